This design comes from an exercise in tuning for small area on the open sky130 flow, not from production work. At most, simulation tests tie the RTL to the original design; equivalence was not proved. Order is by start time. A run may have started before the one above it ended, and the first run may already hold edits. Some runs may be left out. An edit can pass the tests and still lose a function that they never use. No functional check of the RTL was part of run 1. Power and IR drop assume default switching activity.

==> flow/design.v <==
module core
(
    input               clock,
    input               reset_n,
    input               ce,
    output      [15:0]  address,
    input       [ 7:0]  in,
    output reg  [ 7:0]  out,
    output reg          rd,
    output reg          we
);
localparam [4:0]
    LDC  = 5'd0,  ZP   = 5'd1,  AB1  = 5'd2,  ABZ  = 5'd3,
    IX1  = 5'd4,  IX2  = 5'd5,  IX3  = 5'd6,  RUN  = 5'd7,
    BRA  = 5'd8,  JP1  = 5'd9,  JP2  = 5'd10, TRM  = 5'd11,
    POP  = 5'd12, JND0 = 5'd13, JND1 = 5'd14, JND2 = 5'd15,
    JND3 = 5'd16, JSR0 = 5'd17, JSR1 = 5'd18, JSR2 = 5'd19,
    JSR3 = 5'd20, RTS0 = 5'd21, RTS1 = 5'd22, BRK0 = 5'd23,
    BRK1 = 5'd24, BRK2 = 5'd25, BRK3 = 5'd26, BRK4 = 5'd27,
    BRK5 = 5'd28, RTI0 = 5'd29, RTI1 = 5'd30, RTI2 = 5'd31;
localparam [3:0]
    ORA = 0,    AND = 1,    EOR = 2,    ADC = 3,
    STA = 4,    LDA = 5,    CMP = 6,    SBC = 7,
    ASL = 8,    ROL = 9,    LSR = 10,   ROR = 11,
    BIT = 13,   DEC = 14,   INC = 15;
reg [7:0]  a, x, y, s;
reg        fn, fv, f5, fd, fi, fz, fc;
wire [7:0] p = {fn, fv, f5, 1'b0, fd, fi, fz, fc};
reg        cp, vec;
reg [4:0]  t;
reg [15:0] ab, pc;
reg [7:0]  op, w;
assign address = cp ? ab : pc;
reg [3:0] alu;
always @* begin
    alu = 4'bxxxx;
    casex (op)
    8'bxxx_xxx_01: alu = {1'b0, op[7:5]};
    8'b100_xx1_x0: alu = STA;
    8'b101_xx1_x0,
    8'b101_000_x0,
    8'b101_010_00,
    8'b10x_010_10,
    8'b100_110_00: alu = LDA;
    8'b11x_000_00,
    8'b11x_xx1_00: alu = CMP;
    8'b001_0x1_00: alu = BIT;
    8'b110_xx1_10,
    8'b100_010_00,
    8'b110_010_10: alu = DEC;
    8'b111_xx1_10,
    8'b11x_010_00: alu = INC;
    8'b0xx_010_10,
    8'b0xx_xx1_10: alu = {1'b1, op[7:5]};
    endcase
end
reg [1:0] dst;
always @* begin
    casex (op)
    8'h86, 8'hA6, 8'hB6, 8'h96, 8'h8E, 8'hAE,
    8'hBE, 8'hA2, 8'hCA, 8'hE8, 8'h9A,
    8'hE0, 8'b111_xx1_00: dst = 2'd1;
    8'hA0, 8'h84, 8'hA4, 8'h88, 8'hC8,
    8'h8C, 8'hAC, 8'h94, 8'hB4, 8'hBC,
    8'hC0, 8'b110_xx1_00: dst = 2'd2;
    default:              dst = 2'd0;
    endcase
end
reg [1:0] src;
always @* begin
    case (op)
    8'hE8, 8'hCA, 8'h8A: src = 2'd1;
    8'h88, 8'hC8, 8'h98: src = 2'd2;
    8'hA8, 8'hAA,
    8'h0A, 8'h2A, 8'h4A, 8'h6A: src = 2'd3;
    default:             src = 2'd0;
    endcase
end
reg run_st, run_a, run_y, run_x, run_rmw, run_f;
always @* begin
    {run_st, run_a, run_y, run_x, run_rmw, run_f} = 6'b0;
    casex (op)
    8'b100_xxx_01,
    8'b100_xx1_x0: run_st = 1'b1;
    8'bxxx_xxx_01,
    8'b0xx_010_10,
    8'b100_010_10,
    8'b100_110_00: run_a = 1'b1;
    8'b101_xx1_00,
    8'b101_000_00,
    8'b1x0_010_00,
    8'b101_010_00: run_y = 1'b1;
    8'b101_xx1_10,
    8'b101_000_10,
    8'b111_010_00,
    8'b110_010_10,
    8'b101_010_10: run_x = 1'b1;
    8'b0xx_xx1_10,
    8'b11x_xx1_10: run_rmw = 1'b1;
    8'b110_xxx_01,
    8'b11x_000_00,
    8'b11x_xx1_00,
    8'b001_0x1_00: run_f = 1'b1;
    endcase
end
reg imm;
always @* begin
    casex (op)
    8'bxxx_010_x1, 8'b1xx_000_x0: imm = 1'b1;
    default: imm = 1'b0;
    endcase
end
wire idx_y = (op[4:2] == 3'b110) | (op[4] & op[2] & op[7] & ~op[6] & op[1]);
wire idx_x = (op[4:2] == 3'b000) | (op[4] & op[2] & ~(op[7] & ~op[6] & op[1]));
reg [4:0] tn;
always @* begin
    casex (in)
    8'b000_000_00: tn = BRK0;
    8'b010_000_00: tn = RTI0;
    8'b010_011_00: tn = JP1;
    8'b011_011_00: tn = JND0;
    8'b001_000_00: tn = JSR0;
    8'b011_000_00: tn = RTS0;
    8'bxxx_000_x1: tn = IX1;
    8'bxxx_010_x1,
    8'b1xx_000_x0: tn = RUN;
    8'bxxx_100_x1: tn = IX1;
    8'bxxx_110_x1: tn = AB1;
    8'bxxx_001_xx: tn = ZP;
    8'bxxx_011_xx: tn = AB1;
    8'bxxx_101_xx: tn = ZP;
    8'bxxx_111_xx: tn = AB1;
    8'bxxx_100_00: tn = BRA;
    default:       tn = RUN;
    endcase
    casex (in)
    8'b0xx_110_00,
    8'b101_110_00,
    8'b11x_110_00,
    8'b111_010_10,
    8'b10x_110_10: tn = LDC;
    8'b0x0_010_00: tn = TRM;
    8'b0x1_010_00: tn = POP;
    endcase
end
wire l_push = (in[7] == 1'b0) && (in[5:0] == 6'b001000);    
wire l_pull = (in[7] == 1'b0) && (in[5:0] == 6'b101000);    
wire l_rtx  = (in[7:6] == 2'b01) && (in[4:0] == 5'b00000);  
wire l_txs  = (in == 8'h9A);
wire l_tsx  = (in == 8'hBA);
wire l_brk  = (in == 8'h00);
wire [7:0] op1 = dst == 2'd1 ? x : dst == 2'd2 ? y : a;
wire [7:0] op2 = src == 2'd1 ? x : src == 2'd2 ? y : src == 2'd3 ? a : in;
reg  [7:0] ad_a, ad_b;
reg        ad_c;
always @* begin
    ad_a = in; ad_b = 8'h00; ad_c = 1'b0;
    case (t)
    LDC: begin
        ad_a = l_txs ? x : s;
        ad_b = l_push ? 8'hFF : 8'h00;
        ad_c = ~(l_push | l_txs | l_tsx);
    end
    ZP, AB1, IX1: begin
        ad_a = in;
        ad_b = idx_x ? x : idx_y ? y : 8'h00;
    end
    ABZ: begin ad_a = in; ad_c = ab[8]; end
    IX2, JND2, RTS0, RTI0, RTI1, BRK4: begin ad_a = ab[7:0]; ad_c = 1'b1; end
    JSR2, JSR3, BRK1, BRK2, BRK3: begin ad_a = ab[7:0]; ad_b = 8'hFF; end
    RTS1, RTI2: begin ad_a = ab[7:0]; end
    default: begin  
        case (alu)
        ADC: begin ad_a = op1; ad_b = op2;  ad_c = fc; end
        SBC: begin ad_a = op1; ad_b = ~op2; ad_c = fc; end
        CMP: begin ad_a = op1; ad_b = ~op2; ad_c = 1'b1; end
        INC: begin ad_a = op2; ad_c = 1'b1; end
        DEC: begin ad_a = op2; ad_b = 8'hFF; end
        ASL: begin ad_a = op2; ad_b = op2; end
        ROL: begin ad_a = op2; ad_b = op2; ad_c = fc; end
        STA: begin ad_a = op1; end
        default: begin ad_a = op2; end
        endcase
    end
    endcase
end
wire [8:0] ad_cy;
assign ad_cy[0] = ad_c;
genvar gi;
generate for (gi = 0; gi < 8; gi = gi + 1) begin : g_add
    assign ad_cy[gi+1] = (ad_a[gi] & ad_b[gi]) | (ad_cy[gi] & (ad_a[gi] ^ ad_b[gi]));
end endgenerate
wire [8:0] sum = {ad_cy[8], ad_a ^ ad_b ^ ad_cy[7:0]};
reg [7:0] R;
always @* begin
    R = sum[7:0];
    if (t == RUN)
        case (alu)
        ORA: R = op1 | op2;
        AND, BIT: R = op1 & op2;
        EOR: R = op1 ^ op2;
        LSR: R = {1'b0, op2[7:1]};
        ROR: R = {fc, op2[7:1]};
        default: R = sum[7:0];
        endcase
end
wire zero = ~|R;
wire ovf  = ~(ad_a[7] ^ ad_b[7]) & (ad_a[7] ^ sum[7] ^ (alu == SBC));
wire [3:0] bra = {fz, fc, fv, fn};
wire taken = bra[op[7:6]] == op[5];
wire br    = (t == BRA) && taken;
wire [7:0]  pc_ah = (t == RTS1) ? in : pc[15:8];
wire [15:0] pc_b  = br ? {{8{in[7]}}, in} : {15'b0, (t == LDC) && l_brk};
wire [15:0] pc_a = {pc_ah, pc[7:0]};
wire [16:0] pc_cy;
assign pc_cy[0] = 1'b1;
generate for (gi = 0; gi < 16; gi = gi + 1) begin : g_pc
    assign pc_cy[gi+1] = (pc_a[gi] & pc_b[gi]) | (pc_cy[gi] & (pc_a[gi] ^ pc_b[gi]));
end endgenerate
wire [15:0] pc_inc = pc_a ^ pc_b ^ pc_cy[15:0];
always @(posedge clock)
if (reset_n == 1'b0) begin
    {fn, fv, f5, fd, fi, fz, fc} <= 7'b0110001;
    cp  <= 1'b0;
    pc  <= 16'h0000;
    a   <= 8'h80;
    x   <= 8'hFE;
    y   <= 8'hDA;
    s   <= 8'h00;
    t   <= BRK3;
    vec <= 1'b0;
    rd  <= 1'b0;
    we  <= 1'b0;
end
else if (ce) begin
    rd <= 1'b0;
    we <= 1'b0;
    case (t)
    LDC: begin
        pc <= pc_inc;
        op <= in;
        t  <= tn;
        if (l_brk) vec <= 1'b1;
        casex (in)
        8'b00x_110_00: fc <= in[5];
        8'b01x_110_00: fi <= in[5];
        8'b101_110_00: fv <= 1'b0;
        8'b11x_110_00: fd <= in[5];
        endcase
        if (l_txs) s <= sum[7:0];
        if (l_tsx) begin x <= R; fn <= R[7]; fz <= zero; end
        if (l_push) begin
            we  <= 1'b1;
            cp  <= 1'b1;
            out <= in[6] ? a : (p | 8'h30);
            ab  <= {8'h01, s};
            s   <= sum[7:0];
        end
        if (l_pull) begin
            cp <= 1'b1;
            ab <= {8'h01, sum[7:0]};
            s  <= sum[7:0];
        end
        if (l_rtx) begin
            cp <= 1'b1;
            ab <= {8'h01, sum[7:0]};
        end
    end
    ZP:  begin t <= RUN; ab <= {8'h00, sum[7:0]}; cp <= 1'b1; rd <= 1'b1; pc <= pc_inc; end
    AB1: begin t <= ABZ; ab <= {7'h00, sum};                              pc <= pc_inc; end
    ABZ: begin t <= RUN; ab[15:8] <= sum[7:0];    cp <= 1'b1; rd <= 1'b1; pc <= pc_inc; end
    IX1: begin t <= IX2; ab <= {8'h00, sum[7:0]}; cp <= 1'b1;             pc <= pc_inc; end
    IX2: begin t <= IX3; w <= in; ab[7:0] <= sum[7:0]; end
    IX3: begin t <= RUN; rd <= 1'b1; ab <= {in, w}; end
    BRA: begin t <= LDC; pc <= pc_inc; end
    JP1: begin t <= JP2; pc <= pc_inc; w <= in; end
    JP2: begin t <= LDC; pc <= {in, w}; end
    JND0: begin t <= JND1; ab[7:0]  <= in; pc <= pc_inc; end
    JND1: begin t <= JND2; ab[15:8] <= in; pc <= pc_inc; cp <= 1'b1; end
    JND2: begin t <= JND3; pc[7:0]  <= in; ab[7:0] <= sum[7:0]; end
    JND3: begin t <= LDC;  pc[15:8] <= in; cp <= 1'b0; end
    POP: begin
        t  <= LDC;
        cp <= 1'b0;
        if (op[6]) a <= in;
        else {fn, fv, f5, fd, fi, fz, fc} <= {in[7:5], in[3:0]};
    end
    JSR0: begin t <= JSR1; w <= in; pc <= pc_inc; end
    JSR1: begin t <= JSR2; we <= 1'b1; out <= pc[15:8]; ab <= {8'h01, s}; pc[15:8] <= in; cp <= 1'b1; end
    JSR2: begin t <= JSR3; we <= 1'b1; out <= pc[7:0];  ab[7:0] <= sum[7:0]; pc[7:0] <= w; end
    JSR3: begin t <= LDC;  cp <= 1'b0; s <= sum[7:0]; end
    RTS0: begin t <= RTS1; pc[7:0] <= in; ab[7:0] <= sum[7:0]; end
    RTS1: begin t <= LDC;  pc <= pc_inc; s <= sum[7:0]; end
    BRK0: begin t <= BRK1; we <= 1'b1; ab <= {8'h01, s}; out <= pc[15:8]; cp <= 1'b1; end
    BRK1: begin t <= BRK2; we <= 1'b1; ab[7:0] <= sum[7:0]; out <= pc[7:0]; end
    BRK2: begin t <= BRK3; we <= 1'b1; ab[7:0] <= sum[7:0]; out <= p | 8'h10; fi <= 1'b1; end
    BRK3: begin
        t  <= BRK4;
        ab <= {13'h1FFF, vec, vec, 1'b0};
        cp <= 1'b1;
        if (vec) s <= sum[7:0];
    end
    BRK4: begin t <= BRK5; pc[7:0] <= in; ab[7:0] <= sum[7:0]; end
    BRK5: begin t <= LDC;  pc[15:8] <= in; cp <= 1'b0; end
    RTI0: begin t <= RTI1; {fn, fv, f5, fd, fi, fz, fc} <= {in[7:5], in[3:0]}; ab[7:0] <= sum[7:0]; end
    RTI1: begin t <= RTI2; pc[7:0]  <= in; ab[7:0] <= sum[7:0]; end
    RTI2: begin t <= LDC;  pc[15:8] <= in; s <= sum[7:0]; cp <= 1'b0; end
    RUN: begin
        cp <= 1'b0;
        t  <= LDC;
        if (imm) pc <= pc_inc;
        if (run_st) begin
            t <= TRM; out <= R; we <= 1'b1; cp <= 1'b1;
        end else if (run_a | run_y | run_x | run_rmw | run_f) begin
            if (run_a) a <= R;
            if (run_y) y <= R;
            if (run_x) x <= R;
            if (run_rmw) begin t <= TRM; out <= R; we <= 1'b1; cp <= 1'b1; end
            fn <= (alu == BIT) ? in[7] : R[7];
            fz <= zero;
            case (alu)
            ADC, SBC: begin fv <= ovf; fc <= sum[8]; end
            CMP, ASL, ROL: fc <= sum[8];
            LSR, ROR: fc <= op2[0];
            BIT: fv <= in[6];
            default: ;
            endcase
        end
    end
    TRM: begin t <= LDC; cp <= 1'b0; end
    endcase
end
endmodule
==> flow/constraint.sdc <==
create_clock -name core_clock -period 10.0 [get_ports {clock}]
set_input_delay 2.0000 -clock core_clock [delete_from_list [all_inputs] [get_ports {clock}]]
set_output_delay 2.0000 -clock core_clock [all_outputs]
set_load 0.01 [all_outputs]
==> flow/run.sh <==
#!/bin/bash
# synth_recipe.tcl (not shown) runs the flow's synth.tcl, then flattens the netlist and writes it again
# the make line also repeats each setting of config.mk as NAME=value (left out here)
make -C /OpenROAD-flow-scripts/flow DESIGN_CONFIG=/design/flow/config.mk WORK_HOME=/design/flow/orfs CLKGATE_MAP_FILE= SYNTH_SCRIPT=/design/flow/synth_recipe.tcl finish
==> flow/config.mk <==
export PLATFORM = sky130hd
export DESIGN_NAME = core
export DESIGN_NICKNAME = core
export VERILOG_FILES = /design/flow/design.v
export SDC_FILE = /design/flow/constraint.sdc
export NUM_CORES = 4
export LEC_CHECK = 0
export ABC_AREA = 1
export CAP_MARGIN = 20
export CORE_MARGIN = 2
export CORE_UTILIZATION = 60
export SLEW_MARGIN = 20
==> reports/metrics.yaml, run 1 <==
synthesis:
  netlist_instances: 1393
  syn_area_sq_um: 9092
  netlist-cell-type-count: 58
  synth.avg_cell_area_sq_um: 6.527
  synth_edf_count: 40
  yosys_warnings: 1
  async_reset_ff_share_pct: 0
  synth-seq-cells: 104
  synth.net_count: 1444
  ys.flop_type: "sky130_fd_sc_hd__dfxtp_1"
  synth.yosys.seq_area_share_pct: 27.30
grt:
  grt-ovfl-total: 0
  grt.total_usage_pct: 41.58
  maximum_number_of_pins_on_one_net_before_global_route_repair: 38
  antenna_violations_before_repair: 0
  via_count_of_the_first_global_routing_pass: 9473
  wire_length_of_the_first_global_routing_pass_mm: 52.36
die:
  rows: 44
  initial_utilization_pct: 62.09
  horizontal_extent_of_the_die_um: 127.1
  coreArea_sq_um: 14640
  num_io_pins: 37
  die-area_sq_um: 16150
  die-height_um: 127.1
sta:
  timing_worst_slew_pin_value_ns: 1.067
  setup_total_negative_slack_ns: 0
  final_number_of_hold_violating_endpoints: 0
  rsz_0062_raised_after_global_routing: "false"
  timing.fmax_ghz: 0.1041
  period_minus_slack_ns: 9.603
  setup_viol: 0
  relSlewSlack_pct: 28.75
  smallest_setup_slack_after_layout_ns: 0.3969
  drv_slew: 0
  final_min_period_over_clock_period_pct: 96.03
  timing.clock.skew_ns: 0.01066
placement:
  post-dp-hpwl_mm: 25.85
  finalWeightedCongestion: 1.005
  pre_cts_ws_ns: -0.05397
  port_buffers: 36
  postPlaceCellArea_sq_um: 9610
setup_path:
  critical_path.slowest_cell: "sky130_fd_sc_hd__fa_1"
  critical_path.top_delay_family: "adder cells"
  crit_path_frequent_cell: "sky130_fd_sc_hd__fa_1"
  slowest_delay_ns: 0.55
  wp_data_arrival_ns: 9.82
  start_kind: "primary input"
  timing.critical_path.required_ns: 10.22
  cp.buffers_inverters: 8
  worst-setup-path-type: "primary input to flop"
  endpoint_kind: "flop"
  crit_path_max_fanout: 3
pwr:
  vdd_ir_drop_max_v: 0.0001022
  power.density_nw_per_um2: 184.4
  leakage_nw: 4.427
  p_total_w: 0.001826
clock_network:
  cts_tree: "built"
  clockRootBuffer: "sky130_fd_sc_hd__clkbuf_16"
  ctsLongestPathBuffers: 2
  clock_buffers_created_by_tritoncts: 9
  cts_resized: 0
  clk_pin_slew_ns: 0.08
  cts_hold_buf: 0
  worst_skew_pair.late_latency_ns: 0.36
  ctsHtreeMaxLevel: 3
  clkSinkCount: 104
  post_cts.repair.setup_buffers: 0
cells_and_area:
  multi_input_comb_area_sq_um: 5624
  design_area_sq_um: 9907
  fillers: 1303
  drive_gt1_share_pct: 6.921
  seq_area_sq_um: 2482
  n_antenna_cell: 0
  design.final.nets: 1462
  syn2layout_area_growth_pct: 8.958
worst_hold_path:
  timing.hold.worst.class: "flop to flop"
routing:
  detail_route.wl_per_cell_um: 21.01
  route.detailed.vias_per_inst: 6.510
  detail_route.drc_violations: 0
  drt-pass1-iter-count: 7
  wl_mm: 33.62
  dr.first_iter.drc_count: 1644
  num_vias: 10420
  drtAntennaViolNets: 0
flow_run:
  maxCapViolations: 0
status:
  run_status: "no timing/DRC/antenna violations"
[cell usage in the layout (no fill, tap or decap), types with 3 or more instances in the layout]
master and n:
sky130_fd_sc_hd__nand4_2 3, sky130_fd_sc_hd__nor2_2 5, sky130_fd_sc_hd__fa_1 22, sky130_fd_sc_hd__nor2_1 147, sky130_fd_sc_hd__buf_4 18, sky130_fd_sc_hd__o211ai_1 25
sky130_fd_sc_hd__a211oi_1 24, sky130_fd_sc_hd__nand3_1 76, sky130_fd_sc_hd__nand4_1 12, sky130_fd_sc_hd__clkdlybuf4s50_1 36, sky130_fd_sc_hd__nand2_2 15, sky130_fd_sc_hd__nand2_1 316
sky130_fd_sc_hd__nor4_1 9, sky130_fd_sc_hd__ha_1 18, sky130_fd_sc_hd__o21ai_0 125, sky130_fd_sc_hd__edfxtp_1 40, sky130_fd_sc_hd__o21ai_1 3, sky130_fd_sc_hd__nor2_4 5
sky130_fd_sc_hd__inv_2 19, sky130_fd_sc_hd__a221oi_1 14, sky130_fd_sc_hd__o22ai_1 16, sky130_fd_sc_hd__a31oi_1 12, sky130_fd_sc_hd__a22oi_1 8, sky130_fd_sc_hd__nand3b_1 5
sky130_fd_sc_hd__o221ai_1 16, sky130_fd_sc_hd__clkinv_1 3, sky130_fd_sc_hd__dfxtp_1 64, sky130_fd_sc_hd__clkbuf_16 9, sky130_fd_sc_hd__a21oi_1 100, sky130_fd_sc_hd__nor3_1 22
sky130_fd_sc_hd__inv_1 187, sky130_fd_sc_hd__or2_2 4
[synthesized netlist by cell type (all sizes together), types with 14 or more instances]
| master | instances | area (sq um) |
|---|---|---|
| nor3 | 25 | 146.4 |
| a211oi | 24 | 180.2 |
| a21oi | 102 | 525.5 |
| edfxtp | 40 | 1201 |
| o211ai | 26 | 200.2 |
| inv | 206 | 773.2 |
| nand4 | 15 | 112.6 |
| nand3 | 79 | 417.9 |
| clkbuf | 35 | 131.4 |
| o22ai | 16 | 100.1 |
| dfxtp | 64 | 1281 |
| nor2 | 157 | 639.4 |
| nand2 | 332 | 1291 |
| o21ai | 128 | 640.6 |
| o221ai | 16 | 140.1 |
| fa | 22 | 440.4 |
| a221oi | 14 | 122.6 |
| ha | 18 | 225.2 |
[worst paths after layout]
check,end,from,slack (ns),depth (start not counted)
worst min-delay path,pc[15],pc[15],0.47,2
worst min register to register,pc[15],pc[15],0.47,2
worst max register to register,pc[14],op[6],1.43,30
worst max-delay path,pc[14],in[3],0.40,31
[layer usage]
layer,part of all wire (%),global-route usage [%]
met1,38,54.99
met2,44,65.97
met3,12,7.747
met5,0,0
met4,5.8,20.23
[power by group]
| group | total [W] | leakage, nW | switching, W | internal, W |
|---|---|---|---|---|
| Clock | 0.000361 | 0.137 | 0.000187 | 0.000174 |
| Combinational | 0.000934 | 3.40 | 0.000636 | 0.000298 |
| Sequential | 0.000532 | 0.886 | 0.0000395 | 0.000492 |
| Total | 0.00183 | 4.43 | 0.000862 | 0.000964 |
[final cells by class]
cell class	instances	share of cell area, %
multi-input combinational	1033	56.77
sequential	104	25.06
inverter	209	7.919
timing repair buffer	54	5.001
tap	184	2.324
clock buffer	9	2.273
clock inverter	7	0.6567
[through the flow]
step / utilization [%] / hold WS, ns / instances
2_1_floorplan: - / 0.4425 / 1393
3_3_place_gp: 65.63 / 0.4543 / 1584
3_5_place_dp: 65.63 / 0.4567 / 1584
4_1_cts: 67.61 / 0.4686 / 1600
5_1_grt: 67.65 / 0.4912 / 1600
6_report: 67.65 / 0.4671 / 1600
[cell families (layout without fill, tap and decap cells)]
| kind of cell | after synthesis | after routing | share of synthesized area (%) |
|---|---|---|---|
| buffers and inverters | 256 | 279 | 10.91 |
| flip-flops | 104 | 104 | 27.30 |
| AO/OA/AOI/OAI | 359 | 359 | 23.75 |
| adder cells (fa/ha/maj) | 40 | 40 | 7.321 |
| AND/OR/NAND/NOR | 631 | 631 | 30.43 |
| XOR/XNOR | 3 | 3 | 0.2890 |
[flip-flops by register name, indices dropped and copies added (netlist names), 5 cells and up]
name	cells
ab	16
pc	16
a	8
op	8
out	8
s	8
w	8
x	8
y	8
t	5
[worst min-delay path, cell delays in order (launching register included)]
cell,delay [ns]
sky130_fd_sc_hd__dfxtp_1,0.32
sky130_fd_sc_hd__nand2_1,0.06
sky130_fd_sc_hd__a21oi_1,0.05
==> run 2, diff against run 1 <==
==> flow/design.v (replaced) <==
module core
(
    input               clock,
    input               reset_n,
    input               ce,
    output      [15:0]  address,
    input       [ 7:0]  in,
    output reg  [ 7:0]  out,
    output              rd,
    output              we
);
localparam [4:0]
    LDC  = 5'd0,  ZP   = 5'd1,  AB1  = 5'd2,  ABZ  = 5'd3,
    IX1  = 5'd4,  IX2  = 5'd5,  IX3  = 5'd6,  RUN  = 5'd7,
    BRA  = 5'd8,  JP1  = 5'd9,  JP2  = 5'd10, TRM  = 5'd11,
    POP  = 5'd12, JND0 = 5'd13, JND1 = 5'd14, RUNM = 5'd15,
    PCL  = 5'd16, JSR0 = 5'd17, JSR1 = 5'd18, JSR2 = 5'd19,
    JSR3 = 5'd20, PCH  = 5'd21, RTS1 = 5'd22, BRK0 = 5'd23,
    BRK1 = 5'd24, BRK2 = 5'd25, BRK3 = 5'd26, RST3 = 5'd27,
    RTI0 = 5'd29;
localparam [3:0]
    ORA = 0,    AND = 1,    EOR = 2,    ADC = 3,
    STA = 4,    LDA = 5,    CMP = 6,    SBC = 7,
    ASL = 8,    ROL = 9,    LSR = 10,   ROR = 11,
    BIT = 13,   DEC = 14,   INC = 15;
reg [7:0]  a, x, y, s;
reg        fn, fv, f5, fd, fi, fz, fc;
wire [7:0] p = {fn, fv, f5, 1'b0, fd, fi, fz, fc};
reg        cp;
reg [4:0]  t;
reg [15:0] ab, pc;
reg [7:0]  op, w;
assign address = cp ? ab : pc;
wire [19:0] ctl;
assign ctl[0] = (~op[7] & op[2] & op[1] & ~op[0]) | (op[6] & op[2] & op[1] & ~op[0]);
assign ctl[1] = (op[7] & ~op[6] & ~op[5] & ~op[1] & op[0]) | (~op[7] & op[2] & op[1] & ~op[0]) | (op[6] & op[2] & op[1] & ~op[0]) | (op[7] & ~op[6] & ~op[5] & op[2] & ~op[0]);
assign ctl[2] = (op[6] & op[5] & ~op[1] & op[0]);
assign ctl[3] = (op[7] & op[6] & op[5] & ~op[1] & op[0]) | (~op[7] & ~op[6] & op[5] & ~op[4] & op[2] & ~op[1] & ~op[0]);
assign ctl[4] = (op[7] & op[6] & ~op[4] & ~op[3] & ~op[1]) | (~op[7] & op[6] & op[2] & op[1] & ~op[0]) | (op[7] & op[6] & ~op[1] & op[0]) | (op[6] & op[5] & ~op[1] & op[0]) | (~op[7] & op[6] & ~op[4] & op[3] & op[1] & ~op[0]) | (op[7] & op[6] & op[2] & ~op[1]);
assign ctl[5] = (~op[7] & op[2] & op[1] & ~op[0]) | (~op[7] & ~op[4] & op[3] & op[1] & ~op[0]);
assign ctl[6] = (~op[7] & ~op[1] & ~op[0]);
assign ctl[7] = (~op[7] & ~op[1] & op[0]) | (~op[7] & op[2] & op[1] & ~op[0]) | (op[7] & ~op[6] & ~op[5] & op[3] & ~op[2] & ~op[1] & ~op[0]) | (op[7] & ~op[6] & op[5] & ~op[4] & ~op[0]) | (op[5] & ~op[1] & op[0]) | (op[7] & op[6] & ~op[4] & ~op[1]) | (op[6] & ~op[1] & op[0]) | (~op[7] & ~op[4] & op[3] & op[1] & ~op[0]) | (op[7] & op[6] & op[2] & ~op[0]) | (op[7] & op[5] & op[2] & ~op[0]) | (~op[6] & op[5] & ~op[4] & op[2] & ~op[0]) | (~op[5] & ~op[4] & op[3] & ~op[2] & op[1] & ~op[0]);
assign ctl[8] = (op[7] & ~op[6] & op[5] & ~op[4] & ~op[1] & ~op[0]) | (op[7] & ~op[6] & op[5] & op[2] & ~op[1] & ~op[0]) | (op[7] & ~op[5] & ~op[4] & op[3] & ~op[2] & ~op[1] & ~op[0]);
assign ctl[9] = (op[7] & ~op[6] & op[5] & ~op[4] & op[1] & ~op[0]) | (op[7] & op[6] & op[5] & ~op[4] & op[3] & ~op[2] & ~op[1] & ~op[0]) | (op[7] & op[6] & ~op[5] & ~op[4] & op[3] & ~op[2] & op[1] & ~op[0]) | (op[7] & ~op[6] & op[5] & op[2] & op[1] & ~op[0]);
assign ctl[10] = (~op[7] & ~op[1] & op[0]) | (~op[6] & ~op[5] & ~op[4] & op[3] & ~op[2] & op[1] & ~op[0]) | (op[7] & ~op[6] & ~op[5] & op[4] & op[3] & ~op[2] & ~op[1] & ~op[0]) | (op[5] & ~op[1] & op[0]) | (op[6] & ~op[1] & op[0]) | (~op[7] & ~op[4] & op[3] & ~op[2] & op[1] & ~op[0]);
assign ctl[11] = (~op[7] & op[6] & ~op[5]) | (~op[7] & ~op[6] & op[5] & ~op[1]) | (~op[7] & op[6] & op[1]);
assign ctl[12] = (~op[7] & ~op[5] & ~op[1]);
assign ctl[13] = (~op[7] & op[1]);
assign ctl[14] = (op[6] & ~op[5] & ~op[1]) | (op[7] & op[6] & op[5] & ~op[0]);
assign ctl[15] = (op[6] & op[5] & op[0]) | (~op[7] & op[5]);
assign ctl[16] = (~op[6] & ~op[5] & ~op[4] & ~op[1]) | (~op[7]) | (op[6] & ~op[5] & op[1]);
assign ctl[17] = (op[7] & op[6] & op[0]) | (~op[5] & op[2] & ~op[0]) | (op[6] & op[2] & ~op[1] & ~op[0]) | (op[6] & ~op[3] & ~op[1] & ~op[0]) | (op[6] & ~op[2] & op[1]) | (op[7] & ~op[6] & ~op[5] & ~op[4] & ~op[1]);
assign ctl[18] = (op[7] & ~op[5] & op[1]) | (op[7] & ~op[6] & op[0]) | (op[2] & op[1]) | (op[7] & op[5] & op[2] & ~op[0]) | (op[5] & ~op[3] & ~op[2] & ~op[0]) | (op[7] & op[6] & op[5] & ~op[0]);
assign ctl[19] = (op[7] & ~op[6] & op[0]) | (op[7] & ~op[6] & op[2]) | (op[2] & op[1]) | (~op[5] & ~op[1] & ~op[0]) | (op[7] & ~op[6] & ~op[3]);
wire [1:0] r_asel = ctl[19:18];
wire [1:0] r_bsel = ctl[17:16];
wire [1:0] r_csel = ctl[15:14];
wire [2:0] r_rsel = ctl[13:11];
wire       r_wa   = ctl[10];
wire       r_wx   = ctl[9];
wire       r_wy   = ctl[8];
wire       r_fnz  = ctl[7];
wire       r_nbit = ctl[6];
wire [1:0] r_cm   = ctl[5:4];
wire [1:0] r_vm   = ctl[3:2];
wire       r_st   = ctl[1];
wire       r_rmw  = ctl[0];
wire [2:0] osel;
assign osel[0] = (op[7] & ~op[6] & ~op[3] & op[1]) | (op[7] & ~op[6] & ~op[4] & op[1]) | (~op[7] & ~op[6] & ~op[1]);
assign osel[1] = (~op[3] & ~op[1] & ~op[0]) | (~op[6] & ~op[4] & ~op[1] & ~op[0]);
assign osel[2] = (op[6] & op[2]) | (~op[7] & op[2]);
reg imm;
always @* begin
    casex (op)
    8'bxxx_010_x1, 8'b1xx_000_x0: imm = 1'b1;
    default: imm = 1'b0;
    endcase
end
wire idx_y = (op[4:2] == 3'b110) | (op[4] & op[2] & op[7] & ~op[6] & op[1]);
wire idx_x = (op[4:2] == 3'b000) | (op[4] & op[2] & ~(op[7] & ~op[6] & op[1]));
reg [4:0] tn;
always @* begin
    casex (in)
    8'b000_000_00: tn = BRK0;
    8'b010_000_00: tn = RTI0;
    8'b010_011_00: tn = JP1;
    8'b011_011_00: tn = JND0;
    8'b001_000_00: tn = JSR0;
    8'b011_000_00: tn = PCL;
    8'bxxx_000_x1: tn = IX1;
    8'bxxx_010_x1,
    8'b1xx_000_x0: tn = RUN;
    8'bxxx_100_x1: tn = IX1;
    8'bxxx_110_x1: tn = AB1;
    8'bxxx_001_xx: tn = ZP;
    8'bxxx_011_xx: tn = AB1;
    8'bxxx_101_xx: tn = ZP;
    8'bxxx_111_xx: tn = AB1;
    8'bxxx_100_00: tn = BRA;
    default:       tn = RUN;
    endcase
    casex (in)
    8'b0xx_110_00,
    8'b101_110_00,
    8'b11x_110_00,
    8'b111_010_10,
    8'b10x_110_10: tn = LDC;
    8'b0x0_010_00: tn = TRM;
    8'b0x1_010_00: tn = POP;
    endcase
end
wire l_push = (in[7] == 1'b0) && (in[5:0] == 6'b001000);    
wire l_pull = (in[7] == 1'b0) && (in[5:0] == 6'b101000);    
wire l_rtx  = (in[7:6] == 2'b01) && (in[4:0] == 5'b00000);  
wire l_txs  = (in == 8'h9A);
wire l_tsx  = (in == 8'hBA);
wire l_brk  = (in == 8'h00);
wire st_run  = (t == RUN) | (t == RUNM);
wire st_ain  = (t == ZP) | (t == AB1) | (t == IX1) | (t == ABZ) | (t == JND0);
wire st_inc  = (t == IX2) | (t == PCL) | (t == RTI0);
wire st_dec  = (t == JSR2) | (t == JSR3) | (t == BRK1) | (t == BRK2) | (t == BRK3);
wire st_idx  = (t == ZP) | (t == AB1) | (t == IX1);
wire st_ldc  = (t == LDC);
wire sa_a  = st_run & (r_asel == 2'd0);
wire sa_x  = (st_run & (r_asel == 2'd1)) | (st_ldc & l_txs);
wire sa_y  = st_run & (r_asel == 2'd2);
wire sa_in = (st_run & (r_asel == 2'd3)) | st_ain;
wire sa_s  = st_ldc & ~l_txs;
wire sa_ab = st_inc | st_dec;
wire [7:0] ad_a = ({8{sa_a}} & a) | ({8{sa_x}} & x) | ({8{sa_y}} & y) |
                  ({8{sa_in}} & in) | ({8{sa_s}} & s) | ({8{sa_ab}} & ab[7:0]);
wire sb_in  = st_run & (r_bsel == 2'd1);
wire sb_nin = st_run & (r_bsel == 2'd2);
wire sb_ff  = (st_run & (r_bsel == 2'd3)) | st_dec | (st_ldc & l_push);
wire sb_x   = st_idx & idx_x;
wire sb_y   = st_idx & idx_y;
wire [7:0] ad_b = ({8{sb_in}} & in) | ({8{sb_nin}} & ~in) | {8{sb_ff}} |
                  ({8{sb_x}} & x) | ({8{sb_y}} & y);
wire ad_c = (st_run & ((r_csel == 2'd1) | ((r_csel == 2'd2) & fc))) |
            (st_ldc & ~(l_push | l_txs | l_tsx)) |
            ((t == ABZ) & ab[8]) | st_inc;
wire [8:0] ad_cy;
assign ad_cy[0] = ad_c;
genvar gi;
generate for (gi = 0; gi < 8; gi = gi + 1) begin : g_add
    assign ad_cy[gi+1] = (ad_a[gi] & ad_b[gi]) | (ad_cy[gi] & (ad_a[gi] ^ ad_b[gi]));
end endgenerate
wire [8:0] sum = {ad_cy[8], ad_a ^ ad_b ^ ad_cy[7:0]};
reg [7:0] R;
always @* begin
    case (st_run ? r_rsel : 3'd0)
    3'd1:    R = ad_a & ad_b;
    3'd2:    R = ad_a | ad_b;
    3'd3:    R = ad_a ^ ad_b;
    3'd4:    R = {ad_a[6:0], ad_c};
    3'd5:    R = {ad_c, ad_a[7:1]};
    default: R = sum[7:0];
    endcase
end
wire zero = ~|R;
wire ovf  = ~(ad_a[7] ^ ad_b[7]) & (ad_a[7] ^ sum[7] ^ r_vm[1]);
wire [3:0] bra = {fz, fc, fv, fn};
wire taken = bra[op[7:6]] == op[5];
wire br    = (t == BRA) && taken;
wire [7:0]  pc_ah = (t == RTS1) ? in : pc[15:8];
wire [15:0] pc_b  = br ? {{8{in[7]}}, in} : {15'b0, (t == LDC) && l_brk};
wire [15:0] pc_a = {pc_ah, pc[7:0]};
wire [16:0] pc_cy;
assign pc_cy[0] = 1'b1;
generate for (gi = 0; gi < 16; gi = gi + 1) begin : g_pc
    assign pc_cy[gi+1] = (pc_a[gi] & pc_b[gi]) | (pc_cy[gi] & (pc_a[gi] ^ pc_b[gi]));
end endgenerate
wire [15:0] pc_inc = pc_a ^ pc_b ^ pc_cy[15:0];
assign we = (t == TRM) | (t == JSR2) | (t == JSR3) | (t == BRK1) | (t == BRK2) | (t == BRK3);
assign rd = (t == RUNM);
always @* begin
    case (t)
    JSR2, BRK1: out = pc[15:8];
    JSR3, BRK2: out = pc[7:0];
    BRK3:       out = p | 8'h10;
    default:
        case (osel)
        3'd0:    out = a;
        3'd1:    out = x;
        3'd2:    out = y;
        3'd3:    out = p | 8'h30;
        default: out = w;
        endcase
    endcase
end
always @(posedge clock)
if (reset_n == 1'b0) begin
    {fn, fv, f5, fd, fi, fz, fc} <= 7'b0110001;
    cp  <= 1'b0;
    pc  <= 16'h0000;
    a   <= 8'h80;
    x   <= 8'hFE;
    y   <= 8'hDA;
    s   <= 8'h00;
    t   <= RST3;
    op[6:5] <= 2'b00;
end
else if (ce) begin
    case (t)
    LDC: begin
        pc <= pc_inc;
        op <= in;
        t  <= tn;
        casex (in)
        8'b00x_110_00: fc <= in[5];
        8'b01x_110_00: fi <= in[5];
        8'b101_110_00: fv <= 1'b0;
        8'b11x_110_00: fd <= in[5];
        endcase
        if (l_txs) s <= sum[7:0];
        if (l_tsx) begin x <= R; fn <= R[7]; fz <= zero; end
        if (l_push) begin
            cp  <= 1'b1;
            ab  <= {8'h01, s};
            s   <= sum[7:0];
        end
        if (l_pull) begin
            cp <= 1'b1;
            ab <= {8'h01, sum[7:0]};
            s  <= sum[7:0];
        end
        if (l_rtx) begin
            cp <= 1'b1;
            ab <= {8'h01, sum[7:0]};
        end
    end
    ZP:  begin t <= RUNM; ab <= {8'h00, sum[7:0]}; cp <= 1'b1; pc <= pc_inc; end
    AB1: begin t <= ABZ;  ab <= {7'h00, sum};                  pc <= pc_inc; end
    ABZ: begin t <= RUNM; ab[15:8] <= sum[7:0];    cp <= 1'b1; pc <= pc_inc; end
    IX1: begin t <= IX2;  ab <= {8'h00, sum[7:0]}; cp <= 1'b1; pc <= pc_inc; end
    IX2: begin t <= IX3;  w <= in; ab[7:0] <= sum[7:0]; end
    IX3: begin t <= RUNM; ab <= {in, w}; end
    BRA: begin t <= LDC; pc <= pc_inc; end
    JP1: begin t <= JP2; pc <= pc_inc; w <= in; end
    JP2: begin t <= LDC; pc <= {in, w}; end
    JND0: begin t <= JND1; ab[7:0]  <= sum[7:0]; pc <= pc_inc; end
    JND1: begin t <= PCL;  ab[15:8] <= in; pc <= pc_inc; cp <= 1'b1; end
    PCL: begin
        t <= (op[5] & ~op[3]) ? RTS1 : PCH;
        pc[7:0] <= in;
        ab[7:0] <= sum[7:0];
        if (op[6] & ~op[3]) s <= sum[7:0];
    end
    PCH: begin t <= LDC; pc[15:8] <= in; cp <= 1'b0; end
    POP: begin
        t  <= LDC;
        cp <= 1'b0;
        if (op[6]) a <= in;
        else {fn, fv, f5, fd, fi, fz, fc} <= {in[7:5], in[3:0]};
    end
    JSR0: begin t <= JSR1; w <= in; pc <= pc_inc; end
    JSR1: begin t <= JSR2; ab <= {8'h01, s}; op <= in; cp <= 1'b1; end
    JSR2: begin t <= JSR3; ab[7:0] <= sum[7:0]; end
    JSR3: begin t <= LDC;  cp <= 1'b0; s <= sum[7:0]; pc <= {op, w}; end
    RTS1: begin t <= LDC;  pc <= pc_inc; end
    BRK0: begin t <= BRK1; ab <= {8'h01, s}; cp <= 1'b1; end
    BRK1: begin t <= BRK2; ab[7:0] <= sum[7:0]; end
    BRK2: begin t <= BRK3; ab[7:0] <= sum[7:0]; end
    BRK3: begin t <= PCL;  ab <= 16'hFFFE; cp <= 1'b1; s <= sum[7:0]; fi <= 1'b1; end
    RST3: begin t <= PCL;  ab <= 16'hFFF8; cp <= 1'b1; end
    RTI0: begin t <= PCL; {fn, fv, f5, fd, fi, fz, fc} <= {in[7:5], in[3:0]}; ab[7:0] <= sum[7:0]; end
    RUN, RUNM: begin
        cp <= 1'b0;
        t  <= LDC;
        if (imm) pc <= pc_inc;
        if (r_st) begin t <= TRM; cp <= 1'b1; end
        if (r_rmw) w <= R;
        if (r_wa) a <= R;
        if (r_wx) x <= R;
        if (r_wy) y <= R;
        if (r_fnz) begin
            fn <= r_nbit ? in[7] : R[7];
            fz <= zero;
        end
        case (r_cm)
        2'd1: fc <= sum[8];
        2'd2: fc <= ad_a[7];
        2'd3: fc <= ad_a[0];
        default: ;
        endcase
        case (r_vm)
        2'd1, 2'd3: fv <= ovf;
        2'd2: fv <= in[6];
        default: ;
        endcase
    end
    TRM: begin t <= LDC; cp <= 1'b0; end
    default: ;
    endcase
end
endmodule
==> run 2 against run 1 <==
Effect of this change:
- still clean on timing, DRC and antenna
- sequential power grew 9.6%
- area after synthesis shrank 6.0%
- sequential share of layout area shrank 1.7 points
- non-clock buffer count shrank 4
- cell count shrank 5.6%
- worst setup slack gained 0.59 ns
- global-route usage grew 1.3 points
- clock power shrank 2%
- power grew 39%
- first-iteration DRC count grew 0.49%
- flip-flop and latch count shrank 11
- largest power group unchanged
==> reports/metrics.yaml, run 2 <==
sta:
  final_number_of_hold_violating_endpoints: 0  # unchanged
  timing.clock.skew_ns: 0.01014  # -0.0005181 ns
  setup_total_negative_slack_ns: 0  # unchanged
  drv_slew: 0  # unchanged
  timing_worst_slew_pin_value_ns: 1.109  # +0.04221 ns
  timing.fmax_ghz: 0.1109  # +6.5%
  relSlewSlack_pct: 25.96  # -2.8 points
  rsz_0062_raised_after_global_routing: "false"
  final_min_period_over_clock_period_pct: 90.16  # -5.9 points
  period_minus_slack_ns: 9.016  # -0.5867 ns
  setup_viol: 0  # unchanged
cells_and_area:
  n_antenna_cell: 0  # unchanged
  final_util_pct: 66.77  # -0.89 points
  biggestRegsByFlops: "ab: 16 flops, pc: 16 flops"
  syn2layout_area_growth_pct: 8.400
  layout_commonest_cell: "sky130_fd_sc_hd__nand2_1"
  design.final.nets: 1378  # -5.7%
  mostFrequentLayoutCells: "sky130_fd_sc_hd__nand2_1, sky130_fd_sc_hd__inv_1, sky130_fd_sc_hd__o21ai_0"
  fillers: 1325  # +1.7%
  design_area_sq_um: 9268  # -6.5%
  drive_gt1_share_pct: 6.386  # -0.53 points
die:
  coreArea_sq_um: 13880  # -5.2%
  initial_utilization_pct: 61.59  # -0.50 points
  num_io_pins: 37  # unchanged
  horizontal_extent_of_the_die_um: 123.4  # -2.9%
  die-area_sq_um: 15220  # -5.8%
  die-height_um: 123.4  # -2.9%
  rows: 43  # -2.3%
setup_path:
  r2r_setup_slk_ns: 2.34  # +0.91 ns
  wp_data_arrival_ns: 9.26  # -0.56 ns
  crit_path_max_fanout: 4  # +1
  start_kind: "primary input"
  endpoint_kind: "flop"
  worst-setup-path-type: "primary input to flop"
  rr_worst_depth: 30  # unchanged
  critical_path.slowest_cell: "sky130_fd_sc_hd__fa_1"
  slowest_delay_ns: 0.54  # about the same
  timing.rr.start: "op[7]"
  rr_endpoint: "pc[14]"
  crit_path_frequent_cell: "sky130_fd_sc_hd__fa_1"
  timing.critical_path.required_ns: 10.25  # +0.03 ns
grt:
  antenna_violations_before_repair: 0  # unchanged
  grt-ovfl-total: 0  # unchanged
  via_count_of_the_first_global_routing_pass: 8550  # -9.7%
  maximum_number_of_pins_on_one_net_before_global_route_repair: 36  # -5.3%
  grt.total_usage_pct: 42.84  # +1.3 points
  wire_length_of_the_first_global_routing_pass_mm: 48.42  # -7.5%
pwr:
  vdd_ir_drop_max_v: 0.0003129  # +210%
  leakage_nw: 4.113  # -7.1%
  power.density_nw_per_um2: 274.2  # +49%
  p_total_w: 0.002541  # +39%
clock_network:
  ctsHtreeMaxLevel: 3  # unchanged
  clock_buffers_created_by_tritoncts: 9  # unchanged
  cts_hold_buf: 0  # unchanged
  worst_skew_pair.late_latency_ns: 0.37  # about the same
  clockRootBuffer: "sky130_fd_sc_hd__clkbuf_16"
  post_cts.repair.setup_buffers: 0  # unchanged
  clk_pin_slew_ns: 0.07  # about the same
  cts_tree: "built"
  ctsLongestPathBuffers: 2  # unchanged
  clkSinkCount: 93  # -11%
  cts_resized: 0  # unchanged
routing:
  num_vias: 9689  # -7.0%
  drt-pass1-iter-count: 7  # unchanged
  wl_mm: 31.96  # -4.9%
  detail_route.wl_per_cell_um: 21.15  # +0.66%
  drtAntennaViolNets: 0  # unchanged
  route.detailed.vias_per_inst: 6.412  # -1.5%
  dr.first_iter.drc_count: 1652  # +0.49%
  detail_route.drc_violations: 0  # unchanged
synthesis:
  synthTopCellsByCount: "sky130_fd_sc_hd__nand2_1, sky130_fd_sc_hd__inv_1, sky130_fd_sc_hd__o21ai_0, sky130_fd_sc_hd__nor2_1, sky130_fd_sc_hd__nand3_1"
  synth.yosys.seq_area_share_pct: 25.29  # -2.0 points
  netlist_instances: 1315  # -5.6%
  yosysTopAreaCell: "sky130_fd_sc_hd__dfxtp_1"
  syn_area_sq_um: 8549  # -6.0%
  netlist-cell-type-count: 57  # -1.7%
  async_reset_ff_share_pct: 0  # unchanged
  yosys_warnings: 1  # unchanged
  synth-seq-cells: 93  # -11%
  synth_edf_count: 30  # -25%
  ys.flop_type: "sky130_fd_sc_hd__dfxtp_1"
  synth.net_count: 1367  # -5.3%
  yosysMostFrequentCell: "sky130_fd_sc_hd__nand2_1"
  area_share_of_the_largest_cell_type_after_synthesis_pct: 14.75  # +0.66 points
  synthTopCellsByArea: "sky130_fd_sc_hd__dfxtp_1, sky130_fd_sc_hd__nand2_1, sky130_fd_sc_hd__edfxtp_1"
  synth.avg_cell_area_sq_um: 6.501  # -0.39%
worst_hold_path:
  whs_endpoint: "s[6]"
  timing.hold.worst.class: "flop to flop"
  hold-path-cell-count: 2  # unchanged
  hold_start: "s[6]"
flow_run:
  maxCapViolations: 0  # unchanged
placement:
  finalWeightedCongestion: 1.078  # +7.3%
  post-dp-hpwl_mm: 24.30  # -6.0%
  port_buffers: 36  # unchanged
  postPlaceCellArea_sq_um: 8975  # -6.6%
status:
  run_status: "no timing/DRC/antenna violations"
==> run 2: power breakdown <==
group          switching (W)  internal [W]  leakage (nW)
sequential         0.0000941      0.000489         0.786
combinational        0.00106      0.000544          3.18
clock               0.000168      0.000187         0.147
==> run 2: cells by family (layout without fill, tap and decap cells) <==
| group | after synthesis | in the layout | share of synthesized area [%] |
|---|---|---|---|
| muxes | 6 | 6 | 0.7902 |
| adders and majority gates | 41 | 41 | 7.932 |
| and+or+nand+nor | 579 | 579 | 29.47 |
| DFF | 93 | 93 | 25.29 |
| AOI/OAI and AO/OA | 341 | 341 | 24.26 |
| buffers and inverters | 253 | 269 | 12.04 |
| xor gates and xnor gates | 2 | 2 | 0.2049 |
==> run 2: critical path: cells and delay by family <==
family	cells	cell delay, ns
AO/OA/AOI/OAI	4	0.45
adder cells (fa/ha/maj)	15	4.79
buffers and inverters	7	0.98
AND/OR/NAND/NOR	5	1.07
==> run 2: worst max path at each step <==
stage,start,to,slack [ns],depth (start not counted)
floorplan,in[3],pc[14],1.81,31
global placement,in[1],pc[14],0.92,31
detailed placement,in[1],pc[14],0.75,31
CTS,in[1],pc[14],1.07,31
global route,in[1],pc[14],0.52,31
finish,in[1],pc[14],0.98,31
==> run 2: through the flow <==
stage | hold WS [ns] | instances | setup WS [ns]
detailed placement | 0.4742 | 1495 | 0.7516
global placement | 0.4624 | 1495 | 0.9190
finish | 0.4824 | 1511 | 0.9836
floorplan | 0.4371 | 1315 | 1.814
global route | 0.5200 | 1511 | 0.5227
CTS | 0.4843 | 1511 | 1.072
==> run 2: per-layer routing <==
layer	GRT usage, %	part of all wire [%]	vias to the layer above
met2	62.40	41	816
met1	58.31	39	4291
met4	18.96	4.9	0
met5	0	0	-
met3	13.15	15	121
li1	-	-	4461
==> run 2: cell type report <==
type	instances	area, sq um	share of cell area (%)
clock buffers	11	254.0	2.741
clock inverters	5	38.79	0.4185
inverters	203	764.5	8.249
multi-input cells	969	5358	57.81
flip-flops and latches	93	2162	23.33
well taps	180	225.2	2.430
repair buffers	50	465.4	5.022
==> run 3, diff against run 2 <==
==> flow/design.v (replaced) <==
module core(clock, reset_n, ce, address, in, out, rd, we);
  input clock;
  wire clock;
  input reset_n;
  wire reset_n;
  input ce;
  wire ce;
  output [15:0] address;
  wire [15:0] address;
  input [7:0] in;
  wire [7:0] in;
  output [7:0] out;
  reg [7:0] out;
  output rd;
  wire rd;
  output we;
  wire we;
  wire [7:0] R;
  wire _0_;
  wire _1000_;
  wire _1001_;
  wire _1002_;
  wire _1003_;
  wire _1004_;
  wire _1005_;
  wire _1006_;
  wire _1007_;
  wire _1008_;
  wire _1009_;
  wire _100_;
  wire _1010_;
  wire _1011_;
  wire _1012_;
  wire _1013_;
  wire _1014_;
  wire _1015_;
  wire _1016_;
  wire _1017_;
  wire _1018_;
  wire _1019_;
  wire _101_;
  wire _1020_;
  wire _1021_;
  wire _1022_;
  wire _1023_;
  wire _1024_;
  wire _1025_;
  wire _1026_;
  wire _1027_;
  wire _1028_;
  wire _1029_;
  wire _102_;
  wire _1030_;
  wire _1031_;
  wire _1032_;
  wire _1033_;
  wire _1034_;
  wire _103_;
  wire _104_;
  wire _105_;
  wire _106_;
  wire _107_;
  wire _108_;
  wire _109_;
  wire _10_;
  wire _110_;
  wire _111_;
  wire _112_;
  wire _113_;
  wire _114_;
  wire _115_;
  wire _116_;
  wire _117_;
  wire _118_;
  wire _119_;
  wire _11_;
  wire _120_;
  wire _121_;
  wire _122_;
  wire _123_;
  wire _124_;
  wire _125_;
  wire _126_;
  wire _127_;
  wire _128_;
  wire _129_;
  wire _12_;
  wire _130_;
  wire _131_;
  wire _132_;
  wire _133_;
  wire _134_;
  wire _135_;
  wire _136_;
  wire _137_;
  wire _138_;
  wire _139_;
  wire _13_;
  wire _140_;
  wire _141_;
  wire _142_;
  wire _143_;
  wire _144_;
  wire _145_;
  wire _146_;
  wire _147_;
  wire _148_;
  wire _149_;
  wire _14_;
  wire _150_;
  wire _151_;
  wire _152_;
  wire _153_;
  wire _154_;
  wire _155_;
  wire _156_;
  wire _157_;
  wire _158_;
  wire _159_;
  wire _15_;
  wire _160_;
  wire _161_;
  wire _162_;
  wire _163_;
  wire _164_;
  wire _165_;
  wire _166_;
  wire _167_;
  wire _168_;
  wire _169_;
  wire _16_;
  wire _170_;
  wire _171_;
  wire [7:0] _172_;
  wire _173_;
  wire _174_;
  wire _175_;
  wire _176_;
  wire _177_;
  wire _178_;
  wire _179_;
  wire _17_;
  wire _180_;
  wire _181_;
  wire _182_;
  wire _183_;
  wire _184_;
  wire _185_;
  wire _186_;
  wire _187_;
  wire _188_;
  wire _189_;
  wire _18_;
  wire _190_;
  wire _191_;
  wire _192_;
  wire _193_;
  wire _194_;
  wire _195_;
  wire _196_;
  wire _197_;
  wire _198_;
  wire [0:0] _199_;
  wire _19_;
  wire _1_;
  wire _200_;
  wire _201_;
  wire _202_;
  wire _203_;
  wire [7:0] _204_;
  wire _205_;
  wire _206_;
  wire _207_;
  wire _208_;
  wire _209_;
  wire _20_;
  wire _210_;
  wire _211_;
  wire _212_;
  wire _213_;
  wire _214_;
  wire _215_;
  wire _216_;
  wire _217_;
  wire _218_;
  wire _219_;
  wire _21_;
  wire _220_;
  wire [0:0] _221_;
  wire _222_;
  wire _223_;
  wire _224_;
  wire _225_;
  wire _226_;
  wire _227_;
  wire _228_;
  wire _229_;
  wire _22_;
  wire _230_;
  wire _231_;
  wire _232_;
  wire _233_;
  wire _234_;
  wire _235_;
  wire _236_;
  wire _237_;
  wire _238_;
  wire _239_;
  wire _23_;
  wire _240_;
  wire _241_;
  wire _242_;
  wire _243_;
  wire _244_;
  wire _245_;
  wire _246_;
  wire _247_;
  wire _248_;
  wire _249_;
  wire _24_;
  wire _250_;
  wire _251_;
  wire _252_;
  wire _253_;
  wire _254_;
  wire _255_;
  wire _256_;
  wire _257_;
  wire _258_;
  wire _259_;
  wire _25_;
  wire _260_;
  wire _261_;
  wire [7:0] _262_;
  wire _263_;
  wire _264_;
  wire _265_;
  wire _266_;
  wire _267_;
  wire _268_;
  wire _269_;
  wire _26_;
  wire _270_;
  wire _271_;
  wire _272_;
  wire _273_;
  wire _274_;
  wire _275_;
  wire _276_;
  wire _277_;
  wire _278_;
  wire [0:0] _279_;
  wire _27_;
  wire _280_;
  wire _281_;
  wire _282_;
  wire _283_;
  wire _284_;
  wire _285_;
  wire _286_;
  wire _287_;
  wire _288_;
  wire _289_;
  wire _28_;
  wire _290_;
  wire _291_;
  wire _292_;
  wire _293_;
  wire _294_;
  wire _295_;
  wire _296_;
  wire _297_;
  wire _298_;
  wire _299_;
  wire _29_;
  wire _2_;
  wire _300_;
  wire _301_;
  wire _302_;
  wire _303_;
  wire _304_;
  wire _305_;
  wire _306_;
  wire _307_;
  wire _308_;
  wire _309_;
  wire _30_;
  wire _310_;
  wire _311_;
  wire _312_;
  wire _313_;
  wire _314_;
  wire _315_;
  wire _316_;
  wire _317_;
  wire _318_;
  wire _319_;
  wire _31_;
  wire _320_;
  wire _321_;
  wire _322_;
  wire _323_;
  wire _324_;
  wire _325_;
  wire _326_;
  wire _327_;
  wire _328_;
  wire _329_;
  wire _32_;
  wire _330_;
  wire _331_;
  wire _332_;
  wire _333_;
  wire _334_;
  wire _335_;
  wire _336_;
  wire _337_;
  wire _338_;
  wire _339_;
  wire _33_;
  wire [0:0] _340_;
  wire _341_;
  wire _342_;
  wire _343_;
  wire _344_;
  wire _345_;
  wire _346_;
  wire _347_;
  wire _348_;
  wire _349_;
  wire _34_;
  wire _350_;
  wire _351_;
  wire _352_;
  wire _353_;
  wire _354_;
  wire _355_;
  wire _356_;
  wire _357_;
  wire _358_;
  wire _359_;
  wire _35_;
  wire _360_;
  wire _361_;
  wire _362_;
  wire _363_;
  wire _364_;
  wire _365_;
  wire _366_;
  wire _367_;
  wire _368_;
  wire _369_;
  wire _36_;
  wire _370_;
  wire _371_;
  wire _372_;
  wire _373_;
  wire _374_;
  wire _375_;
  wire _376_;
  wire _377_;
  wire _378_;
  wire _379_;
  wire _37_;
  wire _380_;
  wire _381_;
  wire _382_;
  wire _383_;
  wire _384_;
  wire _385_;
  wire _386_;
  wire _387_;
  wire _388_;
  wire _389_;
  wire _38_;
  wire _390_;
  wire _391_;
  wire _392_;
  wire [0:0] _393_;
  wire _394_;
  wire _395_;
  wire _396_;
  wire _397_;
  wire _398_;
  wire _399_;
  wire _39_;
  wire _3_;
  wire _400_;
  wire _401_;
  wire _402_;
  wire _403_;
  wire _404_;
  wire _405_;
  wire _406_;
  wire _407_;
  wire _408_;
  wire _409_;
  wire _40_;
  wire _410_;
  wire _411_;
  wire _412_;
  wire _413_;
  wire _414_;
  wire _415_;
  wire _416_;
  wire _417_;
  wire _418_;
  wire _419_;
  wire _41_;
  wire _420_;
  wire _421_;
  wire _422_;
  wire _423_;
  wire _424_;
  wire _425_;
  wire _426_;
  wire _427_;
  wire _428_;
  wire _429_;
  wire _42_;
  wire _430_;
  wire _431_;
  wire _432_;
  wire _433_;
  wire _434_;
  wire _435_;
  wire _436_;
  wire _437_;
  wire _438_;
  wire _439_;
  wire _43_;
  wire _440_;
  wire _441_;
  wire _442_;
  wire _443_;
  wire _444_;
  wire _445_;
  wire _446_;
  wire _447_;
  wire _448_;
  wire _449_;
  wire _44_;
  wire _450_;
  wire _451_;
  wire _452_;
  wire _453_;
  wire _454_;
  wire _455_;
  wire _456_;
  wire _457_;
  wire _458_;
  wire _459_;
  wire _45_;
  wire _460_;
  wire _461_;
  wire _462_;
  wire _463_;
  wire _464_;
  wire _465_;
  wire _466_;
  wire _467_;
  wire _468_;
  wire _469_;
  wire _46_;
  wire [4:0] _470_;
  wire _471_;
  wire _472_;
  wire _473_;
  wire _474_;
  wire _475_;
  wire _476_;
  wire _477_;
  wire _478_;
  wire _479_;
  wire _47_;
  wire _480_;
  wire _481_;
  wire _482_;
  wire _483_;
  wire _484_;
  wire _485_;
  wire _486_;
  wire _487_;
  wire _488_;
  wire _489_;
  wire _48_;
  wire _490_;
  wire _491_;
  wire _492_;
  wire _493_;
  wire [7:0] _494_;
  wire _495_;
  wire _496_;
  wire _497_;
  wire _498_;
  wire _499_;
  wire _49_;
  wire _4_;
  wire _500_;
  wire _501_;
  wire _502_;
  wire _503_;
  wire _504_;
  wire _505_;
  wire _506_;
  wire _507_;
  wire _508_;
  wire _509_;
  wire _50_;
  wire _510_;
  wire _511_;
  wire _512_;
  wire _513_;
  wire _514_;
  wire _515_;
  wire _516_;
  wire _517_;
  wire _518_;
  wire _519_;
  wire _51_;
  wire _520_;
  wire _521_;
  wire _522_;
  wire _523_;
  wire _524_;
  wire _525_;
  wire _526_;
  wire _527_;
  wire _528_;
  wire _529_;
  wire _52_;
  wire _530_;
  wire _531_;
  wire _532_;
  wire _533_;
  wire _534_;
  wire _535_;
  wire _536_;
  wire _537_;
  wire _538_;
  wire _539_;
  wire _53_;
  wire _540_;
  wire _541_;
  wire _542_;
  wire _543_;
  wire _544_;
  wire _545_;
  wire _546_;
  wire _547_;
  wire _548_;
  wire _549_;
  wire _54_;
  wire _550_;
  wire _551_;
  wire _552_;
  wire _553_;
  wire _554_;
  wire _555_;
  wire _556_;
  wire _557_;
  wire _558_;
  wire _559_;
  wire _55_;
  wire _560_;
  wire _561_;
  wire _562_;
  wire _563_;
  wire _564_;
  wire _565_;
  wire _566_;
  wire _567_;
  wire _568_;
  wire _569_;
  wire _56_;
  wire _570_;
  wire _571_;
  wire _572_;
  wire _573_;
  wire _574_;
  wire _575_;
  wire _576_;
  wire _577_;
  wire _578_;
  wire _579_;
  wire _57_;
  wire _580_;
  wire _581_;
  wire _582_;
  wire _583_;
  wire _584_;
  wire _585_;
  wire _586_;
  wire _587_;
  wire _588_;
  wire _589_;
  wire _58_;
  wire _590_;
  wire _591_;
  wire _592_;
  wire _593_;
  wire _594_;
  wire _595_;
  wire _596_;
  wire _597_;
  wire _598_;
  wire _599_;
  wire _59_;
  wire _5_;
  wire _600_;
  wire _601_;
  wire _602_;
  wire _603_;
  wire _604_;
  wire _605_;
  wire _606_;
  wire _607_;
  wire _608_;
  wire _609_;
  wire _60_;
  wire _610_;
  wire _611_;
  wire _612_;
  wire _613_;
  wire _614_;
  wire _615_;
  wire _616_;
  wire _617_;
  wire _618_;
  wire _619_;
  wire _61_;
  wire _620_;
  wire _621_;
  wire _622_;
  wire _623_;
  wire _624_;
  wire _625_;
  wire _626_;
  wire _627_;
  wire _628_;
  wire _629_;
  wire _62_;
  wire _630_;
  wire _631_;
  wire _632_;
  wire _633_;
  wire _634_;
  wire _635_;
  wire _636_;
  wire _637_;
  wire _638_;
  wire _639_;
  wire _63_;
  wire _640_;
  wire _641_;
  wire _642_;
  wire _643_;
  wire _644_;
  wire _645_;
  wire _646_;
  wire _647_;
  wire _648_;
  wire _649_;
  wire _64_;
  wire _650_;
  wire _651_;
  wire _652_;
  wire _653_;
  wire _654_;
  wire _655_;
  wire _656_;
  wire _657_;
  wire _658_;
  wire _659_;
  wire _65_;
  wire _660_;
  wire _661_;
  wire _662_;
  wire _663_;
  wire _664_;
  wire _665_;
  wire _666_;
  wire _667_;
  wire _668_;
  wire _669_;
  wire _66_;
  wire _670_;
  wire _671_;
  wire _672_;
  wire _673_;
  wire _674_;
  wire _675_;
  wire _676_;
  wire _677_;
  wire _678_;
  wire _679_;
  wire _67_;
  wire _680_;
  wire _681_;
  wire _682_;
  wire _683_;
  wire _684_;
  wire _685_;
  wire _686_;
  wire _687_;
  wire _688_;
  wire _689_;
  wire _68_;
  wire _690_;
  wire _691_;
  wire _692_;
  wire _693_;
  wire _694_;
  wire _695_;
  wire _696_;
  wire _697_;
  wire _698_;
  wire _699_;
  wire _69_;
  wire _6_;
  wire _700_;
  wire _701_;
  wire _702_;
  wire _703_;
  wire _704_;
  wire _705_;
  wire _706_;
  wire _707_;
  wire _708_;
  wire _709_;
  wire _70_;
  wire _710_;
  wire _711_;
  wire _712_;
  wire _713_;
  wire _714_;
  wire _715_;
  wire _716_;
  wire _717_;
  wire _718_;
  wire _719_;
  wire _71_;
  wire _720_;
  wire _721_;
  wire _722_;
  wire _723_;
  wire _724_;
  wire _725_;
  wire _726_;
  wire _727_;
  wire _728_;
  wire _729_;
  wire _72_;
  wire _730_;
  wire _731_;
  wire _732_;
  wire _733_;
  wire _734_;
  wire _735_;
  wire _736_;
  wire _737_;
  wire _738_;
  wire _739_;
  wire _73_;
  wire _740_;
  wire _741_;
  wire _742_;
  wire _743_;
  wire _744_;
  wire _745_;
  wire _746_;
  wire _747_;
  wire _748_;
  wire _749_;
  wire _74_;
  wire _750_;
  wire _751_;
  wire _752_;
  wire _753_;
  wire _754_;
  wire _755_;
  wire _756_;
  wire _757_;
  wire _758_;
  wire _759_;
  wire _75_;
  wire _760_;
  wire _761_;
  wire _762_;
  wire _763_;
  wire _764_;
  wire _765_;
  wire _766_;
  wire _767_;
  wire _768_;
  wire _769_;
  wire _76_;
  wire _770_;
  wire _771_;
  wire _772_;
  wire _773_;
  wire _774_;
  wire _775_;
  wire _776_;
  wire _777_;
  wire _778_;
  wire _779_;
  wire _77_;
  wire _780_;
  wire _781_;
  wire _782_;
  wire _783_;
  wire _784_;
  wire _785_;
  wire _786_;
  wire _787_;
  wire _788_;
  wire _789_;
  wire _78_;
  wire _790_;
  wire _791_;
  wire _792_;
  wire _793_;
  wire _794_;
  wire _795_;
  wire _796_;
  wire _797_;
  wire _798_;
  wire _799_;
  wire _79_;
  wire _7_;
  wire _800_;
  wire _801_;
  wire _802_;
  wire _803_;
  wire _804_;
  wire _805_;
  wire _806_;
  wire _807_;
  wire _808_;
  wire _809_;
  wire _80_;
  wire _810_;
  wire _811_;
  wire _812_;
  wire _813_;
  wire _814_;
  wire _815_;
  wire _816_;
  wire _817_;
  wire _818_;
  wire _819_;
  wire _81_;
  wire _820_;
  wire _821_;
  wire _822_;
  wire _823_;
  wire _824_;
  wire _825_;
  wire _826_;
  wire _827_;
  wire _828_;
  wire _829_;
  wire _82_;
  wire _830_;
  wire _831_;
  wire _832_;
  wire _833_;
  wire _834_;
  wire _835_;
  wire _836_;
  wire _837_;
  wire _838_;
  wire _839_;
  wire _83_;
  wire _840_;
  wire _841_;
  wire _842_;
  wire _843_;
  wire _844_;
  wire _845_;
  wire _846_;
  wire _847_;
  wire _848_;
  wire _849_;
  wire _84_;
  wire _850_;
  wire _851_;
  wire _852_;
  wire _853_;
  wire _854_;
  wire _855_;
  wire _856_;
  wire _857_;
  wire _858_;
  wire _859_;
  wire _85_;
  wire _860_;
  wire _861_;
  wire _862_;
  wire _863_;
  wire _864_;
  wire _865_;
  wire _866_;
  wire _867_;
  wire _868_;
  wire _869_;
  wire _86_;
  wire _870_;
  wire _871_;
  wire _872_;
  wire _873_;
  wire _874_;
  wire _875_;
  wire _876_;
  wire _877_;
  wire _878_;
  wire _879_;
  wire _87_;
  wire _880_;
  wire _881_;
  wire _882_;
  wire _883_;
  wire _884_;
  wire _885_;
  wire _886_;
  wire _887_;
  wire _888_;
  wire _889_;
  wire _88_;
  wire _890_;
  wire _891_;
  wire _892_;
  wire _893_;
  wire _894_;
  wire _895_;
  wire _896_;
  wire _897_;
  wire _898_;
  wire _899_;
  wire _89_;
  wire _8_;
  wire _900_;
  wire _901_;
  wire _902_;
  wire _903_;
  wire _904_;
  wire _905_;
  wire _906_;
  wire _907_;
  wire _908_;
  wire _909_;
  wire _90_;
  wire _910_;
  wire _911_;
  wire _912_;
  wire _913_;
  wire _914_;
  wire _915_;
  wire _916_;
  wire _917_;
  wire _918_;
  wire _919_;
  wire _91_;
  wire _920_;
  wire _921_;
  wire _922_;
  wire _923_;
  wire _924_;
  wire _925_;
  wire _926_;
  wire _927_;
  wire _928_;
  wire _929_;
  wire _92_;
  wire _930_;
  wire _931_;
  wire _932_;
  wire _933_;
  wire _934_;
  wire _935_;
  wire _936_;
  wire _937_;
  wire _938_;
  wire _939_;
  wire _93_;
  wire _940_;
  wire _941_;
  wire _942_;
  wire _943_;
  wire _944_;
  wire _945_;
  wire _946_;
  wire _947_;
  wire _948_;
  wire _949_;
  wire _94_;
  wire _950_;
  wire _951_;
  wire _952_;
  wire _953_;
  wire _954_;
  wire _955_;
  wire _956_;
  wire _957_;
  wire _958_;
  wire _959_;
  wire _95_;
  wire _960_;
  wire _961_;
  wire _962_;
  wire _963_;
  wire _964_;
  wire _965_;
  wire _966_;
  wire _967_;
  wire _968_;
  wire _969_;
  wire _96_;
  wire _970_;
  wire _971_;
  wire _972_;
  wire _973_;
  wire _974_;
  wire _975_;
  wire _976_;
  wire _977_;
  wire _978_;
  wire _979_;
  wire _97_;
  wire _980_;
  wire _981_;
  wire _982_;
  wire _983_;
  wire _984_;
  wire _985_;
  wire _986_;
  wire _987_;
  wire _988_;
  wire _989_;
  wire _98_;
  wire _990_;
  wire _991_;
  wire _992_;
  wire _993_;
  wire _994_;
  wire _995_;
  wire _996_;
  wire _997_;
  wire _998_;
  wire _999_;
  wire _99_;
  wire _9_;
  reg [7:0] a;
  reg [15:0] ab;
  reg cp;
  reg f5;
  reg fc;
  reg fd;
  reg fi;
  reg fn;
  reg fv;
  reg fz;
  reg [7:0] op;
  reg [15:0] pc;
  reg [7:0] s;
  wire [8:0] sum;
  reg [4:0] t;
  reg [7:0] x;
  reg [7:0] y;
  assign _818_ = ~(t[1] & t[0]);
  assign _817_ = t[2] & ~(t[4]);
  assign _816_ = _818_ | ~(_817_);
  assign _815_ = ~op[7];
  assign _814_ = _815_ & ~(_816_);
  assign _813_ = op[1] | ~(op[5]);
  assign _812_ = op[6] & ~(_813_);
  assign _811_ = _814_ & ~(_812_);
  assign _810_ = ~in[3];
  assign _809_ = ~op[0];
  assign _808_ = op[6] & ~(op[2]);
  assign _807_ = op[2] | op[3];
  assign _806_ = op[6] & ~(op[5]);
  assign _805_ = _807_ & ~(_806_);
  assign _804_ = _805_ | _808_;
  assign _803_ = op[4] & ~(op[2]);
  assign _802_ = ~(op[5] | op[1]);
  assign _801_ = op[4] & op[3];
  assign _800_ = _802_ & ~(_801_);
  assign _799_ = _800_ | _803_;
  assign _798_ = _804_ & ~(_799_);
  assign _797_ = _809_ & ~(_798_);
  assign _796_ = op[2] | ~(op[3]);
  assign _795_ = ~op[5];
  assign _794_ = op[6] | ~(op[7]);
  assign _793_ = _794_ | _795_;
  assign _792_ = _809_ & ~(_793_);
  assign _791_ = op[7] & ~(_792_);
  assign _790_ = _791_ | _796_;
  assign _789_ = op[1] | ~(op[0]);
  assign _788_ = op[6] & ~(_789_);
  assign _787_ = _801_ | ~(op[1]);
  assign _786_ = op[5] & op[7];
  assign _785_ = op[1] & op[6];
  assign _784_ = _785_ | _786_;
  assign _783_ = _787_ & ~(_784_);
  assign _782_ = _783_ | _788_;
  assign _781_ = _790_ & ~(_782_);
  assign _780_ = _781_ | _816_;
  assign _779_ = _780_ | ~(_797_);
  assign _778_ = ~(op[1] & op[2]);
  assign _777_ = _815_ & ~(_778_);
  assign _776_ = _777_ | _797_;
  assign _775_ = _778_ & _794_;
  assign _774_ = op[5] & ~(_775_);
  assign _773_ = ~(_774_ | _776_);
  assign _772_ = _776_ | _780_;
  assign _771_ = _816_ | ~(_772_);
  assign _770_ = _771_ | _773_;
  assign _769_ = t[1] | ~(t[0]);
  assign _768_ = ~(t[3] & t[4]);
  assign _767_ = _768_ | _769_;
  assign _766_ = t[3] & ~(t[1]);
  assign _765_ = t[0] | t[4];
  assign _764_ = _766_ & ~(_765_);
  assign _763_ = _767_ & ~(_764_);
  assign _762_ = _763_ | ~(t[2]);
  assign _761_ = t[1] & ~(t[0]);
  assign _760_ = _761_ & _817_;
  assign _759_ = t[3] ? t[4] : _760_;
  assign _758_ = _759_ | ~(_762_);
  assign _757_ = t[3] | t[2];
  assign _756_ = _769_ | t[3];
  assign _755_ = t[1] & ~(t[2]);
  assign _754_ = _756_ & ~(_755_);
  assign _753_ = _754_ | ~(_757_);
  assign _752_ = t[4] & ~(t[2]);
  assign _751_ = _752_ & _761_;
  assign _750_ = ~t[4];
  assign _749_ = _761_ | _750_;
  assign _748_ = t[2] & ~(_749_);
  assign _747_ = ~(_748_ | _751_);
  assign _746_ = ~(_747_ & _753_);
  assign _745_ = ~(_746_ | _758_);
  assign _744_ = _769_ & ~(_749_);
  assign _743_ = _744_ | ~(_745_);
  assign _742_ = ~t[3];
  assign _741_ = t[1] | t[0];
  assign _740_ = t[2] | t[4];
  assign _739_ = _740_ | _741_;
  assign _738_ = _742_ & ~(_739_);
  assign _737_ = t[3] & ~(t[2]);
  assign _736_ = _818_ & ~(_737_);
  assign _735_ = _750_ & ~(_736_);
  assign _734_ = t[4] & ~(_756_);
  assign _733_ = ~t[0];
  assign _732_ = ~(t[2] & t[4]);
  assign _731_ = _733_ & ~(_732_);
  assign _730_ = t[3] & t[2];
  assign _729_ = _730_ & _769_;
  assign _728_ = _729_ | _731_;
  assign _727_ = _728_ | _734_;
  assign _726_ = _727_ | _735_;
  assign _725_ = ~(_726_ | _738_);
  assign _724_ = ~(_725_ | _755_);
  assign _723_ = ~(_724_ | _743_);
  assign _722_ = _770_ & ~(_723_);
  assign _721_ = _722_ | ~(_779_);
  assign _720_ = _721_ | _810_;
  assign _719_ = _732_ | _742_;
  assign _718_ = _817_ & ~(_769_);
  assign _717_ = _718_ | ~(_719_);
  assign _716_ = t[3] & ~(_769_);
  assign _715_ = _752_ & ~(t[1]);
  assign _714_ = _715_ | _716_;
  assign _713_ = _714_ | _717_;
  assign _712_ = _730_ | _733_;
  assign _711_ = _712_ | ~(_754_);
  assign _710_ = t[3] | ~(t[1]);
  assign _709_ = _710_ & ~(_766_);
  assign _708_ = _752_ & ~(_709_);
  assign _707_ = _711_ & ~(_708_);
  assign _706_ = _707_ | _747_;
  assign _705_ = _706_ & _725_;
  assign _704_ = _755_ | t[3];
  assign _703_ = _705_ & ~(_704_);
  assign _702_ = _703_ | ~(_762_);
  assign _701_ = ~(_702_ & _713_);
  assign _700_ = _733_ & ~(_752_);
  assign _699_ = ~(t[3] | t[1]);
  assign _698_ = _699_ | _730_;
  assign _697_ = _700_ & ~(_698_);
  assign _696_ = _697_ | _713_;
  assign _695_ = _696_ | ~(_731_);
  assign _694_ = _818_ ^ t[4];
  assign _693_ = _737_ & ~(_694_);
  assign _692_ = _757_ | _818_;
  assign _691_ = t[4] & ~(_692_);
  assign _690_ = _691_ | _693_;
  assign _689_ = _695_ & ~(_690_);
  assign _688_ = t[4] & ~(_689_);
  assign _687_ = _701_ & ~(_688_);
  assign _686_ = ab[3] & ~(_687_);
  assign _685_ = ~in[5];
  assign _684_ = in[3] & ~(in[2]);
  assign _683_ = ~in[1];
  assign _682_ = in[0] | ~(in[7]);
  assign _681_ = _682_ | _683_;
  assign _680_ = _684_ & ~(_681_);
  assign _679_ = in[6] | ~(in[4]);
  assign _678_ = _679_ | ~(_680_);
  assign _677_ = _685_ & ~(_678_);
  assign _676_ = ~(_677_ & _738_);
  assign _675_ = _773_ & ~(_771_);
  assign _674_ = _676_ & ~(_675_);
  assign _673_ = x[3] & ~(_674_);
  assign _672_ = a[3] & ~(_772_);
  assign _671_ = y[3] & ~(_779_);
  assign _670_ = _677_ | ~(_738_);
  assign _669_ = s[3] & ~(_670_);
  assign _668_ = _669_ | _671_;
  assign _667_ = _668_ | _672_;
  assign _666_ = _667_ | _673_;
  assign _665_ = _666_ | _686_;
  assign _664_ = _720_ & ~(_665_);
  assign _663_ = _718_ | ~(_692_);
  assign _662_ = _663_ | ~(_723_);
  assign _661_ = op[1] & ~(op[6]);
  assign _660_ = _661_ & ~(_815_);
  assign _659_ = op[4] & ~(_660_);
  assign _658_ = _807_ & ~(_659_);
  assign _657_ = ~(_658_ | _803_);
  assign _656_ = ~(_807_ & op[4]);
  assign _655_ = _656_ | _657_;
  assign _654_ = _655_ | _662_;
  assign _653_ = _654_ | ~(y[3]);
  assign _652_ = in[1] | in[0];
  assign _651_ = _652_ | in[7];
  assign _650_ = _651_ | ~(_684_);
  assign _649_ = _650_ | in[4];
  assign _648_ = _649_ | in[5];
  assign _647_ = _738_ & ~(_648_);
  assign _646_ = ~(op[1] | op[6]);
  assign _645_ = op[2] | op[4];
  assign _644_ = _645_ | op[0];
  assign _643_ = _646_ & ~(_644_);
  assign _642_ = _643_ | _785_;
  assign _641_ = _816_ | op[5];
  assign _640_ = _642_ & ~(_641_);
  assign _639_ = _640_ | _647_;
  assign _638_ = _639_ | _688_;
  assign _637_ = op[7] & op[0];
  assign _636_ = op[1] | op[0];
  assign _635_ = _796_ & ~(_636_);
  assign _634_ = _635_ | _637_;
  assign _633_ = ~op[6];
  assign _632_ = _816_ | _633_;
  assign _631_ = _634_ & ~(_632_);
  assign _630_ = ~(_631_ | _638_);
  assign _629_ = _810_ & ~(_630_);
  assign _628_ = _653_ & ~(_629_);
  assign _627_ = _662_ | ~(_657_);
  assign _626_ = x[3] & ~(_627_);
  assign _625_ = ~(_638_ | _814_);
  assign _624_ = in[3] & ~(_625_);
  assign _623_ = _624_ | _626_;
  assign _622_ = _628_ & ~(_623_);
  assign _621_ = _622_ ^ _664_;
  assign _620_ = ~in[2];
  assign _619_ = _721_ | _620_;
  assign _618_ = ab[2] & ~(_687_);
  assign _617_ = a[2] & ~(_772_);
  assign _616_ = s[2] & ~(_670_);
  assign _615_ = y[2] & ~(_779_);
  assign _614_ = _615_ | _616_;
  assign _613_ = _614_ | _617_;
  assign _612_ = _613_ | _618_;
  assign _611_ = x[2] & ~(_674_);
  assign _610_ = _611_ | _612_;
  assign _609_ = _619_ & ~(_610_);
  assign _608_ = _627_ | ~(x[2]);
  assign _607_ = _620_ & ~(_630_);
  assign _606_ = _608_ & ~(_607_);
  assign _605_ = y[2] & ~(_654_);
  assign _604_ = in[2] & ~(_625_);
  assign _603_ = _604_ | _605_;
  assign _602_ = _606_ & ~(_603_);
  assign _601_ = _602_ | _609_;
  assign _600_ = _627_ | ~(x[1]);
  assign _599_ = _683_ & ~(_630_);
  assign _598_ = _600_ & ~(_599_);
  assign _597_ = y[1] & ~(_654_);
  assign _596_ = in[1] & ~(_625_);
  assign _595_ = _596_ | _597_;
  assign _594_ = _598_ & ~(_595_);
  assign _593_ = x[1] & ~(_674_);
  assign _592_ = ab[1] & ~(_687_);
  assign _591_ = a[1] & ~(_772_);
  assign _590_ = y[1] & ~(_779_);
  assign _589_ = s[1] & ~(_670_);
  assign _588_ = _589_ | _590_;
  assign _587_ = _588_ | _591_;
  assign _586_ = _587_ | _592_;
  assign _585_ = _586_ | _593_;
  assign _584_ = in[1] & ~(_721_);
  assign _583_ = ~(_584_ | _585_);
  assign _582_ = ~(_583_ & _594_);
  assign _581_ = ~in[0];
  assign _580_ = _721_ | _581_;
  assign _579_ = ab[0] & ~(_687_);
  assign _578_ = x[0] & ~(_674_);
  assign _577_ = a[0] & ~(_772_);
  assign _576_ = y[0] & ~(_779_);
  assign _575_ = s[0] & ~(_670_);
  assign _574_ = _575_ | _576_;
  assign _573_ = _574_ | _577_;
  assign _572_ = _573_ | _578_;
  assign _571_ = _572_ | _579_;
  assign _570_ = _580_ & ~(_571_);
  assign _569_ = _581_ ? _630_ : _625_;
  assign _568_ = y[0] & ~(_654_);
  assign _567_ = x[0] & ~(_627_);
  assign _566_ = _567_ | _568_;
  assign _565_ = _569_ & ~(_566_);
  assign _564_ = _565_ | _570_;
  assign _563_ = _750_ & ~(_818_);
  assign _562_ = _757_ | ~(ab[8]);
  assign _561_ = op[7] & ~(op[0]);
  assign _560_ = _561_ | fc;
  assign _559_ = op[5] & t[2];
  assign _558_ = ~(_559_ & _794_);
  assign _557_ = _560_ & ~(_558_);
  assign _556_ = _562_ & ~(_557_);
  assign _555_ = _563_ & ~(_556_);
  assign _554_ = _741_ | _757_;
  assign _553_ = _554_ | ~(_678_);
  assign _552_ = _648_ & ~(_553_);
  assign _551_ = _552_ | _555_;
  assign _550_ = _551_ | ~(_701_);
  assign _549_ = _802_ & ~(_632_);
  assign _548_ = _549_ | _550_;
  assign _547_ = _565_ ^ _570_;
  assign _546_ = _547_ & _548_;
  assign _545_ = _564_ & ~(_546_);
  assign _544_ = _583_ ^ _594_;
  assign _543_ = _544_ & _545_;
  assign _542_ = _582_ & ~(_543_);
  assign _541_ = _602_ ^ _609_;
  assign _540_ = _541_ & _542_;
  assign _539_ = _601_ & ~(_540_);
  assign sum[3] = ~(_539_ ^ _621_);
  assign _538_ = sum[3] & ~(_811_);
  assign _537_ = ~_802_;
  assign _536_ = _814_ & ~(_537_);
  assign _535_ = _536_ & _621_;
  assign _534_ = ~_646_;
  assign _533_ = _622_ | _664_;
  assign _532_ = _533_ | _534_;
  assign _531_ = ~in[4];
  assign _530_ = _721_ | _531_;
  assign _529_ = ab[4] & ~(_687_);
  assign _528_ = x[4] & ~(_674_);
  assign _527_ = a[4] & ~(_772_);
  assign _526_ = y[4] & ~(_779_);
  assign _525_ = s[4] & ~(_670_);
  assign _524_ = _525_ | _526_;
  assign _523_ = _524_ | _527_;
  assign _522_ = _523_ | _528_;
  assign _521_ = _522_ | _529_;
  assign _520_ = _530_ & ~(_521_);
  assign _519_ = _785_ & ~(_520_);
  assign _518_ = _661_ & ~(_609_);
  assign _517_ = _518_ | _519_;
  assign _516_ = _532_ & ~(_517_);
  assign _515_ = _811_ & ~(_516_);
  assign _514_ = _515_ | _535_;
  assign R[3] = _514_ | _538_;
  assign _513_ = R[3] & ~(_816_);
  assign _512_ = _817_ & ~(_712_);
  assign _511_ = _512_ | ~(_816_);
  assign _510_ = _707_ & ~(_511_);
  assign _509_ = _510_ | ~(_767_);
  assign _508_ = _509_ | _769_;
  assign _507_ = in[3] & ~(_508_);
  assign _506_ = ~(_510_ & in[6]);
  assign _505_ = a[3] & ~(_506_);
  assign _504_ = pc[11] & ~(_706_);
  assign _503_ = _504_ | _505_;
  assign _502_ = _503_ | _507_;
  assign _501_ = _509_ | _689_;
  assign _500_ = pc[3] & ~(_501_);
  assign _499_ = _510_ ? in[6] : _767_;
  assign _498_ = fd & ~(_499_);
  assign _497_ = _498_ | _500_;
  assign _496_ = _497_ | _502_;
  assign _262_[3] = _496_ | _513_;
  assign _495_ = _794_ ? op[1] : _795_;
  assign _493_ = op[0] | ~(op[2]);
  assign _492_ = _493_ & _789_;
  assign _491_ = _492_ | _816_;
  assign _490_ = _495_ & ~(_491_);
  assign _489_ = _749_ & ~(_757_);
  assign _488_ = _729_ & ~(_750_);
  assign _487_ = _488_ | _489_;
  assign _486_ = _487_ | _490_;
  assign _485_ = op[5] & ~(op[3]);
  assign _484_ = _485_ & ~(_757_);
  assign _483_ = _484_ | t[0];
  assign _482_ = _483_ | _751_;
  assign _481_ = _705_ & ~(_482_);
  assign _480_ = _481_ | _486_;
  assign _479_ = in[5] & ~(_651_);
  assign _478_ = _620_ & ~(_479_);
  assign _477_ = _810_ & ~(_478_);
  assign _476_ = in[0] & ~(in[3]);
  assign _475_ = _651_ | in[4];
  assign _474_ = ~in[6];
  assign _473_ = _474_ & ~(_684_);
  assign _472_ = ~(_473_ | _475_);
  assign _471_ = _472_ | _476_;
  assign _469_ = ~(_471_ | _477_);
  assign _468_ = _472_ & ~(_685_);
  assign _467_ = in[2] | ~(in[4]);
  assign _466_ = ~(_467_ | _652_);
  assign _465_ = in[6] | ~(in[3]);
  assign _464_ = _685_ & ~(_465_);
  assign _463_ = _466_ & ~(_464_);
  assign _462_ = _650_ & ~(_463_);
  assign _461_ = in[5] & in[6];
  assign _460_ = in[4] ? _474_ : _461_;
  assign _459_ = _460_ & _680_;
  assign _458_ = _459_ | ~(_462_);
  assign _457_ = _620_ & ~(_458_);
  assign _456_ = ~(_457_ | _468_);
  assign _455_ = ~(in[3] & in[4]);
  assign _454_ = in[0] & ~(_455_);
  assign _453_ = ~(_454_ | _456_);
  assign _452_ = ~(_453_ & _469_);
  assign _451_ = _461_ | in[0];
  assign _450_ = _462_ & ~(_451_);
  assign _449_ = _450_ | in[2];
  assign _448_ = _449_ & ~(_469_);
  assign _447_ = _732_ & _739_;
  assign _446_ = _447_ | ~(_648_);
  assign _445_ = _446_ | _448_;
  assign _444_ = _452_ & ~(_445_);
  assign _470_[0] = _480_ & ~(_444_);
  assign _443_ = _721_ | _685_;
  assign _442_ = ab[5] & ~(_687_);
  assign _441_ = x[5] & ~(_674_);
  assign _440_ = y[5] & ~(_779_);
  assign _439_ = a[5] & ~(_772_);
  assign _438_ = s[5] & ~(_670_);
  assign _437_ = _438_ | _439_;
  assign _436_ = _437_ | _440_;
  assign _435_ = _436_ | _441_;
  assign _434_ = _435_ | _442_;
  assign _433_ = _443_ & ~(_434_);
  assign _432_ = _654_ | ~(y[5]);
  assign _431_ = _685_ & ~(_630_);
  assign _430_ = _432_ & ~(_431_);
  assign _429_ = x[5] & ~(_627_);
  assign _428_ = in[5] & ~(_625_);
  assign _427_ = _428_ | _429_;
  assign _426_ = _430_ & ~(_427_);
  assign _425_ = _426_ ^ _433_;
  assign _424_ = x[4] & ~(_627_);
  assign _423_ = _531_ ? _630_ : _625_;
  assign _422_ = _423_ & ~(_424_);
  assign _421_ = y[4] & ~(_654_);
  assign _420_ = _422_ & ~(_421_);
  assign _419_ = ~(_420_ & _520_);
  assign _418_ = _621_ & ~(_539_);
  assign _417_ = _533_ & ~(_418_);
  assign _416_ = ~(_420_ ^ _520_);
  assign _415_ = _417_ & ~(_416_);
  assign _414_ = _419_ & ~(_415_);
  assign sum[5] = _414_ ^ _425_;
  assign _413_ = sum[5] & ~(_811_);
  assign _412_ = _425_ & _536_;
  assign _411_ = _426_ | _433_;
  assign _410_ = _411_ | _534_;
  assign _409_ = in[6] & ~(_721_);
  assign _408_ = ab[6] & ~(_687_);
  assign _407_ = x[6] & ~(_674_);
  assign _406_ = a[6] & ~(_772_);
  assign _405_ = y[6] & ~(_779_);
  assign _404_ = s[6] & ~(_670_);
  assign _403_ = _404_ | _405_;
  assign _402_ = _403_ | _406_;
  assign _401_ = _402_ | _407_;
  assign _400_ = _401_ | _408_;
  assign _399_ = ~(_400_ | _409_);
  assign _398_ = _785_ & ~(_399_);
  assign _397_ = _661_ & ~(_520_);
  assign _396_ = _397_ | _398_;
  assign _395_ = _410_ & ~(_396_);
  assign _394_ = _811_ & ~(_395_);
  assign _392_ = _394_ | _412_;
  assign R[5] = _392_ | _413_;
  assign _928_ = _816_ ? in[5] : R[5];
  assign sum[4] = _416_ ^ _417_;
  assign _391_ = sum[4] & ~(_811_);
  assign _390_ = _422_ | _534_;
  assign _389_ = _390_ | _520_;
  assign _388_ = _661_ & ~(_664_);
  assign _387_ = _785_ & ~(_433_);
  assign _386_ = _387_ | _388_;
  assign _385_ = _389_ & ~(_386_);
  assign _384_ = _811_ & ~(_385_);
  assign _383_ = _536_ & ~(_416_);
  assign _382_ = _383_ | _384_;
  assign R[4] = _382_ | _391_;
  assign _926_ = _816_ ? in[4] : R[4];
  assign _381_ = _762_ | in[2];
  assign _380_ = ~(_762_ & _685_);
  assign _379_ = _767_ & ~(_380_);
  assign _340_ = _381_ & ~(_379_);
  assign _923_ = _816_ ? in[3] : R[3];
  assign _378_ = op[7] | op[0];
  assign _377_ = op[1] & ~(_378_);
  assign _376_ = _803_ | ~(_807_);
  assign _375_ = _377_ & ~(_376_);
  assign _374_ = ~in[7];
  assign _373_ = _721_ | _374_;
  assign _372_ = s[7] & ~(_670_);
  assign _371_ = a[7] & ~(_772_);
  assign _370_ = _371_ | _372_;
  assign _369_ = _373_ & ~(_370_);
  assign _368_ = x[7] & ~(_674_);
  assign _367_ = ab[7] & ~(_687_);
  assign _366_ = y[7] & ~(_779_);
  assign _365_ = _366_ | _367_;
  assign _364_ = _365_ | _368_;
  assign _363_ = _364_ | ~(_369_);
  assign _362_ = _374_ ? _630_ : _625_;
  assign _361_ = _363_ | ~(_362_);
  assign _360_ = _363_ & ~(_362_);
  assign _359_ = _360_ | ~(_361_);
  assign _358_ = _654_ | ~(y[7]);
  assign _357_ = x[7] & ~(_627_);
  assign _356_ = _358_ & ~(_357_);
  assign _355_ = _356_ ^ _359_;
  assign _354_ = ~_355_;
  assign _353_ = _654_ | ~(y[6]);
  assign _352_ = _474_ & ~(_630_);
  assign _351_ = _353_ & ~(_352_);
  assign _350_ = x[6] & ~(_627_);
  assign _349_ = in[6] & ~(_625_);
  assign _348_ = _349_ | _350_;
  assign _347_ = _351_ & ~(_348_);
  assign _346_ = _347_ | _399_;
  assign _345_ = ~(_414_ & _425_);
  assign _344_ = ~(_345_ & _411_);
  assign _343_ = _347_ ^ _399_;
  assign _342_ = ~_343_;
  assign _341_ = _344_ & ~(_342_);
  assign _339_ = _341_ | ~(_346_);
  assign _338_ = _354_ ? _363_ : _339_;
  assign _337_ = _338_ | _375_;
  assign _336_ = _570_ | _633_;
  assign _335_ = _633_ & ~(_369_);
  assign _334_ = _335_ | ~(_375_);
  assign _333_ = _336_ & ~(_334_);
  assign _332_ = _333_ | _816_;
  assign _331_ = _337_ & ~(_332_);
  assign _330_ = _816_ & ~(_685_);
  assign _329_ = _762_ ? _330_ : in[0];
  assign _279_ = _329_ | _331_;
  assign _328_ = op[6] ? fv : fn;
  assign _327_ = _328_ | op[5];
  assign _326_ = _328_ & ~(_795_);
  assign _325_ = _326_ | op[7];
  assign _324_ = _327_ & ~(_325_);
  assign _323_ = op[6] ? fz : fc;
  assign _322_ = op[5] | ~(op[7]);
  assign _321_ = _323_ & ~(_322_);
  assign _320_ = _786_ & ~(_323_);
  assign _319_ = _741_ | _742_;
  assign _318_ = _319_ | _320_;
  assign _317_ = _318_ | _321_;
  assign _316_ = _317_ | _324_;
  assign _315_ = in[5] & ~(_316_);
  assign _314_ = ~(_315_ & pc[5]);
  assign _313_ = in[4] & ~(_316_);
  assign _312_ = ~(_313_ & pc[4]);
  assign _311_ = in[3] & ~(_316_);
  assign _310_ = ~(_311_ & pc[3]);
  assign _309_ = in[2] & ~(_316_);
  assign _308_ = ~(_309_ & pc[2]);
  assign _307_ = in[1] & ~(_316_);
  assign _306_ = ~(_307_ & pc[1]);
  assign _305_ = ~pc[0];
  assign _304_ = in[0] & ~(_316_);
  assign _303_ = _475_ | in[2];
  assign _302_ = _303_ | _554_;
  assign _301_ = _469_ & ~(_302_);
  assign _300_ = ~(_301_ | _304_);
  assign _299_ = ~(_300_ & _305_);
  assign _298_ = _307_ ^ pc[1];
  assign _297_ = _298_ & _299_;
  assign _296_ = _297_ | ~(_306_);
  assign _295_ = _309_ ^ pc[2];
  assign _294_ = _295_ & _296_;
  assign _293_ = _294_ | ~(_308_);
  assign _292_ = _311_ ^ pc[3];
  assign _291_ = _292_ & _293_;
  assign _290_ = _291_ | ~(_310_);
  assign _289_ = _313_ ^ pc[4];
  assign _288_ = _289_ & _290_;
  assign _287_ = _288_ | ~(_312_);
  assign _286_ = _315_ ^ pc[5];
  assign _285_ = _286_ & _287_;
  assign _284_ = _285_ | ~(_314_);
  assign _283_ = in[6] & ~(_316_);
  assign _282_ = _283_ ^ pc[6];
  assign _281_ = _282_ ^ _284_;
  assign _280_ = ~(_281_ | _743_);
  assign _278_ = _818_ | op[6];
  assign _277_ = _474_ & ~(_741_);
  assign _276_ = _278_ & ~(_277_);
  assign _275_ = _276_ | _750_;
  assign _274_ = _745_ ? _275_ : out[6];
  assign _172_[6] = _274_ & ~(_280_);
  assign _273_ = _298_ | _299_;
  assign _272_ = _297_ | _743_;
  assign _271_ = _273_ & ~(_272_);
  assign _270_ = out[1] & ~(_745_);
  assign _269_ = _691_ & op[1];
  assign _268_ = _554_ | _750_;
  assign _267_ = in[1] & ~(_268_);
  assign _266_ = _267_ | _269_;
  assign _265_ = _266_ | _270_;
  assign _172_[1] = _265_ | _271_;
  assign _264_ = _602_ | ~(_612_);
  assign _263_ = ~(_264_ | _534_);
  assign _261_ = _785_ & ~(_664_);
  assign _260_ = _261_ | _263_;
  assign _259_ = _612_ | ~(_602_);
  assign _258_ = _537_ | ~(_264_);
  assign _257_ = _259_ & ~(_258_);
  assign _256_ = _661_ & ~(_583_);
  assign _255_ = _256_ | _257_;
  assign _254_ = _255_ | _260_;
  assign sum[2] = _541_ ^ _542_;
  assign R[2] = _811_ ? _254_ : sum[2];
  assign _918_ = _816_ ? in[2] : R[2];
  assign _253_ = _585_ | ~(_594_);
  assign _252_ = _594_ | _633_;
  assign _251_ = _585_ & ~(_252_);
  assign _250_ = _251_ | _537_;
  assign _249_ = _253_ & ~(_250_);
  assign _248_ = _785_ & ~(_609_);
  assign _247_ = _248_ | ~(_811_);
  assign _246_ = _661_ & ~(_570_);
  assign _245_ = _813_ | _683_;
  assign _244_ = ~(_245_ | _583_);
  assign _243_ = _244_ | _246_;
  assign _242_ = _243_ | _247_;
  assign _241_ = _242_ | _249_;
  assign sum[1] = ~(_544_ ^ _545_);
  assign _240_ = ~(sum[1] | _811_);
  assign R[1] = _241_ & ~(_240_);
  assign _916_ = _816_ ? in[1] : R[1];
  assign sum[0] = _547_ ^ _548_;
  assign _239_ = sum[0] & ~(_811_);
  assign _238_ = _536_ & _547_;
  assign _237_ = _564_ | _534_;
  assign _236_ = _550_ & _661_;
  assign _235_ = _785_ & ~(_583_);
  assign _234_ = _235_ | _236_;
  assign _233_ = _237_ & ~(_234_);
  assign _232_ = _811_ & ~(_233_);
  assign _231_ = _232_ | _238_;
  assign R[0] = _231_ | _239_;
  assign _914_ = _816_ ? in[0] : R[0];
  assign _230_ = ~(_740_ | _818_);
  assign _229_ = ~_230_;
  assign _228_ = sum[3] & ~(_229_);
  assign _227_ = _755_ & ~(_768_);
  assign _226_ = _760_ & ~(_810_);
  assign _225_ = _226_ | _227_;
  assign _494_[3] = _225_ | _228_;
  assign _224_ = sum[2] & ~(_229_);
  assign _223_ = _760_ & ~(_620_);
  assign _222_ = _223_ | _227_;
  assign _494_[2] = _222_ | _224_;
  assign _220_ = _292_ | _293_;
  assign _219_ = _291_ | _743_;
  assign _218_ = _220_ & ~(_219_);
  assign _217_ = out[3] & ~(_745_);
  assign _216_ = in[3] & ~(_268_);
  assign _215_ = _691_ & op[3];
  assign _214_ = _215_ | _216_;
  assign _213_ = _214_ | _217_;
  assign _172_[3] = _213_ | _218_;
  assign _212_ = _346_ & ~(_341_);
  assign _211_ = _212_ ^ _355_;
  assign _210_ = _230_ & ~(_211_);
  assign _209_ = _760_ & ~(_374_);
  assign _208_ = _209_ | _227_;
  assign _494_[7] = _208_ | _210_;
  assign sum[7] = ~_211_;
  assign _207_ = R[0] & ~(_816_);
  assign _206_ = in[0] & ~(_508_);
  assign _205_ = pc[8] & ~(_706_);
  assign _203_ = a[0] & ~(_506_);
  assign _202_ = _203_ | _205_;
  assign _201_ = _202_ | _206_;
  assign _200_ = fc & ~(_499_);
  assign _198_ = pc[0] & ~(_501_);
  assign _197_ = _198_ | _200_;
  assign _196_ = _197_ | _201_;
  assign _262_[0] = _196_ | _207_;
  assign _195_ = _506_ | a[5];
  assign _194_ = ~(_928_ & _750_);
  assign _193_ = f5 | t[1];
  assign _192_ = t[1] & ~(pc[13]);
  assign _191_ = _192_ | _750_;
  assign _190_ = _193_ & ~(_191_);
  assign _189_ = _190_ | _510_;
  assign _188_ = _501_ ? _189_ : pc[5];
  assign _187_ = _194_ & ~(_188_);
  assign _262_[5] = _195_ & ~(_187_);
  assign _186_ = _300_ ^ _305_;
  assign _185_ = ~(_186_ | _743_);
  assign _184_ = out[0] & ~(_745_);
  assign _183_ = _691_ & ~(_809_);
  assign _182_ = in[0] & ~(_268_);
  assign _181_ = _182_ | _183_;
  assign _180_ = _181_ | _184_;
  assign _172_[0] = _180_ | _185_;
  assign _179_ = _342_ ^ _344_;
  assign sum[6] = ~_179_;
  assign _178_ = _295_ | _296_;
  assign _177_ = _294_ | _743_;
  assign _176_ = _178_ & ~(_177_);
  assign _175_ = out[2] & ~(_745_);
  assign _174_ = _691_ & op[2];
  assign _173_ = in[2] & ~(_268_);
  assign _171_ = _173_ | _174_;
  assign _170_ = _171_ | _175_;
  assign _172_[2] = _170_ | _176_;
  assign _169_ = ~(_303_ | _473_);
  assign _819_ = _169_ & _648_;
  assign _821_ = ~(_819_ | _725_);
  assign _822_ = _706_ & ~(_821_);
  assign _825_ = _822_ & ~(_211_);
  assign _830_ = s[7] & ~(_822_);
  assign _831_ = ~(_760_ & _742_);
  assign _841_ = out[7] & ~(_831_);
  assign _850_ = _841_ | _227_;
  assign _851_ = _850_ | _830_;
  assign _204_[7] = _851_ | _825_;
  assign _852_ = ~(_211_ | _811_);
  assign _853_ = _536_ & ~(_359_);
  assign _854_ = _360_ | op[1];
  assign _855_ = _399_ & _661_;
  assign _856_ = op[6] & ~(_550_);
  assign _857_ = _856_ | ~(_811_);
  assign _858_ = _857_ | _855_;
  assign _859_ = _854_ & ~(_858_);
  assign _860_ = _859_ | _853_;
  assign R[7] = _860_ | _852_;
  assign _861_ = R[7] & ~(_816_);
  assign _862_ = pc[7] & ~(_501_);
  assign _863_ = a[7] & ~(_506_);
  assign _864_ = pc[15] & ~(_706_);
  assign _865_ = _864_ | _863_;
  assign _866_ = _865_ | _862_;
  assign _867_ = fn & ~(_499_);
  assign _868_ = in[7] & ~(_508_);
  assign _869_ = _868_ | _867_;
  assign _870_ = _869_ | _866_;
  assign _262_[7] = _870_ | _861_;
  assign _871_ = ~(_711_ | _732_);
  assign _872_ = _871_ | _227_;
  assign _873_ = _489_ | _760_;
  assign _874_ = _873_ | _872_;
  assign _875_ = _874_ | ~(_662_);
  assign _883_ = ~(_691_ | _696_);
  assign _884_ = _831_ & ~(_486_);
  assign _885_ = ~(_884_ & _883_);
  assign _393_ = _885_ | _875_;
  assign _886_ = ~(_179_ | _811_);
  assign _887_ = _343_ & _536_;
  assign _888_ = _346_ | _534_;
  assign _889_ = _363_ & _785_;
  assign _890_ = _661_ & ~(_433_);
  assign _891_ = _890_ | _889_;
  assign _892_ = _888_ & ~(_891_);
  assign _893_ = _811_ & ~(_892_);
  assign _894_ = _893_ | _887_;
  assign R[6] = _894_ | _886_;
  assign _895_ = R[6] & ~(_816_);
  assign _896_ = in[6] & ~(_508_);
  assign _897_ = pc[14] & ~(_706_);
  assign _898_ = a[6] & ~(_506_);
  assign _899_ = _898_ | _897_;
  assign _900_ = _899_ | _896_;
  assign _901_ = pc[6] & ~(_501_);
  assign _902_ = fv & ~(_499_);
  assign _903_ = _902_ | _901_;
  assign _904_ = _903_ | _900_;
  assign _262_[6] = _904_ | _895_;
  assign _905_ = sum[1] & ~(_229_);
  assign _906_ = _760_ & ~(_683_);
  assign _907_ = _906_ | _227_;
  assign _494_[1] = _907_ | _905_;
  assign _908_ = R[1] & ~(_816_);
  assign _909_ = fz & ~(_499_);
  assign _910_ = a[1] & ~(_506_);
  assign _911_ = pc[9] & ~(_706_);
  assign _912_ = _911_ | _910_;
  assign _913_ = _912_ | _909_;
  assign _915_ = pc[1] & ~(_501_);
  assign _917_ = in[1] & ~(_508_);
  assign _919_ = _917_ | _915_;
  assign _920_ = _919_ | _913_;
  assign _262_[1] = _920_ | _908_;
  assign _921_ = _554_ & ~(_488_);
  assign _922_ = _921_ | in[3];
  assign _924_ = ~(_922_ | _303_);
  assign _925_ = _760_ & ~(_742_);
  assign _927_ = _752_ | ~(_767_);
  assign _929_ = _927_ | _925_;
  assign _930_ = _929_ | _872_;
  assign _470_[4] = _930_ | _924_;
  assign _931_ = _921_ | _477_;
  assign _932_ = _453_ & ~(_931_);
  assign _933_ = _663_ | _703_;
  assign _470_[2] = _933_ | _932_;
  assign _934_ = _469_ & ~(_458_);
  assign _935_ = _934_ | _446_;
  assign _936_ = t[1] | ~(_732_);
  assign _937_ = _483_ & ~(_936_);
  assign _938_ = _884_ & ~(_937_);
  assign _470_[1] = _935_ & ~(_938_);
  assign _939_ = _286_ | _287_;
  assign _940_ = _285_ | _743_;
  assign _941_ = _939_ & ~(_940_);
  assign _942_ = out[5] & ~(_745_);
  assign _943_ = _691_ & ~(_795_);
  assign _944_ = in[5] & ~(_268_);
  assign _945_ = _944_ | _943_;
  assign _946_ = _945_ | _942_;
  assign _172_[5] = _946_ | _941_;
  assign _947_ = _289_ | _290_;
  assign _948_ = _288_ | _743_;
  assign _949_ = _947_ & ~(_948_);
  assign _950_ = out[4] & ~(_745_);
  assign _951_ = ~op[4];
  assign _952_ = _691_ & ~(_951_);
  assign _953_ = in[4] & ~(_268_);
  assign _954_ = _953_ | _952_;
  assign _955_ = _954_ | _950_;
  assign _172_[4] = _955_ | _949_;
  assign _956_ = _283_ & pc[6];
  assign _957_ = _282_ & _284_;
  assign _958_ = ~(_957_ | _956_);
  assign _959_ = in[7] & ~(_316_);
  assign _960_ = _959_ & ~(pc[7]);
  assign _961_ = pc[7] & ~(_959_);
  assign _962_ = ~(_961_ | _960_);
  assign _963_ = _962_ | _958_;
  assign _964_ = _962_ & _958_;
  assign _965_ = _964_ | _743_;
  assign _966_ = _963_ & ~(_965_);
  assign _967_ = out[7] & ~(_745_);
  assign _968_ = in[7] & ~(_268_);
  assign _969_ = _691_ & ~(_815_);
  assign _970_ = _969_ | _968_;
  assign _971_ = _970_ | _967_;
  assign _172_[7] = _971_ | _966_;
  assign _972_ = op[6] | op[4];
  assign _973_ = _972_ | _795_;
  assign _974_ = _973_ | _493_;
  assign _975_ = _974_ | ~(_775_);
  assign _976_ = _975_ & ~(_816_);
  assign _977_ = ~_360_;
  assign _978_ = _786_ & _788_;
  assign _979_ = _978_ ^ _339_;
  assign _980_ = _979_ ? _361_ : _977_;
  assign _981_ = _976_ & ~(_980_);
  assign _982_ = _814_ & ~(_636_);
  assign _983_ = _982_ | ~(_762_);
  assign _984_ = _976_ | _474_;
  assign _985_ = _983_ & ~(_984_);
  assign _199_ = _985_ | _981_;
  assign _221_ = _983_ ? in[7] : R[7];
  assign _986_ = ~(_961_ | _958_);
  assign _987_ = _958_ & ~(_960_);
  assign _988_ = _987_ | _743_;
  assign _989_ = _988_ | _986_;
  assign _990_ = ~pc[8];
  assign _991_ = _761_ & ~(_704_);
  assign _992_ = ~(_991_ | _743_);
  assign _993_ = _992_ ? _990_ : _581_;
  assign _994_ = _993_ ^ _959_;
  assign _995_ = _994_ | _989_;
  assign _996_ = ~pc[9];
  assign _997_ = _992_ ? _996_ : _683_;
  assign _998_ = ~(_997_ ^ pc[7]);
  assign _999_ = ~(_998_ | _995_);
  assign _1000_ = ~(pc[10] & pc[11]);
  assign _1001_ = _1000_ | _991_;
  assign _1002_ = _1001_ | _959_;
  assign _1003_ = pc[10] | pc[11];
  assign _1004_ = _959_ & ~(_1003_);
  assign _1005_ = ~(in[3] & in[2]);
  assign _1006_ = _991_ & ~(_1005_);
  assign _1007_ = _1006_ | _1004_;
  assign _1008_ = _1002_ & ~(_1007_);
  assign _1009_ = _999_ & ~(_1008_);
  assign _1010_ = pc[12] & pc[13];
  assign _1011_ = ~(pc[12] | pc[13]);
  assign _1012_ = _959_ ? _1011_ : _1010_;
  assign _1013_ = ~(_1012_ & _992_);
  assign _1014_ = _992_ | _531_;
  assign _1015_ = in[5] & ~(_1014_);
  assign _1016_ = _1013_ & ~(_1015_);
  assign _1017_ = _1009_ & ~(_1016_);
  assign _1018_ = ~pc[14];
  assign _1019_ = _992_ ? _1018_ : _474_;
  assign _882_ = ~(_1019_ ^ _1017_);
  assign _1020_ = _992_ ? pc[13] : in[5];
  assign _1021_ = ~pc[12];
  assign _1022_ = _992_ ? _1021_ : _531_;
  assign _1023_ = _1022_ ^ _959_;
  assign _1024_ = _1009_ & ~(_1023_);
  assign _881_ = _1024_ ^ _1020_;
  assign _880_ = ~(_1022_ ^ _1009_);
  assign _1025_ = _992_ ? pc[11] : in[3];
  assign _1026_ = ~pc[10];
  assign _1027_ = _992_ ? _1026_ : _620_;
  assign _1028_ = _1027_ ^ _959_;
  assign _1029_ = _999_ & ~(_1028_);
  assign _879_ = _1029_ ^ _1025_;
  assign _878_ = ~(_1027_ ^ _999_);
  assign _877_ = _997_ ^ _995_;
  assign _876_ = _993_ ^ _989_;
  assign _1030_ = _760_ & ~(in[0]);
  assign _1031_ = _662_ & ~(_1030_);
  assign _1032_ = _710_ | _740_;
  assign _1033_ = _338_ & ~(_1032_);
  assign _1034_ = _1033_ | _1031_;
  assign _0_ = _1031_ & ~(_1032_);
  assign _1_ = _0_ & ~(sum[0]);
  assign _494_[0] = _1034_ & ~(_1_);
  assign address[14] = cp ? ab[14] : pc[14];
  assign address[13] = cp ? ab[13] : pc[13];
  assign address[12] = cp ? ab[12] : pc[12];
  assign address[11] = cp ? ab[11] : pc[11];
  assign address[10] = cp ? ab[10] : pc[10];
  assign address[9] = cp ? ab[9] : pc[9];
  assign address[8] = cp ? ab[8] : pc[8];
  assign address[7] = cp ? ab[7] : pc[7];
  assign address[6] = cp ? ab[6] : pc[6];
  assign address[5] = cp ? ab[5] : pc[5];
  assign address[4] = cp ? ab[4] : pc[4];
  assign address[3] = cp ? ab[3] : pc[3];
  assign address[2] = cp ? ab[2] : pc[2];
  assign address[1] = cp ? ab[1] : pc[1];
  assign address[0] = cp ? ab[0] : pc[0];
  assign _2_ = R[4] & ~(_816_);
  assign _3_ = pc[12] & ~(_706_);
  assign _4_ = in[4] & ~(_508_);
  assign _5_ = _4_ | _3_;
  assign _6_ = pc[4] & ~(_501_);
  assign _7_ = ~(_506_ | a[4]);
  assign _8_ = _509_ & ~(_7_);
  assign _9_ = _8_ | _6_;
  assign _10_ = _9_ | _5_;
  assign _262_[4] = _10_ | _2_;
  assign _11_ = s[0] & ~(_822_);
  assign _12_ = out[0] & ~(_831_);
  assign _13_ = _12_ | sum[0];
  assign _14_ = _227_ | ~(_822_);
  assign _15_ = _13_ & ~(_14_);
  assign _204_[0] = _15_ | _11_;
  assign _16_ = _822_ | s[1];
  assign _17_ = _751_ | ~(_822_);
  assign _18_ = out[1] & ~(_831_);
  assign _19_ = _18_ | _17_;
  assign _20_ = ~(_19_ | sum[1]);
  assign _204_[1] = _16_ & ~(_20_);
  assign _21_ = _822_ & ~(_179_);
  assign _22_ = s[6] & ~(_822_);
  assign _23_ = out[6] & ~(_831_);
  assign _24_ = _23_ | _227_;
  assign _25_ = _24_ | _22_;
  assign _204_[6] = _25_ | _21_;
  assign _26_ = _822_ & sum[5];
  assign _27_ = s[5] & ~(_822_);
  assign _28_ = out[5] & ~(_831_);
  assign _29_ = _28_ | _227_;
  assign _30_ = _29_ | _27_;
  assign _204_[5] = _30_ | _26_;
  assign _31_ = _822_ & sum[4];
  assign _32_ = s[4] & ~(_822_);
  assign _33_ = out[4] & ~(_831_);
  assign _34_ = _33_ | _227_;
  assign _35_ = _34_ | _32_;
  assign _204_[4] = _35_ | _31_;
  assign _36_ = _822_ | s[2];
  assign _37_ = ~(_17_ | sum[2]);
  assign _38_ = _36_ & ~(_37_);
  assign _39_ = out[2] & ~(_831_);
  assign _204_[2] = _39_ | _38_;
  assign _40_ = _822_ & sum[3];
  assign _41_ = s[3] & ~(_822_);
  assign _42_ = out[3] & ~(_831_);
  assign _43_ = _42_ | _227_;
  assign _44_ = _43_ | _41_;
  assign _204_[3] = _44_ | _40_;
  assign _45_ = t[3] & ~(_818_);
  assign rd = _45_ & _817_;
  assign _46_ = _670_ | ~(_649_);
  assign _47_ = op[6] & ~(op[3]);
  assign _48_ = _752_ & ~(_47_);
  assign _49_ = _48_ | ~(_699_);
  assign _50_ = _49_ & ~(_227_);
  assign _51_ = t[0] | ~(ce);
  assign _52_ = _51_ | _817_;
  assign _53_ = _52_ | _50_;
  assign _849_ = _46_ & ~(_53_);
  assign _848_ = _816_ ? in[7] : R[7];
  assign _54_ = ~reset_n;
  assign _55_ = ~ce;
  assign _56_ = _757_ | _55_;
  assign _843_ = _724_ & ~(_56_);
  assign _847_ = _843_ & ~(_54_);
  assign _57_ = ce & ~(_762_);
  assign _58_ = op[6] & ~(t[0]);
  assign _842_ = _57_ & ~(_58_);
  assign _59_ = ~(_650_ | _679_);
  assign _60_ = _738_ & ~(_59_);
  assign _61_ = _650_ | _531_;
  assign _62_ = _60_ & ~(_61_);
  assign _63_ = _767_ & ~(_62_);
  assign _64_ = ce & ~(_63_);
  assign _846_ = _64_ | _842_;
  assign _65_ = _843_ & ~(t[4]);
  assign _66_ = _466_ & ~(_374_);
  assign _67_ = in[3] & in[6];
  assign _68_ = ~(_67_ & _66_);
  assign _69_ = _65_ & ~(_68_);
  assign _845_ = _69_ | _842_;
  assign _70_ = ce & ~(_816_);
  assign _71_ = _70_ | _842_;
  assign _72_ = _71_ | _65_;
  assign _73_ = _951_ & ~(_636_);
  assign _74_ = _73_ | ~(_493_);
  assign _75_ = ~(op[6] & op[7]);
  assign _76_ = _74_ & ~(_75_);
  assign _77_ = _796_ & ~(op[1]);
  assign _78_ = ~(_77_ & _76_);
  assign _79_ = ~(_788_ | _816_);
  assign _80_ = _375_ | ~(_79_);
  assign _81_ = _78_ & ~(_80_);
  assign _82_ = _60_ | _536_;
  assign _83_ = _82_ | _81_;
  assign _844_ = _72_ & ~(_83_);
  assign we = ~_689_;
  assign _840_ = _762_ ? in[5] : in[3];
  assign _84_ = _678_ | _685_;
  assign _85_ = _65_ & ~(_84_);
  assign _86_ = _85_ | _71_;
  assign _87_ = _796_ | ~(_561_);
  assign _88_ = _795_ & ~(_87_);
  assign _89_ = ~(_88_ | _792_);
  assign _90_ = ~(_89_ | _803_);
  assign _91_ = _76_ | _375_;
  assign _92_ = ~(_495_ | _789_);
  assign _93_ = _88_ & ~(_534_);
  assign _94_ = _93_ | _92_;
  assign _95_ = _94_ | _91_;
  assign _96_ = ~(_95_ | _90_);
  assign _97_ = _96_ & _976_;
  assign _839_ = _86_ & ~(_97_);
  assign _98_ = _70_ & ~(_96_);
  assign _99_ = op[5] & ~(_646_);
  assign _100_ = _99_ | _785_;
  assign _101_ = _87_ ? _660_ : _100_;
  assign _102_ = _101_ & _98_;
  assign _838_ = _102_ | _85_;
  assign _103_ = op[1] | ~(_70_);
  assign _837_ = _90_ & ~(_103_);
  assign _104_ = _641_ & ~(_79_);
  assign _105_ = _975_ & ~(_104_);
  assign _106_ = _465_ | _685_;
  assign _107_ = _66_ & ~(_106_);
  assign _108_ = _738_ & ~(_107_);
  assign _109_ = _108_ | _105_;
  assign _836_ = _72_ & ~(_109_);
  assign _110_ = in[1] & ~(_762_);
  assign _111_ = R[0] | ~(_762_);
  assign _112_ = _111_ | R[1];
  assign _113_ = _112_ | R[2];
  assign _114_ = _113_ | R[3];
  assign _115_ = _114_ | R[4];
  assign _116_ = _115_ | R[5];
  assign _117_ = _116_ | R[6];
  assign _118_ = ~(_117_ | R[7]);
  assign _835_ = _118_ | _110_;
  assign _119_ = _58_ & _57_;
  assign _120_ = _101_ | _74_;
  assign _121_ = _98_ & ~(_120_);
  assign _834_ = _121_ | _119_;
  assign _122_ = _393_ & ~(_510_);
  assign _123_ = _122_ | _647_;
  assign _124_ = ~(ce & reset_n);
  assign _833_ = _123_ & ~(_124_);
  assign _125_ = _738_ & ~(_169_);
  assign _126_ = _125_ | _55_;
  assign _832_ = _883_ & ~(_126_);
  assign _127_ = R[2] & ~(_816_);
  assign _128_ = fi & ~(_499_);
  assign _129_ = pc[10] & ~(_706_);
  assign _130_ = a[2] & ~(_506_);
  assign _131_ = _130_ | _129_;
  assign _132_ = _131_ | _128_;
  assign _133_ = in[2] & ~(_508_);
  assign _134_ = pc[2] & ~(_501_);
  assign _135_ = _134_ | _133_;
  assign _136_ = _135_ | _132_;
  assign _262_[2] = _136_ | _127_;
  assign _137_ = _472_ & ~(_931_);
  assign _138_ = _466_ & ~(_922_);
  assign _139_ = _733_ & ~(_757_);
  assign _140_ = _719_ & ~(_139_);
  assign _141_ = _140_ | _138_;
  assign _142_ = _141_ | _137_;
  assign _143_ = _765_ & _766_;
  assign _144_ = _143_ | _871_;
  assign _145_ = _884_ & ~(_144_);
  assign _470_[3] = _142_ & ~(_145_);
  assign _146_ = _126_ | _54_;
  assign _829_ = _875_ & ~(_146_);
  assign _147_ = _45_ | _512_;
  assign _148_ = _561_ | op[3];
  assign _149_ = op[3] & ~(op[0]);
  assign _150_ = ~(t[1] & t[2]);
  assign _151_ = _150_ | _645_;
  assign _152_ = _151_ | _149_;
  assign _153_ = _148_ & ~(_152_);
  assign _154_ = _147_ & ~(_153_);
  assign _155_ = _758_ | _55_;
  assign _156_ = _155_ | _154_;
  assign _828_ = ~(_156_ | _744_);
  assign _827_ = _747_ & ~(_156_);
  assign _826_ = ce & ~(_488_);
  assign _157_ = ~(_179_ | _229_);
  assign _158_ = _760_ & ~(_474_);
  assign _159_ = _158_ | _227_;
  assign _494_[6] = _159_ | _157_;
  assign _160_ = _1019_ ^ _958_;
  assign _161_ = _1017_ & ~(_160_);
  assign _162_ = _992_ ? pc[15] : in[7];
  assign _824_ = _162_ ^ _161_;
  assign _823_ = ~(_146_ | _726_);
  assign _163_ = sum[5] & ~(_229_);
  assign _164_ = _760_ & ~(_685_);
  assign _165_ = _164_ | _227_;
  assign _494_[5] = _165_ | _163_;
  assign _166_ = sum[4] & ~(_229_);
  assign _167_ = _760_ & ~(_531_);
  assign _168_ = _167_ | _227_;
  assign _494_[4] = _168_ | _166_;
  assign _820_ = _816_ ? in[6] : R[6];
  assign address[15] = cp ? ab[15] : pc[15];
  always @(posedge clock)
    if (!reset_n) a[2] <= 1'h0;
    else if (_834_) a[2] <= _918_;
  always @(posedge clock)
    if (!reset_n) a[1] <= 1'h0;
    else if (_834_) a[1] <= _916_;
  always @(posedge clock)
    if (!reset_n) a[0] <= 1'h0;
    else if (_834_) a[0] <= _914_;
  always @(posedge clock)
    if (_829_) ab[10] <= _494_[2];
  always @(posedge clock)
    if (!reset_n) s[6] <= 1'h0;
    else if (_849_) s[6] <= sum[6];
  always @(posedge clock)
    if (!reset_n) op[6] <= 1'h0;
    else if (_843_) op[6] <= in[6];
  always @(posedge clock)
    if (!reset_n) s[5] <= 1'h0;
    else if (_849_) s[5] <= sum[5];
  always @(posedge clock)
    if (!reset_n) s[4] <= 1'h0;
    else if (_849_) s[4] <= sum[4];
  always @(posedge clock)
    if (!reset_n) s[3] <= 1'h0;
    else if (_849_) s[3] <= sum[3];
  always @(posedge clock)
    if (!reset_n) s[2] <= 1'h0;
    else if (_849_) s[2] <= sum[2];
  always @(posedge clock)
    if (_833_) out[6] <= _262_[6];
  always @(posedge clock)
    if (_833_) out[5] <= _262_[5];
  always @(posedge clock)
    if (_833_) out[4] <= _262_[4];
  always @(posedge clock)
    if (_833_) out[3] <= _262_[3];
  always @(posedge clock)
    if (_833_) out[2] <= _262_[2];
  always @(posedge clock)
    if (_833_) out[1] <= _262_[1];
  always @(posedge clock)
    if (_833_) out[0] <= _262_[0];
  always @(posedge clock)
    if (!reset_n) s[1] <= 1'h0;
    else if (_849_) s[1] <= sum[1];
  always @(posedge clock)
    if (!reset_n) s[0] <= 1'h0;
    else if (_849_) s[0] <= sum[0];
  always @(posedge clock)
    if (_829_) ab[15] <= _494_[7];
  always @(posedge clock)
    if (_829_) ab[9] <= _494_[1];
  always @(posedge clock)
    if (!reset_n) t[3] <= 1'h1;
    else if (_826_) t[3] <= _470_[3];
  always @(posedge clock)
    if (!reset_n) t[2] <= 1'h0;
    else if (_826_) t[2] <= _470_[2];
  always @(posedge clock)
    if (!reset_n) t[1] <= 1'h1;
    else if (_826_) t[1] <= _470_[1];
  always @(posedge clock)
    if (!reset_n) t[0] <= 1'h1;
    else if (_826_) t[0] <= _470_[0];
  always @(posedge clock)
    if (_829_) ab[8] <= _494_[0];
  always @(posedge clock)
    if (_823_) ab[6] <= _204_[6];
  always @(posedge clock)
    if (_823_) ab[5] <= _204_[5];
  always @(posedge clock)
    if (_823_) ab[4] <= _204_[4];
  always @(posedge clock)
    if (!reset_n) pc[14] <= 1'h0;
    else if (_828_) pc[14] <= _882_;
  always @(posedge clock)
    if (!reset_n) pc[13] <= 1'h0;
    else if (_828_) pc[13] <= _881_;
  always @(posedge clock)
    if (!reset_n) a[7] <= 1'h1;
    else if (_834_) a[7] <= _848_;
  always @(posedge clock)
    if (!reset_n) pc[12] <= 1'h0;
    else if (_828_) pc[12] <= _880_;
  always @(posedge clock)
    if (!reset_n) y[7] <= 1'h1;
    else if (_837_) y[7] <= R[7];
  always @(posedge clock)
    if (!reset_n) x[7] <= 1'h1;
    else if (_838_) x[7] <= R[7];
  always @(posedge clock)
    if (!reset_n) pc[11] <= 1'h0;
    else if (_828_) pc[11] <= _879_;
  always @(posedge clock)
    if (!reset_n) pc[10] <= 1'h0;
    else if (_828_) pc[10] <= _878_;
  always @(posedge clock)
    if (!reset_n) pc[9] <= 1'h0;
    else if (_828_) pc[9] <= _877_;
  always @(posedge clock)
    if (!reset_n) pc[8] <= 1'h0;
    else if (_828_) pc[8] <= _876_;
  always @(posedge clock)
    if (_823_) ab[3] <= _204_[3];
  always @(posedge clock)
    if (_823_) ab[2] <= _204_[2];
  always @(posedge clock)
    if (_847_) op[4] <= in[4];
  always @(posedge clock)
    if (_847_) op[3] <= in[3];
  always @(posedge clock)
    if (!reset_n) pc[6] <= 1'h0;
    else if (_827_) pc[6] <= _172_[6];
  always @(posedge clock)
    if (!reset_n) pc[5] <= 1'h0;
    else if (_827_) pc[5] <= _172_[5];
  always @(posedge clock)
    if (!reset_n) pc[4] <= 1'h0;
    else if (_827_) pc[4] <= _172_[4];
  always @(posedge clock)
    if (!reset_n) pc[3] <= 1'h0;
    else if (_827_) pc[3] <= _172_[3];
  always @(posedge clock)
    if (!reset_n) pc[15] <= 1'h0;
    else if (_828_) pc[15] <= _824_;
  always @(posedge clock)
    if (!reset_n) pc[2] <= 1'h0;
    else if (_827_) pc[2] <= _172_[2];
  always @(posedge clock)
    if (!reset_n) pc[1] <= 1'h0;
    else if (_827_) pc[1] <= _172_[1];
  always @(posedge clock)
    if (!reset_n) pc[0] <= 1'h0;
    else if (_827_) pc[0] <= _172_[0];
  always @(posedge clock)
    if (_847_) op[2] <= in[2];
  always @(posedge clock)
    if (_847_) op[1] <= in[1];
  always @(posedge clock)
    if (!reset_n) pc[7] <= 1'h0;
    else if (_827_) pc[7] <= _172_[7];
  always @(posedge clock)
    if (_833_) out[7] <= _262_[7];
  always @(posedge clock)
    if (_847_) op[0] <= in[0];
  always @(posedge clock)
    if (_823_) ab[1] <= _204_[1];
  always @(posedge clock)
    if (!reset_n) op[5] <= 1'h0;
    else if (_843_) op[5] <= in[5];
  always @(posedge clock)
    if (!reset_n) x[6] <= 1'h1;
    else if (_838_) x[6] <= R[6];
  always @(posedge clock)
    if (!reset_n) x[5] <= 1'h1;
    else if (_838_) x[5] <= R[5];
  always @(posedge clock)
    if (!reset_n) x[4] <= 1'h1;
    else if (_838_) x[4] <= R[4];
  always @(posedge clock)
    if (!reset_n) x[3] <= 1'h1;
    else if (_838_) x[3] <= R[3];
  always @(posedge clock)
    if (!reset_n) x[2] <= 1'h1;
    else if (_838_) x[2] <= R[2];
  always @(posedge clock)
    if (!reset_n) x[1] <= 1'h1;
    else if (_838_) x[1] <= R[1];
  always @(posedge clock)
    if (!reset_n) x[0] <= 1'h0;
    else if (_838_) x[0] <= R[0];
  always @(posedge clock)
    if (_823_) ab[0] <= _204_[0];
  always @(posedge clock)
    if (_829_) ab[14] <= _494_[6];
  always @(posedge clock)
    if (_829_) ab[13] <= _494_[5];
  always @(posedge clock)
    if (_829_) ab[12] <= _494_[4];
  always @(posedge clock)
    if (!reset_n) y[6] <= 1'h1;
    else if (_837_) y[6] <= R[6];
  always @(posedge clock)
    if (!reset_n) y[5] <= 1'h0;
    else if (_837_) y[5] <= R[5];
  always @(posedge clock)
    if (!reset_n) y[4] <= 1'h1;
    else if (_837_) y[4] <= R[4];
  always @(posedge clock)
    if (_847_) op[7] <= in[7];
  always @(posedge clock)
    if (!reset_n) y[3] <= 1'h1;
    else if (_837_) y[3] <= R[3];
  always @(posedge clock)
    if (!reset_n) y[2] <= 1'h0;
    else if (_837_) y[2] <= R[2];
  always @(posedge clock)
    if (!reset_n) y[1] <= 1'h1;
    else if (_837_) y[1] <= R[1];
  always @(posedge clock)
    if (!reset_n) y[0] <= 1'h0;
    else if (_837_) y[0] <= R[0];
  always @(posedge clock)
    if (_829_) ab[11] <= _494_[3];
  always @(posedge clock)
    if (!reset_n) s[7] <= 1'h0;
    else if (_849_) s[7] <= sum[7];
  always @(posedge clock)
    if (!reset_n) a[6] <= 1'h0;
    else if (_834_) a[6] <= _820_;
  always @(posedge clock)
    if (!reset_n) a[5] <= 1'h0;
    else if (_834_) a[5] <= _928_;
  always @(posedge clock)
    if (!reset_n) a[4] <= 1'h0;
    else if (_834_) a[4] <= _926_;
  always @(posedge clock)
    if (!reset_n) fn <= 1'h0;
    else if (_839_) fn <= _221_;
  always @(posedge clock)
    if (!reset_n) fv <= 1'h1;
    else if (_836_) fv <= _199_;
  always @(posedge clock)
    if (!reset_n) f5 <= 1'h1;
    else if (_842_) f5 <= in[5];
  always @(posedge clock)
    if (!reset_n) fd <= 1'h0;
    else if (_845_) fd <= _840_;
  always @(posedge clock)
    if (!reset_n) fi <= 1'h0;
    else if (_846_) fi <= _340_;
  always @(posedge clock)
    if (!reset_n) fz <= 1'h0;
    else if (_839_) fz <= _835_;
  always @(posedge clock)
    if (!reset_n) fc <= 1'h1;
    else if (_844_) fc <= _279_;
  always @(posedge clock)
    if (!reset_n) cp <= 1'h0;
    else if (_832_) cp <= _393_;
  always @(posedge clock)
    if (!reset_n) t[4] <= 1'h1;
    else if (_826_) t[4] <= _470_[4];
  always @(posedge clock)
    if (_823_) ab[7] <= _204_[7];
  always @(posedge clock)
    if (!reset_n) a[3] <= 1'h0;
    else if (_834_) a[3] <= _923_;
endmodule
==> run 3 against run 2 <==
Effect of this change:
- clock skew grew 0.0018 ns
- maximum frequency rose by 17%
- flip-flop and latch count did not move
- combinational power decreased by 56%
- cell area is 8.0% lower
- synthesized cell count down 7.0%
- register-to-register slack better by 0.65 ns
- global-route usage grew 4.4 points
==> reports/metrics.yaml, run 3 <==
sta:
  timing_worst_slew_pin_value_ns: 1.144  # +0.03498 ns
  rsz_0062_raised_after_global_routing: "false"
  setup_total_negative_slack_ns: 0  # unchanged
  final_number_of_hold_violating_endpoints: 0  # unchanged
  drv_slew: 0  # unchanged
  setup_viol: 0  # unchanged
  period_minus_slack_ns: 7.717  # -1.299 ns
  timing.fmax_ghz: 0.1296  # +17%
  final_min_period_over_clock_period_pct: 77.17  # -13 points
  timing.clock.skew_ns: 0.01197  # +0.001834 ns
  relSlewSlack_pct: 23.42  # -2.5 points
synthesis:
  yosysTopAreaCell: "sky130_fd_sc_hd__dfxtp_1"
  area_share_of_the_largest_cell_type_after_synthesis_pct: 16.24  # +1.5 points
  synth.avg_cell_area_sq_um: 6.349  # -2.3%
  async_reset_ff_share_pct: 0  # unchanged
  synth.yosys.seq_area_share_pct: 27.84  # +2.6 points
  ys.flop_type: "sky130_fd_sc_hd__dfxtp_1"
  synth-seq-cells: 93  # unchanged
  synth.net_count: 1261  # -7.8%
  yosys_warnings: 1  # unchanged
  synthTopCellsByArea: "sky130_fd_sc_hd__dfxtp_1, sky130_fd_sc_hd__nand2_1, sky130_fd_sc_hd__edfxtp_1"
  netlist_instances: 1223  # -7.0%
  synth_edf_count: 30  # unchanged
  netlist-cell-type-count: 58  # +1.8%
  yosysMostFrequentCell: "sky130_fd_sc_hd__nand2_1"
  synthTopCellsByCount: "sky130_fd_sc_hd__nand2_1, sky130_fd_sc_hd__inv_1, sky130_fd_sc_hd__o21ai_0, sky130_fd_sc_hd__nor2_1, sky130_fd_sc_hd__a21oi_1"
  syn_area_sq_um: 7765  # -9.2%
clock_network:
  clkSinkCount: 93  # unchanged
  clockRootBuffer: "sky130_fd_sc_hd__clkbuf_16"
  ctsHtreeMaxLevel: 3  # unchanged
  clock_buffers_created_by_tritoncts: 9  # unchanged
  cts_resized: 0  # unchanged
  cts_tree: "built"
  cts_hold_buf: 0  # unchanged
  ctsLongestPathBuffers: 2  # unchanged
  clk_pin_slew_ns: 0.08  # about the same
  worst_skew_pair.late_latency_ns: 0.38  # about the same
  post_cts.repair.setup_buffers: 0  # unchanged
grt:
  grt-ovfl-total: 0  # unchanged
  via_count_of_the_first_global_routing_pass: 8597  # +0.55%
  wire_length_of_the_first_global_routing_pass_mm: 50.18  # +3.6%
  antenna_violations_before_repair: 0  # unchanged
  grt.total_usage_pct: 47.25  # +4.4 points
  maximum_number_of_pins_on_one_net_before_global_route_repair: 39  # +8.3%
setup_path:
  critical_path.slowest_cell: "sky130_fd_sc_hd__clkdlybuf4s50_1"
  rr_endpoint: "out[6]"
  critical_path.endpoint: "out[6]"
  worst_setup_path_startpoint: "in[2]"
  crit_path_max_fanout: 10  # +6
  rr_worst_depth: 28  # -6.7%
  timing.rr.start: "t[1]"
  slowest_delay_ns: 0.83  # +0.29 ns
  timing.critical_path.required_ns: 10.11  # -0.14 ns
  endpoint_kind: "flop"
  worst-setup-path-type: "primary input to flop"
  wp_data_arrival_ns: 7.83  # -1.43 ns
  start_kind: "primary input"
  r2r_setup_slk_ns: 2.99  # +0.65 ns
  crit_path_frequent_cell: "sky130_fd_sc_hd__fa_1"
worst_hold_path:
  timing.hold.worst.class: "flop to flop"
placement:
  finalWeightedCongestion: 1.134  # +5.3%
  port_buffers: 36  # unchanged
  post-dp-hpwl_mm: 25.31  # +4.1%
  postPlaceCellArea_sq_um: 8212  # -8.5%
die:
  initial_utilization_pct: 61.53  # about the same
  die-area_sq_um: 13870  # -8.9%
  coreArea_sq_um: 12620  # -9.1%
  rows: 41  # -4.7%
  num_io_pins: 37  # unchanged
  die-height_um: 117.8  # -4.5%
  horizontal_extent_of_the_die_um: 117.8  # -4.5%
flow_run:
  maxCapViolations: 0  # unchanged
pwr:
  power.share.clock_pct: 23.7  # +9.7 points
  seqPwrFrac_pct: 30.6  # +7.6 points
  internal_power_w: 0.0008285  # -32%
  vdd_ir_drop_max_v: 0.0002337  # -25%
  leakage_nw: 3.836  # -6.7%
  netSwitchingFraction_pct: 46.48  # -5.5 points
  switching_power_w: 0.0007196  # -46%
  power.density_nw_per_um2: 181.5  # -34%
  comb_power_share_pct: 45.7  # -17 points
cells_and_area:
  design_area_sq_um: 8528  # -8.0%
  n_antenna_cell: 0  # unchanged
  mostFrequentLayoutCells: "sky130_fd_sc_hd__nand2_1, sky130_fd_sc_hd__inv_1, sky130_fd_sc_hd__o21ai_0"
  drive_gt1_share_pct: 5.318  # -1.1 points
  design.final.nets: 1274  # -7.5%
  syn2layout_area_growth_pct: 9.829
  fillers: 1189  # -10%
  layout_commonest_cell: "sky130_fd_sc_hd__nand2_1"
  biggestRegsByFlops: "ab: 16 flops, pc: 16 flops"
routing:
  drt-pass1-iter-count: 9  # +2
  wl_mm: 33.17  # +3.8%
  dr.first_iter.drc_count: 1670  # +1.1%
  detail_route.wl_per_cell_um: 23.48  # +11%
  detail_route.drc_violations: 0  # unchanged
  num_vias: 9430  # -2.7%
  drtAntennaViolNets: 0  # unchanged
  route.detailed.vias_per_inst: 6.674  # +4.1%
status:
  run_status: "no timing/DRC/antenna violations"
## run 3: cell count changes in the layout (fill, tap and decap cells not counted), sizes merged, moves of 6 or more
cell	before	now
a21oi	79	88
o21ai	144	120
mux2	6	0
fa	22	8
a211oi	17	8
nor3	37	17
buf	14	7
nand2	310	317
inv	202	177
o221ai	11	5
nor2	126	110
o211ai	10	20
clkinv	6	12
## run 3: worst min-delay path by stage
stage | start | endpoint | slack (ns) | cells after the start
after global routing | f5 | f5 | 0.52 | 2
after global placement | f5 | f5 | 0.45 | 2
after detailed placement | f5 | f5 | 0.46 | 2
after floorplan | f5 | f5 | 0.44 | 2
final | f5 | f5 | 0.52 | 2
after CTS | f5 | f5 | 0.51 | 2
## run 3: power by group through the flow
stage | clock (W) | combinational (W) | sequential [W]
CTS | 0.000362 | 0.000672 | 0.000470
global placement | 0 | 0.000660 | 0.000479
detailed placement | 0 | 0.000664 | 0.000479
global route | 0.000377 | 0.000753 | 0.000475
floorplan | 0 | 0.000448 | 0.000453
finish | 0.000367 | 0.000707 | 0.000474
## run 3: final cells by class
cell class	count	area, sq um	share of cell area [%]
Clock buffer	9	225.2	2.641
Clock inverter	7	91.34	1.071
Inverter	182	685.7	8.040
Multi-Input combinational cell	907	4736	55.53
Sequential cell	93	2162	25.35
Tap cell	172	215.2	2.523
Timing Repair Buffer	43	412.9	4.842
## run 3: metal layers
metal	vias to the layer above	wire [um]	track usage (%)
li1	4143	-	-
met4	0	2408	26.51
met2	915	13420	68.75
met1	4170	11830	60.71
met5	-	0	0
met3	202	5522	16.86
## run 3: worst max-delay path, delay by kind of cell
kind	cells	cell delay (ns)
buf+inv	8	1.80
fa+ha+maj	7	2.41
compound gates	4	0.46
simple gates	8	1.16
## run 3: cell families after synthesis
kind of cell / after synthesis / share of synthesized area [%]
simple gates: 561 / 31.28
compound gates: 307 / 23.22
buf+inv: 223 / 11.17
flops: 93 / 27.84
fa+ha+maj: 27 / 5.124
xor+xnor: 11 / 1.241
mux: 1 / 0.1289
## run 3: through the flow
stage	setup slack (ns)	power (W)	hold WS [ns]	instances	utilization (%)
after global routing	2.053	0.001605	0.5235	1413	67.58
after global placement	2.317	0.001138	0.4505	1397	65.07
final	2.283	0.001548	0.5156	1413	67.58
after CTS	2.497	0.001504	0.5051	1413	67.58
after floorplan	3.433	0.0009012	0.4407	1223	-
after detailed placement	2.171	0.001143	0.4584	1397	65.07
==> run 4: too many edits to list; what changed since run 3 <==
flow/design.v: 2421 -> 2429 lines; modules unchanged: 0
  core: edited, 2421 -> 2429 lines, shown in part
==> module core, changes in run 4, first 112 of 2711 lines <==
@@ -55,6 +55,10 @@
   wire _1032_;
   wire _1033_;
   wire _1034_;
+  wire _1035_;
+  wire _1036_;
+  wire _1037_;
+  wire _1038_;
   wire _103_;
   wire _104_;
   wire _105_;
@@ -131,7 +135,7 @@
   wire _16_;
   wire _170_;
   wire _171_;
-  wire [7:0] _172_;
+  wire _172_;
   wire _173_;
   wire _174_;
   wire _175_;
@@ -160,37 +164,37 @@
   wire _196_;
   wire _197_;
   wire _198_;
-  wire [0:0] _199_;
+  wire [7:0] _199_;
   wire _19_;
   wire _1_;
   wire _200_;
   wire _201_;
   wire _202_;
   wire _203_;
-  wire [7:0] _204_;
+  wire _204_;
   wire _205_;
   wire _206_;
   wire _207_;
   wire _208_;
-  wire _209_;
+  wire [7:0] _209_;
   wire _20_;
   wire _210_;
   wire _211_;
   wire _212_;
   wire _213_;
   wire _214_;
-  wire _215_;
+  wire [0:0] _215_;
   wire _216_;
   wire _217_;
   wire _218_;
   wire _219_;
   wire _21_;
   wire _220_;
-  wire [0:0] _221_;
+  wire _221_;
   wire _222_;
   wire _223_;
   wire _224_;
-  wire _225_;
+  wire [0:0] _225_;
   wire _226_;
   wire _227_;
   wire _228_;
@@ -224,14 +228,14 @@
   wire _253_;
   wire _254_;
   wire _255_;
-  wire _256_;
+  wire [7:0] _256_;
   wire _257_;
   wire _258_;
   wire _259_;
   wire _25_;
   wire _260_;
   wire _261_;
-  wire [7:0] _262_;
+  wire _262_;
   wire _263_;
   wire _264_;
   wire _265_;
@@ -249,7 +253,7 @@
   wire _276_;
   wire _277_;
   wire _278_;
-  wire [0:0] _279_;
+  wire _279_;
   wire _27_;
   wire _280_;
   wire _281_;
@@ -318,7 +322,7 @@
   wire _338_;
   wire _339_;
   wire _33_;
-  wire [0:0] _340_;
+  wire _340_;
   wire _341_;
   wire _342_;
   wire _343_;
@@ -332,7 +336,7 @@
   wire _350_;
   wire _351_;
   wire _352_;
-  wire _353_;
+  wire [0:0] _353_;
   wire _354_;
   wire _355_;
   wire _356_;
@@ -376,7 +380,7 @@
   wire _390_;
   wire _391_;
   wire _392_;
removed: flow/run.sh
==> flow/flow/run.sh (new file) <==
#!/bin/bash
# The standard layout (standard.sh) with two changes:
#  - after the standard synthesis, the combinational logic between the registers
#    is re-mapped for area with ABC's &nf mapper (flow/remap.tcl); the registers
#    keep their cells and names;
#  - the port buffers inserted at global placement are the smallest buffer cell.
set -euo pipefail
export RES_DIR=$PWD/orfs/results/${FLOW_PLATFORM}/core/base
export BUFFER_PORTS_ARGS="-buffer_cell sky130_fd_sc_hd__buf_1"
YOSYS=$FLOW_HOME/../tools/install/yosys/bin/yosys
bash standard.sh synth > standard_synth.log 2>&1
cp "$RES_DIR/1_2_yosys.v" "$RES_DIR/1_2_yosys_std.v"
"$YOSYS" -c flow/remap.tcl > remap.log 2>&1
rm -f "$RES_DIR/1_synth.odb" "$RES_DIR/1_synth.sdc"
bash standard.sh > standard.log 2>&1
==> flow/flow/dont_use.txt (new file) <==
-dont_use sky130_fd_sc_hd__probe_p_8 -dont_use sky130_fd_sc_hd__probec_p_8 -dont_use sky130_fd_sc_hd__lpflow_bleeder_1 -dont_use sky130_fd_sc_hd__lpflow_clkbufkapwr_1 -dont_use sky130_fd_sc_hd__lpflow_clkbufkapwr_16 -dont_use sky130_fd_sc_hd__lpflow_clkbufkapwr_2 -dont_use sky130_fd_sc_hd__lpflow_clkbufkapwr_4 -dont_use sky130_fd_sc_hd__lpflow_clkbufkapwr_8 -dont_use sky130_fd_sc_hd__lpflow_clkinvkapwr_1 -dont_use sky130_fd_sc_hd__lpflow_clkinvkapwr_16 -dont_use sky130_fd_sc_hd__lpflow_clkinvkapwr_2 -dont_use sky130_fd_sc_hd__lpflow_clkinvkapwr_4 -dont_use sky130_fd_sc_hd__lpflow_clkinvkapwr_8 -dont_use sky130_fd_sc_hd__lpflow_decapkapwr_12 -dont_use sky130_fd_sc_hd__lpflow_decapkapwr_3 -dont_use sky130_fd_sc_hd__lpflow_decapkapwr_4 -dont_use sky130_fd_sc_hd__lpflow_decapkapwr_6 -dont_use sky130_fd_sc_hd__lpflow_decapkapwr_8 -dont_use sky130_fd_sc_hd__lpflow_inputiso0n_1 -dont_use sky130_fd_sc_hd__lpflow_inputiso0p_1 -dont_use sky130_fd_sc_hd__lpflow_inputiso1n_1 -dont_use sky130_fd_sc_hd__lpflow_inputiso1p_1 -dont_use sky130_fd_sc_hd__lpflow_inputisolatch_1 -dont_use sky130_fd_sc_hd__lpflow_isobufsrc_1 -dont_use sky130_fd_sc_hd__lpflow_isobufsrc_16 -dont_use sky130_fd_sc_hd__lpflow_isobufsrc_2 -dont_use sky130_fd_sc_hd__lpflow_isobufsrc_4 -dont_use sky130_fd_sc_hd__lpflow_isobufsrc_8 -dont_use sky130_fd_sc_hd__lpflow_isobufsrckapwr_16 -dont_use sky130_fd_sc_hd__lpflow_lsbuf_lh_hl_isowell_tap_1 -dont_use sky130_fd_sc_hd__lpflow_lsbuf_lh_hl_isowell_tap_2 -dont_use sky130_fd_sc_hd__lpflow_lsbuf_lh_hl_isowell_tap_4 -dont_use sky130_fd_sc_hd__lpflow_lsbuf_lh_isowell_4 -dont_use sky130_fd_sc_hd__lpflow_lsbuf_lh_isowell_tap_1 -dont_use sky130_fd_sc_hd__lpflow_lsbuf_lh_isowell_tap_2 -dont_use sky130_fd_sc_hd__lpflow_lsbuf_lh_isowell_tap_4 
==> flow/flow/remap.tcl (new file) <==
# Re-maps the combinational logic of the standard synthesis netlist for area.
# The registers (and tie cells) are kept as they are, instance for instance:
# they are black boxes here, so only the logic between them is re-mapped.
yosys -import
set lib $::env(FLOW_HOME)/platforms/sky130hd/lib/sky130_fd_sc_hd__tt_025C_1v80.lib
set res $::env(RES_DIR)
set fp [open flow/dont_use.txt r]; set du [string trim [read $fp]]; close $fp
read_liberty -ignore_miss_func $lib
blackbox sky130_fd_sc_hd__dfxtp_1 sky130_fd_sc_hd__edfxtp_1 sky130_fd_sc_hd__conb_1
read_verilog $res/1_2_yosys_std.v
hierarchy -check -top core
flatten
yosys rename -hide w:*.*
opt_clean
tee -o remap_before.txt stat -liberty $lib
abc -liberty $lib {*}$du -script "+strash;&get -n;&dch;&nf -R 1000;&put;topo"
read_liberty -lib -ignore_redef $lib
splitnets
opt_clean -purge
hilomap -singleton -hicell sky130_fd_sc_hd__conb_1 HI -locell sky130_fd_sc_hd__conb_1 LO
insbuf -buf sky130_fd_sc_hd__buf_4 A X
check -assert
tee -o remap_after.txt stat -liberty $lib
write_verilog -noattr -nohex -nodec $res/1_2_yosys.v
==> flow/standard.sh (new file) <==
#!/bin/bash
# synth_recipe.tcl (not shown) runs the flow's synth.tcl, then flattens the netlist and writes it again
# the make line also repeats each setting of config.mk as NAME=value (left out here)
make -C /OpenROAD-flow-scripts/flow DESIGN_CONFIG=/design/flow/config.mk WORK_HOME=/design/flow/orfs CLKGATE_MAP_FILE= SYNTH_SCRIPT=/design/flow/synth_recipe.tcl "${@:-finish}"
--- a/flow/config.mk
+++ b/flow/config.mk
@@ -8,5 +8,6 @@
 export ABC_AREA = 1
 export CAP_MARGIN = 20
 export CORE_MARGIN = 2
-export CORE_UTILIZATION = 60
+export CORE_UTILIZATION = 45
+export CTS_BUF_LIST = sky130_fd_sc_hd__clkbuf_8
 export SLEW_MARGIN = 20
==> run 4 against run 3 <==
Effect of this change:
- synthesized cell count fell by 27%
- worst setup slack got worse by 1.4 ns
- clock-buffer cell count did not move
- first-iteration DRC count fell by 15%
- flip-flop and latch count did not move
- combinational power rose by 8.9%
- critical endpoint is now pc[15]
- still clean
- hold slack got worse by 0.035 ns
- non-clock buffer count rose by 16
- largest power group unchanged
==> reports/metrics.yaml, run 4 <==
status:
  run_status: "no timing/DRC/antenna violations"
routing:
  drt-pass1-iter-count: 9  # unchanged
  route.met2.wl_mm: 12.70  # -5.3%
  detail_route.wl_per_cell_um: 25.49  # +8.6%
  wl_met3_mm: 3.455  # -37%
  wl_mm: 29.24  # -12%
  num_vias: 7994  # -15%
  met1_length_mm: 11.94  # +0.93%
  drtAntennaViolNets: 0  # unchanged
  highest-signal-layer: "met4"
  dr.first_iter.drc_count: 1421  # -15%
  detail_route.drc_violations: 0  # unchanged
  route.detailed.vias_per_inst: 6.969  # +4.4%
setup_path:
  endpoint_kind: "flop"
  worst-setup-path-type: "primary input to flop"
  slowest_delay_ns: 0.58  # -0.25 ns
  timing.critical_path.required_ns: 10.28  # +0.17 ns
  crit_path_frequent_cell: "sky130_fd_sc_hd__a21oi_1"
  wp_data_arrival_ns: 9.39  # +1.56 ns
  start_kind: "primary input"
  critical_path.slowest_cell: "sky130_fd_sc_hd__a2111oi_0"
  crit_path_max_fanout: 5  # -5
sta:
  timing.clock.skew_ns: 0.01621  # +0.004237 ns
  relSlewSlack_pct: 30.44  # +7.0 points
  final_number_of_hold_violating_endpoints: 0  # unchanged
  final_min_period_over_clock_period_pct: 91.10  # +14 points
  timing_worst_slew_pin_value_ns: 1.041  # -0.1032 ns
  drv_slew: 0  # unchanged
  rsz_0062_raised_after_global_routing: "false"
  setup_total_negative_slack_ns: 0  # unchanged
  setup_viol: 0  # unchanged
  timing.fmax_ghz: 0.1098  # -15%
  period_minus_slack_ns: 9.110  # +1.393 ns
placement:
  port_buffers: 36  # unchanged
  postPlaceCellArea_sq_um: 7282  # -11%
  post-dp-hpwl_mm: 21.96  # -13%
  finalWeightedCongestion: 0.9871  # -13%
  dpl.cell_count: 1131  # -19%
clock_network:
  clockRootBuffer: "sky130_fd_sc_hd__clkbuf_8"
  ctsHtreeMaxLevel: 3  # unchanged
  clkSinkCount: 93  # unchanged
  clk_pin_slew_ns: 0.10  # +0.02 ns
  clock_buffers_created_by_tritoncts: 9  # unchanged
  cts_tree: "built"
  cts_hold_buf: 0  # unchanged
  cts_resized: 0  # unchanged
  post_cts.repair.setup_buffers: 0  # unchanged
  ctsLongestPathBuffers: 2  # unchanged
  worst_skew_pair.late_latency_ns: 0.40  # +0.02 ns
synthesis:
  yosys_warnings: 1  # unchanged
  synth.net_count: 899  # -29%
  synth.avg_cell_area_sq_um: 7.585  # +19%
  netlist_instances: 888  # -27%
  syn_area_sq_um: 6735  # -13%
cells_and_area:
  final_instance_count_without_filler_cells: 1147  # -19%
  design.final.nets: 969  # -24%
  layout_commonest_cell: "sky130_fd_sc_hd__nand2_1"
  biggestRegsByFlops: "ab: 16 flops, pc: 16 flops"
  n_antenna_cell: 0  # unchanged
  multi_input_comb_area_sq_um: 4497  # -5.0%
  drive_gt1_share_pct: 4.465  # -0.85 points
  final_util_pct: 51.48  # -16 points
  design_area_sq_um: 7510  # -12%
  syn2layout_area_growth_pct: 11.50
  seq_area_sq_um: 2162  # unchanged
  fillers: 1471  # +24%
  mostFrequentLayoutCells: "sky130_fd_sc_hd__nand2_1, sky130_fd_sc_hd__a21oi_1, sky130_fd_sc_hd__nor2_1"
grt:
  grt.total_usage_pct: 36.24  # -11 points
  antenna_violations_before_repair: 0  # unchanged
  via_count_of_the_first_global_routing_pass: 7313  # -15%
  maximum_number_of_pins_on_one_net_before_global_route_repair: 54  # +38%
  grt-ovfl-total: 0  # unchanged
  wire_length_of_the_first_global_routing_pass_mm: 44.53  # -11%
flow_run:
  maxCapViolations: 0  # unchanged
pwr:
  leakage_nw: 2.619  # -32%
  p_total_w: 0.001569  # +1.3%
  vdd_ir_drop_max_v: 0.0001342  # -43%
  power.density_nw_per_um2: 208.9  # +15%
die:
  initial_utilization_pct: 46.17  # -15 points
  coreArea_sq_um: 14590  # +16%
  die-area_sq_um: 15960  # +15%
  num_io_pins: 37  # unchanged
  rows: 44  # +7.3%
  horizontal_extent_of_the_die_um: 126.3  # +7.3%
  die-height_um: 126.3  # +7.3%
worst_hold_path:
  timing.hold.worst.class: "flop to flop"
[run 4: metrics by stage]
stage                     setup slack [ns]  hold WS, ns
after detailed placement            0.7764       0.4672
after floorplan                      2.036       0.4175
after global placement               1.041       0.4648
final                               0.8896       0.4808
after CTS                            1.176       0.4817
after global routing                0.2117       0.5026
[run 4: worst paths after layout]
kind | depth (start not counted) | startpoint | slack (ns) | to
max reg2reg | 29 | t[4] | 2.51 | fz
min | 2 | fi | 0.48 | fi
min reg2reg | 2 | fi | 0.48 | fi
max | 35 | in[7] | 0.89 | pc[15]
[run 4: worst max-delay path: cells and delay by family]
| kind | cells | cell delay, ns |
|---|---|---|
| adder cells (fa/ha/maj) | 1 | 0.38 |
| AO/OA/AOI/OAI | 14 | 3.26 |
| AND/OR/NAND/NOR | 15 | 2.69 |
| buffers and inverters | 1 | 0.27 |
| XOR/XNOR | 4 | 0.74 |
[run 4: layout make-up]
cell class | instances | share of cell area (%)
Clock buffer | 9 | 1.649
Clock inverter | 7 | 1.300
Inverter | 24 | 1.200
Multi-Input combinational cell | 771 | 59.88
Sequential cell | 93 | 28.79
Tap cell | 184 | 3.066
Timing Repair Buffer | 59 | 4.115
[run 4: power breakdown]
group | internal, W | switching, W
sequential | 0.000441 | 0.0000604
clock | 0.000142 | 0.000156
combinational | 0.000240 | 0.000530
[run 4: layer usage]
layer,GRT usage (%),vias up
met3,6.411,80
met5,0,-
met4,15.00,0
met2,54.95,605
li1,-,3563
met1,51.03,3746
==> run 5, diff against run 4 <==
==> flow/run.sh (new file) <==
#!/bin/bash
# synth_recipe.tcl (not shown) runs the flow's synth.tcl, then flattens the netlist and writes it again
# the make line also repeats each setting of config.mk as NAME=value (left out here)
make -C /OpenROAD-flow-scripts/flow DESIGN_CONFIG=/design/flow/config.mk WORK_HOME=/design/flow/orfs CLKGATE_MAP_FILE= SYNTH_SCRIPT=/design/flow/synth_recipe.tcl finish
removed: flow/flow/run.sh
removed: flow/flow/dont_use.txt
removed: flow/flow/remap.tcl
removed: flow/standard.sh
==> run 5 against run 4 <==
Effect of this change:
- critical path depth rose by 8
- synthesized cell count grew 38%
- flip-flop and latch count is the same
- die area is 18% higher
- cell count increased by 29%
- power grew 18%
- global-route usage is 0.42 points higher
- via count grew 12%
- routed wire length increased by 15%
- non-clock buffer count fell by 9
- clock skew is 0.0026 ns lower
- clock power decreased by 2%
==> reports/metrics.yaml, run 5 <==
status:
  run_status: "no timing/DRC/antenna violations"
placement:
  port_buffers: 36  # unchanged
  post-dp-hpwl_mm: 26.20  # +19%
  finalWeightedCongestion: 1.103  # +12%
  postPlaceCellArea_sq_um: 8493  # +17%
pwr:
  leakage_nw: 4.001  # +53%
  netSwitchingFraction_pct: 50.71  # +3.2 points
  vdd_ir_drop_max_v: 0.0002085  # +55%
  power.density_nw_per_um2: 212.9  # +1.9%
  p_total_w: 0.001854  # +18%
  comb_power_share_pct: 57.2  # +8.1 points
  internal_power_w: 0.0009140  # +11%
  seqPwrFrac_pct: 27.0  # -5.0 points
  switching_power_w: 0.0009404  # +26%
  power.share.clock_pct: 15.8  # -3.2 points
die:
  horizontal_extent_of_the_die_um: 137.1  # +8.5%
  coreArea_sq_um: 17300  # +19%
  initial_utilization_pct: 46.08  # -0.087 points
  die-area_sq_um: 18790  # +18%
  num_io_pins: 37  # unchanged
  rows: 48  # +9.1%
  die-height_um: 137.1  # +8.5%
routing:
  detail_route.drc_violations: 0  # unchanged
  route.met2.wl_mm: 14.78  # +16%
  wl_mm: 33.76  # +15%
  detail_route.wl_per_cell_um: 22.86  # -10%
  drt-pass1-iter-count: 6  # -3
  wl_met3_mm: 3.706  # +7.3%
  route.detailed.vias_per_inst: 6.068  # -13%
  met1_length_mm: 13.77  # +15%
  drtAntennaViolNets: 0  # unchanged
  highest-signal-layer: "met4"
  dr.first_iter.drc_count: 1218  # -14%
  num_vias: 8962  # +12%
sta:
  timing_worst_slew_pin_value_ns: 1.030  # -0.01157 ns
  setup_viol: 0  # unchanged
  final_min_period_over_clock_period_pct: 85.56  # -5.5 points
  setup_total_negative_slack_ns: 0  # unchanged
  timing.clock.skew_ns: 0.01365  # -0.002565 ns
  rsz_0062_raised_after_global_routing: "false"
  relSlewSlack_pct: 31.10  # +0.66 points
  drv_slew: 0  # unchanged
  period_minus_slack_ns: 8.556  # -0.5540 ns
  timing.fmax_ghz: 0.1169  # +6.5%
  final_number_of_hold_violating_endpoints: 0  # unchanged
worst_hold_path:
  timing.hold.worst.class: "flop to flop"
grt:
  via_count_of_the_first_global_routing_pass: 8288  # +13%
  wire_length_of_the_first_global_routing_pass_mm: 50.64  # +14%
  grt-ovfl-total: 0  # unchanged
  grt.total_usage_pct: 36.66  # +0.42 points
  maximum_number_of_pins_on_one_net_before_global_route_repair: 35  # -35%
  antenna_violations_before_repair: 0  # unchanged
cells_and_area:
  design_area_sq_um: 8710  # +16%
  biggestRegsByFlops: "ab: 16 flops, pc: 16 flops"
  mostFrequentLayoutCells: "sky130_fd_sc_hd__nand2_1, sky130_fd_sc_hd__inv_1, sky130_fd_sc_hd__o21ai_0"
  n_antenna_cell: 0  # unchanged
  syn2layout_area_growth_pct: 9.278
  drive_gt1_share_pct: 8.227  # +3.8 points
  design.final.nets: 1290  # +33%
  layout_commonest_cell: "sky130_fd_sc_hd__nand2_1"
setup_path:
  wp_data_arrival_ns: 8.85  # -0.54 ns
  crit_path_max_fanout: 14  # +9
  critical_path.slowest_cell: "sky130_fd_sc_hd__clkdlybuf4s50_1"
  worst-setup-path-type: "primary input to flop"
  endpoint_kind: "flop"
  slowest_delay_ns: 0.86  # +0.28 ns
  start_kind: "primary input"
  r2r_setup_slk_ns: 2.79  # +0.28 ns
  timing.critical_path.required_ns: 10.29  # about the same
clock_network:
  clock_buffers_created_by_tritoncts: 9  # unchanged
  cts_resized: 0  # unchanged
  cts_hold_buf: 0  # unchanged
  worst_skew_pair.late_latency_ns: 0.39  # about the same
  post_cts.repair.setup_buffers: 0  # unchanged
  clk_pin_slew_ns: 0.10  # about the same
  clockRootBuffer: "sky130_fd_sc_hd__clkbuf_8"
  ctsHtreeMaxLevel: 3  # unchanged
  cts_tree: "built"
  clkSinkCount: 93  # unchanged
  ctsLongestPathBuffers: 2  # unchanged
synthesis:
  ys.flop_type: "sky130_fd_sc_hd__dfxtp_1"
  synth.yosys.seq_area_share_pct: 27.13
  synthTopCellsByCount: "sky130_fd_sc_hd__nand2_1, sky130_fd_sc_hd__inv_1, sky130_fd_sc_hd__o21ai_0, sky130_fd_sc_hd__nor2_1, sky130_fd_sc_hd__a21oi_1"
  syn_area_sq_um: 7970  # +18%
  synth-seq-cells: 93
  yosys_warnings: 1  # unchanged
  netlist_instances: 1224  # +38%
  synth.avg_cell_area_sq_um: 6.512  # -14%
  netlist-cell-type-count: 59
  yosysTopAreaCell: "sky130_fd_sc_hd__dfxtp_1"
  yosysMostFrequentCell: "sky130_fd_sc_hd__nand2_1"
  synth_edf_count: 30
  synthTopCellsByArea: "sky130_fd_sc_hd__dfxtp_1, sky130_fd_sc_hd__nand2_1, sky130_fd_sc_hd__edfxtp_1"
  synth.net_count: 1267  # +41%
  area_share_of_the_largest_cell_type_after_synthesis_pct: 15.82
  async_reset_ff_share_pct: 0
flow_run:
  maxCapViolations: 0  # unchanged
[run 5: cell types whose count changed in the layout (fill, tap and decap cells not counted), sizes merged, moves of 25 or more]
cell	before	now
nand2	115	306
inv	3	192
buf	58	14
nand3	33	76
o21ai	94	132
clkdlybuf4s50	0	36
a21oi	111	85
ha	0	25
[run 5: per-layer routing]
metal | track usage [%] | vias up
met3 | 6.852 | 100
met5 | 0 | -
met4 | 15.46 | 0
li1 | - | 4157
met2 | 56.52 | 602
met1 | 50.09 | 4103
[run 5: worst paths after layout]
path,to,startpoint,cells after the start
min reg2reg,fn,fn,2
max reg2reg,fz,t[4],35
max,pc[14],in[6],43
min,fn,fn,2
[run 5: power by group through the flow]
stage / Clock [W] / Sequential (W) / Combinational (W)
after floorplan: 0 / 0.000477 / 0.000678
after global placement: 0 / 0.000508 / 0.00103
after detailed placement: 0 / 0.000506 / 0.00102
after CTS: 0.000293 / 0.000498 / 0.00103
after global routing: 0.000306 / 0.000506 / 0.00114
final: 0.000293 / 0.000500 / 0.00106
[run 5: cells by family (layout without fill, tap and decap cells)]
group / Yosys count / after routing / synth area share [%]
simple gates: 555 / 555 / 31.52
flops: 93 / 93 / 27.13
xor+xnor: 7 / 7 / 0.8635
compound gates: 309 / 309 / 22.89
buf+inv: 227 / 255 / 11.77
mux: 1 / 1 / 0.1413
fa+ha+maj: 32 / 32 / 5.683
[run 5: cell type report]
type	count	area, sq um
inverter	189	714.4
clock inverter	7	91.34
fill	1867	8587
clock buffer	9	123.9
tap	225	281.5
sequential	93	2163
multi-input combinational	904	4870
timing repair buffer	50	465.4
[run 5: critical path: cells and delay by family]
family	cells	cell delay, ns
buffers and inverters	6	1.56
adders and majority gates	6	1.33
xor gates and xnor gates	1	0.18
AOI/OAI and AO/OA	9	1.47
and+or+nand+nor	21	2.34
[run 5: through the flow]
step	utilization, %	setup slack [ns]	hold slack (ns)	std cells
floorplan	-	2.831	0.4387	1224
finish	50.35	1.444	0.4763	1477
global placement	49.10	1.374	0.4568	1461
CTS	50.35	1.633	0.4762	1477
global route	50.35	0.9358	0.5138	1477
detailed placement	49.10	1.255	0.4613	1461
==> run 6, diff against run 5 <==
==> flow/flow/run.sh (new file) <==
#!/bin/bash
# The standard layout (standard.sh) with these changes:
#  - after the standard synthesis, the combinational logic between the registers
#    is re-mapped for area with ABC's &nf mapper (flow/remap.tcl); the registers
#    keep their cells and names;
#  - the port buffers inserted at global placement are the smallest buffer cell;
#  - clock tree synthesis inserts no dummy loads.
set -euo pipefail
export RES_DIR=$PWD/orfs/results/${FLOW_PLATFORM}/core/base
export BUFFER_PORTS_ARGS="-buffer_cell sky130_fd_sc_hd__buf_1"
export CTS_ARGS="-sink_clustering_enable -repair_clock_nets -buf_list sky130_fd_sc_hd__clkbuf_8 -dont_use_dummy_load"
YOSYS=$FLOW_HOME/../tools/install/yosys/bin/yosys
bash standard.sh synth > standard_synth.log 2>&1
cp "$RES_DIR/1_2_yosys.v" "$RES_DIR/1_2_yosys_std.v"
"$YOSYS" -c flow/remap.tcl > remap.log 2>&1
rm -f "$RES_DIR/1_synth.odb" "$RES_DIR/1_synth.sdc"
bash standard.sh > standard.log 2>&1
==> flow/flow/dont_use.txt (new file) <==
-dont_use sky130_fd_sc_hd__probe_p_8 -dont_use sky130_fd_sc_hd__probec_p_8 -dont_use sky130_fd_sc_hd__lpflow_bleeder_1 -dont_use sky130_fd_sc_hd__lpflow_clkbufkapwr_1 -dont_use sky130_fd_sc_hd__lpflow_clkbufkapwr_16 -dont_use sky130_fd_sc_hd__lpflow_clkbufkapwr_2 -dont_use sky130_fd_sc_hd__lpflow_clkbufkapwr_4 -dont_use sky130_fd_sc_hd__lpflow_clkbufkapwr_8 -dont_use sky130_fd_sc_hd__lpflow_clkinvkapwr_1 -dont_use sky130_fd_sc_hd__lpflow_clkinvkapwr_16 -dont_use sky130_fd_sc_hd__lpflow_clkinvkapwr_2 -dont_use sky130_fd_sc_hd__lpflow_clkinvkapwr_4 -dont_use sky130_fd_sc_hd__lpflow_clkinvkapwr_8 -dont_use sky130_fd_sc_hd__lpflow_decapkapwr_12 -dont_use sky130_fd_sc_hd__lpflow_decapkapwr_3 -dont_use sky130_fd_sc_hd__lpflow_decapkapwr_4 -dont_use sky130_fd_sc_hd__lpflow_decapkapwr_6 -dont_use sky130_fd_sc_hd__lpflow_decapkapwr_8 -dont_use sky130_fd_sc_hd__lpflow_inputiso0n_1 -dont_use sky130_fd_sc_hd__lpflow_inputiso0p_1 -dont_use sky130_fd_sc_hd__lpflow_inputiso1n_1 -dont_use sky130_fd_sc_hd__lpflow_inputiso1p_1 -dont_use sky130_fd_sc_hd__lpflow_inputisolatch_1 -dont_use sky130_fd_sc_hd__lpflow_isobufsrc_1 -dont_use sky130_fd_sc_hd__lpflow_isobufsrc_16 -dont_use sky130_fd_sc_hd__lpflow_isobufsrc_2 -dont_use sky130_fd_sc_hd__lpflow_isobufsrc_4 -dont_use sky130_fd_sc_hd__lpflow_isobufsrc_8 -dont_use sky130_fd_sc_hd__lpflow_isobufsrckapwr_16 -dont_use sky130_fd_sc_hd__lpflow_lsbuf_lh_hl_isowell_tap_1 -dont_use sky130_fd_sc_hd__lpflow_lsbuf_lh_hl_isowell_tap_2 -dont_use sky130_fd_sc_hd__lpflow_lsbuf_lh_hl_isowell_tap_4 -dont_use sky130_fd_sc_hd__lpflow_lsbuf_lh_isowell_4 -dont_use sky130_fd_sc_hd__lpflow_lsbuf_lh_isowell_tap_1 -dont_use sky130_fd_sc_hd__lpflow_lsbuf_lh_isowell_tap_2 -dont_use sky130_fd_sc_hd__lpflow_lsbuf_lh_isowell_tap_4 
==> flow/flow/remap.tcl (new file) <==
# Re-maps the combinational logic of the standard synthesis netlist for area.
# The registers (and tie cells) are kept as they are, instance for instance:
# they are black boxes here, so only the logic between them is re-mapped.
yosys -import
set lib $::env(FLOW_HOME)/platforms/sky130hd/lib/sky130_fd_sc_hd__tt_025C_1v80.lib
set res $::env(RES_DIR)
set fp [open flow/dont_use.txt r]; set du [string trim [read $fp]]; close $fp
read_liberty -ignore_miss_func $lib
blackbox sky130_fd_sc_hd__dfxtp_1 sky130_fd_sc_hd__edfxtp_1 sky130_fd_sc_hd__conb_1
read_verilog $res/1_2_yosys_std.v
hierarchy -check -top core
flatten
yosys rename -hide w:*.*
opt_clean
tee -o remap_before.txt stat -liberty $lib
abc -liberty $lib {*}$du -script "+strash;&get -n;&dch;&nf -R 1000 -F 10 -A 10 -a -p;&put;topo"
read_liberty -lib -ignore_redef $lib
splitnets
opt_clean -purge
hilomap -singleton -hicell sky130_fd_sc_hd__conb_1 HI -locell sky130_fd_sc_hd__conb_1 LO
insbuf -buf sky130_fd_sc_hd__buf_4 A X
check -assert
tee -o remap_after.txt stat -liberty $lib
write_verilog -noattr -nohex -nodec $res/1_2_yosys.v
==> flow/standard.sh (new file) <==
#!/bin/bash
# synth_recipe.tcl (not shown) runs the flow's synth.tcl, then flattens the netlist and writes it again
# the make line also repeats each setting of config.mk as NAME=value (left out here)
make -C /OpenROAD-flow-scripts/flow DESIGN_CONFIG=/design/flow/config.mk WORK_HOME=/design/flow/orfs CLKGATE_MAP_FILE= SYNTH_SCRIPT=/design/flow/synth_recipe.tcl "${@:-finish}"
removed: flow/run.sh
==> run 6 against run 5 <==
Effect of this change:
- still clean
- hold slack better by 0.036 ns
- routed wire length is 14% lower
- clock-buffer cell count is the same
- cell area is 15% lower
- clock power down 26%
- via count decreased by 11%
- power is 19% lower
- critical path type unchanged
- largest cell class unchanged
==> reports/metrics.yaml, run 6 <==
status:
  run_status: "no timing/DRC/antenna violations"
worst_hold_path:
  whs_endpoint: "x[4]"
  timing.hold.worst.class: "flop to flop"
  hold_start: "x[4]"
  hold-path-cell-count: 2  # unchanged
routing:
  route.detailed.vias_per_inst: 7.033  # +16%
  dr.first_iter.drc_count: 1312  # +7.7%
  wl_mm: 29.16  # -14%
  drt-pass1-iter-count: 8  # +2
  num_vias: 7996  # -11%
  detail_route.drc_violations: 0  # unchanged
  drtAntennaViolNets: 0  # unchanged
  detail_route.wl_per_cell_um: 25.65  # +12%
cells_and_area:
  mostFrequentLayoutCells: "sky130_fd_sc_hd__a21oi_1, sky130_fd_sc_hd__o21ai_0, sky130_fd_sc_hd__nand2_1"
  drive_gt1_share_pct: 4.302  # -3.9 points
  fillers: 1458  # -22%
  biggestRegsByFlops: "ab: 16 flops, pc: 16 flops"
  layout_commonest_cell: "sky130_fd_sc_hd__a21oi_1"
  final_instance_count_without_filler_cells: 1137  # -23%
  design_area_sq_um: 7397  # -15%
  syn2layout_area_growth_pct: 10.65
  design.final.nets: 966  # -25%
  n_antenna_cell: 0  # unchanged
grt:
  gr-usage-met2_pct: 54.65  # -1.9 points
  globalRoute.busiestLayer: "met2"
  antenna_violations_before_repair: 0  # unchanged
  maximum_number_of_pins_on_one_net_before_global_route_repair: 50  # +43%
  grt.total_usage_pct: 36.01  # -0.65 points
  grt-ovfl-total: 0  # unchanged
  wire_length_of_the_first_global_routing_pass_mm: 44.02  # -13%
  gr-usage-met1_pct: 50.44  # +0.35 points
  globalRouteMet3Util_pct: 7.137  # +0.28 points
  via_count_of_the_first_global_routing_pass: 7240  # -13%
clock_network:
  post_cts.repair.setup_buffers: 0  # unchanged
  cts_hold_buf: 0  # unchanged
  clk_pin_slew_ns: 0.09  # about the same
  ctsHtreeMaxLevel: 3  # unchanged
  worst_skew_pair.late_latency_ns: 0.39  # about the same
  clock_buffers_created_by_tritoncts: 9  # unchanged
  cts_tree: "built"
  clkSinkCount: 93  # unchanged
  clockRootBuffer: "sky130_fd_sc_hd__clkbuf_8"
  ctsLongestPathBuffers: 2  # unchanged
sta:
  timing.fmax_ghz: 0.1079  # -7.7%
  timing.clock.skew_ns: 0.03033  # +0.01669 ns
  rsz_0062_raised_after_global_routing: "false"
  period_minus_slack_ns: 9.269  # +0.7131 ns
  relSlewSlack_pct: 21.36  # -9.7 points
  final_min_period_over_clock_period_pct: 92.69  # +7.1 points
  final_number_of_hold_violating_endpoints: 0  # unchanged
  drv_slew: 0  # unchanged
  setup_viol: 0  # unchanged
  setup_total_negative_slack_ns: 0  # unchanged
  timing_worst_slew_pin_value_ns: 1.177  # +0.1473 ns
pwr:
  netSwitchingFraction_pct: 48.92  # -1.8 points
  leakage_nw: 2.491  # -38%
  power.share.clock_pct: 14.5  # -1.3 points
  seqPwrFrac_pct: 33.9  # +6.9 points
  power.density_nw_per_um2: 201.9  # -5.2%
  internal_power_w: 0.0007627  # -17%
  comb_power_share_pct: 51.7  # -5.5 points
  switching_power_w: 0.0007304  # -22%
  vdd_ir_drop_max_v: 0.0001455  # -30%
setup_path:
  worst-setup-path-type: "primary input to flop"
  critical_path.slowest_cell: "sky130_fd_sc_hd__a31oi_1"
  crit_path_frequent_cell: "sky130_fd_sc_hd__nor2_1"
  rr_worst_depth: 28  # -20%
  wp_data_arrival_ns: 9.57  # +0.72 ns
  timing.critical_path.required_ns: 10.30  # about the same
  endpoint_kind: "flop"
  crit_path_max_fanout: 7  # -7
  r2r_setup_slk_ns: 1.91  # -0.88 ns
  timing.rr.start: "op[5]"
  rr_endpoint: "fz"
  slowest_delay_ns: 0.59  # -0.27 ns
  start_kind: "primary input"
die:
  die-height_um: 125.9  # -8.2%
  horizontal_extent_of_the_die_um: 125.9  # -8.2%
  rows: 44  # -8.3%
  coreArea_sq_um: 14530  # -16%
  initial_utilization_pct: 46.00  # -0.082 points
  die-area_sq_um: 15850  # -16%
  num_io_pins: 37  # unchanged
placement:
  post-dp-hpwl_mm: 21.37  # -18%
  postPlaceCellArea_sq_um: 7269  # -14%
  finalWeightedCongestion: 1.003  # -9.0%
  dpl.cell_count: 1128  # -23%
  port_buffers: 36  # unchanged
synthesis:
  syn_area_sq_um: 6685  # -16%
  yosys_warnings: 1  # unchanged
  synth.avg_cell_area_sq_um: 7.605  # +17%
  synth.net_count: 890  # -30%
  netlist_instances: 879  # -28%
flow_run:
  maxCapViolations: 0  # unchanged
==> run 6: worst max-delay path by stage <==
| stage | endpoint | from | depth (start not counted) |
|---|---|---|---|
| 2_1_floorplan | pc[15] | in[7] | 34 |
| 5_1_grt | fz | in[4] | 33 |
| 3_3_place_gp | fz | in[4] | 33 |
| 3_5_place_dp | fz | in[4] | 33 |
| 6_report | fz | in[4] | 33 |
| 4_1_cts | fz | in[4] | 33 |
==> run 6: what timing repair did <==
action | CTS | global route
setup endpoints to repair | 0 | 1
gates resized for setup | 0 | 1
endpoints found under the hold margin | 0 | 0
==> run 6: through the flow <==
stage	hold slack (ns)	total power, W	worst slack [ns]	util [%]
2_1_floorplan	0.4393	0.0009618	2.293	-
3_3_place_gp	0.4828	0.001238	0.5147	50.02
3_5_place_dp	0.4952	0.001244	0.2898	50.02
4_1_cts	0.5184	0.001456	0.6723	50.87
5_1_grt	0.5371	0.001564	0.08492	50.90
6_report	0.5125	0.001493	0.7305	50.90
==> run 6: power by group through the flow <==
stage | Sequential [W] | Combinational, W | Clock [W]
after floorplan | 0.000488 | 0.000474 | 0
after global placement | 0.000510 | 0.000728 | 0
after detailed placement | 0.000510 | 0.000734 | 0
after CTS | 0.000502 | 0.000737 | 0.000217
after global routing | 0.000509 | 0.000824 | 0.000231
final | 0.000506 | 0.000771 | 0.000216
==> run 6: critical path: cells and delay by family <==
family	cells	cell delay (ns)
compound gates	12	3.22
simple gates	12	2.18
buf+inv	6	0.95
fa+ha+maj	2	0.88
xor+xnor	1	0.34
==> run 6: layer usage <==
layer	routed length, um	up-vias
li1	-	3545
met1	11780	3733
met2	12540	632
met3	3680	86
met4	1162	0
met5	0	-
==> run 6: final cells by class <==
type / count / area, sq um / area share [%]
timing repair buffer: 65 / 354.1 / 4.787
sequential: 93 / 2162 / 29.23
clock buffer: 9 / 123.9 / 1.675
multi-input combinational: 762 / 4437 / 59.98
inverter: 24 / 90.09 / 1.218
tap: 184 / 230.2 / 3.112
==> run 7, diff against run 6 <==
--- a/flow/config.mk
+++ b/flow/config.mk
@@ -10,4 +10,5 @@
 export CORE_MARGIN = 2
 export CORE_UTILIZATION = 45
 export CTS_BUF_LIST = sky130_fd_sc_hd__clkbuf_8
+export GPL_TIMING_DRIVEN = 0
 export SLEW_MARGIN = 20
==> run 7 against run 6 <==
Effect of this change:
- core utilization decreased by 0.90 points
- sequential share of layout area increased by 0.55 points
- cell count decreased by 2.2%
- critical endpoint unchanged
- highest routed layer unchanged
==> reports/metrics.yaml, run 7 <==
placement:
  finalWeightedCongestion: 0.9728  # -3.0%
  postPlaceCellArea_sq_um: 7117  # -2.1%
  port_buffers: 36  # unchanged
  post-dp-hpwl_mm: 20.89  # -2.2%
grt:
  grt-ovfl-total: 0  # unchanged
  via_count_of_the_first_global_routing_pass: 7289  # +0.68%
  maximum_number_of_pins_on_one_net_before_global_route_repair: 36  # -28%
  grt.total_usage_pct: 35.63  # -0.38 points
  antenna_violations_before_repair: 0  # unchanged
  wire_length_of_the_first_global_routing_pass_mm: 43.83  # -0.44%
clock_network:
  ctsHtreeMaxLevel: 3  # unchanged
  clockRootBuffer: "sky130_fd_sc_hd__clkbuf_8"
  worst_skew_pair.late_latency_ns: 0.40  # about the same
  clock_buffers_created_by_tritoncts: 9  # unchanged
  clk_pin_slew_ns: 0.09  # about the same
  clkSinkCount: 93  # unchanged
  cts_tree: "built"
  ctsLongestPathBuffers: 2  # unchanged
routing:
  met1_length_mm: 11.72  # -0.44%
  drtAntennaViolNets: 0  # unchanged
  detail_route.drc_violations: 0  # unchanged
  detail_route.wl_per_cell_um: 25.89  # +0.96%
  dr.first_iter.drc_count: 1398  # +6.6%
  num_vias: 7913  # -1.0%
  wl_mm: 28.79  # -1.3%
  route.detailed.vias_per_inst: 7.116  # +1.2%
  highest-signal-layer: "met4"
  route.met2.wl_mm: 12.80  # +2.1%
  wl_met3_mm: 3.215  # -13%
  drt-pass1-iter-count: 6  # -2
setup_path:
  wp_data_arrival_ns: 9.66  # +0.09 ns
  crit_path_frequent_cell: "sky130_fd_sc_hd__nor2_1"
  rr_worst_depth: 28  # unchanged
  slowest_delay_ns: 0.53  # -0.06 ns
  start_kind: "primary input"
  critical_path.slowest_cell: "sky130_fd_sc_hd__or3_1"
  timing.critical_path.required_ns: 10.31  # about the same
  critical_path.endpoint: "fz"
  endpoint_kind: "flop"
  r2r_setup_slk_ns: 1.61  # -0.30 ns
  rr_endpoint: "fz"
  worst-setup-path-type: "primary input to flop"
  worst_setup_path_startpoint: "in[1]"
  timing.rr.start: "op[6]"
  crit_path_max_fanout: 14  # +7
synthesis:
  netlist_instances: 879  # unchanged
  synth.avg_cell_area_sq_um: 7.605  # unchanged
  yosys_warnings: 1  # unchanged
  syn_area_sq_um: 6685  # unchanged
  synth.net_count: 890  # unchanged
sta:
  timing.hold.ws_ns: 0.5115  # -0.0009650 ns
  final_min_period_over_clock_period_pct: 93.57  # +0.87 points
  setup_viol: 0  # unchanged
  relSlewSlack_pct: 22.39  # +1.0 points
  timing.clock.skew_ns: 0.02991  # -0.0004282 ns
  rsz_0062_raised_after_global_routing: "false"
  timing_worst_slew_pin_value_ns: 1.164  # -0.01284 ns
  period_minus_slack_ns: 9.357  # +0.08736 ns
  final_number_of_hold_violating_endpoints: 0  # unchanged
  timing.fmax_ghz: 0.1069  # -0.93%
  drv_slew: 0  # unchanged
  setup_total_negative_slack_ns: 0  # unchanged
pwr:
  seqPwrFrac_pct: 35.0  # +1.1 points
  p_total_w: 0.001471  # -1.5%
  internal_power_w: 0.0007496  # -1.7%
  power.density_nw_per_um2: 202.5  # +0.32%
  switching_power_w: 0.0007217  # -1.2%
  leakage_nw: 2.392  # -4.0%
  comb_power_share_pct: 50.4  # -1.3 points
  power.share.clock_pct: 14.6  # about the same
  vdd_ir_drop_max_v: 0.0001667  # +15%
  netSwitchingFraction_pct: 49.05  # +0.13 points
cells_and_area:
  syn2layout_area_growth_pct: 8.684
  mostFrequentLayoutCells: "sky130_fd_sc_hd__a21oi_1, sky130_fd_sc_hd__nand2_1, sky130_fd_sc_hd__o21ai_0"
  drive_gt1_share_pct: 3.125  # -1.2 points
  biggestRegsByFlops: "ab: 16 flops, pc: 16 flops"
  n_antenna_cell: 0  # unchanged
  final_util_pct: 49.99  # -0.90 points
  design_area_sq_um: 7266  # -1.8%
  layout_commonest_cell: "sky130_fd_sc_hd__a21oi_1"
  design.final.nets: 941  # -2.6%
  fillers: 1509  # +3.5%
die:
  horizontal_extent_of_the_die_um: 125.9  # unchanged
  num_io_pins: 37  # unchanged
  die-area_sq_um: 15850  # unchanged
  coreArea_sq_um: 14530  # unchanged
  rows: 44  # unchanged
  die-height_um: 125.9  # unchanged
  initial_utilization_pct: 46.00  # unchanged
worst_hold_path:
  hold-path-cell-count: 2  # unchanged
  timing.hold.worst.class: "flop to flop"
flow_run:
  maxCapViolations: 0  # unchanged
status:
  run_status: "no timing/DRC/antenna violations"
==> run 7: layout make-up <==
type	instances	area, sq um	share of cell area, %
inverter	24	90.09	1.240
timing repair buffer	40	185.2	2.549
multi-input combinational	762	4473	61.56
sequential	93	2163	29.77
clock buffer	9	123.9	1.705
tap	184	230.2	3.169
==> run 7: worst min-delay path by stage <==
stage               from  slack (ns)    to
floorplan             f5        0.44    f5
global placement    x[7]        0.48  x[7]
detailed placement  x[7]        0.49  x[7]
CTS                 x[7]        0.51  x[7]
global route        a[7]        0.56  a[7]
finish              x[7]        0.51  x[7]
==> run 7: repair_timing <==
action,CTS,global route
hold buffers,0,0
resized for setup,0,9
setup buffers,0,0
endpoints found under the setup margin,0,6
==> run 7: per-layer routing <==
| metal | vias up | track usage (%) |
|---|---|---|
| met4 | 0 | 14.87 |
| met2 | 569 | 54.27 |
| met5 | - | 0 |
| met1 | 3753 | 49.68 |
| li1 | 3498 | - |
| met3 | 93 | 6.797 |
==> run 7: stage by stage <==
stage,setup WS [ns],std cells
detailed placement,-0.1740,1103
CTS,0.1950,1112
finish,0.6432,1112
global placement,0.01619,1099
floorplan,2.293,879
global route,0.04113,1112
==> run 7: power groups by stage <==
stage | clock network [W] | registers (W) | logic [W]
finish | 0.000215 | 0.000516 | 0.000741
detailed placement | 0 | 0.000519 | 0.000703
global placement | 0 | 0.000517 | 0.000685
global route | 0.000228 | 0.000519 | 0.000787
floorplan | 0 | 0.000488 | 0.000474
CTS | 0.000215 | 0.000510 | 0.000707
==> run 7: critical path, delay by kind of cell <==
family	cells	cell delay [ns]
buffers and inverters	6	1.07
AOI/OAI and AO/OA	12	3.09
adders and majority gates	2	0.86
and+or+nand+nor	11	2.25
xor gates and xnor gates	1	0.39
==> run 8, diff against run 7 <==
==> flow/design.v (replaced) <==
module core(clock, reset_n, ce, address, in, out, rd, we);
  input clock;
  wire clock;
  input reset_n;
  wire reset_n;
  input ce;
  wire ce;
  output [15:0] address;
  wire [15:0] address;
  input [7:0] in;
  wire [7:0] in;
  output [7:0] out;
  reg [7:0] out;
  output rd;
  wire rd;
  output we;
  wire we;
  wire [7:0] R;
  wire _0_;
  wire _1000_;
  wire _1001_;
  wire _1002_;
  wire _1003_;
  wire _1004_;
  wire _1005_;
  wire _1006_;
  wire _1007_;
  wire _1008_;
  wire _1009_;
  wire _100_;
  wire _1010_;
  wire _1011_;
  wire _1012_;
  wire _1013_;
  wire _1014_;
  wire _1015_;
  wire _101_;
  wire _102_;
  wire _103_;
  wire _104_;
  wire _105_;
  wire _106_;
  wire _107_;
  wire _108_;
  wire _109_;
  wire _10_;
  wire _110_;
  wire _111_;
  wire _112_;
  wire _113_;
  wire _114_;
  wire _115_;
  wire _116_;
  wire _117_;
  wire _118_;
  wire _119_;
  wire _11_;
  wire _120_;
  wire _121_;
  wire _122_;
  wire _123_;
  wire _124_;
  wire _125_;
  wire _126_;
  wire _127_;
  wire _128_;
  wire _129_;
  wire _12_;
  wire _130_;
  wire _131_;
  wire _132_;
  wire _133_;
  wire _134_;
  wire _135_;
  wire _136_;
  wire _137_;
  wire _138_;
  wire _139_;
  wire _13_;
  wire _140_;
  wire _141_;
  wire _142_;
  wire _143_;
  wire _144_;
  wire _145_;
  wire _146_;
  wire _147_;
  wire _148_;
  wire _149_;
  wire _14_;
  wire _150_;
  wire _151_;
  wire _152_;
  wire _153_;
  wire _154_;
  wire _155_;
  wire _156_;
  wire _157_;
  wire _158_;
  wire _159_;
  wire _15_;
  wire _160_;
  wire _161_;
  wire _162_;
  wire _163_;
  wire _164_;
  wire _165_;
  wire _166_;
  wire _167_;
  wire _168_;
  wire _169_;
  wire _16_;
  wire _170_;
  wire _171_;
  wire _172_;
  wire _173_;
  wire _174_;
  wire _175_;
  wire _176_;
  wire _177_;
  wire _178_;
  wire _179_;
  wire _17_;
  wire _180_;
  wire _181_;
  wire _182_;
  wire _183_;
  wire _184_;
  wire _185_;
  wire _186_;
  wire _187_;
  wire _188_;
  wire _189_;
  wire _18_;
  wire _190_;
  wire _191_;
  wire _192_;
  wire _193_;
  wire _194_;
  wire _195_;
  wire _196_;
  wire _197_;
  wire _198_;
  wire _199_;
  wire _19_;
  wire _1_;
  wire _200_;
  wire _201_;
  wire _202_;
  wire _203_;
  wire _204_;
  wire _205_;
  wire [0:0] _206_;
  wire _207_;
  wire _208_;
  wire _209_;
  wire _20_;
  wire _210_;
  wire _211_;
  wire _212_;
  wire _213_;
  wire _214_;
  wire _215_;
  wire _216_;
  wire _217_;
  wire [7:0] _218_;
  wire _219_;
  wire _21_;
  wire _220_;
  wire _221_;
  wire _222_;
  wire _223_;
  wire _224_;
  wire _225_;
  wire _226_;
  wire _227_;
  wire _228_;
  wire _229_;
  wire _22_;
  wire _230_;
  wire _231_;
  wire _232_;
  wire _233_;
  wire _234_;
  wire _235_;
  wire _236_;
  wire _237_;
  wire _238_;
  wire _239_;
  wire _23_;
  wire [7:0] _240_;
  wire _241_;
  wire _242_;
  wire _243_;
  wire [0:0] _244_;
  wire _245_;
  wire _246_;
  wire _247_;
  wire _248_;
  wire _249_;
  wire _24_;
  wire _250_;
  wire _251_;
  wire _252_;
  wire _253_;
  wire _254_;
  wire _255_;
  wire _256_;
  wire _257_;
  wire _258_;
  wire _259_;
  wire _25_;
  wire _260_;
  wire _261_;
  wire _262_;
  wire _263_;
  wire _264_;
  wire [0:0] _265_;
  wire _266_;
  wire _267_;
  wire _268_;
  wire _269_;
  wire _26_;
  wire _270_;
  wire _271_;
  wire _272_;
  wire _273_;
  wire _274_;
  wire _275_;
  wire _276_;
  wire _277_;
  wire _278_;
  wire _279_;
  wire _27_;
  wire _280_;
  wire _281_;
  wire _282_;
  wire _283_;
  wire _284_;
  wire _285_;
  wire _286_;
  wire _287_;
  wire _288_;
  wire _289_;
  wire _28_;
  wire _290_;
  wire _291_;
  wire _292_;
  wire _293_;
  wire _294_;
  wire _295_;
  wire _296_;
  wire _297_;
  wire _298_;
  wire _299_;
  wire _29_;
  wire _2_;
  wire _300_;
  wire _301_;
  wire _302_;
  wire _303_;
  wire _304_;
  wire _305_;
  wire _306_;
  wire _307_;
  wire _308_;
  wire _309_;
  wire _30_;
  wire [0:0] _310_;
  wire _311_;
  wire _312_;
  wire _313_;
  wire _314_;
  wire _315_;
  wire _316_;
  wire _317_;
  wire _318_;
  wire _319_;
  wire _31_;
  wire _320_;
  wire _321_;
  wire _322_;
  wire _323_;
  wire _324_;
  wire _325_;
  wire _326_;
  wire _327_;
  wire [7:0] _328_;
  wire _329_;
  wire _32_;
  wire _330_;
  wire _331_;
  wire _332_;
  wire _333_;
  wire _334_;
  wire _335_;
  wire _336_;
  wire _337_;
  wire _338_;
  wire _339_;
  wire _33_;
  wire _340_;
  wire _341_;
  wire _342_;
  wire _343_;
  wire _344_;
  wire _345_;
  wire _346_;
  wire _347_;
  wire _348_;
  wire _349_;
  wire _34_;
  wire _350_;
  wire _351_;
  wire _352_;
  wire _353_;
  wire _354_;
  wire _355_;
  wire _356_;
  wire _357_;
  wire _358_;
  wire _359_;
  wire _35_;
  wire _360_;
  wire _361_;
  wire _362_;
  wire _363_;
  wire _364_;
  wire _365_;
  wire _366_;
  wire _367_;
  wire _368_;
  wire _369_;
  wire _36_;
  wire _370_;
  wire _371_;
  wire _372_;
  wire _373_;
  wire _374_;
  wire _375_;
  wire _376_;
  wire _377_;
  wire _378_;
  wire _379_;
  wire _37_;
  wire _380_;
  wire _381_;
  wire _382_;
  wire _383_;
  wire _384_;
  wire [0:0] _385_;
  wire _386_;
  wire _387_;
  wire _388_;
  wire _389_;
  wire _38_;
  wire [4:0] _390_;
  wire _391_;
  wire _392_;
  wire _393_;
  wire _394_;
  wire _395_;
  wire _396_;
  wire _397_;
  wire _398_;
  wire _399_;
  wire _39_;
  wire _3_;
  wire _400_;
  wire _401_;
  wire _402_;
  wire _403_;
  wire _404_;
  wire _405_;
  wire _406_;
  wire _407_;
  wire _408_;
  wire _409_;
  wire _40_;
  wire _410_;
  wire _411_;
  wire _412_;
  wire _413_;
  wire _414_;
  wire _415_;
  wire _416_;
  wire _417_;
  wire _418_;
  wire _419_;
  wire _41_;
  wire _420_;
  wire _421_;
  wire _422_;
  wire _423_;
  wire _424_;
  wire _425_;
  wire _426_;
  wire _427_;
  wire _428_;
  wire _429_;
  wire _42_;
  wire _430_;
  wire _431_;
  wire _432_;
  wire _433_;
  wire _434_;
  wire _435_;
  wire _436_;
  wire _437_;
  wire _438_;
  wire _439_;
  wire _43_;
  wire _440_;
  wire _441_;
  wire _442_;
  wire _443_;
  wire _444_;
  wire _445_;
  wire _446_;
  wire _447_;
  wire _448_;
  wire _449_;
  wire _44_;
  wire _450_;
  wire _451_;
  wire _452_;
  wire _453_;
  wire _454_;
  wire _455_;
  wire _456_;
  wire _457_;
  wire _458_;
  wire _459_;
  wire _45_;
  wire _460_;
  wire _461_;
  wire _462_;
  wire _463_;
  wire _464_;
  wire _465_;
  wire _466_;
  wire _467_;
  wire _468_;
  wire _469_;
  wire _46_;
  wire _470_;
  wire _471_;
  wire _472_;
  wire _473_;
  wire _474_;
  wire _475_;
  wire _476_;
  wire _477_;
  wire _478_;
  wire _479_;
  wire _47_;
  wire _480_;
  wire _481_;
  wire _482_;
  wire _483_;
  wire _484_;
  wire _485_;
  wire _486_;
  wire _487_;
  wire _488_;
  wire _489_;
  wire _48_;
  wire _490_;
  wire _491_;
  wire _492_;
  wire _493_;
  wire _494_;
  wire _495_;
  wire _496_;
  wire _497_;
  wire _498_;
  wire _499_;
  wire _49_;
  wire _4_;
  wire _500_;
  wire _501_;
  wire _502_;
  wire _503_;
  wire _504_;
  wire _505_;
  wire _506_;
  wire _507_;
  wire _508_;
  wire _509_;
  wire _50_;
  wire _510_;
  wire _511_;
  wire _512_;
  wire _513_;
  wire _514_;
  wire _515_;
  wire _516_;
  wire _517_;
  wire _518_;
  wire _519_;
  wire _51_;
  wire _520_;
  wire _521_;
  wire _522_;
  wire _523_;
  wire _524_;
  wire _525_;
  wire _526_;
  wire _527_;
  wire _528_;
  wire _529_;
  wire _52_;
  wire _530_;
  wire _531_;
  wire _532_;
  wire _533_;
  wire _534_;
  wire _535_;
  wire _536_;
  wire _537_;
  wire _538_;
  wire _539_;
  wire _53_;
  wire _540_;
  wire _541_;
  wire _542_;
  wire _543_;
  wire _544_;
  wire _545_;
  wire _546_;
  wire _547_;
  wire _548_;
  wire _549_;
  wire _54_;
  wire _550_;
  wire _551_;
  wire _552_;
  wire _553_;
  wire _554_;
  wire _555_;
  wire _556_;
  wire _557_;
  wire _558_;
  wire _559_;
  wire _55_;
  wire _560_;
  wire _561_;
  wire _562_;
  wire _563_;
  wire _564_;
  wire _565_;
  wire _566_;
  wire _567_;
  wire _568_;
  wire _569_;
  wire _56_;
  wire _570_;
  wire _571_;
  wire _572_;
  wire _573_;
  wire _574_;
  wire _575_;
  wire _576_;
  wire _577_;
  wire _578_;
  wire _579_;
  wire _57_;
  wire _580_;
  wire _581_;
  wire _582_;
  wire _583_;
  wire _584_;
  wire _585_;
  wire _586_;
  wire _587_;
  wire _588_;
  wire _589_;
  wire _58_;
  wire _590_;
  wire _591_;
  wire _592_;
  wire _593_;
  wire _594_;
  wire _595_;
  wire _596_;
  wire _597_;
  wire _598_;
  wire _599_;
  wire _59_;
  wire _5_;
  wire _600_;
  wire _601_;
  wire _602_;
  wire _603_;
  wire _604_;
  wire _605_;
  wire _606_;
  wire _607_;
  wire _608_;
  wire _609_;
  wire _60_;
  wire _610_;
  wire _611_;
  wire _612_;
  wire _613_;
  wire _614_;
  wire _615_;
  wire _616_;
  wire _617_;
  wire _618_;
  wire _619_;
  wire _61_;
  wire _620_;
  wire _621_;
  wire _622_;
  wire _623_;
  wire _624_;
  wire _625_;
  wire _626_;
  wire _627_;
  wire _628_;
  wire _629_;
  wire _62_;
  wire _630_;
  wire _631_;
  wire _632_;
  wire _633_;
  wire _634_;
  wire _635_;
  wire _636_;
  wire _637_;
  wire _638_;
  wire _639_;
  wire _63_;
  wire _640_;
  wire _641_;
  wire _642_;
  wire _643_;
  wire _644_;
  wire _645_;
  wire _646_;
  wire _647_;
  wire _648_;
  wire _649_;
  wire _64_;
  wire _650_;
  wire _651_;
  wire _652_;
  wire _653_;
  wire _654_;
  wire _655_;
  wire _656_;
  wire _657_;
  wire _658_;
  wire _659_;
  wire _65_;
  wire _660_;
  wire _661_;
  wire _662_;
  wire _663_;
  wire _664_;
  wire _665_;
  wire _666_;
  wire _667_;
  wire _668_;
  wire _669_;
  wire _66_;
  wire _670_;
  wire _671_;
  wire _672_;
  wire _673_;
  wire _674_;
  wire _675_;
  wire _676_;
  wire _677_;
  wire _678_;
  wire _679_;
  wire _67_;
  wire _680_;
  wire _681_;
  wire _682_;
  wire _683_;
  wire _684_;
  wire _685_;
  wire _686_;
  wire _687_;
  wire _688_;
  wire _689_;
  wire _68_;
  wire _690_;
  wire _691_;
  wire _692_;
  wire _693_;
  wire _694_;
  wire _695_;
  wire _696_;
  wire _697_;
  wire _698_;
  wire _699_;
  wire _69_;
  wire _6_;
  wire _700_;
  wire _701_;
  wire _702_;
  wire _703_;
  wire _704_;
  wire _705_;
  wire _706_;
  wire _707_;
  wire _708_;
  wire _709_;
  wire _70_;
  wire _710_;
  wire _711_;
  wire _712_;
  wire _713_;
  wire _714_;
  wire _715_;
  wire _716_;
  wire _717_;
  wire _718_;
  wire _719_;
  wire _71_;
  wire _720_;
  wire _721_;
  wire _722_;
  wire _723_;
  wire _724_;
  wire _725_;
  wire _726_;
  wire _727_;
  wire _728_;
  wire _729_;
  wire _72_;
  wire _730_;
  wire _731_;
  wire _732_;
  wire _733_;
  wire _734_;
  wire _735_;
  wire _736_;
  wire _737_;
  wire _738_;
  wire _739_;
  wire _73_;
  wire _740_;
  wire _741_;
  wire _742_;
  wire _743_;
  wire _744_;
  wire _745_;
  wire _746_;
  wire _747_;
  wire _748_;
  wire _749_;
  wire _74_;
  wire _750_;
  wire _751_;
  wire _752_;
  wire _753_;
  wire _754_;
  wire _755_;
  wire _756_;
  wire _757_;
  wire _758_;
  wire _759_;
  wire _75_;
  wire _760_;
  wire _761_;
  wire _762_;
  wire _763_;
  wire _764_;
  wire _765_;
  wire _766_;
  wire _767_;
  wire _768_;
  wire _769_;
  wire _76_;
  wire _770_;
  wire _771_;
  wire _772_;
  wire _773_;
  wire _774_;
  wire _775_;
  wire _776_;
  wire _777_;
  wire _778_;
  wire _779_;
  wire _77_;
  wire _780_;
  wire _781_;
  wire _782_;
  wire _783_;
  wire _784_;
  wire _785_;
  wire _786_;
  wire _787_;
  wire _788_;
  wire _789_;
  wire _78_;
  wire _790_;
  wire _791_;
  wire _792_;
  wire _793_;
  wire _794_;
  wire _795_;
  wire _796_;
  wire _797_;
  wire _798_;
  wire _799_;
  wire _79_;
  wire _7_;
  wire _800_;
  wire _801_;
  wire _802_;
  wire _803_;
  wire _804_;
  wire _805_;
  wire _806_;
  wire _807_;
  wire _808_;
  wire _809_;
  wire _80_;
  wire _810_;
  wire _811_;
  wire _812_;
  wire _813_;
  wire _814_;
  wire _815_;
  wire _816_;
  wire _817_;
  wire _818_;
  wire _819_;
  wire _81_;
  wire _820_;
  wire _821_;
  wire _822_;
  wire _823_;
  wire _824_;
  wire _825_;
  wire _826_;
  wire _827_;
  wire _828_;
  wire _829_;
  wire _82_;
  wire _830_;
  wire _831_;
  wire _832_;
  wire _833_;
  wire _834_;
  wire _835_;
  wire _836_;
  wire _837_;
  wire _838_;
  wire _839_;
  wire _83_;
  wire _840_;
  wire _841_;
  wire _842_;
  wire _843_;
  wire _844_;
  wire _845_;
  wire _846_;
  wire _847_;
  wire _848_;
  wire _849_;
  wire _84_;
  wire _850_;
  wire _851_;
  wire _852_;
  wire _853_;
  wire _854_;
  wire _855_;
  wire _856_;
  wire _857_;
  wire _858_;
  wire [7:0] _859_;
  wire _85_;
  wire _860_;
  wire _861_;
  wire _862_;
  wire _863_;
  wire _864_;
  wire _865_;
  wire _866_;
  wire _867_;
  wire _868_;
  wire _869_;
  wire _86_;
  wire _870_;
  wire _871_;
  wire _872_;
  wire _873_;
  wire _874_;
  wire _875_;
  wire _876_;
  wire _877_;
  wire _878_;
  wire _879_;
  wire _87_;
  wire _880_;
  wire _881_;
  wire _882_;
  wire _883_;
  wire _884_;
  wire _885_;
  wire _886_;
  wire _887_;
  wire _888_;
  wire _889_;
  wire _88_;
  wire _890_;
  wire _891_;
  wire _892_;
  wire _893_;
  wire _894_;
  wire _895_;
  wire _896_;
  wire _897_;
  wire _898_;
  wire _899_;
  wire _89_;
  wire _8_;
  wire _900_;
  wire _901_;
  wire _902_;
  wire _903_;
  wire _904_;
  wire _905_;
  wire _906_;
  wire _907_;
  wire _908_;
  wire _909_;
  wire _90_;
  wire _910_;
  wire _911_;
  wire _912_;
  wire _913_;
  wire _914_;
  wire _915_;
  wire _916_;
  wire _917_;
  wire _918_;
  wire _919_;
  wire _91_;
  wire _920_;
  wire _921_;
  wire _922_;
  wire _923_;
  wire _924_;
  wire _925_;
  wire _926_;
  wire _927_;
  wire _928_;
  wire _929_;
  wire _92_;
  wire _930_;
  wire _931_;
  wire _932_;
  wire _933_;
  wire _934_;
  wire _935_;
  wire _936_;
  wire _937_;
  wire _938_;
  wire _939_;
  wire _93_;
  wire _940_;
  wire _941_;
  wire _942_;
  wire _943_;
  wire _944_;
  wire _945_;
  wire _946_;
  wire _947_;
  wire _948_;
  wire _949_;
  wire _94_;
  wire _950_;
  wire _951_;
  wire _952_;
  wire _953_;
  wire _954_;
  wire _955_;
  wire _956_;
  wire _957_;
  wire _958_;
  wire _959_;
  wire _95_;
  wire _960_;
  wire _961_;
  wire _962_;
  wire _963_;
  wire _964_;
  wire _965_;
  wire _966_;
  wire _967_;
  wire _968_;
  wire _969_;
  wire _96_;
  wire _970_;
  wire _971_;
  wire _972_;
  wire _973_;
  wire _974_;
  wire _975_;
  wire _976_;
  wire _977_;
  wire _978_;
  wire _979_;
  wire _97_;
  wire _980_;
  wire _981_;
  wire _982_;
  wire _983_;
  wire _984_;
  wire _985_;
  wire _986_;
  wire _987_;
  wire _988_;
  wire _989_;
  wire _98_;
  wire _990_;
  wire _991_;
  wire _992_;
  wire _993_;
  wire _994_;
  wire _995_;
  wire _996_;
  wire _997_;
  wire _998_;
  wire _999_;
  wire _99_;
  wire _9_;
  reg [7:0] a;
  reg [15:0] ab;
  reg cp;
  reg f5;
  reg fc;
  reg fd;
  reg fi;
  reg fn;
  reg fv;
  reg fz;
  wire [7:0] op;
  reg [15:0] pc;
  reg rv_sbc;
  reg [7:0] s;
  wire [8:0] sum;
  reg [4:0] t;
  reg [7:0] x;
  reg [7:0] y;
  assign _806_ = t[0] & t[1];
  assign _805_ = ~_806_;
  assign _804_ = ~t[4];
  assign _803_ = ~(t[3] | t[2]);
  assign _802_ = ~(_803_ & _804_);
  assign _801_ = ~(_802_ | _805_);
  assign _800_ = t[2] | ~(t[3]);
  assign _799_ = t[1] & ~(_800_);
  assign _798_ = _799_ & ~(_804_);
  assign _797_ = _798_ & ~(t[0]);
  assign _796_ = t[0] | t[4];
  assign _795_ = t[3] & t[4];
  assign _794_ = ~(_795_ | _799_);
  assign _793_ = _796_ & ~(_794_);
  assign _792_ = t[0] | t[1];
  assign _791_ = _792_ & ~(_806_);
  assign _790_ = t[4] & ~(_791_);
  assign _789_ = t[0] & ~(t[1]);
  assign _788_ = t[3] | ~(t[2]);
  assign _787_ = _789_ & ~(_788_);
  assign _786_ = _787_ & ~(t[4]);
  assign _785_ = _786_ | _790_;
  assign _784_ = _785_ | _793_;
  assign _783_ = t[0] | ~(t[1]);
  assign _782_ = ~t[3];
  assign _781_ = t[4] & ~(t[2]);
  assign _780_ = ~(_781_ & _782_);
  assign _779_ = ~(_780_ | _783_);
  assign _778_ = _779_ | ~(_802_);
  assign _777_ = t[2] & ~(t[0]);
  assign _776_ = ~(_777_ & t[1]);
  assign _775_ = _776_ | t[4];
  assign _774_ = t[3] | t[0];
  assign _773_ = _804_ & ~(_774_);
  assign _772_ = _773_ | ~(_775_);
  assign _771_ = ~t[1];
  assign _770_ = t[0] & ~(t[3]);
  assign _769_ = ~(t[2] & t[4]);
  assign _768_ = _770_ & ~(_769_);
  assign _767_ = _768_ & ~(_771_);
  assign _766_ = _767_ | _798_;
  assign _765_ = _766_ | _772_;
  assign _764_ = _765_ | _778_;
  assign _763_ = ~(t[3] & t[2]);
  assign _762_ = ~(_763_ | _796_);
  assign _761_ = _806_ & ~(t[4]);
  assign _760_ = _761_ | _768_;
  assign _759_ = ~(_760_ | _762_);
  assign _758_ = _779_ | _798_;
  assign _757_ = t[0] & ~(_802_);
  assign _756_ = _782_ & ~(_792_);
  assign _755_ = _756_ & ~(_781_);
  assign _754_ = _755_ | _757_;
  assign _753_ = _754_ | _758_;
  assign _752_ = _759_ & ~(_753_);
  assign _751_ = _752_ | _764_;
  assign _750_ = ~(_780_ | _805_);
  assign _749_ = t[1] | ~(t[3]);
  assign _748_ = _781_ & ~(_749_);
  assign _747_ = t[2] & ~(t[4]);
  assign _746_ = _747_ & _806_;
  assign _745_ = _746_ | _748_;
  assign _744_ = ~(_745_ | _750_);
  assign _743_ = _744_ & _751_;
  assign _742_ = _784_ & ~(_743_);
  assign we = _742_ | _797_;
  assign _741_ = op[6] & op[1];
  assign _740_ = ~(op[0] | op[4]);
  assign _739_ = op[6] | op[1];
  assign _738_ = _739_ | op[2];
  assign _737_ = _740_ & ~(_738_);
  assign _736_ = ~(_737_ | _741_);
  assign _735_ = _746_ & ~(op[5]);
  assign _734_ = _735_ & ~(_736_);
  assign _733_ = ~(_734_ | we);
  assign _732_ = _746_ & ~(rv_sbc);
  assign _731_ = _733_ & ~(_732_);
  assign _730_ = in[6] & ~(_731_);
  assign _729_ = ~in[6];
  assign _728_ = ~(op[6] & op[0]);
  assign _727_ = rv_sbc & ~(_728_);
  assign _726_ = op[3] & ~(op[2]);
  assign _725_ = op[0] | op[1];
  assign _724_ = op[6] & ~(_725_);
  assign _723_ = _724_ & ~(_726_);
  assign _722_ = _723_ | _727_;
  assign _721_ = _722_ & _746_;
  assign _720_ = _733_ & ~(_721_);
  assign _719_ = _729_ & ~(_720_);
  assign _718_ = t[2] | t[1];
  assign _717_ = _718_ | ~(_773_);
  assign _716_ = ~_717_;
  assign _715_ = in[2] | in[0];
  assign _714_ = ~(in[3] & in[4]);
  assign _713_ = _714_ | in[6];
  assign _712_ = ~(in[1] & in[7]);
  assign _711_ = _712_ | _713_;
  assign _710_ = ~(_711_ | _715_);
  assign _709_ = _710_ & ~(in[5]);
  assign _708_ = ~(_709_ & _716_);
  assign _707_ = _802_ | ~(_792_);
  assign _706_ = _770_ | t[1];
  assign _705_ = _747_ & ~(_706_);
  assign _704_ = _707_ & ~(_705_);
  assign _703_ = _806_ | t[3];
  assign _702_ = ~(_703_ | _704_);
  assign _701_ = op[4] & ~(op[2]);
  assign _700_ = rv_sbc & ~(op[6]);
  assign _699_ = ~(op[1] & op[4]);
  assign _698_ = _700_ & ~(_699_);
  assign _697_ = ~(_698_ | _701_);
  assign _696_ = ~(op[3] | op[2]);
  assign _695_ = _696_ | op[4];
  assign _694_ = ~(_695_ & _697_);
  assign _693_ = _702_ & ~(_694_);
  assign _692_ = _708_ & ~(_693_);
  assign _691_ = x[6] & ~(_692_);
  assign _690_ = ~(_696_ | _697_);
  assign _689_ = ~(_690_ & _702_);
  assign _688_ = y[6] & ~(_689_);
  assign _687_ = _688_ | _691_;
  assign _686_ = _687_ | _719_;
  assign _685_ = ~(_686_ | _730_);
  assign _684_ = _771_ & ~(_777_);
  assign _683_ = ~(_684_ & _800_);
  assign _682_ = _784_ & ~(_683_);
  assign _681_ = ~(_682_ | we);
  assign _680_ = _681_ | ~(ab[6]);
  assign _679_ = ~op[0];
  assign _678_ = ~(_746_ & _679_);
  assign _677_ = ~op[5];
  assign _676_ = ~op[6];
  assign _675_ = op[3] & op[4];
  assign _674_ = _676_ & ~(_675_);
  assign _673_ = op[2] & ~(_674_);
  assign _672_ = _677_ & ~(_673_);
  assign _671_ = _672_ | op[6];
  assign _670_ = op[1] | op[5];
  assign _669_ = _670_ | ~(_671_);
  assign _668_ = _669_ & ~(_701_);
  assign _667_ = _668_ | _678_;
  assign _666_ = y[6] & ~(_667_);
  assign _665_ = ~(_767_ | _779_);
  assign _664_ = _716_ & ~(_709_);
  assign _663_ = _665_ & ~(_664_);
  assign _662_ = s[6] & ~(_663_);
  assign _661_ = rv_sbc & ~(op[0]);
  assign _660_ = ~_661_;
  assign _659_ = _671_ & ~(_660_);
  assign _658_ = op[1] & op[2];
  assign _657_ = _658_ | _700_;
  assign _656_ = _726_ & ~(op[0]);
  assign _655_ = _657_ & ~(_656_);
  assign _654_ = op[6] | ~(op[5]);
  assign _653_ = ~(op[0] | rv_sbc);
  assign _652_ = _654_ & ~(_653_);
  assign _651_ = _655_ & ~(_652_);
  assign _650_ = _651_ | ~(_746_);
  assign _649_ = _650_ | _659_;
  assign _648_ = a[6] & ~(_649_);
  assign _647_ = op[1] | ~(op[6]);
  assign _646_ = op[5] & ~(_647_);
  assign _645_ = ~_646_;
  assign _644_ = _645_ | _678_;
  assign _643_ = ~op[1];
  assign _642_ = ~(_746_ & rv_sbc);
  assign _641_ = _642_ | _643_;
  assign _640_ = _672_ & ~(_641_);
  assign _639_ = _644_ & ~(_640_);
  assign _638_ = x[6] & ~(_639_);
  assign _637_ = _700_ & ~(op[5]);
  assign _636_ = _637_ | ~(_746_);
  assign _635_ = _655_ & ~(_636_);
  assign _634_ = _704_ & ~(_635_);
  assign _633_ = in[6] & ~(_634_);
  assign _632_ = _633_ | _638_;
  assign _631_ = _632_ | _648_;
  assign _630_ = _631_ | _662_;
  assign _629_ = _630_ | _666_;
  assign _628_ = _680_ & ~(_629_);
  assign _627_ = _628_ | _685_;
  assign _626_ = ~in[5];
  assign _625_ = _626_ & ~(_720_);
  assign _624_ = in[5] & ~(_731_);
  assign _623_ = y[5] & ~(_689_);
  assign _622_ = x[5] & ~(_692_);
  assign _621_ = _622_ | _623_;
  assign _620_ = _621_ | _624_;
  assign _619_ = ~(_620_ | _625_);
  assign _618_ = _681_ | ~(ab[5]);
  assign _617_ = y[5] & ~(_667_);
  assign _616_ = s[5] & ~(_663_);
  assign _615_ = a[5] & ~(_649_);
  assign _614_ = in[5] & ~(_634_);
  assign _613_ = x[5] & ~(_639_);
  assign _612_ = _613_ | _614_;
  assign _611_ = _612_ | _615_;
  assign _610_ = _611_ | _616_;
  assign _609_ = _610_ | _617_;
  assign _608_ = _618_ & ~(_609_);
  assign _607_ = _608_ | _619_;
  assign _606_ = in[4] & ~(_731_);
  assign _605_ = ~in[4];
  assign _604_ = _605_ & ~(_720_);
  assign _603_ = x[4] & ~(_692_);
  assign _602_ = y[4] & ~(_689_);
  assign _601_ = _602_ | _603_;
  assign _600_ = _601_ | _604_;
  assign _599_ = ~(_600_ | _606_);
  assign _598_ = _681_ | ~(ab[4]);
  assign _597_ = y[4] & ~(_667_);
  assign _596_ = s[4] & ~(_663_);
  assign _595_ = a[4] & ~(_649_);
  assign _594_ = in[4] & ~(_634_);
  assign _593_ = x[4] & ~(_639_);
  assign _592_ = _593_ | _594_;
  assign _591_ = _592_ | _595_;
  assign _590_ = _591_ | _596_;
  assign _589_ = _590_ | _597_;
  assign _588_ = _598_ & ~(_589_);
  assign _587_ = _588_ | _599_;
  assign _586_ = in[3] & ~(_731_);
  assign _585_ = ~in[3];
  assign _584_ = _585_ & ~(_720_);
  assign _583_ = x[3] & ~(_692_);
  assign _582_ = y[3] & ~(_689_);
  assign _581_ = _582_ | _583_;
  assign _580_ = _581_ | _584_;
  assign _579_ = ~(_580_ | _586_);
  assign _578_ = _681_ | ~(ab[3]);
  assign _577_ = y[3] & ~(_667_);
  assign _576_ = s[3] & ~(_663_);
  assign _575_ = a[3] & ~(_649_);
  assign _574_ = in[3] & ~(_634_);
  assign _573_ = x[3] & ~(_639_);
  assign _572_ = _573_ | _574_;
  assign _571_ = _572_ | _575_;
  assign _570_ = _571_ | _576_;
  assign _569_ = _570_ | _577_;
  assign _568_ = _578_ & ~(_569_);
  assign _567_ = _568_ | _579_;
  assign _566_ = ~(_568_ ^ _579_);
  assign _565_ = in[2] & ~(_731_);
  assign _564_ = ~in[2];
  assign _563_ = _564_ & ~(_720_);
  assign _562_ = x[2] & ~(_692_);
  assign _561_ = y[2] & ~(_689_);
  assign _560_ = _561_ | _562_;
  assign _559_ = _560_ | _563_;
  assign _558_ = _559_ | _565_;
  assign _557_ = _681_ | ~(ab[2]);
  assign _556_ = y[2] & ~(_667_);
  assign _555_ = a[2] & ~(_649_);
  assign _554_ = x[2] & ~(_639_);
  assign _553_ = _554_ | _555_;
  assign _552_ = ~(_553_ | _556_);
  assign _551_ = s[2] & ~(_663_);
  assign _550_ = in[2] & ~(_634_);
  assign _549_ = ~(_550_ | _551_);
  assign _548_ = ~(_549_ & _552_);
  assign _547_ = _557_ & ~(_548_);
  assign _546_ = _547_ | ~(_558_);
  assign _545_ = _558_ | ~(_547_);
  assign _544_ = _720_ | in[1];
  assign _543_ = in[1] & ~(_731_);
  assign _542_ = y[1] & ~(_689_);
  assign _541_ = x[1] & ~(_692_);
  assign _540_ = _541_ | _542_;
  assign _539_ = _540_ | _543_;
  assign _538_ = _544_ & ~(_539_);
  assign _537_ = _681_ | ~(ab[1]);
  assign _536_ = y[1] & ~(_667_);
  assign _535_ = s[1] & ~(_663_);
  assign _534_ = a[1] & ~(_649_);
  assign _533_ = x[1] & ~(_639_);
  assign _532_ = in[1] & ~(_634_);
  assign _531_ = _532_ | _533_;
  assign _530_ = _531_ | _534_;
  assign _529_ = _530_ | _535_;
  assign _528_ = _529_ | _536_;
  assign _527_ = _537_ & ~(_528_);
  assign _526_ = _527_ | _538_;
  assign _525_ = ~in[0];
  assign _524_ = _731_ | _525_;
  assign _523_ = _525_ & ~(_720_);
  assign _522_ = x[0] & ~(_692_);
  assign _521_ = y[0] & ~(_689_);
  assign _520_ = _521_ | _522_;
  assign _519_ = _520_ | _523_;
  assign _518_ = _524_ & ~(_519_);
  assign _517_ = _681_ | ~(ab[0]);
  assign _516_ = y[0] & ~(_667_);
  assign _515_ = s[0] & ~(_663_);
  assign _514_ = a[0] & ~(_649_);
  assign _513_ = in[0] & ~(_634_);
  assign _512_ = x[0] & ~(_639_);
  assign _511_ = _512_ | _513_;
  assign _510_ = _511_ | _514_;
  assign _509_ = _510_ | _515_;
  assign _508_ = _509_ | _516_;
  assign _507_ = _517_ & ~(_508_);
  assign _506_ = _507_ | _518_;
  assign _505_ = _507_ ^ _518_;
  assign _504_ = in[1] | in[7];
  assign _503_ = _504_ | _715_;
  assign _502_ = _503_ | in[4];
  assign _501_ = _502_ | in[5];
  assign _500_ = _501_ | _585_;
  assign _499_ = _803_ & ~(_792_);
  assign _498_ = _710_ | ~(_499_);
  assign _497_ = _500_ & ~(_498_);
  assign _496_ = _801_ & ab[8];
  assign _495_ = _661_ | fc;
  assign _494_ = op[5] & ~(_700_);
  assign _493_ = ~(_494_ & _746_);
  assign _492_ = _495_ & ~(_493_);
  assign _491_ = _492_ | _496_;
  assign _490_ = _491_ | _682_;
  assign _489_ = _490_ | _497_;
  assign _488_ = _735_ & ~(_647_);
  assign _487_ = ~(_488_ | _489_);
  assign _486_ = _505_ & ~(_487_);
  assign _485_ = _486_ | ~(_506_);
  assign _484_ = _527_ ^ _538_;
  assign _483_ = _484_ & _485_;
  assign _482_ = _526_ & ~(_483_);
  assign _481_ = _545_ & ~(_482_);
  assign _480_ = _546_ & ~(_481_);
  assign _479_ = ~(_480_ | _566_);
  assign _478_ = _479_ | ~(_567_);
  assign _477_ = _588_ ^ _599_;
  assign _476_ = _477_ & _478_;
  assign _475_ = _476_ | ~(_587_);
  assign _474_ = _608_ ^ _619_;
  assign _473_ = _474_ & _475_;
  assign _472_ = _473_ | ~(_607_);
  assign _471_ = _628_ ^ _685_;
  assign _470_ = _471_ & _472_;
  assign _469_ = _627_ & ~(_470_);
  assign _468_ = ~in[7];
  assign _467_ = _468_ & ~(_720_);
  assign _466_ = in[7] & ~(_731_);
  assign _465_ = y[7] & ~(_689_);
  assign _464_ = x[7] & ~(_692_);
  assign _463_ = _464_ | _465_;
  assign _462_ = _463_ | _466_;
  assign _461_ = ~(_462_ | _467_);
  assign _460_ = _681_ | ~(ab[7]);
  assign _459_ = y[7] & ~(_667_);
  assign _458_ = s[7] & ~(_663_);
  assign _457_ = a[7] & ~(_649_);
  assign _456_ = in[7] & ~(_634_);
  assign _455_ = x[7] & ~(_639_);
  assign _454_ = _455_ | _456_;
  assign _453_ = _454_ | _457_;
  assign _452_ = _453_ | _458_;
  assign _451_ = _452_ | _459_;
  assign _450_ = _460_ & ~(_451_);
  assign _449_ = ~(_450_ | _461_);
  assign _448_ = _450_ & _461_;
  assign _447_ = ~(_448_ | _449_);
  assign _446_ = _447_ & ~(_469_);
  assign _445_ = _469_ & ~(_447_);
  assign sum[7] = ~(_445_ | _446_);
  assign _444_ = sum[7] & _801_;
  assign _443_ = in[7] & ~(_775_);
  assign _442_ = _443_ | _798_;
  assign _328_[7] = _442_ | _444_;
  assign sum[6] = _471_ ^ _472_;
  assign sum[3] = _480_ ^ _566_;
  assign _441_ = ~(_645_ & _732_);
  assign sum[1] = _484_ ^ _485_;
  assign _440_ = sum[1] & _441_;
  assign _439_ = _670_ | ~(_732_);
  assign _438_ = _484_ & ~(_439_);
  assign _437_ = _526_ | _739_;
  assign _436_ = op[6] | ~(op[1]);
  assign _435_ = ~(_436_ | _507_);
  assign _434_ = _741_ & ~(_547_);
  assign _433_ = _434_ | _435_;
  assign _432_ = _437_ & ~(_433_);
  assign _431_ = ~(_432_ | _441_);
  assign _430_ = _431_ | _438_;
  assign R[1] = _430_ | _440_;
  assign _429_ = R[1] & _746_;
  assign _428_ = ~_786_;
  assign _427_ = ~(_665_ & _744_);
  assign _426_ = _428_ & ~(_427_);
  assign _425_ = _789_ & ~(_782_);
  assign _424_ = _426_ ? _729_ : _425_;
  assign _423_ = _424_ & fz;
  assign _422_ = ~(_426_ & in[6]);
  assign _421_ = a[1] & ~(_422_);
  assign _420_ = _744_ | ~(_790_);
  assign _419_ = pc[1] & ~(_420_);
  assign _418_ = ~in[1];
  assign _417_ = _786_ & ~(_418_);
  assign _416_ = pc[9] & ~(_665_);
  assign _415_ = _416_ | _417_;
  assign _414_ = _415_ | _419_;
  assign _413_ = _414_ | _421_;
  assign _412_ = _413_ | _423_;
  assign _240_[1] = _412_ | _429_;
  assign _411_ = ~pc[0];
  assign _410_ = in[6] & ~(_504_);
  assign _409_ = _525_ & ~(_410_);
  assign _408_ = in[3] & ~(in[4]);
  assign _407_ = _408_ | _409_;
  assign _406_ = in[1] | ~(in[4]);
  assign _405_ = _406_ | ~(_713_);
  assign _404_ = in[3] & ~(_504_);
  assign _403_ = _404_ | ~(_711_);
  assign _402_ = _403_ | ~(_405_);
  assign _401_ = _407_ & ~(_402_);
  assign _400_ = ~(_401_ | _502_);
  assign _399_ = _400_ | _717_;
  assign _398_ = ~(_399_ | _501_);
  assign _397_ = fz | ~(op[6]);
  assign _396_ = ~rv_sbc;
  assign _395_ = ~(op[6] | fc);
  assign _394_ = _395_ | _396_;
  assign _393_ = _394_ | ~(_397_);
  assign _392_ = fv | ~(op[6]);
  assign _391_ = ~(op[6] | fn);
  assign _389_ = _391_ | rv_sbc;
  assign _388_ = _392_ & ~(_389_);
  assign _387_ = _393_ & ~(_388_);
  assign _386_ = _387_ & ~(_677_);
  assign _384_ = _677_ & ~(_387_);
  assign _383_ = _800_ | t[0];
  assign _382_ = _383_ | _384_;
  assign _381_ = _382_ | _386_;
  assign _380_ = in[0] & ~(_381_);
  assign _379_ = _380_ | _398_;
  assign _378_ = _411_ & ~(_379_);
  assign _377_ = _379_ & ~(_411_);
  assign _376_ = ~(_783_ | _788_);
  assign _375_ = _376_ & ~(t[4]);
  assign _374_ = _777_ & ~(_749_);
  assign _373_ = _374_ | _375_;
  assign _372_ = t[0] & ~(t[2]);
  assign _371_ = _372_ | _804_;
  assign _370_ = _776_ & ~(_371_);
  assign _369_ = _370_ | _787_;
  assign _368_ = _369_ | _793_;
  assign _367_ = ~(_368_ | _373_);
  assign _366_ = _796_ | ~(_799_);
  assign _365_ = _366_ & ~(_750_);
  assign _364_ = ~(_365_ & _367_);
  assign _363_ = _364_ | _377_;
  assign _362_ = _363_ | _378_;
  assign _361_ = _525_ & ~(_367_);
  assign _360_ = _679_ & ~(_365_);
  assign _359_ = _360_ | _361_;
  assign _218_[0] = _362_ & ~(_359_);
  assign _358_ = _545_ & _546_;
  assign sum[2] = ~(_358_ ^ _482_);
  assign _357_ = _375_ & out[2];
  assign _356_ = _357_ | _797_;
  assign _859_[2] = _356_ | sum[2];
  assign _355_ = t[4] ? _799_ : _376_;
  assign _354_ = ~(_798_ | out[7]);
  assign _353_ = _355_ & ~(_354_);
  assign _859_[7] = _353_ | sum[7];
  assign _352_ = _447_ & ~(_670_);
  assign _351_ = _449_ | _739_;
  assign _350_ = op[6] & ~(_489_);
  assign _349_ = _628_ & ~(_436_);
  assign _348_ = _349_ | _350_;
  assign _347_ = _351_ & ~(_348_);
  assign _346_ = _347_ | _352_;
  assign R[7] = _441_ ? sum[7] : _346_;
  assign _345_ = R[7] & _746_;
  assign _344_ = _424_ & fn;
  assign _343_ = a[7] & ~(_422_);
  assign _342_ = pc[7] & ~(_420_);
  assign _341_ = pc[15] & ~(_665_);
  assign _340_ = _786_ & ~(_468_);
  assign _339_ = _340_ | _341_;
  assign _338_ = _339_ | _342_;
  assign _337_ = _338_ | _343_;
  assign _336_ = _337_ | _344_;
  assign _240_[7] = _336_ | _345_;
  assign _335_ = op[1] & ~(_700_);
  assign _334_ = ~(_335_ | _636_);
  assign _333_ = op[2] & ~(op[0]);
  assign _332_ = _746_ & ~(_333_);
  assign _331_ = op[0] & ~(op[1]);
  assign _330_ = _332_ & ~(_331_);
  assign _329_ = _330_ | _334_;
  assign _327_ = _746_ & ~(_329_);
  assign _310_ = _327_ | _751_;
  assign _326_ = _375_ & out[1];
  assign _325_ = _326_ | _797_;
  assign _859_[1] = _325_ | sum[1];
  assign _324_ = ~(_566_ | _670_);
  assign _323_ = ~(_567_ | _739_);
  assign _322_ = _741_ & ~(_588_);
  assign _321_ = ~(_436_ | _547_);
  assign _320_ = _321_ | _441_;
  assign _319_ = _320_ | _322_;
  assign _318_ = _319_ | _323_;
  assign _317_ = _318_ | _324_;
  assign _316_ = _441_ & ~(sum[3]);
  assign R[3] = _317_ & ~(_316_);
  assign _315_ = R[3] & _746_;
  assign _314_ = _424_ & fd;
  assign _313_ = a[3] & ~(_422_);
  assign _312_ = pc[3] & ~(_420_);
  assign _311_ = _786_ & ~(_585_);
  assign _309_ = pc[11] & ~(_665_);
  assign _308_ = _309_ | _311_;
  assign _307_ = _308_ | _312_;
  assign _306_ = _307_ | _313_;
  assign _305_ = _306_ | _314_;
  assign _240_[3] = _305_ | _315_;
  assign sum[5] = _474_ ^ _475_;
  assign _304_ = sum[5] | ~(_441_);
  assign _303_ = _670_ | ~(_474_);
  assign _302_ = ~(_607_ | _739_);
  assign _301_ = ~(_436_ | _588_);
  assign _300_ = _301_ | _441_;
  assign _299_ = _300_ | _302_;
  assign _298_ = _303_ & ~(_299_);
  assign _297_ = _304_ & ~(_298_);
  assign _296_ = ~(_732_ & _741_);
  assign _295_ = ~(_296_ | _628_);
  assign R[5] = _295_ | _297_;
  assign _294_ = R[5] & _746_;
  assign _293_ = _789_ ? f5 : pc[5];
  assign _292_ = _293_ & we;
  assign _291_ = _292_ | _426_;
  assign _290_ = ~(_422_ | a[5]);
  assign _289_ = _291_ & ~(_290_);
  assign _288_ = _786_ & ~(_626_);
  assign _287_ = pc[13] & ~(_665_);
  assign _286_ = _287_ | _288_;
  assign _285_ = _286_ | _289_;
  assign _240_[5] = _285_ | _294_;
  assign _284_ = ~(_798_ | out[6]);
  assign _283_ = _355_ & ~(_284_);
  assign _859_[6] = _283_ | sum[6];
  assign _282_ = sum[6] | ~(_441_);
  assign _281_ = _670_ | ~(_471_);
  assign _280_ = ~(_627_ | _739_);
  assign _279_ = ~(_436_ | _608_);
  assign _278_ = _741_ & ~(_450_);
  assign _277_ = _278_ | _441_;
  assign _276_ = _277_ | _279_;
  assign _275_ = _276_ | _280_;
  assign _274_ = _281_ & ~(_275_);
  assign R[6] = _282_ & ~(_274_);
  assign _273_ = R[6] & _746_;
  assign _272_ = _424_ & fv;
  assign _271_ = a[6] & ~(_427_);
  assign _270_ = _428_ & ~(_271_);
  assign _269_ = in[6] & ~(_270_);
  assign _268_ = pc[14] & ~(_665_);
  assign _267_ = pc[6] & ~(_420_);
  assign _266_ = _267_ | _268_;
  assign _264_ = _266_ | _269_;
  assign _263_ = _264_ | _272_;
  assign _240_[6] = _263_ | _273_;
  assign sum[0] = ~(_487_ ^ _505_);
  assign _262_ = ~_789_;
  assign _261_ = t[4] ? _262_ : _776_;
  assign _260_ = t[3] & ~(_261_);
  assign _259_ = _499_ | _795_;
  assign _258_ = _502_ | in[3];
  assign _257_ = _259_ & ~(_258_);
  assign _256_ = _767_ | _781_;
  assign _255_ = _256_ | _257_;
  assign _390_[4] = _255_ | _260_;
  assign _254_ = _769_ | _782_;
  assign _253_ = _262_ & ~(_254_);
  assign _252_ = _803_ & ~(_791_);
  assign _251_ = _252_ | _253_;
  assign _250_ = _406_ | _626_;
  assign _249_ = _250_ & ~(_402_);
  assign _248_ = ~(_249_ | _715_);
  assign _247_ = _408_ & ~(in[0]);
  assign _246_ = in[5] & in[6];
  assign _245_ = _712_ | ~(_246_);
  assign _243_ = _247_ & ~(_245_);
  assign _242_ = _243_ | _248_;
  assign _241_ = _247_ & _410_;
  assign _239_ = in[3] & in[2];
  assign _238_ = _239_ & ~(_241_);
  assign _237_ = _238_ | _242_;
  assign _236_ = in[5] & ~(_502_);
  assign _235_ = in[3] & in[5];
  assign _234_ = in[2] & ~(_235_);
  assign _233_ = in[0] & ~(_714_);
  assign _232_ = _233_ | _234_;
  assign _231_ = _232_ | _236_;
  assign _230_ = _231_ | _237_;
  assign _229_ = _236_ & _237_;
  assign _228_ = _229_ | _781_;
  assign _227_ = _230_ & ~(_228_);
  assign _226_ = _251_ & ~(_227_);
  assign _225_ = _789_ & ~(_804_);
  assign _224_ = _225_ | ~(_763_);
  assign _223_ = _224_ & ~(_425_);
  assign _222_ = _223_ | _761_;
  assign _221_ = _747_ & ~(_222_);
  assign _220_ = _221_ | _757_;
  assign _390_[2] = _220_ | _226_;
  assign _219_ = _715_ | ~(_714_);
  assign _217_ = _402_ & ~(_219_);
  assign _216_ = in[6] & ~(_501_);
  assign _215_ = _782_ ? t[0] : _769_;
  assign _214_ = _215_ | _241_;
  assign _213_ = _214_ | _216_;
  assign _212_ = _213_ | _217_;
  assign _211_ = t[3] & ~(_796_);
  assign _210_ = _789_ & ~(_769_);
  assign _209_ = _210_ | _211_;
  assign _208_ = _718_ & ~(_703_);
  assign _207_ = _799_ | ~(_780_);
  assign _807_ = _207_ | _208_;
  assign _808_ = _807_ | _209_;
  assign _809_ = _808_ | ~(_212_);
  assign _810_ = _809_ & ~(_375_);
  assign _390_[3] = ~(_810_ | _329_);
  assign _811_ = ~(_375_ & out[0]);
  assign _812_ = _811_ & ~(sum[0]);
  assign _859_[0] = ~(_812_ | _798_);
  assign _828_ = sum[0] & _441_;
  assign _836_ = _505_ & ~(_439_);
  assign _837_ = _506_ | _739_;
  assign _838_ = _489_ & ~(_436_);
  assign _839_ = _741_ & ~(_527_);
  assign _840_ = _839_ | _838_;
  assign _841_ = _837_ & ~(_840_);
  assign _842_ = ~(_841_ | _441_);
  assign _843_ = _842_ | _836_;
  assign R[0] = _843_ | _828_;
  assign _844_ = R[0] & _746_;
  assign _845_ = _424_ & fc;
  assign _846_ = a[0] & ~(_422_);
  assign _847_ = pc[0] & ~(_420_);
  assign _848_ = pc[8] & ~(_665_);
  assign _849_ = _786_ & ~(_525_);
  assign _850_ = _849_ | _848_;
  assign _851_ = _850_ | _847_;
  assign _852_ = _851_ | _846_;
  assign _853_ = _852_ | _845_;
  assign _240_[0] = _853_ | _844_;
  assign sum[4] = _477_ ^ _478_;
  assign _854_ = ~(_798_ | out[4]);
  assign _855_ = _355_ & ~(_854_);
  assign _859_[4] = _855_ | sum[4];
  assign _856_ = ~(_798_ | out[3]);
  assign _857_ = _355_ & ~(_856_);
  assign _859_[3] = _857_ | sum[3];
  assign _858_ = _358_ & ~(_670_);
  assign _860_ = _552_ | _739_;
  assign _861_ = _558_ & ~(_860_);
  assign _862_ = _741_ & ~(_568_);
  assign _863_ = ~(_436_ | _527_);
  assign _864_ = _863_ | _441_;
  assign _865_ = _864_ | _862_;
  assign _866_ = _865_ | _861_;
  assign _867_ = _866_ | _858_;
  assign _868_ = _441_ & ~(sum[2]);
  assign R[2] = _867_ & ~(_868_);
  assign _869_ = R[2] & _746_;
  assign _870_ = _424_ & fi;
  assign _871_ = a[2] & ~(_422_);
  assign _879_ = pc[2] & ~(_420_);
  assign _880_ = pc[10] & ~(_665_);
  assign _881_ = _786_ & ~(_564_);
  assign _882_ = _881_ | _880_;
  assign _883_ = _882_ | _879_;
  assign _884_ = _883_ | _871_;
  assign _885_ = _884_ | _870_;
  assign _240_[2] = _885_ | _869_;
  assign _886_ = ~(_373_ | _784_);
  assign _887_ = _209_ & ~(_886_);
  assign _888_ = ~(_887_ | _746_);
  assign _889_ = ~(op[1] | rv_sbc);
  assign _890_ = _740_ & ~(_654_);
  assign _891_ = _660_ & ~(_890_);
  assign _892_ = op[2] & ~(_891_);
  assign _893_ = _892_ & _889_;
  assign _894_ = _746_ & ~(_893_);
  assign _895_ = in[6] & ~(_894_);
  assign _896_ = _895_ & ~(_888_);
  assign _897_ = rv_sbc ? _449_ : _448_;
  assign _898_ = _897_ | _445_;
  assign _899_ = _897_ & _469_;
  assign _900_ = _899_ | ~(_894_);
  assign _901_ = _898_ & ~(_900_);
  assign _206_ = _901_ | _896_;
  assign _902_ = in[7] & ~(_381_);
  assign _903_ = ~_902_;
  assign _904_ = in[6] & ~(_381_);
  assign _905_ = _904_ | pc[6];
  assign _906_ = ~(_904_ & pc[6]);
  assign _907_ = ~(_906_ & _905_);
  assign _908_ = in[5] & ~(_381_);
  assign _909_ = _908_ | pc[5];
  assign _910_ = ~(_908_ & pc[5]);
  assign _911_ = ~(_910_ & _909_);
  assign _912_ = in[2] & ~(_381_);
  assign _913_ = _912_ | pc[2];
  assign _914_ = ~(_912_ & pc[2]);
  assign _915_ = ~(_914_ & _913_);
  assign _916_ = ~pc[1];
  assign _917_ = ~(_378_ & _916_);
  assign _918_ = _378_ | _916_;
  assign _919_ = in[1] & ~(_381_);
  assign _920_ = _918_ & ~(_919_);
  assign _921_ = _917_ & ~(_920_);
  assign _922_ = _921_ | _915_;
  assign _923_ = _921_ & _915_;
  assign _924_ = _923_ | _364_;
  assign _925_ = _922_ & ~(_924_);
  assign _926_ = _914_ & ~(_925_);
  assign _927_ = _913_ & ~(_926_);
  assign _928_ = _927_ | pc[3];
  assign _929_ = ~(_927_ & pc[3]);
  assign _930_ = in[3] & ~(_381_);
  assign _931_ = _929_ & ~(_930_);
  assign _932_ = _928_ & ~(_931_);
  assign _933_ = _932_ & pc[4];
  assign _934_ = _932_ | pc[4];
  assign _935_ = _381_ | _605_;
  assign _936_ = _934_ & ~(_935_);
  assign _937_ = _936_ | _933_;
  assign _938_ = _937_ | _911_;
  assign _939_ = _937_ & _911_;
  assign _940_ = _939_ | _364_;
  assign _941_ = _938_ & ~(_940_);
  assign _942_ = _677_ & ~(_365_);
  assign _943_ = _626_ & ~(_367_);
  assign _944_ = _943_ | _942_;
  assign _945_ = _944_ | _941_;
  assign _946_ = _910_ & ~(_945_);
  assign _947_ = _909_ & ~(_946_);
  assign _948_ = _947_ | _907_;
  assign _949_ = _947_ & _907_;
  assign _950_ = _949_ | _364_;
  assign _951_ = _948_ & ~(_950_);
  assign _952_ = _676_ & ~(_365_);
  assign _953_ = _729_ & ~(_367_);
  assign _954_ = _953_ | _952_;
  assign _955_ = _954_ | _951_;
  assign _956_ = _906_ & ~(_955_);
  assign _957_ = _905_ & ~(_956_);
  assign _958_ = ~(_957_ & _903_);
  assign _959_ = _957_ | _903_;
  assign _960_ = ~(_959_ & _958_);
  assign _961_ = _960_ ^ pc[7];
  assign _962_ = _961_ | _364_;
  assign _963_ = _468_ & ~(_367_);
  assign _964_ = _396_ & ~(_365_);
  assign _965_ = _964_ | _963_;
  assign _218_[7] = _962_ & ~(_965_);
  assign _966_ = _732_ & ~(_725_);
  assign _967_ = _966_ | _887_;
  assign _244_ = _967_ ? in[7] : R[7];
  assign _968_ = pc[7] ? _958_ : _959_;
  assign _969_ = ~(_968_ | _364_);
  assign _970_ = _769_ & ~(_364_);
  assign _971_ = _970_ ? pc[8] : in[0];
  assign _972_ = _971_ ^ _957_;
  assign _973_ = _969_ & ~(_972_);
  assign _974_ = ~(_376_ & in[1]);
  assign _975_ = _974_ | _564_;
  assign _976_ = ~(pc[9] & pc[7]);
  assign _977_ = pc[10] & ~(_976_);
  assign _978_ = _977_ & ~(_376_);
  assign _979_ = _975_ & ~(_978_);
  assign _980_ = _376_ ? in[3] : pc[11];
  assign _981_ = pc[9] | pc[7];
  assign _982_ = ~(_981_ | pc[10]);
  assign _983_ = ~_982_;
  assign _984_ = _980_ ? _979_ : _983_;
  assign _985_ = _973_ & ~(_984_);
  assign _986_ = _970_ ? pc[12] : in[4];
  assign _987_ = _986_ ^ _903_;
  assign _988_ = _985_ & ~(_987_);
  assign _989_ = pc[13] ^ pc[12];
  assign _990_ = _376_ ? _626_ : _989_;
  assign _991_ = _988_ & ~(_990_);
  assign _992_ = _970_ ? pc[14] : in[6];
  assign _878_ = _992_ ^ _991_;
  assign _993_ = _970_ ? pc[13] : in[5];
  assign _877_ = _993_ ^ _988_;
  assign _876_ = _986_ ^ _985_;
  assign _994_ = _979_ & ~(_982_);
  assign _995_ = _994_ | ~(_973_);
  assign _996_ = _980_ | ~(_995_);
  assign _997_ = _980_ & ~(_995_);
  assign _998_ = _997_ | _364_;
  assign _999_ = _996_ & ~(_998_);
  assign _1000_ = _364_ & ~(_585_);
  assign _875_ = _1000_ | _999_;
  assign _1001_ = _981_ & _976_;
  assign _1002_ = _376_ ? _418_ : _1001_;
  assign _1003_ = _973_ & ~(_1002_);
  assign _1004_ = _970_ ? pc[10] : in[2];
  assign _874_ = _1004_ ^ _1003_;
  assign _1005_ = _970_ ? pc[9] : in[1];
  assign _873_ = _1005_ ^ _973_;
  assign _872_ = _971_ ^ _969_;
  assign _1006_ = sum[4] | ~(_441_);
  assign _1007_ = _670_ | ~(_477_);
  assign _1008_ = ~(_587_ | _739_);
  assign _1009_ = _741_ & ~(_608_);
  assign _1010_ = ~(_436_ | _568_);
  assign _1011_ = _1010_ | _441_;
  assign _1012_ = _1011_ | _1009_;
  assign _1013_ = _1012_ | _1008_;
  assign _1014_ = _1007_ & ~(_1013_);
  assign R[4] = _1006_ & ~(_1014_);
  assign _218_[6] = ~_955_;
  assign _218_[5] = ~_945_;
  assign _1015_ = ~(_887_ & _564_);
  assign _0_ = ~(_789_ & _795_);
  assign _1_ = _626_ & ~(_887_);
  assign _2_ = _1_ & _0_;
  assign _385_ = _1015_ & ~(_2_);
  assign _3_ = sum[1] & _801_;
  assign _4_ = in[1] & ~(_775_);
  assign _5_ = _4_ | _798_;
  assign _328_[1] = _5_ | _3_;
  assign _6_ = _775_ | in[0];
  assign _7_ = _6_ & ~(_757_);
  assign _8_ = _7_ | sum[0];
  assign _9_ = ~(_446_ | _449_);
  assign _10_ = t[1] & ~(_9_);
  assign _11_ = _702_ & ~(_10_);
  assign _328_[0] = _8_ & ~(_11_);
  assign _12_ = sum[6] & _801_;
  assign _13_ = in[6] & ~(_775_);
  assign _14_ = _13_ | _798_;
  assign _328_[6] = _14_ | _12_;
  assign address[14] = cp ? ab[14] : pc[14];
  assign address[13] = cp ? ab[13] : pc[13];
  assign address[12] = cp ? ab[12] : pc[12];
  assign address[11] = cp ? ab[11] : pc[11];
  assign address[10] = cp ? ab[10] : pc[10];
  assign address[9] = cp ? ab[9] : pc[9];
  assign address[8] = cp ? ab[8] : pc[8];
  assign address[7] = cp ? ab[7] : pc[7];
  assign address[6] = cp ? ab[6] : pc[6];
  assign address[5] = cp ? ab[5] : pc[5];
  assign address[4] = cp ? ab[4] : pc[4];
  assign address[3] = cp ? ab[3] : pc[3];
  assign address[2] = cp ? ab[2] : pc[2];
  assign address[1] = cp ? ab[1] : pc[1];
  assign address[0] = cp ? ab[0] : pc[0];
  assign _15_ = sum[4] & _801_;
  assign _16_ = in[4] & ~(_775_);
  assign _17_ = _16_ | _798_;
  assign _328_[4] = _17_ | _15_;
  assign _18_ = sum[3] & _801_;
  assign _19_ = in[3] & ~(_775_);
  assign _20_ = _19_ | _798_;
  assign _328_[3] = _20_ | _18_;
  assign _21_ = _253_ | _778_;
  assign _22_ = _21_ | _327_;
  assign _23_ = op[3] | ~(op[5]);
  assign _24_ = _499_ & ~(_23_);
  assign _25_ = _262_ & ~(_376_);
  assign _26_ = _769_ & ~(_25_);
  assign _27_ = _26_ | _24_;
  assign _28_ = _27_ | _22_;
  assign _29_ = _504_ & ~(in[0]);
  assign _30_ = _585_ & ~(_29_);
  assign _31_ = _30_ | in[2];
  assign _32_ = _31_ | _242_;
  assign _33_ = _407_ & ~(_501_);
  assign _34_ = ~(_718_ | _796_);
  assign _35_ = _769_ & ~(_34_);
  assign _36_ = _35_ | _238_;
  assign _37_ = _36_ | _33_;
  assign _38_ = _32_ & ~(_37_);
  assign _390_[1] = _28_ & ~(_38_);
  assign _39_ = sum[2] & _801_;
  assign _40_ = in[2] & ~(_775_);
  assign _41_ = _40_ | _798_;
  assign _328_[2] = _41_ | _39_;
  assign _42_ = sum[5] & _801_;
  assign _43_ = in[5] & ~(_775_);
  assign _44_ = _43_ | _798_;
  assign _328_[5] = _44_ | _42_;
  assign _45_ = op[0] | ~(op[1]);
  assign _46_ = _45_ | _701_;
  assign _47_ = _46_ | _696_;
  assign _48_ = _732_ & ~(_47_);
  assign _49_ = _48_ | ~(_746_);
  assign _50_ = ~(_49_ | _9_);
  assign _51_ = ~(_450_ & _676_);
  assign _52_ = _507_ & ~(_676_);
  assign _53_ = _52_ | ~(_48_);
  assign _54_ = _51_ & ~(_53_);
  assign _55_ = _888_ & ~(_1_);
  assign _56_ = _887_ & ~(_525_);
  assign _57_ = _56_ | _55_;
  assign _58_ = _57_ | _54_;
  assign _265_ = _58_ | _50_;
  assign _59_ = t[0] | ~(_803_);
  assign _60_ = _23_ & ~(_59_);
  assign _61_ = _795_ & ~(_792_);
  assign _62_ = _61_ | _773_;
  assign _63_ = _62_ | _60_;
  assign _64_ = _63_ | _22_;
  assign _65_ = _564_ & ~(_407_);
  assign _66_ = _65_ | _237_;
  assign _67_ = _35_ | ~(_501_);
  assign _68_ = _66_ & ~(_67_);
  assign _390_[0] = _64_ & ~(_68_);
  assign _69_ = ~(_798_ | out[5]);
  assign _70_ = _355_ & ~(_69_);
  assign _859_[5] = _70_ | sum[5];
  assign _71_ = ~(_806_ & t[3]);
  assign rd = _747_ & ~(_71_);
  assign _72_ = ce & ~(_717_);
  assign _73_ = ~_72_;
  assign _74_ = _804_ & ~(_800_);
  assign _75_ = _74_ | _222_;
  assign _76_ = ~(_26_ & ce);
  assign _77_ = _75_ & ~(_76_);
  assign _78_ = _73_ & ~(_77_);
  assign _835_ = ~_78_;
  assign _79_ = op[6] & ~(op[3]);
  assign _80_ = ~(_79_ | _681_);
  assign _81_ = _499_ & ~(_80_);
  assign _82_ = _71_ | ~(_889_);
  assign _83_ = _82_ & ~(_777_);
  assign _84_ = ~(_83_ | _681_);
  assign _85_ = _84_ | _81_;
  assign _86_ = _664_ & ~(_229_);
  assign _87_ = _85_ & ~(_86_);
  assign _88_ = ~(_87_ | _797_);
  assign _834_ = ce & ~(_88_);
  assign _89_ = _500_ | _717_;
  assign _90_ = ~(_89_ & _426_);
  assign _91_ = ~(ce & reset_n);
  assign _92_ = _91_ | _329_;
  assign _833_ = _90_ & ~(_92_);
  assign _93_ = ~(_726_ & op[0]);
  assign _94_ = _661_ & _696_;
  assign _95_ = _94_ | ~(_93_);
  assign _96_ = _95_ & ~(op[4]);
  assign _97_ = _746_ & ~(_96_);
  assign _98_ = ce & ~(_97_);
  assign _832_ = _98_ & _886_;
  assign _99_ = ~(_399_ & ce);
  assign _100_ = reset_n & ~(_99_);
  assign _831_ = _100_ & _764_;
  assign _101_ = ~(_367_ | _499_);
  assign _830_ = _98_ & ~(_101_);
  assign _829_ = reset_n & ~(_78_);
  assign _102_ = R[4] & _746_;
  assign _103_ = _426_ & a[4];
  assign _104_ = pc[4] & ~(_420_);
  assign _105_ = _786_ & ~(_605_);
  assign _106_ = pc[12] & ~(_665_);
  assign _107_ = _106_ | _105_;
  assign _108_ = _107_ | _104_;
  assign _109_ = _108_ | _103_;
  assign _110_ = _109_ | _424_;
  assign _240_[4] = _110_ | _102_;
  assign _111_ = ~(_892_ | _331_);
  assign _112_ = _111_ | _637_;
  assign _113_ = _726_ & ~(op[5]);
  assign _114_ = op[1] ? op[4] : op[6];
  assign _115_ = _114_ | ~(_661_);
  assign _116_ = _113_ & ~(_115_);
  assign _117_ = _116_ | _49_;
  assign _118_ = _112_ & ~(_117_);
  assign _119_ = ~(_647_ & _654_);
  assign _120_ = ~(_740_ & rv_sbc);
  assign _121_ = _119_ & ~(_120_);
  assign _122_ = _118_ & ~(_121_);
  assign _123_ = ~ce;
  assign _124_ = op[6] & ~(t[0]);
  assign _125_ = _124_ | _123_;
  assign _822_ = _887_ & ~(_125_);
  assign _126_ = _746_ & ~(_123_);
  assign _127_ = _126_ | _822_;
  assign _128_ = ~(_710_ & in[5]);
  assign _129_ = _72_ & ~(_128_);
  assign _130_ = _129_ | _127_;
  assign _827_ = _130_ & ~(_122_);
  assign _826_ = _887_ ? in[3] : in[5];
  assign _131_ = _646_ & ~(_679_);
  assign _132_ = _894_ & ~(_131_);
  assign _133_ = _127_ & ~(_132_);
  assign _134_ = _715_ | ~(_72_);
  assign _135_ = _250_ | _402_;
  assign _136_ = ~(_135_ | _134_);
  assign _825_ = _136_ | _133_;
  assign _137_ = _646_ & ~(op[4]);
  assign _138_ = _654_ & ~(_113_);
  assign _139_ = ~(_46_ | _637_);
  assign _140_ = _139_ & ~(_138_);
  assign _141_ = _140_ | _137_;
  assign _142_ = ce & ~(_642_);
  assign _143_ = _722_ | ~(_142_);
  assign _144_ = _141_ & ~(_143_);
  assign _824_ = _144_ | _129_;
  assign _823_ = ce & ~(_253_);
  assign _145_ = rv_sbc & ~(_736_);
  assign _146_ = _332_ & ~(_145_);
  assign _147_ = op[6] & ~(_749_);
  assign _148_ = _147_ | _146_;
  assign _149_ = t[4] | ~(ce);
  assign _150_ = _149_ | _684_;
  assign _151_ = _150_ | _118_;
  assign _821_ = _148_ & ~(_151_);
  assign _152_ = _887_ & ~(_418_);
  assign _153_ = _887_ | R[0];
  assign _154_ = _153_ | R[1];
  assign _155_ = _154_ | R[2];
  assign _156_ = _155_ | R[3];
  assign _157_ = _156_ | R[4];
  assign _158_ = _157_ | R[5];
  assign _159_ = _158_ | R[6];
  assign _160_ = ~(_159_ | R[7]);
  assign _820_ = _160_ | _152_;
  assign _161_ = _701_ | _725_;
  assign _162_ = _161_ | _138_;
  assign _819_ = _142_ & ~(_162_);
  assign _818_ = ~(_99_ | _752_);
  assign _163_ = _777_ & ~(_804_);
  assign _164_ = _163_ | _75_;
  assign _817_ = _100_ & ~(_164_);
  assign _165_ = ~(_134_ | _714_);
  assign _166_ = _405_ | _468_;
  assign _167_ = _165_ & ~(_166_);
  assign _816_ = _167_ | _822_;
  assign _168_ = ce & ~(_0_);
  assign _169_ = _165_ & _410_;
  assign _170_ = _169_ | _168_;
  assign _815_ = _170_ | _822_;
  assign _171_ = _503_ | _713_;
  assign _172_ = _72_ & ~(_171_);
  assign _173_ = _172_ | _127_;
  assign _174_ = op[5] & ~(_728_);
  assign _175_ = _174_ | _722_;
  assign _176_ = ~(_175_ | _49_);
  assign _177_ = _176_ | _122_;
  assign _814_ = _173_ & ~(_177_);
  assign _178_ = ~(_902_ ^ pc[14]);
  assign _179_ = _991_ & ~(_178_);
  assign _180_ = _179_ ^ pc[15];
  assign _181_ = _988_ & _246_;
  assign _182_ = _181_ ^ in[7];
  assign _813_ = _970_ ? _180_ : _182_;
  assign _183_ = _934_ & ~(_933_);
  assign _184_ = _183_ ^ _935_;
  assign _185_ = ~(_184_ | _364_);
  assign _186_ = op[4] & ~(_365_);
  assign _187_ = in[4] & ~(_367_);
  assign _188_ = _187_ | _186_;
  assign _218_[4] = _188_ | _185_;
  assign _189_ = _929_ & _928_;
  assign _190_ = _930_ & ~(_189_);
  assign _191_ = _931_ & _928_;
  assign _192_ = _191_ | _364_;
  assign _193_ = _192_ | _190_;
  assign _194_ = ~(_365_ | op[3]);
  assign _195_ = _585_ & ~(_367_);
  assign _196_ = _195_ | _194_;
  assign _218_[3] = _193_ & ~(_196_);
  assign _197_ = _564_ & ~(_367_);
  assign _198_ = ~(_365_ | op[2]);
  assign _199_ = ~(_198_ | _197_);
  assign _218_[2] = _199_ & ~(_925_);
  assign _200_ = _918_ & _917_;
  assign _201_ = _200_ ^ _919_;
  assign _202_ = _201_ | _364_;
  assign _203_ = _418_ & ~(_367_);
  assign _204_ = _643_ & ~(_365_);
  assign _205_ = _204_ | _203_;
  assign _218_[1] = _202_ & ~(_205_);
  assign address[15] = cp ? ab[15] : pc[15];
  always @(posedge clock)
    if (!reset_n) pc[4] <= 1'h0;
    else if (_830_) pc[4] <= _218_[4];
  always @(posedge clock)
    if (!reset_n) pc[3] <= 1'h0;
    else if (_830_) pc[3] <= _218_[3];
  always @(posedge clock)
    if (!reset_n) a[7] <= 1'h1;
    else if (_821_) a[7] <= R[7];
  always @(posedge clock)
    if (!reset_n) pc[2] <= 1'h0;
    else if (_830_) pc[2] <= _218_[2];
  always @(posedge clock)
    if (!reset_n) pc[1] <= 1'h0;
    else if (_830_) pc[1] <= _218_[1];
  always @(posedge clock)
    if (!reset_n) pc[0] <= 1'h0;
    else if (_830_) pc[0] <= _218_[0];
  always @(posedge clock)
    if (_831_) ab[13] <= _328_[5];
  always @(posedge clock)
    if (_831_) ab[12] <= _328_[4];
  reg _2106_;
  always @(posedge clock)
    if (_829_) _2106_ <= in[4];
  assign op[4] = _2106_;
  always @(posedge clock)
    if (!reset_n) a[6] <= 1'h0;
    else if (_821_) a[6] <= R[6];
  always @(posedge clock)
    if (!reset_n) a[5] <= 1'h0;
    else if (_821_) a[5] <= R[5];
  always @(posedge clock)
    if (!reset_n) a[4] <= 1'h0;
    else if (_821_) a[4] <= R[4];
  always @(posedge clock)
    if (!reset_n) fz <= 1'h0;
    else if (_827_) fz <= _820_;
  always @(posedge clock)
    if (!reset_n) a[3] <= 1'h0;
    else if (_821_) a[3] <= R[3];
  always @(posedge clock)
    if (!reset_n) fc <= 1'h1;
    else if (_814_) fc <= _265_;
  always @(posedge clock)
    if (!reset_n) a[2] <= 1'h0;
    else if (_821_) a[2] <= R[2];
  always @(posedge clock)
    if (!reset_n) a[1] <= 1'h0;
    else if (_821_) a[1] <= R[1];
  always @(posedge clock)
    if (!reset_n) cp <= 1'h0;
    else if (_818_) cp <= _310_;
  always @(posedge clock)
    if (!reset_n) fi <= 1'h0;
    else if (_815_) fi <= _385_;
  always @(posedge clock)
    if (!reset_n) t[4] <= 1'h1;
    else if (_823_) t[4] <= _390_[4];
  always @(posedge clock)
    if (!reset_n) a[0] <= 1'h0;
    else if (_821_) a[0] <= R[0];
  reg _2119_;
  always @(posedge clock)
    if (_829_) _2119_ <= in[3];
  assign op[3] = _2119_;
  reg _2120_;
  always @(posedge clock)
    if (_829_) _2120_ <= in[2];
  assign op[2] = _2120_;
  reg _2121_;
  always @(posedge clock)
    if (_829_) _2121_ <= in[1];
  assign op[1] = _2121_;
  always @(posedge clock)
    if (!reset_n) fd <= 1'h0;
    else if (_816_) fd <= _826_;
  reg _2123_;
  always @(posedge clock)
    if (_829_) _2123_ <= in[0];
  assign op[0] = _2123_;
  reg _2124_;
  always @(posedge clock)
    if (!reset_n) _2124_ <= 1'h0;
    else if (_835_) _2124_ <= in[6];
  assign op[6] = _2124_;
  always @(posedge clock)
    if (_817_) ab[6] <= _859_[6];
  reg _2126_;
  always @(posedge clock)
    if (!reset_n) _2126_ <= 1'h0;
    else if (_835_) _2126_ <= in[5];
  assign op[5] = _2126_;
  always @(posedge clock)
    if (!reset_n) y[6] <= 1'h1;
    else if (_819_) y[6] <= R[6];
  always @(posedge clock)
    if (!reset_n) y[5] <= 1'h0;
    else if (_819_) y[5] <= R[5];
  always @(posedge clock)
    if (!reset_n) y[4] <= 1'h1;
    else if (_819_) y[4] <= R[4];
  always @(posedge clock)
    if (!reset_n) y[3] <= 1'h1;
    else if (_819_) y[3] <= R[3];
  always @(posedge clock)
    if (!reset_n) y[2] <= 1'h0;
    else if (_819_) y[2] <= R[2];
  always @(posedge clock)
    if (!reset_n) y[1] <= 1'h1;
    else if (_819_) y[1] <= R[1];
  always @(posedge clock)
    if (!reset_n) y[0] <= 1'h0;
    else if (_819_) y[0] <= R[0];
  always @(posedge clock)
    if (_831_) ab[15] <= _328_[7];
  always @(posedge clock)
    if (_833_) out[6] <= _240_[6];
  always @(posedge clock)
    if (!reset_n) x[6] <= 1'h1;
    else if (_824_) x[6] <= R[6];
  always @(posedge clock)
    if (!reset_n) s[7] <= 1'h0;
    else if (_834_) s[7] <= sum[7];
  always @(posedge clock)
    if (!reset_n) x[5] <= 1'h1;
    else if (_824_) x[5] <= R[5];
  always @(posedge clock)
    if (!reset_n) x[4] <= 1'h1;
    else if (_824_) x[4] <= R[4];
  always @(posedge clock)
    if (!reset_n) x[3] <= 1'h1;
    else if (_824_) x[3] <= R[3];
  always @(posedge clock)
    if (!reset_n) x[2] <= 1'h1;
    else if (_824_) x[2] <= R[2];
  always @(posedge clock)
    if (!reset_n) x[1] <= 1'h1;
    else if (_824_) x[1] <= R[1];
  always @(posedge clock)
    if (!reset_n) x[0] <= 1'h0;
    else if (_824_) x[0] <= R[0];
  always @(posedge clock)
    if (_833_) out[5] <= _240_[5];
  always @(posedge clock)
    if (_833_) out[4] <= _240_[4];
  always @(posedge clock)
    if (_833_) out[3] <= _240_[3];
  always @(posedge clock)
    if (_833_) out[2] <= _240_[2];
  always @(posedge clock)
    if (!reset_n) s[6] <= 1'h0;
    else if (_834_) s[6] <= sum[6];
  always @(posedge clock)
    if (!reset_n) s[5] <= 1'h0;
    else if (_834_) s[5] <= sum[5];
  always @(posedge clock)
    if (!reset_n) s[4] <= 1'h0;
    else if (_834_) s[4] <= sum[4];
  always @(posedge clock)
    if (!reset_n) s[3] <= 1'h0;
    else if (_834_) s[3] <= sum[3];
  always @(posedge clock)
    if (!reset_n) x[7] <= 1'h1;
    else if (_824_) x[7] <= R[7];
  always @(posedge clock)
    if (!reset_n) s[2] <= 1'h0;
    else if (_834_) s[2] <= sum[2];
  always @(posedge clock)
    if (!reset_n) pc[7] <= 1'h0;
    else if (_830_) pc[7] <= _218_[7];
  always @(posedge clock)
    if (!reset_n) s[1] <= 1'h0;
    else if (_834_) s[1] <= sum[1];
  always @(posedge clock)
    if (!reset_n) y[7] <= 1'h1;
    else if (_819_) y[7] <= R[7];
  always @(posedge clock)
    if (!reset_n) s[0] <= 1'h0;
    else if (_834_) s[0] <= sum[0];
  always @(posedge clock)
    if (_833_) out[1] <= _240_[1];
  always @(posedge clock)
    if (!reset_n) f5 <= 1'h1;
    else if (_822_) f5 <= in[5];
  always @(posedge clock)
    if (_833_) out[0] <= _240_[0];
  always @(posedge clock)
    if (!reset_n) fv <= 1'h1;
    else if (_825_) fv <= _206_;
  always @(posedge clock)
    if (_817_) ab[5] <= _859_[5];
  always @(posedge clock)
    if (_817_) ab[4] <= _859_[4];
  always @(posedge clock)
    if (_817_) ab[3] <= _859_[3];
  always @(posedge clock)
    if (_817_) ab[2] <= _859_[2];
  always @(posedge clock)
    if (_817_) ab[1] <= _859_[1];
  always @(posedge clock)
    if (_817_) ab[0] <= _859_[0];
  always @(posedge clock)
    if (_831_) ab[11] <= _328_[3];
  always @(posedge clock)
    if (_831_) ab[10] <= _328_[2];
  always @(posedge clock)
    if (_831_) ab[9] <= _328_[1];
  always @(posedge clock)
    if (_831_) ab[8] <= _328_[0];
  always @(posedge clock)
    if (!reset_n) t[2] <= 1'h0;
    else if (_823_) t[2] <= _390_[2];
  always @(posedge clock)
    if (!reset_n) pc[14] <= 1'h0;
    else if (_832_) pc[14] <= _878_;
  always @(posedge clock)
    if (!reset_n) pc[13] <= 1'h0;
    else if (_832_) pc[13] <= _877_;
  always @(posedge clock)
    if (!reset_n) pc[15] <= 1'h0;
    else if (_832_) pc[15] <= _813_;
  always @(posedge clock)
    if (_833_) out[7] <= _240_[7];
  always @(posedge clock)
    if (!reset_n) pc[12] <= 1'h0;
    else if (_832_) pc[12] <= _876_;
  always @(posedge clock)
    if (!reset_n) pc[11] <= 1'h0;
    else if (_832_) pc[11] <= _875_;
  always @(posedge clock)
    if (!reset_n) pc[10] <= 1'h0;
    else if (_832_) pc[10] <= _874_;
  always @(posedge clock)
    if (!reset_n) fn <= 1'h0;
    else if (_827_) fn <= _244_;
  always @(posedge clock)
    if (!reset_n) pc[9] <= 1'h0;
    else if (_832_) pc[9] <= _873_;
  always @(posedge clock)
    if (_829_) rv_sbc <= in[7];
  always @(posedge clock)
    if (!reset_n) pc[8] <= 1'h0;
    else if (_832_) pc[8] <= _872_;
  always @(posedge clock)
    if (!reset_n) t[1] <= 1'h1;
    else if (_823_) t[1] <= _390_[1];
  always @(posedge clock)
    if (!reset_n) t[0] <= 1'h1;
    else if (_823_) t[0] <= _390_[0];
  always @(posedge clock)
    if (_817_) ab[7] <= _859_[7];
  always @(posedge clock)
    if (!reset_n) t[3] <= 1'h1;
    else if (_823_) t[3] <= _390_[3];
  always @(posedge clock)
    if (_831_) ab[14] <= _328_[6];
  always @(posedge clock)
    if (!reset_n) pc[6] <= 1'h0;
    else if (_830_) pc[6] <= _218_[6];
  always @(posedge clock)
    if (!reset_n) pc[5] <= 1'h0;
    else if (_830_) pc[5] <= _218_[5];
  assign op[7] = rv_sbc;
endmodule
==> run 8 against run 7 <==
Effect of this change:
- area after synthesis fell by 0.54%
- power fell by 17%
- critical path type unchanged
- die area shrank 0.52%
- largest power group unchanged
- critical endpoint is now pc[15]
- largest cell class unchanged
- highest routed layer unchanged
- critical path depth is 2 lower
- worst setup slack better by 0.39 ns
- core utilization down 0.13 points
==> reports/metrics.yaml, run 8 <==
routing:
  drt-pass1-iter-count: 5  # -1
  detail_route.wl_per_cell_um: 25.01  # -3.4%
  drtAntennaViolNets: 0  # unchanged
  detail_route.drc_violations: 0  # unchanged
  dr.first_iter.drc_count: 1122  # -20%
  route.detailed.vias_per_inst: 6.871  # -3.4%
  num_vias: 7537  # -4.8%
  wl_mm: 27.43  # -4.7%
cells_and_area:
  layout_commonest_cell: "sky130_fd_sc_hd__nand2_1"
  drive_gt1_share_pct: 2.851  # -0.27 points
  design.final.nets: 925  # -1.7%
  biggestRegsByFlops: "ab: 16 flops, pc: 16 flops"
  mostFrequentLayoutCells: "sky130_fd_sc_hd__nand2_1, sky130_fd_sc_hd__a21oi_1, sky130_fd_sc_hd__o21ai_0"
  syn2layout_area_growth_pct: 8.581  # about the same
  fillers: 1447  # -4.1%
flow_run:
  maxCapViolations: 0  # unchanged
clock_network:
  post_cts.repair.setup_buffers: 0  # unchanged
  cts_hold_buf: 0  # unchanged
  clockRootBuffer: "sky130_fd_sc_hd__clkbuf_8"
  clkSinkCount: 93  # unchanged
  clock_buffers_created_by_tritoncts: 9  # unchanged
  cts_tree: "built"
  ctsHtreeMaxLevel: 3  # unchanged
  worst_skew_pair.late_latency_ns: 0.38  # -0.02 ns
  ctsLongestPathBuffers: 2  # unchanged
  cts_resized: 0  # unchanged
  clk_pin_slew_ns: 0.09  # about the same
synthesis:
  synth.net_count: 875  # -1.7%
  yosys_warnings: 1  # unchanged
  syn_area_sq_um: 6649  # -0.54%
  netlist_instances: 864  # -1.7%
  synth.avg_cell_area_sq_um: 7.695  # +1.2%
setup_path:
  crit_path_max_fanout: 17  # +3
  worst_setup_path_startpoint: "in[1]"
  slowest_delay_ns: 0.66  # +0.13 ns
  wp_data_arrival_ns: 9.28  # -0.38 ns
  timing.rr.start: "t[3]"
  critical_path.slowest_cell: "sky130_fd_sc_hd__nor2_1"
  timing.critical_path.required_ns: 10.31  # about the same
  worst-setup-path-type: "primary input to flop"
  endpoint_kind: "flop"
  start_kind: "primary input"
sta:
  period_minus_slack_ns: 8.970  # -0.3865 ns
  drv_slew: 0  # unchanged
  final_number_of_hold_violating_endpoints: 0  # unchanged
  setup_total_negative_slack_ns: 0  # unchanged
  rsz_0062_raised_after_global_routing: "false"
  timing.fmax_ghz: 0.1115  # +4.3%
  relSlewSlack_pct: 18.89  # -3.5 points
  timing_worst_slew_pin_value_ns: 1.217  # +0.05251 ns
  timing.clock.skew_ns: 0.01657  # -0.01333 ns
  final_min_period_over_clock_period_pct: 89.70  # -3.9 points
  setup_viol: 0  # unchanged
die:
  rows: 44  # unchanged
  die-area_sq_um: 15760  # -0.52%
  horizontal_extent_of_the_die_um: 125.6  # -0.26%
  die-height_um: 125.6  # -0.26%
  num_io_pins: 37  # unchanged
  initial_utilization_pct: 45.92  # -0.076 points
  coreArea_sq_um: 14480  # -0.38%
worst_hold_path:
  timing.hold.worst.class: "flop to flop"
  hold_start: "x[0]"
grt:
  antenna_violations_before_repair: 0  # unchanged
  grt-ovfl-total: 0  # unchanged
  via_count_of_the_first_global_routing_pass: 6943  # -4.7%
  grt.total_usage_pct: 34.05  # -1.6 points
  wire_length_of_the_first_global_routing_pass_mm: 41.59  # -5.1%
  maximum_number_of_pins_on_one_net_before_global_route_repair: 45  # +25%
placement:
  port_buffers: 36  # unchanged
  finalWeightedCongestion: 0.9873  # +1.5%
  post-dp-hpwl_mm: 19.79  # -5.2%
pwr:
  power.density_nw_per_um2: 168.5  # -17%
  switching_power_w: 0.0005479  # -24%
  power.share.clock_pct: 17.7  # +3.1 points
  internal_power_w: 0.0006683  # -11%
  seqPwrFrac_pct: 38.2  # +3.2 points
  vdd_ir_drop_max_v: 0.00007364  # -56%
  comb_power_share_pct: 44.1  # -6.3 points
  leakage_nw: 2.540  # +6.2%
  netSwitchingFraction_pct: 45.05  # -4.0 points
  p_total_w: 0.001216  # -17%
status:
  run_status: "no timing/DRC/antenna violations"
==> run 8: cell types whose count changed in the layout (fill, tap and decap cells not counted), sizes merged, moves of 7 or more <==
cell,before,now
nand2,109,125
o21ai,110,86
a22oi,17,10
nor3,11,22
a22o,0,8
nor2b,24,10
nand2b,12,19
o21a,2,10
a21oi,115,91
==> run 8: critical path, delay by kind of cell <==
family,cells,cell delay [ns]
and+or+nand+nor,15,3.65
AOI/OAI and AO/OA,9,2.06
adders and majority gates,2,0.58
buffers and inverters,1,0.48
muxes,1,0.28
xor gates and xnor gates,2,0.21
==> run 8: path summary, 6_finish.rpt <==
check | to | slack [ns] | cells after the start
max | pc[15] | 1.03 | 30
max reg2reg | fz | 1.99 | 20
min reg2reg | x[0] | 0.50 | 2
min | x[0] | 0.50 | 2
==> run 8: cell type report <==
cell class | instances | area (sq um) | share of cell area [%]
Clock buffer | 9 | 123.9 | 1.716
Antenna cell | 1 | 2.502 | 0.03466
Sequential cell | 93 | 2162 | 29.95
Inverter | 28 | 105.1 | 1.456
Timing Repair Buffer | 39 | 173.9 | 2.409
Multi-Input combinational cell | 743 | 4422 | 61.25
Tap cell | 184 | 230.2 | 3.189
==> run 8: power groups by stage <==
stage                     clock network (W)  logic (W)  registers, W
final                              0.000215   0.000537      0.000465
after detailed placement                  0   0.000517      0.000471
after CTS                          0.000219   0.000519      0.000462
after global placement                    0   0.000509      0.000471
after global routing               0.000229   0.000576      0.000467
after floorplan                           0   0.000346      0.000455
==> run 8: through the flow <==
| step | instances | hold WS, ns | utilization (%) | area, sq um | setup WS (ns) |
|---|---|---|---|---|---|
| floorplan | 864 | 0.4184 | - | 6649 | 2.602 |
| global placement | 1084 | 0.4714 | 48.44 | 7014 | 0.9489 |
| detailed placement | 1086 | 0.4782 | 48.89 | 7078 | 0.9125 |
| CTS | 1095 | 0.4905 | 49.74 | 7202 | 1.327 |
| global route | 1096 | 0.5041 | 49.84 | 7217 | 0.5735 |
| finish | 1097 | 0.5018 | 49.86 | 7219 | 1.030 |
==> run 8: routing by layer <==
| layer | up-vias | track usage [%] | part of all wire (%) |
|---|---|---|---|
| li1 | 3416 | - | - |
| met1 | 3655 | 47.03 | 42 |
| met2 | 424 | 54.21 | 46 |
| met3 | 42 | 6.632 | 9.5 |
| met4 | 0 | 9.935 | 2.4 |
| met5 | - | 0 | 0 |
==> run 9, diff against run 8 <==
--- a/flow/flow/run.sh
+++ b/flow/flow/run.sh
@@ -8,7 +8,7 @@
 set -euo pipefail
 export RES_DIR=$PWD/orfs/results/${FLOW_PLATFORM}/core/base
 export BUFFER_PORTS_ARGS="-buffer_cell sky130_fd_sc_hd__buf_1"
-export CTS_ARGS="-sink_clustering_enable -repair_clock_nets -buf_list sky130_fd_sc_hd__clkbuf_8 -dont_use_dummy_load"
+export CTS_ARGS="-sink_clustering_enable -repair_clock_nets -buf_list sky130_fd_sc_hd__clkbuf_4 -root_buf sky130_fd_sc_hd__clkbuf_8 -sink_clustering_size 8 -dont_use_dummy_load"
 YOSYS=$FLOW_HOME/../tools/install/yosys/bin/yosys
 bash standard.sh synth > standard_synth.log 2>&1
 cp "$RES_DIR/1_2_yosys.v" "$RES_DIR/1_2_yosys_std.v"
==> run 9 against run 8 <==
Effect of this change:
- highest routed layer unchanged
- die area stayed put
- clock power hardly changed
- via count stayed put
- sequential power hardly changed
==> reports/metrics.yaml, run 9 <==
status:
  run_status: "no timing/DRC/antenna violations"
clock_network:
  clockRootBuffer: "sky130_fd_sc_hd__clkbuf_8"
  worst_skew_pair.late_latency_ns: 0.38  # about the same
  post_cts.repair.setup_buffers: 0  # unchanged
  clkSinkCount: 93  # unchanged
  cts_tree: "built"
  ctsLongestPathBuffers: 2  # unchanged
  clk_pin_slew_ns: 0.09  # about the same
  cts_hold_buf: 0  # unchanged
  clock_buffers_created_by_tritoncts: 9  # unchanged
  cts_resized: 0  # unchanged
  ctsHtreeMaxLevel: 3  # unchanged
die:
  coreArea_sq_um: 14480  # unchanged
  rows: 44  # unchanged
  initial_utilization_pct: 45.92  # unchanged
  num_io_pins: 37  # unchanged
  horizontal_extent_of_the_die_um: 125.6  # unchanged
  die-area_sq_um: 15760  # unchanged
  die-height_um: 125.6  # unchanged
pwr:
  comb_power_share_pct: 44.1  # about the same
  switching_power_w: 0.0005479  # unchanged
  internal_power_w: 0.0006683  # unchanged
  vdd_ir_drop_max_v: 0.00007364  # unchanged
  power.share.clock_pct: 17.7  # about the same
  seqPwrFrac_pct: 38.2  # about the same
  leakage_nw: 2.540  # unchanged
  power.density_nw_per_um2: 168.5  # unchanged
  netSwitchingFraction_pct: 45.05  # unchanged
sta:
  setup_viol: 0  # unchanged
  drv_slew: 0  # unchanged
  rsz_0062_raised_after_global_routing: "false"
  final_number_of_hold_violating_endpoints: 0  # unchanged
  period_minus_slack_ns: 8.970  # unchanged
  setup_total_negative_slack_ns: 0  # unchanged
  timing.fmax_ghz: 0.1115  # unchanged
  timing.clock.skew_ns: 0.01657  # unchanged
  timing_worst_slew_pin_value_ns: 1.217  # unchanged
  relSlewSlack_pct: 18.89  # unchanged
  final_min_period_over_clock_period_pct: 89.70  # unchanged
cells_and_area:
  syn2layout_area_growth_pct: 8.581  # unchanged
  final_util_pct: 49.86  # unchanged
  seq_area_sq_um: 2162  # unchanged
  drive_gt1_share_pct: 2.851  # unchanged
  fillers: 1447  # unchanged
  design.final.nets: 925  # unchanged
  layout_commonest_cell: "sky130_fd_sc_hd__nand2_1"
  biggestRegsByFlops: "ab: 16 flops, pc: 16 flops"
  mostFrequentLayoutCells: "sky130_fd_sc_hd__nand2_1, sky130_fd_sc_hd__a21oi_1, sky130_fd_sc_hd__o21ai_0"
  multi_input_comb_area_sq_um: 4422  # unchanged
worst_hold_path:
  hold_start: "x[0]"
  timing.hold.worst.class: "flop to flop"
  whs_endpoint: "x[0]"
  hold-path-cell-count: 2  # unchanged
setup_path:
  endpoint_kind: "flop"
  crit_path_max_fanout: 17  # unchanged
  start_kind: "primary input"
  rr_worst_depth: 20  # unchanged
  timing.rr.start: "t[3]"
  critical_path.slowest_cell: "sky130_fd_sc_hd__nor2_1"
  worst-setup-path-type: "primary input to flop"
  slowest_delay_ns: 0.66  # about the same
  r2r_setup_slk_ns: 1.99  # about the same
  rr_endpoint: "fz"
  wp_data_arrival_ns: 9.28  # about the same
  timing.critical_path.required_ns: 10.31  # about the same
routing:
  dr.first_iter.drc_count: 1122  # unchanged
  drt-pass1-iter-count: 5  # unchanged
  wl_mm: 27.43  # unchanged
  detail_route.drc_violations: 0  # unchanged
  detail_route.wl_per_cell_um: 25.01  # unchanged
  drtAntennaViolNets: 0  # unchanged
  route.detailed.vias_per_inst: 6.871  # unchanged
  num_vias: 7537  # unchanged
grt:
  grt-ovfl-total: 0  # unchanged
  wire_length_of_the_first_global_routing_pass_mm: 41.59  # unchanged
  antenna_violations_before_repair: 0  # unchanged
  maximum_number_of_pins_on_one_net_before_global_route_repair: 45  # unchanged
  via_count_of_the_first_global_routing_pass: 6943  # unchanged
  grt.total_usage_pct: 34.05  # unchanged
placement:
  post-dp-hpwl_mm: 19.79  # unchanged
  finalWeightedCongestion: 0.9873  # unchanged
  port_buffers: 36  # unchanged
synthesis:
  netlist_instances: 864  # unchanged
  synth.net_count: 875  # unchanged
  syn_area_sq_um: 6649  # unchanged
  synth.avg_cell_area_sq_um: 7.695  # unchanged
  yosys_warnings: 1  # unchanged
flow_run:
  maxCapViolations: 0  # unchanged
==> run 9: power groups by stage <==
stage | logic, W | clock network [W] | registers [W]
2_1_floorplan | 0.000346 | 0 | 0.000455
3_3_place_gp | 0.000509 | 0 | 0.000471
3_5_place_dp | 0.000517 | 0 | 0.000471
4_1_cts | 0.000519 | 0.000219 | 0.000462
5_1_grt | 0.000576 | 0.000229 | 0.000467
6_report | 0.000537 | 0.000215 | 0.000465
==> run 9: metrics by stage <==
stage / power, W / instance area, sq um / setup WS [ns] / hold WS (ns) / cells
final: 0.001216 / 7219 / 1.030 / 0.5018 / 1097
after floorplan: 0.0008008 / 6649 / 2.602 / 0.4184 / 864
after global placement: 0.0009802 / 7014 / 0.9489 / 0.4714 / 1084
after CTS: 0.001200 / 7202 / 1.327 / 0.4905 / 1095
after global routing: 0.001273 / 7217 / 0.5735 / 0.5041 / 1096
after detailed placement: 0.0009884 / 7078 / 0.9125 / 0.4782 / 1086
==> run 9: how the worst max path moves through the flow <==
stage / start / cells after the start / to / slack [ns]
floorplan: in[7] / 29 / pc[15] / 2.60
global placement: in[3] / 33 / pc[15] / 0.95
detailed placement: in[1] / 30 / pc[15] / 0.91
CTS: in[1] / 30 / pc[15] / 1.33
global route: in[4] / 33 / pc[15] / 0.57
finish: in[1] / 30 / pc[15] / 1.03
==> run 9: area by class of cell <==
class                   count  share of cell area [%]
well taps                 184                   3.189
diodes                      1                 0.03466
inverters                  28                   1.456
flip-flops and latches     93                   29.95
repair buffers             39                   2.409
multi-input cells         743                   61.25
clock buffers               9                   1.716
==> run 9: worst max-delay path, delay by kind of cell <==
kind / cells / cell delay (ns)
adder cells (fa/ha/maj): 2 / 0.58
multiplexers: 1 / 0.28
AND/OR/NAND/NOR: 15 / 3.65
AO/OA/AOI/OAI: 9 / 2.06
XOR/XNOR: 2 / 0.21
buffers and inverters: 1 / 0.48
==> run 9: per-layer routing <==
layer / global-route usage (%) / part of all wire [%] / up-vias
met2: 54.21 / 46 / 424
li1: - / - / 3416
met5: 0 / 0 / -
met4: 9.935 / 2.4 / 0
met3: 6.632 / 9.5 / 42
met1: 47.03 / 42 / 3655
==> run 10, diff against run 9 <==
==> flow/flow/run.sh (replaced) <==
#!/bin/bash
# The standard layout (standard.sh) with these changes:
#  - after the standard synthesis, the combinational logic between the registers
#    is restructured (ABC &deepsyn) and re-mapped for area (ABC &nf), see flow/remap.tcl; the registers
#    keep their cells and names;
#  - the port buffers inserted at global placement are the smallest buffer cell;
#  - clock tree synthesis inserts no dummy loads.
set -euo pipefail
export RES_DIR=$PWD/orfs/results/${FLOW_PLATFORM}/core/base
export BUFFER_PORTS_ARGS="-buffer_cell sky130_fd_sc_hd__buf_1"
export CTS_ARGS="-sink_clustering_enable -repair_clock_nets -buf_list sky130_fd_sc_hd__clkbuf_8 -dont_use_dummy_load"
YOSYS=$FLOW_HOME/../tools/install/yosys/bin/yosys
bash standard.sh synth > standard_synth.log 2>&1
cp "$RES_DIR/1_2_yosys.v" "$RES_DIR/1_2_yosys_std.v"
"$YOSYS" -c flow/remap.tcl > remap.log 2>&1
rm -f "$RES_DIR/1_synth.odb" "$RES_DIR/1_synth.sdc"
bash standard.sh > standard.log 2>&1
--- a/flow/flow/remap.tcl
+++ b/flow/flow/remap.tcl
@@ -1,4 +1,5 @@
-# Re-maps the combinational logic of the standard synthesis netlist for area.
+# Re-maps the combinational logic of the standard synthesis netlist for area:
+# two rounds of ABC's &deepsyn (90 s each) followed by the &nf area mapper.
 # The registers (and tie cells) are kept as they are, instance for instance:
 # they are black boxes here, so only the logic between them is re-mapped.
 yosys -import
@@ -13,7 +14,9 @@
 yosys rename -hide w:*.*
 opt_clean
 tee -o remap_before.txt stat -liberty $lib
-abc -liberty $lib {*}$du -script "+strash;&get -n;&dch;&nf -R 1000 -F 10 -A 10 -a -p;&put;topo"
+set nf "&nf -R 1000 -F 10 -A 10 -a -p"
+set round "strash;&get -n;&deepsyn -T 90;&dch;$nf;&put"
+abc -liberty $lib {*}$du -script "+strash;dc2;&get -n;&deepsyn -T 90;&dch;$nf;&put;$round;topo"
 read_liberty -lib -ignore_redef $lib
 splitnets
 opt_clean -purge
==> run 10 against run 9 <==
Effect of this change:
- still clean
- first-iteration DRC count shrank 21%
- area after synthesis fell by 2.9%
- clock power about the same
- synthesized cell count shrank 3.0%
- core utilization is 0.55 points higher
- clock-buffer cell count stayed put
==> reports/metrics.yaml, run 10 <==
worst_hold_path:
  hold_start: "s[6]"
  hold-path-cell-count: 2  # unchanged
  timing.hold.worst.class: "flop to flop"
  whs_endpoint: "s[6]"
sta:
  period_minus_slack_ns: 9.230  # +0.2597 ns
  setup_total_negative_slack_ns: 0  # unchanged
  rsz_0062_raised_after_global_routing: "false"
  final_min_period_over_clock_period_pct: 92.30  # +2.6 points
  smallest_setup_slack_after_layout_ns: 0.7700  # -0.2597 ns
  setup_viol: 0  # unchanged
  relSlewSlack_pct: 22.74  # +3.8 points
  timing_worst_slew_pin_value_ns: 1.159  # -0.05774 ns
  timing.clock.skew_ns: 0.03786  # +0.02129 ns
  final_number_of_hold_violating_endpoints: 0  # unchanged
  drv_slew: 0  # unchanged
  timing.fmax_ghz: 0.1083  # -2.8%
setup_path:
  endpoint_kind: "flop"
  rr_worst_depth: 23  # +15%
  crit_path_max_fanout: 25  # +8
  start_kind: "flop"
  r2r_setup_slk_ns: 0.77  # -1.22 ns
  cell_chain_critical_path: "nor2b_1 -> nor2_1 -> nand2_1 -> nor2_1 -> nor4_1 -> clkinv_1 -> a31oi_1 -> and2_0 -> nand2b_1 -> or3_1 -> o32ai_2 -> a22o_1 -> o21ai_0 -> a31oi_1 -> a21boi_0 -> maj3_1 -> nor3_1 -> nor2_1 -> xnor2_1 -> o221ai_1 -> or4_1 -> or3_1 -> a31oi_1"
  timing.rr.start: "t[4]"
  critical_path.slowest_cell: "sky130_fd_sc_hd__dfxtp_1"
  timing.critical_path.required_ns: 10.30  # about the same
  wp_data_arrival_ns: 9.53  # +0.25 ns
  rr_endpoint: "fz"
  slowest_delay_ns: 0.93  # +0.27 ns
  worst-setup-path-type: "flop to flop"
flow_run:
  maxCapViolations: 0  # unchanged
routing:
  drt-pass1-iter-count: 6  # +1
  dr.first_iter.drc_count: 890  # -21%
  num_vias: 7300  # -3.1%
  wl_mm: 25.99  # -5.3%
  detail_route.drc_violations: 0  # unchanged
  drtAntennaViolNets: 0  # unchanged
  detail_route.wl_per_cell_um: 24.38  # -2.5%
  route.detailed.vias_per_inst: 6.848  # -0.33%
placement:
  post-dp-hpwl_mm: 18.74  # -5.3%
  finalWeightedCongestion: 0.9904  # +0.31%
  postPlaceCellArea_sq_um: 6893  # -2.6%
  port_buffers: 36  # unchanged
  pre_cts_ws_ns: 1.195  # +0.2829 ns
cells_and_area:
  design.final.nets: 899  # -2.8%
  layout_commonest_cell: "sky130_fd_sc_hd__nand2_1"
  n_antenna_cell: 0  # -1
  mostFrequentLayoutCells: "sky130_fd_sc_hd__nand2_1, sky130_fd_sc_hd__o21ai_0, sky130_fd_sc_hd__nor2_1"
  biggestRegsByFlops: "ab: 16 flops, pc: 16 flops"
  fillers: 1409  # -2.6%
  design_area_sq_um: 7024  # -2.7%
  syn2layout_area_growth_pct: 8.820
  drive_gt1_share_pct: 3.273  # +0.42 points
die:
  coreArea_sq_um: 13930  # -3.8%
  horizontal_extent_of_the_die_um: 123.8  # -1.4%
  initial_utilization_pct: 46.32  # +0.40 points
  num_io_pins: 37  # unchanged
  die-height_um: 123.8  # -1.4%
  die-area_sq_um: 15320  # -2.8%
  rows: 43  # -2.3%
synthesis:
  syn_area_sq_um: 6455  # -2.9%
  yosys_warnings: 1  # unchanged
  synth.avg_cell_area_sq_um: 7.703  # about the same
  netlist_instances: 838  # -3.0%
  synth.net_count: 849  # -3.0%
clock_network:
  clock_buffers_created_by_tritoncts: 9  # unchanged
  worst_skew_pair.late_latency_ns: 0.38  # about the same
  clkSinkCount: 93  # unchanged
  cts_tree: "built"
  ctsHtreeMaxLevel: 3  # unchanged
  cts_resized: 0  # unchanged
  cts_hold_buf: 0  # unchanged
  post_cts.repair.setup_buffers: 0  # unchanged
  clockRootBuffer: "sky130_fd_sc_hd__clkbuf_8"
  clk_pin_slew_ns: 0.08  # about the same
  ctsLongestPathBuffers: 2  # unchanged
pwr:
  leakage_nw: 2.394  # -5.7%
  vdd_ir_drop_max_v: 0.00009667  # +31%
  power.density_nw_per_um2: 164.6  # -2.3%
grt:
  wire_length_of_the_first_global_routing_pass_mm: 39.07  # -6.0%
  grt-ovfl-total: 0  # unchanged
  antenna_violations_before_repair: 0  # unchanged
  maximum_number_of_pins_on_one_net_before_global_route_repair: 26  # -42%
  via_count_of_the_first_global_routing_pass: 6612  # -4.8%
  grt.total_usage_pct: 34.43  # +0.39 points
status:
  run_status: "no timing/DRC/antenna violations"
-- run 10: how the worst max path moves through the flow --
stage	to	cells after the start	slack, ns	startpoint
2_1_floorplan	out[7]	24	3.32	t[4]
3_3_place_gp	fz	23	0.91	t[4]
3_5_place_dp	fz	23	1.20	t[4]
4_1_cts	fz	23	1.14	t[4]
5_1_grt	fn	25	0.28	t[4]
6_report	fz	23	0.77	t[4]
-- run 10: through the flow --
step                power (W)  hold WS [ns]  utilization, %  instances
global placement    0.0009174        0.4356           48.91       1054
detailed placement  0.0009288        0.4444           49.47       1057
floorplan           0.0007487        0.4240               -        838
global route         0.001203        0.4933           50.41       1066
finish               0.001156        0.4579           50.41       1066
CTS                  0.001137        0.4622           50.35       1066
-- run 10: routing by layer --
layer	part of all wire (%)	vias up	track usage (%)	wire [um]
li1	-	3296	-	-
met5	0	-	0	0
met2	44	449	51.61	11360
met3	11	67	9.386	2749
met1	42	3488	47.27	11040
met4	3.2	0	12.93	832
-- run 10: where the power goes --
| part | internal, W | switching, W |
|---|---|---|
| Sequential | 0.000423 | 0.0000381 |
| Combinational | 0.000140 | 0.000343 |
| Clock | 0.0000811 | 0.000131 |
| Total | 0.000644 | 0.000512 |
-- run 10: worst max-delay path, delay by kind of cell (launching register included) --
kind | cells | cell delay (ns)
fa+ha+maj | 1 | 0.43
compound gates | 8 | 3.06
buf+inv | 1 | 0.16
flops | 1 | 0.93
simple gates | 12 | 4.03
xor+xnor | 1 | 0.56
-- run 10: cell type report --
class	count	area [sq um]	area share [%]
multi-input combinational	721	4262	60.67
sequential	93	2162	30.78
tap	180	225.2	3.206
timing repair buffer	39	161.4	2.298
clock buffer	9	123.9	1.763
inverter	24	90.09	1.283
==> run 11, diff against run 10 <==
==> flow/flow/run.sh (replaced) <==
#!/bin/bash
# The standard layout (standard.sh) with these changes:
#  - after the standard synthesis, the combinational logic between the registers
#    is re-mapped for area with ABC's &nf mapper (flow/remap.tcl); the registers
#    keep their cells and names;
#  - the port buffers inserted at global placement are the smallest buffer cell;
#  - clock tree synthesis inserts no dummy loads.
set -euo pipefail
export RES_DIR=$PWD/orfs/results/${FLOW_PLATFORM}/core/base
export BUFFER_PORTS_ARGS="-buffer_cell sky130_fd_sc_hd__buf_1"
export CTS_ARGS="-sink_clustering_enable -repair_clock_nets -buf_list sky130_fd_sc_hd__clkbuf_16 -sink_clustering_size 32 -dont_use_dummy_load"
YOSYS=$FLOW_HOME/../tools/install/yosys/bin/yosys
bash standard.sh synth > standard_synth.log 2>&1
cp "$RES_DIR/1_2_yosys.v" "$RES_DIR/1_2_yosys_std.v"
"$YOSYS" -c flow/remap.tcl > remap.log 2>&1
rm -f "$RES_DIR/1_synth.odb" "$RES_DIR/1_synth.sdc"
bash standard.sh > standard.log 2>&1
--- a/flow/flow/remap.tcl
+++ b/flow/flow/remap.tcl
@@ -1,5 +1,4 @@
-# Re-maps the combinational logic of the standard synthesis netlist for area:
-# two rounds of ABC's &deepsyn (90 s each) followed by the &nf area mapper.
+# Re-maps the combinational logic of the standard synthesis netlist for area.
 # The registers (and tie cells) are kept as they are, instance for instance:
 # they are black boxes here, so only the logic between them is re-mapped.
 yosys -import
@@ -14,9 +13,7 @@
 yosys rename -hide w:*.*
 opt_clean
 tee -o remap_before.txt stat -liberty $lib
-set nf "&nf -R 1000 -F 10 -A 10 -a -p"
-set round "strash;&get -n;&deepsyn -T 90;&dch;$nf;&put"
-abc -liberty $lib {*}$du -script "+strash;dc2;&get -n;&deepsyn -T 90;&dch;$nf;&put;$round;topo"
+abc -liberty $lib {*}$du -script "+strash;&get -n;&dch;&nf -R 1000 -F 10 -A 10 -a -p;&put;topo"
 read_liberty -lib -ignore_redef $lib
 splitnets
 opt_clean -purge
==> run 11 against run 10 <==
Effect of this change:
- still clean on timing, DRC and antenna
- combinational power grew 11%
- synthesized cell count increased by 3.1%
- maximum frequency up 3.4%
- critical path type is now primary input to flop
==> reports/metrics.yaml, run 11 <==
grt:
  grt.total_usage_pct: 34.12  # -0.31 points
  grt-ovfl-total: 0  # unchanged
  wire_length_of_the_first_global_routing_pass_mm: 41.49  # +6.2%
  via_count_of_the_first_global_routing_pass: 6907  # +4.5%
  maximum_number_of_pins_on_one_net_before_global_route_repair: 45  # +73%
  antenna_violations_before_repair: 0  # unchanged
clock_network:
  post_cts.repair.setup_buffers: 0  # unchanged
  clkSinkCount: 93  # unchanged
  cts_resized: 0  # unchanged
  clock_buffers_created_by_tritoncts: 9  # unchanged
  cts_hold_buf: 0  # unchanged
  clk_pin_slew_ns: 0.07  # about the same
  cts_tree: "built"
  ctsHtreeMaxLevel: 3  # unchanged
  worst_skew_pair.late_latency_ns: 0.36  # -0.02 ns
  clockRootBuffer: "sky130_fd_sc_hd__clkbuf_16"
  ctsLongestPathBuffers: 2  # unchanged
setup_path:
  endpoint_kind: "flop"
  slowest_delay_ns: 0.65  # -0.28 ns
  wp_data_arrival_ns: 9.21  # -0.32 ns
  worst-setup-path-type: "primary input to flop"
  start_kind: "primary input"
  timing.critical_path.required_ns: 10.28  # -0.02 ns
  cp.buffers_inverters: 1  # unchanged
  crit_path_max_fanout: 15  # -40%
  critical_path.slowest_cell: "sky130_fd_sc_hd__nor4b_1"
  critical_path.top_delay_family: "simple AND/OR/NAND/NOR gates"
routing:
  route.detailed.vias_per_inst: 6.827  # -0.31%
  detail_route.drc_violations: 0  # unchanged
  wl_mm: 27.48  # +5.7%
  drtAntennaViolNets: 0  # unchanged
  dr.first_iter.drc_count: 1187  # +33%
  num_vias: 7496  # +2.7%
  drt-pass1-iter-count: 8  # +2
  detail_route.wl_per_cell_um: 25.02  # +2.7%
pwr:
  internal_power_w: 0.0007477  # +16%
  seqPwrFrac_pct: 35.6  # -4.3 points
  vdd_ir_drop_max_v: 0.0001045  # +8.0%
  netSwitchingFraction_pct: 42.84  # -1.5 points
  power.share.clock_pct: 23.3  # +4.9 points
  leakage_nw: 2.600  # +8.6%
  switching_power_w: 0.0005604  # +9.4%
  power.density_nw_per_um2: 178.1  # +8.2%
  comb_power_share_pct: 41.1  # -0.7 points
sta:
  setup_viol: 0  # unchanged
  timing.clock.skew_ns: 0.01025  # -0.02761 ns
  relSlewSlack_pct: 23.13  # +0.40 points
  timing.fmax_ghz: 0.1120  # +3.4%
  rsz_0062_raised_after_global_routing: "false"
  timing.hold.ws_ns: 0.4916  # +0.03369 ns
  drv_slew: 0  # unchanged
  period_minus_slack_ns: 8.926  # -0.3038 ns
  timing_worst_slew_pin_value_ns: 1.153  # -0.005936 ns
  setup_total_negative_slack_ns: 0  # unchanged
  final_number_of_hold_violating_endpoints: 0  # unchanged
  final_min_period_over_clock_period_pct: 89.26  # -3.0 points
die:
  horizontal_extent_of_the_die_um: 125.6  # +1.4%
  die-height_um: 125.6  # +1.4%
  num_io_pins: 37  # unchanged
  rows: 44  # +2.3%
  die-area_sq_um: 15760  # +2.9%
  coreArea_sq_um: 14480  # +3.9%
  initial_utilization_pct: 45.92  # -0.40 points
placement:
  port_buffers: 36  # unchanged
  finalWeightedCongestion: 0.9873  # -0.31%
  post-dp-hpwl_mm: 19.79  # +5.6%
synthesis:
  syn_area_sq_um: 6649  # +3.0%
  synth.net_count: 875  # +3.1%
  netlist_instances: 864  # +3.1%
  yosys_warnings: 1  # unchanged
  synth.avg_cell_area_sq_um: 7.695  # about the same
cells_and_area:
  design.final.nets: 927  # +3.1%
  mostFrequentLayoutCells: "sky130_fd_sc_hd__nand2_1, sky130_fd_sc_hd__a21oi_1, sky130_fd_sc_hd__o21ai_0"
  drive_gt1_share_pct: 3.063  # -0.21 points
  fillers: 1438  # +2.1%
  biggestRegsByFlops: "ab: 16 flops, pc: 16 flops"
  layout_commonest_cell: "sky130_fd_sc_hd__nand2_1"
  n_antenna_cell: 0  # unchanged
  syn2layout_area_growth_pct: 10.46
worst_hold_path:
  timing.hold.worst.class: "flop to flop"
flow_run:
  maxCapViolations: 0  # unchanged
status:
  run_status: "no timing/DRC/antenna violations"
run 11: power groups by stage:
stage | Clock (W) | Combinational, W | Sequential (W)
floorplan | 0 | 0.000346 | 0.000455
finish | 0.000305 | 0.000537 | 0.000465
global route | 0.000318 | 0.000577 | 0.000467
CTS | 0.000308 | 0.000519 | 0.000463
detailed placement | 0 | 0.000517 | 0.000471
global placement | 0 | 0.000509 | 0.000471
run 11: worst paths after layout:
kind	start	to	slack [ns]	cells after the start
max	in[7]	pc[15]	1.07	30
min	x[0]	x[0]	0.49	2
max reg2reg	t[3]	fz	2.09	20
min reg2reg	x[0]	x[0]	0.49	2
run 11: final cells by class:
class / count / area [sq um] / area share [%]
Tap cell: 184 / 230.2 / 3.135
Sequential cell: 93 / 2162 / 29.44
Timing Repair Buffer: 41 / 200.2 / 2.726
Inverter: 28 / 105.1 / 1.431
Multi-Input combinational cell: 743 / 4422 / 60.20
Clock buffer: 9 / 225.2 / 3.066
run 11: per-layer routing:
| metal | part of all wire [%] | track usage, % | vias to the layer above |
|---|---|---|---|
| li1 | - | - | 3418 |
| met5 | 0 | 0 | - |
| met1 | 41 | 47.08 | 3577 |
| met2 | 46 | 54.24 | 443 |
| met4 | 3.0 | 10.78 | 0 |
| met3 | 10 | 6.290 | 58 |
run 11: metrics by stage:
step	instances	utilization [%]	total power, W	worst slack [ns]	instance area [sq um]
final	1098	50.73	0.001308	1.074	7345
after CTS	1095	50.44	0.001290	1.288	7303
after detailed placement	1086	48.89	0.0009884	0.9125	7078
after floorplan	864	-	0.0008008	2.602	6649
after global placement	1084	48.44	0.0009802	0.9489	7014
after global routing	1098	50.73	0.001363	0.5772	7345
run 11: tightest hold or removal path, delay by kind of cell (launching register included):
| kind | cells | cell delay (ns) |
|---|---|---|
| flip-flops | 1 | 0.34 |
| buffers and inverters | 1 | 0.06 |
| AO/OA/AOI/OAI | 1 | 0.05 |
==> run 12, diff against run 11 <==
==> flow/design.v (replaced) <==
module core(clock, reset_n, ce, address, in, out, rd, we);
  input clock;
  wire clock;
  input reset_n;
  wire reset_n;
  input ce;
  wire ce;
  output [15:0] address;
  wire [15:0] address;
  input [7:0] in;
  wire [7:0] in;
  output [7:0] out;
  reg [7:0] out;
  output rd;
  wire rd;
  output we;
  wire we;
  wire [7:0] R;
  wire _0_;
  wire _1000_;
  wire _1001_;
  wire _1002_;
  wire _100_;
  wire _101_;
  wire _102_;
  wire _103_;
  wire _104_;
  wire _105_;
  wire _106_;
  wire _107_;
  wire _108_;
  wire _109_;
  wire _10_;
  wire _110_;
  wire _111_;
  wire _112_;
  wire _113_;
  wire _114_;
  wire _115_;
  wire _116_;
  wire _117_;
  wire _118_;
  wire _119_;
  wire _11_;
  wire _120_;
  wire _121_;
  wire _122_;
  wire _123_;
  wire _124_;
  wire _125_;
  wire _126_;
  wire _127_;
  wire _128_;
  wire _129_;
  wire _12_;
  wire _130_;
  wire _131_;
  wire _132_;
  wire _133_;
  wire _134_;
  wire _135_;
  wire _136_;
  wire _137_;
  wire _138_;
  wire _139_;
  wire _13_;
  wire _140_;
  wire _141_;
  wire _142_;
  wire _143_;
  wire _144_;
  wire _145_;
  wire _146_;
  wire _147_;
  wire _148_;
  wire _149_;
  wire _14_;
  wire _150_;
  wire _151_;
  wire _152_;
  wire _153_;
  wire _154_;
  wire _155_;
  wire _156_;
  wire _157_;
  wire _158_;
  wire _159_;
  wire _15_;
  wire _160_;
  wire _161_;
  wire _162_;
  wire _163_;
  wire _164_;
  wire _165_;
  wire _166_;
  wire _167_;
  wire _168_;
  wire _169_;
  wire _16_;
  wire _170_;
  wire _171_;
  wire _172_;
  wire _173_;
  wire _174_;
  wire _175_;
  wire _176_;
  wire _177_;
  wire _178_;
  wire _179_;
  wire _17_;
  wire _180_;
  wire _181_;
  wire _182_;
  wire _183_;
  wire _184_;
  wire _185_;
  wire _186_;
  wire _187_;
  wire _188_;
  wire _189_;
  wire _18_;
  wire _190_;
  wire _191_;
  wire _192_;
  wire _193_;
  wire _194_;
  wire _195_;
  wire _196_;
  wire _197_;
  wire _198_;
  wire _199_;
  wire _19_;
  wire _1_;
  wire _200_;
  wire _201_;
  wire _202_;
  wire _203_;
  wire _204_;
  wire _205_;
  wire _206_;
  wire _207_;
  wire _208_;
  wire _209_;
  wire _20_;
  wire _210_;
  wire _211_;
  wire _212_;
  wire _213_;
  wire _214_;
  wire _215_;
  wire _216_;
  wire _217_;
  wire _218_;
  wire _219_;
  wire _21_;
  wire _220_;
  wire _221_;
  wire _222_;
  wire [7:0] _223_;
  wire _224_;
  wire _225_;
  wire _226_;
  wire _227_;
  wire _228_;
  wire _229_;
  wire _22_;
  wire _230_;
  wire _231_;
  wire _232_;
  wire _233_;
  wire _234_;
  wire _235_;
  wire _236_;
  wire [7:0] _237_;
  wire _238_;
  wire _239_;
  wire _23_;
  wire _240_;
  wire _241_;
  wire _242_;
  wire _243_;
  wire [0:0] _244_;
  wire _245_;
  wire _246_;
  wire _247_;
  wire _248_;
  wire [0:0] _249_;
  wire _24_;
  wire _250_;
  wire _251_;
  wire _252_;
  wire _253_;
  wire _254_;
  wire _255_;
  wire _256_;
  wire _257_;
  wire _258_;
  wire _259_;
  wire _25_;
  wire _260_;
  wire _261_;
  wire _262_;
  wire _263_;
  wire _264_;
  wire _265_;
  wire _266_;
  wire _267_;
  wire _268_;
  wire _269_;
  wire _26_;
  wire _270_;
  wire _271_;
  wire _272_;
  wire _273_;
  wire _274_;
  wire _275_;
  wire _276_;
  wire _277_;
  wire _278_;
  wire _279_;
  wire _27_;
  wire _280_;
  wire _281_;
  wire _282_;
  wire _283_;
  wire [7:0] _284_;
  wire _285_;
  wire _286_;
  wire _287_;
  wire _288_;
  wire _289_;
  wire _28_;
  wire _290_;
  wire _291_;
  wire _292_;
  wire _293_;
  wire _294_;
  wire _295_;
  wire _296_;
  wire _297_;
  wire _298_;
  wire _299_;
  wire _29_;
  wire _2_;
  wire _300_;
  wire [0:0] _301_;
  wire _302_;
  wire _303_;
  wire _304_;
  wire _305_;
  wire _306_;
  wire _307_;
  wire _308_;
  wire _309_;
  wire _30_;
  wire _310_;
  wire _311_;
  wire _312_;
  wire _313_;
  wire _314_;
  wire _315_;
  wire _316_;
  wire _317_;
  wire _318_;
  wire _319_;
  wire _31_;
  wire _320_;
  wire _321_;
  wire _322_;
  wire _323_;
  wire _324_;
  wire _325_;
  wire _326_;
  wire _327_;
  wire _328_;
  wire _329_;
  wire _32_;
  wire _330_;
  wire _331_;
  wire _332_;
  wire _333_;
  wire _334_;
  wire _335_;
  wire _336_;
  wire _337_;
  wire _338_;
  wire _339_;
  wire _33_;
  wire _340_;
  wire _341_;
  wire _342_;
  wire _343_;
  wire _344_;
  wire _345_;
  wire _346_;
  wire _347_;
  wire _348_;
  wire _349_;
  wire _34_;
  wire _350_;
  wire _351_;
  wire _352_;
  wire _353_;
  wire _354_;
  wire _355_;
  wire _356_;
  wire _357_;
  wire _358_;
  wire _359_;
  wire _35_;
  wire _360_;
  wire _361_;
  wire _362_;
  wire _363_;
  wire _364_;
  wire _365_;
  wire _366_;
  wire _367_;
  wire _368_;
  wire _369_;
  wire _36_;
  wire _370_;
  wire _371_;
  wire _372_;
  wire _373_;
  wire _374_;
  wire _375_;
  wire _376_;
  wire _377_;
  wire _378_;
  wire _379_;
  wire _37_;
  wire _380_;
  wire _381_;
  wire _382_;
  wire _383_;
  wire [4:0] _384_;
  wire _385_;
  wire _386_;
  wire _387_;
  wire _388_;
  wire _389_;
  wire _38_;
  wire _390_;
  wire _391_;
  wire _392_;
  wire _393_;
  wire _394_;
  wire _395_;
  wire _396_;
  wire _397_;
  wire _398_;
  wire _399_;
  wire _39_;
  wire _3_;
  wire _400_;
  wire _401_;
  wire _402_;
  wire _403_;
  wire _404_;
  wire _405_;
  wire _406_;
  wire _407_;
  wire _408_;
  wire _409_;
  wire _40_;
  wire _410_;
  wire _411_;
  wire _412_;
  wire _413_;
  wire _414_;
  wire _415_;
  wire _416_;
  wire _417_;
  wire _418_;
  wire _419_;
  wire _41_;
  wire _420_;
  wire _421_;
  wire _422_;
  wire _423_;
  wire _424_;
  wire _425_;
  wire _426_;
  wire _427_;
  wire _428_;
  wire _429_;
  wire _42_;
  wire _430_;
  wire _431_;
  wire _432_;
  wire _433_;
  wire _434_;
  wire _435_;
  wire _436_;
  wire _437_;
  wire _438_;
  wire _439_;
  wire _43_;
  wire _440_;
  wire _441_;
  wire _442_;
  wire _443_;
  wire _444_;
  wire _445_;
  wire _446_;
  wire _447_;
  wire _448_;
  wire _449_;
  wire _44_;
  wire _450_;
  wire _451_;
  wire _452_;
  wire _453_;
  wire _454_;
  wire _455_;
  wire _456_;
  wire _457_;
  wire _458_;
  wire _459_;
  wire _45_;
  wire _460_;
  wire _461_;
  wire _462_;
  wire _463_;
  wire _464_;
  wire _465_;
  wire _466_;
  wire _467_;
  wire _468_;
  wire _469_;
  wire _46_;
  wire _470_;
  wire _471_;
  wire _472_;
  wire _473_;
  wire _474_;
  wire _475_;
  wire _476_;
  wire _477_;
  wire _478_;
  wire _479_;
  wire _47_;
  wire _480_;
  wire _481_;
  wire _482_;
  wire _483_;
  wire _484_;
  wire _485_;
  wire _486_;
  wire _487_;
  wire _488_;
  wire _489_;
  wire _48_;
  wire _490_;
  wire _491_;
  wire _492_;
  wire _493_;
  wire _494_;
  wire _495_;
  wire _496_;
  wire _497_;
  wire _498_;
  wire _499_;
  wire _49_;
  wire _4_;
  wire _500_;
  wire _501_;
  wire _502_;
  wire _503_;
  wire _504_;
  wire _505_;
  wire _506_;
  wire _507_;
  wire _508_;
  wire _509_;
  wire _50_;
  wire _510_;
  wire _511_;
  wire _512_;
  wire _513_;
  wire _514_;
  wire _515_;
  wire _516_;
  wire _517_;
  wire _518_;
  wire _519_;
  wire _51_;
  wire _520_;
  wire _521_;
  wire _522_;
  wire _523_;
  wire _524_;
  wire _525_;
  wire _526_;
  wire _527_;
  wire _528_;
  wire _529_;
  wire _52_;
  wire _530_;
  wire _531_;
  wire _532_;
  wire _533_;
  wire _534_;
  wire _535_;
  wire _536_;
  wire _537_;
  wire _538_;
  wire _539_;
  wire _53_;
  wire _540_;
  wire _541_;
  wire _542_;
  wire _543_;
  wire _544_;
  wire _545_;
  wire _546_;
  wire _547_;
  wire _548_;
  wire _549_;
  wire _54_;
  wire _550_;
  wire _551_;
  wire _552_;
  wire _553_;
  wire _554_;
  wire _555_;
  wire _556_;
  wire _557_;
  wire _558_;
  wire _559_;
  wire _55_;
  wire _560_;
  wire _561_;
  wire _562_;
  wire _563_;
  wire _564_;
  wire _565_;
  wire _566_;
  wire _567_;
  wire _568_;
  wire _569_;
  wire _56_;
  wire _570_;
  wire _571_;
  wire _572_;
  wire _573_;
  wire _574_;
  wire _575_;
  wire _576_;
  wire _577_;
  wire _578_;
  wire _579_;
  wire _57_;
  wire _580_;
  wire _581_;
  wire _582_;
  wire _583_;
  wire _584_;
  wire _585_;
  wire _586_;
  wire _587_;
  wire _588_;
  wire _589_;
  wire _58_;
  wire _590_;
  wire _591_;
  wire _592_;
  wire _593_;
  wire _594_;
  wire _595_;
  wire _596_;
  wire _597_;
  wire _598_;
  wire _599_;
  wire _59_;
  wire _5_;
  wire _600_;
  wire _601_;
  wire _602_;
  wire _603_;
  wire _604_;
  wire _605_;
  wire _606_;
  wire _607_;
  wire _608_;
  wire _609_;
  wire _60_;
  wire _610_;
  wire _611_;
  wire _612_;
  wire _613_;
  wire _614_;
  wire _615_;
  wire _616_;
  wire _617_;
  wire _618_;
  wire _619_;
  wire _61_;
  wire _620_;
  wire _621_;
  wire _622_;
  wire _623_;
  wire _624_;
  wire _625_;
  wire _626_;
  wire _627_;
  wire _628_;
  wire _629_;
  wire _62_;
  wire _630_;
  wire _631_;
  wire _632_;
  wire _633_;
  wire _634_;
  wire _635_;
  wire _636_;
  wire _637_;
  wire _638_;
  wire _639_;
  wire _63_;
  wire _640_;
  wire _641_;
  wire _642_;
  wire _643_;
  wire _644_;
  wire _645_;
  wire _646_;
  wire _647_;
  wire _648_;
  wire _649_;
  wire _64_;
  wire _650_;
  wire _651_;
  wire _652_;
  wire _653_;
  wire _654_;
  wire _655_;
  wire _656_;
  wire _657_;
  wire _658_;
  wire _659_;
  wire _65_;
  wire _660_;
  wire _661_;
  wire _662_;
  wire _663_;
  wire _664_;
  wire _665_;
  wire _666_;
  wire _667_;
  wire _668_;
  wire _669_;
  wire _66_;
  wire _670_;
  wire _671_;
  wire _672_;
  wire _673_;
  wire _674_;
  wire _675_;
  wire _676_;
  wire _677_;
  wire _678_;
  wire _679_;
  wire _67_;
  wire _680_;
  wire _681_;
  wire _682_;
  wire _683_;
  wire _684_;
  wire _685_;
  wire _686_;
  wire _687_;
  wire _688_;
  wire _689_;
  wire _68_;
  wire _690_;
  wire _691_;
  wire _692_;
  wire _693_;
  wire _694_;
  wire _695_;
  wire _696_;
  wire _697_;
  wire _698_;
  wire _699_;
  wire _69_;
  wire _6_;
  wire _700_;
  wire _701_;
  wire _702_;
  wire _703_;
  wire _704_;
  wire _705_;
  wire _706_;
  wire _707_;
  wire _708_;
  wire _709_;
  wire _70_;
  wire _710_;
  wire _711_;
  wire _712_;
  wire _713_;
  wire _714_;
  wire _715_;
  wire _716_;
  wire _717_;
  wire _718_;
  wire _719_;
  wire _71_;
  wire _720_;
  wire _721_;
  wire _722_;
  wire _723_;
  wire _724_;
  wire _725_;
  wire _726_;
  wire _727_;
  wire _728_;
  wire _729_;
  wire _72_;
  wire _730_;
  wire _731_;
  wire _732_;
  wire _733_;
  wire _734_;
  wire _735_;
  wire _736_;
  wire _737_;
  wire _738_;
  wire _739_;
  wire _73_;
  wire _740_;
  wire _741_;
  wire _742_;
  wire _743_;
  wire _744_;
  wire _745_;
  wire _746_;
  wire _747_;
  wire _748_;
  wire _749_;
  wire _74_;
  wire _750_;
  wire _751_;
  wire _752_;
  wire _753_;
  wire _754_;
  wire _755_;
  wire _756_;
  wire _757_;
  wire _758_;
  wire _759_;
  wire _75_;
  wire _760_;
  wire _761_;
  wire _762_;
  wire [7:0] _763_;
  wire _764_;
  wire _765_;
  wire _766_;
  wire _767_;
  wire _768_;
  wire _769_;
  wire _76_;
  wire _770_;
  wire _771_;
  wire _772_;
  wire _773_;
  wire _774_;
  wire _775_;
  wire _776_;
  wire _777_;
  wire _778_;
  wire _779_;
  wire _77_;
  wire _780_;
  wire _781_;
  wire _782_;
  wire _783_;
  wire _784_;
  wire _785_;
  wire _786_;
  wire _787_;
  wire _788_;
  wire _789_;
  wire _78_;
  wire _790_;
  wire _791_;
  wire _792_;
  wire _793_;
  wire _794_;
  wire _795_;
  wire _796_;
  wire _797_;
  wire _798_;
  wire _799_;
  wire _79_;
  wire _7_;
  wire _800_;
  wire _801_;
  wire _802_;
  wire _803_;
  wire _804_;
  wire _805_;
  wire _806_;
  wire _807_;
  wire _808_;
  wire _809_;
  wire _80_;
  wire _810_;
  wire _811_;
  wire _812_;
  wire _813_;
  wire _814_;
  wire _815_;
  wire _816_;
  wire _817_;
  wire _818_;
  wire _819_;
  wire _81_;
  wire _820_;
  wire _821_;
  wire _822_;
  wire _823_;
  wire _824_;
  wire _825_;
  wire _826_;
  wire _827_;
  wire _828_;
  wire _829_;
  wire _82_;
  wire _830_;
  wire _831_;
  wire _832_;
  wire _833_;
  wire _834_;
  wire _835_;
  wire _836_;
  wire _837_;
  wire _838_;
  wire _839_;
  wire _83_;
  wire _840_;
  wire _841_;
  wire _842_;
  wire _843_;
  wire _844_;
  wire _845_;
  wire _846_;
  wire _847_;
  wire _848_;
  wire _849_;
  wire _84_;
  wire _850_;
  wire _851_;
  wire _852_;
  wire _853_;
  wire _854_;
  wire _855_;
  wire _856_;
  wire _857_;
  wire _858_;
  wire _859_;
  wire _85_;
  wire _860_;
  wire _861_;
  wire _862_;
  wire _863_;
  wire _864_;
  wire _865_;
  wire _866_;
  wire _867_;
  wire _868_;
  wire _869_;
  wire _86_;
  wire _870_;
  wire _871_;
  wire _872_;
  wire _873_;
  wire _874_;
  wire _875_;
  wire _876_;
  wire _877_;
  wire _878_;
  wire _879_;
  wire _87_;
  wire _880_;
  wire _881_;
  wire _882_;
  wire _883_;
  wire _884_;
  wire _885_;
  wire _886_;
  wire _887_;
  wire _888_;
  wire _889_;
  wire _88_;
  wire _890_;
  wire _891_;
  wire [0:0] _892_;
  wire _893_;
  wire _894_;
  wire _895_;
  wire _896_;
  wire _897_;
  wire _898_;
  wire _899_;
  wire _89_;
  wire _8_;
  wire _900_;
  wire _901_;
  wire _902_;
  wire _903_;
  wire _904_;
  wire _905_;
  wire _906_;
  wire _907_;
  wire _908_;
  wire _909_;
  wire _90_;
  wire _910_;
  wire _911_;
  wire _912_;
  wire _913_;
  wire _914_;
  wire _915_;
  wire _916_;
  wire _917_;
  wire _918_;
  wire _919_;
  wire _91_;
  wire _920_;
  wire _921_;
  wire _922_;
  wire _923_;
  wire _924_;
  wire _925_;
  wire [0:0] _926_;
  wire _927_;
  wire _928_;
  wire _929_;
  wire _92_;
  wire _930_;
  wire _931_;
  wire _932_;
  wire _933_;
  wire _934_;
  wire _935_;
  wire _936_;
  wire _937_;
  wire _938_;
  wire _939_;
  wire _93_;
  wire _940_;
  wire _941_;
  wire _942_;
  wire _943_;
  wire _944_;
  wire _945_;
  wire _946_;
  wire _947_;
  wire _948_;
  wire _949_;
  wire _94_;
  wire _950_;
  wire _951_;
  wire _952_;
  wire _953_;
  wire _954_;
  wire _955_;
  wire _956_;
  wire _957_;
  wire _958_;
  wire _959_;
  wire _95_;
  wire _960_;
  wire _961_;
  wire _962_;
  wire _963_;
  wire _964_;
  wire _965_;
  wire _966_;
  wire _967_;
  wire _968_;
  wire _969_;
  wire _96_;
  wire _970_;
  wire _971_;
  wire _972_;
  wire _973_;
  wire _974_;
  wire _975_;
  wire _976_;
  wire _977_;
  wire _978_;
  wire _979_;
  wire _97_;
  wire _980_;
  wire _981_;
  wire _982_;
  wire _983_;
  wire _984_;
  wire _985_;
  wire _986_;
  wire _987_;
  wire _988_;
  wire _989_;
  wire _98_;
  wire _990_;
  wire _991_;
  wire _992_;
  wire _993_;
  wire _994_;
  wire _995_;
  wire _996_;
  wire _997_;
  wire _998_;
  wire _999_;
  wire _99_;
  wire _9_;
  reg [7:0] a;
  reg [15:0] ab;
  reg cp;
  reg f5;
  reg fc;
  reg fd;
  reg fi;
  reg fn;
  reg fv;
  reg fz;
  wire [7:0] op;
  reg [15:0] pc;
  reg rv_sbc;
  reg [7:0] s;
  wire [8:0] sum;
  reg [4:0] t;
  reg [7:0] x;
  reg [7:0] y;
  assign _792_ = ~(t[0] & t[1]);
  assign _791_ = t[4] | ~(t[2]);
  assign _790_ = _791_ | _792_;
  assign _789_ = t[3] & t[4];
  assign _788_ = _789_ & ~(t[2]);
  assign _787_ = _788_ & _792_;
  assign _786_ = ~t[2];
  assign _785_ = t[3] | ~(t[4]);
  assign _784_ = _785_ | _792_;
  assign _783_ = _786_ & ~(_784_);
  assign _782_ = ~(_783_ | _787_);
  assign _781_ = t[3] | ~(t[2]);
  assign _780_ = t[0] & ~(_781_);
  assign _779_ = t[0] | t[1];
  assign _778_ = _786_ & ~(_779_);
  assign _777_ = _778_ | _780_;
  assign _776_ = ~(t[3] | t[2]);
  assign _775_ = t[1] & ~(t[0]);
  assign _774_ = t[4] & ~(_775_);
  assign _773_ = _774_ | ~(_776_);
  assign _772_ = t[1] & t[4];
  assign _771_ = ~_772_;
  assign _770_ = _780_ & ~(_771_);
  assign _769_ = _773_ & ~(_770_);
  assign _768_ = ~t[0];
  assign _767_ = t[3] | t[4];
  assign _766_ = _768_ & ~(_767_);
  assign _765_ = t[3] & ~(t[2]);
  assign _764_ = _765_ & _772_;
  assign _762_ = _775_ & ~(_791_);
  assign _761_ = _762_ | _764_;
  assign _760_ = _761_ | _766_;
  assign _759_ = _760_ | ~(_769_);
  assign _758_ = t[4] & ~(_765_);
  assign _757_ = _758_ | _792_;
  assign _756_ = t[1] | ~(t[0]);
  assign _755_ = _756_ | _791_;
  assign _754_ = _755_ | t[3];
  assign _753_ = _775_ | _781_;
  assign _752_ = _754_ & ~(_753_);
  assign _751_ = _757_ & ~(_752_);
  assign _750_ = _751_ | ~(_791_);
  assign _749_ = _750_ | _759_;
  assign _748_ = ~(_749_ | _777_);
  assign _747_ = _782_ & ~(_748_);
  assign _746_ = ~(op[0] | op[1]);
  assign _745_ = op[2] | op[4];
  assign _744_ = _746_ & ~(_745_);
  assign _743_ = _744_ | op[6];
  assign _742_ = ~op[5];
  assign _741_ = op[6] & ~(op[1]);
  assign _740_ = _742_ & ~(_741_);
  assign _739_ = _790_ | ~(_740_);
  assign _738_ = _743_ & ~(_739_);
  assign _737_ = _747_ & ~(_738_);
  assign _736_ = ~rv_sbc;
  assign _735_ = _736_ & ~(_790_);
  assign _734_ = _737_ & ~(_735_);
  assign _733_ = in[2] & ~(_734_);
  assign _732_ = ~in[2];
  assign _731_ = op[0] | op[2];
  assign _730_ = op[3] & ~(_731_);
  assign _729_ = ~(_730_ | _790_);
  assign _728_ = op[0] & ~(rv_sbc);
  assign _727_ = ~op[6];
  assign _726_ = op[1] & ~(op[0]);
  assign _725_ = _726_ | _727_;
  assign _724_ = _725_ | _728_;
  assign _723_ = _729_ & ~(_724_);
  assign _722_ = _737_ & ~(_723_);
  assign _721_ = _732_ & ~(_722_);
  assign _720_ = in[4] & ~(in[6]);
  assign _719_ = ~in[3];
  assign _718_ = in[2] | in[0];
  assign _717_ = _718_ | _719_;
  assign _716_ = ~(in[1] & in[7]);
  assign _715_ = _716_ | _717_;
  assign _714_ = _715_ | ~(_720_);
  assign _713_ = in[5] & ~(_714_);
  assign _712_ = _767_ | ~(_778_);
  assign _711_ = _712_ | _713_;
  assign _710_ = ~(_711_ | _714_);
  assign _709_ = _792_ & ~(_767_);
  assign _708_ = t[2] & t[1];
  assign _707_ = _708_ | t[4];
  assign _706_ = _707_ | _765_;
  assign _705_ = _706_ | _777_;
  assign _704_ = _709_ & ~(_705_);
  assign _703_ = rv_sbc & ~(op[6]);
  assign _702_ = op[1] & op[2];
  assign _701_ = _702_ & _703_;
  assign _700_ = op[2] ^ op[4];
  assign _699_ = _700_ | _701_;
  assign _698_ = _699_ | ~(_704_);
  assign _697_ = _698_ & ~(_710_);
  assign _696_ = x[2] & ~(_697_);
  assign _695_ = ~(_701_ & op[4]);
  assign _694_ = op[3] & ~(op[2]);
  assign _693_ = ~_694_;
  assign _692_ = ~(_693_ & _695_);
  assign _691_ = ~(_692_ & _704_);
  assign _690_ = y[2] & ~(_691_);
  assign _689_ = _690_ | _696_;
  assign _688_ = _689_ | _721_;
  assign _687_ = ~(_688_ | _733_);
  assign _686_ = ~t[1];
  assign _685_ = _765_ & ~(_686_);
  assign _684_ = _767_ & ~(_789_);
  assign _683_ = _684_ & ~(t[0]);
  assign _682_ = _683_ & _685_;
  assign _681_ = ~(_682_ | _783_);
  assign _680_ = _775_ | ~(_756_);
  assign _679_ = t[4] & ~(_680_);
  assign _678_ = ~t[3];
  assign _677_ = _791_ | _678_;
  assign _676_ = ~(_677_ | _779_);
  assign _675_ = _676_ | _789_;
  assign _674_ = ~(_675_ | _679_);
  assign _673_ = t[0] | t[2];
  assign _672_ = _772_ & ~(_673_);
  assign _671_ = _672_ | _685_;
  assign _670_ = _781_ | ~(_680_);
  assign _669_ = _771_ & ~(_670_);
  assign _668_ = _669_ | _671_;
  assign _667_ = _668_ | ~(_674_);
  assign _666_ = ~(_667_ & _681_);
  assign _665_ = _792_ & ~(_679_);
  assign _664_ = _776_ & ~(_665_);
  assign _663_ = _755_ & ~(_664_);
  assign _662_ = ~(t[3] & t[2]);
  assign _661_ = t[0] & ~(_662_);
  assign _660_ = _661_ & ~(t[1]);
  assign _659_ = _663_ & ~(_660_);
  assign _658_ = ~(_659_ | _666_);
  assign _657_ = _747_ & ~(_658_);
  assign _656_ = _657_ | ~(ab[2]);
  assign _655_ = _710_ | _712_;
  assign _654_ = ~t[4];
  assign _653_ = _769_ | _654_;
  assign _652_ = _653_ & _655_;
  assign _651_ = s[2] & ~(_652_);
  assign _650_ = _702_ | ~(_735_);
  assign _649_ = ~_703_;
  assign _648_ = op[3] & op[4];
  assign _647_ = _727_ & ~(_648_);
  assign _646_ = op[2] & ~(_647_);
  assign _645_ = _646_ | op[5];
  assign _644_ = _645_ & ~(_649_);
  assign _643_ = _644_ | op[0];
  assign _642_ = op[6] | ~(op[5]);
  assign _641_ = ~(_642_ | _730_);
  assign _640_ = _641_ | _790_;
  assign _639_ = _643_ & ~(_640_);
  assign _638_ = _650_ & ~(_639_);
  assign _637_ = a[2] & ~(_638_);
  assign _636_ = op[1] & rv_sbc;
  assign _635_ = _645_ | ~(_636_);
  assign _634_ = _741_ & ~(_742_);
  assign _633_ = _634_ & ~(op[0]);
  assign _632_ = _635_ & ~(_633_);
  assign _631_ = _632_ | _790_;
  assign _630_ = x[2] & ~(_631_);
  assign _629_ = _703_ & ~(_742_);
  assign _628_ = ~(_629_ & _729_);
  assign _627_ = _703_ | _790_;
  assign _626_ = _702_ & ~(_627_);
  assign _625_ = _626_ | ~(_705_);
  assign _624_ = _628_ & ~(_625_);
  assign _623_ = in[2] & ~(_624_);
  assign _622_ = op[4] & ~(_731_);
  assign _621_ = ~(_648_ & _727_);
  assign _620_ = ~(_746_ & _742_);
  assign _619_ = _620_ | ~(_621_);
  assign _618_ = _619_ & ~(_622_);
  assign _617_ = _618_ | _790_;
  assign _616_ = y[2] & ~(_617_);
  assign _615_ = _616_ | _623_;
  assign _614_ = _615_ | _630_;
  assign _613_ = _614_ | _637_;
  assign _612_ = _613_ | _651_;
  assign _611_ = _656_ & ~(_612_);
  assign _610_ = _611_ ^ _687_;
  assign _609_ = ab[1] & ~(_657_);
  assign _608_ = s[1] & ~(_652_);
  assign _607_ = a[1] & ~(_638_);
  assign _606_ = x[1] & ~(_631_);
  assign _605_ = y[1] & ~(_617_);
  assign _604_ = in[1] & ~(_624_);
  assign _603_ = _604_ | _605_;
  assign _602_ = _603_ | _606_;
  assign _601_ = _602_ | _607_;
  assign _600_ = _601_ | _608_;
  assign _599_ = _600_ | _609_;
  assign _598_ = _697_ | ~(x[1]);
  assign _597_ = in[1] & ~(_734_);
  assign _596_ = ~in[1];
  assign _595_ = _596_ & ~(_722_);
  assign _594_ = y[1] & ~(_691_);
  assign _593_ = _594_ | _595_;
  assign _592_ = _593_ | _597_;
  assign _591_ = _598_ & ~(_592_);
  assign _590_ = _591_ | ~(_599_);
  assign _589_ = _657_ | ~(ab[0]);
  assign _588_ = s[0] & ~(_652_);
  assign _587_ = a[0] & ~(_638_);
  assign _586_ = x[0] & ~(_631_);
  assign _585_ = in[0] & ~(_624_);
  assign _584_ = y[0] & ~(_617_);
  assign _583_ = _584_ | _585_;
  assign _582_ = _583_ | _586_;
  assign _581_ = _582_ | _587_;
  assign _580_ = _581_ | _588_;
  assign _579_ = _589_ & ~(_580_);
  assign _578_ = in[0] ? _734_ : _722_;
  assign _577_ = ~(_578_ | _579_);
  assign _576_ = _578_ ^ _579_;
  assign _575_ = in[1] | in[7];
  assign _574_ = _575_ | in[4];
  assign _573_ = _574_ | _718_;
  assign _572_ = _573_ | in[5];
  assign _571_ = _572_ | _719_;
  assign _570_ = ~_712_;
  assign _569_ = ~(_570_ & _714_);
  assign _568_ = _571_ & ~(_569_);
  assign _567_ = t[2] | ~(t[0]);
  assign _566_ = ~(_567_ | _767_);
  assign _565_ = _566_ & ~(_686_);
  assign _564_ = _565_ & ab[8];
  assign _563_ = rv_sbc & ~(op[0]);
  assign _562_ = op[5] & ~(fc);
  assign _561_ = _562_ & ~(_563_);
  assign _560_ = ~(_561_ | _740_);
  assign _559_ = _560_ & ~(_627_);
  assign _558_ = _559_ | _564_;
  assign _557_ = _558_ | _568_;
  assign _556_ = ~(_557_ | _658_);
  assign _555_ = x[0] & ~(_697_);
  assign _554_ = y[0] & ~(_691_);
  assign _553_ = _554_ | _555_;
  assign _552_ = _556_ & ~(_553_);
  assign _551_ = _576_ & ~(_552_);
  assign _550_ = _551_ | _577_;
  assign _549_ = ~(_591_ ^ _599_);
  assign _548_ = _549_ & _550_;
  assign _547_ = _590_ & ~(_548_);
  assign sum[2] = ~(_547_ ^ _610_);
  assign _546_ = _735_ & ~(_634_);
  assign _545_ = sum[2] & ~(_546_);
  assign _544_ = ~(op[1] | rv_sbc);
  assign _543_ = ~(_708_ & _742_);
  assign _542_ = _543_ | ~(_544_);
  assign _541_ = _610_ & ~(_542_);
  assign _540_ = ~(_611_ | _687_);
  assign _539_ = op[6] | ~(t[2]);
  assign _538_ = _539_ | _768_;
  assign _537_ = _544_ & ~(_538_);
  assign _536_ = ~_537_;
  assign _535_ = _540_ & ~(_536_);
  assign _534_ = ~(_735_ & op[1]);
  assign _533_ = _727_ & ~(_534_);
  assign _532_ = _533_ & _599_;
  assign _531_ = op[6] & ~(_534_);
  assign _530_ = _657_ | ~(ab[3]);
  assign _529_ = s[3] & ~(_652_);
  assign _528_ = a[3] & ~(_638_);
  assign _527_ = x[3] & ~(_631_);
  assign _526_ = in[3] & ~(_624_);
  assign _525_ = y[3] & ~(_617_);
  assign _524_ = _525_ | _526_;
  assign _523_ = _524_ | _527_;
  assign _522_ = _523_ | _528_;
  assign _521_ = _522_ | _529_;
  assign _520_ = _530_ & ~(_521_);
  assign _519_ = _531_ & ~(_520_);
  assign _518_ = _519_ | _532_;
  assign _517_ = _518_ | _535_;
  assign _516_ = _517_ | _541_;
  assign R[2] = _516_ | _545_;
  assign _515_ = R[2] & ~(_790_);
  assign _514_ = _680_ | _782_;
  assign _513_ = ~(_754_ & _790_);
  assign _512_ = _513_ | ~(_514_);
  assign _511_ = _512_ | ~(_653_);
  assign _510_ = ~in[6];
  assign _509_ = _789_ & ~(_756_);
  assign _508_ = _509_ & ~(t[2]);
  assign _507_ = _508_ | _511_;
  assign _506_ = _507_ | _510_;
  assign _505_ = _511_ | ~(_506_);
  assign _504_ = fi & ~(_505_);
  assign _503_ = a[2] & ~(_506_);
  assign _502_ = pc[10] & ~(_653_);
  assign _501_ = pc[2] & ~(_514_);
  assign _500_ = in[2] & ~(_754_);
  assign _499_ = _500_ | _501_;
  assign _498_ = _499_ | _502_;
  assign _497_ = _498_ | _503_;
  assign _496_ = _497_ | _504_;
  assign _237_[2] = _496_ | _515_;
  assign _495_ = _697_ | ~(x[6]);
  assign _494_ = in[6] & ~(_734_);
  assign _493_ = _510_ & ~(_722_);
  assign _492_ = y[6] & ~(_691_);
  assign _491_ = _492_ | _493_;
  assign _490_ = _491_ | _494_;
  assign _489_ = _495_ & ~(_490_);
  assign _488_ = _657_ | ~(ab[6]);
  assign _487_ = s[6] & ~(_652_);
  assign _486_ = a[6] & ~(_638_);
  assign _485_ = x[6] & ~(_631_);
  assign _484_ = y[6] & ~(_617_);
  assign _483_ = in[6] & ~(_624_);
  assign _482_ = _483_ | _484_;
  assign _481_ = _482_ | _485_;
  assign _480_ = _481_ | _486_;
  assign _479_ = _480_ | _487_;
  assign _478_ = _488_ & ~(_479_);
  assign _477_ = _478_ | _489_;
  assign _476_ = x[5] & ~(_697_);
  assign _475_ = in[5] & ~(_734_);
  assign _474_ = ~in[5];
  assign _473_ = _474_ & ~(_722_);
  assign _472_ = y[5] & ~(_691_);
  assign _471_ = _472_ | _473_;
  assign _470_ = _471_ | _475_;
  assign _469_ = ~(_470_ | _476_);
  assign _468_ = _657_ | ~(ab[5]);
  assign _467_ = s[5] & ~(_652_);
  assign _466_ = a[5] & ~(_638_);
  assign _465_ = x[5] & ~(_631_);
  assign _464_ = in[5] & ~(_624_);
  assign _463_ = y[5] & ~(_617_);
  assign _462_ = _463_ | _464_;
  assign _461_ = _462_ | _465_;
  assign _460_ = _461_ | _466_;
  assign _459_ = _460_ | _467_;
  assign _458_ = _468_ & ~(_459_);
  assign _457_ = ~(_458_ | _469_);
  assign _456_ = ~(_458_ & _469_);
  assign _455_ = _697_ | ~(x[3]);
  assign _454_ = in[3] & ~(_734_);
  assign _453_ = _719_ & ~(_722_);
  assign _452_ = y[3] & ~(_691_);
  assign _451_ = _452_ | _453_;
  assign _450_ = _451_ | _454_;
  assign _449_ = _455_ & ~(_450_);
  assign _448_ = _449_ | _520_;
  assign _447_ = _610_ & ~(_547_);
  assign _446_ = _447_ | _540_;
  assign _445_ = _449_ ^ _520_;
  assign _444_ = _445_ & _446_;
  assign _443_ = _448_ & ~(_444_);
  assign _442_ = _657_ | ~(ab[4]);
  assign _441_ = s[4] & ~(_652_);
  assign _440_ = a[4] & ~(_638_);
  assign _439_ = x[4] & ~(_631_);
  assign _438_ = y[4] & ~(_617_);
  assign _437_ = in[4] & ~(_624_);
  assign _436_ = _437_ | _438_;
  assign _435_ = _436_ | _439_;
  assign _434_ = _435_ | _440_;
  assign _433_ = _434_ | _441_;
  assign _432_ = _442_ & ~(_433_);
  assign _431_ = _432_ | _443_;
  assign _430_ = x[4] & ~(_697_);
  assign _429_ = in[4] & ~(_734_);
  assign _428_ = ~in[4];
  assign _427_ = _428_ & ~(_722_);
  assign _426_ = y[4] & ~(_691_);
  assign _425_ = _426_ | _427_;
  assign _424_ = _425_ | _429_;
  assign _423_ = _424_ | _430_;
  assign _422_ = _432_ ^ _443_;
  assign _421_ = _422_ & _423_;
  assign _420_ = _431_ & ~(_421_);
  assign _419_ = _456_ & ~(_420_);
  assign _418_ = _419_ | _457_;
  assign _417_ = _478_ & _489_;
  assign _416_ = _418_ & ~(_417_);
  assign _415_ = _477_ & ~(_416_);
  assign _414_ = _652_ | ~(s[7]);
  assign _413_ = ab[7] & ~(_657_);
  assign _412_ = a[7] & ~(_638_);
  assign _411_ = x[7] & ~(_631_);
  assign _410_ = in[7] & ~(_624_);
  assign _409_ = y[7] & ~(_617_);
  assign _408_ = _409_ | _410_;
  assign _407_ = _408_ | _411_;
  assign _406_ = _407_ | _412_;
  assign _405_ = _406_ | _413_;
  assign _404_ = _414_ & ~(_405_);
  assign _403_ = ~in[7];
  assign _402_ = _734_ | _403_;
  assign _401_ = _403_ & ~(_722_);
  assign _400_ = x[7] & ~(_697_);
  assign _399_ = y[7] & ~(_691_);
  assign _398_ = _399_ | _400_;
  assign _397_ = _398_ | _401_;
  assign _396_ = _402_ & ~(_397_);
  assign _395_ = _396_ | _404_;
  assign _394_ = _396_ & _404_;
  assign _393_ = _395_ & ~(_394_);
  assign _392_ = _393_ ^ _415_;
  assign _391_ = _565_ & ~(_392_);
  assign _390_ = _762_ & ~(_403_);
  assign _389_ = _390_ | _764_;
  assign _284_[7] = _389_ | _391_;
  assign sum[7] = ~_392_;
  assign sum[4] = _422_ ^ _423_;
  assign sum[0] = ~(_552_ ^ _576_);
  assign _388_ = ~pc[0];
  assign _387_ = ~(in[3] | in[6]);
  assign _386_ = ~(_387_ | _573_);
  assign _385_ = ~(_386_ | _712_);
  assign _383_ = _385_ & ~(_572_);
  assign _382_ = fz | ~(op[6]);
  assign _381_ = ~(op[6] | fc);
  assign _380_ = _381_ | _736_;
  assign _379_ = _380_ | ~(_382_);
  assign _378_ = fv | ~(op[6]);
  assign _377_ = ~(op[6] | fn);
  assign _376_ = _377_ | rv_sbc;
  assign _375_ = _378_ & ~(_376_);
  assign _374_ = _379_ & ~(_375_);
  assign _373_ = _374_ & ~(_742_);
  assign _372_ = _742_ & ~(_374_);
  assign _371_ = _673_ | _678_;
  assign _370_ = _371_ | _372_;
  assign _369_ = _370_ | _373_;
  assign _368_ = in[0] & ~(_369_);
  assign _367_ = _368_ | _383_;
  assign _366_ = _367_ & ~(_388_);
  assign _365_ = _388_ & ~(_367_);
  assign _364_ = _365_ | _667_;
  assign _363_ = _364_ | _366_;
  assign _362_ = ~in[0];
  assign _361_ = _362_ & ~(_666_);
  assign _360_ = ~op[0];
  assign _359_ = _360_ & ~(_681_);
  assign _358_ = _359_ | _361_;
  assign _223_[0] = _363_ & ~(_358_);
  assign _357_ = _477_ & ~(_417_);
  assign _356_ = ~(_357_ ^ _418_);
  assign _355_ = ~(_356_ | _546_);
  assign _354_ = _478_ | _542_;
  assign _353_ = ~(_354_ | _490_);
  assign _352_ = _478_ ? _542_ : _536_;
  assign _351_ = _490_ & ~(_352_);
  assign _350_ = _533_ & ~(_458_);
  assign _349_ = _405_ & _531_;
  assign _348_ = _349_ | _350_;
  assign _347_ = _348_ | _351_;
  assign _346_ = _347_ | _353_;
  assign R[6] = _346_ | _355_;
  assign _345_ = R[6] & ~(_790_);
  assign _344_ = fv & ~(_505_);
  assign _343_ = a[6] & ~(_507_);
  assign _342_ = _754_ & ~(_343_);
  assign _341_ = in[6] & ~(_342_);
  assign _340_ = pc[6] & ~(_514_);
  assign _339_ = pc[14] & ~(_653_);
  assign _338_ = _339_ | _340_;
  assign _337_ = _338_ | _341_;
  assign _336_ = _337_ | _344_;
  assign _237_[6] = _336_ | _345_;
  assign _335_ = _456_ & ~(_457_);
  assign sum[5] = ~(_335_ ^ _420_);
  assign _334_ = ~(_762_ & _678_);
  assign _333_ = out[5] & ~(_334_);
  assign _332_ = _333_ | _764_;
  assign _763_[5] = _332_ | sum[5];
  assign _331_ = out[7] & ~(_334_);
  assign _330_ = _331_ | _764_;
  assign _763_[7] = _330_ | ~(_392_);
  assign _329_ = _392_ | _546_;
  assign _328_ = _393_ & ~(_542_);
  assign _327_ = ~(_395_ | _536_);
  assign _326_ = ~(fc & op[5]);
  assign _325_ = _531_ & ~(_326_);
  assign _324_ = _533_ & ~(_478_);
  assign _323_ = _324_ | _325_;
  assign _322_ = _323_ | _327_;
  assign _321_ = _322_ | _328_;
  assign R[7] = _321_ | ~(_329_);
  assign _320_ = R[7] & ~(_790_);
  assign _319_ = fn & ~(_505_);
  assign _318_ = a[7] & ~(_506_);
  assign _317_ = pc[15] & ~(_653_);
  assign _316_ = pc[7] & ~(_514_);
  assign _315_ = in[7] & ~(_754_);
  assign _314_ = _315_ | _316_;
  assign _313_ = _314_ | _317_;
  assign _312_ = _313_ | _318_;
  assign _311_ = _312_ | _319_;
  assign _237_[7] = _311_ | _320_;
  assign _310_ = sum[0] & ~(_764_);
  assign _309_ = out[0] & ~(_334_);
  assign _763_[0] = _309_ | _310_;
  assign _308_ = _731_ & ~(_629_);
  assign _307_ = op[1] ? op[0] : _649_;
  assign _306_ = _308_ & ~(_307_);
  assign _305_ = ~(_306_ | _790_);
  assign _304_ = _305_ | _676_;
  assign _301_ = _749_ & ~(_304_);
  assign _303_ = out[4] & ~(_334_);
  assign _302_ = _303_ | _764_;
  assign _763_[4] = _302_ | sum[4];
  assign _300_ = out[2] & ~(_334_);
  assign _299_ = _775_ & _788_;
  assign _298_ = _299_ | _300_;
  assign _763_[2] = _298_ | sum[2];
  assign sum[3] = _445_ ^ _446_;
  assign _297_ = sum[3] & ~(_546_);
  assign _296_ = _520_ | _542_;
  assign _295_ = ~(_296_ | _450_);
  assign _294_ = _520_ ? _542_ : _536_;
  assign _293_ = _450_ & ~(_294_);
  assign _292_ = _531_ & ~(_432_);
  assign _291_ = _533_ & ~(_611_);
  assign _290_ = _291_ | _292_;
  assign _289_ = _290_ | _293_;
  assign _288_ = _289_ | _295_;
  assign R[3] = _288_ | _297_;
  assign _287_ = R[3] & ~(_790_);
  assign _286_ = fd & ~(_505_);
  assign _285_ = a[3] & ~(_506_);
  assign _283_ = pc[11] & ~(_653_);
  assign _282_ = pc[3] & ~(_514_);
  assign _281_ = in[3] & ~(_754_);
  assign _280_ = _281_ | _282_;
  assign _279_ = _280_ | _283_;
  assign _278_ = _279_ | _285_;
  assign _277_ = _278_ | _286_;
  assign _237_[3] = _277_ | _287_;
  assign _276_ = _709_ | _788_;
  assign _275_ = _276_ | _660_;
  assign _274_ = _789_ & ~(_275_);
  assign _273_ = _274_ & ~(_661_);
  assign _272_ = _767_ & ~(_661_);
  assign _271_ = t[1] & ~(_272_);
  assign _270_ = ~(_271_ | _273_);
  assign _269_ = ~(_707_ & _781_);
  assign _268_ = _270_ & ~(_269_);
  assign _267_ = t[3] ? t[4] : _778_;
  assign _266_ = _573_ | in[3];
  assign _265_ = _267_ & ~(_266_);
  assign _264_ = _265_ | ~(_784_);
  assign _384_[4] = _264_ | _268_;
  assign _263_ = _270_ & _773_;
  assign _262_ = ~(_263_ | _305_);
  assign _261_ = op[5] & ~(op[3]);
  assign _260_ = _776_ & ~(_261_);
  assign _259_ = _260_ | ~(_684_);
  assign _258_ = _259_ & ~(_779_);
  assign _257_ = _258_ | _262_;
  assign _256_ = in[6] | ~(in[3]);
  assign _255_ = _256_ | in[5];
  assign _254_ = in[1] | ~(in[4]);
  assign _253_ = _254_ | _718_;
  assign _252_ = _255_ & ~(_253_);
  assign _251_ = in[4] | ~(in[6]);
  assign _250_ = in[5] & ~(_251_);
  assign _248_ = _250_ & ~(_715_);
  assign _247_ = _248_ | _252_;
  assign _246_ = ~(_575_ | _717_);
  assign _245_ = _246_ | ~(_714_);
  assign _243_ = _245_ | _247_;
  assign _242_ = _732_ & ~(_243_);
  assign _241_ = in[5] & ~(_574_);
  assign _240_ = ~(_241_ | _718_);
  assign _239_ = _719_ & ~(_240_);
  assign _238_ = _575_ | in[0];
  assign _236_ = ~(_238_ | _251_);
  assign _235_ = _236_ | _239_;
  assign _234_ = ~(_235_ | _242_);
  assign _233_ = _235_ | in[4];
  assign _232_ = _362_ & ~(_250_);
  assign _231_ = _232_ | in[2];
  assign _230_ = _233_ & ~(_231_);
  assign _229_ = ~(_230_ | _234_);
  assign _228_ = _712_ & ~(_274_);
  assign _227_ = _228_ | ~(_571_);
  assign _226_ = ~(_227_ | _229_);
  assign _384_[0] = _257_ & ~(_226_);
  assign _225_ = ~(_235_ | _243_);
  assign _224_ = _240_ ^ in[3];
  assign _222_ = _224_ & ~(_225_);
  assign _221_ = _222_ | _227_;
  assign _220_ = _686_ & ~(_767_);
  assign _219_ = _677_ & ~(_220_);
  assign _218_ = _768_ & ~(_219_);
  assign _217_ = _566_ | _672_;
  assign _216_ = _217_ | _218_;
  assign _215_ = _776_ & ~(_216_);
  assign _214_ = t[2] & t[4];
  assign _793_ = _214_ & ~(_768_);
  assign _794_ = _781_ & ~(_793_);
  assign _796_ = _686_ & ~(_794_);
  assign _797_ = _671_ | _683_;
  assign _798_ = _797_ | _796_;
  assign _799_ = _798_ | _305_;
  assign _811_ = _799_ | _215_;
  assign _384_[3] = _221_ & ~(_811_);
  assign _822_ = out[3] & ~(_334_);
  assign _823_ = _822_ | _764_;
  assign _763_[3] = _823_ | sum[3];
  assign sum[1] = _549_ ^ _550_;
  assign _824_ = sum[1] & ~(_546_);
  assign _825_ = _592_ | _599_;
  assign _826_ = _592_ & _599_;
  assign _827_ = _826_ | _542_;
  assign _828_ = _825_ & ~(_827_);
  assign _829_ = _826_ & ~(_536_);
  assign _830_ = _531_ & ~(_611_);
  assign _831_ = _533_ & ~(_579_);
  assign _832_ = _831_ | _830_;
  assign _833_ = _832_ | _829_;
  assign _834_ = _833_ | _828_;
  assign R[1] = _834_ | _824_;
  assign _835_ = R[1] & ~(_790_);
  assign _836_ = fz & ~(_505_);
  assign _837_ = a[1] & ~(_506_);
  assign _838_ = pc[9] & ~(_653_);
  assign _839_ = pc[1] & ~(_514_);
  assign _840_ = in[1] & ~(_754_);
  assign _841_ = _840_ | _839_;
  assign _842_ = _841_ | _838_;
  assign _843_ = _842_ | _837_;
  assign _844_ = _843_ | _836_;
  assign _237_[1] = _844_ | _835_;
  assign _845_ = _506_ | a[5];
  assign _846_ = sum[5] & ~(_546_);
  assign _847_ = _458_ | _542_;
  assign _848_ = ~(_847_ | _470_);
  assign _849_ = _458_ ? _542_ : _536_;
  assign _850_ = _470_ & ~(_849_);
  assign _851_ = _533_ & ~(_432_);
  assign _852_ = _531_ & ~(_478_);
  assign _853_ = _852_ | _851_;
  assign _854_ = _853_ | _850_;
  assign _855_ = _854_ | _848_;
  assign R[5] = _855_ | _846_;
  assign _856_ = _790_ | ~(R[5]);
  assign _857_ = pc[5] & ~(_514_);
  assign _865_ = _214_ & ~(_775_);
  assign _866_ = ~(_865_ | _672_);
  assign _867_ = pc[13] & ~(_866_);
  assign _868_ = f5 | ~(t[3]);
  assign _869_ = ~(t[3] | in[5]);
  assign _870_ = _869_ | _756_;
  assign _871_ = _868_ & ~(_870_);
  assign _872_ = _871_ | _867_;
  assign _873_ = _872_ | _857_;
  assign _874_ = _873_ | ~(_507_);
  assign _875_ = _856_ & ~(_874_);
  assign _237_[5] = _845_ & ~(_875_);
  assign sum[6] = ~_356_;
  assign _876_ = out[6] & ~(_334_);
  assign _877_ = _876_ | _764_;
  assign _763_[6] = _877_ | ~(_356_);
  assign _878_ = _415_ ^ _736_;
  assign _879_ = _394_ | ~(_878_);
  assign _880_ = _395_ & ~(_878_);
  assign _881_ = ~op[4];
  assign _882_ = ~(_746_ & _881_);
  assign _883_ = ~(_882_ | _642_);
  assign _884_ = _883_ & _308_;
  assign _885_ = ~(_884_ | _790_);
  assign _886_ = _880_ | ~(_885_);
  assign _887_ = _879_ & ~(_886_);
  assign _888_ = ~(_509_ | _676_);
  assign _889_ = t[2] & ~(_888_);
  assign _890_ = _735_ & _746_;
  assign _891_ = _890_ | _889_;
  assign _893_ = _885_ | _510_;
  assign _894_ = _891_ & ~(_893_);
  assign _926_ = _894_ | _887_;
  assign _895_ = in[7] & ~(_369_);
  assign _896_ = pc[7] & ~(_895_);
  assign _897_ = _895_ & ~(pc[7]);
  assign _898_ = ~(_897_ | _896_);
  assign _899_ = _365_ & ~(pc[1]);
  assign _900_ = _369_ | _596_;
  assign _901_ = _365_ ^ pc[1];
  assign _902_ = _901_ | ~(_900_);
  assign _903_ = _902_ & ~(_899_);
  assign _904_ = _903_ | pc[2];
  assign _905_ = _369_ | _732_;
  assign _906_ = ~(_903_ ^ pc[2]);
  assign _907_ = _905_ & ~(_906_);
  assign _908_ = _904_ & ~(_907_);
  assign _909_ = _908_ | pc[3];
  assign _910_ = in[3] & ~(_369_);
  assign _911_ = ~(_908_ ^ pc[3]);
  assign _912_ = ~(_911_ | _910_);
  assign _913_ = _909_ & ~(_912_);
  assign _914_ = _913_ | pc[4];
  assign _915_ = _369_ | _428_;
  assign _916_ = ~pc[4];
  assign _917_ = _913_ ^ _916_;
  assign _918_ = _915_ & ~(_917_);
  assign _919_ = _914_ & ~(_918_);
  assign _920_ = _919_ | pc[5];
  assign _921_ = in[5] & ~(_369_);
  assign _922_ = ~(_919_ ^ pc[5]);
  assign _923_ = ~(_922_ | _921_);
  assign _924_ = _920_ & ~(_923_);
  assign _925_ = _924_ | pc[6];
  assign _927_ = in[6] & ~(_369_);
  assign _928_ = ~(_924_ ^ pc[6]);
  assign _929_ = ~(_928_ | _927_);
  assign _930_ = _929_ | ~(_925_);
  assign _931_ = _930_ | _898_;
  assign _932_ = _925_ & ~(_929_);
  assign _933_ = _898_ & ~(_932_);
  assign _934_ = _933_ | _667_;
  assign _935_ = _931_ & ~(_934_);
  assign _936_ = rv_sbc & ~(_681_);
  assign _937_ = in[7] & ~(_666_);
  assign _938_ = _937_ | _936_;
  assign _223_[7] = _938_ | _935_;
  assign _249_ = _891_ ? in[7] : R[7];
  assign _939_ = ~pc[13];
  assign _940_ = ~(_214_ | _667_);
  assign _941_ = _940_ ? _939_ : _474_;
  assign _942_ = ~(_930_ & _897_);
  assign _943_ = _667_ | pc[8];
  assign _944_ = _943_ | _942_;
  assign _945_ = _944_ | pc[9];
  assign _946_ = pc[12] | pc[10];
  assign _947_ = _946_ | pc[11];
  assign _948_ = ~(_947_ | _945_);
  assign _949_ = _775_ & ~(_781_);
  assign _950_ = pc[11] & pc[12];
  assign _951_ = _949_ ? in[4] : _950_;
  assign _952_ = ~pc[10];
  assign _953_ = _940_ ? _952_ : _732_;
  assign _954_ = _896_ & ~(_930_);
  assign _955_ = ~pc[8];
  assign _956_ = _949_ ? _362_ : _955_;
  assign _957_ = _956_ | _667_;
  assign _958_ = _954_ & ~(_957_);
  assign _959_ = ~pc[9];
  assign _960_ = _940_ ? _959_ : _596_;
  assign _961_ = _960_ | ~(_958_);
  assign _962_ = _953_ ? _945_ : _961_;
  assign _963_ = ~pc[11];
  assign _964_ = _940_ ? _963_ : _719_;
  assign _965_ = _964_ ^ _895_;
  assign _966_ = ~(_965_ | _962_);
  assign _967_ = _966_ & _951_;
  assign _968_ = _941_ ? _948_ : _967_;
  assign _969_ = ~pc[14];
  assign _970_ = _940_ ? _969_ : _510_;
  assign _864_ = ~(_970_ ^ _968_);
  assign _971_ = ~(_967_ | _948_);
  assign _863_ = _971_ ^ _941_;
  assign _972_ = _940_ ? pc[12] : in[4];
  assign _862_ = _972_ ^ _966_;
  assign _861_ = _964_ ^ _962_;
  assign _973_ = _961_ & _945_;
  assign _860_ = _973_ ^ _953_;
  assign _974_ = _944_ & ~(_958_);
  assign _859_ = _974_ ^ _960_;
  assign _975_ = ~(_667_ & _362_);
  assign _976_ = _942_ & ~(_954_);
  assign _977_ = _956_ | ~(_976_);
  assign _978_ = _956_ & ~(_976_);
  assign _979_ = _978_ | _667_;
  assign _980_ = _977_ & ~(_979_);
  assign _858_ = _975_ & ~(_980_);
  assign _981_ = sum[4] & ~(_546_);
  assign _982_ = _432_ | ~(_424_);
  assign _983_ = _432_ & ~(_424_);
  assign _984_ = _983_ | _542_;
  assign _985_ = _982_ & ~(_984_);
  assign _986_ = ~(_982_ | _536_);
  assign _987_ = _531_ & ~(_458_);
  assign _988_ = _533_ & ~(_520_);
  assign _989_ = _988_ | _987_;
  assign _990_ = _989_ | _986_;
  assign _991_ = _990_ | _985_;
  assign R[4] = _991_ | _981_;
  assign _992_ = sum[0] & ~(_546_);
  assign _993_ = _576_ & ~(_542_);
  assign _994_ = _577_ & ~(_536_);
  assign _995_ = _531_ & _599_;
  assign _996_ = _533_ & ~(_556_);
  assign _997_ = _996_ | _995_;
  assign _998_ = _997_ | _994_;
  assign _999_ = _998_ | _993_;
  assign R[0] = _999_ | _992_;
  assign _1000_ = ~(_888_ & _474_);
  assign _1001_ = _889_ & ~(in[2]);
  assign _244_ = _1000_ & ~(_1001_);
  assign _1002_ = _928_ & _927_;
  assign _0_ = _929_ | _667_;
  assign _1_ = _0_ | _1002_;
  assign _2_ = _727_ & ~(_681_);
  assign _3_ = _510_ & ~(_666_);
  assign _4_ = _3_ | _2_;
  assign _223_[6] = _1_ & ~(_4_);
  assign _5_ = _922_ & _921_;
  assign _6_ = _923_ | _667_;
  assign _7_ = _6_ | _5_;
  assign _8_ = _474_ & ~(_666_);
  assign _9_ = _742_ & ~(_681_);
  assign _10_ = _9_ | _8_;
  assign _223_[5] = _7_ & ~(_10_);
  assign _11_ = ~_565_;
  assign _12_ = sum[4] & ~(_11_);
  assign _13_ = _762_ & ~(_428_);
  assign _14_ = _13_ | _764_;
  assign _284_[4] = _14_ | _12_;
  assign _15_ = _565_ & ~(_356_);
  assign _16_ = _762_ & ~(_510_);
  assign _17_ = _16_ | _764_;
  assign _284_[6] = _17_ | _15_;
  assign _18_ = sum[5] & ~(_11_);
  assign _19_ = _762_ & ~(_474_);
  assign _20_ = _19_ | _764_;
  assign _284_[5] = _20_ | _18_;
  assign address[14] = cp ? ab[14] : pc[14];
  assign address[13] = cp ? ab[13] : pc[13];
  assign address[12] = cp ? ab[12] : pc[12];
  assign address[11] = cp ? ab[11] : pc[11];
  assign address[10] = cp ? ab[10] : pc[10];
  assign address[9] = cp ? ab[9] : pc[9];
  assign address[8] = cp ? ab[8] : pc[8];
  assign address[7] = cp ? ab[7] : pc[7];
  assign address[6] = cp ? ab[6] : pc[6];
  assign address[5] = cp ? ab[5] : pc[5];
  assign address[4] = cp ? ab[4] : pc[4];
  assign address[3] = cp ? ab[3] : pc[3];
  assign address[2] = cp ? ab[2] : pc[2];
  assign address[1] = cp ? ab[1] : pc[1];
  assign address[0] = cp ? ab[0] : pc[0];
  assign _21_ = _393_ & ~(_415_);
  assign _22_ = _21_ | ~(_395_);
  assign _23_ = _22_ & ~(_673_);
  assign _24_ = ~(_762_ & _362_);
  assign _25_ = _24_ & ~(_565_);
  assign _26_ = _25_ | sum[0];
  assign _27_ = _26_ & ~(_704_);
  assign _284_[0] = _27_ | _23_;
  assign _28_ = op[3] & ~(_745_);
  assign _29_ = _28_ | op[2];
  assign _30_ = ~(op[0] | rv_sbc);
  assign _31_ = ~(_30_ & op[1]);
  assign _32_ = _29_ & ~(_31_);
  assign _33_ = ~(_32_ | _790_);
  assign _34_ = _22_ | ~(_33_);
  assign _35_ = _404_ | op[6];
  assign _36_ = op[6] & ~(_579_);
  assign _37_ = _36_ | ~(_32_);
  assign _38_ = _35_ & ~(_37_);
  assign _39_ = _38_ | _790_;
  assign _40_ = _889_ | _474_;
  assign _41_ = _790_ & ~(_40_);
  assign _42_ = _889_ & ~(_362_);
  assign _43_ = _42_ | _41_;
  assign _44_ = _39_ & ~(_43_);
  assign _892_ = _34_ & ~(_44_);
  assign _45_ = sum[3] & ~(_11_);
  assign _46_ = _762_ & ~(_719_);
  assign _47_ = _46_ | _764_;
  assign _284_[3] = _47_ | _45_;
  assign _48_ = sum[2] & _565_;
  assign _49_ = _762_ & ~(_732_);
  assign _50_ = _49_ | _764_;
  assign _284_[2] = _50_ | _48_;
  assign _51_ = sum[1] & ~(_11_);
  assign _52_ = _762_ & ~(_596_);
  assign _53_ = _52_ | _764_;
  assign _284_[1] = _53_ | _51_;
  assign _54_ = ~(_653_ | pc[12]);
  assign _55_ = ~(_54_ | _512_);
  assign _56_ = _654_ ? _428_ : _916_;
  assign _57_ = ~(_56_ | _657_);
  assign _58_ = _57_ | _55_;
  assign _59_ = ~(_506_ | a[4]);
  assign _60_ = _58_ & ~(_59_);
  assign _61_ = R[4] & ~(_790_);
  assign _237_[4] = _61_ | _60_;
  assign _62_ = ~(in[5] & in[3]);
  assign _63_ = in[5] & ~(_573_);
  assign _64_ = _732_ & ~(_63_);
  assign _65_ = _62_ & ~(_64_);
  assign _66_ = ~(_229_ | _239_);
  assign _67_ = _66_ | _65_;
  assign _68_ = ~(_574_ | _717_);
  assign _69_ = _67_ & ~(_68_);
  assign _70_ = ~(_69_ | _227_);
  assign _71_ = _766_ & ~(_786_);
  assign _72_ = ~(_71_ | _566_);
  assign _73_ = ~(_72_ & _663_);
  assign _384_[2] = _73_ | _70_;
  assign _74_ = _225_ | _227_;
  assign _75_ = ~(_214_ | _756_);
  assign _76_ = _778_ & ~(t[3]);
  assign _77_ = _261_ & _76_;
  assign _78_ = ~(_77_ | _75_);
  assign _79_ = _78_ & ~(_262_);
  assign _384_[1] = _74_ & ~(_79_);
  assign rd = t[3] & ~(_790_);
  assign _80_ = out[1] & ~(_334_);
  assign _81_ = _80_ | _299_;
  assign _763_[1] = _81_ | sum[1];
  assign _82_ = ~ce;
  assign _83_ = _385_ | _82_;
  assign _84_ = reset_n & ~(_83_);
  assign _821_ = _84_ & _759_;
  assign _85_ = _68_ & ~(_474_);
  assign _86_ = _85_ | _655_;
  assign _87_ = op[3] | ~(op[6]);
  assign _88_ = _76_ & ~(_87_);
  assign _89_ = _299_ | ~(_712_);
  assign _90_ = _89_ | _88_;
  assign _91_ = ~(_90_ | _748_);
  assign _92_ = t[0] & ~(_544_);
  assign _93_ = _92_ | _82_;
  assign _94_ = _93_ | _91_;
  assign _820_ = _86_ & ~(_94_);
  assign _95_ = _678_ & ~(_673_);
  assign _96_ = _95_ | _275_;
  assign _97_ = _784_ & ~(_96_);
  assign _819_ = _84_ & ~(_97_);
  assign _98_ = ~op[3];
  assign _99_ = _98_ & ~(_563_);
  assign _100_ = _745_ | _786_;
  assign _101_ = _100_ | _730_;
  assign _102_ = ~(_101_ | _99_);
  assign _103_ = _776_ | _792_;
  assign _104_ = ~(_103_ | _102_);
  assign _105_ = _654_ & ~(_670_);
  assign _106_ = _105_ | _82_;
  assign _107_ = ~(_106_ | _104_);
  assign _818_ = _107_ & _674_;
  assign _108_ = ~(_571_ | _712_);
  assign _109_ = _108_ | _507_;
  assign _110_ = ~(ce & reset_n);
  assign _111_ = _110_ | _305_;
  assign _817_ = _109_ & ~(_111_);
  assign _112_ = _75_ & ~(_96_);
  assign _113_ = _712_ & ~(_112_);
  assign _815_ = ce & ~(_113_);
  assign _816_ = _815_ & reset_n;
  assign _814_ = _889_ ? in[3] : in[5];
  assign _114_ = _676_ & ~(_727_);
  assign _115_ = _790_ & ~(_114_);
  assign _116_ = _888_ | _82_;
  assign _117_ = _115_ & ~(_116_);
  assign _808_ = _117_ & ~(_786_);
  assign _118_ = ce & ~(_790_);
  assign _119_ = ce & ~(_712_);
  assign _120_ = _119_ | _118_;
  assign _121_ = _120_ | _808_;
  assign _122_ = _703_ & ~(op[5]);
  assign _123_ = _30_ | op[1];
  assign _124_ = _702_ & ~(op[0]);
  assign _125_ = _123_ & ~(_124_);
  assign _126_ = _125_ | _122_;
  assign _127_ = _693_ & ~(_629_);
  assign _128_ = _881_ & ~(_127_);
  assign _129_ = _128_ & ~(op[0]);
  assign _130_ = _126_ & ~(_129_);
  assign _131_ = _622_ & ~(op[1]);
  assign _132_ = _131_ | _790_;
  assign _133_ = _132_ | _883_;
  assign _134_ = _130_ & ~(_133_);
  assign _135_ = _134_ | ~(_711_);
  assign _813_ = _121_ & ~(_135_);
  assign _136_ = _634_ & ~(_360_);
  assign _137_ = _885_ & ~(_136_);
  assign _138_ = _256_ | _403_;
  assign _139_ = _247_ & ~(_138_);
  assign _140_ = ~(_139_ | _712_);
  assign _141_ = _140_ | _137_;
  assign _812_ = _121_ & ~(_141_);
  assign we = ~_747_;
  assign _810_ = ce & ~(_274_);
  assign _142_ = _563_ | _702_;
  assign _143_ = ~(_142_ | _130_);
  assign _144_ = ~(_730_ & op[1]);
  assign _145_ = _122_ & ~(_144_);
  assign _146_ = _145_ | _132_;
  assign _147_ = _146_ | _143_;
  assign _148_ = _115_ | _82_;
  assign _809_ = _147_ & ~(_148_);
  assign _149_ = _119_ & _713_;
  assign _150_ = _636_ & ~(_130_);
  assign _151_ = _150_ | _634_;
  assign _152_ = _727_ ? op[5] : _730_;
  assign _153_ = ~(_152_ & _118_);
  assign _154_ = _151_ & ~(_153_);
  assign _807_ = _154_ | _149_;
  assign _155_ = R[0] | R[1];
  assign _156_ = _155_ | R[2];
  assign _157_ = _156_ | R[3];
  assign _158_ = _157_ | R[4];
  assign _159_ = _158_ | R[5];
  assign _160_ = ~(_159_ | R[6]);
  assign _161_ = _160_ & ~(R[7]);
  assign _806_ = _889_ ? in[1] : _161_;
  assign _162_ = op[5] ? _703_ : _128_;
  assign _163_ = ~(_118_ & _746_);
  assign _805_ = _162_ & ~(_163_);
  assign _164_ = _751_ & ~(_216_);
  assign _804_ = ~(_164_ | _83_);
  assign _165_ = _675_ | ~(_866_);
  assign _803_ = _107_ & ~(_165_);
  assign _166_ = ~(in[3] & in[6]);
  assign _167_ = ~(_166_ | _253_);
  assign _168_ = ~(_167_ & _119_);
  assign _169_ = in[7] & ~(_168_);
  assign _802_ = _169_ | _808_;
  assign _170_ = _403_ & ~(_168_);
  assign _801_ = _170_ | _117_;
  assign _171_ = _741_ & ~(_730_);
  assign _172_ = op[0] & op[5];
  assign _173_ = _736_ & ~(_172_);
  assign _174_ = _173_ | _622_;
  assign _175_ = _171_ & ~(_174_);
  assign _176_ = _33_ & ~(_175_);
  assign _177_ = _246_ & _720_;
  assign _178_ = _570_ & ~(_177_);
  assign _179_ = _178_ | _176_;
  assign _800_ = _121_ & ~(_179_);
  assign _180_ = ~(_917_ ^ _915_);
  assign _181_ = ~(_180_ | _667_);
  assign _182_ = op[4] & ~(_681_);
  assign _183_ = in[4] & ~(_666_);
  assign _184_ = _183_ | _182_;
  assign _223_[4] = _184_ | _181_;
  assign _185_ = _911_ & _910_;
  assign _186_ = _912_ | _667_;
  assign _187_ = _186_ | _185_;
  assign _188_ = _98_ & ~(_681_);
  assign _189_ = _719_ & ~(_666_);
  assign _190_ = _189_ | _188_;
  assign _223_[3] = _187_ & ~(_190_);
  assign _191_ = ~(_906_ ^ _905_);
  assign _192_ = ~(_191_ | _667_);
  assign _193_ = op[2] & ~(_681_);
  assign _194_ = in[2] & ~(_666_);
  assign _195_ = _194_ | _193_;
  assign _223_[2] = _195_ | _192_;
  assign _196_ = ~(_901_ ^ _900_);
  assign _197_ = ~(_196_ | _667_);
  assign _198_ = op[1] & ~(_681_);
  assign _199_ = in[1] & ~(_666_);
  assign _200_ = _199_ | _198_;
  assign _223_[1] = _200_ | _197_;
  assign _201_ = _970_ ^ _930_;
  assign _202_ = _968_ & ~(_201_);
  assign _203_ = _940_ ? pc[15] : in[7];
  assign _795_ = _203_ ^ _202_;
  assign _204_ = R[0] & ~(_790_);
  assign _205_ = fc & ~(_505_);
  assign _206_ = a[0] & ~(_506_);
  assign _207_ = pc[8] & ~(_653_);
  assign _208_ = pc[0] & ~(_514_);
  assign _209_ = in[0] & ~(_754_);
  assign _210_ = _209_ | _208_;
  assign _211_ = _210_ | _207_;
  assign _212_ = _211_ | _206_;
  assign _213_ = _212_ | _205_;
  assign _237_[0] = _213_ | _204_;
  assign address[15] = cp ? ab[15] : pc[15];
  always @(posedge clock)
    if (_817_) out[3] <= _237_[3];
  always @(posedge clock)
    if (_817_) out[2] <= _237_[2];
  always @(posedge clock)
    if (_819_) ab[7] <= _763_[7];
  always @(posedge clock)
    if (_817_) out[1] <= _237_[1];
  always @(posedge clock)
    if (_817_) out[0] <= _237_[0];
  always @(posedge clock)
    if (_821_) ab[14] <= _284_[6];
  always @(posedge clock)
    if (_821_) ab[13] <= _284_[5];
  always @(posedge clock)
    if (!reset_n) pc[7] <= 1'h0;
    else if (_803_) pc[7] <= _223_[7];
  always @(posedge clock)
    if (_821_) ab[12] <= _284_[4];
  always @(posedge clock)
    if (_821_) ab[11] <= _284_[3];
  always @(posedge clock)
    if (_817_) out[7] <= _237_[7];
  always @(posedge clock)
    if (_821_) ab[10] <= _284_[2];
  always @(posedge clock)
    if (_821_) ab[9] <= _284_[1];
  always @(posedge clock)
    if (_821_) ab[8] <= _284_[0];
  always @(posedge clock)
    if (!reset_n) pc[11] <= 1'h0;
    else if (_818_) pc[11] <= _861_;
  always @(posedge clock)
    if (!reset_n) pc[10] <= 1'h0;
    else if (_818_) pc[10] <= _860_;
  always @(posedge clock)
    if (!reset_n) pc[9] <= 1'h0;
    else if (_818_) pc[9] <= _859_;
  always @(posedge clock)
    if (!reset_n) pc[8] <= 1'h0;
    else if (_818_) pc[8] <= _858_;
  reg _2090_;
  always @(posedge clock)
    if (_816_) _2090_ <= in[4];
  assign op[4] = _2090_;
  always @(posedge clock)
    if (!reset_n) fz <= 1'h0;
    else if (_813_) fz <= _806_;
  always @(posedge clock)
    if (!reset_n) fi <= 1'h0;
    else if (_801_) fi <= _244_;
  always @(posedge clock)
    if (!reset_n) fc <= 1'h1;
    else if (_800_) fc <= _892_;
  always @(posedge clock)
    if (!reset_n) cp <= 1'h0;
    else if (_804_) cp <= _301_;
  always @(posedge clock)
    if (!reset_n) fd <= 1'h0;
    else if (_802_) fd <= _814_;
  reg _2096_;
  always @(posedge clock)
    if (_816_) _2096_ <= in[3];
  assign op[3] = _2096_;
  always @(posedge clock)
    if (!reset_n) t[4] <= 1'h1;
    else if (_810_) t[4] <= _384_[4];
  reg _2098_;
  always @(posedge clock)
    if (_816_) _2098_ <= in[2];
  assign op[2] = _2098_;
  reg _2099_;
  always @(posedge clock)
    if (_816_) _2099_ <= in[1];
  assign op[1] = _2099_;
  reg _2100_;
  always @(posedge clock)
    if (_816_) _2100_ <= in[0];
  assign op[0] = _2100_;
  always @(posedge clock)
    if (_821_) ab[15] <= _284_[7];
  always @(posedge clock)
    if (!reset_n) t[2] <= 1'h0;
    else if (_810_) t[2] <= _384_[2];
  reg _2103_;
  always @(posedge clock)
    if (!reset_n) _2103_ <= 1'h0;
    else if (_815_) _2103_ <= in[5];
  assign op[5] = _2103_;
  always @(posedge clock)
    if (!reset_n) a[6] <= 1'h0;
    else if (_809_) a[6] <= R[6];
  always @(posedge clock)
    if (!reset_n) a[5] <= 1'h0;
    else if (_809_) a[5] <= R[5];
  always @(posedge clock)
    if (!reset_n) a[4] <= 1'h0;
    else if (_809_) a[4] <= R[4];
  always @(posedge clock)
    if (!reset_n) a[3] <= 1'h0;
    else if (_809_) a[3] <= R[3];
  always @(posedge clock)
    if (!reset_n) a[2] <= 1'h0;
    else if (_809_) a[2] <= R[2];
  always @(posedge clock)
    if (!reset_n) s[7] <= 1'h0;
    else if (_820_) s[7] <= sum[7];
  always @(posedge clock)
    if (!reset_n) a[1] <= 1'h0;
    else if (_809_) a[1] <= R[1];
  always @(posedge clock)
    if (!reset_n) a[0] <= 1'h0;
    else if (_809_) a[0] <= R[0];
  always @(posedge clock)
    if (!reset_n) t[1] <= 1'h1;
    else if (_810_) t[1] <= _384_[1];
  always @(posedge clock)
    if (!reset_n) pc[6] <= 1'h0;
    else if (_803_) pc[6] <= _223_[6];
  always @(posedge clock)
    if (!reset_n) x[7] <= 1'h1;
    else if (_807_) x[7] <= R[7];
  always @(posedge clock)
    if (!reset_n) pc[5] <= 1'h0;
    else if (_803_) pc[5] <= _223_[5];
  always @(posedge clock)
    if (!reset_n) pc[4] <= 1'h0;
    else if (_803_) pc[4] <= _223_[4];
  always @(posedge clock)
    if (!reset_n) pc[3] <= 1'h0;
    else if (_803_) pc[3] <= _223_[3];
  always @(posedge clock)
    if (!reset_n) y[7] <= 1'h1;
    else if (_805_) y[7] <= R[7];
  always @(posedge clock)
    if (!reset_n) pc[2] <= 1'h0;
    else if (_803_) pc[2] <= _223_[2];
  always @(posedge clock)
    if (!reset_n) y[6] <= 1'h1;
    else if (_805_) y[6] <= R[6];
  always @(posedge clock)
    if (!reset_n) y[5] <= 1'h0;
    else if (_805_) y[5] <= R[5];
  always @(posedge clock)
    if (!reset_n) y[4] <= 1'h1;
    else if (_805_) y[4] <= R[4];
  always @(posedge clock)
    if (!reset_n) y[3] <= 1'h1;
    else if (_805_) y[3] <= R[3];
  always @(posedge clock)
    if (!reset_n) y[2] <= 1'h0;
    else if (_805_) y[2] <= R[2];
  always @(posedge clock)
    if (!reset_n) y[1] <= 1'h1;
    else if (_805_) y[1] <= R[1];
  always @(posedge clock)
    if (!reset_n) y[0] <= 1'h0;
    else if (_805_) y[0] <= R[0];
  always @(posedge clock)
    if (!reset_n) pc[1] <= 1'h0;
    else if (_803_) pc[1] <= _223_[1];
  always @(posedge clock)
    if (!reset_n) pc[15] <= 1'h0;
    else if (_818_) pc[15] <= _795_;
  always @(posedge clock)
    if (!reset_n) x[6] <= 1'h1;
    else if (_807_) x[6] <= R[6];
  always @(posedge clock)
    if (!reset_n) x[5] <= 1'h1;
    else if (_807_) x[5] <= R[5];
  always @(posedge clock)
    if (!reset_n) x[4] <= 1'h1;
    else if (_807_) x[4] <= R[4];
  always @(posedge clock)
    if (!reset_n) x[3] <= 1'h1;
    else if (_807_) x[3] <= R[3];
  always @(posedge clock)
    if (!reset_n) x[2] <= 1'h1;
    else if (_807_) x[2] <= R[2];
  always @(posedge clock)
    if (!reset_n) x[1] <= 1'h1;
    else if (_807_) x[1] <= R[1];
  always @(posedge clock)
    if (!reset_n) f5 <= 1'h1;
    else if (_808_) f5 <= in[5];
  always @(posedge clock)
    if (!reset_n) x[0] <= 1'h0;
    else if (_807_) x[0] <= R[0];
  always @(posedge clock)
    if (!reset_n) pc[0] <= 1'h0;
    else if (_803_) pc[0] <= _223_[0];
  always @(posedge clock)
    if (!reset_n) fv <= 1'h1;
    else if (_812_) fv <= _926_;
  always @(posedge clock)
    if (_819_) ab[6] <= _763_[6];
  always @(posedge clock)
    if (_819_) ab[5] <= _763_[5];
  always @(posedge clock)
    if (_819_) ab[4] <= _763_[4];
  always @(posedge clock)
    if (_816_) rv_sbc <= in[7];
  always @(posedge clock)
    if (!reset_n) s[6] <= 1'h0;
    else if (_820_) s[6] <= sum[6];
  always @(posedge clock)
    if (!reset_n) s[5] <= 1'h0;
    else if (_820_) s[5] <= sum[5];
  always @(posedge clock)
    if (!reset_n) s[4] <= 1'h0;
    else if (_820_) s[4] <= sum[4];
  always @(posedge clock)
    if (!reset_n) s[3] <= 1'h0;
    else if (_820_) s[3] <= sum[3];
  always @(posedge clock)
    if (!reset_n) s[2] <= 1'h0;
    else if (_820_) s[2] <= sum[2];
  always @(posedge clock)
    if (!reset_n) s[1] <= 1'h0;
    else if (_820_) s[1] <= sum[1];
  always @(posedge clock)
    if (!reset_n) s[0] <= 1'h0;
    else if (_820_) s[0] <= sum[0];
  reg _2150_;
  always @(posedge clock)
    if (!reset_n) _2150_ <= 1'h0;
    else if (_815_) _2150_ <= in[6];
  assign op[6] = _2150_;
  always @(posedge clock)
    if (!reset_n) fn <= 1'h0;
    else if (_813_) fn <= _249_;
  always @(posedge clock)
    if (!reset_n) a[7] <= 1'h1;
    else if (_809_) a[7] <= R[7];
  always @(posedge clock)
    if (_819_) ab[3] <= _763_[3];
  always @(posedge clock)
    if (_819_) ab[2] <= _763_[2];
  always @(posedge clock)
    if (_819_) ab[1] <= _763_[1];
  always @(posedge clock)
    if (_819_) ab[0] <= _763_[0];
  always @(posedge clock)
    if (!reset_n) t[0] <= 1'h1;
    else if (_810_) t[0] <= _384_[0];
  always @(posedge clock)
    if (!reset_n) t[3] <= 1'h1;
    else if (_810_) t[3] <= _384_[3];
  always @(posedge clock)
    if (!reset_n) pc[14] <= 1'h0;
    else if (_818_) pc[14] <= _864_;
  always @(posedge clock)
    if (!reset_n) pc[13] <= 1'h0;
    else if (_818_) pc[13] <= _863_;
  always @(posedge clock)
    if (!reset_n) pc[12] <= 1'h0;
    else if (_818_) pc[12] <= _862_;
  always @(posedge clock)
    if (_817_) out[6] <= _237_[6];
  always @(posedge clock)
    if (_817_) out[5] <= _237_[5];
  always @(posedge clock)
    if (_817_) out[4] <= _237_[4];
  assign op[7] = rv_sbc;
endmodule
==> flow/flow/run.sh (replaced) <==
#!/bin/bash
# The standard layout (standard.sh) with these changes:
#  - after the standard synthesis, the combinational logic between the registers
#    is restructured (ABC &deepsyn) and re-mapped for area (ABC &nf), see flow/remap.tcl; the registers
#    keep their cells and names;
#  - the port buffers inserted at global placement are the smallest buffer cell;
#  - clock tree synthesis inserts no dummy loads.
set -euo pipefail
export RES_DIR=$PWD/orfs/results/${FLOW_PLATFORM}/core/base
export BUFFER_PORTS_ARGS="-buffer_cell sky130_fd_sc_hd__buf_1"
export CTS_ARGS="-sink_clustering_enable -repair_clock_nets -buf_list sky130_fd_sc_hd__clkbuf_8 -dont_use_dummy_load"
YOSYS=$FLOW_HOME/../tools/install/yosys/bin/yosys
bash standard.sh synth > standard_synth.log 2>&1
cp "$RES_DIR/1_2_yosys.v" "$RES_DIR/1_2_yosys_std.v"
"$YOSYS" -c flow/remap.tcl > remap.log 2>&1
rm -f "$RES_DIR/1_synth.odb" "$RES_DIR/1_synth.sdc"
bash standard.sh > standard.log 2>&1
--- a/flow/flow/remap.tcl
+++ b/flow/flow/remap.tcl
@@ -1,4 +1,5 @@
-# Re-maps the combinational logic of the standard synthesis netlist for area.
+# Re-maps the combinational logic of the standard synthesis netlist for area:
+# two rounds of ABC's &deepsyn (90 s each) followed by the &nf area mapper.
 # The registers (and tie cells) are kept as they are, instance for instance:
 # they are black boxes here, so only the logic between them is re-mapped.
 yosys -import
@@ -13,7 +14,9 @@
 yosys rename -hide w:*.*
 opt_clean
 tee -o remap_before.txt stat -liberty $lib
-abc -liberty $lib {*}$du -script "+strash;&get -n;&dch;&nf -R 1000 -F 10 -A 10 -a -p;&put;topo"
+set nf "&nf -R 1000 -F 10 -A 10 -a -p"
+set round "strash;&get -n;&deepsyn -T 90;&dch;$nf;&put"
+abc -liberty $lib {*}$du -script "+strash;dc2;&get -n;&deepsyn -T 90;&dch;$nf;&put;$round;topo"
 read_liberty -lib -ignore_redef $lib
 splitnets
 opt_clean -purge
==> run 12 against run 11 <==
Effect of this change:
- largest power group unchanged
- largest cell class unchanged
- non-clock buffer count shrank 3
- core utilization shrank 0.35 points
- routed wire length down 4.3%
- register-to-register slack got worse by 0.71 ns
- still clean
- maximum frequency up 3.5%
==> reports/metrics.yaml, run 12 <==
routing:
  route.detailed.vias_per_inst: 6.823  # about the same
  detail_route.drc_violations: 0  # unchanged
  wl_mm: 26.29  # -4.3%
  dr.first_iter.drc_count: 1079  # -9.1%
  num_vias: 7457  # -0.52%
  detail_route.wl_per_cell_um: 24.05  # -3.9%
  drt-pass1-iter-count: 6  # -2
  drtAntennaViolNets: 0  # unchanged
clock_network:
  clock_buffers_created_by_tritoncts: 9  # unchanged
  clk_pin_slew_ns: 0.10  # +0.03 ns
  clockRootBuffer: "sky130_fd_sc_hd__clkbuf_8"
  worst_skew_pair.late_latency_ns: 0.40  # +0.04 ns
  cts_resized: 0  # unchanged
  clkSinkCount: 93  # unchanged
  ctsHtreeMaxLevel: 3  # unchanged
  cts_tree: "built"
  cts_hold_buf: 0  # unchanged
  post_cts.repair.setup_buffers: 0  # unchanged
  ctsLongestPathBuffers: 2  # unchanged
die:
  die-height_um: 124.3  # -0.99%
  horizontal_extent_of_the_die_um: 124.3  # -0.99%
  initial_utilization_pct: 46.57  # +0.64 points
  rows: 43  # -2.3%
  coreArea_sq_um: 13990  # -3.4%
  num_io_pins: 37  # unchanged
  die-area_sq_um: 15450  # -2.0%
cells_and_area:
  design.final.nets: 926  # -0.11%
  syn2layout_area_growth_pct: 8.183
  n_antenna_cell: 0  # unchanged
  drive_gt1_share_pct: 2.081  # -0.98 points
  mostFrequentLayoutCells: "sky130_fd_sc_hd__nand2_1, sky130_fd_sc_hd__a21oi_1, sky130_fd_sc_hd__nor2_1"
  biggestRegsByFlops: "ab: 16 flops, pc: 16 flops"
  layout_commonest_cell: "sky130_fd_sc_hd__nand2_1"
  final_instance_count_without_filler_cells: 1093  # -0.46%
flow_run:
  maxCapViolations: 0  # unchanged
sta:
  setup_total_negative_slack_ns: 0  # unchanged
  timing.clock.skew_ns: 0.05266  # +0.04241 ns
  timing_worst_slew_pin_value_ns: 1.215  # +0.06211 ns
  final_number_of_hold_violating_endpoints: 0  # unchanged
  period_minus_slack_ns: 8.625  # -0.3013 ns
  rsz_0062_raised_after_global_routing: "false"
  setup_viol: 0  # unchanged
  drv_slew: 0  # unchanged
  relSlewSlack_pct: 18.61  # -4.5 points
  final_min_period_over_clock_period_pct: 86.25  # -3.0 points
  timing.fmax_ghz: 0.1159  # +3.5%
grt:
  wire_length_of_the_first_global_routing_pass_mm: 39.63  # -4.5%
  grt-ovfl-total: 0  # unchanged
  via_count_of_the_first_global_routing_pass: 6682  # -3.3%
  grt.total_usage_pct: 32.80  # -1.3 points
  antenna_violations_before_repair: 0  # unchanged
  maximum_number_of_pins_on_one_net_before_global_route_repair: 28  # -38%
worst_hold_path:
  timing.hold.worst.class: "flop to flop"
  hold_start: "s[5]"
setup_path:
  endpoint_kind: "flop"
  worst_setup_path_startpoint: "in[3]"
  worst-setup-path-type: "primary input to flop"
  timing.critical_path.required_ns: 10.32  # +0.04 ns
  r2r_setup_slk_ns: 1.38  # -0.71 ns
  wp_data_arrival_ns: 8.94  # -0.27 ns
  start_kind: "primary input"
  crit_path_max_fanout: 17  # +2
  timing.rr.start: "t[4]"
pwr:
  switching_power_w: 0.0006140  # +9.6%
  comb_power_share_pct: 47.2  # +6.1 points
  internal_power_w: 0.0006966  # -6.8%
  leakage_nw: 2.463  # -5.3%
  power.density_nw_per_um2: 186.0  # +4.4%
  netSwitchingFraction_pct: 46.85  # +4.0 points
  power.share.clock_pct: 16.6  # -6.7 points
  seqPwrFrac_pct: 36.3  # +0.7 points
  vdd_ir_drop_max_v: 0.00008053  # -23%
synthesis:
  netlist_instances: 866  # +0.23%
  yosys_warnings: 1  # unchanged
  synth.net_count: 877  # +0.23%
  syn_area_sq_um: 6514  # -2.0%
  synth.avg_cell_area_sq_um: 7.522  # -2.3%
placement:
  post-dp-hpwl_mm: 19.60  # -0.98%
  finalWeightedCongestion: 0.9517  # -3.6%
  dpl.cell_count: 1084  # -0.18%
  port_buffers: 36  # unchanged
status:
  run_status: "no timing/DRC/antenna violations"
run 12: critical path, cell delays in order:
cell and delay, ns:
sky130_fd_sc_hd__buf_1 0.85, sky130_fd_sc_hd__and3_1 0.32, sky130_fd_sc_hd__nand3_1 0.22, sky130_fd_sc_hd__nand2_1 0.23
sky130_fd_sc_hd__nand3b_1 0.31, sky130_fd_sc_hd__a221oi_1 0.78, sky130_fd_sc_hd__xor2_1 0.32, sky130_fd_sc_hd__or2_0 0.22
sky130_fd_sc_hd__nand3_1 0.11, sky130_fd_sc_hd__nor2b_1 0.18, sky130_fd_sc_hd__nand3_1 0.09, sky130_fd_sc_hd__nand2_1 0.11
sky130_fd_sc_hd__maj3_1 0.40, sky130_fd_sc_hd__nand2_1 0.08, sky130_fd_sc_hd__nand2_1 0.08, sky130_fd_sc_hd__o21ai_0 0.28
sky130_fd_sc_hd__a21oi_1 0.15, sky130_fd_sc_hd__maj3_1 0.49, sky130_fd_sc_hd__xnor2_1 0.41, sky130_fd_sc_hd__o221ai_1 0.45
sky130_fd_sc_hd__or4b_1 0.67, sky130_fd_sc_hd__a31oi_1 0.15
run 12: final timing paths:
| kind | endpoint | cells past startpoint |
|---|---|---|
| setup / recovery | fz | 22 |
| hold / removal | s[5] | 2 |
| setup reg to reg | fz | 25 |
| hold reg to reg | s[5] | 2 |
run 12: power by group through the flow:
stage / logic, W / registers [W] / clock network, W
after floorplan: 0.000401 / 0.000463 / 0
after global placement: 0.000586 / 0.000480 / 0
after detailed placement: 0.000597 / 0.000481 / 0
after CTS: 0.000599 / 0.000472 / 0.000216
after global routing: 0.000668 / 0.000478 / 0.000233
final: 0.000618 / 0.000475 / 0.000217
run 12: per-stage QoR:
stage                     total power (W)  util [%]  worst slack, ns  hold WS, ns  area (sq um)
after CTS                        0.001287     50.38            1.574       0.4690          7047
after global placement           0.001067     49.14            1.145       0.4350          6874
after global routing             0.001379     50.38           0.8869       0.5003          7047
after floorplan                 0.0008638         -            3.421       0.4201          6514
final                            0.001311     50.38            1.375       0.4634          7047
after detailed placement         0.001078     49.49            1.184       0.4493          6923
run 12: area by class of cell:
class | instances | area [sq um]
fill | 1434 | 6942
multi-input combinational | 747 | 4284
sequential | 93 | 2162
tap | 180 | 225.2
timing repair buffer | 38 | 153.9
clock buffer | 9 | 123.9
inverter | 26 | 97.59
run 12: routing by layer:
| layer | vias to the layer above | global-route usage [%] | share of wire, % |
|---|---|---|---|
| met5 | - | 0 | 0 |
| li1 | 3364 | - | - |
| met2 | 483 | 51.66 | 45 |
| met1 | 3545 | 45.01 | 42 |
| met3 | 65 | 5.627 | 9.9 |
| met4 | 0 | 12.62 | 3.3 |
==> run 13, diff against run 12 <==
--- a/flow/config.mk
+++ b/flow/config.mk
@@ -8,7 +8,7 @@
 export ABC_AREA = 1
 export CAP_MARGIN = 20
 export CORE_MARGIN = 2
-export CORE_UTILIZATION = 45
+export CORE_UTILIZATION = 60
 export CTS_BUF_LIST = sky130_fd_sc_hd__clkbuf_8
 export GPL_TIMING_DRIVEN = 0
 export SLEW_MARGIN = 20
==> run 13 against run 12 <==
Effect of this change:
- still clean on timing, DRC and antenna
- hold slack better by 0.0072 ns
- worst setup slack gained 0.084 ns
- clock-buffer cell count is the same
- routed wire length down 7.5%
- global-route usage up 9.9 points
- area after synthesis is the same
- via count increased by 1.2%
- flip-flop and latch count unchanged
- non-clock buffer count fell by 1
- die area down 24%
==> reports/metrics.yaml, run 13 <==
status:
  run_status: "no timing/DRC/antenna violations"
worst_hold_path:
  timing.hold.worst.class: "flop to flop"
  hold-path-cell-count: 2  # unchanged
  hold_start: "s[1]"
  whs_endpoint: "s[1]"
die:
  die-height_um: 108.2  # -13%
  die-area_sq_um: 11710  # -24%
  horizontal_extent_of_the_die_um: 108.2  # -13%
  num_io_pins: 37  # unchanged
  rows: 38  # -12%
  coreArea_sq_um: 10700  # -24%
  initial_utilization_pct: 60.89  # +14 points
sta:
  relSlewSlack_pct: 23.59  # +5.0 points
  timing.clock.skew_ns: 0.03101  # -0.02164 ns
  setup_total_negative_slack_ns: 0  # unchanged
  setup_viol: 0  # unchanged
  drv_slew: 0  # unchanged
  timing.hold.ws_ns: 0.4706  # +0.007202 ns
  rsz_0062_raised_after_global_routing: "false"
  period_minus_slack_ns: 8.541  # -0.08400 ns
  final_min_period_over_clock_period_pct: 85.41  # -0.84 points
  smallest_setup_slack_after_layout_ns: 1.459  # +0.08400 ns
  timing_worst_slew_pin_value_ns: 1.136  # -0.07951 ns
  final_number_of_hold_violating_endpoints: 0  # unchanged
  timing.fmax_ghz: 0.1171  # +0.98%
setup_path:
  critical_path.slowest_cell: "sky130_fd_sc_hd__buf_1"
  start_kind: "primary input"
  slowest_delay_ns: 0.81  # -0.04 ns
  crit_path_max_fanout: 16  # -1
  endpoint_kind: "flop"
  timing.critical_path.required_ns: 10.31  # about the same
  r2r_setup_slk_ns: 1.50  # +0.12 ns
  cell_chain_critical_path: "buf_1 -> nor2b_1 -> nand3_1 -> nand2_1 -> nand3b_1 -> a221oi_1 -> xor2_1 -> or2_0 -> nand3_1 -> nor2b_1 -> nand3_1 -> nand2_1 -> maj3_1 -> nand2_1 -> nand2_1 -> o21ai_0 -> a21oi_1 -> maj3_1 -> xnor2_1 -> o221ai_1 -> or4b_1 -> a31oi_1"
  rr_endpoint: "fz"
  timing.rr.start: "t[4]"
  worst-setup-path-type: "primary input to flop"
  rr_worst_depth: 25  # unchanged
  wp_data_arrival_ns: 8.85  # -0.09 ns
  crit_path_frequent_cell: "sky130_fd_sc_hd__nand2_1"
clock_network:
  post_cts.repair.setup_buffers: 0  # unchanged
  ctsHtreeMaxLevel: 3  # unchanged
  clk_pin_slew_ns: 0.09  # about the same
  cts_resized: 0  # unchanged
  clockRootBuffer: "sky130_fd_sc_hd__clkbuf_8"
  ctsLongestPathBuffers: 2  # unchanged
  clkSinkCount: 93  # unchanged
  cts_tree: "built"
  cts_hold_buf: 0  # unchanged
  worst_skew_pair.late_latency_ns: 0.39  # about the same
  clock_buffers_created_by_tritoncts: 9  # unchanged
routing:
  drt-pass1-iter-count: 11  # +5
  dr.first_iter.drc_count: 1295  # +20%
  drtAntennaViolNets: 0  # unchanged
  wl_mm: 24.33  # -7.5%
  route.detailed.vias_per_inst: 7.173  # +5.1%
  num_vias: 7546  # +1.2%
  detail_route.drc_violations: 0  # unchanged
  detail_route.wl_per_cell_um: 23.12  # -3.9%
cells_and_area:
  final_instance_count_without_filler_cells: 1052  # -3.8%
  design.final.nets: 925  # -0.11%
  fillers: 958  # -33%
  n_antenna_cell: 0  # unchanged
  design_area_sq_um: 6987  # -0.85%
  syn2layout_area_growth_pct: 7.261
  layout_commonest_cell: "sky130_fd_sc_hd__nand2_1"
  drive_gt1_share_pct: 2.083  # +0.0023 points
  biggestRegsByFlops: "ab: 16 flops, pc: 16 flops"
  mostFrequentLayoutCells: "sky130_fd_sc_hd__nand2_1, sky130_fd_sc_hd__a21oi_1, sky130_fd_sc_hd__nor2_1"
placement:
  post-dp-hpwl_mm: 18.03  # -8.0%
  finalWeightedCongestion: 1.014  # +6.5%
  dpl.cell_count: 1043  # -3.8%
  port_buffers: 36  # unchanged
  pre_cts_ws_ns: 1.420  # +0.2362 ns
  postPlaceCellArea_sq_um: 6849  # -1.1%
synthesis:
  netlist_instances: 866  # unchanged
  syn_area_sq_um: 6514  # unchanged
  synth.net_count: 877  # unchanged
  yosys_warnings: 1  # unchanged
  synth.avg_cell_area_sq_um: 7.522  # unchanged
pwr:
  vdd_ir_drop_max_v: 0.0001344  # +67%
  switching_power_w: 0.0005997  # -2.3%
  power.density_nw_per_um2: 185.4  # -0.29%
  power.share.clock_pct: 16.3  # -0.3 points
  comb_power_share_pct: 47.2  # about the same
  leakage_nw: 2.460  # -0.13%
  seqPwrFrac_pct: 36.5  # +0.2 points
  netSwitchingFraction_pct: 46.28  # -0.57 points
  internal_power_w: 0.0006960  # about the same
flow_run:
  maxCapViolations: 0  # unchanged
grt:
  via_count_of_the_first_global_routing_pass: 6782  # +1.5%
  antenna_violations_before_repair: 0  # unchanged
  wire_length_of_the_first_global_routing_pass_mm: 37.74  # -4.8%
  grt-ovfl-total: 0  # unchanged
  grt.total_usage_pct: 42.67  # +9.9 points
  maximum_number_of_pins_on_one_net_before_global_route_repair: 28  # unchanged
==> run 13: stage by stage <==
stage | util [%] | total power [W]
3_3_place_gp | 63.79 | 0.001040
2_1_floorplan | - | 0.0008638
5_1_grt | 65.31 | 0.001356
3_5_place_dp | 64.02 | 0.001061
4_1_cts | 65.18 | 0.001264
6_report | 65.31 | 0.001296
==> run 13: cell type report <==
type                    instances  area [sq um]  share of cell area, %
multi-input cells             747          4284                  61.32
flip-flops and latches         93          2162                  30.95
well taps                     140         175.2                  2.507
clock buffers                   9         123.9                  1.773
inverters                      26         97.59                  1.397
repair buffers                 37         143.9                  2.059
==> run 13: metal layers <==
metal	global-route usage, %	vias up	share of wire, %
met5	0	-	0
met4	22.53	0	5.7
met3	9.222	118	13
met2	63.75	575	43
met1	57.87	3492	38
li1	-	3361	-
==> run 13: power by group through the flow <==
stage               logic (W)  registers, W  clock network (W)
finish               0.000611      0.000473           0.000211
global route         0.000658      0.000475           0.000222
CTS                  0.000584      0.000470           0.000209
detailed placement   0.000582      0.000479                  0
global placement     0.000562      0.000478                  0
floorplan            0.000401      0.000463                  0
==> run 13: worst max-delay path: cells and delay by family <==
kind | cells | cell delay [ns]
simple gates | 12 | 2.63
compound gates | 5 | 1.80
fa+ha+maj | 2 | 0.87
buf+inv | 1 | 0.81
xor+xnor | 2 | 0.74
==> run 13: worst max-delay path by stage <==
stage / startpoint / to / slack, ns / depth (start not counted)
3_3_place_gp: in[3] / fz / 1.38 / 22
4_1_cts: in[3] / fz / 1.78 / 22
3_5_place_dp: in[4] / fz / 1.42 / 22
5_1_grt: in[3] / fz / 1.07 / 22
2_1_floorplan: in[2] / fz / 3.42 / 22
6_report: in[4] / fz / 1.46 / 22

==> afterwards: timing with drivers on the ports <==
Ports are ideal in the flow. The routed layouts listed here were re-timed in OpenROAD. Step 1: set_driving_cell puts a clkbuf_16 on clock and a buf_2 on each other input, an assumption about the parent block. Step 2 times the ports against the registers' clock, not the clock port: input delays grow and output delays shrink by t, the midpoint of the rising clock arrivals with the driver on. Slacks: ideal ports / drivers / drivers and shift; pairs: ideal ports / drivers.
run | t, ns | slack for setup (ns) | worst hold slack (ns)
run 1 | 0.406 | 0.397 / 0.421 / 0.015 | 0.467 / 0.467 / 0.467
run 2 | 0.409 | 0.984 / 1.012 / 0.603 | 0.482 / 0.482 / 0.482
run 3 | 0.413 | 2.283 / 2.297 / 1.884 | 0.516 / 0.516 / 0.516
run 4 | 0.433 | 0.890 / 0.904 / 0.471 | 0.481 / 0.481 / 0.481
run 5 | 0.422 | 1.444 / 1.448 / 1.026 | 0.476 / 0.476 / 0.476
run 6 | 0.415 | 0.731 / 0.746 / 0.331 | 0.512 / 0.512 / 0.512
run 7 | 0.418 | 0.643 / 0.660 / 0.241 | 0.512 / 0.512 / 0.512
run 8 | 0.414 | 1.030 / 1.050 / 0.636 | 0.502 / 0.502 / 0.502
run 9 | 0.414 | 1.030 / 1.050 / 0.636 | 0.502 / 0.502 / 0.502
run 10 | 0.401 | 0.770 / 0.770 / 0.770 | 0.458 / 0.458 / 0.458
run 11 | 0.398 | 1.074 / 1.099 / 0.702 | 0.492 / 0.492 / 0.492
run 12 | 0.415 | 1.375 / 1.382 / 0.969 | 0.463 / 0.463 / 0.463
run 13 | 0.416 | 1.459 / 1.467 / 1.051 | 0.471 / 0.471 / 0.471
After both steps setup and hold are still met in every run listed. For run 4, which loses most, drivers alone change the setup slack by +0.014 ns; drivers and shift together by -0.419 ns.
